Background: an optimization exercise with open tools, aiming at small area. Do not read the settings as production practice.
At most, simulation tests tie the RTL to the original design; equivalence was not proved.
Order is by start time. A run may have started before the one above it ended, and the first run may already hold edits.
Some runs may be left out. An edit can pass the tests and still lose a function that they never use.
The RTL of runs 4 and 5 was laid out without a check of its function.
No driver is modelled on the clock port, so clocking that relies on it looks cheaper here than on a real chip.
Power figures rest on the tool's default switching activity, not on a simulated workload.

<file path="run.sh">
#!/bin/bash
# synth_recipe.tcl (not shown) runs the flow's synth.tcl, then flattens the netlist and writes it again
# the make line also repeats each setting of config.mk as NAME=value (left out here)
make -C /OpenROAD-flow-scripts/flow DESIGN_CONFIG=/design/flow/config.mk WORK_HOME=/design/flow/orfs CLKGATE_MAP_FILE= SYNTH_SCRIPT=/design/flow/synth_recipe.tcl finish
</file>
<file path="config.mk">
export PLATFORM = sky130hd
export DESIGN_NAME = top_module1
export DESIGN_NICKNAME = top_module1
export VERILOG_FILES = /design/flow/design.v
export SDC_FILE = /design/flow/constraint.sdc
export NUM_CORES = 4
export LEC_CHECK = 0
export CAP_MARGIN = 20
export CORE_MARGIN = 2
export CORE_UTILIZATION = 40
export SLEW_MARGIN = 20
</file>
<file path="design.v">
`timescale 1ns / 1ps
module clk_div(clk, rst, ce);
input clk;
input rst;
output ce;
reg clk_d;
reg count;
always @(posedge clk)
    begin
        if (rst) count <= 0;
        else if (count == 1)
            count <= 0;
        else
            count <= count + 1;
    end
always @(posedge clk)
    begin
        if (rst) clk_d <= 0;
        else if (count == 1)
            clk_d <= ~clk_d;
    end
assign ce = (count == 1) && !clk_d;
endmodule
module counter_10_bit(clk, rst, ce, count, trig);
input clk;
input rst;
input ce;
output [9:0] count;
output trig;
reg trig;
reg [9:0] count;
always @(posedge clk)
    begin
        if (rst) begin
            count <= 0;
            trig <= 0;
        end else if (ce) begin
            if (count <= 799)
                begin
                    count <= count + 1;
                    trig <= 0;
                end
            else
                begin
                    count <= 0;
                    trig <= 1;
                end
        end
    end
endmodule
module counter_10_bit1(clk, rst, ce, count, enable);
input clk;
input rst;
input ce;
input enable;
output [9:0] count;
reg [9:0] count;
always @(posedge clk)
    begin
        if (rst)
            count <= 0;
        else if (ce && enable == 1)
            begin
                if (count <= 523)
                    count <= count + 1;
                else
                    count <= 0;
            end
    end
endmodule
        module vga_sync(
            input [9:0] h_count,
            input [9:0] v_count,
            output h_sync,
            output v_sync,
            output video_on,
            output [9:0] x_loc,
            output [9:0] y_loc);
localparam HD = 640;
localparam HF = 16;
localparam HB = 48;
localparam HR = 96;
localparam VD = 480;
localparam VF = 10;
localparam VB = 33;
localparam VR = 2;
assign h_sync = ((h_count < (HD + HF)) || (h_count >= (HD + HF + HR)));
assign v_sync = ((v_count < (VD + VF)) || (v_count >= (VD + VF + VR)));
assign video_on = ((h_count < HD) && (v_count < VD));
assign x_loc = h_count;  
assign y_loc = v_count;  
endmodule
    module
    Keyboard(
        input CLK,
        input RST,
        input CE,
        input PS2_CLK,
        input PS2_DATA,
        output reg up, down, left, right, w, a, s, dk, enter, space  
    );
wire [7:0] ARROW_UP = 8'h75;  
wire [7:0] ARROW_DOWN = 8'h72;
wire [7:0] ARROW_LEFT = 8'h6B;
wire [7:0] ARROW_RIGHT = 8'h74;
wire [7:0] W_KEY = 8'h1D;  
wire [7:0] A_KEY = 8'h1C;
wire [7:0] S_KEY = 8'h1B;
wire [7:0] D_KEY = 8'h23;
wire [7:0] ENTER = 8'h5A;
wire [7:0] SPACE = 8'h29;
reg read;
reg [11:0] count_reading;
reg PREVIOUS_STATE;
reg scan_err;
reg [10:0] scan_code;
reg [7:0] CODEWORD;
reg TRIG_ARR;
reg [3:0] COUNT;
        always @(posedge CLK) if (RST) begin count_reading <= 0; end else if (CE) begin
    if (read)
        count_reading
    <= count_reading + 1;
else count_reading <= 0;
end
        always @(posedge CLK) if (RST) begin read <= 0; scan_err <= 0; scan_code <= 0; COUNT <= 0; TRIG_ARR <= 0; PREVIOUS_STATE <= 1; end else if (CE) begin
    if (PS2_CLK != PREVIOUS_STATE) begin
    if (!PS2_CLK) begin
    read
    <= 1;
scan_err <= 0;
scan_code [10:0] <= {PS2_DATA, scan_code [10:1]};
COUNT <= COUNT + 1;
end
        end else if (COUNT == 11) begin
            COUNT <= 0;
read <= 0;
TRIG_ARR <= 1;
if (!scan_code[10] || scan_code[0] || !(scan_code[1] ^ scan_code[2] ^ scan_code[3] ^ scan_code[4] ^ scan_code[5] ^ scan_code[6] ^ scan_code[7] ^ scan_code[8] ^ scan_code[9]))
  scan_err <= 1;
else
  scan_err <= 0;
end else begin
        TRIG_ARR <= 0;
if (COUNT < 11 && count_reading >= 4000)
  begin
          COUNT <= 0;
read <= 0;
end
        end
            PREVIOUS_STATE <= PS2_CLK;
end
        always @(posedge CLK) if (RST) begin CODEWORD <= 0; end else if (CE) begin
    if (1'b1) begin  
    if (TRIG_ARR) begin
    if (scan_err) begin
    CODEWORD
    <= 8'd0;
end else begin
        CODEWORD <= scan_code [8:1];
end
        end else CODEWORD <= 8'd0;
end else CODEWORD <= 8'd0;
end
        always @(posedge CLK) if (RST) begin up <= 0; down <= 0; right <= 0; left <= 0; w <= 0; a <= 0; s <= 0; dk <= 0; enter <= 0; space <= 0; end else if (CE) begin
    up
    <= 0;
down <= 0;
right <= 0;
left <= 0;
w <= 0;
a <= 0;
s <= 0;
dk <= 0;
enter <= 0;
space <= 0;
if (CODEWORD == ARROW_UP)
  begin
          up <= 1;
end if (CODEWORD == ARROW_DOWN)
        begin
            down <= 1;
end if (CODEWORD == ARROW_LEFT)
        begin
            left <= 1;
end if (CODEWORD == ARROW_RIGHT)
        begin
            right <= 1;
end if (CODEWORD == W_KEY)
        begin
            w <= 1;
end if (CODEWORD == A_KEY)
        begin
            a <= 1;
end if (CODEWORD == S_KEY)
        begin
            s <= 1;
end if (CODEWORD == D_KEY)
        begin
            dk <= 1;
end
    if (CODEWORD == ENTER)
        begin
            enter <= 1;
end
    if (CODEWORD == SPACE)
        begin
            space <= 1;
end
    end
        endmodule
            module pixel_gen(
                input [9:0] pixel_x,
                input [9:0] pixel_y,
                input clk_d,
                input rst,
                input video_on,
                output reg [3:0] red,
                output reg [3:0] blue,
                output reg [3:0] green,
                input circle_x,
                input circle_y,
                input clk_d2,
                input up,
                input down,
                input left,
                input right,
                input w,
                input a,
                input s,
                input dk,
                input enter,
                input space,
                output reg p1, p2, game_on, pause);
reg [2:0] score_1;
reg [2:0] score_2;
reg [23:0] cp;
reg [23:0] cm;
reg w1;
reg v1;
reg [10:0] pc_x;
reg [10:0] pc_y;
reg [10:0] upc_x;
reg [10:0] upc_y;
reg [10:0] dpc_x;
reg [10:0] dpc_y;
reg [3:0] a1;
reg [3:0] a2;
reg [3:0] a3;
reg [3:0] a4;
reg [3:0] a5;
reg [3:0] a6;
reg [3:0] a7;
reg [3:0] b1;
reg [3:0] b2;
reg [3:0] b3;
reg [3:0] b4;
reg [3:0] b5;
reg [3:0] b6;
reg [3:0] b7;
reg start;
parameter pc_x_init = 320;
parameter pc_y_init = 240;
parameter upc_x_init = 320;
parameter upc_y_init = 100;
parameter dpc_x_init = 320;
parameter dpc_y_init = 380;
reg x_mov;
reg y_mov;
reg [2:0] counter_m;
        always @(posedge clk_d) if (rst) begin
red <= 0;
blue <= 0;
green <= 0;
p1 <= 0;
p2 <= 0;
game_on <= 0;
pause <= 0;
score_1 <= 0;
score_2 <= 0;
cp <= 0;
cm <= 0;
w1 <= 1'b0;
v1 <= 1'b0;
pc_x <= 10'd320;
pc_y <= 10'd240;
upc_x <= 10'd320;
upc_y <= 10'd100;
dpc_x <= 10'd320;
dpc_y <= 10'd380;
a1 <= 4'h2;
a2 <= 4'h2;
a3 <= 4'h2;
a4 <= 4'h2;
a5 <= 4'h2;
a6 <= 4'h2;
a7 <= 4'h2;
b1 <= 4'h2;
b2 <= 4'h2;
b3 <= 4'h2;
b4 <= 4'h2;
b5 <= 4'h2;
b6 <= 4'h2;
b7 <= 4'h2;
start <= 1'b0;
x_mov <= 1'b0;
y_mov <= 1'b0;
counter_m <= 0;
end else begin
    if (enter && ~start) begin start
    <= 1;
end if (enter && ~game_on) begin start <= 0;
game_on <= 1;
score_1 <= 0;
score_2 <= 0;
pc_x <= pc_x_init;
pc_y <= pc_y;
upc_x <= upc_x_init;
upc_y <= upc_y_init;
dpc_y <= dpc_y_init;
dpc_x <= dpc_x_init;
end if (start && game_on) begin  
    if (up && dpc_y - 20 > 240) begin
        dpc_y <= dpc_y - 1;
end if (down && dpc_y + 20 < 460) begin
        dpc_y <= dpc_y + 1;
end if (left && dpc_x - 15 > 160) begin
        dpc_x <= dpc_x - 1;
end if (right && dpc_x + 15 < 480) begin
        dpc_x <= dpc_x + 1;
end if (w && upc_y - 20 > 20) begin
        upc_y <= upc_y - 1;
end if (s && upc_y + 20 < 240) begin
        upc_y <= upc_y + 1;
end if (a && upc_x - 15 > 160) begin
        upc_x <= upc_x - 1;
end if (dk && upc_x + 15 < 480) begin
        upc_x <= upc_x + 1;
end if (counter_m == 1) begin
    if (score_1 == 7 || score_2 == 7) begin
        game_on <= 0;
if (score_1 == 7)
  begin p1 <= 1;
end else if (score_2 == 7) begin p2 <= 1;
end
        pc_x <= 320;
pc_y <= 240;
end
        cm <= cm + 1;
cp <= cp + 1;
cp <= 0;
if (space && start)
  begin
          pause <= ~pause;
end else if (~pause && start) begin
    if (cm >= 31) begin
        cm <= 0;
if (x_mov && y_mov)
  begin
      if (~(pc_x - 9 >= 160)) begin w1 <= 1'b0;
pc_x <= pc_x + 2;
end if (~(pc_x + 9 <= 480)) begin w1 <= 1'b1;
pc_x <= pc_x - 2;
end if (~(pc_y - 12 >= 20)) begin v1 <= 1'b1;
pc_y <= pc_y + 2;
end if (~(pc_y + 12 <= 460)) begin v1 <= 1'b0;
pc_y <= pc_y - 2;
end
    if (~w1) begin pc_x <= pc_x + 1;
end if (w1) begin pc_x <= pc_x - 1;
end if (~v1) begin pc_y <= pc_y - 1;
end if (v1) begin pc_y <= pc_y + 1;
end
    if (pc_y + 12 == 460 && pc_x - 9 >= 290 && pc_x + 9 <= 350) begin
        score_2 <= score_2 + 1;
pc_x <= 320;
pc_y <= 280;
x_mov <= 0;
y_mov <= 0;
upc_x <= upc_x_init;
upc_y <= upc_y_init;
dpc_x <= dpc_x_init;
dpc_y <= dpc_y_init;
end else if (pc_y - 12 == 20 && pc_x - 9 >= 290 && pc_x + 9 <= 350) begin
        score_1 <= score_1 + 1;
x_mov <= 0;
y_mov <= 0;
pc_x <= 320;
pc_y <= 200;
upc_x <= upc_x_init;
upc_y <= upc_y_init;
dpc_x <= dpc_x_init;
dpc_y <= dpc_y_init;
end
        end
            end
                end
    if (((upc_x - 15 <= pc_x + 3 && pc_x + 3 <= upc_x - 4 && upc_y - 20 <= pc_y + 12 && pc_y + 12 <= upc_y - 5) || (upc_x - 15 <= pc_x + 9 && pc_x + 9 <= upc_x - 4 && upc_y - 20 <= pc_y + 4 && pc_y + 4 <= upc_y - 5))) begin if (~x_mov && ~y_mov) begin x_mov <= 1;
y_mov <= 1;
end w1 <= 1;
v1 <= 0;
pc_x <= pc_x - 2;
pc_y <= pc_y - 2;
end if (((upc_x + 4 <= pc_x - 9 && pc_x - 9 <= upc_x + 15 && upc_y + 5 <= pc_y - 4 && pc_y - 4 <= upc_y + 20) || (upc_x + 4 <= pc_x - 3 && pc_x - 3 <= upc_x + 15 && upc_y + 5 <= pc_y - 12 && pc_y - 12 <= upc_y + 20))) begin if (~x_mov && ~y_mov) begin x_mov <= 1;
y_mov <= 1;
end w1 <= 0;
v1 <= 1;
pc_x <= pc_x + 2;
pc_y <= pc_y + 2;
end if (((upc_x + 4 <= pc_x - 9 && pc_x - 9 <= upc_x + 15 && upc_y - 20 <= pc_y + 4 && pc_y + 4 <= upc_y - 5) || (upc_x + 4 <= pc_x - 3 && pc_x - 3 <= upc_x + 15 && upc_y - 20 <= pc_y + 12 && pc_y + 12 <= upc_y - 5))) begin if (~x_mov && ~y_mov) begin x_mov <= 1;
y_mov <= 1;
end w1 <= 0;
v1 <= 0;
pc_x <= pc_x + 2;
pc_y <= pc_y - 2;
end if (((upc_x - 15 <= pc_x + 3 && pc_x + 3 <= upc_x - 4 && upc_y + 5 <= pc_y - 12 && pc_y - 12 <= upc_y + 20) || (upc_x - 15 <= pc_x + 9 && pc_x + 9 <= upc_x - 4 && upc_y + 5 <= pc_y - 4 && pc_y - 4 <= upc_y + 20))) begin if (~x_mov && ~y_mov) begin x_mov <= 1;
y_mov <= 1;
end w1 <= 1;
v1 <= 1;
pc_x <= pc_x - 2;
pc_y <= pc_y - 2;
end if (((upc_x - 4 < pc_x + 3 && pc_x + 3 < upc_x + 4 && upc_y - 20 == pc_y + 12) || (upc_x - 4 < pc_x - 3 && pc_x - 3 < upc_x + 4 && upc_y - 20 == pc_y + 12))) begin v1 <= ~v1;
pc_y <= pc_y - 2;
end if (((upc_x - 4 < pc_x + 3 && pc_x + 3 < upc_x + 4 && upc_y + 20 == pc_y - 12) || (upc_x - 4 < pc_x - 3 && pc_x - 3 < upc_x + 4 && upc_y + 20 == pc_y - 12))) begin v1 <= ~v1;
pc_y <= pc_y + 2;
end if (((upc_y - 5 < pc_y - 4 && pc_y - 4 < upc_y + 5 && upc_x - 15 == pc_x + 9) || (upc_y - 5 < pc_y + 4 && pc_y + 4 < upc_y + 5 && upc_x - 15 == pc_x + 9))) begin w1 <= ~w1;
pc_x <= pc_x - 2;
end if (((upc_y - 5 < pc_y - 4 && pc_y - 4 < upc_y + 5 && upc_x + 15 == pc_x - 9) || (upc_y - 5 < pc_y + 4 && pc_y + 4 < upc_y + 5 && upc_x + 15 == pc_x - 9))) begin w1 <= ~w1;
pc_x <= pc_x + 2;
end
    if (((dpc_x - 15 <= pc_x + 3 && pc_x + 3 <= dpc_x - 4 && dpc_y - 20 <= pc_y + 12 && pc_y + 12 <= dpc_y - 5) || (dpc_x - 15 <= pc_x + 9 && pc_x + 9 <= dpc_x - 4 && dpc_y - 20 <= pc_y + 4 && pc_y + 4 <= dpc_y - 5))) begin if (~x_mov && ~y_mov) begin x_mov <= 1;
y_mov <= 1;
end w1 <= 1;
v1 <= 0;
pc_x <= pc_x - 2;
pc_y <= pc_y - 2;
end if (((dpc_x + 4 <= pc_x - 9 && pc_x - 9 <= dpc_x + 15 && dpc_y + 5 <= pc_y - 4 && pc_y - 4 <= dpc_y + 20) || (dpc_x + 4 <= pc_x - 3 && pc_x - 3 <= dpc_x + 15 && dpc_y + 5 <= pc_y - 12 && pc_y - 12 <= dpc_y + 20))) begin if (~x_mov && ~y_mov) begin x_mov <= 1;
y_mov <= 1;
end w1 <= 0;
v1 <= 1;
pc_x <= pc_x + 2;
pc_y <= pc_y + 2;
end if (((dpc_x + 4 <= pc_x - 9 && pc_x - 9 <= dpc_x + 15 && dpc_y - 20 <= pc_y + 4 && pc_y + 4 <= dpc_y - 5) || (dpc_x + 4 <= pc_x - 3 && pc_x - 3 <= dpc_x + 15 && dpc_y - 20 <= pc_y + 12 && pc_y + 12 <= dpc_y - 5))) begin if (~x_mov && ~y_mov) begin x_mov <= 1;
y_mov <= 1;
end w1 <= 0;
v1 <= 0;
pc_x <= pc_x + 2;
pc_y <= pc_y - 2;
end if (((dpc_x - 15 <= pc_x + 3 && pc_x + 3 <= dpc_x - 4 && dpc_y + 5 <= pc_y - 12 && pc_y - 12 <= dpc_y + 20) || (dpc_x - 15 <= pc_x + 9 && pc_x + 9 <= dpc_x - 4 && dpc_y + 5 <= pc_y - 4 && pc_y - 4 <= dpc_y + 20))) begin if (~x_mov && ~y_mov) begin x_mov <= 1;
y_mov <= 1;
end w1 <= 1;
v1 <= 1;
pc_x <= pc_x - 2;
pc_y <= pc_y - 2;
end if (((dpc_x - 4 < pc_x + 3 && pc_x + 3 < dpc_x + 4 && dpc_y - 20 == pc_y + 12) || (dpc_x - 4 < pc_x - 3 && pc_x - 3 < dpc_x + 4 && dpc_y - 20 == pc_y + 12))) begin if (~x_mov && ~y_mov) begin y_mov <= 1;
end v1 <= ~v1;
pc_y <= pc_y - 2;
end if (((dpc_x - 4 < pc_x + 3 && pc_x + 3 < dpc_x + 4 && dpc_y + 20 == pc_y - 12) || (dpc_x - 4 < pc_x - 3 && pc_x - 3 < dpc_x + 4 && dpc_y + 20 == pc_y - 12))) begin if (~x_mov && ~y_mov) begin y_mov <= 1;
end v1 <= ~v1;
pc_y <= pc_y + 2;
end if (((dpc_y - 5 < pc_y - 4 && pc_y - 4 < dpc_y + 5 && dpc_x - 15 == pc_x + 9) || (dpc_y - 5 < pc_y + 4 && pc_y + 4 < dpc_y + 5 && dpc_x - 15 == pc_x + 9))) begin if (~x_mov && ~y_mov) begin x_mov <= 1;
end w1 <= ~w1;
pc_x <= pc_x - 2;
end if (((dpc_y - 5 < pc_y - 4 && pc_y - 4 < dpc_y + 5 && dpc_x + 15 == pc_x - 9) || (dpc_y - 5 < pc_y + 4 && pc_y + 4 < dpc_y + 5 && dpc_x + 15 == pc_x - 9))) begin if (~x_mov && ~y_mov) begin x_mov <= 1;
end w1 <= ~w1;
pc_x <= pc_x + 2;
end
    if (score_1 == 2 || score_1 == 3 || score_1 == 5 || score_1 == 6 || score_1 == 7 || score_1 == 8 || score_1 == 0) begin a1 <= 4'hF;
end else begin a1 <= 4'h2;
end if (score_1 == 4 || score_1 == 5 || score_1 == 6 || score_1 == 8 || score_1 == 0) begin a2 <= 4'hF;
end else begin a2 <= 4'h2;
end if (score_1 == 1 || score_1 == 2 || score_1 == 3 || score_1 == 4 || score_1 == 7 || score_1 == 8 || score_1 == 0) begin a3 <= 4'hF;
end else begin a3 <= 4'h2;
end if (score_1 == 2 || score_1 == 3 || score_1 == 4 || score_1 == 5 || score_1 == 6 || score_1 == 8) begin a4 <= 4'hF;
end else begin a4 <= 4'h2;
end if (score_1 == 2 || score_1 == 6 || score_1 == 8 || score_1 == 0) begin a5 <= 4'hF;
end else begin a5 <= 4'h2;
end if (~(score_1 == 2)) begin a6 <= 4'hF;
end else begin a6 <= 4'h2;
end if (score_1 == 2 || score_1 == 3 || score_1 == 5 || score_1 == 6 || score_1 == 8 || score_1 == 0) begin a7 <= 4'hF;
end else begin a7 <= 4'h2;
end
    if (score_2 == 2 || score_2 == 3 || score_2 == 5 || score_2 == 6 || score_2 == 7 || score_2 == 8 || score_2 == 0) begin b1 <= 4'hF;
end else begin b1 <= 4'h2;
end if (score_2 == 4 || score_2 == 5 || score_2 == 6 || score_2 == 8 || score_2 == 0) begin b2 <= 4'hF;
end else begin b2 <= 4'h2;
end if (score_2 == 1 || score_2 == 2 || score_2 == 3 || score_2 == 4 || score_2 == 7 || score_2 == 8 || score_2 == 0) begin b3 <= 4'hF;
end else begin b3 <= 4'h2;
end if (score_2 == 2 || score_2 == 3 || score_2 == 4 || score_2 == 5 || score_2 == 6 || score_2 == 8) begin b4 <= 4'hF;
end else begin b4 <= 4'h2;
end if (score_2 == 2 || score_2 == 6 || score_2 == 8 || score_2 == 0) begin b5 <= 4'hF;
end else begin b5 <= 4'h2;
end if (~(score_2 == 2)) begin b6 <= 4'hF;
end else begin b6 <= 4'h2;
end if (score_2 == 2 || score_2 == 3 || score_2 == 5 || score_2 == 6 || score_2 == 8 || score_2 == 0) begin b7 <= 4'hF;
end else begin b7 <= 4'h2;
end
        end
            end
    if (((pixel_x <= 160) || (pixel_x >= 480)) || ((pixel_y <= 20) || (pixel_y >= 460))) begin
        red <= 4'h0;
blue <= 4'h0;
green <= 4'h0;
end
    if (50 <= pixel_x && pixel_x <= 110 && 120 <= pixel_y && pixel_y <= 140) begin
        red <= a1;
blue <= 4'h0;
green <= 4'h0;
end if (50 <= pixel_x && pixel_x <= 110 && 230 <= pixel_y && pixel_y <= 250) begin
        red <= a4;
blue <= 4'h0;
green <= 4'h0;
end if (50 <= pixel_x && pixel_x <= 110 && 340 <= pixel_y && pixel_y <= 360) begin
        red <= a7;
blue <= 4'h0;
green <= 4'h0;
end if (25 <= pixel_x && pixel_x <= 45 && 145 <= pixel_y && pixel_y <= 225) begin
        red <= a2;
blue <= 4'h0;
green <= 4'h0;
end if (25 <= pixel_x && pixel_x <= 45 && 255 <= pixel_y && pixel_y <= 335) begin
        red <= a5;
blue <= 4'h0;
green <= 4'h0;
end if (115 <= pixel_x && pixel_x <= 135 && 145 <= pixel_y && pixel_y <= 225) begin
        red <= a3;
blue <= 4'h0;
green <= 4'h0;
end if (115 <= pixel_x && pixel_x <= 135 && 255 <= pixel_y && pixel_y <= 335) begin
        red <= a6;
blue <= 4'h0;
green <= 4'h0;
end
    if (530 <= pixel_x && pixel_x <= 590 && 120 <= pixel_y && pixel_y <= 140) begin
        red <= b1;
blue <= 4'h0;
green <= 4'h0;
end if (530 <= pixel_x && pixel_x <= 590 && 230 <= pixel_y && pixel_y <= 250) begin
        red <= b4;
blue <= 4'h0;
green <= 4'h0;
end if (530 <= pixel_x && pixel_x <= 590 && 340 <= pixel_y && pixel_y <= 360) begin
        red <= b7;
blue <= 4'h0;
green <= 4'h0;
end if (505 <= pixel_x && pixel_x <= 525 && 145 <= pixel_y && pixel_y <= 225) begin
        red <= b2;
blue <= 4'h0;
green <= 4'h0;
end if (505 <= pixel_x && pixel_x <= 525 && 255 <= pixel_y && pixel_y <= 335) begin
        red <= b5;
blue <= 4'h0;
green <= 4'h0;
end if (595 <= pixel_x && pixel_x <= 615 && 145 <= pixel_y && pixel_y <= 225) begin
        red <= b3;
blue <= 4'h0;
green <= 4'h0;
end if (595 <= pixel_x && pixel_x <= 615 && 255 <= pixel_y && pixel_y <= 335) begin
        red <= b6;
blue <= 4'h0;
green <= 4'h0;
end
    if ((pixel_x > 160 && pixel_x < 480) && (pixel_y > 20 && pixel_y < 460)) begin
        red <= 4'h0;
blue <= 4'hF;
green <= 4'h0;
if ((pixel_x > 290 && pixel_x < 350) && ((pixel_y > 20 && pixel_y < 50) || (pixel_y > 430 && pixel_y < 460)))
  begin
          red <= 4'hF;
blue <= 4'hF;
green <= 4'hF;
end if ((pixel_x > 160 && pixel_x < 480) && (pixel_y > 238 && pixel_y < 241)) begin
        red <= 4'h0;
blue <= 4'h0;
green <= 4'h0;
end
    if ((18 * 18 * (pixel_y - 430) * (pixel_y - 430) <= ((18 * 18 * 24 * 24) - (24 * 24 * (pixel_x - 320) * (pixel_x - 320)))) && ((pixel_x > 302 && pixel_x < 338) && (pixel_y > 406 && pixel_y < 454))) begin
        red <= 4'hF;
green <= 4'hF;
blue <= 4'hF;
end if ((18 * 18 * (pixel_y - 50) * (pixel_y - 50) <= ((18 * 18 * 24 * 24) - (24 * 24 * (pixel_x - 320) * (pixel_x - 320)))) && ((pixel_x > 302 && pixel_x < 338) && (pixel_y > 26 && pixel_y < 74))) begin
        red <= 4'hF;
green <= 4'hF;
blue <= 4'hF;
end if (circle_x && circle_y) begin if (((9 * 9 * (pixel_y - pc_y) * (pixel_y - pc_y)) <= ((12 * 12 * 9 * 9) - ((12 * 12 * (pixel_x - pc_x) * (pixel_x - pc_x))))) && ((pixel_x > pc_x - 9 && pixel_x < pc_x + 9) && (pixel_y > pc_y - 12 && pixel_y < pc_y + 12))) begin
        red <= 4'hF;
green <= 4'h0;
blue <= 4'h0;
end
        end else begin
            score_1 <= 0;
score_2 <= 0;
if (((9 * 9 * (pixel_y - pc_y_init) * (pixel_y - pc_y_init)) <= ((12 * 12 * 9 * 9) - ((12 * 12 * (pixel_x - pc_x_init) * (pixel_x - pc_x_init))))) && ((pixel_x > pc_x_init - 9 && pixel_x < pc_x_init + 9) && (pixel_y > pc_y_init - 12 && pixel_y < pc_y_init + 12)))
  begin
          red <= 4'hF;
green <= 4'h0;
blue <= 4'h0;
pc_y <= pc_y_init;
pc_x <= pc_x_init;
end
        end
            end if (circle_x && circle_y) begin if ((15 * 15 * (pixel_y - upc_y) * (pixel_y - upc_y) <= ((15 * 15 * 20 * 20) - (20 * 20 * (pixel_x - upc_x) * (pixel_x - upc_x)))) && ((pixel_x > upc_x - 15 && pixel_x < upc_x + 15) && (pixel_y > upc_y - 20 && pixel_y < upc_y + 20))) begin
                red <= 4'hF;
green <= 4'hF;
blue <= 4'h0;
end
        end else begin if ((15 * 15 * (pixel_y - upc_y_init) * (pixel_y - upc_y_init) <= ((15 * 15 * 20 * 20) - (20 * 20 * (pixel_x - upc_x_init) * (pixel_x - upc_x_init)))) && ((pixel_x > upc_x_init - 15 && pixel_x < upc_x_init + 15) && (pixel_y > upc_y_init - 20 && pixel_y < upc_y_init + 20))) begin
            red <= 4'hF;
green <= 4'hF;
blue <= 4'h0;
upc_y <= upc_y_init;
upc_x <= upc_x_init;
end
        end
    if (circle_x && circle_y) begin if ((15 * 15 * (pixel_y - dpc_y) * (pixel_y - dpc_y) <= ((15 * 15 * 20 * 20) - (20 * 20 * (pixel_x - dpc_x) * (pixel_x - dpc_x)))) && ((pixel_x > dpc_x - 15 && pixel_x < dpc_x + 15) && (pixel_y > dpc_y - 20 && pixel_y < dpc_y + 20))) begin
        red <= 4'hF;
green <= 4'hF;
blue <= 4'h0;
end
        end else begin if ((15 * 15 * (pixel_y - dpc_y_init) * (pixel_y - dpc_y_init) <= ((20 * 20 * 15 * 15) - (20 * 20 * (pixel_x - dpc_x_init) * (pixel_x - dpc_x_init)))) && ((pixel_x > dpc_x_init - 15 && pixel_x < dpc_x_init + 15) && (pixel_y > dpc_y_init - 20 && pixel_y < dpc_y_init + 20))) begin
            red <= 4'hF;
green <= 4'hF;
blue <= 4'h0;
dpc_y <= dpc_y_init;
dpc_x <= dpc_x_init;
end
        end
    if (~start) begin if (pixel_x > 160 && pixel_x < 480 && pixel_y > 223 && pixel_y < 257) begin
        red <= 4'h2;
green <= 4'h2;
blue <= 4'h2;
end
    if (281 <= pixel_x && pixel_x <= 291 && 226 <= pixel_y && pixel_y <= 227) begin red <= 4'hF;
green <= 4'h0;
blue <= 4'h0;
end if (279 <= pixel_x && pixel_x <= 280 && 228 <= pixel_y && pixel_y <= 238) begin red <= 4'hF;
green <= 4'h0;
blue <= 4'h0;
end if (281 <= pixel_x && pixel_x <= 291 && 239 <= pixel_y && pixel_y <= 240) begin red <= 4'hF;
green <= 4'h0;
blue <= 4'h0;
end if (292 <= pixel_x && pixel_x <= 293 && 241 <= pixel_y && pixel_y <= 251) begin red <= 4'hF;
green <= 4'h0;
blue <= 4'h0;
end if (281 <= pixel_x && pixel_x <= 291 && 252 <= pixel_y && pixel_y <= 253) begin red <= 4'hF;
green <= 4'h0;
blue <= 4'h0;
end
    if (293 <= pixel_x && pixel_x <= 307 && 226 <= pixel_y && pixel_y <= 227) begin red <= 4'hF;
green <= 4'h0;
blue <= 4'h0;
end if (300 <= pixel_x && pixel_x <= 301 && 226 <= pixel_y && pixel_y <= 253) begin red <= 4'hF;
green <= 4'h0;
blue <= 4'h0;
end
    if (312 <= pixel_x && pixel_x <= 322 && 226 <= pixel_y && pixel_y <= 227) begin red <= 4'hF;
green <= 4'h0;
blue <= 4'h0;
end if (310 <= pixel_x && pixel_x <= 311 && 228 <= pixel_y && pixel_y <= 238) begin red <= 4'hF;
green <= 4'h0;
blue <= 4'h0;
end if (310 <= pixel_x && pixel_x <= 311 && 241 <= pixel_y && pixel_y <= 251) begin red <= 4'hF;
green <= 4'h0;
blue <= 4'h0;
end if (312 <= pixel_x && pixel_x <= 322 && 239 <= pixel_y && pixel_y <= 240) begin red <= 4'hF;
green <= 4'h0;
blue <= 4'h0;
end if (323 <= pixel_x && pixel_x <= 324 && 228 <= pixel_y && pixel_y <= 238) begin red <= 4'hF;
green <= 4'h0;
blue <= 4'h0;
end if (323 <= pixel_x && pixel_x <= 324 && 241 <= pixel_y && pixel_y <= 251) begin red <= 4'hF;
green <= 4'h0;
blue <= 4'h0;
end
    if (329 <= pixel_x && pixel_x <= 339 && 226 <= pixel_y && pixel_y <= 227) begin red <= 4'hF;
green <= 4'h0;
blue <= 4'h0;
end if (327 <= pixel_x && pixel_x <= 328 && 228 <= pixel_y && pixel_y <= 238) begin red <= 4'hF;
green <= 4'h0;
blue <= 4'h0;
end if (327 <= pixel_x && pixel_x <= 328 && 241 <= pixel_y && pixel_y <= 251) begin red <= 4'hF;
green <= 4'h0;
blue <= 4'h0;
end if (329 <= pixel_x && pixel_x <= 339 && 239 <= pixel_y && pixel_y <= 240) begin red <= 4'hF;
green <= 4'h0;
blue <= 4'h0;
end if (340 <= pixel_x && pixel_x <= 341 && 228 <= pixel_y && pixel_y <= 238) begin red <= 4'hF;
green <= 4'h0;
blue <= 4'h0;
end if (337 <= pixel_x && pixel_x <= 338 && 241 <= pixel_y && pixel_y <= 251) begin red <= 4'hF;
green <= 4'h0;
blue <= 4'h0;
end
    if (344 <= pixel_x && pixel_x <= 358 && 226 <= pixel_y && pixel_y <= 227) begin red <= 4'hF;
green <= 4'h0;
blue <= 4'h0;
end if (351 <= pixel_x && pixel_x <= 352 && 226 <= pixel_y && pixel_y <= 253) begin red <= 4'hF;
green <= 4'h0;
blue <= 4'h0;
end
        end
    else if (pause) begin if (pixel_x > 160 && pixel_x < 480 && pixel_y > 223 && pixel_y < 257) begin
        red <= 4'h2;
green <= 4'h2;
blue <= 4'h2;
end
    if (281 <= pixel_x && pixel_x <= 291 && 226 <= pixel_y && pixel_y <= 227) begin red <= 4'hF;
green <= 4'h0;
blue <= 4'h0;
end if (279 <= pixel_x && pixel_x <= 280 && 228 <= pixel_y && pixel_y <= 238) begin red <= 4'hF;
green <= 4'h0;
blue <= 4'h0;
end if (281 <= pixel_x && pixel_x <= 291 && 239 <= pixel_y && pixel_y <= 240) begin red <= 4'hF;
green <= 4'h0;
blue <= 4'h0;
end if (279 <= pixel_x && pixel_x <= 280 && 241 <= pixel_y && pixel_y <= 251) begin red <= 4'hF;
green <= 4'h0;
blue <= 4'h0;
end if (292 <= pixel_x && pixel_x <= 293 && 228 <= pixel_y && pixel_y <= 238) begin red <= 4'hF;
green <= 4'h0;
blue <= 4'h0;
end
    if (298 <= pixel_x && pixel_x <= 308 && 226 <= pixel_y && pixel_y <= 227) begin red <= 4'hF;
green <= 4'h0;
blue <= 4'h0;
end if (296 <= pixel_x && pixel_x <= 297 && 228 <= pixel_y && pixel_y <= 238) begin red <= 4'hF;
green <= 4'h0;
blue <= 4'h0;
end if (298 <= pixel_x && pixel_x <= 308 && 239 <= pixel_y && pixel_y <= 240) begin red <= 4'hF;
green <= 4'h0;
blue <= 4'h0;
end if (296 <= pixel_x && pixel_x <= 297 && 241 <= pixel_y && pixel_y <= 251) begin red <= 4'hF;
green <= 4'h0;
blue <= 4'h0;
end if (309 <= pixel_x && pixel_x <= 310 && 228 <= pixel_y && pixel_y <= 238) begin red <= 4'hF;
green <= 4'h0;
blue <= 4'h0;
end if (309 <= pixel_x && pixel_x <= 310 && 241 <= pixel_y && pixel_y <= 251) begin red <= 4'hF;
green <= 4'h0;
blue <= 4'h0;
end
    if (315 <= pixel_x && pixel_x <= 325 && 252 <= pixel_y && pixel_y <= 253) begin red <= 4'hF;
green <= 4'h0;
blue <= 4'h0;
end if (313 <= pixel_x && pixel_x <= 314 && 228 <= pixel_y && pixel_y <= 238) begin red <= 4'hF;
green <= 4'h0;
blue <= 4'h0;
end if (313 <= pixel_x && pixel_x <= 314 && 241 <= pixel_y && pixel_y <= 251) begin red <= 4'hF;
green <= 4'h0;
blue <= 4'h0;
end if (326 <= pixel_x && pixel_x <= 327 && 228 <= pixel_y && pixel_y <= 238) begin red <= 4'hF;
green <= 4'h0;
blue <= 4'h0;
end if (326 <= pixel_x && pixel_x <= 327 && 241 <= pixel_y && pixel_y <= 251) begin red <= 4'hF;
green <= 4'h0;
blue <= 4'h0;
end
    if (332 <= pixel_x && pixel_x <= 342 && 226 <= pixel_y && pixel_y <= 227) begin red <= 4'hF;
green <= 4'h0;
blue <= 4'h0;
end if (330 <= pixel_x && pixel_x <= 331 && 228 <= pixel_y && pixel_y <= 238) begin red <= 4'hF;
green <= 4'h0;
blue <= 4'h0;
end if (332 <= pixel_x && pixel_x <= 342 && 239 <= pixel_y && pixel_y <= 240) begin red <= 4'hF;
green <= 4'h0;
blue <= 4'h0;
end if (332 <= pixel_x && pixel_x <= 342 && 252 <= pixel_y && pixel_y <= 253) begin red <= 4'hF;
green <= 4'h0;
blue <= 4'h0;
end if (343 <= pixel_x && pixel_x <= 344 && 241 <= pixel_y && pixel_y <= 251) begin red <= 4'hF;
green <= 4'h0;
blue <= 4'h0;
end
    if (349 <= pixel_x && pixel_x <= 359 && 226 <= pixel_y && pixel_y <= 227) begin red <= 4'hF;
green <= 4'h0;
blue <= 4'h0;
end if (347 <= pixel_x && pixel_x <= 348 && 228 <= pixel_y && pixel_y <= 238) begin red <= 4'hF;
green <= 4'h0;
blue <= 4'h0;
end if (349 <= pixel_x && pixel_x <= 359 && 239 <= pixel_y && pixel_y <= 240) begin red <= 4'hF;
green <= 4'h0;
blue <= 4'h0;
end if (349 <= pixel_x && pixel_x <= 359 && 252 <= pixel_y && pixel_y <= 253) begin red <= 4'hF;
green <= 4'h0;
blue <= 4'h0;
end if (347 <= pixel_x && pixel_x <= 348 && 241 <= pixel_y && pixel_y <= 251) begin red <= 4'hF;
green <= 4'h0;
blue <= 4'h0;
end
        end
    else if (~game_on) begin if (pixel_x > 160 && pixel_x < 480 && pixel_y > 223 && pixel_y < 257) begin
        red <= 4'h2;
green <= 4'h2;
blue <= 4'h2;
end
    if (281 <= pixel_x && pixel_x <= 291 && 226 <= pixel_y && pixel_y <= 227) begin red <= 4'hF;
green <= 4'h0;
blue <= 4'h0;
end if (279 <= pixel_x && pixel_x <= 280 && 228 <= pixel_y && pixel_y <= 238) begin red <= 4'hF;
green <= 4'h0;
blue <= 4'h0;
end if (281 <= pixel_x && pixel_x <= 291 && 239 <= pixel_y && pixel_y <= 240) begin red <= 4'hF;
green <= 4'h0;
blue <= 4'h0;
end if (279 <= pixel_x && pixel_x <= 280 && 241 <= pixel_y && pixel_y <= 251) begin red <= 4'hF;
green <= 4'h0;
blue <= 4'h0;
end if (292 <= pixel_x && pixel_x <= 293 && 228 <= pixel_y && pixel_y <= 238) begin red <= 4'hF;
green <= 4'h0;
blue <= 4'h0;
end
    if (p1) begin if (298 <= pixel_x && pixel_x <= 308 && 226 <= pixel_y && pixel_y <= 227) begin red <= 4'hF;
green <= 4'h0;
blue <= 4'h0;
end if (309 <= pixel_x && pixel_x <= 310 && 228 <= pixel_y && pixel_y <= 238) begin red <= 4'hF;
green <= 4'h0;
blue <= 4'h0;
end if (298 <= pixel_x && pixel_x <= 308 && 239 <= pixel_y && pixel_y <= 240) begin red <= 4'hF;
green <= 4'h0;
blue <= 4'h0;
end if (298 <= pixel_x && pixel_x <= 308 && 252 <= pixel_y && pixel_y <= 253) begin red <= 4'hF;
green <= 4'h0;
blue <= 4'h0;
end if (296 <= pixel_x && pixel_x <= 297 && 241 <= pixel_y && pixel_y <= 251) begin red <= 4'hF;
green <= 4'h0;
blue <= 4'h0;
end
        end
    else if (p2) begin if (309 <= pixel_x && pixel_x <= 310 && 228 <= pixel_y && pixel_y <= 238) begin red <= 4'hF;
green <= 4'h0;
blue <= 4'h0;
end if (309 <= pixel_x && pixel_x <= 310 && 241 <= pixel_y && pixel_y <= 251) begin red <= 4'hF;
green <= 4'h0;
blue <= 4'h0;
end
        end
    if (315 <= pixel_x && pixel_x <= 325 && 252 <= pixel_y && pixel_y <= 253) begin red <= 4'hF;
green <= 4'h0;
blue <= 4'h0;
end if (313 <= pixel_x && pixel_x <= 314 && 228 <= pixel_y && pixel_y <= 238) begin red <= 4'hF;
green <= 4'h0;
blue <= 4'h0;
end if (313 <= pixel_x && pixel_x <= 314 && 241 <= pixel_y && pixel_y <= 251) begin red <= 4'hF;
green <= 4'h0;
blue <= 4'h0;
end if (326 <= pixel_x && pixel_x <= 327 && 228 <= pixel_y && pixel_y <= 238) begin red <= 4'hF;
green <= 4'h0;
blue <= 4'h0;
end if (326 <= pixel_x && pixel_x <= 327 && 241 <= pixel_y && pixel_y <= 251) begin red <= 4'hF;
green <= 4'h0;
blue <= 4'h0;
end if (328 <= pixel_x && pixel_x <= 338 && 252 <= pixel_y && pixel_y <= 253) begin red <= 4'hF;
green <= 4'h0;
blue <= 4'h0;
end if (339 <= pixel_x && pixel_x <= 340 && 228 <= pixel_y && pixel_y <= 238) begin red <= 4'hF;
green <= 4'h0;
blue <= 4'h0;
end if (339 <= pixel_x && pixel_x <= 340 && 241 <= pixel_y && pixel_y <= 251) begin red <= 4'hF;
green <= 4'h0;
blue <= 4'h0;
end
    if (345 <= pixel_x && pixel_x <= 355 && 226 <= pixel_y && pixel_y <= 227) begin red <= 4'hF;
green <= 4'h0;
blue <= 4'h0;
end if (345 <= pixel_x && pixel_x <= 355 && 252 <= pixel_y && pixel_y <= 253) begin red <= 4'hF;
green <= 4'h0;
blue <= 4'h0;
end if (343 <= pixel_x && pixel_x <= 344 && 228 <= pixel_y && pixel_y <= 238) begin red <= 4'hF;
green <= 4'h0;
blue <= 4'h0;
end if (343 <= pixel_x && pixel_x <= 344 && 241 <= pixel_y && pixel_y <= 251) begin red <= 4'hF;
green <= 4'h0;
blue <= 4'h0;
end if (356 <= pixel_x && pixel_x <= 357 && 228 <= pixel_y && pixel_y <= 238) begin red <= 4'hF;
green <= 4'h0;
blue <= 4'h0;
end if (356 <= pixel_x && pixel_x <= 357 && 241 <= pixel_y && pixel_y <= 251) begin red <= 4'hF;
green <= 4'h0;
blue <= 4'h0;
end
    if (362 <= pixel_x && pixel_x <= 372 && 226 <= pixel_y && pixel_y <= 227) begin red <= 4'hF;
green <= 4'h0;
blue <= 4'h0;
end if (360 <= pixel_x && pixel_x <= 361 && 228 <= pixel_y && pixel_y <= 238) begin red <= 4'hF;
green <= 4'h0;
blue <= 4'h0;
end if (360 <= pixel_x && pixel_x <= 361 && 241 <= pixel_y && pixel_y <= 251) begin red <= 4'hF;
green <= 4'h0;
blue <= 4'h0;
end if (373 <= pixel_x && pixel_x <= 374 && 228 <= pixel_y && pixel_y <= 238) begin red <= 4'hF;
green <= 4'h0;
blue <= 4'h0;
end if (373 <= pixel_x && pixel_x <= 374 && 241 <= pixel_y && pixel_y <= 251) begin red <= 4'hF;
green <= 4'h0;
blue <= 4'h0;
end
        end
            counter_m <= counter_m + 1;
end
    endmodule
module top_module1(clk_i, rst, h_sync, v_sync, red_o, green_o, blue_o, x_in, y_in, ps2clk, ps2data, ld1);
input clk_i;
input rst;
input x_in;
input y_in;
output h_sync;
output v_sync;
output [3:0] red_o;
output [3:0] green_o;
output [3:0] blue_o;
input ps2clk;
input ps2data;
output ld1;
wire ce;
wire [9:0] h_count;
wire [9:0] v_count;
wire trig_o;
wire video_on;
wire [9:0] x_loc;
wire [9:0] y_loc;
wire u, d, l, r;
wire w, a, s, d1, C, D;
wire p1, p2, game_on, pause;
clk_div g1(.clk(clk_i), .rst(rst), .ce(ce));
counter_10_bit h_1(.clk(clk_i), .rst(rst), .ce(ce), .count(h_count), .trig(trig_o));
counter_10_bit1 v_1(.clk(clk_i), .rst(rst), .ce(ce), .enable(trig_o), .count(v_count));
vga_sync vga_sync1(.h_count(h_count), .v_count(v_count), .h_sync(h_sync), .v_sync(v_sync), .video_on(video_on), .x_loc(x_loc), .y_loc(y_loc));
Keyboard k1(clk_i, rst, ce, ps2clk, ps2data, u, d, l, r, w, a, s, d1, C, D);
assign ld1 = u;
pixel_gen pixel_gen1(.clk_d(clk_i), .rst(rst), .pixel_x(x_loc), .pixel_y(y_loc), .video_on(video_on), .red(red_o), .green(green_o), .blue(blue_o), .circle_x(x_in), .circle_y(y_in), .clk_d2(1'b0), .up(u), .left(l), .right(r), .down(d), .w(w), .a(a), .s(s), .dk(d1), .enter(C), .space(D), .p1(p1), .p2(p2), .game_on(game_on), .pause(pause));
endmodule
</file>
<file path="constraint.sdc">
create_clock -name core_clock -period 20.0 [get_ports {clk_i}]
set_input_delay 4.0000 -clock core_clock [delete_from_list [all_inputs] [get_ports {clk_i}]]
set_output_delay 4.0000 -clock core_clock [all_outputs]
set_load 0.01 [all_outputs]
</file>
==> results of run 1 <==
area by class of cell:
cell class                 instances  area, sq um
timing repair buffer             388         2960
multi-input combinational      17600       183000
tap                             6994         8750
inverter                        6220        23400
clock buffer                      37          753
sequential                       206         4160
antenna                            3         7.51
fill                           53100       306000
clock inverter                     7         58.8
state kept, by name (all words and copies together) (netlist names), 3 cells and up:
signal	count
k1.count_reading	12
pixel_gen1.pc_x	11
pixel_gen1.red	4
pixel_gen1.dpc_y	11
pixel_gen1.score_2	3
k1.COUNT	4
pixel_gen1.green	4
pixel_gen1.upc_y	11
v_1.count	10
pixel_gen1.dpc_x	11
pixel_gen1.cm	24
h_1.count	10
pixel_gen1.upc_x	11
pixel_gen1.blue	4
pixel_gen1.counter_m	3
k1.CODEWORD	8
pixel_gen1.score_1	3
k1.scan_code	11
pixel_gen1.pc_y	11
Yosys cell counts (all sizes together) (206+ instances only):
library cell	instances	area share (%)
inv	6188	11
fa	4276	40
ha	2965	17
nand2	2294	4.1
nor2	1615	2.9
xnor2	1171	4.8
a21oi	771	1.8
clkbuf	629	1.1
o21ai	540	1.3
nand2b	413	1.2
a21o	346	1.2
and2	338	1.0
nor3	323	0.76
nand3	320	0.77
xor2	287	1.2
nor2b	228	0.67
dfxtp	206	1.9
critical path: cells and delay by family (launching register included):
kind | cells | cell delay [ns]
adders and majority gates | 17 | 7.85
AOI/OAI and AO/OA | 16 | 5.48
DFF | 1 | 0.64
xor gates and xnor gates | 2 | 0.31
buffers and inverters | 10 | 1.78
and+or+nand+nor | 10 | 1.76
kinds of logic (layout without fill, tap and decap cells):
kind of cell,count (synthesis),after routing,share of synthesized area (%)
compound gates,2698,2698,8.19
simple gates,6222,6222,13.6
flops,206,206,1.94
other cells,1,4,0.00177
fa+ha+maj,7243,7243,57.8
mux,14,14,0.0672
xor+xnor,1466,1466,6.11
buf+inv,6948,6652,12.3
worst max path at each step:
stage                      start                  to  slack (ns)
floorplan           v_1.count[2]   pixel_gen1.red[0]        4.41
global placement    v_1.count[3]  pixel_gen1.blue[1]        2.30
detailed placement  v_1.count[3]  pixel_gen1.blue[1]        2.08
CTS                 v_1.count[3]  pixel_gen1.blue[1]        2.03
global route        v_1.count[3]  pixel_gen1.blue[1]        0.97
finish              v_1.count[3]  pixel_gen1.blue[1]        2.04
through the flow:
step | hold slack, ns | cell area [sq um] | util [%] | setup slack, ns | std cells
floorplan | 0.417 | 212000 | - | 4.41 | 24800
global placement | 0.436 | 222000 | 42.0 | 2.30 | 31500
detailed placement | 0.449 | 222000 | 42.0 | 2.08 | 31500
CTS | 0.464 | 223000 | 42.1 | 2.03 | 31500
global route | 0.481 | 223000 | 42.1 | 0.974 | 31500
finish | 0.464 | 223000 | 42.1 | 2.04 | 31500
layer usage:
layer / routed length (microns) / vias to the layer above / global-route usage, %
met5: 213 / - / 0.205
met4: 20700 / 12 / 6.38
met3: 44900 / 934 / 3.43
met2: 295000 / 5375 / 39.6
met1: 287000 / 82900 / 34.1
li1: - / 75300 / -
==> flow_summary.json, run 1 <==
{
  "cp_data_required_time_ns": 20.54,
  "die_area_sq_um": 536000,
  "r2r_setup_slack_ns": 2.04,
  "die_w_microns": 732,
  "cts_max_path_buffers": 3,
  "ctsHoldBuffers": 0,
  "io_buffers": 20,
  "synth_enable_flop_cells": 0,
  "cts.repair_timing.setup_buffer_count": 0,
  "min-delay-path-class": "reg -> reg",
  "postSynthAreaPerCell_sq_um": 8.56,
  "cts_htree_levels": 1,
  "cts_root_buffer": "clkbuf_16",
  "post_synth_inst_count": 24800,
  "timing.final.hold_violations": 0,
  "final_cell_mix": "inv_1 (6,169), fa_1 (4,276), ha_1 (2,965)",
  "clock.fmax_mhz": 55.7,
  "report.final.slew_viol_count": 0,
  "startpoint_type": "register",
  "grt_start_max_net_pins": 47,
  "criticalPathCategory": "reg -> reg",
  "crit_path_max_incr_delay_ns": 0.82,
  "layout-drive-gt1-share_pct": 3.02,
  "setup_tns_ns": 0,
  "initial_core_utilization_pct": 40.2,
  "drt-wirelength-per-cell_microns": 20.5,
  "pin_count": 21,
  "run_status": "timing/DRC/antenna clean",
  "vias_per_cell": 5.22,
  "ant_nets": 0,
  "grt_pass1_vias": 175000,
  "worst_slew_margin_rel_pct": 16.3,
  "crit_path_frequent_cell": "fa_1",
  "critical_path.slowest_cell": "ha_1",
  "timing.final.crit_share_pct": 89.8,
  "synth-main-ff-cell": "dfxtp_1",
  "grt_pass1_wl_mm": 1030,
  "worst_clock_skew_ns": 0.0549,
  "detailedPlacementHpwl_mm": 546,
  "period_minus_slack_ns": 17.96,
  "design.core.area_sq_um": 528000,
  "clkTransAtPathRegs_ns": 0.06,
  "layout_commonest_cell": "inv_1",
  "cts_buffers": 26,
  "grt_antenna_before_repair": 15,
  "critical_path.endpoint_type": "register",
  "critical_path.reg2reg.startpoint": "v_1.count[3]",
  "ys_async_sr_fraction_pct": 0,
  "num_vias": 164000,
  "place.gp.congestion": 0.969,
  "synth_seq_area_share_pct": 1.94,
  "rsz0062_at_grt": "no",
  "synth.distinct_cells": 111,
  "postCtsResizedCells": 0,
  "timing.hold.worst_path_depth": 1,
  "detail_route.first_pass.iterations": 8,
  "wirelength_mm": 647,
  "clkLatencyLatePin_ns": 0.64,
  "die_height_microns": 732,
  "tightestPinTransition_ns": 1.25,
  "first_iter_violations": 12300,
  "worst_hold_startpoint": "pixel_gen1.counter_m[0]",
  "critical_path_arrival_ns": 18.49,
  "regToRegEndpoint": "pixel_gen1.blue[1]",
  "setup_violations": 0,
  "area.growth.synth_to_final_pct": 4.91,
  "worst_r2r_path_depth": 55,
  "ys_seq_elements": 206,
  "tritoncts_clock_tree": "yes",
  "hold-path-endpoint": "pixel_gen1.counter_m[0]",
  "worst-path-max-fanout": 41,
  "finish.net_count": 31700,
  "synthesis.nets": 32000,
  "ys.warnings.count": 5,
  "maxcap_viol_count": 0,
  "mapped_area_sq_um": 212000,
  "tritoncts_num_sinks": 206,
  "drt_drc_violations_left": 0,
  "groute.usage.overall_pct": 24.4,
  "globalRouteOverflowTotal": 0,
  "rows": 267
}
Power of run 1 is left out: the tool's default activity adds up to more than one toggle a clock period on the data nets, which glitch-free logic cannot reach.
==> run 2, diff against run 1 <==
==> design.v (replaced) <==
`timescale 1ns / 1ps
module top_module1(clk_i, rst, h_sync, v_sync, red_o, green_o, blue_o, x_in, y_in, ps2clk, ps2data, ld1);
input clk_i;
input rst;
input x_in;
input y_in;
output h_sync;
output v_sync;
output [3:0] red_o;
output [3:0] green_o;
output [3:0] blue_o;
input ps2clk;
input ps2data;
output ld1;
function [6:0] xpred;
    input [5:0] d;
    case (d)
        6'd0: xpred = 7'd16;
        6'd1: xpred = 7'd16;
        6'd2: xpred = 7'd16;
        6'd3: xpred = 7'd16;
        6'd4: xpred = 7'd16;
        6'd5: xpred = 7'd16;
        6'd6: xpred = 7'd16;
        6'd7: xpred = 7'd8;
        6'd8: xpred = 7'd8;
        6'd9: xpred = 7'd8;
        6'd10: xpred = 7'd8;
        6'd11: xpred = 7'd8;
        6'd12: xpred = 7'd8;
        6'd13: xpred = 7'd12;
        6'd14: xpred = 7'd12;
        6'd15: xpred = 7'd12;
        6'd16: xpred = 7'd12;
        6'd17: xpred = 7'd12;
        6'd18: xpred = 7'd12;
        6'd19: xpred = 7'd4;
        6'd20: xpred = 7'd4;
        6'd21: xpred = 7'd4;
        6'd22: xpred = 7'd4;
        6'd23: xpred = 7'd4;
        6'd24: xpred = 7'd68;
        6'd25: xpred = 7'd0;
        6'd26: xpred = 7'd0;
        6'd27: xpred = 7'd0;
        6'd28: xpred = 7'd0;
        6'd29: xpred = 7'd0;
        6'd30: xpred = 7'd0;
        6'd31: xpred = 7'd0;
        6'd32: xpred = 7'd0;
        6'd33: xpred = 7'd0;
        6'd34: xpred = 7'd0;
        6'd35: xpred = 7'd0;
        6'd36: xpred = 7'd0;
        6'd37: xpred = 7'd0;
        6'd38: xpred = 7'd0;
        6'd39: xpred = 7'd0;
        6'd40: xpred = 7'd34;
        6'd41: xpred = 7'd2;
        6'd42: xpred = 7'd2;
        6'd43: xpred = 7'd2;
        6'd44: xpred = 7'd2;
        6'd45: xpred = 7'd2;
        6'd46: xpred = 7'd3;
        6'd47: xpred = 7'd3;
        6'd48: xpred = 7'd3;
        6'd49: xpred = 7'd3;
        6'd50: xpred = 7'd3;
        6'd51: xpred = 7'd3;
        6'd52: xpred = 7'd1;
        6'd53: xpred = 7'd1;
        6'd54: xpred = 7'd1;
        6'd55: xpred = 7'd1;
        6'd56: xpred = 7'd1;
        6'd57: xpred = 7'd1;
        6'd58: xpred = 7'd16;
        6'd59: xpred = 7'd16;
        6'd60: xpred = 7'd16;
        6'd61: xpred = 7'd16;
        6'd62: xpred = 7'd16;
        6'd63: xpred = 7'd16;
    endcase
endfunction
function [6:0] ypred;
    input [6:0] d;
    case (d)
        7'd0: ypred = 7'd16;
        7'd1: ypred = 7'd16;
        7'd2: ypred = 7'd16;
        7'd3: ypred = 7'd16;
        7'd4: ypred = 7'd16;
        7'd5: ypred = 7'd16;
        7'd6: ypred = 7'd16;
        7'd7: ypred = 7'd16;
        7'd8: ypred = 7'd16;
        7'd9: ypred = 7'd4;
        7'd10: ypred = 7'd4;
        7'd11: ypred = 7'd4;
        7'd12: ypred = 7'd4;
        7'd13: ypred = 7'd4;
        7'd14: ypred = 7'd4;
        7'd15: ypred = 7'd4;
        7'd16: ypred = 7'd4;
        7'd17: ypred = 7'd12;
        7'd18: ypred = 7'd12;
        7'd19: ypred = 7'd12;
        7'd20: ypred = 7'd12;
        7'd21: ypred = 7'd12;
        7'd22: ypred = 7'd12;
        7'd23: ypred = 7'd12;
        7'd24: ypred = 7'd12;
        7'd25: ypred = 7'd8;
        7'd26: ypred = 7'd8;
        7'd27: ypred = 7'd8;
        7'd28: ypred = 7'd8;
        7'd29: ypred = 7'd8;
        7'd30: ypred = 7'd8;
        7'd31: ypred = 7'd8;
        7'd32: ypred = 7'd72;
        7'd33: ypred = 7'd0;
        7'd34: ypred = 7'd0;
        7'd35: ypred = 7'd0;
        7'd36: ypred = 7'd0;
        7'd37: ypred = 7'd0;
        7'd38: ypred = 7'd0;
        7'd39: ypred = 7'd0;
        7'd40: ypred = 7'd0;
        7'd41: ypred = 7'd0;
        7'd42: ypred = 7'd0;
        7'd43: ypred = 7'd0;
        7'd44: ypred = 7'd0;
        7'd45: ypred = 7'd0;
        7'd46: ypred = 7'd0;
        7'd47: ypred = 7'd0;
        7'd48: ypred = 7'd0;
        7'd49: ypred = 7'd0;
        7'd50: ypred = 7'd0;
        7'd51: ypred = 7'd0;
        7'd52: ypred = 7'd0;
        7'd53: ypred = 7'd0;
        7'd54: ypred = 7'd0;
        7'd55: ypred = 7'd0;
        7'd56: ypred = 7'd0;
        7'd57: ypred = 7'd0;
        7'd58: ypred = 7'd0;
        7'd59: ypred = 7'd0;
        7'd60: ypred = 7'd0;
        7'd61: ypred = 7'd0;
        7'd62: ypred = 7'd0;
        7'd63: ypred = 7'd0;
        7'd64: ypred = 7'd0;
        7'd65: ypred = 7'd0;
        7'd66: ypred = 7'd0;
        7'd67: ypred = 7'd0;
        7'd68: ypred = 7'd0;
        7'd69: ypred = 7'd0;
        7'd70: ypred = 7'd0;
        7'd71: ypred = 7'd0;
        7'd72: ypred = 7'd0;
        7'd73: ypred = 7'd0;
        7'd74: ypred = 7'd0;
        7'd75: ypred = 7'd0;
        7'd76: ypred = 7'd0;
        7'd77: ypred = 7'd0;
        7'd78: ypred = 7'd0;
        7'd79: ypred = 7'd0;
        7'd80: ypred = 7'd0;
        7'd81: ypred = 7'd0;
        7'd82: ypred = 7'd0;
        7'd83: ypred = 7'd0;
        7'd84: ypred = 7'd0;
        7'd85: ypred = 7'd0;
        7'd86: ypred = 7'd0;
        7'd87: ypred = 7'd0;
        7'd88: ypred = 7'd0;
        7'd89: ypred = 7'd0;
        7'd90: ypred = 7'd0;
        7'd91: ypred = 7'd0;
        7'd92: ypred = 7'd0;
        7'd93: ypred = 7'd0;
        7'd94: ypred = 7'd0;
        7'd95: ypred = 7'd0;
        7'd96: ypred = 7'd33;
        7'd97: ypred = 7'd1;
        7'd98: ypred = 7'd1;
        7'd99: ypred = 7'd1;
        7'd100: ypred = 7'd1;
        7'd101: ypred = 7'd1;
        7'd102: ypred = 7'd1;
        7'd103: ypred = 7'd1;
        7'd104: ypred = 7'd3;
        7'd105: ypred = 7'd3;
        7'd106: ypred = 7'd3;
        7'd107: ypred = 7'd3;
        7'd108: ypred = 7'd3;
        7'd109: ypred = 7'd3;
        7'd110: ypred = 7'd3;
        7'd111: ypred = 7'd3;
        7'd112: ypred = 7'd2;
        7'd113: ypred = 7'd2;
        7'd114: ypred = 7'd2;
        7'd115: ypred = 7'd2;
        7'd116: ypred = 7'd2;
        7'd117: ypred = 7'd2;
        7'd118: ypred = 7'd2;
        7'd119: ypred = 7'd2;
        7'd120: ypred = 7'd16;
        7'd121: ypred = 7'd16;
        7'd122: ypred = 7'd16;
        7'd123: ypred = 7'd16;
        7'd124: ypred = 7'd16;
        7'd125: ypred = 7'd16;
        7'd126: ypred = 7'd16;
        7'd127: ypred = 7'd16;
    endcase
endfunction
function [4:0] pad_row;
    input [4:0] d;
    case (d)
        5'd0: pad_row = 5'd20;
        5'd1: pad_row = 5'd20;
        5'd2: pad_row = 5'd20;
        5'd3: pad_row = 5'd20;
        5'd4: pad_row = 5'd20;
        5'd5: pad_row = 5'd19;
        5'd6: pad_row = 5'd19;
        5'd7: pad_row = 5'd18;
        5'd8: pad_row = 5'd17;
        5'd9: pad_row = 5'd17;
        5'd10: pad_row = 5'd15;
        5'd11: pad_row = 5'd14;
        5'd12: pad_row = 5'd13;
        5'd13: pad_row = 5'd10;
        5'd14: pad_row = 5'd8;
        5'd15: pad_row = 5'd0;
        5'd16: pad_row = 5'd0;
        5'd17: pad_row = 5'd0;
        5'd18: pad_row = 5'd8;
        5'd19: pad_row = 5'd10;
        5'd20: pad_row = 5'd13;
        5'd21: pad_row = 5'd14;
        5'd22: pad_row = 5'd15;
        5'd23: pad_row = 5'd17;
        5'd24: pad_row = 5'd17;
        5'd25: pad_row = 5'd18;
        5'd26: pad_row = 5'd19;
        5'd27: pad_row = 5'd19;
        5'd28: pad_row = 5'd20;
        5'd29: pad_row = 5'd20;
        5'd30: pad_row = 5'd20;
        5'd31: pad_row = 5'd20;
    endcase
endfunction
function [3:0] puck_row;
    input [4:0] d;
    case (d)
        5'd0: puck_row = 4'd12;
        5'd1: puck_row = 4'd12;
        5'd2: puck_row = 4'd12;
        5'd3: puck_row = 4'd12;
        5'd4: puck_row = 4'd11;
        5'd5: puck_row = 4'd10;
        5'd6: puck_row = 4'd9;
        5'd7: puck_row = 4'd8;
        5'd8: puck_row = 4'd6;
        5'd9: puck_row = 4'd0;
        5'd10: puck_row = 4'd0;
        5'd11: puck_row = 4'd0;
        5'd12: puck_row = 4'd0;
        5'd13: puck_row = 4'd0;
        5'd14: puck_row = 4'd0;
        5'd15: puck_row = 4'd0;
        5'd16: puck_row = 4'd0;
        5'd17: puck_row = 4'd0;
        5'd18: puck_row = 4'd0;
        5'd19: puck_row = 4'd0;
        5'd20: puck_row = 4'd0;
        5'd21: puck_row = 4'd0;
        5'd22: puck_row = 4'd0;
        5'd23: puck_row = 4'd0;
        5'd24: puck_row = 4'd6;
        5'd25: puck_row = 4'd8;
        5'd26: puck_row = 4'd9;
        5'd27: puck_row = 4'd10;
        5'd28: puck_row = 4'd11;
        5'd29: puck_row = 4'd12;
        5'd30: puck_row = 4'd12;
        5'd31: puck_row = 4'd12;
    endcase
endfunction
function [4:0] arc_row;
    input [5:0] d;
    case (d)
        6'd0: arc_row = 5'd24;
        6'd1: arc_row = 5'd24;
        6'd2: arc_row = 5'd24;
        6'd3: arc_row = 5'd24;
        6'd4: arc_row = 5'd24;
        6'd5: arc_row = 5'd24;
        6'd6: arc_row = 5'd23;
        6'd7: arc_row = 5'd23;
        6'd8: arc_row = 5'd22;
        6'd9: arc_row = 5'd21;
        6'd10: arc_row = 5'd20;
        6'd11: arc_row = 5'd19;
        6'd12: arc_row = 5'd18;
        6'd13: arc_row = 5'd17;
        6'd14: arc_row = 5'd16;
        6'd15: arc_row = 5'd14;
        6'd16: arc_row = 5'd11;
        6'd17: arc_row = 5'd8;
        6'd18: arc_row = 5'd0;
        6'd19: arc_row = 5'd0;
        6'd20: arc_row = 5'd0;
        6'd21: arc_row = 5'd0;
        6'd22: arc_row = 5'd0;
        6'd23: arc_row = 5'd0;
        6'd24: arc_row = 5'd0;
        6'd25: arc_row = 5'd0;
        6'd26: arc_row = 5'd0;
        6'd27: arc_row = 5'd0;
        6'd28: arc_row = 5'd0;
        6'd29: arc_row = 5'd0;
        6'd30: arc_row = 5'd0;
        6'd31: arc_row = 5'd0;
        6'd32: arc_row = 5'd0;
        6'd33: arc_row = 5'd0;
        6'd34: arc_row = 5'd0;
        6'd35: arc_row = 5'd0;
        6'd36: arc_row = 5'd0;
        6'd37: arc_row = 5'd0;
        6'd38: arc_row = 5'd0;
        6'd39: arc_row = 5'd0;
        6'd40: arc_row = 5'd0;
        6'd41: arc_row = 5'd0;
        6'd42: arc_row = 5'd0;
        6'd43: arc_row = 5'd0;
        6'd44: arc_row = 5'd0;
        6'd45: arc_row = 5'd0;
        6'd46: arc_row = 5'd0;
        6'd47: arc_row = 5'd8;
        6'd48: arc_row = 5'd11;
        6'd49: arc_row = 5'd14;
        6'd50: arc_row = 5'd16;
        6'd51: arc_row = 5'd17;
        6'd52: arc_row = 5'd18;
        6'd53: arc_row = 5'd19;
        6'd54: arc_row = 5'd20;
        6'd55: arc_row = 5'd21;
        6'd56: arc_row = 5'd22;
        6'd57: arc_row = 5'd23;
        6'd58: arc_row = 5'd23;
        6'd59: arc_row = 5'd24;
        6'd60: arc_row = 5'd24;
        6'd61: arc_row = 5'd24;
        6'd62: arc_row = 5'd24;
        6'd63: arc_row = 5'd24;
    endcase
endfunction
reg [2:0] ph;
wire ce = (ph[1:0] == 2'b01);
wire gtick = (ph == 3'd1);
reg [9:0] hc;    
reg [9:0] vc;    
reg trig;
wire h_end = hc[9] & hc[8] & hc[5];         
wire v_end = vc[9] & vc[3] & vc[2];         
always @(posedge clk_i)
    if (rst) ph <= 3'd0;
    else ph <= ph + 3'd1;
always @(posedge clk_i)
    if (rst) begin
        hc <= 10'd0;
        trig <= 1'b0;
    end else if (ce) begin
        hc <= h_end ? 10'd0 : hc + 10'd1;
        trig <= h_end;
    end
always @(posedge clk_i)
    if (rst) vc <= 10'd0;
    else if (ce && trig) vc <= v_end ? 10'd0 : vc + 10'd1;
assign h_sync = (hc < 10'd656) || (hc >= 10'd752);
assign v_sync = (vc < 10'd490) || (vc >= 10'd492);
reg read;
reg [11:0] count_reading;
reg prev_clk;
reg scan_err;
reg [10:0] scan_code;
reg trig_arr;
reg [3:0] kcount;
reg [3:0] code_id;
reg [3:0] key_id;
function [3:0] key_of;
    input [7:0] c;
    case (c)
        8'h75: key_of = 4'b0100;
        8'h72: key_of = 4'b0101;
        8'h6B: key_of = 4'b0110;
        8'h74: key_of = 4'b0111;
        8'h1D: key_of = 4'b1000;
        8'h1B: key_of = 4'b1001;
        8'h1C: key_of = 4'b1010;
        8'h23: key_of = 4'b1011;
        8'h5A: key_of = 4'b1100;
        8'h29: key_of = 4'b1101;
        default: key_of = 4'b0000;
    endcase
endfunction
always @(posedge clk_i)
    if (rst) count_reading <= 12'd0;
    else if (ce) count_reading <= read ? count_reading + 12'd1 : 12'd0;
always @(posedge clk_i)
    if (rst) begin
        read <= 1'b0;
        scan_err <= 1'b0;
        scan_code <= 11'd0;
        kcount <= 4'd0;
        trig_arr <= 1'b0;
        prev_clk <= 1'b1;
    end else if (ce) begin
        if (ps2clk != prev_clk) begin
            if (!ps2clk) begin
                read <= 1'b1;
                scan_err <= 1'b0;
                scan_code <= {ps2data, scan_code[10:1]};
                kcount <= kcount + 4'd1;
            end
        end else if (kcount == 4'd11) begin
            kcount <= 4'd0;
            read <= 1'b0;
            trig_arr <= 1'b1;
            scan_err <= !scan_code[10] || scan_code[0] || !(^scan_code[9:1]);
        end else begin
            trig_arr <= 1'b0;
            if (kcount < 4'd11 && count_reading >= 12'd4000) begin
                kcount <= 4'd0;
                read <= 1'b0;
            end
        end
        prev_clk <= ps2clk;
    end
always @(posedge clk_i)
    if (rst) begin
        code_id <= 4'd0;
        key_id <= 4'd0;
    end else if (ce) begin
        code_id <= (trig_arr && !scan_err) ? key_of(scan_code[8:1]) : 4'd0;
        key_id <= code_id;
    end
wire k_dn_pad = (key_id[3:2] == 2'b01);
wire k_up_pad = (key_id[3:2] == 2'b10);
wire k_up    = (key_id == 4'b0100);
wire enter   = (key_id == 4'b1100);
wire space   = (key_id == 4'b1101);
assign ld1 = k_up;
reg [2:0] score_1;
reg [2:0] score_2;
reg [23:0] cm;
reg w1, v1, x_mov, y_mov;
reg [10:0] pc_x;
reg [10:0] pc_y;
reg [8:0] upc_x;     
reg [7:0] upc_y;     
reg [8:0] dpc_x;     
reg [7:0] dpy;       
reg start, game_on, pause, p1, p2;
reg seg_v;           
reg [2:0] seg_s1;    
reg [2:0] seg_s2;
wire [8:0] dpc_y = {1'b1, dpy};
wire xy = x_in & y_in;
wire [9:0] px = hc;
wire [9:0] py = vc;
wire [11:0] cux = {1'b0, pc_x} - {3'b0, upc_x};
wire [11:0] cuy = {1'b0, pc_y} - {4'b0, upc_y};
wire [11:0] cdx = {1'b0, pc_x} - {3'b0, dpc_x};
wire [11:0] cdy = {1'b0, pc_y} - {3'b0, dpc_y};
function [7:0] coll;
    input [11:0] dx;
    input [11:0] dy;
    reg [6:0] xp, yp;
    reg near;
    begin
        near = ((dx[11:5] == 7'h00) || (dx[11:5] == 7'h7f)) &&
               ((dy[11:6] == 6'h00) || (dy[11:6] == 6'h3f));
        xp = near ? xpred(dx[5:0]) : 7'd0;
        yp = ypred(dy[6:0]);
        coll[0] = (xp[0] & yp[0]) | (xp[1] & yp[1]);
        coll[1] = (xp[2] & yp[2]) | (xp[3] & yp[3]);
        coll[2] = (xp[2] & yp[1]) | (xp[3] & yp[0]);
        coll[3] = (xp[0] & yp[3]) | (xp[1] & yp[2]);
        coll[4] = xp[4] & yp[5];
        coll[5] = xp[4] & yp[6];
        coll[6] = yp[4] & xp[5];
        coll[7] = yp[4] & xp[6];
    end
endfunction
wire [7:0] cu = coll(cux, cuy);
wire [7:0] cd = coll(cdx, cdy);
function in_row;
    input [5:0] r;
    input [5:0] dy;      
    reg [5:0] m;
    begin
        m = dy[5] ? ~dy : dy;    
        in_row = dy[5] ? (m + 6'd1 < r) : (m < r);
    end
endfunction
wire [11:0] px320 = {2'b0, px} - 12'd320;
wire near320 = (px320[11:4] == 8'h00) || (px320[11:4] == 8'hff);
wire [11:0] ppx_m = {2'b0, px} - {1'b0, pc_x};
wire [11:0] ppy_m = {2'b0, py} - {1'b0, pc_y};
wire [11:0] ppy_i = {2'b0, py} - 12'd240;
wire ppx_near = xy ? ((ppx_m[11:4] == 8'h00) || (ppx_m[11:4] == 8'hff)) && (pc_x >= 11'd9) : near320;
wire [4:0] ppx = xy ? ppx_m[4:0] : px320[4:0];
wire [11:0] ppy_w = xy ? ppy_m : ppy_i;
wire ppy_near = ((ppy_w[11:4] == 8'h00) || (ppy_w[11:4] == 8'hff)) && (!xy || pc_y >= 11'd12);
wire puck_on = ppx_near && ppy_near && in_row({2'b0, puck_row(ppx)}, {ppy_w[4], ppy_w[4:0]});
wire [10:0] upx_m = {1'b0, px} - {2'b0, upc_x};
wire [9:0] upy_m = py - {2'b0, upc_y};
wire [9:0] upy_i = py - 10'd100;
wire upx_near = xy ? ((upx_m[10:4] == 7'h00) || (upx_m[10:4] == 7'h7f)) : near320;
wire [4:0] upx = xy ? upx_m[4:0] : px320[4:0];
wire [9:0] upy_w = xy ? upy_m : upy_i;
wire upy_near = (upy_w[9:5] == 5'h00) || (upy_w[9:5] == 5'h1f);
wire up_on = upx_near && upy_near && in_row({1'b0, pad_row(upx)}, upy_w[5:0]);
wire [10:0] dpx_m = {1'b0, px} - {2'b0, dpc_x};
wire [9:0] dpy_m = py - {1'b0, dpc_y};
wire [9:0] dpy_i = py - 10'd380;
wire dpx_near = xy ? ((dpx_m[10:4] == 7'h00) || (dpx_m[10:4] == 7'h7f)) : near320;
wire [4:0] dpx = xy ? dpx_m[4:0] : px320[4:0];
wire [9:0] dpy_w = xy ? dpy_m : dpy_i;
wire dpy_near = (dpy_w[9:5] == 5'h00) || (dpy_w[9:5] == 5'h1f);
wire dn_on = dpx_near && dpy_near && in_row({1'b0, pad_row(dpx)}, dpy_w[5:0]);
wire near320w = (px320[11:5] == 7'h00) || (px320[11:5] == 7'h7f);
wire [5:0] arc_r = near320w ? {1'b0, arc_row(px320[5:0])} : 6'd0;
wire [9:0] ab = py - 10'd430;
wire [9:0] at = py - 10'd50;
wire arc_b = ((ab[9:5] == 5'h00) || (ab[9:5] == 5'h1f)) && in_row(arc_r, ab[5:0]);
wire arc_t = ((at[9:5] == 5'h00) || (at[9:5] == 5'h1f)) && in_row(arc_r, at[5:0]);
wire side = (px <= 10'd160) || (px >= 10'd480) || (py <= 10'd20) || (py >= 10'd460);
wire sg = start & game_on;
wire s7 = (score_1 == 3'd7) || (score_2 == 3'd7);
wire step = sg & gtick & ~space & ~pause & (cm >= 24'd31);
wire move = step & x_mov & y_mov;
wire gx = (pc_x <= 11'd341) && ((pc_x >= 11'd299) || (pc_x < 11'd9));
wire goal_b = move && (pc_y == 11'd448) && gx;
wire goal_t = move && (pc_y == 11'd32) && gx && !goal_b;
wire init_puck = !xy && !side && puck_on;
wire init_up = !xy && up_on;
wire init_dn = !xy && dn_on;
wire cg = sg & gtick;    
wire [7:0] ccu = cg ? cu : 8'd0;
wire [7:0] ccd = cg ? cd : 8'd0;
wire cxd = ccd[7] | ccd[6] | ccd[3] | ccd[2] | ccd[1] | ccd[0];
wire cxu = ccu[7] | ccu[6] | ccu[3] | ccu[2] | ccu[1] | ccu[0];
wire cx = cxd | cxu;
wire cx_pos = cxd ? (ccd[7] | (~ccd[6] & ~ccd[3] & (ccd[2] | ccd[1])))
                  : (ccu[7] | (~ccu[6] & ~ccu[3] & (ccu[2] | ccu[1])));
wire cyd = |ccd[5:0];
wire cyu = |ccu[5:0];
wire cy = cyd | cyu;
wire cy_pos = cyd ? (ccd[5] | (~ccd[4] & ~ccd[3] & ~ccd[2] & ccd[1]))
                  : (ccu[5] | (~ccu[4] & ~ccu[3] & ~ccu[2] & ccu[1]));
wire wall_l = (pc_x >= 11'd9) && (pc_x < 11'd169);
wire wall_r = pc_x > 11'd471;
wire wall_t = (pc_y >= 11'd12) && (pc_y < 11'd32);
wire wall_b = pc_y > 11'd448;
wire w_m = (move & wall_l) ? 1'b0 : (move & wall_r) ? 1'b1 : w1;
wire v_m = (move & wall_t) ? 1'b1 : (move & wall_b) ? 1'b0 : v1;
reg nw1, nv1;
always @* begin
    nw1 = w_m;
    if (ccu[0]) nw1 = 1'b1;
    if (ccu[1]) nw1 = 1'b0;
    if (ccu[2]) nw1 = 1'b0;
    if (ccu[3]) nw1 = 1'b1;
    if (ccu[6]) nw1 = ~w1;
    if (ccu[7]) nw1 = ~w1;
    if (ccd[0]) nw1 = 1'b1;
    if (ccd[1]) nw1 = 1'b0;
    if (ccd[2]) nw1 = 1'b0;
    if (ccd[3]) nw1 = 1'b1;
    if (ccd[6]) nw1 = ~w1;
    if (ccd[7]) nw1 = ~w1;
    nv1 = v_m;
    if (ccu[0]) nv1 = 1'b0;
    if (ccu[1]) nv1 = 1'b1;
    if (ccu[2]) nv1 = 1'b0;
    if (ccu[3]) nv1 = 1'b1;
    if (ccu[4]) nv1 = ~v1;
    if (ccu[5]) nv1 = ~v1;
    if (ccd[0]) nv1 = 1'b0;
    if (ccd[1]) nv1 = 1'b1;
    if (ccd[2]) nv1 = 1'b0;
    if (ccd[3]) nv1 = 1'b1;
    if (ccd[4]) nv1 = ~v1;
    if (ccd[5]) nv1 = ~v1;
end
wire idle = ~x_mov & ~y_mov;
wire goal = goal_b | goal_t;
wire nxm = ~goal & (x_mov | (idle & ((|ccu[3:0]) | (|ccd[3:0]) | ccd[6] | ccd[7])));
wire nym = ~goal & (y_mov | (idle & ((|ccu[3:0]) | (|ccd[3:0]) | ccd[4] | ccd[5])));
wire xc = init_puck | (~cx & ((enter & ~game_on) | goal | (cg & s7 & ~move)));
wire yc = init_puck | (~cy & (goal | (cg & s7 & ~move)));
wire [10:0] ycv = init_puck ? 11'd240 : goal_b ? 11'd280 : goal_t ? 11'd200 : 11'd240;
wire [2:0] xd = cx ? (cx_pos ? 3'b010 : 3'b110) : move ? (w1 ? 3'b111 : 3'b001) : 3'b000;
wire [2:0] yd = cy ? (cy_pos ? 3'b010 : 3'b110) : move ? (v1 ? 3'b001 : 3'b111) : 3'b000;
wire [10:0] pc_x_add = pc_x + {{8{xd[2]}}, xd};
wire [10:0] pc_y_add = pc_y + {{8{yd[2]}}, yd};
wire pad_rst = (enter & ~game_on) | goal_b | goal_t;
wire mv = sg & (key_id[3:2] != 2'b00) & (key_id[3:2] != 2'b11);
wire kdir = key_id[0];           
wire khor = key_id[1];
wire upc_x_mv = mv & k_up_pad & khor & (kdir ? (upc_x < 9'd465) : (upc_x > 9'd175));
wire upc_y_mv = mv & k_up_pad & ~khor & (kdir ? (upc_y < 8'd220) : (upc_y > 8'd40));
wire dpc_x_mv = mv & k_dn_pad & khor & (kdir ? (dpc_x < 9'd465) : (dpc_x > 9'd175));
wire dpy_mv = mv & k_dn_pad & ~khor & (kdir ? (dpy < 8'd184) : (dpy > 8'd4));
always @(posedge clk_i)
    if (rst) begin
        p1 <= 1'b0;
        p2 <= 1'b0;
        game_on <= 1'b0;
        pause <= 1'b0;
        score_1 <= 3'd0;
        score_2 <= 3'd0;
        cm <= 24'd0;
        w1 <= 1'b0;
        v1 <= 1'b0;
        pc_x <= 11'd320;
        pc_y <= 11'd240;
        upc_x <= 9'd320;
        upc_y <= 8'd100;
        dpc_x <= 9'd320;
        dpy <= 8'd124;
        start <= 1'b0;
        x_mov <= 1'b0;
        y_mov <= 1'b0;
        seg_v <= 1'b0;
        seg_s1 <= 3'd0;
        seg_s2 <= 3'd0;
    end else begin
        if (enter && ~start) start <= 1'b1;
        if (enter && ~game_on) begin
            start <= 1'b0;
            game_on <= 1'b1;
        end
        if (cg) begin
            if (s7) begin
                game_on <= 1'b0;
                if (score_1 == 3'd7) p1 <= 1'b1;
                else p2 <= 1'b1;
            end
            if (space) pause <= ~pause;
            seg_v <= 1'b1;
            seg_s1 <= score_1;
            seg_s2 <= score_2;
        end
        if (step) cm <= 24'd0;
        else if (cg) cm <= cm + 24'd1;
        if ((enter && ~game_on) || (!xy && !side)) begin
            score_1 <= 3'd0;
            score_2 <= 3'd0;
        end else begin
            if (goal_b) score_2 <= score_2 + 3'd1;
            if (goal_t) score_1 <= score_1 + 3'd1;
        end
        w1 <= nw1;
        v1 <= nv1;
        x_mov <= nxm;
        y_mov <= nym;
        pc_x <= xc ? 11'd320 : pc_x_add;
        pc_y <= yc ? ycv : pc_y_add;
        if (pad_rst || init_up) begin
            upc_x <= 9'd320;
            upc_y <= 8'd100;
        end else begin
            if (upc_x_mv) upc_x <= kdir ? upc_x + 9'd1 : upc_x - 9'd1;
            if (upc_y_mv) upc_y <= kdir ? upc_y + 8'd1 : upc_y - 8'd1;
        end
        if (pad_rst || init_dn) begin
            dpc_x <= 9'd320;
            dpy <= 8'd124;
        end else begin
            if (dpc_x_mv) dpc_x <= kdir ? dpc_x + 9'd1 : dpc_x - 9'd1;
            if (dpy_mv) dpy <= kdir ? dpy + 8'd1 : dpy - 8'd1;
        end
    end
function [6:0] segs;
    input [2:0] s;
    case (s)
        3'd0: segs = 7'b1110111;
        3'd1: segs = 7'b0100100;
        3'd2: segs = 7'b1011101;
        3'd3: segs = 7'b1101101;
        3'd4: segs = 7'b0101110;
        3'd5: segs = 7'b1101011;
        3'd6: segs = 7'b1111011;
        default: segs = 7'b0100101;
    endcase
endfunction
wire [6:0] sa = seg_v ? segs(seg_s1) : 7'd0;
wire [6:0] sb = seg_v ? segs(seg_s2) : 7'd0;
function in_box;
    input [9:0] v;
    input [9:0] lo;
    input [9:0] hi;
    in_box = (v >= lo) && (v <= hi);
endfunction
reg seg_hit, seg_lit;
always @* begin
    seg_hit = 1'b0;
    seg_lit = 1'b0;
    if (in_box(px, 50, 110) && in_box(py, 120, 140)) begin seg_hit = 1'b1; seg_lit = sa[0]; end
    if (in_box(px, 50, 110) && in_box(py, 230, 250)) begin seg_hit = 1'b1; seg_lit = sa[3]; end
    if (in_box(px, 50, 110) && in_box(py, 340, 360)) begin seg_hit = 1'b1; seg_lit = sa[6]; end
    if (in_box(px, 25, 45) && in_box(py, 145, 225)) begin seg_hit = 1'b1; seg_lit = sa[1]; end
    if (in_box(px, 25, 45) && in_box(py, 255, 335)) begin seg_hit = 1'b1; seg_lit = sa[4]; end
    if (in_box(px, 115, 135) && in_box(py, 145, 225)) begin seg_hit = 1'b1; seg_lit = sa[2]; end
    if (in_box(px, 115, 135) && in_box(py, 255, 335)) begin seg_hit = 1'b1; seg_lit = sa[5]; end
    if (in_box(px, 530, 590) && in_box(py, 120, 140)) begin seg_hit = 1'b1; seg_lit = sb[0]; end
    if (in_box(px, 530, 590) && in_box(py, 230, 250)) begin seg_hit = 1'b1; seg_lit = sb[3]; end
    if (in_box(px, 530, 590) && in_box(py, 340, 360)) begin seg_hit = 1'b1; seg_lit = sb[6]; end
    if (in_box(px, 505, 525) && in_box(py, 145, 225)) begin seg_hit = 1'b1; seg_lit = sb[1]; end
    if (in_box(px, 505, 525) && in_box(py, 255, 335)) begin seg_hit = 1'b1; seg_lit = sb[4]; end
    if (in_box(px, 595, 615) && in_box(py, 145, 225)) begin seg_hit = 1'b1; seg_lit = sb[2]; end
    if (in_box(px, 595, 615) && in_box(py, 255, 335)) begin seg_hit = 1'b1; seg_lit = sb[5]; end
end
reg txt;
always @* begin
    txt = 1'b0;
    if (~start) begin
        if (in_box(px, 281, 291) && in_box(py, 226, 227)) txt = 1'b1;
        if (in_box(px, 279, 280) && in_box(py, 228, 238)) txt = 1'b1;
        if (in_box(px, 281, 291) && in_box(py, 239, 240)) txt = 1'b1;
        if (in_box(px, 292, 293) && in_box(py, 241, 251)) txt = 1'b1;
        if (in_box(px, 281, 291) && in_box(py, 252, 253)) txt = 1'b1;
        if (in_box(px, 293, 307) && in_box(py, 226, 227)) txt = 1'b1;
        if (in_box(px, 300, 301) && in_box(py, 226, 253)) txt = 1'b1;
        if (in_box(px, 312, 322) && in_box(py, 226, 227)) txt = 1'b1;
        if (in_box(px, 310, 311) && in_box(py, 228, 238)) txt = 1'b1;
        if (in_box(px, 310, 311) && in_box(py, 241, 251)) txt = 1'b1;
        if (in_box(px, 312, 322) && in_box(py, 239, 240)) txt = 1'b1;
        if (in_box(px, 323, 324) && in_box(py, 228, 238)) txt = 1'b1;
        if (in_box(px, 323, 324) && in_box(py, 241, 251)) txt = 1'b1;
        if (in_box(px, 329, 339) && in_box(py, 226, 227)) txt = 1'b1;
        if (in_box(px, 327, 328) && in_box(py, 228, 238)) txt = 1'b1;
        if (in_box(px, 327, 328) && in_box(py, 241, 251)) txt = 1'b1;
        if (in_box(px, 329, 339) && in_box(py, 239, 240)) txt = 1'b1;
        if (in_box(px, 340, 341) && in_box(py, 228, 238)) txt = 1'b1;
        if (in_box(px, 337, 338) && in_box(py, 241, 251)) txt = 1'b1;
        if (in_box(px, 344, 358) && in_box(py, 226, 227)) txt = 1'b1;
        if (in_box(px, 351, 352) && in_box(py, 226, 253)) txt = 1'b1;
    end else if (pause) begin
        if (in_box(px, 281, 291) && in_box(py, 226, 227)) txt = 1'b1;
        if (in_box(px, 279, 280) && in_box(py, 228, 238)) txt = 1'b1;
        if (in_box(px, 281, 291) && in_box(py, 239, 240)) txt = 1'b1;
        if (in_box(px, 279, 280) && in_box(py, 241, 251)) txt = 1'b1;
        if (in_box(px, 292, 293) && in_box(py, 228, 238)) txt = 1'b1;
        if (in_box(px, 298, 308) && in_box(py, 226, 227)) txt = 1'b1;
        if (in_box(px, 296, 297) && in_box(py, 228, 238)) txt = 1'b1;
        if (in_box(px, 298, 308) && in_box(py, 239, 240)) txt = 1'b1;
        if (in_box(px, 296, 297) && in_box(py, 241, 251)) txt = 1'b1;
        if (in_box(px, 309, 310) && in_box(py, 228, 238)) txt = 1'b1;
        if (in_box(px, 309, 310) && in_box(py, 241, 251)) txt = 1'b1;
        if (in_box(px, 315, 325) && in_box(py, 252, 253)) txt = 1'b1;
        if (in_box(px, 313, 314) && in_box(py, 228, 238)) txt = 1'b1;
        if (in_box(px, 313, 314) && in_box(py, 241, 251)) txt = 1'b1;
        if (in_box(px, 326, 327) && in_box(py, 228, 238)) txt = 1'b1;
        if (in_box(px, 326, 327) && in_box(py, 241, 251)) txt = 1'b1;
        if (in_box(px, 332, 342) && in_box(py, 226, 227)) txt = 1'b1;
        if (in_box(px, 330, 331) && in_box(py, 228, 238)) txt = 1'b1;
        if (in_box(px, 332, 342) && in_box(py, 239, 240)) txt = 1'b1;
        if (in_box(px, 332, 342) && in_box(py, 252, 253)) txt = 1'b1;
        if (in_box(px, 343, 344) && in_box(py, 241, 251)) txt = 1'b1;
        if (in_box(px, 349, 359) && in_box(py, 226, 227)) txt = 1'b1;
        if (in_box(px, 347, 348) && in_box(py, 228, 238)) txt = 1'b1;
        if (in_box(px, 349, 359) && in_box(py, 239, 240)) txt = 1'b1;
        if (in_box(px, 349, 359) && in_box(py, 252, 253)) txt = 1'b1;
        if (in_box(px, 347, 348) && in_box(py, 241, 251)) txt = 1'b1;
    end else if (~game_on) begin
        if (in_box(px, 281, 291) && in_box(py, 226, 227)) txt = 1'b1;
        if (in_box(px, 279, 280) && in_box(py, 228, 238)) txt = 1'b1;
        if (in_box(px, 281, 291) && in_box(py, 239, 240)) txt = 1'b1;
        if (in_box(px, 279, 280) && in_box(py, 241, 251)) txt = 1'b1;
        if (in_box(px, 292, 293) && in_box(py, 228, 238)) txt = 1'b1;
        if (p1) begin
            if (in_box(px, 298, 308) && in_box(py, 226, 227)) txt = 1'b1;
            if (in_box(px, 309, 310) && in_box(py, 228, 238)) txt = 1'b1;
            if (in_box(px, 298, 308) && in_box(py, 239, 240)) txt = 1'b1;
            if (in_box(px, 298, 308) && in_box(py, 252, 253)) txt = 1'b1;
            if (in_box(px, 296, 297) && in_box(py, 241, 251)) txt = 1'b1;
        end else if (p2) begin
            if (in_box(px, 309, 310) && in_box(py, 228, 238)) txt = 1'b1;
            if (in_box(px, 309, 310) && in_box(py, 241, 251)) txt = 1'b1;
        end
        if (in_box(px, 315, 325) && in_box(py, 252, 253)) txt = 1'b1;
        if (in_box(px, 313, 314) && in_box(py, 228, 238)) txt = 1'b1;
        if (in_box(px, 313, 314) && in_box(py, 241, 251)) txt = 1'b1;
        if (in_box(px, 326, 327) && in_box(py, 228, 238)) txt = 1'b1;
        if (in_box(px, 326, 327) && in_box(py, 241, 251)) txt = 1'b1;
        if (in_box(px, 328, 338) && in_box(py, 252, 253)) txt = 1'b1;
        if (in_box(px, 339, 340) && in_box(py, 228, 238)) txt = 1'b1;
        if (in_box(px, 339, 340) && in_box(py, 241, 251)) txt = 1'b1;
        if (in_box(px, 345, 355) && in_box(py, 226, 227)) txt = 1'b1;
        if (in_box(px, 345, 355) && in_box(py, 252, 253)) txt = 1'b1;
        if (in_box(px, 343, 344) && in_box(py, 228, 238)) txt = 1'b1;
        if (in_box(px, 343, 344) && in_box(py, 241, 251)) txt = 1'b1;
        if (in_box(px, 356, 357) && in_box(py, 228, 238)) txt = 1'b1;
        if (in_box(px, 356, 357) && in_box(py, 241, 251)) txt = 1'b1;
        if (in_box(px, 362, 372) && in_box(py, 226, 227)) txt = 1'b1;
        if (in_box(px, 360, 361) && in_box(py, 228, 238)) txt = 1'b1;
        if (in_box(px, 360, 361) && in_box(py, 241, 251)) txt = 1'b1;
        if (in_box(px, 373, 374) && in_box(py, 228, 238)) txt = 1'b1;
        if (in_box(px, 373, 374) && in_box(py, 241, 251)) txt = 1'b1;
    end
end
wire banner = ~(start & ~pause & game_on);
wire gray = banner && (py > 10'd223) && (py < 10'd257);
reg r_f, r_n, g_f, g_n, b_f, b_n;
reg nr_f, nr_n, ng_f, ng_n, nb_f, nb_n;
always @* begin
    if (side) begin
        nr_f = seg_hit & seg_lit;
        nr_n = seg_hit;
        ng_f = 1'b0; ng_n = 1'b0;
        nb_f = 1'b0; nb_n = 1'b0;
    end else begin
        nr_f = 1'b0; ng_f = 1'b0; nb_f = 1'b1;
        if ((px > 10'd290) && (px < 10'd350) && ((py < 10'd50) || (py > 10'd430))) begin
            nr_f = 1'b1; ng_f = 1'b1; nb_f = 1'b1;
        end
        if ((py == 10'd239) || (py == 10'd240)) begin
            nr_f = 1'b0; ng_f = 1'b0; nb_f = 1'b0;
        end
        if (arc_b || arc_t) begin
            nr_f = 1'b1; ng_f = 1'b1; nb_f = 1'b1;
        end
        if (puck_on) begin
            nr_f = 1'b1; ng_f = 1'b0; nb_f = 1'b0;
        end
        if (up_on || dn_on) begin
            nr_f = 1'b1; ng_f = 1'b1; nb_f = 1'b0;
        end
        nr_n = nr_f; ng_n = ng_f; nb_n = nb_f;
        if (gray) begin
            nr_f = 1'b0; ng_f = 1'b0; nb_f = 1'b0;
            nr_n = 1'b1; ng_n = 1'b1; nb_n = 1'b1;
        end
        if (txt) begin
            nr_f = 1'b1; ng_f = 1'b0; nb_f = 1'b0;
            nr_n = 1'b1; ng_n = 1'b0; nb_n = 1'b0;
        end
    end
end
always @(posedge clk_i)
    if (rst) begin
        r_f <= 1'b0; r_n <= 1'b0;
        g_f <= 1'b0; g_n <= 1'b0;
        b_f <= 1'b0; b_n <= 1'b0;
    end else begin
        r_f <= nr_f; r_n <= nr_n;
        g_f <= ng_f; g_n <= ng_n;
        b_f <= nb_f; b_n <= nb_n;
    end
assign red_o = {r_f, r_f, r_n, r_f};
assign green_o = {g_f, g_f, g_n, g_f};
assign blue_o = {b_f, b_f, b_n, b_f};
endmodule
==> flow_summary.json, run 2 <==
{
  "synth-main-ff-cell": "dfxtp_1",
  "grt_start_max_net_pins": 69,
  "tightestPinTransition_ns": 1.09,
  "timing.final.hold_violations": 0,
  "detail_route.first_pass.iterations": 6,
  "total_leakage_power_nw": 8.90,
  "grt_pass1_wl_mm": 113,
  "postSynthAreaPerCell_sq_um": 7.32,
  "synth_seq_area_share_pct": 15.9,
  "synth.distinct_cells": 100,
  "ctsHoldBuffers": 0,
  "rsz0062_at_grt": "no",
  "timing.final.crit_share_pct": 44.5,
  "die_w_microns": 236,
  "area.growth.synth_to_final_pct": 6.52,
  "rows": 85,
  "highest-signal-layer": "met4",
  "max_ffs_per_register": 24,
  "first_iter_violations": 1922,
  "startpoint_type": "primary input",
  "detailroute.wirelength.met2_mm": 31.9,
  "place.gp.congestion": 0.939,
  "insertedDiodeCount": 0,
  "p_total_w": 0.000777,
  "cts.repair_timing.setup_buffer_count": 0,
  "synth_enable_flop_cells": 0,
  "io_buffers": 20,
  "finish.net_count": 3137,
  "ys.warnings.count": 1,
  "cts_buffers": 17,
  "run_status": "timing/DRC/antenna clean",
  "tritoncts_clock_tree": "yes",
  "synth_area_leader_cell": "dfxtp_1",
  "reg_top3": "cm (24), count_reading (12)",
  "maxcap_viol_count": 0,
  "dpl.cell_count": 3555,
  "worst_clock_skew_ns": 0.0142,
  "clkTransAtPathRegs_ns": 0.07,
  "tritoncts_num_sinks": 171,
  "registers.top_by_ff_count": "cm",
  "ir_worst_vdd_mv": 0.0787,
  "final_util_pct": 42.9,
  "die_area_sq_um": 55700,
  "drt_drc_violations_left": 0,
  "synthMostInstantiatedCell": "nor2_1",
  "power.density_cell_area_nw_per_um2": 33.9,
  "cts_root_buffer": "clkbuf_16",
  "clkLatencyLatePin_ns": 0.47,
  "grt_pass1_vias": 20600,
  "final_cell_mix": "nor2_1 (291), nand2_1 (243), ha_1 (236)",
  "layout_commonest_cell": "nor2_1",
  "min-delay-path-class": "reg -> reg",
  "dr_wl_met3_mm": 4.88,
  "globalRouteOverflowTotal": 0,
  "mapped_area_sq_um": 21500,
  "grt_antenna_before_repair": 0,
  "cp_data_required_time_ns": 20.36,
  "groute.usage.overall_pct": 25.2,
  "die_height_microns": 236,
  "period_minus_slack_ns": 8.90,
  "report.final.slew_viol_count": 0,
  "yosys.area.top_type_share_pct": 15.9,
  "synthesis.nets": 3202,
  "num_vias": 22000,
  "criticalPathCategory": "in -> reg",
  "layout-drive-gt1-share_pct": 4.50,
  "ant_nets": 0,
  "wirelength_mm": 71.9,
  "clock.fmax_mhz": 112,
  "critical_path.endpoint_type": "register",
  "initial_core_utilization_pct": 40.3,
  "setup_tns_ns": 0,
  "critical_path_arrival_ns": 9.25,
  "pin_count": 21,
  "vias_per_cell": 6.14,
  "post_synth_inst_count": 2944,
  "fin_cells": 3588,
  "detailedPlacementHpwl_mm": 55.5,
  "worst-path-max-fanout": 68,
  "cts_htree_levels": 4,
  "ys_seq_elements": 171,
  "post_synth_main_area_contributors": "dfxtp_1 (16%), ha_1 (14%), xnor2_1 (5.8%)",
  "cts_max_path_buffers": 2,
  "postCtsResizedCells": 0,
  "setup_violations": 0,
  "ys_async_sr_fraction_pct": 0,
  "worst_slew_margin_rel_pct": 26.6,
  "synth_top_cells_by_count": "nor2_1 (291), nand2_1 (244), ha_1 (236)",
  "design.core.area_sq_um": 53500,
  "drt-wirelength-per-cell_microns": 20.0,
  "met1Wirelength_mm": 32.7
}
run 2: cell types whose count changed after synthesis, sizes merged, moves of 235 or more:
cell and change:
inv -6035, and2 -319, o21ai -364, ha -2729, a21oi -536, nor3 -235, nor2 -1324, a21o -293
xnor2 -1027, clkbuf -532, nand2 -2050, fa -4260, nand2b -368
run 2: per-stage QoR:
stage               setup slack [ns]  hold WS [ns]  instance area (sq um)
floorplan                      11.51         0.421                  21500
global placement               10.87         0.430                  22300
detailed placement             10.73         0.445                  22300
CTS                            11.20         0.463                  22900
global route                   10.75         0.484                  22900
finish                         11.10         0.456                  22900
run 2: worst paths after layout:
| check | startpoint | to | slack [ns] | depth (start not counted) |
|---|---|---|---|---|
| min | ph[0] | ph[0] | 0.46 | 1 |
| min reg2reg | ph[0] | ph[0] | 0.46 | 1 |
| max | x_in | r_f | 11.10 | 21 |
| max reg2reg | upc_y[0] | pc_x[10] | 12.85 | 27 |
run 2: kinds of logic (layout without fill, tap and decap cells):
family / after synthesis / count (layout) / synth area share, %
compound gates: 876 / 876 / 27.2
flops: 171 / 171 / 15.9
buf+inv: 298 / 246 / 5.51
simple gates: 1086 / 1086 / 25.2
mux: 40 / 40 / 1.87
fa+ha+maj: 254 / 254 / 15.3
xor+xnor: 219 / 219 / 9.10
run 2: power breakdown:
group	internal [W]	switching, W
combinational	0.0000270	0.0000491
clock	0.000181	0.000176
sequential	0.000342	0.00000229
total	0.000550	0.000227
run 2: cell type report:
type / instances / area (sq um)
clock buffers: 17 / 425
clock inverters: 15 / 195
fillers: 5481 / 30500
inverters: 157 / 589
multi-input cells: 2475 / 17000
flip-flops and latches: 171 / 3420
well taps: 696 / 871
repair buffers: 57 / 473
run 2: metal layers:
| metal | GRT usage [%] | vias up |
|---|---|---|
| li1 | - | 10700 |
| met1 | 34.0 | 10400 |
| met2 | 40.0 | 787 |
| met3 | 4.25 | 144 |
| met4 | 9.57 | 0 |
| met5 | 0 | - |
run 2: worst max-delay path: stages:
cell and delay [ns]:
clkdlybuf4s50_1 0.54, nand2_2 0.12, buf_4 0.55, o31a_1 0.22, o31ai_1 0.06, nand3b_1 0.43, xnor2_1 0.36, inv_2 0.06
ha_1 0.20, xor2_1 0.16, ha_1 0.30, a21o_1 0.18, a21o_1 0.17, a211o_1 0.29, a31oi_1 0.16, nand4_1 0.13
a2111o_1 0.32, nand2_1 0.11, o2bb2ai_1 0.28, o31ai_1 0.18, a2111oi_2 0.39
==> run 3, diff against run 2 <==
--- a/design.v
+++ b/design.v
@@ -216,145 +216,215 @@
 endfunction
-function [4:0] pad_row;
-    input [4:0] d;
+function [4:0] pad_w;
+    input [5:0] d;
     case (d)
-        5'd0: pad_row = 5'd20;
-        5'd1: pad_row = 5'd20;
-        5'd2: pad_row = 5'd20;
-        5'd3: pad_row = 5'd20;
-        5'd4: pad_row = 5'd20;
-        5'd5: pad_row = 5'd19;
-        5'd6: pad_row = 5'd19;
-        5'd7: pad_row = 5'd18;
-        5'd8: pad_row = 5'd17;
-        5'd9: pad_row = 5'd17;
-        5'd10: pad_row = 5'd15;
-        5'd11: pad_row = 5'd14;
-        5'd12: pad_row = 5'd13;
-        5'd13: pad_row = 5'd10;
-        5'd14: pad_row = 5'd8;
-        5'd15: pad_row = 5'd0;
-        5'd16: pad_row = 5'd0;
-        5'd17: pad_row = 5'd0;
-        5'd18: pad_row = 5'd8;
-        5'd19: pad_row = 5'd10;
-        5'd20: pad_row = 5'd13;
-        5'd21: pad_row = 5'd14;
-        5'd22: pad_row = 5'd15;
-        5'd23: pad_row = 5'd17;
-        5'd24: pad_row = 5'd17;
-        5'd25: pad_row = 5'd18;
-        5'd26: pad_row = 5'd19;
-        5'd27: pad_row = 5'd19;
-        5'd28: pad_row = 5'd20;
-        5'd29: pad_row = 5'd20;
-        5'd30: pad_row = 5'd20;
-        5'd31: pad_row = 5'd20;
+        6'd0: pad_w = 5'd15;
+        6'd1: pad_w = 5'd15;
+        6'd2: pad_w = 5'd15;
+        6'd3: pad_w = 5'd15;
+        6'd4: pad_w = 5'd15;
+        6'd5: pad_w = 5'd15;
+        6'd6: pad_w = 5'd15;
+        6'd7: pad_w = 5'd15;
+        6'd8: pad_w = 5'd14;
+        6'd9: pad_w = 5'd14;
+        6'd10: pad_w = 5'd13;
+        6'd11: pad_w = 5'd13;
+        6'd12: pad_w = 5'd13;
+        6'd13: pad_w = 5'd12;
+        6'd14: pad_w = 5'd11;
+        6'd15: pad_w = 5'd10;
+        6'd16: pad_w = 5'd10;
+        6'd17: pad_w = 5'd8;
+        6'd18: pad_w = 5'd7;
+        6'd19: pad_w = 5'd5;
+        6'd20: pad_w = 5'd0;
+        6'd21: pad_w = 5'd0;
+        6'd22: pad_w = 5'd0;
+        6'd23: pad_w = 5'd0;
+        6'd24: pad_w = 5'd0;
+        6'd25: pad_w = 5'd0;
+        6'd26: pad_w = 5'd0;
+        6'd27: pad_w = 5'd0;
+        6'd28: pad_w = 5'd0;
+        6'd29: pad_w = 5'd0;
+        6'd30: pad_w = 5'd0;
+        6'd31: pad_w = 5'd0;
+        6'd32: pad_w = 5'd0;
+        6'd33: pad_w = 5'd0;
+        6'd34: pad_w = 5'd0;
+        6'd35: pad_w = 5'd0;
+        6'd36: pad_w = 5'd0;
+        6'd37: pad_w = 5'd0;
+        6'd38: pad_w = 5'd0;
+        6'd39: pad_w = 5'd0;
+        6'd40: pad_w = 5'd0;
+        6'd41: pad_w = 5'd0;
+        6'd42: pad_w = 5'd0;
+        6'd43: pad_w = 5'd0;
+        6'd44: pad_w = 5'd0;
+        6'd45: pad_w = 5'd5;
+        6'd46: pad_w = 5'd7;
+        6'd47: pad_w = 5'd8;
+        6'd48: pad_w = 5'd10;
+        6'd49: pad_w = 5'd10;
+        6'd50: pad_w = 5'd11;
+        6'd51: pad_w = 5'd12;
+        6'd52: pad_w = 5'd13;
+        6'd53: pad_w = 5'd13;
+        6'd54: pad_w = 5'd13;
+        6'd55: pad_w = 5'd14;
+        6'd56: pad_w = 5'd14;
+        6'd57: pad_w = 5'd15;
+        6'd58: pad_w = 5'd15;
+        6'd59: pad_w = 5'd15;
+        6'd60: pad_w = 5'd15;
+        6'd61: pad_w = 5'd15;
+        6'd62: pad_w = 5'd15;
+        6'd63: pad_w = 5'd15;
     endcase
 endfunction
-function [3:0] puck_row;
+function [3:0] puck_w;
     input [4:0] d;
     case (d)
-        5'd0: puck_row = 4'd12;
-        5'd1: puck_row = 4'd12;
-        5'd2: puck_row = 4'd12;
-        5'd3: puck_row = 4'd12;
-        5'd4: puck_row = 4'd11;
-        5'd5: puck_row = 4'd10;
-        5'd6: puck_row = 4'd9;
-        5'd7: puck_row = 4'd8;
-        5'd8: puck_row = 4'd6;
-        5'd9: puck_row = 4'd0;
-        5'd10: puck_row = 4'd0;
-        5'd11: puck_row = 4'd0;
-        5'd12: puck_row = 4'd0;
-        5'd13: puck_row = 4'd0;
-        5'd14: puck_row = 4'd0;
-        5'd15: puck_row = 4'd0;
-        5'd16: puck_row = 4'd0;
-        5'd17: puck_row = 4'd0;
-        5'd18: puck_row = 4'd0;
-        5'd19: puck_row = 4'd0;
-        5'd20: puck_row = 4'd0;
-        5'd21: puck_row = 4'd0;
-        5'd22: puck_row = 4'd0;
-        5'd23: puck_row = 4'd0;
-        5'd24: puck_row = 4'd6;
-        5'd25: puck_row = 4'd8;
-        5'd26: puck_row = 4'd9;
-        5'd27: puck_row = 4'd10;
-        5'd28: puck_row = 4'd11;
-        5'd29: puck_row = 4'd12;
-        5'd30: puck_row = 4'd12;
-        5'd31: puck_row = 4'd12;
+        5'd0: puck_w = 4'd9;
+        5'd1: puck_w = 4'd9;
+        5'd2: puck_w = 4'd9;
+        5'd3: puck_w = 4'd9;
+        5'd4: puck_w = 4'd9;
+        5'd5: puck_w = 4'd9;
+        5'd6: puck_w = 4'd8;
+        5'd7: puck_w = 4'd8;
+        5'd8: puck_w = 4'd7;
+        5'd9: puck_w = 4'd6;
+        5'd10: puck_w = 4'd5;
+        5'd11: puck_w = 4'd4;
+        5'd12: puck_w = 4'd0;
+        5'd13: puck_w = 4'd0;
+        5'd14: puck_w = 4'd0;
+        5'd15: puck_w = 4'd0;
+        5'd16: puck_w = 4'd0;
+        5'd17: puck_w = 4'd0;
+        5'd18: puck_w = 4'd0;
+        5'd19: puck_w = 4'd0;
+        5'd20: puck_w = 4'd0;
+        5'd21: puck_w = 4'd4;
+        5'd22: puck_w = 4'd5;
+        5'd23: puck_w = 4'd6;
+        5'd24: puck_w = 4'd7;
+        5'd25: puck_w = 4'd8;
+        5'd26: puck_w = 4'd8;
+        5'd27: puck_w = 4'd9;
+        5'd28: puck_w = 4'd9;
+        5'd29: puck_w = 4'd9;
+        5'd30: puck_w = 4'd9;
+        5'd31: puck_w = 4'd9;
     endcase
 endfunction
-function [4:0] arc_row;
+function [4:0] arc_w;
     input [5:0] d;
     case (d)
-        6'd0: arc_row = 5'd24;
-        6'd1: arc_row = 5'd24;
-        6'd2: arc_row = 5'd24;
-        6'd3: arc_row = 5'd24;
-        6'd4: arc_row = 5'd24;
-        6'd5: arc_row = 5'd24;
-        6'd6: arc_row = 5'd23;
-        6'd7: arc_row = 5'd23;
-        6'd8: arc_row = 5'd22;
-        6'd9: arc_row = 5'd21;
-        6'd10: arc_row = 5'd20;
-        6'd11: arc_row = 5'd19;
-        6'd12: arc_row = 5'd18;
-        6'd13: arc_row = 5'd17;
-        6'd14: arc_row = 5'd16;
-        6'd15: arc_row = 5'd14;
-        6'd16: arc_row = 5'd11;
-        6'd17: arc_row = 5'd8;
-        6'd18: arc_row = 5'd0;
-        6'd19: arc_row = 5'd0;
-        6'd20: arc_row = 5'd0;
-        6'd21: arc_row = 5'd0;
-        6'd22: arc_row = 5'd0;
-        6'd23: arc_row = 5'd0;
-        6'd24: arc_row = 5'd0;
-        6'd25: arc_row = 5'd0;
-        6'd26: arc_row = 5'd0;
-        6'd27: arc_row = 5'd0;
-        6'd28: arc_row = 5'd0;
-        6'd29: arc_row = 5'd0;
-        6'd30: arc_row = 5'd0;
-        6'd31: arc_row = 5'd0;
-        6'd32: arc_row = 5'd0;
-        6'd33: arc_row = 5'd0;
-        6'd34: arc_row = 5'd0;
-        6'd35: arc_row = 5'd0;
-        6'd36: arc_row = 5'd0;
-        6'd37: arc_row = 5'd0;
-        6'd38: arc_row = 5'd0;
-        6'd39: arc_row = 5'd0;
-        6'd40: arc_row = 5'd0;
-        6'd41: arc_row = 5'd0;
-        6'd42: arc_row = 5'd0;
-        6'd43: arc_row = 5'd0;
-        6'd44: arc_row = 5'd0;
-        6'd45: arc_row = 5'd0;
-        6'd46: arc_row = 5'd0;
-        6'd47: arc_row = 5'd8;
-        6'd48: arc_row = 5'd11;
-        6'd49: arc_row = 5'd14;
-        6'd50: arc_row = 5'd16;
-        6'd51: arc_row = 5'd17;
-        6'd52: arc_row = 5'd18;
-        6'd53: arc_row = 5'd19;
-        6'd54: arc_row = 5'd20;
-        6'd55: arc_row = 5'd21;
-        6'd56: arc_row = 5'd22;
-        6'd57: arc_row = 5'd23;
-        6'd58: arc_row = 5'd23;
-        6'd59: arc_row = 5'd24;
-        6'd60: arc_row = 5'd24;
-        6'd61: arc_row = 5'd24;
-        6'd62: arc_row = 5'd24;
-        6'd63: arc_row = 5'd24;
+        6'd0: arc_w = 5'd18;
+        6'd1: arc_w = 5'd18;
+        6'd2: arc_w = 5'd18;
+        6'd3: arc_w = 5'd18;
+        6'd4: arc_w = 5'd18;
+        6'd5: arc_w = 5'd18;
+        6'd6: arc_w = 5'd18;
+        6'd7: arc_w = 5'd18;
+        6'd8: arc_w = 5'd17;
+        6'd9: arc_w = 5'd17;
+        6'd10: arc_w = 5'd17;
+        6'd11: arc_w = 5'd16;
+        6'd12: arc_w = 5'd16;
+        6'd13: arc_w = 5'd16;
+        6'd14: arc_w = 5'd15;
+        6'd15: arc_w = 5'd15;
+        6'd16: arc_w = 5'd14;
+        6'd17: arc_w = 5'd13;
+        6'd18: arc_w = 5'd12;
+        6'd19: arc_w = 5'd11;
+        6'd20: arc_w = 5'd10;
+        6'd21: arc_w = 5'd9;
+        6'd22: arc_w = 5'd8;
+        6'd23: arc_w = 5'd6;
+        6'd24: arc_w = 5'd0;
+        6'd25: arc_w = 5'd0;
+        6'd26: arc_w = 5'd0;
+        6'd27: arc_w = 5'd0;
+        6'd28: arc_w = 5'd0;
+        6'd29: arc_w = 5'd0;
+        6'd30: arc_w = 5'd0;
+        6'd31: arc_w = 5'd0;
+        6'd32: arc_w = 5'd0;
+        6'd33: arc_w = 5'd0;
+        6'd34: arc_w = 5'd0;
+        6'd35: arc_w = 5'd0;
+        6'd36: arc_w = 5'd0;
+        6'd37: arc_w = 5'd0;
+        6'd38: arc_w = 5'd0;
+        6'd39: arc_w = 5'd0;
+        6'd40: arc_w = 5'd0;
+        6'd41: arc_w = 5'd6;
+        6'd42: arc_w = 5'd8;
+        6'd43: arc_w = 5'd9;
+        6'd44: arc_w = 5'd10;
+        6'd45: arc_w = 5'd11;
+        6'd46: arc_w = 5'd12;
+        6'd47: arc_w = 5'd13;
+        6'd48: arc_w = 5'd14;
+        6'd49: arc_w = 5'd15;
+        6'd50: arc_w = 5'd15;
+        6'd51: arc_w = 5'd16;
+        6'd52: arc_w = 5'd16;
+        6'd53: arc_w = 5'd16;
+        6'd54: arc_w = 5'd17;
+        6'd55: arc_w = 5'd17;
+        6'd56: arc_w = 5'd17;
+        6'd57: arc_w = 5'd18;
+        6'd58: arc_w = 5'd18;
+        6'd59: arc_w = 5'd18;
+        6'd60: arc_w = 5'd18;
+        6'd61: arc_w = 5'd18;
+        6'd62: arc_w = 5'd18;
+        6'd63: arc_w = 5'd18;
     endcase
 endfunction
+function [11:0] rsub;
+    input [11:0] a;
+    input [11:0] b;
+    reg br;
+    integer k;
+    begin
+        br = 1'b0;
+        for (k = 0; k < 12; k = k + 1) begin
+            rsub[k] = a[k] ^ b[k] ^ br;
+            br = (~a[k] & b[k]) | (~(a[k] ^ b[k]) & br);
+        end
+    end
+endfunction
+function ult;
+    input [11:0] a;
+    input [11:0] b;
+    reg br;
+    integer k;
+    begin
+        br = 1'b0;
+        for (k = 0; k < 12; k = k + 1)
+            br = (~a[k] & b[k]) | (~(a[k] ^ b[k]) & br);
+        ult = br;
+    end
+endfunction
+function [11:0] radd;
+    input [11:0] a;
+    input [11:0] b;
+    reg c;
+    integer k;
+    begin
+        c = 1'b0;
+        for (k = 0; k < 12; k = k + 1) begin
+            radd[k] = a[k] ^ b[k] ^ c;
+            c = (a[k] & b[k]) | ((a[k] ^ b[k]) & c);
+        end
+    end
+endfunction
 reg [2:0] ph;
@@ -381,4 +451,4 @@
     else if (ce && trig) vc <= v_end ? 10'd0 : vc + 10'd1;
-assign h_sync = (hc < 10'd656) || (hc >= 10'd752);
-assign v_sync = (vc < 10'd490) || (vc >= 10'd492);
+assign h_sync = ult(hc, 656) || !ult(hc, 752);
+assign v_sync = ult(vc, 490) || !ult(vc, 492);
 reg read;
@@ -409,4 +479,12 @@
 always @(posedge clk_i)
-    if (rst) count_reading <= 12'd0;
-    else if (ce) count_reading <= read ? count_reading + 12'd1 : 12'd0;
+    if (ce) count_reading <= read ? count_reading + 12'd1 : 12'd0;
+always @(posedge clk_i)
+    if (ce && ps2clk != prev_clk && !ps2clk) scan_code <= {ps2data, scan_code[10:1]};
+always @(posedge clk_i)
+    if (ce) begin
+        if (ps2clk != prev_clk) begin
+            if (!ps2clk) scan_err <= 1'b0;
+        end else if (kcount == 4'd11)
+            scan_err <= !scan_code[10] || scan_code[0] || !(^scan_code[9:1]);
+    end
 always @(posedge clk_i)
@@ -414,4 +492,2 @@
         read <= 1'b0;
-        scan_err <= 1'b0;
-        scan_code <= 11'd0;
         kcount <= 4'd0;
@@ -423,4 +499,2 @@
                 read <= 1'b1;
-                scan_err <= 1'b0;
-                scan_code <= {ps2data, scan_code[10:1]};
                 kcount <= kcount + 4'd1;
@@ -431,6 +505,5 @@
             trig_arr <= 1'b1;
-            scan_err <= !scan_code[10] || scan_code[0] || !(^scan_code[9:1]);
         end else begin
             trig_arr <= 1'b0;
-            if (kcount < 4'd11 && count_reading >= 12'd4000) begin
+            if (ult(kcount, 11) && !ult(count_reading, 4000)) begin
                 kcount <= 4'd0;
@@ -473,6 +546,6 @@
 wire [9:0] py = vc;
-wire [11:0] cux = {1'b0, pc_x} - {3'b0, upc_x};
-wire [11:0] cuy = {1'b0, pc_y} - {4'b0, upc_y};
-wire [11:0] cdx = {1'b0, pc_x} - {3'b0, dpc_x};
-wire [11:0] cdy = {1'b0, pc_y} - {3'b0, dpc_y};
+wire [11:0] cux = rsub({1'b0, pc_x}, {3'b0, upc_x});
+wire [11:0] cuy = rsub({1'b0, pc_y}, {4'b0, upc_y});
+wire [11:0] cdx = rsub({1'b0, pc_x}, {3'b0, dpc_x});
+wire [11:0] cdy = rsub({1'b0, pc_y}, {3'b0, dpc_y});
 function [7:0] coll;
@@ -505,43 +578,45 @@
         m = dy[5] ? ~dy : dy;    
-        in_row = dy[5] ? (m + 6'd1 < r) : (m < r);
+        in_row = dy[5] ? ult(m + 6'd1, r) : ult(m, r);
     end
 endfunction
+wire [10:0] pk_x = xy ? pc_x : 11'd320;
+wire [10:0] pk_y = xy ? pc_y : 11'd240;
+wire [8:0] ux = xy ? upc_x : 9'd320;
+wire [7:0] uy = xy ? upc_y : 8'd100;
+wire [8:0] dx_ = xy ? dpc_x : 9'd320;
+wire [7:0] dyl = xy ? dpy : 8'd124;
+wire [11:0] ppx = rsub({2'b0, px}, {1'b0, pk_x});
+wire [11:0] ppy = rsub({2'b0, py}, {1'b0, pk_y});
+wire ppx_near = ((ppx[11:4] == 8'h00) || (ppx[11:4] == 8'hff)) && !ult(pk_x, 9);
+wire ppy_near = ((ppy[11:4] == 8'h00) || (ppy[11:4] == 8'hff)) && !ult(pk_y, 12);
+wire [4:0] ppx_a = ppx[4] ? 5'd0 - ppx[4:0] : ppx[4:0];
+wire puck_on = ppx_near && ppy_near && ult(ppx_a, puck_w(ppy[4:0]));
+wire [11:0] upx_f = rsub({2'b0, px}, {3'b0, ux});
+wire [10:0] upx = upx_f[10:0];
+wire [11:0] upy_f = rsub({2'b0, py}, {4'b0, uy});
+wire [9:0] upy = upy_f[9:0];
+wire upx_near = (upx[10:4] == 7'h00) || (upx[10:4] == 7'h7f);
+wire upy_near = (upy[9:5] == 5'h00) || (upy[9:5] == 5'h1f);
+wire [4:0] upx_a = upx[4] ? 5'd0 - upx[4:0] : upx[4:0];
+wire up_on = upx_near && upy_near && ult(upx_a, pad_w(upy[5:0]));
+wire [11:0] dpx_f = rsub({2'b0, px}, {3'b0, dx_});
+wire [10:0] dpx = dpx_f[10:0];
+wire [11:0] dpy_f = rsub({2'b0, py}, {3'b001, dyl});
+wire [9:0] dpy_d = dpy_f[9:0];
+wire dpx_near = (dpx[10:4] == 7'h00) || (dpx[10:4] == 7'h7f);
+wire dpy_near = (dpy_d[9:5] == 5'h00) || (dpy_d[9:5] == 5'h1f);
+wire [4:0] dpx_a = dpx[4] ? 5'd0 - dpx[4:0] : dpx[4:0];
+wire dn_on = dpx_near && dpy_near && ult(dpx_a, pad_w(dpy_d[5:0]));
 wire [11:0] px320 = {2'b0, px} - 12'd320;
-wire near320 = (px320[11:4] == 8'h00) || (px320[11:4] == 8'hff);
-wire [11:0] ppx_m = {2'b0, px} - {1'b0, pc_x};
-wire [11:0] ppy_m = {2'b0, py} - {1'b0, pc_y};
-wire [11:0] ppy_i = {2'b0, py} - 12'd240;
-wire ppx_near = xy ? ((ppx_m[11:4] == 8'h00) || (ppx_m[11:4] == 8'hff)) && (pc_x >= 11'd9) : near320;
-wire [4:0] ppx = xy ? ppx_m[4:0] : px320[4:0];
-wire [11:0] ppy_w = xy ? ppy_m : ppy_i;
-wire ppy_near = ((ppy_w[11:4] == 8'h00) || (ppy_w[11:4] == 8'hff)) && (!xy || pc_y >= 11'd12);
-wire puck_on = ppx_near && ppy_near && in_row({2'b0, puck_row(ppx)}, {ppy_w[4], ppy_w[4:0]});
-wire [10:0] upx_m = {1'b0, px} - {2'b0, upc_x};
-wire [9:0] upy_m = py - {2'b0, upc_y};
-wire [9:0] upy_i = py - 10'd100;
-wire upx_near = xy ? ((upx_m[10:4] == 7'h00) || (upx_m[10:4] == 7'h7f)) : near320;
-wire [4:0] upx = xy ? upx_m[4:0] : px320[4:0];
-wire [9:0] upy_w = xy ? upy_m : upy_i;
-wire upy_near = (upy_w[9:5] == 5'h00) || (upy_w[9:5] == 5'h1f);
-wire up_on = upx_near && upy_near && in_row({1'b0, pad_row(upx)}, upy_w[5:0]);
-wire [10:0] dpx_m = {1'b0, px} - {2'b0, dpc_x};
-wire [9:0] dpy_m = py - {1'b0, dpc_y};
-wire [9:0] dpy_i = py - 10'd380;
-wire dpx_near = xy ? ((dpx_m[10:4] == 7'h00) || (dpx_m[10:4] == 7'h7f)) : near320;
-wire [4:0] dpx = xy ? dpx_m[4:0] : px320[4:0];
-wire [9:0] dpy_w = xy ? dpy_m : dpy_i;
-wire dpy_near = (dpy_w[9:5] == 5'h00) || (dpy_w[9:5] == 5'h1f);
-wire dn_on = dpx_near && dpy_near && in_row({1'b0, pad_row(dpx)}, dpy_w[5:0]);
-wire near320w = (px320[11:5] == 7'h00) || (px320[11:5] == 7'h7f);
-wire [5:0] arc_r = near320w ? {1'b0, arc_row(px320[5:0])} : 6'd0;
-wire [9:0] ab = py - 10'd430;
-wire [9:0] at = py - 10'd50;
-wire arc_b = ((ab[9:5] == 5'h00) || (ab[9:5] == 5'h1f)) && in_row(arc_r, ab[5:0]);
-wire arc_t = ((at[9:5] == 5'h00) || (at[9:5] == 5'h1f)) && in_row(arc_r, at[5:0]);
-wire side = (px <= 10'd160) || (px >= 10'd480) || (py <= 10'd20) || (py >= 10'd460);
+wire arc_rb = !ult(py, 407) && ult(py, 454);
+wire arc_rt = !ult(py, 27) && ult(py, 74);
+wire [5:0] arc_dy = arc_rb ? py[5:0] - 6'd46 : py[5:0] - 6'd50;
+wire [4:0] arc_ax = px[5] ? 5'd0 - px[4:0] : px[4:0];     
+wire arc_on = (arc_rb | arc_rt) && !ult(px, 303) && ult(px, 338) && ult(arc_ax, arc_w(arc_dy));
+wire side = ult(px, 161) || !ult(px, 480) || ult(py, 21) || !ult(py, 460);
 wire sg = start & game_on;
 wire s7 = (score_1 == 3'd7) || (score_2 == 3'd7);
-wire step = sg & gtick & ~space & ~pause & (cm >= 24'd31);
+wire step = sg & gtick & ~space & ~pause & ((|cm[23:5]) | (&cm[4:0]));
 wire move = step & x_mov & y_mov;
-wire gx = (pc_x <= 11'd341) && ((pc_x >= 11'd299) || (pc_x < 11'd9));
+wire gx = ult(pc_x, 342) && (!ult(pc_x, 299) || ult(pc_x, 9));
 wire goal_b = move && (pc_y == 11'd448) && gx;
@@ -564,6 +639,6 @@
                   : (ccu[5] | (~ccu[4] & ~ccu[3] & ~ccu[2] & ccu[1]));
-wire wall_l = (pc_x >= 11'd9) && (pc_x < 11'd169);
-wire wall_r = pc_x > 11'd471;
-wire wall_t = (pc_y >= 11'd12) && (pc_y < 11'd32);
-wire wall_b = pc_y > 11'd448;
+wire wall_l = !ult(pc_x, 9) && ult(pc_x, 169);
+wire wall_r = ult(471, pc_x);
+wire wall_t = !ult(pc_y, 12) && ult(pc_y, 32);
+wire wall_b = ult(448, pc_y);
 wire w_m = (move & wall_l) ? 1'b0 : (move & wall_r) ? 1'b1 : w1;
@@ -608,4 +683,6 @@
 wire [2:0] yd = cy ? (cy_pos ? 3'b010 : 3'b110) : move ? (v1 ? 3'b001 : 3'b111) : 3'b000;
-wire [10:0] pc_x_add = pc_x + {{8{xd[2]}}, xd};
-wire [10:0] pc_y_add = pc_y + {{8{yd[2]}}, yd};
+wire [11:0] pc_x_sum = radd({1'b0, pc_x}, {{9{xd[2]}}, xd});
+wire [10:0] pc_x_add = pc_x_sum[10:0];
+wire [11:0] pc_y_sum = radd({1'b0, pc_y}, {{9{yd[2]}}, yd});
+wire [10:0] pc_y_add = pc_y_sum[10:0];
 wire pad_rst = (enter & ~game_on) | goal_b | goal_t;
@@ -614,6 +691,9 @@
 wire khor = key_id[1];
-wire upc_x_mv = mv & k_up_pad & khor & (kdir ? (upc_x < 9'd465) : (upc_x > 9'd175));
-wire upc_y_mv = mv & k_up_pad & ~khor & (kdir ? (upc_y < 8'd220) : (upc_y > 8'd40));
-wire dpc_x_mv = mv & k_dn_pad & khor & (kdir ? (dpc_x < 9'd465) : (dpc_x > 9'd175));
-wire dpy_mv = mv & k_dn_pad & ~khor & (kdir ? (dpy < 8'd184) : (dpy > 8'd4));
+wire [8:0] pad_sel = k_up_pad ? (khor ? upc_x : {1'b0, upc_y}) : (khor ? dpc_x : {1'b0, dpy});
+wire [11:0] pad_sum = radd({3'b0, pad_sel}, {{11{~kdir}}, 1'b1});
+wire [8:0] pad_nxt = pad_sum[8:0];
+wire upc_x_mv = mv & k_up_pad & khor & (kdir ? ult(upc_x, 465) : ult(175, upc_x));
+wire upc_y_mv = mv & k_up_pad & ~khor & (kdir ? ult(upc_y, 220) : ult(40, upc_y));
+wire dpc_x_mv = mv & k_dn_pad & khor & (kdir ? ult(dpc_x, 465) : ult(175, dpc_x));
+wire dpy_mv = mv & k_dn_pad & ~khor & (kdir ? ult(dpy, 184) : ult(4, dpy));
 always @(posedge clk_i)
@@ -639,4 +719,2 @@
         seg_v <= 1'b0;
-        seg_s1 <= 3'd0;
-        seg_s2 <= 3'd0;
     end else begin
@@ -655,4 +733,2 @@
             seg_v <= 1'b1;
-            seg_s1 <= score_1;
-            seg_s2 <= score_2;
         end
@@ -677,4 +753,4 @@
         end else begin
-            if (upc_x_mv) upc_x <= kdir ? upc_x + 9'd1 : upc_x - 9'd1;
-            if (upc_y_mv) upc_y <= kdir ? upc_y + 8'd1 : upc_y - 8'd1;
+            if (upc_x_mv) upc_x <= pad_nxt;
+            if (upc_y_mv) upc_y <= pad_nxt[7:0];
         end
@@ -684,4 +760,4 @@
         end else begin
-            if (dpc_x_mv) dpc_x <= kdir ? dpc_x + 9'd1 : dpc_x - 9'd1;
-            if (dpy_mv) dpy <= kdir ? dpy + 8'd1 : dpy - 8'd1;
+            if (dpc_x_mv) dpc_x <= pad_nxt;
+            if (dpy_mv) dpy <= pad_nxt[7:0];
         end
@@ -701,2 +777,7 @@
 endfunction
+always @(posedge clk_i)
+    if (cg) begin
+        seg_s1 <= score_1;
+        seg_s2 <= score_2;
+    end
 wire [6:0] sa = seg_v ? segs(seg_s1) : 7'd0;
@@ -707,3 +788,3 @@
     input [9:0] hi;
-    in_box = (v >= lo) && (v <= hi);
+    in_box = !ult(v, lo) && !ult(hi, v);
 endfunction
@@ -818,3 +899,3 @@
 wire banner = ~(start & ~pause & game_on);
-wire gray = banner && (py > 10'd223) && (py < 10'd257);
+wire gray = banner && ult(223, py) && ult(py, 257);
 reg r_f, r_n, g_f, g_n, b_f, b_n;
@@ -829,3 +910,3 @@
         nr_f = 1'b0; ng_f = 1'b0; nb_f = 1'b1;
-        if ((px > 10'd290) && (px < 10'd350) && ((py < 10'd50) || (py > 10'd430))) begin
+        if (ult(290, px) && ult(px, 350) && (ult(py, 50) || ult(430, py))) begin
             nr_f = 1'b1; ng_f = 1'b1; nb_f = 1'b1;
@@ -835,3 +916,3 @@
         end
-        if (arc_b || arc_t) begin
+        if (arc_on) begin
             nr_f = 1'b1; ng_f = 1'b1; nb_f = 1'b1;
==> flow_summary.json, run 3 <==
{
  "run_status": "timing/DRC/antenna clean",
  "maxcap_viol_count": 0,
  "ir_worst_vdd_mv": 0.0555,
  "cts_max_path_buffers": 2,
  "worst_r2r_path_depth": 32,
  "reg_top3": "cm (24), count_reading (12)",
  "criticalPathCategory": "in -> reg",
  "initial_core_utilization_pct": 40.7,
  "period_minus_slack_ns": 10.22,
  "drt-wirelength-per-cell_microns": 19.7,
  "setup_tns_ns": 0,
  "grt_pass1_vias": 13900,
  "worst-path-max-fanout": 11,
  "critical_path.endpoint_type": "register",
  "ys_seq_elements": 171,
  "p_sw_share_pct": 25.4,
  "timing.final.crit_share_pct": 51.1,
  "rsz0062_at_grt": "no",
  "finish.net_count": 2119,
  "detail_route.first_pass.iterations": 5,
  "sequentialPowerShare_pct": 48.2,
  "critical-path-top-delay-family": "adder cells",
  "tritoncts_num_sinks": 171,
  "ys_async_sr_fraction_pct": 0,
  "ys.warnings.count": 1,
  "pin_count": 21,
  "post_synth_inst_count": 1934,
  "power_switching_w": 0.000189,
  "cts_htree_levels": 4,
  "clkTransAtPathRegs_ns": 0.07,
  "yosys.area.top_type_share_pct": 17.8,
  "timing.final.hold_violations": 0,
  "synthesis.nets": 2153,
  "first_iter_violations": 1495,
  "cts_buffers": 17,
  "die_w_microns": 203,
  "drt_drc_violations_left": 0,
  "ant_nets": 0,
  "place.gp.congestion": 0.960,
  "grt_start_max_net_pins": 45,
  "pwr-share-clk_pct": 46.7,
  "postSynthAreaPerCell_sq_um": 8.20,
  "cts.repair_timing.setup_buffer_count": 0,
  "postCtsResizedCells": 0,
  "min-delay-path-class": "reg -> reg",
  "post_synth_main_area_contributors": "dfxtp_1 (18%), fa_1 (13%), ha_1 (8.6%)",
  "crit_path_frequent_cell": "fa_1",
  "rows": 72,
  "critical_path_cell_count": 26,
  "layout-drive-gt1-share_pct": 4.70,
  "num_vias": 14200,
  "insertedDiodeCount": 0,
  "vias_per_cell": 5.83,
  "final_cell_mix": "nor2_1 (214), nand2_1 (200), inv_1 (174)",
  "tightestPinTransition_ns": 1.13,
  "crit_path_max_incr_delay_ns": 0.73,
  "combPwrFrac_pct": 5.1,
  "synth_seq_area_share_pct": 23.5,
  "total_leakage_power_nw": 6.53,
  "design.core.area_sq_um": 38900,
  "power.density_cell_area_nw_per_um2": 43.6,
  "wirelength_mm": 48.0,
  "synth_top_cells_by_count": "nor2_1 (214), nand2_1 (200), inv_1 (174)",
  "startpoint_type": "primary input",
  "tritoncts_clock_tree": "yes",
  "cellInternalPower_w": 0.000555,
  "layout_commonest_cell": "nor2_1",
  "post-route-cell-area_sq_um": 17000,
  "io_buffers": 20,
  "placed_cell_area_sq_um": 16400,
  "mapped_area_sq_um": 15900,
  "clkLatencyLatePin_ns": 0.47,
  "cts_root_buffer": "clkbuf_16",
  "synthMostInstantiatedCell": "nor2_1",
  "critical_path_arrival_ns": 10.64,
  "setup_violations": 0,
  "registers.top_by_ff_count": "cm",
  "globalRouteOverflowTotal": 0,
  "grt_pass1_wl_mm": 76.4,
  "max_ffs_per_register": 24,
  "grt_antenna_before_repair": 0,
  "worst_clock_skew_ns": 0.0147,
  "report.final.slew_viol_count": 0,
  "timing.hold.worst_path_depth": 1,
  "clock.fmax_mhz": 97.8,
  "synth.distinct_cells": 89,
  "cp_data_required_time_ns": 20.42,
  "synth_enable_flop_cells": 30,
  "ctsHoldBuffers": 0,
  "die_height_microns": 203,
  "synth-main-ff-cell": "dfxtp_1",
  "die_area_sq_um": 41200,
  "synth_area_leader_cell": "dfxtp_1",
  "area.growth.synth_to_final_pct": 7.49,
  "groute.usage.overall_pct": 23.6,
  "worst_slew_margin_rel_pct": 24.7,
  "worst-path-buf-inv": 6,
  "detailedPlacementHpwl_mm": 36.7,
  "critical_path.slowest_cell": "a221oi_1"
}
==> run 3: cell count changes after synthesis, sizes merged, moves of 33 or more <==
cell / change
ha: -127
nor2: -77
o21ai: -75
a21o: -39
nand2: -44
o21a: -38
xor2: -40
nand3: -33
xnor2: -107
nor3: -42
a21oi: -125
fa: +88
==> run 3: power groups by stage <==
stage	combinational, W	clock (W)	sequential (W)
final	0.0000378	0.000347	0.000359
after global routing	0.0000422	0.000368	0.000359
after CTS	0.0000379	0.000356	0.000359
after detailed placement	0.0000375	0	0.000366
after global placement	0.0000368	0	0.000366
after floorplan	0.0000271	0	0.000365
==> run 3: worst register-to-register path, delay by kind of cell (launching register included) <==
| kind | cells | cell delay (ns) |
|---|---|---|
| compound gates | 4 | 1.26 |
| xor+xnor | 2 | 0.31 |
| buf+inv | 4 | 0.38 |
| simple gates | 4 | 0.99 |
| fa+ha+maj | 18 | 6.45 |
| flops | 1 | 0.34 |
==> run 3: final cells by class <==
type | instances | area (sq um)
Clock buffer | 21 | 514
Clock inverter | 11 | 92.6
Fill cell | 3899 | 21900
Inverter | 177 | 664
Multi-Input combinational cell | 1494 | 11100
Sequential cell | 171 | 3720
Tap cell | 518 | 648
Timing Repair Buffer | 39 | 338
==> run 3: final timing paths <==
| kind | start | endpoint | slack, ns |
|---|---|---|---|
| hold / removal | ph[0] | ph[0] | 0.45 |
| setup reg to reg | pc_x[0] | pc_x[10] | 10.15 |
| setup / recovery | x_in | pc_x[6] | 9.78 |
| hold reg to reg | ph[0] | ph[0] | 0.45 |
==> run 3: through the flow <==
| step | cells | hold slack [ns] | power, W | utilization [%] | worst slack [ns] |
|---|---|---|---|---|---|
| finish | 2431 | 0.446 | 0.000744 | 43.8 | 9.78 |
| global route | 2431 | 0.484 | 0.000769 | 43.8 | 9.32 |
| CTS | 2431 | 0.447 | 0.000752 | 43.8 | 9.84 |
| detailed placement | 2399 | 0.423 | 0.000404 | 42.2 | 9.34 |
| global placement | 2399 | 0.418 | 0.000403 | 42.2 | 9.51 |
| floorplan | 1934 | 0.406 | 0.000392 | - | 10.86 |
==> run 3: cell families (layout without fill, tap and decap cells) <==
kind of cell / after synthesis / in the layout / synth area share, %
and+or+nand+nor: 754 / 754 / 23.5
adders and majority gates: 214 / 214 / 21.8
muxes: 37 / 37 / 2.99
DFF: 171 / 171 / 23.5
xor gates and xnor gates: 70 / 70 / 3.87
AOI/OAI and AO/OA: 419 / 419 / 17.4
buffers and inverters: 269 / 248 / 6.91
==> run 3: routing by layer <==
metal	routed length, microns	global-route usage, %	vias up
li1	-	-	6712
met1	21400	31.9	6826
met2	21900	38.1	531
met3	3410	4.62	92
met4	1200	7.48	0
met5	0	0	-
==> run 4, diff against run 3 <==
--- a/design.v
+++ b/design.v
@@ -546,16 +546,20 @@
 wire [9:0] py = vc;
-wire [11:0] cux = rsub({1'b0, pc_x}, {3'b0, upc_x});
-wire [11:0] cuy = rsub({1'b0, pc_y}, {4'b0, upc_y});
-wire [11:0] cdx = rsub({1'b0, pc_x}, {3'b0, dpc_x});
-wire [11:0] cdy = rsub({1'b0, pc_y}, {3'b0, dpc_y});
+wire pc_lo_x = (pc_x[10:9] == 2'b00);
+wire pc_lo_y = (pc_y[10:9] == 2'b00);
+wire [11:0] cux = rsub({3'b0, pc_x[8:0]}, {3'b0, upc_x});
+wire [11:0] cuy = rsub({3'b0, pc_y[8:0]}, {4'b0, upc_y});
+wire [11:0] cdx = rsub({3'b0, pc_x[8:0]}, {3'b0, dpc_x});
+wire [11:0] cdy = rsub({3'b0, pc_y[8:0]}, {3'b0, dpc_y});
+wire cux_n = pc_lo_x && ((cux[9:5] == 5'h00) || (cux[9:5] == 5'h1f));
+wire cuy_n = pc_lo_y && ((cuy[9:6] == 4'h0) || (cuy[9:6] == 4'hf));
+wire cdx_n = pc_lo_x && ((cdx[9:5] == 5'h00) || (cdx[9:5] == 5'h1f));
+wire cdy_n = pc_lo_y && ((cdy[9:6] == 4'h0) || (cdy[9:6] == 4'hf));
 function [7:0] coll;
-    input [11:0] dx;
-    input [11:0] dy;
+    input near;
+    input [5:0] dx;
+    input [6:0] dy;
     reg [6:0] xp, yp;
-    reg near;
     begin
-        near = ((dx[11:5] == 7'h00) || (dx[11:5] == 7'h7f)) &&
-               ((dy[11:6] == 6'h00) || (dy[11:6] == 6'h3f));
-        xp = near ? xpred(dx[5:0]) : 7'd0;
-        yp = ypred(dy[6:0]);
+        xp = near ? xpred(dx) : 7'd0;
+        yp = ypred(dy);
         coll[0] = (xp[0] & yp[0]) | (xp[1] & yp[1]);
@@ -570,4 +574,4 @@
 endfunction
-wire [7:0] cu = coll(cux, cuy);
-wire [7:0] cd = coll(cdx, cdy);
+wire [7:0] cu = coll(cux_n & cuy_n, cux[5:0], cuy[6:0]);
+wire [7:0] cd = coll(cdx_n & cdy_n, cdx[5:0], cdy[6:0]);
 function in_row;
@@ -587,22 +591,18 @@
 wire [7:0] dyl = xy ? dpy : 8'd124;
-wire [11:0] ppx = rsub({2'b0, px}, {1'b0, pk_x});
-wire [11:0] ppy = rsub({2'b0, py}, {1'b0, pk_y});
-wire ppx_near = ((ppx[11:4] == 8'h00) || (ppx[11:4] == 8'hff)) && !ult(pk_x, 9);
-wire ppy_near = ((ppy[11:4] == 8'h00) || (ppy[11:4] == 8'hff)) && !ult(pk_y, 12);
+wire [11:0] ppx = rsub({2'b0, px}, {2'b0, pk_x[9:0]});
+wire [11:0] ppy = rsub({2'b0, py}, {2'b0, pk_y[9:0]});
+wire ppx_near = !pk_x[10] && ((ppx[10:4] == 7'h00) || (ppx[10:4] == 7'h7f)) && !ult(pk_x, 9);
+wire ppy_near = !pk_y[10] && ((ppy[10:4] == 7'h00) || (ppy[10:4] == 7'h7f)) && !ult(pk_y, 12);
 wire [4:0] ppx_a = ppx[4] ? 5'd0 - ppx[4:0] : ppx[4:0];
 wire puck_on = ppx_near && ppy_near && ult(ppx_a, puck_w(ppy[4:0]));
-wire [11:0] upx_f = rsub({2'b0, px}, {3'b0, ux});
-wire [10:0] upx = upx_f[10:0];
-wire [11:0] upy_f = rsub({2'b0, py}, {4'b0, uy});
-wire [9:0] upy = upy_f[9:0];
-wire upx_near = (upx[10:4] == 7'h00) || (upx[10:4] == 7'h7f);
-wire upy_near = (upy[9:5] == 5'h00) || (upy[9:5] == 5'h1f);
+wire [11:0] upx = rsub({3'b0, px[8:0]}, {3'b0, ux});
+wire [11:0] upy = rsub({4'b0, py[7:0]}, {4'b0, uy});
+wire upx_near = !px[9] && ((upx[9:4] == 6'h00) || (upx[9:4] == 6'h3f));
+wire upy_near = (py[9:8] == 2'b00) && ((upy[8:5] == 4'h0) || (upy[8:5] == 4'hf));
 wire [4:0] upx_a = upx[4] ? 5'd0 - upx[4:0] : upx[4:0];
 wire up_on = upx_near && upy_near && ult(upx_a, pad_w(upy[5:0]));
-wire [11:0] dpx_f = rsub({2'b0, px}, {3'b0, dx_});
-wire [10:0] dpx = dpx_f[10:0];
-wire [11:0] dpy_f = rsub({2'b0, py}, {3'b001, dyl});
-wire [9:0] dpy_d = dpy_f[9:0];
-wire dpx_near = (dpx[10:4] == 7'h00) || (dpx[10:4] == 7'h7f);
-wire dpy_near = (dpy_d[9:5] == 5'h00) || (dpy_d[9:5] == 5'h1f);
+wire [11:0] dpx = rsub({3'b0, px[8:0]}, {3'b0, dx_});
+wire [11:0] dpy_d = rsub({3'b0, py[8:0]}, {3'b001, dyl});
+wire dpx_near = !px[9] && ((dpx[9:4] == 6'h00) || (dpx[9:4] == 6'h3f));
+wire dpy_near = !py[9] && ((dpy_d[9:5] == 5'h00) || (dpy_d[9:5] == 5'h1f));
 wire [4:0] dpx_a = dpx[4] ? 5'd0 - dpx[4:0] : dpx[4:0];
==> flow/run.sh (new file) <==
#!/bin/bash
# Own layout flow: the standard flow (standard.sh) unchanged, except that
# the synthesis maps the combinational logic with an area-oriented ABC script
# (flow/area.abc) instead of ORFS's delay-oriented one. Registers, their
# names and cells are those of the standard synthesis (ABC maps only the
# logic between them).
set -euo pipefail
W=$(pwd)
export OWN_ABC_SCRIPT="$W/flow/area.abc"
# The standard flow's synthesis script, with every abc call given the script above
{
  echo 'proc abc {args} {'
  echo '  set i [lsearch -exact $args -script]'
  echo '  if {$i >= 0} { lset args [expr {$i + 1}] $::env(OWN_ABC_SCRIPT) }'
  echo '  yosys abc {*}$args'
  echo '}'
  cat "$W/synth_recipe.tcl"
} > "$W/own_synth.tcl"
sed -E "s#SYNTH_SCRIPT=[^ ]*synth_recipe\.tcl'?#SYNTH_SCRIPT=$W/own_synth.tcl#" "$W/standard.sh" > "$W/own_standard.sh"
grep -q "SYNTH_SCRIPT=$W/own_synth.tcl" "$W/own_standard.sh"
bash "$W/own_standard.sh" > "$W/own_flow.log" 2>&1
cp "$W"/orfs/logs/*/top_module1/base/1_2_yosys.log "$W/yosys.log" 2>/dev/null || true
==> flow/area.abc (new file) <==
strash
balance -l
resub -K 6 -l
rewrite -l
resub -K 6 -N 2 -l
refactor -l
resub -K 8 -l
balance -l
resub -K 8 -N 2 -l
rewrite -l
resub -K 10 -l
rewrite -z -l
resub -K 10 -N 2 -l
balance -l
resub -K 12 -l
refactor -z -l
resub -K 12 -N 2 -l
rewrite -z -l
balance -l
&get -n
&deepsyn -T 60
&put
balance -l
resub -K 6 -l
rewrite -l
resub -K 6 -N 2 -l
refactor -l
resub -K 8 -l
balance -l
resub -K 8 -N 2 -l
rewrite -l
resub -K 10 -l
rewrite -z -l
resub -K 10 -N 2 -l
balance -l
resub -K 12 -l
refactor -z -l
resub -K 12 -N 2 -l
rewrite -z -l
balance -l
dch -f
amap
topo
==> standard.sh (new file) <==
#!/bin/bash
# synth_recipe.tcl (not shown) runs the flow's synth.tcl, then flattens the netlist and writes it again
# the make line also repeats each setting of config.mk as NAME=value (left out here)
make -C /OpenROAD-flow-scripts/flow DESIGN_CONFIG=/design/flow/config.mk WORK_HOME=/design/flow/orfs CLKGATE_MAP_FILE= SYNTH_SCRIPT=/design/flow/synth_recipe.tcl "${@:-finish}"
removed: run.sh
==> flow_summary.json, run 4 <==
{
  "met1Wirelength_mm": 19.4,
  "post_synth_inst_count": 1757,
  "min-delay-path-class": "reg -> reg",
  "critical_path_arrival_ns": 10.90,
  "worst_r2r_path_depth": 31,
  "wirelength_mm": 41.9,
  "rows": 68,
  "registers.top_by_ff_count": "cm",
  "timing.critical_path.to": "r_n",
  "grt_antenna_before_repair": 0,
  "worst-path-max-fanout": 43,
  "total_leakage_power_nw": 5.11,
  "grt_pass1_wl_mm": 67.2,
  "grt_start_max_net_pins": 44,
  "finish.net_count": 1995,
  "synth_area_leader_cell": "dfxtp_1",
  "cellInternalPower_w": 0.000532,
  "post_synth_main_area_contributors": "dfxtp_1 (20%), fa_1 (15%), ha_1 (8.4%)",
  "maxcap_viol_count": 0,
  "ys_seq_elements": 171,
  "p_sw_share_pct": 26.7,
  "cp_data_required_time_ns": 20.33,
  "combPwrFrac_pct": 5.3,
  "postCtsResizedCells": 0,
  "sequentialPowerShare_pct": 49.4,
  "startpoint_type": "primary input",
  "clkTransAtPathRegs_ns": 0.08,
  "cts_htree_levels": 4,
  "run_status": "timing/DRC/antenna clean",
  "ctsHoldBuffers": 0,
  "worst_clock_skew_ns": 0.0199,
  "dr_wl_met3_mm": 2.34,
  "power_switching_w": 0.000193,
  "detail_route.first_pass.iterations": 6,
  "synth_top_cells_by_count": "clkinv_1 (295), nor2_1 (266), nand2_1 (171)",
  "report.final.slew_viol_count": 0,
  "setup_tns_ns": 0,
  "crit_path_frequent_cell": "fa_1",
  "initial_core_utilization_pct": 40.4,
  "ys.warnings.count": 1,
  "power.density_cell_area_nw_per_um2": 47.7,
  "clock.fmax_mhz": 94.7,
  "setup_violations": 0,
  "clkLatencyLatePin_ns": 0.45,
  "place.gp.congestion": 0.916,
  "layout-drive-gt1-share_pct": 2.22,
  "synth_enable_flop_cells": 30,
  "synth-main-ff-cell": "dfxtp_1",
  "pin_count": 21,
  "groute.usage.overall_pct": 23.8,
  "num_vias": 13000,
  "highest-signal-layer": "met4",
  "pwr-share-clk_pct": 45.3,
  "drt-wirelength-per-cell_microns": 18.6,
  "tritoncts_num_sinks": 171,
  "tightestPinTransition_ns": 0.942,
  "ant_nets": 0,
  "yosys.area.top_type_share_pct": 20.3,
  "crit_path_max_incr_delay_ns": 0.46,
  "period_minus_slack_ns": 10.56,
  "ir_worst_vdd_mv": 0.0639,
  "worst_slew_margin_rel_pct": 36.4,
  "timing.final.crit_share_pct": 52.8,
  "design.core.area_sq_um": 34400,
  "criticalPathCategory": "in -> reg",
  "detailedPlacementHpwl_mm": 33.6,
  "synthMostInstantiatedCell": "clkinv_1",
  "drt_drc_violations_left": 0,
  "cts_buffers": 17,
  "mapped_area_sq_um": 13900,
  "crit_path_start": "x_in",
  "vias_per_cell": 5.77,
  "synthesis.nets": 1960,
  "cts.repair_timing.setup_buffer_count": 0,
  "postSynthAreaPerCell_sq_um": 7.90,
  "post-route-cell-area_sq_um": 15200,
  "grt_pass1_vias": 12300,
  "detailroute.wirelength.met2_mm": 18.9,
  "critical_path.endpoint_type": "register",
  "layout_commonest_cell": "clkinv_1",
  "first_iter_violations": 1240,
  "synth_seq_area_share_pct": 26.8,
  "filler_cell_count": 3472,
  "regToRegEndpoint": "pc_y[10]",
  "globalRouteOverflowTotal": 0,
  "final_cell_mix": "clkinv_1 (295), nor2_1 (266), nand2_1 (171)",
  "die_w_microns": 190,
  "max_ffs_per_register": 24,
  "critical_path_cell_count": 26,
  "critical-path-top-delay-family": "adder cells",
  "r2r_setup_slack_ns": 9.82,
  "reg_top3": "cm (24), count_reading (12)",
  "rsz0062_at_grt": "no",
  "tritoncts_clock_tree": "yes",
  "die_height_microns": 190,
  "io_buffers": 20,
  "synth.distinct_cells": 53,
  "timing.final.hold_violations": 0,
  "critical_path.reg2reg.startpoint": "pc_x[0]",
  "ys_async_sr_fraction_pct": 0,
  "critical_path.slowest_cell": "clkdlybuf4s50_1",
  "cts_max_path_buffers": 2,
  "insertedDiodeCount": 0,
  "die_area_sq_um": 36200,
  "placed_cell_area_sq_um": 14600,
  "cts_root_buffer": "clkbuf_16",
  "area.growth.synth_to_final_pct": 9.47,
  "worst-path-buf-inv": 8
}
run 4: logic make-up after synthesis:
logic type      synth area share, %
flops                          26.8
buf+inv                        8.63
compound gates                 19.9
fa+ha+maj                      23.4
xor+xnor                     0.0631
simple gates                   21.2
run 4: metal layers:
layer | vias to the layer above | track usage [%]
met2 | 486 | 37.5
met3 | 77 | 2.78
met5 | - | 0
li1 | 6282 | -
met1 | 6195 | 33.5
met4 | 0 | 8.62
run 4: how the worst min path moves through the flow:
| stage | startpoint | endpoint | slack [ns] | depth (start not counted) |
|---|---|---|---|---|
| after global placement | ph[0] | ph[0] | 0.42 | 1 |
| after global routing | ph[0] | ph[0] | 0.47 | 1 |
| after CTS | ph[0] | ph[0] | 0.45 | 1 |
| after floorplan | ph[0] | ph[0] | 0.41 | 1 |
| final | ph[0] | ph[0] | 0.45 | 1 |
| after detailed placement | ph[0] | ph[0] | 0.44 | 1 |
run 4: final cells by class:
| cell class | instances | area [sq um] | area share, % |
|---|---|---|---|
| tap | 455 | 569 | 3.75 |
| clock buffer | 19 | 434 | 2.86 |
| timing repair buffer | 28 | 260 | 1.71 |
| sequential | 171 | 3720 | 24.5 |
| multi-input combinational | 1279 | 8960 | 59.0 |
| clock inverter | 13 | 136 | 0.897 |
| inverter | 295 | 1110 | 7.29 |
run 4: stage by stage:
step | worst slack, ns | power [W] | util [%] | cells | hold slack, ns
2_1_floorplan | 10.15 | 0.000391 | - | 1757 | 0.406
3_5_place_dp | 9.02 | 0.000404 | 42.5 | 2228 | 0.436
6_report | 9.44 | 0.000725 | 44.2 | 2260 | 0.446
5_1_grt | 9.05 | 0.000748 | 44.2 | 2260 | 0.472
3_3_place_gp | 9.32 | 0.000404 | 42.5 | 2228 | 0.420
4_1_cts | 9.49 | 0.000729 | 44.2 | 2260 | 0.453
run 4: power by group through the flow:
stage          Clock, W  Combinational (W)  Sequential [W]
3_3_place_gp          0          0.0000376        0.000366
4_1_cts        0.000332          0.0000383        0.000358
2_1_floorplan         0          0.0000257        0.000365
5_1_grt        0.000346          0.0000433        0.000359
3_5_place_dp          0          0.0000381        0.000366
6_report       0.000329          0.0000383        0.000358
==> run 5, diff against run 4 <==
--- a/design.v
+++ b/design.v
@@ -530,3 +530,5 @@
 reg [2:0] score_2;
-reg [23:0] cm;
+reg [4:0] cml;
+reg [18:0] cmh;
+wire cmh_fb = cmh[18] ^ cmh[5] ^ cmh[1] ^ cmh[0] ^ (cmh[17:0] == 18'd0);
 reg w1, v1, x_mov, y_mov;
@@ -618,3 +620,3 @@
 wire s7 = (score_1 == 3'd7) || (score_2 == 3'd7);
-wire step = sg & gtick & ~space & ~pause & ((|cm[23:5]) | (&cm[4:0]));
+wire step = sg & gtick & ~space & ~pause & ((|cmh) | (&cml));
 wire move = step & x_mov & y_mov;
@@ -706,3 +708,4 @@
         score_2 <= 3'd0;
-        cm <= 24'd0;
+        cml <= 5'd0;
+        cmh <= 19'd0;
         w1 <= 1'b0;
@@ -734,4 +737,9 @@
         end
-        if (step) cm <= 24'd0;
-        else if (cg) cm <= cm + 24'd1;
+        if (step) begin
+            cml <= 5'd0;
+            cmh <= 19'd0;
+        end else if (cg) begin
+            cml <= cml + 5'd1;
+            if (&cml) cmh <= {cmh[17:0], cmh_fb};
+        end
         if ((enter && ~game_on) || (!xy && !side)) begin
@@ -790,21 +798,17 @@
 endfunction
-reg seg_hit, seg_lit;
-always @* begin
-    seg_hit = 1'b0;
-    seg_lit = 1'b0;
-    if (in_box(px, 50, 110) && in_box(py, 120, 140)) begin seg_hit = 1'b1; seg_lit = sa[0]; end
-    if (in_box(px, 50, 110) && in_box(py, 230, 250)) begin seg_hit = 1'b1; seg_lit = sa[3]; end
-    if (in_box(px, 50, 110) && in_box(py, 340, 360)) begin seg_hit = 1'b1; seg_lit = sa[6]; end
-    if (in_box(px, 25, 45) && in_box(py, 145, 225)) begin seg_hit = 1'b1; seg_lit = sa[1]; end
-    if (in_box(px, 25, 45) && in_box(py, 255, 335)) begin seg_hit = 1'b1; seg_lit = sa[4]; end
-    if (in_box(px, 115, 135) && in_box(py, 145, 225)) begin seg_hit = 1'b1; seg_lit = sa[2]; end
-    if (in_box(px, 115, 135) && in_box(py, 255, 335)) begin seg_hit = 1'b1; seg_lit = sa[5]; end
-    if (in_box(px, 530, 590) && in_box(py, 120, 140)) begin seg_hit = 1'b1; seg_lit = sb[0]; end
-    if (in_box(px, 530, 590) && in_box(py, 230, 250)) begin seg_hit = 1'b1; seg_lit = sb[3]; end
-    if (in_box(px, 530, 590) && in_box(py, 340, 360)) begin seg_hit = 1'b1; seg_lit = sb[6]; end
-    if (in_box(px, 505, 525) && in_box(py, 145, 225)) begin seg_hit = 1'b1; seg_lit = sb[1]; end
-    if (in_box(px, 505, 525) && in_box(py, 255, 335)) begin seg_hit = 1'b1; seg_lit = sb[4]; end
-    if (in_box(px, 595, 615) && in_box(py, 145, 225)) begin seg_hit = 1'b1; seg_lit = sb[2]; end
-    if (in_box(px, 595, 615) && in_box(py, 255, 335)) begin seg_hit = 1'b1; seg_lit = sb[5]; end
-end
+wire seg_r = !ult(px, 480);
+wire [4:0] seg_xh = px[9:5] - 5'd15;
+wire [9:0] seg_x = seg_r ? {seg_xh, px[4:0]} : px;
+wire [6:0] seg_d = seg_r ? sb : sa;
+wire sx1 = in_box(seg_x, 25, 45);
+wire sx2 = in_box(seg_x, 50, 110);
+wire sx3 = in_box(seg_x, 115, 135);
+wire sy1 = in_box(py, 120, 140);
+wire sy2 = in_box(py, 145, 225);
+wire sy3 = in_box(py, 230, 250);
+wire sy4 = in_box(py, 255, 335);
+wire sy5 = in_box(py, 340, 360);
+wire seg_hit = (sx2 & (sy1 | sy3 | sy5)) | ((sx1 | sx3) & (sy2 | sy4));
+wire seg_lit = (sx2 & sy1 & seg_d[0]) | (sx2 & sy3 & seg_d[3]) | (sx2 & sy5 & seg_d[6]) |
+               (sx1 & sy2 & seg_d[1]) | (sx1 & sy4 & seg_d[4]) | (sx3 & sy2 & seg_d[2]) | (sx3 & sy4 & seg_d[5]);
 reg txt;
--- a/config.mk
+++ b/config.mk
@@ -9,3 +9,4 @@
 export CORE_MARGIN = 2
-export CORE_UTILIZATION = 40
+export CORE_UTILIZATION = 60
+export CTS_BUF_LIST = sky130_fd_sc_hd__clkbuf_2 sky130_fd_sc_hd__clkbuf_4 sky130_fd_sc_hd__clkbuf_8
 export SLEW_MARGIN = 20
==> flow_summary.json, run 5 <==
{
  "ys_seq_elements": 171,
  "power_switching_w": 0.000195,
  "criticalPathCategory": "reg -> reg",
  "pin_count": 21,
  "cts_root_buffer": "clkbuf_8",
  "cts.repair_timing.setup_buffer_count": 0,
  "grt_antenna_before_repair": 0,
  "tritoncts_clock_tree": "yes",
  "p_total_w": 0.000658,
  "dr_wl_met3_mm": 4.02,
  "clkTransAtPathRegs_ns": 0.13,
  "worst-path-max-fanout": 9,
  "critical_path.endpoint_type": "register",
  "max_ffs_per_register": 19,
  "insertedDiodeCount": 0,
  "tritoncts_num_sinks": 171,
  "timing.critical_path.to": "pc_y[10]",
  "rsz0062_at_grt": "no",
  "worst_r2r_path_depth": 33,
  "first_iter_violations": 1571,
  "design.core.area_sq_um": 22600,
  "synth_enable_flop_cells": 30,
  "vias_per_cell": 6.32,
  "p_sw_share_pct": 29.6,
  "grt_pass1_vias": 12500,
  "num_vias": 13100,
  "cellInternalPower_w": 0.000464,
  "setup_tns_ns": 0,
  "crit_path_start": "pc_x[0]",
  "place.gp.congestion": 1.03,
  "detailedPlacementHpwl_mm": 32.8,
  "crit_path_max_incr_delay_ns": 0.56,
  "critical_path_arrival_ns": 10.57,
  "timing.final.hold_violations": 0,
  "die_area_sq_um": 24300,
  "clock.fmax_mhz": 98.1,
  "timing.final.crit_share_pct": 51.0,
  "finish.net_count": 1978,
  "report.final.slew_viol_count": 0,
  "crit_path_frequent_cell": "fa_1",
  "grt_pass1_wl_mm": 66.6,
  "synth_area_leader_cell": "dfxtp_1",
  "clkLatencyLatePin_ns": 0.49,
  "wirelength_mm": 41.0,
  "power.density_cell_area_nw_per_um2": 44.4,
  "met1Wirelength_mm": 17.6,
  "area.growth.synth_to_final_pct": 7.27,
  "r2r_setup_slack_ns": 9.80,
  "period_minus_slack_ns": 10.20,
  "postSynthAreaPerCell_sq_um": 7.97,
  "post_synth_main_area_contributors": "dfxtp_1 (20%), fa_1 (15%), ha_1 (8.6%)",
  "cp_data_required_time_ns": 20.38,
  "run_status": "timing/DRC/antenna clean",
  "maxcap_viol_count": 0,
  "synth_seq_area_share_pct": 26.9,
  "critical_path.slowest_cell": "fa_1",
  "grt_start_max_net_pins": 43,
  "ant_nets": 0,
  "drt-wirelength-per-cell_microns": 19.8,
  "yosys.area.top_type_share_pct": 20.4,
  "groute.usage.overall_pct": 35.2,
  "layout_commonest_cell": "clkinv_1",
  "synthMostInstantiatedCell": "clkinv_1",
  "startpoint_type": "register",
  "registers.top_by_ff_count": "cmh",
  "cts_max_path_buffers": 2,
  "combPwrFrac_pct": 5.0,
  "cts_htree_levels": 4,
  "pwr-share-clk_pct": 40.7,
  "setup_violations": 0,
  "cts_buffers": 17,
  "min-delay-path-class": "reg -> reg",
  "rows": 55,
  "synth-main-ff-cell": "dfxtp_1",
  "globalRouteOverflowTotal": 0,
  "ys.warnings.count": 1,
  "initial_core_utilization_pct": 61.1,
  "ctsHoldBuffers": 0,
  "post_synth_inst_count": 1735,
  "final_cell_mix": "clkinv_1 (299), nor2_1 (261), nand2_1 (148)",
  "synth_top_cells_by_count": "clkinv_1 (299), nor2_1 (261), nand2_1 (148)",
  "reg_top3": "cmh (19), count_reading (12)",
  "synthesis.nets": 1940,
  "total_leakage_power_nw": 5.07,
  "mapped_area_sq_um": 13800,
  "postCtsResizedCells": 0,
  "die_height_microns": 156,
  "worst_slew_margin_rel_pct": 36.0,
  "filler_cell_count": 1993,
  "detail_route.first_pass.iterations": 7,
  "worst_clock_skew_ns": 0.0251,
  "drt_drc_violations_left": 0,
  "io_buffers": 20,
  "regToRegEndpoint": "pc_y[10]",
  "critical_path.reg2reg.startpoint": "pc_x[0]",
  "highest-signal-layer": "met4",
  "sequentialPowerShare_pct": 54.4,
  "die_w_microns": 156,
  "detailroute.wirelength.met2_mm": 17.8,
  "synth.distinct_cells": 63,
  "ys_async_sr_fraction_pct": 0,
  "ir_worst_vdd_mv": 0.0396,
  "tightestPinTransition_ns": 0.951,
  "layout-drive-gt1-share_pct": 2.46
}
run 5: worst max-delay path: cells and delay by family, from the launching register on:
kind                     cells  cell delay (ns)
buffers and inverters        4             0.81
AO/OA/AOI/OAI                5             0.73
flip-flops                   1             0.35
AND/OR/NAND/NOR              7             1.73
adder cells (fa/ha/maj)     17             6.50
run 5: cell families after synthesis:
logic type | after synthesis | share of synthesized area, %
xor gates and xnor gates | 1 | 0.0634
and+or+nand+nor | 620 | 19.9
AOI/OAI and AO/OA | 433 | 20.6
buffers and inverters | 311 | 8.77
DFF | 171 | 26.9
adders and majority gates | 199 | 23.7
run 5: metrics by stage:
| step | utilization, % | hold WS, ns | setup slack [ns] | cells | cell area (sq um) |
|---|---|---|---|---|---|
| 2_1_floorplan | - | 0.420 | 10.54 | 1735 | 13800 |
| 3_3_place_gp | 63.5 | 0.434 | 9.72 | 2039 | 14400 |
| 4_1_cts | 65.5 | 0.464 | 9.85 | 2071 | 14800 |
| 3_5_place_dp | 63.5 | 0.440 | 9.54 | 2039 | 14400 |
| 6_report | 65.5 | 0.462 | 9.80 | 2071 | 14800 |
| 5_1_grt | 65.5 | 0.491 | 9.01 | 2071 | 14800 |
run 5: worst min path at each step:
stage,startpoint,to,slack (ns),cells past startpoint
after floorplan,scan_code[10],scan_code[9],0.42,0
after global routing,trig_arr,trig_arr,0.49,2
after global placement,ph[0],ph[0],0.43,1
after detailed placement,scan_code[10],scan_code[9],0.44,0
after CTS,cml[3],cml[3],0.46,1
final,cml[3],cml[3],0.46,1
run 5: layout make-up:
| cell class | count | area, sq um | share of cell area, % |
|---|---|---|---|
| inverter | 299 | 1120 | 7.57 |
| clock buffer | 17 | 234 | 1.58 |
| tap | 285 | 357 | 2.40 |
| multi-input combinational | 1253 | 8890 | 60.0 |
| timing repair buffer | 31 | 283 | 1.91 |
| sequential | 171 | 3720 | 25.1 |
| clock inverter | 15 | 216 | 1.46 |
run 5: layer usage:
| metal | GRT usage, % | vias to the layer above |
|---|---|---|
| li1 | - | 6180 |
| met5 | 0 | - |
| met4 | 12.0 | 0 |
| met1 | 49.8 | 6119 |
| met3 | 6.31 | 114 |
| met2 | 54.6 | 679 |
run 5: power groups by stage:
stage | Clock [W] | Combinational [W] | Sequential (W)
floorplan | 0 | 0.0000212 | 0.000365
global placement | 0 | 0.0000312 | 0.000365
detailed placement | 0 | 0.0000320 | 0.000366
CTS | 0.000271 | 0.0000322 | 0.000358
global route | 0.000286 | 0.0000364 | 0.000359
finish | 0.000268 | 0.0000326 | 0.000358
==> run 6, diff against run 5 <==
--- a/design.v
+++ b/design.v
@@ -441,12 +441,11 @@
 always @(posedge clk_i)
-    if (rst) begin
-        hc <= 10'd0;
-        trig <= 1'b0;
-    end else if (ce) begin
-        hc <= h_end ? 10'd0 : hc + 10'd1;
-        trig <= h_end;
-    end
+    if (rst || (ce && h_end)) hc <= 10'd0;
+    else hc <= hc + {9'd0, ce};
 always @(posedge clk_i)
-    if (rst) vc <= 10'd0;
-    else if (ce && trig) vc <= v_end ? 10'd0 : vc + 10'd1;
+    if (rst) trig <= 1'b0;
+    else if (ce) trig <= h_end;
+wire vinc = ce & trig;
+always @(posedge clk_i)
+    if (rst || (vinc && v_end)) vc <= 10'd0;
+    else vc <= vc + {9'd0, vinc};
 assign h_sync = ult(hc, 656) || !ult(hc, 752);
@@ -479,3 +478,4 @@
 always @(posedge clk_i)
-    if (ce) count_reading <= read ? count_reading + 12'd1 : 12'd0;
+    if (ce && !read) count_reading <= 12'd0;
+    else count_reading <= count_reading + {11'd0, ce};
 always @(posedge clk_i)
@@ -489,2 +489,9 @@
     end
+wire ps_edge = ps2clk != prev_clk;
+wire ps_fall = ce & ps_edge & !ps2clk;
+wire ps_chk = ce & !ps_edge & (kcount == 4'd11);
+wire ps_tmo = ce & !ps_edge & ult(kcount, 11) && !ult(count_reading, 4000);
+always @(posedge clk_i)
+    if (rst || ps_chk || ps_tmo) kcount <= 4'd0;
+    else kcount <= kcount + {3'd0, ps_fall};
 always @(posedge clk_i)
@@ -492,3 +499,2 @@
         read <= 1'b0;
-        kcount <= 4'd0;
         trig_arr <= 1'b0;
@@ -496,9 +502,5 @@
     end else if (ce) begin
-        if (ps2clk != prev_clk) begin
-            if (!ps2clk) begin
-                read <= 1'b1;
-                kcount <= kcount + 4'd1;
-            end
+        if (ps_edge) begin
+            if (!ps2clk) read <= 1'b1;
         end else if (kcount == 4'd11) begin
-            kcount <= 4'd0;
             read <= 1'b0;
@@ -507,6 +509,3 @@
             trig_arr <= 1'b0;
-            if (ult(kcount, 11) && !ult(count_reading, 4000)) begin
-                kcount <= 4'd0;
-                read <= 1'b0;
-            end
+            if (ps_tmo) read <= 1'b0;
         end
@@ -530,5 +529,3 @@
 reg [2:0] score_2;
-reg [4:0] cml;
-reg [18:0] cmh;
-wire cmh_fb = cmh[18] ^ cmh[5] ^ cmh[1] ^ cmh[0] ^ (cmh[17:0] == 18'd0);
+reg [23:0] cm;
 reg w1, v1, x_mov, y_mov;
@@ -620,3 +617,3 @@
 wire s7 = (score_1 == 3'd7) || (score_2 == 3'd7);
-wire step = sg & gtick & ~space & ~pause & ((|cmh) | (&cml));
+wire step = sg & gtick & ~space & ~pause & ((|cm[23:5]) | (&cm[4:0]));
 wire move = step & x_mov & y_mov;
@@ -706,6 +703,2 @@
         pause <= 1'b0;
-        score_1 <= 3'd0;
-        score_2 <= 3'd0;
-        cml <= 5'd0;
-        cmh <= 19'd0;
         w1 <= 1'b0;
@@ -737,16 +730,2 @@
         end
-        if (step) begin
-            cml <= 5'd0;
-            cmh <= 19'd0;
-        end else if (cg) begin
-            cml <= cml + 5'd1;
-            if (&cml) cmh <= {cmh[17:0], cmh_fb};
-        end
-        if ((enter && ~game_on) || (!xy && !side)) begin
-            score_1 <= 3'd0;
-            score_2 <= 3'd0;
-        end else begin
-            if (goal_b) score_2 <= score_2 + 3'd1;
-            if (goal_t) score_1 <= score_1 + 3'd1;
-        end
         w1 <= nw1;
@@ -772,2 +751,14 @@
     end
+always @(posedge clk_i)
+    if (rst || step) cm <= 24'd0;
+    else cm <= cm + {23'd0, cg};
+wire score_clr = rst || (enter && ~game_on) || (!xy && !side);
+always @(posedge clk_i)
+    if (score_clr) begin
+        score_1 <= 3'd0;
+        score_2 <= 3'd0;
+    end else begin
+        score_1 <= score_1 + {2'd0, goal_t};
+        score_2 <= score_2 + {2'd0, goal_b};
+    end
 function [6:0] segs;
--- a/flow/run.sh
+++ b/flow/run.sh
@@ -3,5 +3,5 @@
 # the synthesis maps the combinational logic with an area-oriented ABC script
-# (flow/area.abc) instead of ORFS's delay-oriented one. Registers, their
-# names and cells are those of the standard synthesis (ABC maps only the
-# logic between them).
+# (flow/area.abc) instead of ORFS's delay-oriented one, and the port buffers
+# are the smallest buffer cell. Registers, their names and cells are those of
+# the standard synthesis (ABC maps only the logic between them).
 set -euo pipefail
@@ -18,4 +18,7 @@
 } > "$W/own_synth.tcl"
-sed -E "s#SYNTH_SCRIPT=[^ ]*synth_recipe\.tcl'?#SYNTH_SCRIPT=$W/own_synth.tcl#" "$W/standard.sh" > "$W/own_standard.sh"
+sed -E -e "s#SYNTH_SCRIPT=[^ ]*synth_recipe\.tcl'?#SYNTH_SCRIPT=$W/own_synth.tcl#" \
+  -e "s#CLKGATE_MAP_FILE= #CLKGATE_MAP_FILE= 'BUFFER_PORTS_ARGS=-buffer_cell sky130_fd_sc_hd__buf_1' 'CTS_ARGS=-sink_clustering_enable -repair_clock_nets -dont_use_dummy_load -root_buf sky130_fd_sc_hd__clkbuf_16 -buf_list sky130_fd_sc_hd__clkbuf_8' #" \
+  "$W/standard.sh" > "$W/own_standard.sh"
 grep -q "SYNTH_SCRIPT=$W/own_synth.tcl" "$W/own_standard.sh"
+grep -q "BUFFER_PORTS_ARGS" "$W/own_standard.sh"
 bash "$W/own_standard.sh" > "$W/own_flow.log" 2>&1
--- a/config.mk
+++ b/config.mk
@@ -9,4 +9,3 @@
 export CORE_MARGIN = 2
-export CORE_UTILIZATION = 60
-export CTS_BUF_LIST = sky130_fd_sc_hd__clkbuf_2 sky130_fd_sc_hd__clkbuf_4 sky130_fd_sc_hd__clkbuf_8
+export CORE_UTILIZATION = 65
 export SLEW_MARGIN = 20
==> flow_summary.json, run 6 <==
{
  "rsz0062_at_grt": "no",
  "wirelength_mm": 38.4,
  "reg_top3": "cm (24), count_reading (12)",
  "cts_root_buffer": "clkbuf_16",
  "die_w_microns": 149,
  "vias_per_cell": 6.30,
  "die_height_microns": 149,
  "startpoint_type": "register",
  "rows": 52,
  "finalHoldWorstSlack_ns": 0.464,
  "globalRouteOverflowTotal": 0,
  "critical_path_arrival_ns": 11.02,
  "design.core.area_sq_um": 20400,
  "cts_max_path_buffers": 2,
  "power.density_cell_area_nw_per_um2": 40.8,
  "detail_route.first_pass.iterations": 6,
  "finish.net_count": 1972,
  "setup_tns_ns": 0,
  "postCtsResizedCells": 0,
  "cts_htree_levels": 4,
  "pin_count": 21,
  "critical-path-top-delay-family": "adder cells",
  "postSynthAreaPerCell_sq_um": 7.85,
  "crit_path_max_incr_delay_ns": 0.56,
  "grt_pass1_wl_mm": 61.8,
  "mapped_area_sq_um": 13600,
  "ys.warnings.count": 1,
  "place.gp.congestion": 0.973,
  "grt_antenna_before_repair": 0,
  "total_leakage_power_nw": 4.89,
  "tritoncts_num_sinks": 171,
  "synth_seq_area_share_pct": 26.5,
  "run_status": "timing/DRC/antenna clean",
  "synth_area_leader_cell": "dfxtp_1",
  "ys_async_sr_fraction_pct": 0,
  "timing.final.hold_violations": 0,
  "setup_violations": 0,
  "final_cell_mix": "nor2_1 (297), clkinv_1 (264), nand2_1 (165)",
  "groute.usage.overall_pct": 35.6,
  "maxcap_viol_count": 0,
  "registers.top_by_ff_count": "cm",
  "synth.distinct_cells": 57,
  "grt_start_max_net_pins": 42,
  "criticalPathCategory": "reg -> reg",
  "synthesis.nets": 1938,
  "io_buffers": 20,
  "grt_pass1_vias": 12300,
  "synth-main-ff-cell": "dfxtp_1",
  "first_iter_violations": 1323,
  "period_minus_slack_ns": 10.74,
  "drt-wirelength-per-cell_microns": 18.9,
  "post_synth_main_area_contributors": "dfxtp_1 (23%), fa_1 (15%), ha_1 (8.7%)",
  "max_ffs_per_register": 24,
  "clock.fmax_mhz": 93.1,
  "clkLatencyLatePin_ns": 0.41,
  "num_vias": 12800,
  "post_synth_inst_count": 1733,
  "layout-drive-gt1-share_pct": 1.42,
  "timing.final.crit_share_pct": 53.7,
  "worst-path-buf-inv": 3,
  "ys_seq_elements": 171,
  "worst-path-max-fanout": 8,
  "tritoncts_clock_tree": "yes",
  "report.final.slew_viol_count": 0,
  "crit_path_frequent_cell": "fa_1",
  "synthMostInstantiatedCell": "nor2_1",
  "layout_commonest_cell": "nor2_1",
  "final_util_pct": 69.8,
  "cts.repair_timing.setup_buffer_count": 0,
  "cp_data_required_time_ns": 20.28,
  "yosys.area.top_type_share_pct": 22.5,
  "die_area_sq_um": 22100,
  "worst_slew_margin_rel_pct": 39.9,
  "initial_core_utilization_pct": 66.8,
  "synth_enable_flop_cells": 18,
  "critical_path.endpoint_type": "register",
  "ir_worst_vdd_mv": 0.0603,
  "ctsHoldBuffers": 0,
  "worst_clock_skew_ns": 0.0542,
  "drt_drc_violations_left": 0,
  "clkTransAtPathRegs_ns": 0.09,
  "critical_path.slowest_cell": "fa_1",
  "area.growth.synth_to_final_pct": 4.60,
  "ant_nets": 0,
  "insertedDiodeCount": 0,
  "tightestPinTransition_ns": 0.895,
  "min-delay-path-class": "reg -> reg",
  "cts_buffers": 17,
  "detailedPlacementHpwl_mm": 30.5,
  "synth_top_cells_by_count": "nor2_1 (297), clkinv_1 (264), nand2_1 (165)"
}
[run 6: cell types whose count changed after synthesis, sizes merged, moves of 8 or more]
cell / before / now
nand3: 30 / 40
o22ai: 76 / 63
o22a: 12 / 2
nor2: 261 / 297
o21ai: 89 / 79
nor3: 71 / 63
a211oi: 18 / 34
a22oi: 18 / 8
nand2: 148 / 165
clkinv: 299 / 264
edfxtp: 30 / 18
dfxtp: 141 / 153
[run 6: path summary, 6_finish.rpt]
| check | startpoint | endpoint | slack, ns | cells after the start |
|---|---|---|---|---|
| setup / recovery | pc_x[0] | pc_y[10] | 9.26 | 36 |
| hold reg to reg | ph[0] | ph[0] | 0.46 | 1 |
| hold / removal | ph[0] | ph[0] | 0.46 | 1 |
| setup reg to reg | pc_x[0] | pc_y[10] | 9.26 | 36 |
[run 6: per-stage QoR]
stage                     cells  total power [W]  setup WS (ns)  cell area, sq um
after floorplan            1733         0.000381          10.07             13600
after global placement     2018         0.000390           9.58             14000
after detailed placement   2018         0.000391           9.26             14000
after CTS                  2035         0.000582           9.30             14200
after global routing       2035         0.000600           8.63             14200
final                      2035         0.000581           9.26             14200
[run 6: cells by family (layout without fill, tap and decap cells)]
kind of cell | after synthesis | in the layout | synth area share, %
AND/OR/NAND/NOR | 691 | 691 | 22.7
AO/OA/AOI/OAI | 395 | 395 | 18.8
buffers and inverters | 276 | 308 | 7.95
adder cells (fa/ha/maj) | 199 | 199 | 24.1
flip-flops | 171 | 171 | 26.5
XOR/XNOR | 1 | 1 | 0.0644
[run 6: where the power goes]
part           internal, W  switching (W)
registers         0.000350     0.00000300
logic           0.00000971      0.0000211
clock network    0.0000807       0.000116
total             0.000441       0.000140
[run 6: layout make-up]
class                   count  area [sq um]
clock buffers              17           245
well taps                 270           338
fillers                  1741          6140
multi-input cells        1286          8920
flip-flops and latches    171          3600
repair buffers             27           128
inverters                 264           991
[run 6: routing by layer]
layer,vias to the layer above,routed length [microns],track usage (%)
met5,-,0,0
met4,0,1650,14.3
met3,123,3570,7.64
met2,566,17000,55.7
met1,6024,16100,48.5
li1,6116,-,-
[run 6: worst register-to-register path: cells and delay by family (launching register included)]
family                     cells  cell delay (ns)
and+or+nand+nor               11             2.45
adders and majority gates     17             6.46
DFF                            1             0.33
buffers and inverters          3             0.64
AOI/OAI and AO/OA              5             0.76
==> run 7, diff against run 6 <==
--- a/flow/run.sh
+++ b/flow/run.sh
@@ -19,3 +19,3 @@
 sed -E -e "s#SYNTH_SCRIPT=[^ ]*synth_recipe\.tcl'?#SYNTH_SCRIPT=$W/own_synth.tcl#" \
-  -e "s#CLKGATE_MAP_FILE= #CLKGATE_MAP_FILE= 'BUFFER_PORTS_ARGS=-buffer_cell sky130_fd_sc_hd__buf_1' 'CTS_ARGS=-sink_clustering_enable -repair_clock_nets -dont_use_dummy_load -root_buf sky130_fd_sc_hd__clkbuf_16 -buf_list sky130_fd_sc_hd__clkbuf_8' #" \
+  -e "s#CLKGATE_MAP_FILE= #CLKGATE_MAP_FILE= 'BUFFER_PORTS_ARGS=-buffer_cell sky130_fd_sc_hd__buf_1' 'CTS_ARGS=-sink_clustering_enable -repair_clock_nets -dont_use_dummy_load -root_buf sky130_fd_sc_hd__clkbuf_16 -buf_list sky130_fd_sc_hd__clkbuf_8 -sink_buffer_max_cap_derate 0.5' #" \
   "$W/standard.sh" > "$W/own_standard.sh"
==> flow_summary.json, run 7 <==
{
  "first_iter_violations": 1323,
  "crit_path_frequent_cell": "fa_1",
  "die_height_microns": 149,
  "worst-path-max-fanout": 8,
  "finish.net_count": 1972,
  "total_leakage_power_nw": 4.89,
  "ys_async_sr_fraction_pct": 0,
  "setup_violations": 0,
  "design.core.area_sq_um": 20400,
  "cts_max_path_buffers": 2,
  "ys.warnings.count": 1,
  "startpoint_type": "register",
  "place.gp.congestion": 0.973,
  "multi_input_comb_area_sq_um": 8920,
  "timing.final.hold_violations": 0,
  "ctsHoldBuffers": 0,
  "insertedDiodeCount": 0,
  "ir_worst_vdd_mv": 0.0603,
  "synth_enable_flop_cells": 18,
  "fin_cells": 2035,
  "layout-drive-gt1-share_pct": 1.42,
  "cts.repair_timing.setup_buffer_count": 0,
  "criticalPathCategory": "reg -> reg",
  "post-route-cell-area_sq_um": 14200,
  "postSynthAreaPerCell_sq_um": 7.85,
  "critical_path_arrival_ns": 11.02,
  "worst-path-buf-inv": 3,
  "timing.final.crit_share_pct": 53.7,
  "clkLatencyLatePin_ns": 0.41,
  "min-delay-path-class": "reg -> reg",
  "grt_start_max_net_pins": 42,
  "critical_path.endpoint_type": "register",
  "crit_path_max_incr_delay_ns": 0.56,
  "setup_tns_ns": 0,
  "power.density_cell_area_nw_per_um2": 40.8,
  "die_area_sq_um": 22100,
  "rows": 52,
  "report.final.slew_viol_count": 0,
  "ant_nets": 0,
  "globalRouteOverflowTotal": 0,
  "cts_htree_levels": 4,
  "drt_drc_violations_left": 0,
  "final_cell_mix": "nor2_1 (297), clkinv_1 (264), nand2_1 (165)",
  "reg_top3": "cm (24), count_reading (12)",
  "post_synth_main_area_contributors": "dfxtp_1 (23%), fa_1 (15%), ha_1 (8.7%)",
  "critical_path.slowest_cell": "fa_1",
  "filler_cell_count": 1741,
  "post_synth_inst_count": 1733,
  "synth_top_cells_by_count": "nor2_1 (297), clkinv_1 (264), nand2_1 (165)",
  "maxcap_viol_count": 0,
  "detail_route.first_pass.iterations": 6,
  "io_buffers": 20,
  "grt_antenna_before_repair": 0,
  "register_area_sq_um": 3600,
  "tightestPinTransition_ns": 0.895,
  "detailedPlacementHpwl_mm": 30.5,
  "worst_slew_margin_rel_pct": 39.9,
  "worst_clock_skew_ns": 0.0542,
  "synthMostInstantiatedCell": "nor2_1",
  "groute.usage.overall_pct": 35.6,
  "pin_count": 21,
  "clock.fmax_mhz": 93.1,
  "critical-path-top-delay-family": "adder cells",
  "grt_pass1_wl_mm": 61.8,
  "registers.top_by_ff_count": "cm",
  "tritoncts_num_sinks": 171,
  "run_status": "timing/DRC/antenna clean",
  "cts_root_buffer": "clkbuf_16",
  "yosys.area.top_type_share_pct": 22.5,
  "num_vias": 12800,
  "dpl.cell_count": 2018,
  "ys_seq_elements": 171,
  "initial_core_utilization_pct": 66.8,
  "wirelength_mm": 38.4,
  "drt-wirelength-per-cell_microns": 18.9,
  "synth-main-ff-cell": "dfxtp_1",
  "cts_buffers": 17,
  "max_ffs_per_register": 24,
  "cp_data_required_time_ns": 20.28,
  "rsz0062_at_grt": "no",
  "mapped_area_sq_um": 13600,
  "placed_cell_area_sq_um": 14000,
  "tritoncts_clock_tree": "yes",
  "synth.distinct_cells": 57,
  "grt_pass1_vias": 12300,
  "postCtsResizedCells": 0,
  "layout_commonest_cell": "nor2_1",
  "vias_per_cell": 6.30,
  "period_minus_slack_ns": 10.74,
  "synth_seq_area_share_pct": 26.5,
  "area.growth.synth_to_final_pct": 4.60,
  "clkTransAtPathRegs_ns": 0.09,
  "die_w_microns": 149,
  "synth_area_leader_cell": "dfxtp_1",
  "synthesis.nets": 1938
}
## run 7: cell counts after synthesis
No cell type changed its count.
## run 7: cells by family after synthesis
logic type | after synthesis | synth area share (%)
buf+inv | 276 | 7.95
xor+xnor | 1 | 0.0644
flops | 171 | 26.5
compound gates | 395 | 18.8
simple gates | 691 | 22.7
fa+ha+maj | 199 | 24.1
## run 7: path summary, 6_finish.rpt
kind	startpoint	endpoint	slack (ns)	depth (start not counted)
setup / recovery	pc_x[0]	pc_y[10]	9.26	36
hold / removal	ph[0]	ph[0]	0.46	1
setup reg to reg	pc_x[0]	pc_y[10]	9.26	36
hold reg to reg	ph[0]	ph[0]	0.46	1
## run 7: metrics by stage
stage	setup WS [ns]	utilization (%)	hold WS (ns)	power, W
6_report	9.26	69.8	0.464	0.000581
2_1_floorplan	10.07	-	0.415	0.000381
4_1_cts	9.30	69.8	0.466	0.000582
3_5_place_dp	9.26	68.6	0.442	0.000391
5_1_grt	8.63	69.8	0.483	0.000600
3_3_place_gp	9.58	68.6	0.434	0.000390
## run 7: final cells by class
class,count,share of cell area [%]
Tap cell,270,2.38
Inverter,264,6.97
Sequential cell,171,25.3
Timing Repair Buffer,27,0.897
Multi-Input combinational cell,1286,62.7
Clock buffer,17,1.72
## run 7: power breakdown
| group | total (W) | internal (W) | switching, W |
|---|---|---|---|
| Clock | 0.000197 | 0.0000807 | 0.000116 |
| Combinational | 0.0000308 | 0.00000971 | 0.0000211 |
| Sequential | 0.000353 | 0.000350 | 0.00000300 |
| Total | 0.000581 | 0.000441 | 0.000140 |
## run 7: worst reg2reg max path: cells and delay by family, from the launching register on
kind,cells,cell delay [ns]
DFF,1,0.33
buffers and inverters,3,0.64
adders and majority gates,17,6.46
and+or+nand+nor,11,2.45
AOI/OAI and AO/OA,5,0.76
## run 7: layer usage
metal	up-vias	global-route usage (%)	wire, microns
met5	-	0	0
met4	0	14.3	1650
met3	123	7.64	3570
met2	566	55.7	17000
met1	6024	48.5	16100
li1	6116	-	-
==> run 8, diff against run 7 <==
--- a/flow/run.sh
+++ b/flow/run.sh
@@ -19,3 +19,3 @@
 sed -E -e "s#SYNTH_SCRIPT=[^ ]*synth_recipe\.tcl'?#SYNTH_SCRIPT=$W/own_synth.tcl#" \
-  -e "s#CLKGATE_MAP_FILE= #CLKGATE_MAP_FILE= 'BUFFER_PORTS_ARGS=-buffer_cell sky130_fd_sc_hd__buf_1' 'CTS_ARGS=-sink_clustering_enable -repair_clock_nets -dont_use_dummy_load -root_buf sky130_fd_sc_hd__clkbuf_16 -buf_list sky130_fd_sc_hd__clkbuf_8 -sink_buffer_max_cap_derate 0.5' #" \
+  -e "s#CLKGATE_MAP_FILE= #CLKGATE_MAP_FILE= 'BUFFER_PORTS_ARGS=-buffer_cell sky130_fd_sc_hd__buf_1' 'CTS_ARGS=-sink_clustering_enable -repair_clock_nets -dont_use_dummy_load -root_buf sky130_fd_sc_hd__clkbuf_16 -buf_list sky130_fd_sc_hd__clkbuf_8 -sink_clustering_size 10 -sink_clustering_max_diameter 40' #" \
   "$W/standard.sh" > "$W/own_standard.sh"
==> flow_summary.json, run 8 <==
{
  "postCtsResizedCells": 0,
  "grt_antenna_before_repair": 0,
  "cts_buffers": 17,
  "vias_per_cell": 6.30,
  "area.growth.synth_to_final_pct": 4.60,
  "hold-path-endpoint": "ph[0]",
  "ant_nets": 0,
  "io_buffers": 20,
  "ys_async_sr_fraction_pct": 0,
  "ir_worst_vdd_mv": 0.0603,
  "wirelength_mm": 38.4,
  "timing.final.hold_violations": 0,
  "cts.repair_timing.setup_buffer_count": 0,
  "place.gp.congestion": 0.973,
  "worst-path-max-fanout": 8,
  "startpoint_type": "register",
  "cts_root_buffer": "clkbuf_16",
  "reg_top3": "cm (24), count_reading (12)",
  "design.core.area_sq_um": 20400,
  "detail_route.first_pass.iterations": 6,
  "detailedPlacementHpwl_mm": 30.5,
  "regToRegEndpoint": "pc_y[10]",
  "worst_r2r_path_depth": 36,
  "post-place-ws_ns": 9.26,
  "die_area_sq_um": 22100,
  "timing.hold.worst_path_depth": 1,
  "period_minus_slack_ns": 10.74,
  "power.density_cell_area_nw_per_um2": 40.8,
  "groute.usage.overall_pct": 35.6,
  "post_synth_inst_count": 1733,
  "setup_violations": 0,
  "grt_start_max_net_pins": 42,
  "final_cell_mix": "nor2_1 (297), clkinv_1 (264), nand2_1 (165)",
  "layout-drive-gt1-share_pct": 1.42,
  "drt-wirelength-per-cell_microns": 18.9,
  "clkLatencyLatePin_ns": 0.41,
  "synth_top_family_by_area": "adder cells",
  "worst_slew_margin_rel_pct": 39.9,
  "pin_count": 21,
  "tightestPinTransition_ns": 0.895,
  "critical_path_arrival_ns": 11.02,
  "die_w_microns": 149,
  "cts_max_path_buffers": 2,
  "r2r_setup_slack_ns": 9.26,
  "drt_drc_violations_left": 0,
  "max_ffs_per_register": 24,
  "post_synth_fa_ha_maj_area_fraction_pct": 24.1,
  "muxShareOfSynthArea_pct": 0,
  "xor_and_xnor_fraction_of_the_mapped_netlist_area_pct": 0.0644,
  "timing.final.crit_share_pct": 53.7,
  "layout_commonest_cell": "nor2_1",
  "maxcap_viol_count": 0,
  "insertedDiodeCount": 0,
  "worst_clock_skew_ns": 0.0542,
  "multi_input_comb_area_sq_um": 8920,
  "setup_tns_ns": 0,
  "synth-simple-area-share_pct": 22.7,
  "cp_data_required_time_ns": 20.28,
  "first_iter_violations": 1323,
  "worst_hold_startpoint": "ph[0]",
  "register_area_sq_um": 3600,
  "post_synth_main_area_contributors": "dfxtp_1 (23%), fa_1 (15%), ha_1 (8.7%)",
  "total_leakage_power_nw": 4.89,
  "cts_htree_levels": 4,
  "synthMostInstantiatedCell": "nor2_1",
  "mapped_area_sq_um": 13600,
  "tritoncts_clock_tree": "yes",
  "clock.fmax_mhz": 93.1,
  "synth_area_leader_cell": "dfxtp_1",
  "timing.final.ws_setup_ns": 9.26,
  "synth.distinct_cells": 57,
  "grt_pass1_vias": 12300,
  "tritoncts_num_sinks": 171,
  "rows": 52,
  "critical_path.slowest_cell": "fa_1",
  "filler_cell_count": 1741,
  "globalRouteOverflowTotal": 0,
  "ys_seq_elements": 171,
  "synth_enable_flop_cells": 18,
  "synth-main-ff-cell": "dfxtp_1",
  "synth_seq_area_share_pct": 26.5,
  "synth_top_cells_by_count": "nor2_1 (297), clkinv_1 (264), nand2_1 (165)",
  "crit_path_max_incr_delay_ns": 0.56,
  "die_height_microns": 149,
  "initial_core_utilization_pct": 66.8,
  "crit_path_frequent_cell": "fa_1",
  "critical_path.reg2reg.startpoint": "pc_x[0]",
  "run_status": "timing/DRC/antenna clean",
  "finish.net_count": 1972,
  "synthesis.nets": 1938,
  "ctsHoldBuffers": 0,
  "criticalPathCategory": "reg -> reg",
  "yosys.area.top_type_share_pct": 22.5,
  "min-delay-path-class": "reg -> reg",
  "registers.top_by_ff_count": "cm",
  "ys.warnings.count": 1,
  "postSynthAreaPerCell_sq_um": 7.85,
  "grt_pass1_wl_mm": 61.8,
  "synth_compound_area_share_pct": 18.8,
  "num_vias": 12800,
  "critical_path.endpoint_type": "register",
  "report.final.slew_viol_count": 0,
  "clkTransAtPathRegs_ns": 0.09,
  "rsz0062_at_grt": "no"
}
## run 8: cell counts after synthesis
Identical to the previous run, type by type.
## run 8: critical path: cells and delay by family (launching register included)
family	cells	cell delay, ns
adder cells (fa/ha/maj)	17	6.45
buffers and inverters	3	0.64
AO/OA/AOI/OAI	5	0.76
AND/OR/NAND/NOR	11	2.45
flip-flops	1	0.33
## run 8: worst max-delay path by stage
stage | startpoint | endpoint | slack [ns] | depth (start not counted)
detailed placement | pc_x[0] | pc_y[10] | 9.26 | 36
CTS | pc_x[0] | pc_y[10] | 9.30 | 36
finish | pc_x[0] | pc_y[10] | 9.26 | 36
global placement | pc_x[0] | pc_y[10] | 9.58 | 36
floorplan | pc_x[0] | pc_y[10] | 10.07 | 36
global route | pc_x[0] | pc_y[10] | 8.63 | 36
## run 8: logic make-up (layout without fill, tap and decap cells)
kind of cell,Yosys count,count (layout)
adder cells (fa/ha/maj),199,199
AO/OA/AOI/OAI,395,395
flip-flops,171,171
buffers and inverters,276,308
XOR/XNOR,1,1
AND/OR/NAND/NOR,691,691
## run 8: routing by layer
layer	up-vias	wire [microns]	global-route usage, %
li1	6116	-	-
met1	6024	16100	48.5
met2	566	17000	55.7
met3	123	3570	7.64
met4	0	1650	14.3
met5	-	0	0
## run 8: power breakdown
| part | switching [W] | total, W | internal, W |
|---|---|---|---|
| clock | 0.000116 | 0.000197 | 0.0000807 |
| combinational | 0.0000211 | 0.0000308 | 0.00000971 |
| sequential | 0.00000300 | 0.000353 | 0.000350 |
## run 8: stage by stage
step | total power, W | utilization, % | hold WS [ns] | std cells | instance area [sq um]
floorplan | 0.000381 | - | 0.415 | 1733 | 13600
global placement | 0.000390 | 68.6 | 0.434 | 2018 | 14000
detailed placement | 0.000391 | 68.6 | 0.442 | 2018 | 14000
CTS | 0.000582 | 69.8 | 0.466 | 2035 | 14200
global route | 0.000600 | 69.8 | 0.483 | 2035 | 14200
finish | 0.000581 | 69.8 | 0.464 | 2035 | 14200
## run 8: final cells by class
class | count | area share, %
inverter | 264 | 6.97
tap | 270 | 2.38
multi-input combinational | 1286 | 62.7
sequential | 171 | 25.3
clock buffer | 17 | 1.72
timing repair buffer | 27 | 0.897
==> run 9, diff against run 8 <==
==> flow/run.sh (replaced) <==
#!/bin/bash
# Own layout flow: the standard flow (standard.sh), with three changes:
# the synthesis maps the combinational logic with an area-oriented ABC script
# (flow/area.abc) instead of ORFS's delay-oriented one; the port buffers are
# the smallest buffer cell; and clock tree synthesis inserts no dummy loads
# and uses smaller clock buffers. Registers, their names and cells are those
# of the standard synthesis (ABC maps only the logic between them).
set -euo pipefail
W=$(pwd)
export OWN_ABC_SCRIPT="$W/flow/area.abc"
export BUFFER_PORTS_ARGS="-buffer_cell sky130_fd_sc_hd__buf_1"
export CTS_ARGS="-sink_clustering_enable -repair_clock_nets -dont_use_dummy_load -root_buf sky130_fd_sc_hd__clkbuf_16 -buf_list {sky130_fd_sc_hd__clkbuf_8 sky130_fd_sc_hd__clkbuf_16}"
# The standard flow's synthesis script, with every abc call given the script above
{
  echo 'proc abc {args} {'
  echo '  set i [lsearch -exact $args -script]'
  echo '  if {$i >= 0} { lset args [expr {$i + 1}] $::env(OWN_ABC_SCRIPT) }'
  echo '  yosys abc {*}$args'
  echo '}'
  cat "$W/synth_recipe.tcl"
} > "$W/own_synth.tcl"
sed -E "s#SYNTH_SCRIPT=[^ ]*synth_recipe\.tcl'?#SYNTH_SCRIPT=$W/own_synth.tcl#" "$W/standard.sh" > "$W/own_standard.sh"
grep -q "SYNTH_SCRIPT=$W/own_synth.tcl" "$W/own_standard.sh"
bash "$W/own_standard.sh" > "$W/own_flow.log" 2>&1
cp "$W"/orfs/logs/*/top_module1/base/1_2_yosys.log "$W/yosys.log" 2>/dev/null || true
cp "$W"/orfs/logs/*/top_module1/base/4_1_cts.log "$W/cts.log" 2>/dev/null || true
==> flow_summary.json, run 9 <==
{
  "run_status": "timing/DRC/antenna clean",
  "mapped_area_sq_um": 13600,
  "ys.warnings.count": 1,
  "post-route-cell-area_sq_um": 14400,
  "area.growth.synth_to_final_pct": 5.93,
  "drt-wirelength-per-cell_microns": 18.8,
  "synth-simple-area-share_pct": 22.7,
  "maxcap_viol_count": 0,
  "worst-path-buf-inv": 3,
  "synth_seq_area_share_pct": 26.5,
  "clkLatencyLatePin_ns": 0.45,
  "final_cell_mix": "nor2_1 (297), clkinv_1 (264), nand2_1 (165)",
  "xor_and_xnor_fraction_of_the_mapped_netlist_area_pct": 0.0644,
  "critical_path.endpoint_type": "register",
  "layout-drive-gt1-share_pct": 1.42,
  "ys_seq_elements": 171,
  "register_area_sq_um": 3600,
  "synthMostInstantiatedCell": "nor2_1",
  "io_buffers": 20,
  "grt_pass1_vias": 12400,
  "ant_nets": 0,
  "muxShareOfSynthArea_pct": 0,
  "criticalPathCategory": "reg -> reg",
  "synthesis.nets": 1938,
  "cp_data_required_time_ns": 20.32,
  "reg_top3": "cm (24), count_reading (12)",
  "detailedPlacementHpwl_mm": 30.5,
  "postSynthAreaPerCell_sq_um": 7.85,
  "min-delay-path-class": "reg -> reg",
  "ys_async_sr_fraction_pct": 0,
  "timing.final.crit_share_pct": 53.7,
  "detail_route.first_pass.iterations": 6,
  "drt_drc_violations_left": 0,
  "pin_count": 21,
  "first_iter_violations": 1156,
  "setup_violations": 0,
  "place.gp.congestion": 0.973,
  "clock.fmax_mhz": 93.2,
  "postCtsResizedCells": 0,
  "synth_area_leader_cell": "dfxtp_1",
  "cts.repair_timing.setup_buffer_count": 0,
  "clkTransAtPathRegs_ns": 0.07,
  "power.density_cell_area_nw_per_um2": 45.7,
  "initial_core_utilization_pct": 66.8,
  "grt_start_max_net_pins": 42,
  "critical_path_arrival_ns": 11.05,
  "die_w_microns": 149,
  "worst-path-max-fanout": 8,
  "insertedDiodeCount": 0,
  "die_area_sq_um": 22100,
  "p_total_w": 0.000658,
  "cts_buffers": 17,
  "rsz0062_at_grt": "no",
  "synth_top_family_by_area": "adder cells",
  "post_synth_main_area_contributors": "dfxtp_1 (23%), fa_1 (15%), ha_1 (8.7%)",
  "startpoint_type": "register",
  "crit_path_max_incr_delay_ns": 0.55,
  "post_synth_inst_count": 1733,
  "globalRouteOverflowTotal": 0,
  "synth.distinct_cells": 57,
  "tritoncts_clock_tree": "yes",
  "total_leakage_power_nw": 4.97,
  "cts_root_buffer": "clkbuf_16",
  "num_vias": 12800,
  "groute.usage.overall_pct": 35.7,
  "design.core.area_sq_um": 20400,
  "grt_antenna_before_repair": 0,
  "rows": 52,
  "critical_path.slowest_cell": "fa_1",
  "synth_compound_area_share_pct": 18.8,
  "cts_max_path_buffers": 2,
  "registers.top_by_ff_count": "cm",
  "r2r_setup_slack_ns": 9.27,
  "synth_enable_flop_cells": 18,
  "ir_worst_vdd_mv": 0.0602,
  "vias_per_cell": 6.30,
  "layout_commonest_cell": "nor2_1",
  "report.final.slew_viol_count": 0,
  "synth-main-ff-cell": "dfxtp_1",
  "worst_clock_skew_ns": 0.0352,
  "finish.net_count": 1972,
  "post_synth_fa_ha_maj_area_fraction_pct": 24.1,
  "cts_htree_levels": 4,
  "multi_input_comb_area_sq_um": 8920,
  "filler_cell_count": 1699,
  "ctsHoldBuffers": 0,
  "max_ffs_per_register": 24,
  "synth_top_cells_by_count": "nor2_1 (297), clkinv_1 (264), nand2_1 (165)",
  "critical-path-top-delay-family": "adder cells",
  "timing.final.hold_violations": 0,
  "yosys.area.top_type_share_pct": 22.5,
  "wirelength_mm": 38.3,
  "period_minus_slack_ns": 10.73,
  "placed_cell_area_sq_um": 14000,
  "tritoncts_num_sinks": 171,
  "crit_path_frequent_cell": "fa_1",
  "grt_pass1_wl_mm": 61.6,
  "tightestPinTransition_ns": 0.932,
  "die_height_microns": 149,
  "setup_tns_ns": 0,
  "worst_slew_margin_rel_pct": 37.4
}
run 9: area by class of cell:
| class | instances | area share, % |
|---|---|---|
| repair buffers | 27 | 0.886 |
| flip-flops and latches | 171 | 25.0 |
| clock buffers | 17 | 2.95 |
| well taps | 270 | 2.35 |
| multi-input cells | 1286 | 61.9 |
| inverters | 264 | 6.88 |
run 9: kinds of logic (layout without fill, tap and decap cells):
logic type,count (synthesis),after routing
and+or+nand+nor,691,691
AOI/OAI and AO/OA,395,395
buffers and inverters,276,308
adders and majority gates,199,199
DFF,171,171
xor gates and xnor gates,1,1
run 9: path summary, 6_finish.rpt:
| check | start | cells past startpoint | end |
|---|---|---|---|
| worst max-delay path | pc_x[0] | 36 | pc_y[10] |
| worst max register to register | pc_x[0] | 36 | pc_y[10] |
| worst min-delay path | ph[0] | 1 | ph[0] |
| worst min register to register | ph[0] | 1 | ph[0] |
run 9: through the flow:
step | setup slack (ns) | utilization (%) | hold WS (ns) | cells
2_1_floorplan | 10.07 | - | 0.415 | 1733
3_3_place_gp | 9.58 | 68.6 | 0.434 | 2018
3_5_place_dp | 9.26 | 68.6 | 0.442 | 2018
4_1_cts | 9.28 | 70.7 | 0.461 | 2035
5_1_grt | 8.62 | 70.7 | 0.478 | 2035
6_report | 9.27 | 70.7 | 0.459 | 2035
run 9: power by group:
part	total (W)	leakage [nW]	switching, W	internal [W]
clock network	0.000273	0.209	0.000126	0.000148
logic	0.0000307	3.37	0.0000210	0.00000968
registers	0.000354	1.39	0.00000303	0.000351
run 9: layer usage:
metal	global-route usage (%)	vias to the layer above	part of all wire, %
met4	15.7	2	4.5
met2	55.0	607	44
li1	-	6130	-
met3	9.91	118	9.8
met1	46.9	5963	41
met5	3.41	-	0.25
==> run 10, diff against run 9 <==
--- a/flow/run.sh
+++ b/flow/run.sh
@@ -11,3 +11,3 @@
 export BUFFER_PORTS_ARGS="-buffer_cell sky130_fd_sc_hd__buf_1"
-export CTS_ARGS="-sink_clustering_enable -repair_clock_nets -dont_use_dummy_load -root_buf sky130_fd_sc_hd__clkbuf_16 -buf_list {sky130_fd_sc_hd__clkbuf_8 sky130_fd_sc_hd__clkbuf_16}"
+export CTS_ARGS="-sink_clustering_enable -repair_clock_nets -dont_use_dummy_load -buf_list sky130_fd_sc_hd__clkbuf_16"
 # The standard flow's synthesis script, with every abc call given the script above
==> flow_summary.json, run 10 <==
{
  "run_status": "timing/DRC/antenna clean",
  "die_w_microns": 149,
  "clkTransAtPathRegs_ns": 0.07,
  "grt_pass1_wl_mm": 61.6,
  "area.growth.synth_to_final_pct": 5.93,
  "criticalPathCategory": "reg -> reg",
  "wirelength_mm": 38.3,
  "ant_nets": 0,
  "cts_max_path_buffers": 2,
  "rows": 52,
  "report.final.slew_viol_count": 0,
  "initial_core_utilization_pct": 66.8,
  "critical_path_arrival_ns": 11.05,
  "design.core.area_sq_um": 20400,
  "max_ffs_per_register": 24,
  "ctsHoldBuffers": 0,
  "ir_worst_vdd_mv": 0.0602,
  "synth_area_leader_cell": "dfxtp_1",
  "layout_commonest_cell": "nor2_1",
  "tritoncts_clock_tree": "yes",
  "io_buffers": 20,
  "critical_path.slowest_cell": "fa_1",
  "post_synth_inst_count": 1733,
  "registers.top_by_ff_count": "cm",
  "synth-main-ff-cell": "dfxtp_1",
  "synthMostInstantiatedCell": "nor2_1",
  "setup_tns_ns": 0,
  "maxcap_viol_count": 0,
  "clkLatencyLatePin_ns": 0.45,
  "worst_clock_skew_ns": 0.0352,
  "synth.distinct_cells": 57,
  "timing.final.hold_violations": 0,
  "power.density_cell_area_nw_per_um2": 45.7,
  "insertedDiodeCount": 0,
  "first_iter_violations": 1156,
  "synth_seq_area_share_pct": 26.5,
  "cts_root_buffer": "clkbuf_16",
  "total_leakage_power_nw": 4.97,
  "globalRouteOverflowTotal": 0,
  "cp_data_required_time_ns": 20.32,
  "synth_enable_flop_cells": 18,
  "tightestPinTransition_ns": 0.932,
  "crit_path_max_incr_delay_ns": 0.55,
  "cts_htree_levels": 4,
  "die_height_microns": 149,
  "place.gp.congestion": 0.973,
  "ys.warnings.count": 1,
  "tritoncts_num_sinks": 171,
  "min-delay-path-class": "reg -> reg",
  "synth_top_cells_by_count": "nor2_1 (297), clkinv_1 (264), nand2_1 (165)",
  "worst_slew_margin_rel_pct": 37.4,
  "detailedPlacementHpwl_mm": 30.5,
  "ys_async_sr_fraction_pct": 0,
  "detail_route.first_pass.iterations": 6,
  "post_synth_main_area_contributors": "dfxtp_1 (23%), fa_1 (15%), ha_1 (8.7%)",
  "drt-wirelength-per-cell_microns": 18.8,
  "drt_drc_violations_left": 0,
  "final_cell_mix": "nor2_1 (297), clkinv_1 (264), nand2_1 (165)",
  "grt_pass1_vias": 12400,
  "grt_antenna_before_repair": 0,
  "vias_per_cell": 6.30,
  "setup_violations": 0,
  "synthesis.nets": 1938,
  "period_minus_slack_ns": 10.73,
  "filler_cell_count": 1699,
  "finish.net_count": 1972,
  "crit_path_frequent_cell": "fa_1",
  "mapped_area_sq_um": 13600,
  "yosys.area.top_type_share_pct": 22.5,
  "layout-drive-gt1-share_pct": 1.42,
  "rsz0062_at_grt": "no",
  "cts.repair_timing.setup_buffer_count": 0,
  "pin_count": 21,
  "postCtsResizedCells": 0,
  "grt_start_max_net_pins": 42,
  "timing.final.crit_share_pct": 53.7,
  "num_vias": 12800,
  "die_area_sq_um": 22100,
  "ys_seq_elements": 171,
  "startpoint_type": "register",
  "clock.fmax_mhz": 93.2,
  "final_util_pct": 70.7,
  "reg_top3": "cm (24), count_reading (12)",
  "postSynthAreaPerCell_sq_um": 7.85,
  "cts_buffers": 17,
  "groute.usage.overall_pct": 35.7,
  "critical_path.endpoint_type": "register",
  "worst-path-max-fanout": 8
}
[run 10: cell counts after synthesis]
Identical to the previous run, type by type.
[run 10: where the power goes]
part	internal, W	switching [W]	total [W]
combinational	0.00000968	0.0000210	0.0000307
sequential	0.000351	0.00000303	0.000354
clock	0.000148	0.000126	0.000273
total	0.000508	0.000150	0.000658
[run 10: worst max-delay path, delay by kind of cell (launching register included)]
family / cells / cell delay, ns
AND/OR/NAND/NOR: 11 / 2.47
AO/OA/AOI/OAI: 5 / 0.75
adder cells (fa/ha/maj): 17 / 6.45
buffers and inverters: 3 / 0.63
flip-flops: 1 / 0.32
[run 10: path summary, 6_finish.rpt]
path	startpoint	endpoint	slack (ns)	cells after the start
setup / recovery	pc_x[0]	pc_y[10]	9.27	36
hold / removal	ph[0]	ph[0]	0.46	1
setup reg to reg	pc_x[0]	pc_y[10]	9.27	36
hold reg to reg	ph[0]	ph[0]	0.46	1
[run 10: stage by stage]
| step | instances | setup WS [ns] | hold WS [ns] | cell area (sq um) | power (W) |
|---|---|---|---|---|---|
| 3_3_place_gp | 2018 | 9.58 | 0.434 | 14000 | 0.000390 |
| 2_1_floorplan | 1733 | 10.07 | 0.415 | 13600 | 0.000381 |
| 6_report | 2035 | 9.27 | 0.459 | 14400 | 0.000658 |
| 5_1_grt | 2035 | 8.62 | 0.478 | 14400 | 0.000678 |
| 4_1_cts | 2035 | 9.28 | 0.461 | 14400 | 0.000659 |
| 3_5_place_dp | 2018 | 9.26 | 0.442 | 14000 | 0.000391 |
[run 10: final cells by class]
class                      instances  area (sq um)  share of cell area (%)
multi-input combinational       1286          8920                    61.9
sequential                       171          3600                    25.0
timing repair buffer              27           128                   0.886
clock buffer                      17           425                    2.95
tap                              270           338                    2.35
inverter                         264           991                    6.88
[run 10: cells by family (layout without fill, tap and decap cells)]
| group | after synthesis | in the layout | synth area share (%) |
|---|---|---|---|
| AND/OR/NAND/NOR | 691 | 691 | 22.7 |
| AO/OA/AOI/OAI | 395 | 395 | 18.8 |
| XOR/XNOR | 1 | 1 | 0.0644 |
| adder cells (fa/ha/maj) | 199 | 199 | 24.1 |
| buffers and inverters | 276 | 308 | 7.95 |
| flip-flops | 171 | 171 | 26.5 |
[run 10: per-layer routing]
| layer | routed length (microns) | global-route usage [%] | vias up | share of wire, % |
|---|---|---|---|---|
| met2 | 16900 | 55.0 | 607 | 44 |
| met4 | 1740 | 15.7 | 2 | 4.5 |
| met3 | 3770 | 9.91 | 118 | 9.8 |
| met5 | 94 | 3.41 | - | 0.25 |
| met1 | 15800 | 46.9 | 5963 | 41 |
| li1 | - | - | 6130 | - |
==> run 11, diff against run 10 <==
--- a/design.v
+++ b/design.v
@@ -429,2 +429,15 @@
 endfunction
+function [23:0] rinc;
+    input [23:0] a;
+    input ci;
+    reg c;
+    integer k;
+    begin
+        c = ci;
+        for (k = 0; k < 24; k = k + 1) begin
+            rinc[k] = a[k] ^ c;
+            c = a[k] & c;
+        end
+    end
+endfunction
 reg [2:0] ph;
@@ -439,6 +452,6 @@
     if (rst) ph <= 3'd0;
-    else ph <= ph + 3'd1;
+    else ph <= rinc({21'd0, ph}, 1'b1);
 always @(posedge clk_i)
     if (rst || (ce && h_end)) hc <= 10'd0;
-    else hc <= hc + {9'd0, ce};
+    else hc <= rinc({14'd0, hc}, ce);
 always @(posedge clk_i)
@@ -449,3 +462,3 @@
     if (rst || (vinc && v_end)) vc <= 10'd0;
-    else vc <= vc + {9'd0, vinc};
+    else vc <= rinc({14'd0, vc}, vinc);
 assign h_sync = ult(hc, 656) || !ult(hc, 752);
@@ -479,3 +492,3 @@
     if (ce && !read) count_reading <= 12'd0;
-    else count_reading <= count_reading + {11'd0, ce};
+    else count_reading <= rinc({12'd0, count_reading}, ce);
 always @(posedge clk_i)
@@ -495,3 +508,3 @@
     if (rst || ps_chk || ps_tmo) kcount <= 4'd0;
-    else kcount <= kcount + {3'd0, ps_fall};
+    else kcount <= rinc({20'd0, kcount}, ps_fall);
 always @(posedge clk_i)
@@ -575,11 +588,2 @@
 wire [7:0] cd = coll(cdx_n & cdy_n, cdx[5:0], cdy[6:0]);
-function in_row;
-    input [5:0] r;
-    input [5:0] dy;      
-    reg [5:0] m;
-    begin
-        m = dy[5] ? ~dy : dy;    
-        in_row = dy[5] ? ult(m + 6'd1, r) : ult(m, r);
-    end
-endfunction
 wire [10:0] pk_x = xy ? pc_x : 11'd320;
@@ -594,3 +598,4 @@
 wire ppy_near = !pk_y[10] && ((ppy[10:4] == 7'h00) || (ppy[10:4] == 7'h7f)) && !ult(pk_y, 12);
-wire [4:0] ppx_a = ppx[4] ? 5'd0 - ppx[4:0] : ppx[4:0];
+wire [23:0] ppx_n = rinc({19'd0, ~ppx[4:0]}, 1'b1);
+wire [4:0] ppx_a = ppx[4] ? ppx_n[4:0] : ppx[4:0];
 wire puck_on = ppx_near && ppy_near && ult(ppx_a, puck_w(ppy[4:0]));
@@ -600,3 +605,4 @@
 wire upy_near = (py[9:8] == 2'b00) && ((upy[8:5] == 4'h0) || (upy[8:5] == 4'hf));
-wire [4:0] upx_a = upx[4] ? 5'd0 - upx[4:0] : upx[4:0];
+wire [23:0] upx_n = rinc({19'd0, ~upx[4:0]}, 1'b1);
+wire [4:0] upx_a = upx[4] ? upx_n[4:0] : upx[4:0];
 wire up_on = upx_near && upy_near && ult(upx_a, pad_w(upy[5:0]));
@@ -606,9 +612,12 @@
 wire dpy_near = !py[9] && ((dpy_d[9:5] == 5'h00) || (dpy_d[9:5] == 5'h1f));
-wire [4:0] dpx_a = dpx[4] ? 5'd0 - dpx[4:0] : dpx[4:0];
+wire [23:0] dpx_n = rinc({19'd0, ~dpx[4:0]}, 1'b1);
+wire [4:0] dpx_a = dpx[4] ? dpx_n[4:0] : dpx[4:0];
 wire dn_on = dpx_near && dpy_near && ult(dpx_a, pad_w(dpy_d[5:0]));
-wire [11:0] px320 = {2'b0, px} - 12'd320;
 wire arc_rb = !ult(py, 407) && ult(py, 454);
 wire arc_rt = !ult(py, 27) && ult(py, 74);
-wire [5:0] arc_dy = arc_rb ? py[5:0] - 6'd46 : py[5:0] - 6'd50;
-wire [4:0] arc_ax = px[5] ? 5'd0 - px[4:0] : px[4:0];     
+wire [11:0] arc_db = rsub({6'd0, py[5:0]}, 12'd46);
+wire [11:0] arc_dt = rsub({6'd0, py[5:0]}, 12'd50);
+wire [5:0] arc_dy = arc_rb ? arc_db[5:0] : arc_dt[5:0];
+wire [23:0] arc_n = rinc({19'd0, ~px[4:0]}, 1'b1);
+wire [4:0] arc_ax = px[5] ? arc_n[4:0] : px[4:0];     
 wire arc_on = (arc_rb | arc_rt) && !ult(px, 303) && ult(px, 338) && ult(arc_ax, arc_w(arc_dy));
@@ -753,3 +762,3 @@
     if (rst || step) cm <= 24'd0;
-    else cm <= cm + {23'd0, cg};
+    else cm <= rinc(cm, cg);
 wire score_clr = rst || (enter && ~game_on) || (!xy && !side);
@@ -760,4 +769,4 @@
     end else begin
-        score_1 <= score_1 + {2'd0, goal_t};
-        score_2 <= score_2 + {2'd0, goal_b};
+        score_1 <= rinc({21'd0, score_1}, goal_t);
+        score_2 <= rinc({21'd0, score_2}, goal_b);
     end
@@ -790,3 +799,4 @@
 wire seg_r = !ult(px, 480);
-wire [4:0] seg_xh = px[9:5] - 5'd15;
+wire [11:0] seg_xf = rsub({7'd0, px[9:5]}, 12'd15);
+wire [4:0] seg_xh = seg_xf[4:0];
 wire [9:0] seg_x = seg_r ? {seg_xh, px[4:0]} : px;
==> flow/run.sh (replaced) <==
#!/bin/bash
# Own layout flow: the standard flow (standard.sh), with these changes:
# - synthesis leaves adders to ABC (no full/half adder extraction) and maps
#   the combinational logic with an area-oriented ABC script (flow/area.abc)
#   instead of ORFS's delay-oriented one; the registers, their names and
#   cells are those of the standard synthesis (ABC maps only the logic
#   between them);
# - the port buffers are the smallest buffer cell;
# - clock tree synthesis inserts no dummy loads.
set -euo pipefail
W=$(pwd)
export OWN_ABC_SCRIPT="$W/flow/area.abc"
export BUFFER_PORTS_ARGS="-buffer_cell sky130_fd_sc_hd__buf_1"
export CTS_ARGS="-sink_clustering_enable -repair_clock_nets -dont_use_dummy_load -buf_list sky130_fd_sc_hd__clkbuf_16"
# The standard flow's synthesis script, with every abc call given the script above
{
  echo 'proc abc {args} {'
  echo '  set i [lsearch -exact $args -script]'
  echo '  if {$i >= 0} { lset args [expr {$i + 1}] $::env(OWN_ABC_SCRIPT) }'
  echo '  yosys abc {*}$args'
  echo '}'
  cat "$W/synth_recipe.tcl"
} > "$W/own_synth.tcl"
sed -E -e "s#SYNTH_SCRIPT=[^ ]*synth_recipe\.tcl'?#SYNTH_SCRIPT=$W/own_synth.tcl ADDER_MAP_FILE=#" \
  "$W/standard.sh" > "$W/own_standard.sh"
grep -q "SYNTH_SCRIPT=$W/own_synth.tcl ADDER_MAP_FILE=" "$W/own_standard.sh"
bash "$W/own_standard.sh" > "$W/own_flow.log" 2>&1
cp "$W"/orfs/logs/*/top_module1/base/1_2_yosys.log "$W/yosys.log" 2>/dev/null || true
cp "$W"/orfs/logs/*/top_module1/base/4_1_cts.log "$W/cts.log" 2>/dev/null || true
==> flow_summary.json, run 11 <==
{
  "synthMostInstantiatedCell": "nor2_1",
  "cellInternalPower_w": 0.000513,
  "cts_root_buffer": "clkbuf_16",
  "rsz0062_at_grt": "no",
  "ys.warnings.count": 1,
  "insertedDiodeCount": 0,
  "p_total_w": 0.000690,
  "synth_enable_flop_cells": 18,
  "vias_per_cell": 7.05,
  "period_minus_slack_ns": 10.30,
  "startpoint_type": "primary input",
  "yosys.area.top_type_share_pct": 23.7,
  "groute.usage.overall_pct": 46.8,
  "postCtsResizedCells": 0,
  "drt_drc_violations_left": 0,
  "report.final.slew_viol_count": 0,
  "die_w_microns": 145,
  "worst-path-max-fanout": 58,
  "ant_nets": 0,
  "tritoncts_num_sinks": 171,
  "synth-main-ff-cell": "dfxtp_1",
  "total_leakage_power_nw": 4.40,
  "worst_r2r_path_depth": 41,
  "critical_path_arrival_ns": 10.60,
  "area.growth.synth_to_final_pct": 6.31,
  "first_iter_violations": 2540,
  "final_util_pct": 70.5,
  "post_synth_main_area_contributors": "dfxtp_1 (24%), nor2_1 (13%), clkinv_1 (7.2%)",
  "synthesis.nets": 2006,
  "cp_data_required_time_ns": 20.31,
  "cts_buffers": 17,
  "grt_pass1_wl_mm": 78.8,
  "maxcap_viol_count": 0,
  "run_status": "timing/DRC/antenna clean",
  "cts_htree_levels": 4,
  "die_height_microns": 145,
  "max_ffs_per_register": 24,
  "sequentialPowerShare_pct": 51.6,
  "ctsHoldBuffers": 0,
  "globalRouteOverflowTotal": 0,
  "grt_antenna_before_repair": 0,
  "layout_commonest_cell": "nor2_1",
  "met1Wirelength_mm": 18.4,
  "dr_wl_met3_mm": 7.50,
  "p_sw_share_pct": 25.7,
  "rows": 51,
  "synth_seq_area_share_pct": 27.9,
  "highest-signal-layer": "met4",
  "timing.critical_path.to": "upc_x[6]",
  "io_buffers": 20,
  "place.gp.congestion": 1.10,
  "critical_path.endpoint_type": "register",
  "power.density_cell_area_nw_per_um2": 50.3,
  "detail_route.first_pass.iterations": 9,
  "min-delay-path-class": "reg -> reg",
  "wirelength_mm": 50.5,
  "layout-drive-gt1-share_pct": 1.38,
  "synth_area_leader_cell": "dfxtp_1",
  "grt_start_max_net_pins": 59,
  "worst_slew_margin_rel_pct": 28.5,
  "num_vias": 16200,
  "pin_count": 21,
  "synth_top_cells_by_count": "nor2_1 (457), clkinv_1 (247), nand2_1 (169)",
  "final_cell_mix": "nor2_1 (457), clkinv_1 (247), nand2_1 (168)",
  "timing.final.crit_share_pct": 51.5,
  "ir_worst_vdd_mv": 0.0559,
  "postSynthAreaPerCell_sq_um": 6.45,
  "drt-wirelength-per-cell_microns": 22.0,
  "critical_path.reg2reg.startpoint": "pc_x[3]",
  "timing.final.hold_violations": 0,
  "crit_path_start": "x_in",
  "post_synth_inst_count": 2000,
  "initial_core_utilization_pct": 66.3,
  "power_switching_w": 0.000178,
  "r2r_setup_slack_ns": 11.41,
  "finish.net_count": 2041,
  "ys_seq_elements": 171,
  "detailedPlacementHpwl_mm": 37.8,
  "setup_tns_ns": 0,
  "die_area_sq_um": 21000,
  "combPwrFrac_pct": 8.5,
  "tightestPinTransition_ns": 1.05,
  "ys_async_sr_fraction_pct": 0,
  "tritoncts_clock_tree": "yes",
  "clkLatencyLatePin_ns": 0.45,
  "setup_violations": 0,
  "detailroute.wirelength.met2_mm": 20.8,
  "regToRegEndpoint": "pc_y[8]",
  "worst_clock_skew_ns": 0.0354,
  "mapped_area_sq_um": 12900,
  "clkTransAtPathRegs_ns": 0.06,
  "cts.repair_timing.setup_buffer_count": 0,
  "criticalPathCategory": "in -> reg",
  "registers.top_by_ff_count": "cm",
  "reg_top3": "cm (24), count_reading (12)",
  "grt_pass1_vias": 14900,
  "cts_max_path_buffers": 2,
  "design.core.area_sq_um": 19500,
  "synth.distinct_cells": 59,
  "clock.fmax_mhz": 97.1,
  "pwr-share-clk_pct": 39.9
}
## run 11: cell count changes in the layout (fill, tap and decap cells not counted), sizes merged, moves of 17 or more
cell / previous run / this run
fa: 104 / 0
ha: 95 / 0
nor3: 63 / 107
o21ai: 79 / 161
a22oi: 8 / 32
a21oi: 80 / 137
o221ai: 7 / 25
o22ai: 63 / 83
clkinv: 264 / 247
nor2: 297 / 457
## run 11: worst min-delay path by stage
stage	startpoint	to	slack, ns	cells after the start
4_1_cts	ph[0]	ph[0]	0.46	1
2_1_floorplan	ph[0]	ph[0]	0.42	1
6_report	ph[0]	ph[0]	0.45	1
3_3_place_gp	ph[0]	ph[0]	0.43	1
5_1_grt	trig	trig	0.49	2
3_5_place_dp	ph[0]	ph[0]	0.44	1
## run 11: power by group through the flow
stage,Combinational (W),Sequential (W),Clock [W]
floorplan,0.0000383,0.000361,0
global placement,0.0000532,0.000363,0
detailed placement,0.0000549,0.000363,0
CTS,0.0000554,0.000356,0.000274
global route,0.0000629,0.000356,0.000286
finish,0.0000586,0.000356,0.000276
## run 11: layout make-up
cell class | count | area (sq um)
fill | 1643 | 5740
tap | 265 | 332
sequential | 171 | 3600
inverter | 247 | 927
clock buffer | 17 | 425
multi-input combinational | 1570 | 8300
timing repair buffer | 28 | 135
## run 11: through the flow
step           cell area [sq um]  hold slack, ns  setup slack, ns  cells
3_3_place_gp               13300           0.429             9.88   2281
6_report                   13700           0.454             9.70   2298
4_1_cts                    13700           0.456            10.11   2298
2_1_floorplan              12900           0.417            10.30   2000
3_5_place_dp               13300           0.441             9.74   2281
5_1_grt                    13700           0.485             9.19   2298
## run 11: per-layer routing
metal / vias up / global-route usage [%]
met5: - / 0
met4: 0 / 29.0
met3: 344 / 14.9
met2: 1357 / 70.9
met1: 7136 / 57.8
li1: 7358 / -
## run 11: cell families after synthesis
logic type / synth area share, %
flip-flops: 27.9
buffers and inverters: 7.88
AO/OA/AOI/OAI: 34.3
AND/OR/NAND/NOR: 29.9
## run 11: worst max-delay path, cell delays in order
cell and delay, ns:
buf_1 0.08, nand2_2 0.05, buf_4 0.52, clkinv_1 0.98, a31oi_1 0.47, nand2_1 0.13, a32oi_1 0.25, or2_0 0.18
o21ai_0 0.17, o21ai_0 0.56, clkinv_1 0.29, nand2_1 0.18, nor2_1 0.06, a41oi_1 0.16, nor2_1 0.06, a2111oi_0 0.29
a22o_1 0.19, o221ai_1 0.11, o221ai_1 0.11, o21ai_0 0.10, a21boi_0 0.13, nor2_1 0.11, clkinv_1 0.06, nor2b_1 0.14
a21boi_0 0.54, nand2_1 0.35, o22a_1 0.29
==> run 12, diff against run 11 <==
--- a/design.v
+++ b/design.v
@@ -219,22 +219,22 @@
     case (d)
-        6'd0: pad_w = 5'd15;
-        6'd1: pad_w = 5'd15;
-        6'd2: pad_w = 5'd15;
-        6'd3: pad_w = 5'd15;
-        6'd4: pad_w = 5'd15;
-        6'd5: pad_w = 5'd15;
-        6'd6: pad_w = 5'd15;
-        6'd7: pad_w = 5'd15;
-        6'd8: pad_w = 5'd14;
-        6'd9: pad_w = 5'd14;
-        6'd10: pad_w = 5'd13;
-        6'd11: pad_w = 5'd13;
-        6'd12: pad_w = 5'd13;
-        6'd13: pad_w = 5'd12;
-        6'd14: pad_w = 5'd11;
-        6'd15: pad_w = 5'd10;
-        6'd16: pad_w = 5'd10;
-        6'd17: pad_w = 5'd8;
-        6'd18: pad_w = 5'd7;
-        6'd19: pad_w = 5'd5;
+        6'd0: pad_w = 5'd30;
+        6'd1: pad_w = 5'd30;
+        6'd2: pad_w = 5'd30;
+        6'd3: pad_w = 5'd30;
+        6'd4: pad_w = 5'd30;
+        6'd5: pad_w = 5'd30;
+        6'd6: pad_w = 5'd30;
+        6'd7: pad_w = 5'd30;
+        6'd8: pad_w = 5'd29;
+        6'd9: pad_w = 5'd29;
+        6'd10: pad_w = 5'd28;
+        6'd11: pad_w = 5'd28;
+        6'd12: pad_w = 5'd28;
+        6'd13: pad_w = 5'd27;
+        6'd14: pad_w = 5'd26;
+        6'd15: pad_w = 5'd25;
+        6'd16: pad_w = 5'd25;
+        6'd17: pad_w = 5'd23;
+        6'd18: pad_w = 5'd22;
+        6'd19: pad_w = 5'd20;
         6'd20: pad_w = 5'd0;
@@ -264,127 +264,127 @@
         6'd44: pad_w = 5'd0;
-        6'd45: pad_w = 5'd5;
-        6'd46: pad_w = 5'd7;
-        6'd47: pad_w = 5'd8;
-        6'd48: pad_w = 5'd10;
-        6'd49: pad_w = 5'd10;
-        6'd50: pad_w = 5'd11;
-        6'd51: pad_w = 5'd12;
-        6'd52: pad_w = 5'd13;
-        6'd53: pad_w = 5'd13;
-        6'd54: pad_w = 5'd13;
-        6'd55: pad_w = 5'd14;
-        6'd56: pad_w = 5'd14;
-        6'd57: pad_w = 5'd15;
-        6'd58: pad_w = 5'd15;
-        6'd59: pad_w = 5'd15;
-        6'd60: pad_w = 5'd15;
-        6'd61: pad_w = 5'd15;
-        6'd62: pad_w = 5'd15;
-        6'd63: pad_w = 5'd15;
+        6'd45: pad_w = 5'd20;
+        6'd46: pad_w = 5'd22;
+        6'd47: pad_w = 5'd23;
+        6'd48: pad_w = 5'd25;
+        6'd49: pad_w = 5'd25;
+        6'd50: pad_w = 5'd26;
+        6'd51: pad_w = 5'd27;
+        6'd52: pad_w = 5'd28;
+        6'd53: pad_w = 5'd28;
+        6'd54: pad_w = 5'd28;
+        6'd55: pad_w = 5'd29;
+        6'd56: pad_w = 5'd29;
+        6'd57: pad_w = 5'd30;
+        6'd58: pad_w = 5'd30;
+        6'd59: pad_w = 5'd30;
+        6'd60: pad_w = 5'd30;
+        6'd61: pad_w = 5'd30;
+        6'd62: pad_w = 5'd30;
+        6'd63: pad_w = 5'd30;
     endcase
 endfunction
-function [3:0] puck_w;
+function [4:0] puck_w;
     input [4:0] d;
     case (d)
-        5'd0: puck_w = 4'd9;
-        5'd1: puck_w = 4'd9;
-        5'd2: puck_w = 4'd9;
-        5'd3: puck_w = 4'd9;
-        5'd4: puck_w = 4'd9;
-        5'd5: puck_w = 4'd9;
-        5'd6: puck_w = 4'd8;
-        5'd7: puck_w = 4'd8;
-        5'd8: puck_w = 4'd7;
-        5'd9: puck_w = 4'd6;
-        5'd10: puck_w = 4'd5;
-        5'd11: puck_w = 4'd4;
-        5'd12: puck_w = 4'd0;
-        5'd13: puck_w = 4'd0;
-        5'd14: puck_w = 4'd0;
-        5'd15: puck_w = 4'd0;
-        5'd16: puck_w = 4'd0;
-        5'd17: puck_w = 4'd0;
-        5'd18: puck_w = 4'd0;
-        5'd19: puck_w = 4'd0;
-        5'd20: puck_w = 4'd0;
-        5'd21: puck_w = 4'd4;
-        5'd22: puck_w = 4'd5;
-        5'd23: puck_w = 4'd6;
-        5'd24: puck_w = 4'd7;
-        5'd25: puck_w = 4'd8;
-        5'd26: puck_w = 4'd8;
-        5'd27: puck_w = 4'd9;
-        5'd28: puck_w = 4'd9;
-        5'd29: puck_w = 4'd9;
-        5'd30: puck_w = 4'd9;
-        5'd31: puck_w = 4'd9;
+        5'd0: puck_w = 5'd24;
+        5'd1: puck_w = 5'd24;
+        5'd2: puck_w = 5'd24;
+        5'd3: puck_w = 5'd24;
+        5'd4: puck_w = 5'd24;
+        5'd5: puck_w = 5'd24;
+        5'd6: puck_w = 5'd23;
+        5'd7: puck_w = 5'd23;
+        5'd8: puck_w = 5'd22;
+        5'd9: puck_w = 5'd21;
+        5'd10: puck_w = 5'd20;
+        5'd11: puck_w = 5'd19;
+        5'd12: puck_w = 5'd0;
+        5'd13: puck_w = 5'd0;
+        5'd14: puck_w = 5'd0;
+        5'd15: puck_w = 5'd0;
+        5'd16: puck_w = 5'd0;
+        5'd17: puck_w = 5'd0;
+        5'd18: puck_w = 5'd0;
+        5'd19: puck_w = 5'd0;
+        5'd20: puck_w = 5'd0;
+        5'd21: puck_w = 5'd19;
+        5'd22: puck_w = 5'd20;
+        5'd23: puck_w = 5'd21;
+        5'd24: puck_w = 5'd22;
+        5'd25: puck_w = 5'd23;
+        5'd26: puck_w = 5'd23;
+        5'd27: puck_w = 5'd24;
+        5'd28: puck_w = 5'd24;
+        5'd29: puck_w = 5'd24;
+        5'd30: puck_w = 5'd24;
+        5'd31: puck_w = 5'd24;
     endcase
 endfunction
-function [4:0] arc_w;
+function [5:0] arc_w;
     input [5:0] d;
     case (d)
-        6'd0: arc_w = 5'd18;
-        6'd1: arc_w = 5'd18;
-        6'd2: arc_w = 5'd18;
-        6'd3: arc_w = 5'd18;
-        6'd4: arc_w = 5'd18;
-        6'd5: arc_w = 5'd18;
-        6'd6: arc_w = 5'd18;
-        6'd7: arc_w = 5'd18;
-        6'd8: arc_w = 5'd17;
-        6'd9: arc_w = 5'd17;
-        6'd10: arc_w = 5'd17;
-        6'd11: arc_w = 5'd16;
-        6'd12: arc_w = 5'd16;
-        6'd13: arc_w = 5'd16;
-        6'd14: arc_w = 5'd15;
-        6'd15: arc_w = 5'd15;
-        6'd16: arc_w = 5'd14;
-        6'd17: arc_w = 5'd13;
-        6'd18: arc_w = 5'd12;
-        6'd19: arc_w = 5'd11;
-        6'd20: arc_w = 5'd10;
-        6'd21: arc_w = 5'd9;
-        6'd22: arc_w = 5'd8;
-        6'd23: arc_w = 5'd6;
-        6'd24: arc_w = 5'd0;
-        6'd25: arc_w = 5'd0;
-        6'd26: arc_w = 5'd0;
-        6'd27: arc_w = 5'd0;
-        6'd28: arc_w = 5'd0;
-        6'd29: arc_w = 5'd0;
-        6'd30: arc_w = 5'd0;
-        6'd31: arc_w = 5'd0;
-        6'd32: arc_w = 5'd0;
-        6'd33: arc_w = 5'd0;
-        6'd34: arc_w = 5'd0;
-        6'd35: arc_w = 5'd0;
-        6'd36: arc_w = 5'd0;
-        6'd37: arc_w = 5'd0;
-        6'd38: arc_w = 5'd0;
-        6'd39: arc_w = 5'd0;
-        6'd40: arc_w = 5'd0;
-        6'd41: arc_w = 5'd6;
-        6'd42: arc_w = 5'd8;
-        6'd43: arc_w = 5'd9;
-        6'd44: arc_w = 5'd10;
-        6'd45: arc_w = 5'd11;
-        6'd46: arc_w = 5'd12;
-        6'd47: arc_w = 5'd13;
-        6'd48: arc_w = 5'd14;
-        6'd49: arc_w = 5'd15;
-        6'd50: arc_w = 5'd15;
-        6'd51: arc_w = 5'd16;
-        6'd52: arc_w = 5'd16;
-        6'd53: arc_w = 5'd16;
-        6'd54: arc_w = 5'd17;
-        6'd55: arc_w = 5'd17;
-        6'd56: arc_w = 5'd17;
-        6'd57: arc_w = 5'd18;
-        6'd58: arc_w = 5'd18;
-        6'd59: arc_w = 5'd18;
-        6'd60: arc_w = 5'd18;
-        6'd61: arc_w = 5'd18;
-        6'd62: arc_w = 5'd18;
-        6'd63: arc_w = 5'd18;
+        6'd0: arc_w = 6'd49;
+        6'd1: arc_w = 6'd49;
+        6'd2: arc_w = 6'd49;
+        6'd3: arc_w = 6'd49;
+        6'd4: arc_w = 6'd49;
+        6'd5: arc_w = 6'd49;
+        6'd6: arc_w = 6'd49;
+        6'd7: arc_w = 6'd49;
+        6'd8: arc_w = 6'd48;
+        6'd9: arc_w = 6'd48;
+        6'd10: arc_w = 6'd48;
+        6'd11: arc_w = 6'd47;
+        6'd12: arc_w = 6'd47;
+        6'd13: arc_w = 6'd47;
+        6'd14: arc_w = 6'd46;
+        6'd15: arc_w = 6'd46;
+        6'd16: arc_w = 6'd45;
+        6'd17: arc_w = 6'd44;
+        6'd18: arc_w = 6'd43;
+        6'd19: arc_w = 6'd42;
+        6'd20: arc_w = 6'd41;
+        6'd21: arc_w = 6'd40;
+        6'd22: arc_w = 6'd39;
+        6'd23: arc_w = 6'd37;
+        6'd24: arc_w = 6'd0;
+        6'd25: arc_w = 6'd0;
+        6'd26: arc_w = 6'd0;
+        6'd27: arc_w = 6'd0;
+        6'd28: arc_w = 6'd0;
+        6'd29: arc_w = 6'd0;
+        6'd30: arc_w = 6'd0;
+        6'd31: arc_w = 6'd0;
+        6'd32: arc_w = 6'd0;
+        6'd33: arc_w = 6'd0;
+        6'd34: arc_w = 6'd0;
+        6'd35: arc_w = 6'd0;
+        6'd36: arc_w = 6'd0;
+        6'd37: arc_w = 6'd0;
+        6'd38: arc_w = 6'd0;
+        6'd39: arc_w = 6'd0;
+        6'd40: arc_w = 6'd0;
+        6'd41: arc_w = 6'd37;
+        6'd42: arc_w = 6'd39;
+        6'd43: arc_w = 6'd40;
+        6'd44: arc_w = 6'd41;
+        6'd45: arc_w = 6'd42;
+        6'd46: arc_w = 6'd43;
+        6'd47: arc_w = 6'd44;
+        6'd48: arc_w = 6'd45;
+        6'd49: arc_w = 6'd46;
+        6'd50: arc_w = 6'd46;
+        6'd51: arc_w = 6'd47;
+        6'd52: arc_w = 6'd47;
+        6'd53: arc_w = 6'd47;
+        6'd54: arc_w = 6'd48;
+        6'd55: arc_w = 6'd48;
+        6'd56: arc_w = 6'd48;
+        6'd57: arc_w = 6'd49;
+        6'd58: arc_w = 6'd49;
+        6'd59: arc_w = 6'd49;
+        6'd60: arc_w = 6'd49;
+        6'd61: arc_w = 6'd49;
+        6'd62: arc_w = 6'd49;
+        6'd63: arc_w = 6'd49;
     endcase
@@ -442,2 +442,15 @@
 endfunction
+function in_w;
+    input neg;
+    input [4:0] m;
+    input [4:0] wp;
+    reg br;
+    integer k;
+    begin
+        br = ~neg;
+        for (k = 0; k < 5; k = k + 1)
+            br = (~m[k] & wp[k]) | (~(m[k] ^ wp[k]) & br);
+        in_w = br;
+    end
+endfunction
 reg [2:0] ph;
@@ -558,12 +571,2 @@
 wire [9:0] py = vc;
-wire pc_lo_x = (pc_x[10:9] == 2'b00);
-wire pc_lo_y = (pc_y[10:9] == 2'b00);
-wire [11:0] cux = rsub({3'b0, pc_x[8:0]}, {3'b0, upc_x});
-wire [11:0] cuy = rsub({3'b0, pc_y[8:0]}, {4'b0, upc_y});
-wire [11:0] cdx = rsub({3'b0, pc_x[8:0]}, {3'b0, dpc_x});
-wire [11:0] cdy = rsub({3'b0, pc_y[8:0]}, {3'b0, dpc_y});
-wire cux_n = pc_lo_x && ((cux[9:5] == 5'h00) || (cux[9:5] == 5'h1f));
-wire cuy_n = pc_lo_y && ((cuy[9:6] == 4'h0) || (cuy[9:6] == 4'hf));
-wire cdx_n = pc_lo_x && ((cdx[9:5] == 5'h00) || (cdx[9:5] == 5'h1f));
-wire cdy_n = pc_lo_y && ((cdy[9:6] == 4'h0) || (cdy[9:6] == 4'hf));
 function [7:0] coll;
@@ -586,4 +589,4 @@
 endfunction
-wire [7:0] cu = coll(cux_n & cuy_n, cux[5:0], cuy[6:0]);
-wire [7:0] cd = coll(cdx_n & cdy_n, cdx[5:0], cdy[6:0]);
+wire [7:0] cu;    
+wire [7:0] cd;    
 wire [10:0] pk_x = xy ? pc_x : 11'd320;
@@ -598,5 +601,5 @@
 wire ppy_near = !pk_y[10] && ((ppy[10:4] == 7'h00) || (ppy[10:4] == 7'h7f)) && !ult(pk_y, 12);
-wire [23:0] ppx_n = rinc({19'd0, ~ppx[4:0]}, 1'b1);
-wire [4:0] ppx_a = ppx[4] ? ppx_n[4:0] : ppx[4:0];
-wire puck_on = ppx_near && ppy_near && ult(ppx_a, puck_w(ppy[4:0]));
+wire [4:0] ppw = puck_w(ppy[4:0]);
+wire puck_on = ppx_near && ppy_near && ppw[4] &&
+               in_w(ppx[4], {1'b0, ppx[3:0] ^ {4{ppx[4]}}}, {1'b0, ppw[3:0]});
 wire [11:0] upx = rsub({3'b0, px[8:0]}, {3'b0, ux});
@@ -605,5 +608,5 @@
 wire upy_near = (py[9:8] == 2'b00) && ((upy[8:5] == 4'h0) || (upy[8:5] == 4'hf));
-wire [23:0] upx_n = rinc({19'd0, ~upx[4:0]}, 1'b1);
-wire [4:0] upx_a = upx[4] ? upx_n[4:0] : upx[4:0];
-wire up_on = upx_near && upy_near && ult(upx_a, pad_w(upy[5:0]));
+wire [4:0] upw = pad_w(upy[5:0]);
+wire up_on = upx_near && upy_near && upw[4] &&
+             in_w(upx[4], {1'b0, upx[3:0] ^ {4{upx[4]}}}, {1'b0, upw[3:0]});
 wire [11:0] dpx = rsub({3'b0, px[8:0]}, {3'b0, dx_});
@@ -612,5 +615,5 @@
 wire dpy_near = !py[9] && ((dpy_d[9:5] == 5'h00) || (dpy_d[9:5] == 5'h1f));
-wire [23:0] dpx_n = rinc({19'd0, ~dpx[4:0]}, 1'b1);
-wire [4:0] dpx_a = dpx[4] ? dpx_n[4:0] : dpx[4:0];
-wire dn_on = dpx_near && dpy_near && ult(dpx_a, pad_w(dpy_d[5:0]));
+wire [4:0] dnw = pad_w(dpy_d[5:0]);
+wire dn_on = dpx_near && dpy_near && dnw[4] &&
+             in_w(dpx[4], {1'b0, dpx[3:0] ^ {4{dpx[4]}}}, {1'b0, dnw[3:0]});
 wire arc_rb = !ult(py, 407) && ult(py, 454);
@@ -620,5 +623,5 @@
 wire [5:0] arc_dy = arc_rb ? arc_db[5:0] : arc_dt[5:0];
-wire [23:0] arc_n = rinc({19'd0, ~px[4:0]}, 1'b1);
-wire [4:0] arc_ax = px[5] ? arc_n[4:0] : px[4:0];     
-wire arc_on = (arc_rb | arc_rt) && !ult(px, 303) && ult(px, 338) && ult(arc_ax, arc_w(arc_dy));
+wire [5:0] arc_wv = arc_w(arc_dy);
+wire arc_on = (arc_rb | arc_rt) && !ult(px, 303) && ult(px, 338) && arc_wv[5] &&
+              in_w(px[5], px[4:0] ^ {5{px[5]}}, arc_wv[4:0]);     
 wire side = ult(px, 161) || !ult(px, 480) || ult(py, 21) || !ult(py, 460);
@@ -706,2 +709,16 @@
 wire dpy_mv = mv & k_dn_pad & ~khor & (kdir ? ult(dpy, 184) : ult(4, dpy));
+wire [10:0] cpx = (!gtick && ((enter && ~game_on) || init_puck)) ? 11'd320 : pc_x;
+wire [10:0] cpy = (!gtick && init_puck) ? 11'd240 : pc_y;
+wire [8:0] upc_x_n = (pad_rst || init_up) ? 9'd320 : upc_x_mv ? pad_nxt : upc_x;
+wire [7:0] upc_y_n = (pad_rst || init_up) ? 8'd100 : upc_y_mv ? pad_nxt[7:0] : upc_y;
+wire [8:0] cqx = gtick ? dpc_x : upc_x_n;
+wire [8:0] cqy = gtick ? dpc_y : {1'b0, upc_y_n};
+wire [11:0] cdx = rsub({3'b0, cpx[8:0]}, {3'b0, cqx});
+wire [11:0] cdy = rsub({3'b0, cpy[8:0]}, {3'b0, cqy});
+wire cdx_n = (cpx[10:9] == 2'b00) && ((cdx[9:5] == 5'h00) || (cdx[9:5] == 5'h1f));
+wire cdy_n = (cpy[10:9] == 2'b00) && ((cdy[9:6] == 4'h0) || (cdy[9:6] == 4'hf));
+reg [7:0] cu_r;
+always @(posedge clk_i) cu_r <= cd;
+assign cd = coll(cdx_n & cdy_n, cdx[5:0], cdy[6:0]);
+assign cu = cu_r;
 always @(posedge clk_i)
@@ -745,9 +762,4 @@
         pc_y <= yc ? ycv : pc_y_add;
-        if (pad_rst || init_up) begin
-            upc_x <= 9'd320;
-            upc_y <= 8'd100;
-        end else begin
-            if (upc_x_mv) upc_x <= pad_nxt;
-            if (upc_y_mv) upc_y <= pad_nxt[7:0];
-        end
+        upc_x <= upc_x_n;
+        upc_y <= upc_y_n;
         if (pad_rst || init_dn) begin
--- a/config.mk
+++ b/config.mk
@@ -7,5 +7,5 @@
 export LEC_CHECK = 0
-export CAP_MARGIN = 20
+export CAP_MARGIN = 0
 export CORE_MARGIN = 2
 export CORE_UTILIZATION = 65
-export SLEW_MARGIN = 20
+export SLEW_MARGIN = 0
==> flow_summary.json, run 12 <==
{
  "total_leakage_power_nw": 4.55,
  "postSynthAreaPerCell_sq_um": 6.43,
  "max_ffs_per_register": 24,
  "tightestPinTransition_ns": 1.16,
  "timing.final.crit_share_pct": 90.7,
  "die_area_sq_um": 20800,
  "cts.repair_timing.setup_buffer_count": 0,
  "critical_path.slowest_cell": "nor4_1",
  "grt_antenna_before_repair": 1,
  "synth-main-ff-cell": "dfxtp_1",
  "cts_htree_levels": 4,
  "detailedPlacementHpwl_mm": 31.9,
  "drt-wirelength-per-cell_microns": 18.4,
  "synthMostInstantiatedCell": "nor2_1",
  "fin_cells": 2301,
  "post_synth_fa_ha_maj_area_fraction_pct": 0,
  "synth_top_family_by_area": "compound AO/OA/AOI/OAI gates",
  "grt_pass1_vias": 13600,
  "mapped_area_sq_um": 12800,
  "pin_count": 21,
  "cts_max_path_buffers": 2,
  "grt_start_max_net_pins": 58,
  "finish.net_count": 2043,
  "worst_slew_margin_rel_pct": 22.6,
  "synth_compound_area_share_pct": 32.1,
  "post_synth_main_area_contributors": "dfxtp_1 (25%), nor2_1 (13%), o21ai_0 (8.5%)",
  "first_iter_violations": 1401,
  "criticalPathCategory": "in -> reg",
  "synth_enable_flop_cells": 18,
  "crit_path_start": "x_in",
  "detail_route.first_pass.iterations": 12,
  "layout_commonest_cell": "nor2_1",
  "post-route-cell-area_sq_um": 13700,
  "maxcap_viol_count": 0,
  "ys.warnings.count": 1,
  "synth_area_leader_cell": "dfxtp_1",
  "clkTransAtPathRegs_ns": 0.07,
  "wirelength_mm": 42.3,
  "power.density_cell_area_nw_per_um2": 52.5,
  "groute.usage.overall_pct": 40.7,
  "ys_seq_elements": 179,
  "rsz0062_at_grt": "no",
  "ys_async_sr_fraction_pct": 0,
  "clock.fmax_mhz": 55.1,
  "clkLatencyLatePin_ns": 0.44,
  "io_buffers": 20,
  "post_synth_inst_count": 1987,
  "timing.final.ws_setup_ns": 1.86,
  "synth.distinct_cells": 52,
  "muxShareOfSynthArea_pct": 0,
  "crit_path_max_incr_delay_ns": 0.59,
  "globalRouteOverflowTotal": 0,
  "die_height_microns": 144,
  "tritoncts_num_sinks": 179,
  "num_vias": 15300,
  "grt_pass1_wl_mm": 66.9,
  "run_status": "timing/DRC/antenna clean",
  "finalHoldWorstSlack_ns": 0.444,
  "dpl.cell_count": 2283,
  "layout-drive-gt1-share_pct": 2.16,
  "critical_path.reg2reg.startpoint": "vc[1]",
  "registers.top_by_ff_count": "cm",
  "synth_top_cells_by_count": "nor2_1 (444), nand2_1 (221), clkinv_1 (219)",
  "place.gp.congestion": 1.05,
  "setup_tns_ns": 0,
  "tritoncts_clock_tree": "yes",
  "area.growth.synth_to_final_pct": 7.28,
  "die_w_microns": 144,
  "synth-simple-area-share_pct": 31.3,
  "drt_drc_violations_left": 0,
  "post-place-ws_ns": 2.06,
  "ctsHoldBuffers": 0,
  "critical_path.endpoint_type": "register",
  "rows": 51,
  "final_cell_mix": "nor2_1 (444), nand2_1 (220), clkinv_1 (219)",
  "synth_seq_area_share_pct": 29.4,
  "cts_buffers": 17,
  "cp_data_required_time_ns": 20.35,
  "worst_hold_startpoint": "code_id[3]",
  "worst-path-max-fanout": 12,
  "synthesis.nets": 1993,
  "startpoint_type": "primary input",
  "setup_violations": 0,
  "design.core.area_sq_um": 19400,
  "ant_nets": 0,
  "yosys.area.top_type_share_pct": 25.2,
  "critical-path-top-delay-family": "compound AO/OA/AOI/OAI gates",
  "placed_cell_area_sq_um": 13300,
  "initial_core_utilization_pct": 65.9,
  "report.final.slew_viol_count": 0,
  "critical_path_arrival_ns": 18.49,
  "min-delay-path-class": "reg -> reg",
  "timing.final.hold_violations": 0,
  "period_minus_slack_ns": 18.14,
  "worst_clock_skew_ns": 0.0279,
  "reg_top3": "cm (24), count_reading (12)",
  "postCtsResizedCells": 0,
  "crit_path_frequent_cell": "nand2_1",
  "xor_and_xnor_fraction_of_the_mapped_netlist_area_pct": 0,
  "worst-path-buf-inv": 7,
  "ir_worst_vdd_mv": 0.0717,
  "vias_per_cell": 6.64,
  "cts_root_buffer": "clkbuf_16"
}
[run 12: changes by cell type after synthesis, moves of 18 or more]
cell      previous run  this run
clkinv_1           247       219
nand2_1            169       221
nor4_1              17        35
nor3_1             107        83
o22ai_1             83        57
o21ai_0            161       218
[run 12: worst min-delay path, delay by kind of cell (launching register included)]
kind / cells / cell delay [ns]
flip-flops: 1 / 0.30
buffers and inverters: 1 / 0.05
AO/OA/AOI/OAI: 1 / 0.05
[run 12: logic make-up after synthesis]
family	after synthesis
AOI/OAI and AO/OA	653
buffers and inverters	231
DFF	179
and+or+nand+nor	924
[run 12: path summary, 6_finish.rpt]
kind	endpoint	slack [ns]	depth (start not counted)
max	pc_x[10]	1.86	79
min	key_id[3]	0.44	2
max reg2reg	pc_x[10]	4.70	76
min reg2reg	key_id[3]	0.44	2
[run 12: power breakdown]
part / leakage (nW) / switching (W) / internal (W) / total, W
sequential: 1.45 / 0.00000431 / 0.000366 / 0.000370
combinational: 2.89 / 0.0000523 / 0.0000197 / 0.0000720
clock: 0.210 / 0.000129 / 0.000148 / 0.000277
[run 12: final cells by class]
| type | count | area (sq um) |
|---|---|---|
| Multi-Input combinational cell | 1577 | 8120 |
| Fill cell | 1663 | 5690 |
| Sequential cell | 179 | 3760 |
| Inverter | 219 | 822 |
| Clock buffer | 17 | 425 |
| Tap cell | 265 | 332 |
| Timing Repair Buffer | 43 | 249 |
| Antenna cell | 1 | 2.50 |
[run 12: metrics by stage]
stage | power, W | utilization (%)
global route | 0.000737 | 70.7
finish | 0.000720 | 70.7
CTS | 0.000716 | 70.7
floorplan | 0.000424 | -
global placement | 0.000444 | 68.5
detailed placement | 0.000446 | 68.5
[run 12: layer usage]
metal	global-route usage [%]	wire length, microns	vias to the layer above
li1	-	-	7267
met1	49.1	16000	6801
met2	66.4	18800	960
met3	7.52	4330	245
met4	26.8	3130	0
met5	0	0	-
==> run 13, diff against run 12 <==
--- a/config.mk
+++ b/config.mk
@@ -7,5 +7,5 @@
 export LEC_CHECK = 0
-export CAP_MARGIN = 0
+export CAP_MARGIN = 20
 export CORE_MARGIN = 2
 export CORE_UTILIZATION = 65
-export SLEW_MARGIN = 0
+export SLEW_MARGIN = 20
==> flow_summary.json, run 13 <==
{
  "globalRouteOverflowTotal": 0,
  "synthMostInstantiatedCell": "nor2_1",
  "report.final.slew_viol_count": 0,
  "num_vias": 15300,
  "timing.final.hold_violations": 0,
  "r2r_setup_slack_ns": 4.65,
  "yosys.area.top_type_share_pct": 25.2,
  "sequentialPowerShare_pct": 51.4,
  "grt_antenna_before_repair": 1,
  "register_area_sq_um": 3760,
  "ys_async_sr_fraction_pct": 0,
  "ys_seq_elements": 179,
  "groute.usage.overall_pct": 40.7,
  "combPwrFrac_pct": 10.1,
  "cellInternalPower_w": 0.000534,
  "timing.final.crit_share_pct": 90.8,
  "finish.net_count": 2043,
  "cp_data_required_time_ns": 20.35,
  "critical_path.endpoint_type": "register",
  "detail_route.first_pass.iterations": 7,
  "drt_drc_violations_left": 0,
  "ctsHoldBuffers": 0,
  "layout-drive-gt1-share_pct": 2.16,
  "detailedPlacementHpwl_mm": 31.9,
  "synth_seq_area_share_pct": 29.4,
  "ant_nets": 0,
  "synth_area_leader_cell": "dfxtp_1",
  "initial_core_utilization_pct": 65.9,
  "cts_buffers": 17,
  "timing.final.ws_setup_ns": 1.85,
  "layout_commonest_cell": "nor2_1",
  "synth-main-ff-cell": "dfxtp_1",
  "synth.distinct_cells": 52,
  "synthesis.nets": 1993,
  "vias_per_cell": 6.64,
  "tritoncts_num_sinks": 179,
  "p_sw_share_pct": 25.9,
  "worst_slew_margin_rel_pct": 28.9,
  "power.density_cell_area_nw_per_um2": 52.5,
  "rsz0062_at_grt": "no",
  "hold-path-endpoint": "key_id[3]",
  "grt_start_max_net_pins": 58,
  "reg_top3": "cm (24), count_reading (12)",
  "cts_max_path_buffers": 2,
  "post-place-ws_ns": 2.06,
  "setup_tns_ns": 0,
  "wirelength_mm": 42.4,
  "maxcap_viol_count": 0,
  "filler_cell_count": 1662,
  "tightestPinTransition_ns": 1.06,
  "mapped_area_sq_um": 12800,
  "worst_clock_skew_ns": 0.0339,
  "crit_path_frequent_cell": "nand2_1",
  "period_minus_slack_ns": 18.15,
  "postSynthAreaPerCell_sq_um": 6.43,
  "max_ffs_per_register": 24,
  "post_synth_main_area_contributors": "dfxtp_1 (25%), nor2_1 (13%), o21ai_0 (8.5%)",
  "crit_path_max_incr_delay_ns": 0.60,
  "die_w_microns": 144,
  "io_buffers": 20,
  "synth_top_cells_by_count": "nor2_1 (444), nand2_1 (221), clkinv_1 (219)",
  "grt_pass1_vias": 13600,
  "place.gp.congestion": 1.05,
  "worst-path-max-fanout": 12,
  "timing.hold.worst_path_depth": 2,
  "registers.top_by_ff_count": "cm",
  "drt-wirelength-per-cell_microns": 18.4,
  "area.growth.synth_to_final_pct": 7.34,
  "startpoint_type": "primary input",
  "clock.fmax_mhz": 55.1,
  "worst_hold_startpoint": "code_id[3]",
  "post_synth_inst_count": 1987,
  "critical_path.reg2reg.startpoint": "vc[1]",
  "pwr-share-clk_pct": 38.5,
  "clkLatencyLatePin_ns": 0.45,
  "ys.warnings.count": 1,
  "die_area_sq_um": 20800,
  "first_iter_violations": 1471,
  "die_height_microns": 144,
  "multi_input_comb_area_sq_um": 8130,
  "pin_count": 21,
  "design.core.area_sq_um": 19400,
  "setup_violations": 0,
  "postCtsResizedCells": 0,
  "critical_path.slowest_cell": "nor4_1",
  "run_status": "timing/DRC/antenna clean",
  "grt_pass1_wl_mm": 66.9,
  "total_leakage_power_nw": 4.55,
  "tritoncts_clock_tree": "yes",
  "critical_path_arrival_ns": 18.50,
  "synth_enable_flop_cells": 18,
  "cts_root_buffer": "clkbuf_16",
  "final_cell_mix": "nor2_1 (444), nand2_1 (220), clkinv_1 (219)",
  "cts_htree_levels": 4,
  "power_switching_w": 0.000187,
  "clkTransAtPathRegs_ns": 0.07,
  "cts.repair_timing.setup_buffer_count": 0,
  "ir_worst_vdd_mv": 0.0720,
  "rows": 51,
  "worst_r2r_path_depth": 76,
  "criticalPathCategory": "in -> reg",
  "regToRegEndpoint": "pc_x[10]",
  "min-delay-path-class": "reg -> reg"
}
-- run 13: final cells by class --
cell class	count	area share, %
diodes	1	0.0182
clock buffers	17	3.10
multi-input cells	1577	59.2
repair buffers	43	1.81
well taps	265	2.42
flip-flops and latches	179	27.4
inverters	219	5.99
-- run 13: power by group through the flow --
stage	Clock, W	Combinational [W]	Sequential [W]
floorplan	0	0.0000464	0.000377
global placement	0	0.0000661	0.000378
finish	0.000277	0.0000724	0.000370
CTS	0.000277	0.0000687	0.000370
detailed placement	0	0.0000681	0.000378
global route	0.000288	0.0000788	0.000371
-- run 13: critical path: cells and delay by family --
kind / cells / cell delay (ns)
AO/OA/AOI/OAI: 34 / 7.28
AND/OR/NAND/NOR: 38 / 5.90
buffers and inverters: 7 / 1.29
-- run 13: stage by stage --
step	area [sq um]	utilization (%)	cells	hold WS (ns)	power, W
final	13700	70.7	2301	0.444	0.000720
after global routing	13700	70.7	2300	0.473	0.000737
after CTS	13700	70.7	2300	0.443	0.000716
after detailed placement	13300	68.5	2283	0.414	0.000446
after global placement	13300	68.5	2283	0.411	0.000444
after floorplan	12800	-	1987	0.396	0.000424
-- run 13: worst max-delay path by stage --
stage	end	startpoint
floorplan	pc_x[10]	y_in
global placement	pc_x[10]	x_in
detailed placement	pc_x[10]	x_in
CTS	pc_x[10]	x_in
global route	pc_x[10]	y_in
finish	pc_x[10]	x_in
-- run 13: logic make-up (layout without fill, tap and decap cells) --
kind of cell | after synthesis | in the layout | synth area share (%)
flip-flops | 179 | 179 | 29.4
AO/OA/AOI/OAI | 653 | 653 | 32.1
AND/OR/NAND/NOR | 924 | 924 | 31.3
other | 0 | 1 | 0
buffers and inverters | 231 | 279 | 7.14
-- run 13: per-layer routing --
metal	GRT usage [%]	routed length [microns]
met1	49.1	16200
met2	66.4	18900
met3	7.52	4340
met4	26.8	3030
met5	0	0
==> run 14, diff against run 13 <==
--- a/flow/run.sh
+++ b/flow/run.sh
@@ -13,3 +13,3 @@
 export BUFFER_PORTS_ARGS="-buffer_cell sky130_fd_sc_hd__buf_1"
-export CTS_ARGS="-sink_clustering_enable -repair_clock_nets -dont_use_dummy_load -buf_list sky130_fd_sc_hd__clkbuf_16"
+export CTS_ARGS="-sink_clustering_enable -repair_clock_nets -dont_use_dummy_load -root_buf sky130_fd_sc_hd__clkbuf_16 -buf_list sky130_fd_sc_hd__clkbuf_8"
 # The standard flow's synthesis script, with every abc call given the script above
==> flow_summary.json, run 14 <==
{
  "synth_enable_flop_cells": 18,
  "synth-simple-area-share_pct": 31.3,
  "post_synth_main_area_contributors": "dfxtp_1 (25%), nor2_1 (13%), o21ai_0 (8.5%)",
  "grt_pass1_wl_mm": 66.2,
  "max_ffs_per_register": 24,
  "clkTransAtPathRegs_ns": 0.08,
  "pin_count": 21,
  "worst_slew_margin_rel_pct": 26.4,
  "finalHoldWorstSlack_ns": 0.439,
  "place.gp.congestion": 1.05,
  "critical_path_arrival_ns": 18.43,
  "synthMostInstantiatedCell": "nor2_1",
  "rows": 51,
  "startpoint_type": "primary input",
  "synth_seq_area_share_pct": 29.4,
  "worst-path-max-fanout": 12,
  "regToRegEndpoint": "pc_x[10]",
  "worst_clock_skew_ns": 0.0334,
  "synth-main-ff-cell": "dfxtp_1",
  "cellInternalPower_w": 0.000466,
  "ctsHoldBuffers": 0,
  "combPwrFrac_pct": 11.2,
  "synth_area_leader_cell": "dfxtp_1",
  "timing.final.crit_share_pct": 90.6,
  "ys_async_sr_fraction_pct": 0,
  "clkLatencyLatePin_ns": 0.41,
  "p_total_w": 0.000643,
  "detail_route.first_pass.iterations": 6,
  "timing.final.ws_setup_ns": 1.88,
  "period_minus_slack_ns": 18.12,
  "critical_path.reg2reg.startpoint": "vc[1]",
  "tritoncts_clock_tree": "yes",
  "wirelength_mm": 41.8,
  "die_area_sq_um": 20800,
  "worst_hold_startpoint": "ph[0]",
  "postSynthAreaPerCell_sq_um": 6.43,
  "tritoncts_num_sinks": 179,
  "worst_r2r_path_depth": 76,
  "reg_top3": "cm (24), count_reading (12)",
  "post-place-ws_ns": 2.06,
  "synthesis.nets": 1993,
  "design.core.area_sq_um": 19400,
  "post_synth_fa_ha_maj_area_fraction_pct": 0,
  "groute.usage.overall_pct": 40.3,
  "run_status": "timing/DRC/antenna clean",
  "r2r_setup_slack_ns": 4.73,
  "globalRouteOverflowTotal": 0,
  "synth_compound_area_share_pct": 32.1,
  "vias_per_cell": 6.62,
  "p_sw_share_pct": 27.5,
  "tightestPinTransition_ns": 1.09,
  "postCtsResizedCells": 0,
  "grt_pass1_vias": 13500,
  "first_iter_violations": 1522,
  "setup_tns_ns": 0,
  "registers.top_by_ff_count": "cm",
  "layout_commonest_cell": "nor2_1",
  "synth_top_family_by_area": "compound AO/OA/AOI/OAI gates",
  "clock.fmax_mhz": 55.2,
  "ys_seq_elements": 179,
  "cp_data_required_time_ns": 20.32,
  "ant_nets": 0,
  "cts_max_path_buffers": 2,
  "initial_core_utilization_pct": 65.9,
  "setup_violations": 0,
  "grt_start_max_net_pins": 58,
  "xor_and_xnor_fraction_of_the_mapped_netlist_area_pct": 0,
  "grt_antenna_before_repair": 1,
  "timing.final.hold_violations": 0,
  "drt_drc_violations_left": 0,
  "cts_root_buffer": "clkbuf_16",
  "yosys.area.top_type_share_pct": 25.2,
  "detailedPlacementHpwl_mm": 31.9,
  "num_vias": 15200,
  "drt-wirelength-per-cell_microns": 18.2,
  "power_switching_w": 0.000177,
  "finish.net_count": 2043,
  "cts.repair_timing.setup_buffer_count": 0,
  "crit_path_frequent_cell": "nand2_1",
  "sequentialPowerShare_pct": 57.6,
  "min-delay-path-class": "reg -> reg",
  "crit_path_start": "x_in",
  "mapped_area_sq_um": 12800,
  "post_synth_inst_count": 1987,
  "report.final.slew_viol_count": 0,
  "criticalPathCategory": "in -> reg",
  "synth.distinct_cells": 52,
  "timing.hold.worst_path_depth": 1,
  "maxcap_viol_count": 0,
  "cts_buffers": 17,
  "total_leakage_power_nw": 4.47,
  "power.density_cell_area_nw_per_um2": 47.5,
  "critical_path.endpoint_type": "register",
  "layout-drive-gt1-share_pct": 2.16,
  "io_buffers": 20,
  "ir_worst_vdd_mv": 0.0505,
  "synth_top_cells_by_count": "nor2_1 (444), nand2_1 (221), clkinv_1 (219)",
  "rsz0062_at_grt": "no",
  "die_height_microns": 144,
  "pwr-share-clk_pct": 31.3,
  "crit_path_max_incr_delay_ns": 0.61,
  "muxShareOfSynthArea_pct": 0,
  "critical_path.slowest_cell": "nor4_1",
  "final_util_pct": 69.8,
  "die_w_microns": 144,
  "final_cell_mix": "nor2_1 (444), nand2_1 (220), clkinv_1 (219)",
  "ys.warnings.count": 1,
  "hold-path-endpoint": "ph[0]",
  "cts_htree_levels": 4,
  "area.growth.synth_to_final_pct": 5.93
}
run 14: cell counts after synthesis:
Identical to the previous run, type by type.
run 14: stage by stage:
| stage | area [sq um] | cells |
|---|---|---|
| after floorplan | 12800 | 1987 |
| after global placement | 13300 | 2283 |
| after detailed placement | 13300 | 2283 |
| after CTS | 13500 | 2300 |
| after global routing | 13500 | 2300 |
| final | 13500 | 2301 |
run 14: layer usage:
metal	track usage, %	vias to the layer above	share of wire, %	routed length, microns
li1	-	7275	-	-
met2	65.5	952	45	18700
met4	25.5	0	6.6	2760
met3	7.05	217	9.7	4070
met1	49.5	6784	39	16300
met5	0	-	0	0
run 14: cell type report:
class / count / area, sq um
Inverter: 219 / 822
Multi-Input combinational cell: 1577 / 8130
Timing Repair Buffer: 43 / 249
Antenna cell: 1 / 2.50
Sequential cell: 179 / 3760
Tap cell: 265 / 332
Fill cell: 1687 / 5860
Clock buffer: 17 / 245
run 14: kinds of logic after synthesis:
| logic type | after synthesis |
|---|---|
| AND/OR/NAND/NOR | 924 |
| AO/OA/AOI/OAI | 653 |
| flip-flops | 179 |
| buffers and inverters | 231 |
run 14: power by group through the flow:
| stage | registers (W) | clock network, W | logic (W) |
|---|---|---|---|
| after global placement | 0.000378 | 0 | 0.0000661 |
| after CTS | 0.000370 | 0.000198 | 0.0000684 |
| after global routing | 0.000370 | 0.000211 | 0.0000782 |
| after floorplan | 0.000377 | 0 | 0.0000464 |
| after detailed placement | 0.000378 | 0 | 0.0000681 |
| final | 0.000370 | 0.000201 | 0.0000717 |
run 14: worst max-delay path by stage:
stage	to	cells after the start
5_1_grt	pc_x[10]	79
4_1_cts	pc_x[10]	79
6_report	pc_x[10]	79
2_1_floorplan	pc_x[10]	78
3_3_place_gp	pc_x[10]	79
3_5_place_dp	pc_x[10]	79
run 14: worst max-delay path: cells and delay by family:
kind            cells  cell delay [ns]
simple gates       38             5.85
compound gates     34             7.26
buf+inv             7             1.31
==> run 15, diff against run 14 <==
--- a/flow/run.sh
+++ b/flow/run.sh
@@ -8,3 +8,4 @@
 # - the port buffers are the smallest buffer cell;
-# - clock tree synthesis inserts no dummy loads.
+# - clock tree synthesis inserts no dummy loads and uses clkbuf_8 below a
+#   clkbuf_16 root.
 set -euo pipefail
==> flow_summary.json, run 15 <==
{
  "run_status": "timing/DRC/antenna clean",
  "drt-wirelength-per-cell_microns": 18.2,
  "grt_pass1_vias": 13500,
  "design.core.area_sq_um": 19400,
  "synth.distinct_cells": 52,
  "worst-path-max-fanout": 12,
  "globalRouteMet1Util_pct": 49.5,
  "registers.top_by_ff_count": "cm",
  "first_iter_violations": 1522,
  "max_ffs_per_register": 24,
  "ir_worst_vdd_mv": 0.0505,
  "postSynthAreaPerCell_sq_um": 6.43,
  "p_total_w": 0.000643,
  "rows": 51,
  "post-place-ws_ns": 2.06,
  "ant_nets": 0,
  "cts.repair_timing.setup_buffer_count": 0,
  "tightestPinTransition_ns": 1.09,
  "period_minus_slack_ns": 18.12,
  "detailedPlacementHpwl_mm": 31.9,
  "tritoncts_clock_tree": "yes",
  "criticalPathCategory": "in -> reg",
  "wirelength_mm": 41.8,
  "crit_path_frequent_cell": "nand2_1",
  "timing.final.hold_violations": 0,
  "cts_max_path_buffers": 2,
  "layout-drive-gt1-share_pct": 2.16,
  "cts_buffers": 17,
  "report.final.slew_viol_count": 0,
  "clkLatencyLatePin_ns": 0.41,
  "setup_tns_ns": 0,
  "initial_core_utilization_pct": 65.9,
  "worst_clock_skew_ns": 0.0334,
  "tritoncts_num_sinks": 179,
  "yosys.area.top_type_share_pct": 25.2,
  "critical_path.slowest_cell": "nor4_1",
  "rsz0062_at_grt": "no",
  "ys_seq_elements": 179,
  "area.growth.synth_to_final_pct": 5.93,
  "globalRouteOverflowTotal": 0,
  "synth_seq_area_share_pct": 29.4,
  "setup_violations": 0,
  "num_vias": 15200,
  "worst_slew_margin_rel_pct": 26.4,
  "register_area_sq_um": 3760,
  "grt_pass1_wl_mm": 66.2,
  "gr-usage-met2_pct": 65.5,
  "synth_top_cells_by_count": "nor2_1 (444), nand2_1 (221), clkinv_1 (219)",
  "synthesis.nets": 1993,
  "min-delay-path-class": "reg -> reg",
  "filler_cell_count": 1687,
  "timing.final.crit_share_pct": 90.6,
  "die_w_microns": 144,
  "critical_path_arrival_ns": 18.43,
  "groute.usage.overall_pct": 40.3,
  "detail_route.first_pass.iterations": 6,
  "timing.final.ws_setup_ns": 1.88,
  "grt_start_max_net_pins": 58,
  "postCtsResizedCells": 0,
  "clock.fmax_mhz": 55.2,
  "clkTransAtPathRegs_ns": 0.08,
  "post_synth_main_area_contributors": "dfxtp_1 (25%), nor2_1 (13%), o21ai_0 (8.5%)",
  "grt_antenna_before_repair": 1,
  "synth-main-ff-cell": "dfxtp_1",
  "maxcap_viol_count": 0,
  "die_height_microns": 144,
  "power.density_cell_area_nw_per_um2": 47.5,
  "ys.warnings.count": 1,
  "finish.net_count": 2043,
  "cts_root_buffer": "clkbuf_16",
  "critical_path.endpoint_type": "register",
  "cp_data_required_time_ns": 20.32,
  "pin_count": 21,
  "reg_top3": "cm (24), count_reading (12)",
  "finalHoldWorstSlack_ns": 0.439,
  "startpoint_type": "primary input",
  "synthMostInstantiatedCell": "nor2_1",
  "synth_area_leader_cell": "dfxtp_1",
  "synth_enable_flop_cells": 18,
  "post_synth_inst_count": 1987,
  "layout_commonest_cell": "nor2_1",
  "vias_per_cell": 6.62,
  "multi_input_comb_area_sq_um": 8130,
  "ctsHoldBuffers": 0,
  "final_cell_mix": "nor2_1 (444), nand2_1 (220), clkinv_1 (219)",
  "total_leakage_power_nw": 4.47,
  "drt_drc_violations_left": 0,
  "busiest_layer": "met2",
  "place.gp.congestion": 1.05,
  "io_buffers": 20,
  "grt_util_met3_pct": 7.05,
  "cts_htree_levels": 4,
  "mapped_area_sq_um": 12800,
  "crit_path_max_incr_delay_ns": 0.61,
  "ys_async_sr_fraction_pct": 0,
  "die_area_sq_um": 20800
}
==> run 15: final timing paths <==
kind              start        to  slack (ns)  cells after the start
setup / recovery   x_in  pc_x[10]        1.88                     79
hold / removal    ph[0]     ph[0]        0.44                      1
setup reg to reg  vc[1]  pc_x[10]        4.73                     76
hold reg to reg   ph[0]     ph[0]        0.44                      1
==> run 15: per-stage QoR <==
step / cell area (sq um) / cells / utilization, %
detailed placement: 13300 / 2283 / 68.5
finish: 13500 / 2301 / 69.8
global route: 13500 / 2300 / 69.8
floorplan: 12800 / 1987 / -
CTS: 13500 / 2300 / 69.7
global placement: 13300 / 2283 / 68.5
==> run 15: per-layer routing <==
| layer | wire length [microns] | vias to the layer above |
|---|---|---|
| met2 | 18700 | 952 |
| met4 | 2760 | 0 |
| met5 | 0 | - |
| li1 | - | 7275 |
| met1 | 16300 | 6784 |
| met3 | 4070 | 217 |
==> run 15: worst max-delay path: cells and delay by family <==
| kind | cells | cell delay (ns) |
|---|---|---|
| AO/OA/AOI/OAI | 34 | 7.26 |
| AND/OR/NAND/NOR | 38 | 5.85 |
| buffers and inverters | 7 | 1.31 |
==> run 15: report_power, final <==
| part | internal [W] | leakage, nW | switching, W |
|---|---|---|---|
| clock network | 0.0000806 | 0.127 | 0.000120 |
| logic | 0.0000197 | 2.89 | 0.0000520 |
| registers | 0.000366 | 1.45 | 0.00000431 |
| total | 0.000466 | 4.47 | 0.000177 |
==> run 15: layout make-up <==
class | instances | share of cell area, %
diodes | 1 | 0.0185
well taps | 265 | 2.45
repair buffers | 43 | 1.84
multi-input cells | 1577 | 60.0
inverters | 219 | 6.07
flip-flops and latches | 179 | 27.8
clock buffers | 17 | 1.81
==> run 15: logic make-up after synthesis <==
group | share of synthesized area [%]
flops | 29.4
simple gates | 31.3
buf+inv | 7.14
compound gates | 32.1
==> run 16, diff against run 15 <==
--- a/flow/area.abc
+++ b/flow/area.abc
@@ -20,3 +20,3 @@
 &get -n
-&deepsyn -T 60
+&deepsyn -T 150
 &put
==> flow_summary.json, run 16 <==
{
  "run_status": "timing/DRC/antenna clean",
  "regToRegEndpoint": "pc_y[10]",
  "first_iter_violations": 2638,
  "ys_seq_elements": 179,
  "critical_path_arrival_ns": 15.96,
  "post_synth_main_area_contributors": "dfxtp_1 (25%), nor2_1 (14%), clkinv_1 (6.8%)",
  "ant_nets": 0,
  "grt_start_max_net_pins": 54,
  "setup_tns_ns": 0,
  "period_minus_slack_ns": 15.69,
  "drt_drc_violations_left": 0,
  "criticalPathCategory": "in -> reg",
  "power.density_cell_area_nw_per_um2": 48.9,
  "detailedPlacementHpwl_mm": 35.4,
  "crit_path_max_incr_delay_ns": 0.76,
  "cp_data_required_time_ns": 20.26,
  "worst_slew_margin_rel_pct": 20.7,
  "tritoncts_clock_tree": "yes",
  "ctsHoldBuffers": 0,
  "groute.usage.overall_pct": 46.5,
  "synth.distinct_cells": 56,
  "die_w_microns": 144,
  "postSynthAreaPerCell_sq_um": 6.48,
  "synth-main-ff-cell": "dfxtp_1",
  "startpoint_type": "primary input",
  "finish.net_count": 1998,
  "cts_max_path_buffers": 2,
  "vias_per_cell": 6.97,
  "synth_top_cells_by_count": "nor2_1 (479), clkinv_1 (230), dfxtp_1 (161)",
  "tritoncts_num_sinks": 179,
  "registers.top_by_ff_count": "cm",
  "synth_seq_area_share_pct": 29.8,
  "yosys.area.top_type_share_pct": 25.5,
  "critical_path.slowest_cell": "nor4_1",
  "synthesis.nets": 1959,
  "clkTransAtPathRegs_ns": 0.07,
  "die_area_sq_um": 20600,
  "worst_r2r_path_depth": 66,
  "cts_buffers": 17,
  "grt_pass1_vias": 14000,
  "pin_count": 21,
  "timing.final.crit_share_pct": 78.5,
  "reg_top3": "cm (24), count_reading (12)",
  "cts.repair_timing.setup_buffer_count": 0,
  "post-place-ws_ns": 4.51,
  "report.final.slew_viol_count": 0,
  "die_height_microns": 144,
  "critical_path.endpoint_type": "register",
  "rsz0062_at_grt": "no",
  "timing.final.ws_setup_ns": 4.31,
  "tightestPinTransition_ns": 1.18,
  "clock.fmax_mhz": 63.7,
  "ys_async_sr_fraction_pct": 0,
  "drt-wirelength-per-cell_microns": 21.2,
  "worst-path-max-fanout": 53,
  "design.core.area_sq_um": 19300,
  "grt_antenna_before_repair": 0,
  "final_cell_mix": "nor2_1 (479), clkinv_1 (230), dfxtp_1 (161)",
  "ir_worst_vdd_mv": 0.0512,
  "cts_root_buffer": "clkbuf_16",
  "detail_route.first_pass.iterations": 9,
  "place.gp.congestion": 1.06,
  "p_total_w": 0.000651,
  "r2r_setup_slack_ns": 5.31,
  "clkLatencyLatePin_ns": 0.41,
  "layout_commonest_cell": "nor2_1",
  "grt_pass1_wl_mm": 74.3,
  "worst_clock_skew_ns": 0.0437,
  "insertedDiodeCount": 0,
  "mapped_area_sq_um": 12600,
  "ys.warnings.count": 1,
  "synth_enable_flop_cells": 18,
  "rows": 51,
  "postCtsResizedCells": 0,
  "io_buffers": 20,
  "setup_violations": 0,
  "critical_path.reg2reg.startpoint": "ph[0]",
  "crit_path_frequent_cell": "a21oi_1",
  "timing.final.hold_violations": 0,
  "wirelength_mm": 47.9,
  "globalRouteOverflowTotal": 0,
  "final_util_pct": 69.1,
  "max_ffs_per_register": 24,
  "min-delay-path-class": "reg -> reg",
  "layout-drive-gt1-share_pct": 1.61,
  "total_leakage_power_nw": 4.28,
  "num_vias": 15700,
  "maxcap_viol_count": 0,
  "synthMostInstantiatedCell": "nor2_1",
  "post_synth_inst_count": 1953,
  "timing.hold.worst_path_depth": 2,
  "initial_core_utilization_pct": 65.6,
  "cts_htree_levels": 4,
  "hold-path-endpoint": "trig",
  "synth_area_leader_cell": "dfxtp_1",
  "area.growth.synth_to_final_pct": 5.22,
  "worst_hold_startpoint": "trig"
}
==> run 16: power by group <==
| part | total (W) | switching, W | internal [W] |
|---|---|---|---|
| Clock | 0.000204 | 0.000123 | 0.0000808 |
| Sequential | 0.000370 | 0.00000511 | 0.000365 |
| Combinational | 0.0000770 | 0.0000554 | 0.0000216 |
==> run 16: metrics by stage <==
step	cell area, sq um	instances	hold slack, ns
6_report	13300	2255	0.455
5_1_grt	13300	2255	0.485
4_1_cts	13300	2255	0.454
3_5_place_dp	13100	2238	0.443
3_3_place_gp	13100	2238	0.444
2_1_floorplan	12600	1953	0.421
==> run 16: final cells by class <==
cell class / instances / area, sq um
sequential: 179 / 3760
multi-input combinational: 1532 / 7940
clock buffer: 17 / 245
fill: 1741 / 5960
inverter: 230 / 863
tap: 265 / 332
timing repair buffer: 32 / 166
==> run 16: worst max-delay path, delay by kind of cell <==
| kind | cells | cell delay, ns |
|---|---|---|
| AO/OA/AOI/OAI | 26 | 5.20 |
| AND/OR/NAND/NOR | 28 | 4.86 |
| buffers and inverters | 9 | 1.85 |
==> run 16: logic make-up after synthesis <==
kind of cell / Yosys count / share of synthesized area [%]
AND/OR/NAND/NOR: 894 / 30.9
AO/OA/AOI/OAI: 637 / 31.8
buffers and inverters: 242 / 7.54
flip-flops: 179 / 29.8
XOR/XNOR: 1 / 0.0693
==> run 16: worst max path at each step <==
stage / start / cells after the start / end
2_1_floorplan: x_in / 64 / pc_y[10]
3_3_place_gp: x_in / 63 / pc_y[10]
3_5_place_dp: x_in / 63 / pc_y[10]
4_1_cts: x_in / 63 / pc_y[10]
5_1_grt: y_in / 63 / pc_y[10]
6_report: x_in / 63 / pc_y[10]
==> run 16: per-layer routing <==
metal | part of all wire (%) | global-route usage [%] | routed length (microns)
met2 | 42 | 70.5 | 19900
met4 | 8.1 | 28.8 | 3860
met1 | 36 | 57.3 | 17100
met5 | 0 | 0 | 0
met3 | 14 | 15.1 | 6930
==> run 17, diff against run 16 <==
--- a/flow/run.sh
+++ b/flow/run.sh
@@ -8,4 +8,3 @@
 # - the port buffers are the smallest buffer cell;
-# - clock tree synthesis inserts no dummy loads and uses clkbuf_8 below a
-#   clkbuf_16 root.
+# - clock tree synthesis inserts no dummy loads.
 set -euo pipefail
@@ -14,3 +13,3 @@
 export BUFFER_PORTS_ARGS="-buffer_cell sky130_fd_sc_hd__buf_1"
-export CTS_ARGS="-sink_clustering_enable -repair_clock_nets -dont_use_dummy_load -root_buf sky130_fd_sc_hd__clkbuf_16 -buf_list sky130_fd_sc_hd__clkbuf_8"
+export CTS_ARGS="-sink_clustering_enable -repair_clock_nets -dont_use_dummy_load -buf_list sky130_fd_sc_hd__clkbuf_16"
 # The standard flow's synthesis script, with every abc call given the script above
==> flow_summary.json, run 17 <==
{
  "mapped_area_sq_um": 12600,
  "vias_per_cell": 7.02,
  "initial_core_utilization_pct": 65.6,
  "crit_path_frequent_cell": "a21oi_1",
  "insertedDiodeCount": 0,
  "reg_top3": "cm (24), count_reading (12)",
  "grt_pass1_vias": 14000,
  "setup_violations": 0,
  "criticalPathCategory": "in -> reg",
  "final_cell_mix": "nor2_1 (479), clkinv_1 (230), dfxtp_1 (161)",
  "globalRouteOverflowTotal": 0,
  "tritoncts_num_sinks": 179,
  "synth.distinct_cells": 56,
  "synth-main-ff-cell": "dfxtp_1",
  "clkTransAtPathRegs_ns": 0.05,
  "sequentialPowerShare_pct": 50.9,
  "die_w_microns": 144,
  "area.growth.synth_to_final_pct": 6.65,
  "tritoncts_clock_tree": "yes",
  "first_iter_violations": 2517,
  "cp_data_required_time_ns": 20.31,
  "cts_htree_levels": 4,
  "rsz0062_at_grt": "no",
  "grt_start_max_net_pins": 54,
  "power.density_cell_area_nw_per_um2": 54.0,
  "ctsHoldBuffers": 0,
  "grt_pass1_wl_mm": 75.3,
  "combPwrFrac_pct": 10.6,
  "post-route-cell-area_sq_um": 13500,
  "critical_path.slowest_cell": "nor4_1",
  "maxcap_viol_count": 0,
  "finish.net_count": 1998,
  "detail_route.first_pass.iterations": 14,
  "p_sw_share_pct": 26.6,
  "ys_seq_elements": 179,
  "rows": 51,
  "total_leakage_power_nw": 4.36,
  "setup_tns_ns": 0,
  "cellInternalPower_w": 0.000535,
  "cts_max_path_buffers": 2,
  "wirelength_mm": 48.5,
  "pwr-share-clk_pct": 38.5,
  "groute.usage.overall_pct": 47.1,
  "detailedPlacementHpwl_mm": 35.4,
  "period_minus_slack_ns": 15.71,
  "clock.fmax_mhz": 63.7,
  "tightestPinTransition_ns": 1.15,
  "synthMostInstantiatedCell": "nor2_1",
  "die_height_microns": 144,
  "post_synth_main_area_contributors": "dfxtp_1 (25%), nor2_1 (14%), clkinv_1 (6.8%)",
  "dpl.cell_count": 2238,
  "synthesis.nets": 1959,
  "post_synth_inst_count": 1953,
  "io_buffers": 20,
  "layout_commonest_cell": "nor2_1",
  "report.final.slew_viol_count": 0,
  "worst_slew_margin_rel_pct": 22.9,
  "critical_path.endpoint_type": "register",
  "drt-wirelength-per-cell_microns": 21.5,
  "die_area_sq_um": 20600,
  "worst_clock_skew_ns": 0.0277,
  "ys_async_sr_fraction_pct": 0,
  "ir_worst_vdd_mv": 0.0623,
  "num_vias": 15800,
  "ant_nets": 0,
  "registers.top_by_ff_count": "cm",
  "run_status": "timing/DRC/antenna clean",
  "fin_cells": 2255,
  "timing.final.hold_violations": 0,
  "timing.final.crit_share_pct": 78.5,
  "worst-path-max-fanout": 53,
  "placed_cell_area_sq_um": 13100,
  "grt_antenna_before_repair": 0,
  "filler_cell_count": 1704,
  "postCtsResizedCells": 0,
  "yosys.area.top_type_share_pct": 25.5,
  "p_total_w": 0.000729,
  "min-delay-path-class": "reg -> reg",
  "drt_drc_violations_left": 0,
  "power_switching_w": 0.000194,
  "cts.repair_timing.setup_buffer_count": 0,
  "place.gp.congestion": 1.06,
  "final_util_pct": 70.0,
  "critical_path_arrival_ns": 16.02,
  "clkLatencyLatePin_ns": 0.45,
  "pin_count": 21,
  "register_area_sq_um": 3760,
  "startpoint_type": "primary input",
  "cts_root_buffer": "clkbuf_16",
  "cts_buffers": 17,
  "crit_path_max_incr_delay_ns": 0.79,
  "ys.warnings.count": 1,
  "multi_input_comb_area_sq_um": 7940,
  "synth_enable_flop_cells": 18,
  "max_ffs_per_register": 24,
  "design.core.area_sq_um": 19300,
  "postSynthAreaPerCell_sq_um": 6.48,
  "synth_top_cells_by_count": "nor2_1 (479), clkinv_1 (230), dfxtp_1 (161)",
  "synth_area_leader_cell": "dfxtp_1",
  "synth_seq_area_share_pct": 29.8,
  "layout-drive-gt1-share_pct": 1.61
}
run 17: power by group through the flow:
stage | Sequential (W) | Clock, W | Combinational (W)
floorplan | 0.000377 | 0 | 0.0000511
global placement | 0.000378 | 0 | 0.0000705
detailed placement | 0.000378 | 0 | 0.0000730
CTS | 0.000370 | 0.000276 | 0.0000736
global route | 0.000371 | 0.000291 | 0.0000845
finish | 0.000371 | 0.000281 | 0.0000773
run 17: per-layer routing:
layer  wire [microns]  part of all wire, %  track usage [%]  vias to the layer above
met1            17400                   36             58.3                     7004
li1                 -                    -                -                     7149
met3             7040                   15             15.3                      346
met5                0                    0                0                        -
met4             3700                  7.6             28.7                        0
met2            20300                   42             71.3                     1323
run 17: worst max-delay path, delay by kind of cell:
family / cells / cell delay [ns]
and+or+nand+nor: 28 / 4.92
AOI/OAI and AO/OA: 26 / 5.18
buffers and inverters: 9 / 1.87
run 17: layout make-up:
type / instances / share of cell area (%)
Inverter: 230 / 6.40
Multi-Input combinational cell: 1532 / 58.9
Sequential cell: 179 / 27.9
Clock buffer: 17 / 3.15
Timing Repair Buffer: 32 / 1.23
Tap cell: 265 / 2.46
run 17: final timing paths:
| kind | start | endpoint | slack, ns | cells after the start |
|---|---|---|---|---|
| worst max-delay path | x_in | pc_y[10] | 4.29 | 63 |
| worst min-delay path | trig | trig | 0.45 | 2 |
| worst max register to register | ph[0] | pc_y[10] | 5.32 | 66 |
| worst min register to register | trig | trig | 0.45 | 2 |
run 17: metrics by stage:
stage               setup slack, ns  hold WS [ns]
finish                         4.29         0.452
CTS                            4.80         0.452
global route                   3.00         0.483
global placement               5.15         0.444
floorplan                      5.36         0.421
detailed placement             4.51         0.443
run 17: cell families after synthesis:
family	Yosys count	share of synthesized area (%)
AO/OA/AOI/OAI	637	31.8
XOR/XNOR	1	0.0693
buffers and inverters	242	7.54
flip-flops	179	29.8
AND/OR/NAND/NOR	894	30.9
==> run 18, diff against run 17 <==
--- a/flow/run.sh
+++ b/flow/run.sh
@@ -8,3 +8,4 @@
 # - the port buffers are the smallest buffer cell;
-# - clock tree synthesis inserts no dummy loads.
+# - clock tree synthesis inserts no dummy loads and uses clkbuf_8 below a
+#   clkbuf_16 root.
 set -euo pipefail
@@ -13,3 +14,3 @@
 export BUFFER_PORTS_ARGS="-buffer_cell sky130_fd_sc_hd__buf_1"
-export CTS_ARGS="-sink_clustering_enable -repair_clock_nets -dont_use_dummy_load -buf_list sky130_fd_sc_hd__clkbuf_16"
+export CTS_ARGS="-sink_clustering_enable -repair_clock_nets -dont_use_dummy_load -root_buf sky130_fd_sc_hd__clkbuf_16 -buf_list sky130_fd_sc_hd__clkbuf_8"
 # The standard flow's synthesis script, with every abc call given the script above
--- a/flow/area.abc
+++ b/flow/area.abc
@@ -20,3 +20,3 @@
 &get -n
-&deepsyn -T 150
+&deepsyn -T 300
 &put
==> flow_summary.json, run 18 <==
{
  "run_status": "timing/DRC/antenna clean",
  "power.density_cell_area_nw_per_um2": 50.0,
  "tritoncts_clock_tree": "yes",
  "tritoncts_num_sinks": 179,
  "timing.final.ws_setup_ns": 4.00,
  "cts_root_buffer": "clkbuf_16",
  "num_vias": 15200,
  "crit_path_frequent_cell": "nand2_1",
  "p_sw_share_pct": 28.5,
  "final_cell_mix": "nor2_1 (433), clkinv_1 (239), o21ai_0 (175)",
  "synth_top_cells_by_count": "nor2_1 (434), clkinv_1 (239), o21ai_0 (175)",
  "max_ffs_per_register": 24,
  "cts.repair_timing.setup_buffer_count": 0,
  "setup_tns_ns": 0,
  "post-route-cell-area_sq_um": 13100,
  "cts_buffers": 17,
  "detailedPlacementHpwl_mm": 34.1,
  "post_synth_inst_count": 1936,
  "grt_antenna_before_repair": 0,
  "ctsHoldBuffers": 0,
  "grt_start_max_net_pins": 51,
  "wirelength_mm": 45.2,
  "place.gp.congestion": 1.05,
  "layout-drive-gt1-share_pct": 1.62,
  "setup_violations": 0,
  "drt-wirelength-per-cell_microns": 20.5,
  "groute.usage.overall_pct": 44.3,
  "clkLatencyLatePin_ns": 0.42,
  "die_w_microns": 143,
  "postCtsResizedCells": 0,
  "crit_path_max_incr_delay_ns": 0.51,
  "clock.fmax_mhz": 62.5,
  "yosys.area.top_type_share_pct": 25.8,
  "synth_seq_area_share_pct": 30.1,
  "postSynthAreaPerCell_sq_um": 6.46,
  "critical_path.slowest_cell": "a21oi_1",
  "pin_count": 21,
  "clkTransAtPathRegs_ns": 0.11,
  "cp_data_required_time_ns": 20.28,
  "ant_nets": 0,
  "cts_max_path_buffers": 2,
  "insertedDiodeCount": 0,
  "grt_pass1_wl_mm": 70.4,
  "synth.distinct_cells": 53,
  "timing.final.crit_share_pct": 80.0,
  "critical_path_arrival_ns": 16.28,
  "report.final.slew_viol_count": 0,
  "synthMostInstantiatedCell": "nor2_1",
  "combPwrFrac_pct": 12.2,
  "first_iter_violations": 2463,
  "vias_per_cell": 6.86,
  "cts_htree_levels": 4,
  "power_switching_w": 0.000187,
  "detail_route.first_pass.iterations": 7,
  "synth-main-ff-cell": "dfxtp_1",
  "layout_commonest_cell": "nor2_1",
  "rows": 50,
  "ir_worst_vdd_mv": 0.0518,
  "reg_top3": "cm (24), count_reading (12)",
  "post_synth_main_area_contributors": "dfxtp_1 (26%), nor2_1 (13%), clkinv_1 (7.2%)",
  "critical_path.endpoint_type": "register",
  "drt_drc_violations_left": 0,
  "placed_cell_area_sq_um": 12900,
  "die_height_microns": 143,
  "synthesis.nets": 1942,
  "design.core.area_sq_um": 18800,
  "worst_slew_margin_rel_pct": 31.6,
  "cellInternalPower_w": 0.000470,
  "pwr-share-clk_pct": 31.2,
  "rsz0062_at_grt": "no",
  "initial_core_utilization_pct": 66.6,
  "synth_enable_flop_cells": 18,
  "registers.top_by_ff_count": "cm",
  "final_util_pct": 70.0,
  "ys_async_sr_fraction_pct": 0,
  "total_leakage_power_nw": 4.22,
  "finish.net_count": 1982,
  "mapped_area_sq_um": 12500,
  "tightestPinTransition_ns": 1.02,
  "ys.warnings.count": 1,
  "criticalPathCategory": "in -> reg",
  "worst-path-max-fanout": 50,
  "area.growth.synth_to_final_pct": 5.03,
  "die_area_sq_um": 20400,
  "post-place-ws_ns": 4.11,
  "ys_seq_elements": 179,
  "sequentialPowerShare_pct": 56.5,
  "min-delay-path-class": "reg -> reg",
  "worst_clock_skew_ns": 0.0495,
  "io_buffers": 20,
  "synth_area_leader_cell": "dfxtp_1",
  "startpoint_type": "primary input",
  "globalRouteOverflowTotal": 0,
  "maxcap_viol_count": 0,
  "timing.final.hold_violations": 0,
  "grt_pass1_vias": 13600,
  "period_minus_slack_ns": 16.00
}
## run 18: cell count changes in the layout (fill, tap and decap cells not counted), sizes merged, moves of 9 or more
| cell | delta |
|---|---|
| a21oi | -12 |
| nand2 | +20 |
| nor2 | -45 |
| nor3 | +16 |
| o21ai | +22 |
| clkinv | +9 |
| nor2b | -11 |
## run 18: final timing paths
path / from / to / slack (ns) / depth (start not counted)
worst max-delay path: x_in / pc_x[8] / 4.00 / 76
worst min-delay path: trig / trig / 0.47 / 2
worst max register to register: ph[0] / pc_x[8] / 5.81 / 68
worst min register to register: trig / trig / 0.47 / 2
## run 18: power groups by stage
stage          Sequential (W)  Clock (W)  Combinational, W
6_report             0.000371   0.000205         0.0000803
5_1_grt              0.000372   0.000215         0.0000875
4_1_cts              0.000371   0.000202         0.0000766
3_5_place_dp         0.000379          0         0.0000764
3_3_place_gp         0.000379          0         0.0000745
2_1_floorplan        0.000377          0         0.0000552
## run 18: through the flow
stage	cells	power (W)	hold slack (ns)
finish	2208	0.000657	0.467
floorplan	1936	0.000433	0.417
global route	2208	0.000674	0.481
CTS	2208	0.000649	0.462
detailed placement	2191	0.000456	0.442
global placement	2191	0.000453	0.435
## run 18: cell type report
class                   instances  area [sq um]
repair buffers                 33           173
fillers                      1617          5640
multi-input cells            1506          7760
flip-flops and latches        179          3760
inverters                     239           897
clock buffers                  17           245
well taps                     234           293
## run 18: worst max-delay path, delay by kind of cell
| kind | cells | cell delay [ns] |
|---|---|---|
| AOI/OAI and AO/OA | 30 | 5.71 |
| buffers and inverters | 12 | 1.87 |
| and+or+nand+nor | 34 | 4.69 |
## run 18: logic make-up (layout without fill, tap and decap cells)
kind of cell           after synthesis  after routing  share of synthesized area (%)
buffers and inverters              251            289                           7.90
AND/OR/NAND/NOR                    861            861                           29.9
flip-flops                         179            179                           30.1
AO/OA/AOI/OAI                      645            645                           32.1
## run 18: routing by layer
layer | GRT usage [%] | share of wire, %
met4 | 24.3 | 6.5
met1 | 56.7 | 38
met5 | 0 | 0
met2 | 68.8 | 42
met3 | 10.6 | 13
==> run 19, diff against run 18 <==
--- a/flow/area.abc
+++ b/flow/area.abc
@@ -20,3 +20,3 @@
 &get -n
-&deepsyn -T 300
+&deepsyn -T 600
 &put
==> flow_summary.json, run 19 <==
{
  "grt_pass1_wl_mm": 70.3,
  "crit_path_max_incr_delay_ns": 0.74,
  "pin_count": 21,
  "registers.top_by_ff_count": "cm",
  "synth_enable_flop_cells": 18,
  "cts_root_buffer": "clkbuf_16",
  "max_ffs_per_register": 24,
  "synth_area_leader_cell": "dfxtp_1",
  "ir_worst_vdd_mv": 0.0513,
  "place.gp.congestion": 1.04,
  "timing.final.hold_violations": 0,
  "tightestPinTransition_ns": 1.14,
  "reg_top3": "cm (24), count_reading (12)",
  "mapped_area_sq_um": 12400,
  "r2r_setup_slack_ns": 5.36,
  "synthesis.nets": 1900,
  "grt_antenna_before_repair": 0,
  "final_cell_mix": "nor2_1 (411), clkinv_1 (231), nand2_1 (170)",
  "first_iter_violations": 1840,
  "tritoncts_num_sinks": 179,
  "power.density_cell_area_nw_per_um2": 49.6,
  "wirelength_mm": 45.3,
  "regToRegEndpoint": "pc_y[9]",
  "post_synth_main_area_contributors": "dfxtp_1 (26%), nor2_1 (12%), clkinv_1 (7.0%)",
  "io_buffers": 20,
  "cp_data_required_time_ns": 20.30,
  "num_vias": 15000,
  "worst_slew_margin_rel_pct": 22.9,
  "final_util_pct": 69.4,
  "cts.repair_timing.setup_buffer_count": 0,
  "finish.net_count": 1936,
  "clkTransAtPathRegs_ns": 0.09,
  "clock.fmax_mhz": 64.5,
  "ctsHoldBuffers": 0,
  "critical_path.endpoint_type": "register",
  "synth_top_cells_by_count": "nor2_1 (411), clkinv_1 (231), nand2_1 (170)",
  "area.growth.synth_to_final_pct": 4.81,
  "die_height_microns": 142,
  "detail_route.first_pass.iterations": 9,
  "setup_violations": 0,
  "layout-drive-gt1-share_pct": 1.40,
  "ys_async_sr_fraction_pct": 0,
  "period_minus_slack_ns": 15.51,
  "groute.usage.overall_pct": 44.6,
  "vias_per_cell": 6.96,
  "startpoint_type": "primary input",
  "criticalPathCategory": "in -> reg",
  "timing.critical_path.to": "pc_y[9]",
  "fin_cells": 2162,
  "min-delay-path-class": "reg -> reg",
  "total_leakage_power_nw": 4.21,
  "crit_path_start": "x_in",
  "cts_buffers": 17,
  "postCtsResizedCells": 0,
  "die_area_sq_um": 20200,
  "postSynthAreaPerCell_sq_um": 6.54,
  "worst_clock_skew_ns": 0.0499,
  "synth.distinct_cells": 58,
  "grt_pass1_vias": 13800,
  "detailedPlacementHpwl_mm": 33.9,
  "finalHoldWorstSlack_ns": 0.457,
  "post_synth_inst_count": 1894,
  "cts_htree_levels": 4,
  "timing.hold.worst_path_depth": 0,
  "grt_start_max_net_pins": 45,
  "report.final.slew_viol_count": 0,
  "initial_core_utilization_pct": 66.2,
  "synthMostInstantiatedCell": "nor2_1",
  "ys_seq_elements": 179,
  "run_status": "timing/DRC/antenna clean",
  "rows": 50,
  "ys.warnings.count": 1,
  "synth-main-ff-cell": "dfxtp_1",
  "rsz0062_at_grt": "no",
  "critical_path.reg2reg.startpoint": "ph[0]",
  "p_total_w": 0.000644,
  "die_w_microns": 142,
  "crit_path_frequent_cell": "nand2_1",
  "globalRouteOverflowTotal": 0,
  "clkLatencyLatePin_ns": 0.41,
  "maxcap_viol_count": 0,
  "design.core.area_sq_um": 18700,
  "layout_commonest_cell": "nor2_1",
  "synth_seq_area_share_pct": 30.4,
  "ant_nets": 0,
  "critical_path_arrival_ns": 15.81,
  "drt-wirelength-per-cell_microns": 20.9,
  "tritoncts_clock_tree": "yes",
  "drt_drc_violations_left": 0,
  "cts_max_path_buffers": 2,
  "yosys.area.top_type_share_pct": 26.0,
  "worst-path-max-fanout": 44,
  "setup_tns_ns": 0,
  "dpl.cell_count": 2145,
  "critical_path.slowest_cell": "o21ai_0",
  "timing.final.crit_share_pct": 77.5,
  "worst_r2r_path_depth": 56,
  "insertedDiodeCount": 0
}
==> run 19: worst min path at each step <==
stage                     startpoint         to  slack [ns]
after floorplan           score_2[0]  seg_s2[0]        0.42
after global placement    score_2[0]  seg_s2[0]        0.42
after detailed placement  score_2[0]  seg_s2[0]        0.43
after CTS                 score_2[0]  seg_s2[0]        0.43
after global routing      score_2[0]  seg_s2[0]        0.47
final                     score_2[0]  seg_s2[0]        0.46
==> run 19: per-stage QoR <==
| step | worst slack, ns | area (sq um) |
|---|---|---|
| finish | 4.49 | 13000 |
| floorplan | 5.58 | 12400 |
| global placement | 5.12 | 12700 |
| detailed placement | 4.68 | 12700 |
| global route | 3.43 | 13000 |
| CTS | 4.97 | 13000 |
==> run 19: cell type report <==
cell class	count	area [sq um]
flip-flops and latches	179	3760
well taps	234	293
multi-input cells	1472	7670
inverters	231	867
repair buffers	29	143
clock buffers	17	245
fillers	1595	5720
==> run 19: where the power goes <==
| group | internal (W) | switching [W] |
|---|---|---|
| logic | 0.0000193 | 0.0000513 |
| registers | 0.000365 | 0.00000466 |
| clock network | 0.0000808 | 0.000123 |
| total | 0.000465 | 0.000179 |
==> run 19: kinds of logic after synthesis <==
family	Yosys count	synth area share [%]
compound gates	634	32.2
xor+xnor	1	0.0707
buf+inv	243	7.73
flops	179	30.4
simple gates	837	29.6
==> run 19: worst max-delay path, delay by kind of cell <==
kind / cells / cell delay [ns]
AND/OR/NAND/NOR: 31 / 4.29
buffers and inverters: 6 / 1.04
AO/OA/AOI/OAI: 30 / 6.46
==> run 19: metal layers <==
layer	wire length, microns	global-route usage (%)	up-vias
li1	-	-	6949
met1	16100	52.3	6732
met2	20100	71.4	1078
met3	5590	11.3	284
met4	3460	31.1	0
met5	0	0	-

-- port drivers added, routing unchanged --
In the flow no input, the clock included, has a driving cell. The finished layouts below were timed again as built, in two steps. Step 1 (the two cells are an assumption about what drives the block):
set clk [get_ports {clk_i}]
set_driving_cell -lib_cell sky130_fd_sc_hd__clkbuf_16 $clk
set_driving_cell -lib_cell sky130_fd_sc_hd__buf_2 [delete_from_list [all_inputs] $clk]
Step 2 adds t to the input delays and takes it off the output delays; t is the mean of the earliest and latest rising clock arrival at the registers after step 1. Input paths then give back, and output paths get back, about the clock's delay inside the block. Three values: ideal ports, drivers, drivers and shift; two values: the first two.
run | t, ns | setup WS [ns] | worst setup path after step 2
run 1 | 0.694 | 2.045 / 2.045 / 2.045 | register to register
run 2 | 0.530 | 11.104 / 11.139 / 10.610 | input to register
run 3 | 0.518 | 9.779 / 9.788 / 9.270 | input to register
run 4 | 0.495 | 9.438 / 9.467 / 8.972 | input to register
run 5 | 0.518 | 9.803 / 9.803 / 9.380 | input to register
run 6 | 0.435 | 9.256 / 9.256 / 9.256 | register to register
run 7 | 0.435 | 9.256 / 9.256 / 9.256 | register to register
run 8 | 0.435 | 9.256 / 9.256 / 9.256 | register to register
run 9 | 0.480 | 9.269 / 9.269 / 9.269 | register to register
run 10 | 0.480 | 9.269 / 9.269 / 9.269 | register to register
run 11 | 0.481 | 9.703 / 9.731 / 9.250 | input to register
run 12 | 0.477 | 1.863 / 1.887 / 1.410 | input to register
run 13 | 0.477 | 1.847 / 1.872 / 1.395 | input to register
run 14 | 0.446 | 1.885 / 1.910 / 1.464 | input to register
run 15 | 0.446 | 1.885 / 1.910 / 1.464 | input to register
run 16 | 0.441 | 4.306 / 4.333 / 3.892 | input to register
run 17 | 0.487 | 4.291 / 4.322 / 3.835 | input to register
run 18 | 0.447 | 3.999 / 4.025 / 3.578 | input to register
run 19 | 0.435 | 4.492 / 4.520 / 4.085 | input to register
After both steps every run listed still meets setup and hold. The setup slack of run 3, which loses most, moves by +0.009 ns with the drivers and by -0.509 ns with both steps.
